Context: an optimization exercise on an open-source flow, tuned for small area and a short achievable clock period. The choices shown serve that exercise and are no tape-out recipe. Where RTL was checked, it was by simulation tests only, not by an equivalence proof against the original. Order is by start time. A run may have started before the one above it ended, and the first run may already hold edits. Not every run is shown, and edits may drop behaviour that the tests do not exercise. The RTL of runs 2 to 14, 28 and 29 was laid out without a check of its function. No activity file was given, so power comes from the tool's default toggle rates.

==> flow/design.v <==
module p#(parameter DATA_WIDTH = 16, OUT_WIDTH = 32)
(
  input [DATA_WIDTH-1:0] a,  
  input [DATA_WIDTH-1:0] b,  
output reg [OUT_WIDTH-1:0] c,  
output reg done,
input clk,
input rst  
    );
wire [DATA_WIDTH-1:0] a2,a1,d,e;
wire [DATA_WIDTH:0] na;  
assign a1 = (~a) +1'b1;
assign a2 = a;
assign na = (~{a[DATA_WIDTH-1],a}) + 1'b1;
assign d=2*a;
assign e=2*a1;
reg  [DATA_WIDTH+1:0] y;
reg[2:0] j;  
reg[5:0] i;
reg  [DATA_WIDTH:0] b1;  
reg  [OUT_WIDTH-1:0] y1;  
localparam  count = DATA_WIDTH / 2;
localparam  p = OUT_WIDTH / 2;
localparam k = DATA_WIDTH ;
localparam v= (OUT_WIDTH/2)-2;
always@(posedge clk)
begin
if(rst==1)        
begin
c=0;
i=0;
y=0;
done<=0;
end
if(rst==0 && i<count) 
begin
if(rst==0)
begin
b1={b,1'b0};      
if(i<count)
begin
j={b1[2*i+2],b1[2*i+1],b1[2*i]};   
case(j)           
3'b000:y=0*a;
3'b001:y={{2{a2[k-1]}},a2};
3'b010:y={{2{a2[k-1]}},a2};
3'b011:y={a2[k-1],a2,1'b0};
3'b100:y={na,1'b0};
3'b101:y={na[k],na};
3'b110:y={na[k],na};
3'b111:y=0*a;
default:y=128'dX;
endcase
y1={{v{y[p+1]}},y}; 
c=c+(y1*(4**i));      
i=i+1;                
if(i==count)
begin
done<=1;
end
end
end
end
end
endmodule
`timescale 1ns / 1ps
module mac#(
    parameter DATA_WIDTH = 16,
              OUT_WIDTH = 32
)(  
        input clk,
        input rst,
        input clr,
        input [DATA_WIDTH - 1: 0] a,
        input [DATA_WIDTH - 1: 0] b,
        output reg [OUT_WIDTH-1: 0] out
    );
    wire ready;
    wire  [OUT_WIDTH -1: 0] pro;
    wire reset;
    assign reset= rst;
    p#( .DATA_WIDTH(DATA_WIDTH), .OUT_WIDTH(OUT_WIDTH))
product (
   .a(a),.b(b),.c(pro),.done(ready),.clk(clk),.rst(rst)
   );
    always@(posedge clk)
     begin
        if(clr==1)
        begin
            out <= 0;
        end
        else if(ready==1 && reset==0)
        begin
            out <= pro + out;
        end
     end
endmodule
==> flow/run.sh <==
#!/bin/bash
# synth_recipe.tcl (not shown) runs the flow's synth.tcl, then flattens the netlist and writes it again
# the make line also repeats each setting of config.mk as NAME=value (left out here)
make -C /OpenROAD-flow-scripts/flow DESIGN_CONFIG=/design/flow/config.mk WORK_HOME=/design/flow/orfs CLKGATE_MAP_FILE= SYNTH_SCRIPT=/design/flow/synth_recipe.tcl finish
==> flow/config.mk <==
export PLATFORM = sky130hd
export DESIGN_NAME = mac
export DESIGN_NICKNAME = mac
export VERILOG_FILES = /design/flow/design.v
export SDC_FILE = /design/flow/constraint.sdc
export NUM_CORES = 4
export LEC_CHECK = 0
export CAP_MARGIN = 20
export CORE_MARGIN = 2
export CORE_UTILIZATION = 40
export SLEW_MARGIN = 20
==> flow/constraint.sdc <==
create_clock -name core_clock -period 12.0 [get_ports {clk}]
set_input_delay 2.4000 -clock core_clock [delete_from_list [all_inputs] [get_ports {clk}]]
set_output_delay 2.4000 -clock core_clock [all_outputs]
set_load 0.01 [all_outputs]
==> impl_metrics.py, run 1 <==
metrics = {
    "outcome": {
        "status": "no timing/DRC/antenna violations",
    },
    "yosys": {
        "synth_area_um2": 14600,
        "synth-seq-cells": 71,
        "synth_top_area_cell": "fa_1",
        "yosysWarnings": 2,
        "synth_top_area_frac": 0.239,
        "syn_area_per_cell_um2": 8.40,
        "synth_compound_area_frac": 0.139,
        "synth.distinct_cells": 77,
        "ys_seq_area_frac": 0.0975,
        "synthCells": 1736,
        "synth_top_family_by_area": "adder cells",
        "synthTopCellsByArea": "fa_1, ha_1, dfxtp_1",
        "synth_xor_xnor_area_share": 0.0457,
        "synth_mux_area_frac": 0.00635,
        "synth_edf_count": 0,
        "synth_commonest_cells": "inv_1, ha_1, nor2_1",
        "synthFlopType": "dfxtp_1",
        "yosys.area_share.simple": 0.167,
        "async_flop_share": 0,
        "yosysMostFrequentCell": "inv_1",
        "synth_fa_ha_area_frac": 0.460,
    },
    "global_route": {
        "grt_pass1_wl_mm": 62.3,
        "first_global_vias": 12200,
        "gr-total-overflow": 0,
        "grt_max_degree": 40,
        "antenna_found_initial": 0,
        "grt.total_usage": 0.203,
    },
    "timing": {
        "tightest_slew_ns": 0.953,
        "fmax_ghz": 0.0901,
        "fin_tns_setup_ns": 0,
        "setup_viol": 0,
        "hold_viol_final": 0,
        "slew_viol_final": 0,
        "whs_ns": 0.472,
        "fin_crit_ns": 11.10,
        "rsz0062_at_grt": "false",
        "worst_clock_skew_ns": 0.00834,
        "timing.final.crit_share": 0.925,
        "slew_headroom": 0.365,
    },
    "clock_tree": {
        "cts_tree": "yes",
        "cts-resized-gates": 0,
        "clk_pin_slew_worst_paths_ns": 0.07,
        "cts_hold_buf": 0,
        "clock-sinks": 71,
        "cts-root-buf": "clkbuf_16",
        "htree_levels": 3,
        "cts-buffers-inserted": 9,
        "cts_max_path_buffers": 2,
        "post-cts-setup-buffers": 0,
        "clk_latency_ns": 0.35,
    },
    "critical_path": {
        "endpoint_kind": "flip-flop",
        "cp-start-kind": "input port",
        "cp.required_ns": 12.22,
        "worstPathArrival_ns": 11.32,
        "cp_max_fo": 8,
        "crit_type": "in -> reg",
    },
    "drt": {
        "drc": 0,
        "drt_iter0_drc": 639,
        "drt_wl_total_mm": 37.2,
        "vias": 12100,
        "route.detailed.wl_per_inst_um": 16.2,
        "via_per_inst": 5.28,
        "drt_first_pass_iters": 5,
        "ant_nets": 0,
    },
    "floorplanning": {
        "rows": 69,
        "die-width_um": 195,
        "fp.dieH_um": 195,
        "die_area_um2": 38000,
        "coreArea_um2": 35700,
        "initial_core_util": 0.408,
        "io_pins": 67,
    },
    "power": {
        "vdd_ir_drop_max_v": 0.000141,
        "power_density_nw_per_um2": 160,
        "p_leak_uw": 0.00815,
    },
    "placement": {
        "dp_hpwl_mm": 30.6,
        "portBuffers": 66,
        "routabilityCongestion": 0.900,
    },
    "cells_and_area": {
        "nFillCells": 3557,
        "seq_area_um2": 1420,
        "diodes": 0,
        "layout.nets": 2296,
        "multi_input_area_um2": 12100,
        "drive_gt1_frac": 0.0474,
        "area_growth_pct": 11.8,
    },
    "min_path": {
        "hold_path_class": "reg -> reg",
    },
    "flow_run": {
        "cap_violations": 0,
    },
}
## path summary, 6_finish.rpt
| path | end | start | cells after the start | slack (ns) |
|---|---|---|---|---|
| min reg2reg | out[2] | out[2] | 2 | 0.47 |
| max reg2reg | product.c[30] | product.i[0] | 30 | 2.66 |
| min | out[2] | out[2] | 2 | 0.47 |
| max | product.c[30] | a[1] | 28 | 0.90 |
## metal layers
metal,vias up,GRT usage,share of wire
met4,0,0.0563,0.020
met1,5832,0.280,0.46
li1,5941,-,-
met3,44,0.0161,0.046
met2,303,0.340,0.47
met5,-,0,0
## state kept, by name, indices dropped and copies added (netlist names)
| signal | count |
|---|---|
| product.i | 6 |
| out | 32 |
| product.c | 32 |
| product.done | 1 |
## metrics by stage
step / instances / setup WS, ns / util / instance area, µm² / total power, µW
6_report: 2296 / 0.905 / 0.456 / 16300 / 2600
5_1_grt: 2296 / 0.373 / 0.456 / 16300 / 2870
4_1_cts: 2295 / 1.03 / 0.455 / 16300 / 2610
3_5_place_dp: 2279 / 0.691 / 0.447 / 16000 / 2310
3_3_place_gp: 2279 / 0.874 / 0.447 / 16000 / 2290
2_1_floorplan: 1783 / 1.77 / - / 14800 / 1800
## cell usage in the layout, fill, tap and decap left out, types with 19 or more instances in the layout
master and n:
a211oi_1 26, a21o_1 19, a21oi_1 88, buf_4 31, clkdlybuf4s50_1 65, conb_1 49, dfxtp_1 71, fa_1 174
ha_1 257, inv_1 263, nand2_1 139, nand2b_1 38, nand3_1 25, nor2_1 196, nor3_1 29, o21ai_0 44
xnor2_1 55, xor2_1 21
## area by class of cell
cell class,instances,area share
clock inverters,7,0.00476
flip-flops and latches,71,0.0872
well taps,461,0.0354
multi-input cells,1387,0.743
clock buffers,9,0.0138
inverters,263,0.0606
repair buffers,98,0.0554
## critical path: stages
cell and delay [ns]:
clkdlybuf4s50_1 0.44, inv_1 0.12, ha_1 0.22, nor3b_1 0.62, nand2_1 0.22, nor3_1 0.48, nand3_1 0.23, nand2_1 0.13
a211oi_1 0.08, or4_1 0.69, nor2_2 0.16, ha_1 0.24, ha_1 0.31, fa_1 0.53, fa_1 0.44, fa_1 0.47
fa_1 0.52, fa_1 0.43, ha_1 0.38, a22o_1 0.27, nor4_1 0.40, o211ai_1 0.21, o211ai_1 0.18, a31oi_1 0.22
a221o_1 0.42, o21ai_0 0.22, xor2_1 0.16, o22ai_1 0.09
## power breakdown
part	leakage [µW]	switching, µW	internal (µW)
Clock	0.000147	121	163
Combinational	0.00742	1100	859
Sequential	0.000580	64.6	290
## cell families (layout without fill, tap and decap cells)
group | count (synthesis) | after routing
compound gates | 302 | 302
simple gates | 520 | 520
flops | 71 | 71
other cells | 2 | 49
xor+xnor | 76 | 76
buf+inv | 325 | 377
mux | 9 | 9
fa+ha+maj | 431 | 431
==> run 2, diff against run 1 <==
==> flow/design.v (replaced) <==
module p #(parameter DATA_WIDTH = 16, OUT_WIDTH = 32)
(
    input [DATA_WIDTH-1:0] a,
    input [DATA_WIDTH-1:0] b,
    output [OUT_WIDTH-1:0] c,
    output reg done,
    input clk,
    input rst
);
    localparam K = DATA_WIDTH;
    reg [K-1:0] areg;    
    reg [K-1:0] hi;      
    reg [K-1:0] lo;      
    reg bprev;           
    reg [2:0] cnt;
    assign c = {hi, lo};
    wire one = lo[0] ^ bprev;
    wire two = (lo[1] & ~lo[0] & ~bprev) | (~lo[1] & lo[0] & bprev);
    wire neg = lo[1];
    wire [K+1:0] m = one ? {{2{areg[K-1]}}, areg} :
                     two ? {areg[K-1], areg, 1'b0} : {(K+2){1'b0}};
    wire [K+1:0] sum = {{2{hi[K-1]}}, hi} + (m ^ {(K+2){neg}}) + neg;
    always @(posedge clk) begin
        areg <= a;
        if (rst) begin
            hi <= 0;
            lo <= b;
            bprev <= 1'b0;
            cnt <= 3'd0;
            done <= 1'b0;
        end else if (!done) begin
            hi <= sum[K+1:2];
            lo <= {sum[1:0], lo[K-1:2]};
            bprev <= lo[1];
            cnt <= cnt + 3'd1;
            done <= (cnt == 3'd7);
        end
    end
endmodule
`timescale 1ns / 1ps
module mac #(
    parameter DATA_WIDTH = 16,
              OUT_WIDTH = 32
)(
    input clk,
    input rst,
    input clr,
    input [DATA_WIDTH - 1: 0] a,
    input [DATA_WIDTH - 1: 0] b,
    output reg [OUT_WIDTH-1: 0] out
);
    wire ready;
    wire [OUT_WIDTH-1:0] pro;
    p #(.DATA_WIDTH(DATA_WIDTH), .OUT_WIDTH(OUT_WIDTH)) product (
        .a(a), .b(b), .c(pro), .done(ready), .clk(clk), .rst(rst)
    );
    always @(posedge clk) begin
        if (clr)
            out <= 0;
        else if (ready && !rst)
            out <= out + pro;
    end
endmodule
==> impl_metrics.py, run 2 <==
metrics = {
    "outcome": {
        "status": "no timing/DRC/antenna violations",
    },
    "cells_and_area": {
        "largest_reg_flops": 32,
        "area_growth_pct": 17.6,
        "final_common_cell": "a21oi_1",
        "layout.nets": 811,
        "top_register": "out",
        "final_cell_mix": "a21oi_1, nor2_1, dfxtp_1, clkdlybuf4s50_1, nand2_1",
        "diodes": 0,
        "drive_gt1_frac": 0.0726,
    },
    "yosys": {
        "yosysMostFrequentCell": "a21oi_1",
        "synthFlopType": "dfxtp_1",
        "synth_top_area_frac": 0.238,
        "synth_area_um2": 5810,
        "syn_area_per_cell_um2": 8.53,
        "synth_commonest_cells": "a21oi_1, nor2_1, dfxtp_1",
        "synth_edf_count": 16,
        "synth-seq-cells": 85,
        "async_flop_share": 0,
        "ys_seq_area_frac": 0.320,
        "synthTopCellsByArea": "dfxtp_1, ha_1, edfxtp_1",
        "synth_top_area_cell": "dfxtp_1",
        "synthCells": 681,
        "yosysWarnings": 2,
        "synth.distinct_cells": 67,
    },
    "power": {
        "vdd_ir_drop_max_v": 0.0000688,
        "power_density_nw_per_um2": 161,
        "p_leak_uw": 0.00271,
    },
    "global_route": {
        "grt_pass1_wl_mm": 25.2,
        "grt.total_usage": 0.199,
        "gr-total-overflow": 0,
        "first_global_vias": 5078,
        "antenna_found_initial": 0,
        "grt_max_degree": 38,
    },
    "floorplanning": {
        "initial_core_util": 0.404,
        "die_area_um2": 15500,
        "coreArea_um2": 14400,
        "rows": 44,
        "fp.dieH_um": 125,
        "io_pins": 67,
        "die-width_um": 125,
    },
    "timing": {
        "slew_viol_final": 0,
        "fmax_ghz": 0.229,
        "worst_clock_skew_ns": 0.00678,
        "rsz0062_at_grt": "false",
        "fin_tns_setup_ns": 0,
        "slew_headroom": 0.323,
        "hold_viol_final": 0,
        "setup_viol": 0,
        "timing.final.crit_share": 0.364,
        "fin_crit_ns": 4.37,
        "tightest_slew_ns": 1.01,
        "final.setup.worst_slack_ns": 7.63,
    },
    "clock_tree": {
        "htree_levels": 3,
        "cts_max_path_buffers": 2,
        "cts_tree": "yes",
        "clock-sinks": 85,
        "cts-root-buf": "clkbuf_16",
        "clk_latency_ns": 0.35,
        "clk_pin_slew_worst_paths_ns": 0.06,
        "cts-resized-gates": 0,
        "post-cts-setup-buffers": 0,
        "cts-buffers-inserted": 9,
        "cts_hold_buf": 0,
    },
    "flow_run": {
        "cap_violations": 0,
    },
    "critical_path": {
        "worstPathArrival_ns": 4.66,
        "cp-start-kind": "input port",
        "cp_max_fo": 24,
        "crit_type": "in -> reg",
        "cp.required_ns": 12.29,
        "endpoint_kind": "flip-flop",
    },
    "drt": {
        "vias": 5160,
        "drt_first_pass_iters": 5,
        "drt_wl_total_mm": 15.0,
        "via_per_inst": 5.65,
        "drc": 0,
        "drt_iter0_drc": 215,
        "ant_nets": 0,
        "route.detailed.wl_per_inst_um": 16.4,
    },
    "placement": {
        "portBuffers": 66,
        "dp_hpwl_mm": 11.6,
        "place_ws_ns": 7.23,
        "routabilityCongestion": 0.910,
    },
    "min_path": {
        "hold_path_class": "reg -> reg",
    },
}
run 2: where the power goes:
group	internal, µW	leakage (µW)	switching (µW)
Clock	160	0.000137	116
Sequential	331	0.000737	41.1
Combinational	201	0.00184	250
Total	692	0.00271	408
run 2: worst paths after layout:
kind | slack, ns | cells after the start | start | to
worst max register to register | 7.81 | 12 | product.bprev | product.hi[12]
worst max-delay path | 7.63 | 4 | clr | out[25]
worst min register to register | 0.47 | 2 | out[5] | out[5]
worst min-delay path | 0.47 | 2 | out[5] | out[5]
run 2: routing by layer:
layer	routed length, µm	global-route usage
met1	6840	0.252
met2	7490	0.347
met3	506	0.0335
met4	205	0.0588
met5	0	0
run 2: area by class of cell:
type	count	area (µm²)
multi-input cells	537	3680
inverters	21	78.8
clock buffers	11	233
clock inverters	5	51.3
repair buffers	71	698
fillers	1374	7540
flip-flops and latches	85	1860
well taps	184	230
run 2: logic make-up (layout without fill, tap and decap cells):
logic type | count (synthesis) | after routing | share of synthesized area
xor+xnor | 42 | 42 | 0.0633
fa+ha+maj | 51 | 51 | 0.112
flops | 85 | 85 | 0.320
simple gates | 181 | 181 | 0.137
buf+inv | 59 | 108 | 0.0469
compound gates | 243 | 243 | 0.283
mux | 20 | 20 | 0.0377
run 2: worst max-delay path, stage by stage:
cell and delay [ns]:
clkdlybuf4s50_1 0.93, nor2_1 1.02, a22oi_1 0.20, nand2_1 0.11
run 2: per-stage QoR:
stage               area (µm²)  instances  total power (µW)  hold slack (ns)  utilization
global route              6830        914              1180            0.495        0.475
floorplan                 5810        681               732            0.468            -
CTS                       6830        914              1110            0.473        0.475
finish                    6830        914              1100            0.474        0.475
detailed placement        6550        898               829            0.465        0.456
global placement          6550        898               821            0.457        0.456
==> run 3, diff against run 2 <==
--- a/flow/config.mk
+++ b/flow/config.mk
@@ -6,4 +6,5 @@
 export NUM_CORES = 4
 export LEC_CHECK = 0
+export ABC_CLOCK_PERIOD_IN_PS = 3500
 export CAP_MARGIN = 20
 export CORE_MARGIN = 2
==> impl_metrics.py, run 3 <==
metrics = {
    "outcome": {
        "status": "no timing/DRC/antenna violations",
    },
    "clock_tree": {
        "cts_tree": "yes",
        "cts_max_path_buffers": 2,
        "cts-resized-gates": 0,
        "cts-buffers-inserted": 9,
        "cts_hold_buf": 0,
        "clk_latency_ns": 0.35,
        "clock-sinks": 85,
        "clk_pin_slew_worst_paths_ns": 0.06,
        "post-cts-setup-buffers": 0,
        "cts-root-buf": "clkbuf_16",
        "htree_levels": 3,
    },
    "flow_run": {
        "cap_violations": 0,
    },
    "yosys": {
        "synth-seq-cells": 85,
        "synthCells": 681,
        "synth_edf_count": 16,
        "synthTopCellsByArea": "dfxtp_1, ha_1, edfxtp_1",
        "synth_top_area_cell": "dfxtp_1",
        "synth_commonest_cells": "a21oi_1, nor2_1, dfxtp_1",
        "syn_area_per_cell_um2": 8.53,
        "synth_top_area_frac": 0.238,
        "ys_seq_area_frac": 0.320,
        "yosysMostFrequentCell": "a21oi_1",
        "yosysWarnings": 2,
        "synth_area_um2": 5810,
        "async_flop_share": 0,
        "synth.distinct_cells": 67,
        "synthFlopType": "dfxtp_1",
    },
    "drt": {
        "drt_first_pass_iters": 5,
        "drt_iter0_drc": 215,
        "route.detailed.wl_per_inst_um": 16.4,
        "drc": 0,
        "drt_wl_total_mm": 15.0,
        "vias": 5160,
        "via_per_inst": 5.65,
        "ant_nets": 0,
    },
    "placement": {
        "dp_hpwl_mm": 11.6,
        "place_inst": 898,
        "portBuffers": 66,
        "place_ws_ns": 7.23,
        "routabilityCongestion": 0.910,
        "placed_area_um2": 6550,
    },
    "critical_path": {
        "worstReg2RegEnd": "product.hi[12]",
        "cp.required_ns": 12.29,
        "reg2regPathDepth": 12,
        "endpoint_kind": "flip-flop",
        "worstPathArrival_ns": 4.66,
        "crit_type": "in -> reg",
        "cp_max_fo": 24,
        "reg2reg_setup_slack_ns": 7.81,
        "cp-start-kind": "input port",
        "r2r-start": "product.bprev",
    },
    "timing": {
        "fmax_ghz": 0.229,
        "setup_viol": 0,
        "fin_tns_setup_ns": 0,
        "rsz0062_at_grt": "false",
        "hold_viol_final": 0,
        "fin_crit_ns": 4.37,
        "tightest_slew_ns": 1.01,
        "final.setup.worst_slack_ns": 7.63,
        "slew_headroom": 0.323,
        "slew_viol_final": 0,
        "worst_clock_skew_ns": 0.00678,
        "timing.final.crit_share": 0.364,
    },
    "min_path": {
        "hold_depth": 2,
        "min_to": "out[5]",
        "hp-start": "out[5]",
        "hold_path_class": "reg -> reg",
    },
    "cells_and_area": {
        "fin_util": 0.475,
        "layout.nets": 811,
        "diodes": 0,
        "largest_reg_flops": 32,
        "final_cell_area_um2": 6830,
        "top_register": "out",
        "area_growth_pct": 17.6,
        "drive_gt1_frac": 0.0726,
        "final_common_cell": "a21oi_1",
        "final_cell_mix": "a21oi_1, nor2_1, dfxtp_1, clkdlybuf4s50_1, nand2_1",
        "stdcell_count": 914,
    },
    "global_route": {
        "first_global_vias": 5078,
        "grt_max_degree": 38,
        "gr-total-overflow": 0,
        "grt_pass1_wl_mm": 25.2,
        "antenna_found_initial": 0,
        "grt.total_usage": 0.199,
    },
    "floorplanning": {
        "die_area_um2": 15500,
        "fp.dieH_um": 125,
        "initial_core_util": 0.404,
        "coreArea_um2": 14400,
        "die-width_um": 125,
        "io_pins": 67,
        "rows": 44,
    },
    "power": {
        "p_leak_uw": 0.00271,
        "power_density_nw_per_um2": 161,
        "vdd_ir_drop_max_v": 0.0000688,
    },
}
run 3: cell counts in the layout (fill, tap and decap cells not counted):
No cell type changed its count.
run 3: cell families (layout without fill, tap and decap cells):
logic type / count (synthesis) / count (layout) / share of synthesized area
compound gates: 243 / 243 / 0.283
xor+xnor: 42 / 42 / 0.0633
fa+ha+maj: 51 / 51 / 0.112
buf+inv: 59 / 108 / 0.0469
flops: 85 / 85 / 0.320
mux: 20 / 20 / 0.0377
simple gates: 181 / 181 / 0.137
run 3: how the worst max path moves through the flow:
stage | from | to | slack (ns) | cells past startpoint
after CTS | rst | out[25] | 7.60 | 7
after global placement | rst | out[25] | 7.28 | 7
after floorplan | rst | product.lo[10] | 8.31 | 3
final | clr | out[25] | 7.63 | 4
after global routing | clr | out[25] | 7.36 | 4
after detailed placement | rst | out[25] | 7.23 | 7
run 3: per-stage QoR:
step	total power, µW	hold slack, ns
floorplan	732	0.468
global placement	821	0.457
detailed placement	829	0.465
CTS	1110	0.473
global route	1180	0.495
finish	1100	0.474
run 3: report_power, final:
| part | switching [µW] | total, µW | leakage, µW | internal (µW) |
|---|---|---|---|---|
| Clock | 116 | 276 | 0.000137 | 160 |
| Combinational | 250 | 452 | 0.00184 | 201 |
| Sequential | 41.1 | 372 | 0.000737 | 331 |
run 3: final cells by class:
type	count	area [µm²]
clock inverters	5	51.3
repair buffers	71	698
inverters	21	78.8
fillers	1374	7540
clock buffers	11	233
flip-flops and latches	85	1860
well taps	184	230
multi-input cells	537	3680
run 3: critical path, cell delays in order:
cell,delay (ns)
clkdlybuf4s50_1,0.93
nor2_1,1.02
a22oi_1,0.20
nand2_1,0.11
run 3: metal layers:
metal / wire, µm / global-route usage / vias to the layer above
met5: 0 / 0 / -
met4: 205 / 0.0588 / 0
met3: 506 / 0.0335 / 13
met2: 7490 / 0.347 / 102
met1: 6840 / 0.252 / 2431
li1: - / - / 2614
==> run 4, diff against run 3 <==
--- a/flow/config.mk
+++ b/flow/config.mk
@@ -6,5 +6,5 @@
 export NUM_CORES = 4
 export LEC_CHECK = 0
-export ABC_CLOCK_PERIOD_IN_PS = 3500
+export ABC_AREA = 1
 export CAP_MARGIN = 20
 export CORE_MARGIN = 2
==> impl_metrics.py, run 4 <==
metrics = {
    "outcome": {
        "status": "no timing/DRC/antenna violations",
    },
    "yosys": {
        "synth_commonest_cells": "nand2_1, nor2_1, inv_1",
        "yosysMostFrequentCell": "nand2_1",
        "ys_seq_area_frac": 0.295,
        "synth.distinct_cells": 37,
        "synth_top_area_frac": 0.219,
        "synth_area_um2": 6300,
        "synthCells": 959,
        "synthFlopType": "dfxtp_1",
        "synth_edf_count": 16,
        "syn_area_per_cell_um2": 6.57,
        "synth-seq-cells": 85,
        "synthTopCellsByArea": "dfxtp_1, nand2_1, ha_1",
        "yosysWarnings": 2,
        "async_flop_share": 0,
        "synth_top_area_cell": "dfxtp_1",
    },
    "cells_and_area": {
        "final_common_cell": "nand2_1",
        "largest_reg_flops": 32,
        "fin_util": 0.484,
        "stdcell_count": 1235,
        "nFillCells": 1660,
        "final_cell_mix": "nand2_1, nor2_1, inv_1, dfxtp_1, clkdlybuf4s50_1",
        "drive_gt1_frac": 0.0400,
        "top_register": "out",
        "diodes": 0,
        "area_growth_pct": 17.7,
        "layout.nets": 1105,
    },
    "drt": {
        "dr_wl_met2_mm": 7.82,
        "drt_wl_total_mm": 16.8,
        "via_per_inst": 4.89,
        "drc": 0,
        "route.detailed.wl_per_inst_um": 13.6,
        "vias": 6038,
        "wl_met1_mm": 7.98,
        "drt_first_pass_iters": 4,
        "drt_iter0_drc": 317,
        "routed-wl-met3_um": 618,
        "dr.max_layer_used": "met4",
        "ant_nets": 0,
    },
    "clock_tree": {
        "cts_tree": "yes",
        "clk_latency_ns": 0.35,
        "cts-root-buf": "clkbuf_16",
        "post-cts-setup-buffers": 0,
        "cts-resized-gates": 0,
        "clock-sinks": 85,
        "cts-buffers-inserted": 9,
        "htree_levels": 3,
        "cts_hold_buf": 0,
        "clk_pin_slew_worst_paths_ns": 0.06,
        "cts_max_path_buffers": 2,
    },
    "critical_path": {
        "crit_end": "product.lo[14]",
        "reg2reg_setup_slack_ns": 8.28,
        "cpLargestDelayFamily": "buffers and inverters",
        "cp_max_fo": 25,
        "cp-startpoint": "rst",
        "worstReg2RegEnd": "product.hi[7]",
        "endpoint_kind": "flip-flop",
        "cp_slowest_cell": "clkdlybuf4s50_1",
        "worstPathArrival_ns": 4.39,
        "reg2regPathDepth": 13,
        "cp_cell_sequence": "clkdlybuf4s50_1 > inv_1 > nor2_1 > a31oi_1",
        "critical-path-max-stage-delay_ns": 1.02,
        "critPathBufInv": 2,
        "cp-start-kind": "input port",
        "r2r-start": "product.lo[1]",
        "cp.required_ns": 12.07,
        "crit_type": "in -> reg",
        "cp.depth": 4,
    },
    "power": {
        "clockPowerShare": 0.244,
        "switching_share": 0.410,
        "switchingPower_uw": 443,
        "vdd_ir_drop_max_v": 0.000103,
        "seq_power_share": 0.345,
        "power_uw": 1080,
        "combPwrFrac": 0.411,
        "p_leak_uw": 0.00367,
        "p_int_uw": 636,
        "power_density_nw_per_um2": 145,
    },
    "min_path": {
        "hold_path_class": "reg -> reg",
    },
    "timing": {
        "hold_viol_final": 0,
        "fin_tns_setup_ns": 0,
        "final.setup.worst_slack_ns": 7.68,
        "fmax_ghz": 0.232,
        "setup_viol": 0,
        "worst_clock_skew_ns": 0.00981,
        "timing.final.crit_share": 0.360,
        "fin_crit_ns": 4.32,
        "slew_viol_final": 0,
        "rsz0062_at_grt": "false",
        "slew_headroom": 0.376,
        "tightest_slew_ns": 0.935,
    },
    "global_route": {
        "grt_max_degree": 58,
        "grt_pass1_wl_mm": 27.3,
        "gr-total-overflow": 0,
        "first_global_vias": 5757,
        "grt.total_usage": 0.208,
        "antenna_found_initial": 0,
    },
    "floorplanning": {
        "io_pins": 67,
        "coreArea_um2": 15300,
        "rows": 45,
        "die-width_um": 130,
        "initial_core_util": 0.411,
        "fp.dieH_um": 130,
        "die_area_um2": 16800,
    },
    "placement": {
        "portBuffers": 66,
        "place_ws_ns": 7.26,
        "place_inst": 1218,
        "routabilityCongestion": 0.931,
        "dp_hpwl_mm": 13.4,
    },
    "flow_run": {
        "cap_violations": 0,
    },
}
==> run 4: worst min-delay path by stage <==
| stage | start | endpoint | slack [ns] | cells past startpoint |
|---|---|---|---|---|
| floorplan | product.cnt[1] | product.cnt[1] | 0.45 | 1 |
| global placement | product.cnt[2] | product.cnt[2] | 0.46 | 1 |
| detailed placement | product.cnt[1] | product.cnt[1] | 0.46 | 1 |
| CTS | product.cnt[1] | product.cnt[1] | 0.48 | 1 |
| global route | product.cnt[1] | product.cnt[1] | 0.51 | 1 |
| finish | product.cnt[1] | product.cnt[1] | 0.48 | 1 |
==> run 4: stage by stage <==
stage / hold WS, ns / area (µm²)
2_1_floorplan: 0.446 / 6300
3_5_place_dp: 0.459 / 7140
4_1_cts: 0.483 / 7400
6_report: 0.481 / 7420
5_1_grt: 0.510 / 7420
3_3_place_gp: 0.465 / 7140
==> run 4: metal layers <==
layer  vias up  global-route usage
met2       122               0.353
li1       3222                   -
met1      2665               0.266
met4         0              0.0772
met5         -                   0
met3        29              0.0355
==> run 4: area by class of cell <==
type	instances	area (µm²)	area share
multi-input cells	719	3830	0.516
flip-flops and latches	85	1860	0.251
repair buffers	69	691	0.0931
inverters	135	507	0.0683
well taps	211	264	0.0356
clock buffers	11	233	0.0314
clock inverters	5	33.8	0.00455
==> run 4: logic make-up (layout without fill, tap and decap cells) <==
family | count (synthesis) | count (layout) | synth area share
AO/OA/AOI/OAI | 159 | 159 | 0.140
AND/OR/NAND/NOR | 472 | 472 | 0.311
flip-flops | 85 | 85 | 0.295
adder cells (fa/ha/maj) | 51 | 51 | 0.104
XOR/XNOR | 37 | 37 | 0.0514
buffers and inverters | 155 | 220 | 0.0983
==> run 4: power by group through the flow <==
stage          Combinational, µW  Clock, µW  Sequential (µW)
2_1_floorplan                347          0              355
3_3_place_gp                 437          0              378
3_5_place_dp                 439          0              378
4_1_cts                      442        271              372
5_1_grt                      503        281              377
6_report                     444        263              372
==> run 5, diff against run 4 <==
--- a/flow/design.v
+++ b/flow/design.v
@@ -9,5 +9,4 @@
 );
     localparam K = DATA_WIDTH;
-    reg [K-1:0] areg;    
     reg [K-1:0] hi;      
     reg [K-1:0] lo;      
@@ -18,9 +17,8 @@
     wire two = (lo[1] & ~lo[0] & ~bprev) | (~lo[1] & lo[0] & bprev);
     wire neg = lo[1];
-    wire [K+1:0] m = one ? {{2{areg[K-1]}}, areg} :
-                     two ? {areg[K-1], areg, 1'b0} : {(K+2){1'b0}};
+    wire [K+1:0] m = one ? {{2{a[K-1]}}, a} :
+                     two ? {a[K-1], a, 1'b0} : {(K+2){1'b0}};
     wire [K+1:0] sum = {{2{hi[K-1]}}, hi} + (m ^ {(K+2){neg}}) + neg;
     always @(posedge clk) begin
-        areg <= a;
         if (rst) begin
             hi <= 0;
--- a/flow/config.mk
+++ b/flow/config.mk
@@ -6,5 +6,4 @@
 export NUM_CORES = 4
 export LEC_CHECK = 0
-export ABC_AREA = 1
 export CAP_MARGIN = 20
 export CORE_MARGIN = 2
==> impl_metrics.py, run 5 <==
metrics = {
    "timing": {
        "setup_viol": 0,
        "fmax_ghz": 0.185,
        "rsz0062_at_grt": "false",
        "hold_viol_final": 0,
        "fin_tns_setup_ns": 0,
        "slew_headroom": 0.292,
        "slew_viol_final": 0,
        "worst_clock_skew_ns": 0.00840,
        "timing.final.crit_share": 0.451,
        "fin_crit_ns": 5.42,
        "tightest_slew_ns": 1.06,
    },
    "yosys": {
        "synth_area_um2": 5390,
        "synth_top_area_frac": 0.197,
        "yosys.area_share.simple": 0.158,
        "ys_seq_area_frac": 0.286,
        "synth_edf_count": 16,
        "synthTopCellsByArea": "dfxtp_1, ha_1, edfxtp_1",
        "synth_commonest_cells": "nor2_1, a21oi_1, dfxtp_1",
        "synth_xor_xnor_area_share": 0.0582,
        "async_flop_share": 0,
        "yosysWarnings": 2,
        "synth-seq-cells": 69,
        "synth.distinct_cells": 67,
        "synthFlopType": "dfxtp_1",
        "synth_mux_area_frac": 0.0445,
        "synth_compound_area_frac": 0.292,
        "synth_top_area_cell": "dfxtp_1",
        "yosysMostFrequentCell": "nor2_1",
        "syn_area_per_cell_um2": 8.36,
        "synth_fa_ha_area_frac": 0.121,
        "synthCells": 645,
        "synth_top_family_by_area": "compound AO/OA/AOI/OAI gates",
    },
    "power": {
        "vdd_ir_drop_max_v": 0.0000765,
        "p_leak_uw": 0.00260,
        "power_density_nw_per_um2": 156,
    },
    "drt": {
        "ant_nets": 0,
        "dr.max_layer_used": "met4",
        "wl_met1_mm": 6.49,
        "vias": 4882,
        "route.detailed.wl_per_inst_um": 15.1,
        "via_per_inst": 5.59,
        "drc": 0,
        "dr_wl_met2_mm": 5.92,
        "drt_wl_total_mm": 13.2,
        "drt_iter0_drc": 300,
        "routed-wl-met3_um": 607,
        "drt_first_pass_iters": 5,
    },
    "critical_path": {
        "cp.required_ns": 12.22,
        "cp_slowest_cell": "clkdlybuf4s50_1",
        "crit_type": "in -> reg",
        "critPathBufInv": 1,
        "cp_max_fo": 5,
        "cp-start-kind": "input port",
        "cp_cell_sequence": "clkdlybuf4s50_1 > o22ai_1 > nor2_1 > nor2_1 > a221oi_1 > ha_1 > a21o_1 > a21o_1 > a21oi_1 > a2bb2oi_1 > o21ai_1 > o21a_1 > or3_1 > a32o_1",
        "reg2reg_setup_slack_ns": 7.50,
        "cpLargestDelayFamily": "compound AO/OA/AOI/OAI gates",
        "worstPathArrival_ns": 5.64,
        "critical-path-max-stage-delay_ns": 0.55,
        "endpoint_kind": "flip-flop",
    },
    "floorplanning": {
        "initial_core_util": 0.409,
        "die-width_um": 120,
        "fp.dieH_um": 120,
        "coreArea_um2": 13200,
        "io_pins": 67,
        "die_area_um2": 14400,
        "rows": 42,
    },
    "clock_tree": {
        "cts-root-buf": "clkbuf_16",
        "clk_latency_ns": 0.34,
        "cts-resized-gates": 0,
        "clk_pin_slew_worst_paths_ns": 0.06,
        "cts_tree": "yes",
        "cts_hold_buf": 0,
        "post-cts-setup-buffers": 0,
        "clock-sinks": 69,
        "htree_levels": 3,
        "cts-buffers-inserted": 9,
        "cts_max_path_buffers": 2,
    },
    "global_route": {
        "antenna_found_initial": 0,
        "first_global_vias": 4620,
        "grt.total_usage": 0.188,
        "grt_max_degree": 38,
        "grt_pass1_wl_mm": 22.2,
        "gr-total-overflow": 0,
    },
    "placement": {
        "portBuffers": 66,
        "routabilityCongestion": 0.907,
        "dp_hpwl_mm": 10.1,
        "place_inst": 857,
    },
    "flow_run": {
        "cap_violations": 0,
    },
    "cells_and_area": {
        "fin_util": 0.490,
        "area_growth_pct": 19.7,
        "top_register": "out",
        "final_common_cell": "nor2_1",
        "stdcell_count": 873,
        "largest_reg_flops": 32,
        "drive_gt1_frac": 0.0760,
        "layout.nets": 778,
        "diodes": 0,
        "final_cell_mix": "nor2_1, a21oi_1, clkdlybuf4s50_1, dfxtp_1, nand2_1",
    },
    "min_path": {
        "hold_path_class": "reg -> reg",
    },
    "outcome": {
        "status": "no timing/DRC/antenna violations",
    },
}
## run 5: cell count changes in the layout (fill, tap and decap cells not counted), sizes merged, moves of 10 or more
| cell | previous run | this run |
|---|---|---|
| nand3 | 59 | 3 |
| nand2 | 246 | 50 |
| mux2 | 0 | 16 |
| o21ai | 61 | 26 |
| a221oi | 0 | 17 |
| xor2 | 34 | 11 |
| xnor2 | 3 | 24 |
| inv | 137 | 24 |
| dfxtp | 69 | 53 |
| a211oi | 0 | 12 |
| a21o | 4 | 21 |
| a21oi | 60 | 70 |
| nor2 | 143 | 71 |
## run 5: through the flow
step	total power (µW)	setup WS, ns	area [µm²]	hold slack, ns
2_1_floorplan	658	7.15	5390	0.453
3_3_place_gp	743	6.35	6170	0.460
3_5_place_dp	756	6.27	6170	0.470
4_1_cts	1010	6.61	6460	0.480
5_1_grt	1080	6.33	6460	0.494
6_report	1000	6.58	6460	0.476
## run 5: layout make-up
| class | instances | area, µm² |
|---|---|---|
| Tap cell | 176 | 220 |
| Inverter | 20 | 75.1 |
| Timing Repair Buffer | 71 | 698 |
| Multi-Input combinational cell | 521 | 3640 |
| Fill cell | 1247 | 6730 |
| Clock buffer | 9 | 225 |
| Clock inverter | 7 | 57.6 |
| Sequential cell | 69 | 1540 |
## run 5: final timing paths
| kind | start | cells after the start | end |
|---|---|---|---|
| setup / recovery | a[7] | 14 | product.hi[12] |
| hold / removal | out[17] | 2 | out[17] |
| setup reg to reg | product.lo[0] | 14 | product.hi[12] |
| hold reg to reg | out[17] | 2 | out[17] |
## run 5: cell families after synthesis
logic type,count (synthesis)
AO/OA/AOI/OAI,230
XOR/XNOR,35
adder cells (fa/ha/maj),51
buffers and inverters,55
flip-flops,69
multiplexers,22
AND/OR/NAND/NOR,183
## run 5: metal layers
| layer | up-vias | global-route usage |
|---|---|---|
| met5 | - | 0 |
| met4 | 0 | 0.0588 |
| met3 | 16 | 0.0295 |
| met2 | 119 | 0.295 |
| met1 | 2249 | 0.264 |
| li1 | 2498 | - |
## run 5: power by group
part / switching [µW] / internal, µW / total, µW
Clock: 106 / 143 / 249
Sequential: 48.6 / 276 / 324
Combinational: 229 / 202 / 431
## run 5: worst min-delay path: cells and delay by family (launching register included)
family,cells,cell delay (ns)
compound gates,1,0.05
flops,1,0.32
simple gates,1,0.06
==> run 6, diff against run 5 <==
--- a/flow/design.v
+++ b/flow/design.v
@@ -11,18 +11,20 @@
     reg [K-1:0] hi;      
     reg [K-1:0] lo;      
-    reg bprev;           
+    reg [K:0] pp;        
+    reg pneg;            
     reg [2:0] cnt;
     assign c = {hi, lo};
-    wire one = lo[0] ^ bprev;
-    wire two = (lo[1] & ~lo[0] & ~bprev) | (~lo[1] & lo[0] & bprev);
-    wire neg = lo[1];
-    wire [K+1:0] m = one ? {{2{a[K-1]}}, a} :
-                     two ? {a[K-1], a, 1'b0} : {(K+2){1'b0}};
-    wire [K+1:0] sum = {{2{hi[K-1]}}, hi} + (m ^ {(K+2){neg}}) + neg;
+    wire [2:0] bits = rst ? {b[1:0], 1'b0} : lo[3:1];
+    wire one = bits[0] ^ bits[1];
+    wire two = (bits[2] & ~bits[1] & ~bits[0]) | (~bits[2] & bits[1] & bits[0]);
+    wire neg = bits[2];
+    wire [K:0] m = one ? {a[K-1], a} : two ? {a, 1'b0} : {(K+1){1'b0}};
+    wire [K+1:0] sum = {{2{hi[K-1]}}, hi} + {pp[K], pp} + pneg;
     always @(posedge clk) begin
+        pp <= m ^ {(K+1){neg}};
+        pneg <= neg;
         if (rst) begin
             hi <= 0;
             lo <= b;
-            bprev <= 1'b0;
             cnt <= 3'd0;
             done <= 1'b0;
@@ -30,5 +32,4 @@
             hi <= sum[K+1:2];
             lo <= {sum[1:0], lo[K-1:2]};
-            bprev <= lo[1];
             cnt <= cnt + 3'd1;
             done <= (cnt == 3'd7);
==> impl_metrics.py, run 6 <==
metrics = {
    "drt": {
        "route.detailed.wl_per_inst_um": 15.9,
        "ant_nets": 0,
        "vias": 5168,
        "drt_first_pass_iters": 5,
        "via_per_inst": 5.67,
        "drc": 0,
        "drt_wl_total_mm": 14.5,
        "drt_iter0_drc": 206,
    },
    "yosys": {
        "ys_seq_area_frac": 0.327,
        "synthCells": 678,
        "synthFlopType": "dfxtp_1",
        "synth_commonest_cells": "nand2_1, dfxtp_1, a21oi_1",
        "synth_edf_count": 16,
        "synth-seq-cells": 86,
        "async_flop_share": 0,
        "synth_top_area_cell": "dfxtp_1",
        "synth.distinct_cells": 67,
        "yosysWarnings": 2,
        "synthTopCellsByArea": "dfxtp_1, ha_1, edfxtp_1",
        "yosysMostFrequentCell": "nand2_1",
        "syn_area_per_cell_um2": 8.49,
        "synth_area_um2": 5760,
        "synth_top_area_frac": 0.243,
    },
    "timing": {
        "worst_clock_skew_ns": 0.00817,
        "slew_headroom": 0.522,
        "fin_tns_setup_ns": 0,
        "hold_viol_final": 0,
        "slew_viol_final": 0,
        "timing.final.crit_share": 0.361,
        "setup_viol": 0,
        "tightest_slew_ns": 0.717,
        "fin_crit_ns": 4.34,
        "rsz0062_at_grt": "false",
        "fmax_ghz": 0.231,
    },
    "cells_and_area": {
        "area_growth_pct": 18.6,
        "largest_reg_flops": 32,
        "final_cell_mix": "nand2_1, dfxtp_1, a21oi_1, clkdlybuf4s50_1, ha_1",
        "final_common_cell": "nand2_1",
        "layout.nets": 813,
        "drive_gt1_frac": 0.0698,
        "diodes": 0,
        "top_register": "out",
        "fin_util": 0.488,
    },
    "critical_path": {
        "crit_type": "in -> reg",
        "reg2reg_setup_slack_ns": 9.03,
        "reg2regPathDepth": 9,
        "cp-start-kind": "input port",
        "cp_max_fo": 55,
        "worstPathArrival_ns": 4.61,
        "cp-startpoint": "rst",
        "crit_end": "out[29]",
        "r2r-start": "product.hi[0]",
        "endpoint_kind": "flip-flop",
        "cp.required_ns": 12.27,
        "worstReg2RegEnd": "product.hi[14]",
    },
    "floorplanning": {
        "rows": 43,
        "initial_core_util": 0.412,
        "die_area_um2": 15400,
        "fp.dieH_um": 124,
        "die-width_um": 124,
        "io_pins": 67,
        "coreArea_um2": 14000,
    },
    "global_route": {
        "grt_pass1_wl_mm": 23.4,
        "first_global_vias": 4942,
        "grt_max_degree": 56,
        "antenna_found_initial": 0,
        "gr-total-overflow": 0,
        "grt.total_usage": 0.195,
    },
    "placement": {
        "portBuffers": 66,
        "dp_hpwl_mm": 10.9,
        "routabilityCongestion": 0.877,
    },
    "clock_tree": {
        "clk_pin_slew_worst_paths_ns": 0.06,
        "cts-resized-gates": 0,
        "cts_max_path_buffers": 2,
        "cts-root-buf": "clkbuf_16",
        "htree_levels": 3,
        "clock-sinks": 86,
        "cts_tree": "yes",
        "clk_latency_ns": 0.35,
        "post-cts-setup-buffers": 0,
        "cts-buffers-inserted": 9,
        "cts_hold_buf": 0,
    },
    "outcome": {
        "status": "no timing/DRC/antenna violations",
    },
    "power": {
        "vdd_ir_drop_max_v": 0.0000902,
        "p_leak_uw": 0.00272,
        "power_density_nw_per_um2": 159,
    },
    "flow_run": {
        "cap_violations": 0,
    },
    "min_path": {
        "hold_path_class": "reg -> reg",
    },
}
[run 6: worst max-delay path: stages]
cell and delay (ns):
buf_2 0.09, buf_4 0.30, nor2b_4 0.59, inv_1 0.13
nor2_1 0.56, nand3b_1 0.14, a211o_1 0.28, o211ai_1 0.09
[run 6: layout make-up]
cell class / count / area (µm²)
multi-input combinational: 539 / 3690
fill: 1357 / 7160
sequential: 86 / 1880
tap: 180 / 225
inverter: 20 / 75.1
timing repair buffer: 70 / 686
clock buffer: 10 / 239
clock inverter: 6 / 35.0
[run 6: per-layer routing]
metal,global-route usage,wire length (µm),vias up
met2,0.330,6850,140
met4,0.0702,272,0
met3,0.0449,791,25
met5,0,0,-
met1,0.243,6580,2421
li1,-,-,2582
[run 6: kinds of logic after synthesis]
kind of cell    after synthesis  synth area share
flops                        86             0.327
xor+xnor                     46            0.0700
mux                          23            0.0428
fa+ha+maj                    52             0.117
simple gates                206             0.171
compound gates              212             0.236
buf+inv                      53            0.0369
[run 6: metrics by stage]
stage                     power (µW)  worst slack (ns)  cells  hold WS, ns  area [µm²]
after floorplan                  725              8.04    678        0.462        5760
after global placement           810              7.02    895        0.459        6540
after detailed placement         824              6.92    895        0.471        6540
after CTS                       1090              7.27    911        0.479        6810
after global routing            1160              7.48    911        0.500        6830
final                           1080              7.66    911        0.478        6830
[run 6: how the worst min path moves through the flow]
stage,from,endpoint,slack (ns),cells after the start
global placement,out[11],out[11],0.46,2
floorplan,product.hi[8],product.hi[8],0.46,2
detailed placement,out[7],out[7],0.47,2
global route,out[11],out[11],0.50,2
finish,out[12],out[12],0.48,2
CTS,out[7],out[7],0.48,2
[run 6: report_power, final]
part	switching (µW)	internal [µW]
Clock	114	145
Combinational	246	192
Sequential	39.0	347
==> run 7, diff against run 6 <==
==> flow/flow/run.sh (new file) <==
#!/bin/bash
# Standard ORFS layout, with port buffers of a plain buffer cell and setup repair
# aiming further below the clock period. Make's full output goes to flow_make.log.
set -euo pipefail
bash standard.sh \
  "BUFFER_PORTS_ARGS=-buffer_cell sky130_fd_sc_hd__buf_2" \
  SETUP_SLACK_MARGIN=${MARGIN:-8.5} \
  finish > flow_make.log 2>&1
==> flow/standard.sh (new file) <==
#!/bin/bash
# synth_recipe.tcl (not shown) runs the flow's synth.tcl, then flattens the netlist and writes it again
# the make line also repeats each setting of config.mk as NAME=value (left out here)
make -C /OpenROAD-flow-scripts/flow DESIGN_CONFIG=/design/flow/config.mk WORK_HOME=/design/flow/orfs CLKGATE_MAP_FILE= SYNTH_SCRIPT=/design/flow/synth_recipe.tcl "${@:-finish}"
removed: flow/run.sh
==> impl_metrics.py, run 7 <==
metrics = {
    "timing": {
        "fmax_ghz": 0.288,
        "final.setup.worst_slack_ns": 8.52,
        "tightest_slew_ns": 0.766,
        "hold_viol_final": 0,
        "rsz0062_at_grt": "true",
        "slew_headroom": 0.482,
        "setup_viol": 0,
        "fin_tns_setup_ns": 0,
        "fin_crit_ns": 3.48,
        "worst_clock_skew_ns": 0.00913,
        "slew_viol_final": 0,
        "whs_ns": 0.470,
        "timing.final.crit_share": 0.290,
    },
    "drt": {
        "drc": 0,
        "drt_wl_total_mm": 15.0,
        "vias": 5211,
        "route.detailed.wl_per_inst_um": 16.0,
        "drt_iter0_drc": 287,
        "drt_first_pass_iters": 5,
        "ant_nets": 0,
        "via_per_inst": 5.55,
    },
    "yosys": {
        "synth_top_family_by_area": "compound AO/OA/AOI/OAI gates",
        "yosysWarnings": 2,
        "synthCells": 678,
        "synth_edf_count": 16,
        "async_flop_share": 0,
        "synth_mux_area_frac": 0.0428,
        "synth_fa_ha_area_frac": 0.117,
        "synth.distinct_cells": 67,
        "syn_area_per_cell_um2": 8.49,
        "yosysMostFrequentCell": "nand2_1",
        "synthTopCellsByArea": "dfxtp_1, ha_1, edfxtp_1",
        "synth_commonest_cells": "nand2_1, dfxtp_1, a21oi_1",
        "ys_seq_area_frac": 0.327,
        "synthFlopType": "dfxtp_1",
        "synth-seq-cells": 86,
        "yosys.area_share.simple": 0.171,
        "synth_xor_xnor_area_share": 0.0700,
        "synth_compound_area_frac": 0.236,
        "synth_area_um2": 5760,
        "synth_top_area_frac": 0.243,
        "synth_top_area_cell": "dfxtp_1",
    },
    "global_route": {
        "gr-total-overflow": 0,
        "grt_pass1_wl_mm": 23.7,
        "grt_max_degree": 40,
        "first_global_vias": 4843,
        "antenna_found_initial": 0,
        "grt.total_usage": 0.200,
    },
    "outcome": {
        "status": "no timing/DRC/antenna violations",
    },
    "cells_and_area": {
        "largest_reg_flops": 32,
        "diodes": 0,
        "area_growth_pct": 22.3,
        "seq_area_um2": 1880,
        "layout.nets": 841,
        "top_register": "out",
        "drive_gt1_frac": 0.212,
        "final_common_cell": "nand2_1",
        "nFillCells": 1321,
        "final_cell_mix": "nand2_1, dfxtp_1, a21oi_1, buf_2, ha_1",
        "multi_input_area_um2": 3790,
        "final_cell_area_um2": 7040,
    },
    "clock_tree": {
        "cts_max_path_buffers": 2,
        "cts-buffers-inserted": 9,
        "clk_latency_ns": 0.35,
        "clk_pin_slew_worst_paths_ns": 0.06,
        "cts-root-buf": "clkbuf_16",
        "cts_tree": "yes",
        "htree_levels": 3,
        "cts_hold_buf": 0,
        "clock-sinks": 86,
    },
    "power": {
        "vdd_ir_drop_max_v": 0.000100,
        "p_leak_uw": 0.00305,
        "power_density_nw_per_um2": 160,
        "power_uw": 1130,
    },
    "placement": {
        "dp_hpwl_mm": 10.7,
        "placed_area_um2": 6290,
        "portBuffers": 66,
        "routabilityCongestion": 0.916,
        "place_ws_ns": 7.25,
    },
    "critical_path": {
        "endpoint_kind": "flip-flop",
        "worstReg2RegEnd": "out[27]",
        "r2r-start": "product.lo[1]",
        "reg2reg_setup_slack_ns": 9.01,
        "crit_end": "product.pp[12]",
        "cp_max_fo": 8,
        "cp-startpoint": "rst",
        "cp-start-kind": "input port",
        "cp.required_ns": 12.22,
        "reg2regPathDepth": 9,
        "crit_type": "in -> reg",
        "worstPathArrival_ns": 3.70,
    },
    "floorplanning": {
        "coreArea_um2": 14000,
        "die-width_um": 124,
        "die_area_um2": 15400,
        "io_pins": 67,
        "rows": 43,
        "fp.dieH_um": 124,
        "initial_core_util": 0.412,
    },
    "flow_run": {
        "cap_violations": 0,
    },
    "min_path": {
        "hold_path_class": "reg -> reg",
    },
}
run 7: final cells by class:
type / instances / area share
Timing Repair Buffer: 97 / 0.103
Clock inverter: 4 / 0.00640
Sequential cell: 86 / 0.267
Multi-Input combinational cell: 539 / 0.538
Inverter: 20 / 0.0144
Tap cell: 180 / 0.0320
Clock buffer: 12 / 0.0366
Timing Repair inverter: 1 / 0.00160
run 7: cells by family after synthesis:
logic type                 Yosys count
AOI/OAI and AO/OA                  212
xor gates and xnor gates            46
adders and majority gates           52
buffers and inverters               53
DFF                                 86
muxes                               23
and+or+nand+nor                    206
run 7: how the worst min path moves through the flow:
stage	endpoint	depth (start not counted)	slack, ns	from
after detailed placement	out[9]	2	0.46	out[9]
after floorplan	product.hi[8]	2	0.46	product.hi[8]
after CTS	out[9]	2	0.47	out[9]
final	out[14]	2	0.47	out[14]
after global placement	out[12]	2	0.46	out[12]
after global routing	out[3]	2	0.48	out[3]
run 7: critical path: stages:
cell and delay, ns:
buf_8 0.10, buf_12 0.13, mux2i_4 0.19, o31ai_4 0.30, buf_4 0.17, buf_12 0.12
buf_6 0.09, a22oi_2 0.05, xnor2_1 0.14
run 7: timing repair:
| action | 4_1_cts | 5_1_grt |
|---|---|---|
| setup buffers | 12 | 13 |
| pin swaps | 3 | 9 |
| cloned | 3 | 1 |
| gates resized for setup | 17 | 8 |
| endpoints found under the setup margin | 65 | 21 |
run 7: metal layers:
layer  up-vias  track usage  share of wire  wire length (µm)
met3        23       0.0554          0.062               934
met4         0       0.0534          0.018               267
met1      2393        0.252           0.45              6750
met2       159        0.336           0.47              7090
met5         -            0              0                 0
li1       2636            -              -                 -
run 7: power breakdown:
part	internal (µW)	switching (µW)	leakage [µW]	total (µW)
Clock	173	114	0.000151	287
Combinational	204	251	0.00215	454
Sequential	347	39.4	0.000747	386
run 7: metrics by stage:
stage | instances | util
3_3_place_gp | 894 | 0.450
3_5_place_dp | 894 | 0.450
2_1_floorplan | 678 | -
4_1_cts | 925 | 0.492
5_1_grt | 939 | 0.503
6_report | 939 | 0.503
==> run 8, diff against run 7 <==
==> flow/flow/run.sh (replaced) <==
#!/bin/bash
# Standard ORFS layout (standard.sh), with port buffers of a plain buffer
# cell and setup repair aiming further below the clock period. Make's full output
# goes to flow_make.log; ORFS keeps each tool's log under orfs/logs.
set -euo pipefail
bash standard.sh \
  "BUFFER_PORTS_ARGS=-buffer_cell sky130_fd_sc_hd__buf_2" \
  SETUP_SLACK_MARGIN=9.0 \
  finish > flow_make.log 2>&1
==> impl_metrics.py, run 8 <==
metrics = {
    "clock_tree": {
        "cts_tree": "yes",
        "htree_levels": 3,
        "cts-buffers-inserted": 9,
        "clk_latency_ns": 0.35,
        "clk_pin_slew_worst_paths_ns": 0.07,
        "cts-root-buf": "clkbuf_16",
        "clock-sinks": 86,
        "cts_max_path_buffers": 2,
    },
    "yosys": {
        "synth_area_um2": 5760,
        "synth_edf_count": 16,
        "synth_fa_ha_area_frac": 0.117,
        "synth.distinct_cells": 67,
        "synth_top_area_cell": "dfxtp_1",
        "synth_xor_xnor_area_share": 0.0700,
        "synth_commonest_cells": "nand2_1, dfxtp_1, a21oi_1",
        "synthCells": 678,
        "synthFlopType": "dfxtp_1",
        "synth-seq-cells": 86,
        "async_flop_share": 0,
        "synth_top_area_frac": 0.243,
        "synthTopCellsByArea": "dfxtp_1, ha_1, edfxtp_1",
        "synth_compound_area_frac": 0.236,
        "synth_top_family_by_area": "compound AO/OA/AOI/OAI gates",
        "yosys.area_share.simple": 0.171,
        "ys_seq_area_frac": 0.327,
        "yosysWarnings": 2,
        "synth_mux_area_frac": 0.0428,
        "yosysMostFrequentCell": "nand2_1",
        "syn_area_per_cell_um2": 8.49,
    },
    "floorplanning": {
        "die-width_um": 124,
        "io_pins": 67,
        "fp.dieH_um": 124,
        "initial_core_util": 0.412,
        "coreArea_um2": 14000,
        "rows": 43,
        "die_area_um2": 15400,
    },
    "min_path": {
        "hold_path_class": "reg -> reg",
    },
    "critical_path": {
        "critical-path-max-stage-delay_ns": 0.21,
        "cp_cell_sequence": "buf_12 > buf_12 > nor2b_4 > buf_12 > inv_16 > nor2_4 > buf_6 > buf_6 > nand2_2 > nor2_2 > a221o_1",
        "path_common_cell": "buf_12",
        "crit_end": "out[27]",
        "worstPathArrival_ns": 3.72,
        "cp_max_fo": 7,
        "crit_type": "in -> reg",
        "worstReg2RegEnd": "out[27]",
        "cp-startpoint": "rst",
        "reg2regPathDepth": 9,
        "r2r-start": "product.lo[1]",
        "cp_slowest_cell": "nor2_4",
        "critPathBufInv": 6,
        "cp.required_ns": 12.29,
        "cp-start-kind": "input port",
        "endpoint_kind": "flip-flop",
        "cpLargestDelayFamily": "buffers and inverters",
        "cp.depth": 11,
        "reg2reg_setup_slack_ns": 9.06,
    },
    "drt": {
        "drt_first_pass_iters": 5,
        "via_per_inst": 5.63,
        "vias": 5662,
        "drt_wl_total_mm": 17.7,
        "drt_iter0_drc": 326,
        "drc": 0,
        "route.detailed.wl_per_inst_um": 17.6,
        "ant_nets": 0,
    },
    "cells_and_area": {
        "fin_util": 0.599,
        "stdcell_count": 1005,
        "drive_gt1_frac": 0.398,
        "top_register": "out",
        "area_growth_pct": 45.6,
        "layout.nets": 907,
        "diodes": 0,
        "final_common_cell": "buf_6",
        "final_cell_mix": "buf_6, nand2_1, a21oi_1, ha_1, buf_4",
        "nFillCells": 1174,
        "final_cell_area_um2": 8380,
        "largest_reg_flops": 32,
    },
    "timing": {
        "hold_viol_final": 0,
        "slew_headroom": 0.530,
        "tightest_slew_ns": 0.696,
        "rsz0062_at_grt": "true",
        "fin_crit_ns": 3.43,
        "timing.final.crit_share": 0.286,
        "fmax_ghz": 0.291,
        "worst_clock_skew_ns": 0.00835,
        "fin_tns_setup_ns": 0,
        "setup_viol": 0,
        "slew_viol_final": 0,
    },
    "global_route": {
        "grt_max_degree": 40,
        "antenna_found_initial": 0,
        "gr-total-overflow": 0,
        "grt.total_usage": 0.224,
        "grt_pass1_wl_mm": 26.5,
        "first_global_vias": 5386,
    },
    "power": {
        "combPwrFrac": 0.432,
        "vdd_ir_drop_max_v": 0.000103,
        "seq_power_share": 0.330,
        "power_uw": 1170,
        "p_leak_uw": 0.00358,
        "switchingPower_uw": 443,
        "power_density_nw_per_um2": 140,
        "p_int_uw": 729,
        "clockPowerShare": 0.238,
        "switching_share": 0.378,
    },
    "outcome": {
        "status": "no timing/DRC/antenna violations",
    },
    "flow_run": {
        "cap_violations": 0,
    },
    "placement": {
        "place_inst": 894,
        "routabilityCongestion": 0.852,
        "dp_hpwl_mm": 10.6,
        "placed_area_um2": 6360,
        "portBuffers": 66,
    },
}
[run 8: power groups by stage]
stage | Sequential (µW) | Combinational (µW) | Clock [µW]
after floorplan | 375 | 363 | 0
after global placement | 392 | 418 | 0
after detailed placement | 393 | 432 | 0
after CTS | 386 | 467 | 283
after global routing | 392 | 561 | 293
final | 387 | 506 | 279
[run 8: cell type report]
cell class	instances	area (µm²)	share of cell area
inverter	20	96.3	0.0115
clock buffer	10	250	0.0299
sequential	86	1930	0.230
clock inverter	6	43.8	0.00523
timing repair inverter	1	16.3	0.00194
multi-input combinational	539	4130	0.493
tap	180	225	0.0269
timing repair buffer	163	1690	0.201
[run 8: timing repair]
item,4_1_cts,5_1_grt
pin swaps,32,34
setup endpoints to repair,120,120
setup buffers,71,15
hold buffers,0,0
resized for setup,157,60
cloned,8,1
[run 8: metrics by stage]
stage                     hold slack, ns  setup WS [ns]
after floorplan                    0.461           8.43
after global placement             0.460           7.55
after detailed placement           0.466           7.47
after CTS                          0.516           8.64
after global routing               0.549           8.53
final                              0.523           8.57
[run 8: tightest hold or removal path, stage by stage (launching register included)]
cell	delay [ns]
dfxtp_1	0.34
nand2_1	0.09
a21oi_2	0.05
[run 8: per-layer routing]
metal  wire length, µm  track usage  share of wire  vias to the layer above
met5                 0            0              0                        -
met3               970       0.0545          0.055                       36
met2              8900        0.397           0.50                      179
li1                  -            -              -                     2778
met1              7350        0.262           0.42                     2669
met4               448       0.0815          0.025                        0
[run 8: worst min path at each step]
stage | slack (ns) | from | depth (start not counted) | end
floorplan | 0.46 | product.hi[8] | 2 | product.hi[8]
global placement | 0.46 | out[7] | 2 | out[7]
detailed placement | 0.47 | out[0] | 2 | out[0]
CTS | 0.52 | product.hi[8] | 2 | product.hi[8]
global route | 0.55 | product.hi[8] | 2 | product.hi[8]
finish | 0.52 | product.hi[8] | 2 | product.hi[8]
[run 8: logic make-up (layout without fill, tap and decap cells)]
kind of cell,after synthesis,count (layout)
mux,23,23
simple gates,206,206
fa+ha+maj,52,52
buf+inv,53,200
compound gates,212,212
xor+xnor,46,46
flops,86,86
==> run 9, diff against run 8 <==
--- a/flow/flow/run.sh
+++ b/flow/flow/run.sh
@@ -5,5 +5,5 @@
 set -euo pipefail
 bash standard.sh \
-  "BUFFER_PORTS_ARGS=-buffer_cell sky130_fd_sc_hd__buf_2" \
-  SETUP_SLACK_MARGIN=9.0 \
+  "BUFFER_PORTS_ARGS=-buffer_cell sky130_fd_sc_hd__buf_1" \
+  SETUP_SLACK_MARGIN=8.8 \
   finish > flow_make.log 2>&1
==> impl_metrics.py, run 9 <==
metrics = {
    "timing": {
        "fmax_ghz": 0.291,
        "tightest_slew_ns": 0.704,
        "hold_viol_final": 0,
        "worst_clock_skew_ns": 0.00628,
        "timing.final.crit_share": 0.286,
        "slew_headroom": 0.525,
        "fin_tns_setup_ns": 0,
        "rsz0062_at_grt": "true",
        "slew_viol_final": 0,
        "fin_crit_ns": 3.43,
        "setup_viol": 0,
    },
    "cells_and_area": {
        "final_cell_mix": "nand2_1, a21oi_1, buf_4, ha_1, buf_6",
        "largest_reg_flops": 32,
        "top_register": "out",
        "layout.nets": 894,
        "nFillCells": 1256,
        "diodes": 0,
        "area_growth_pct": 37.7,
        "drive_gt1_frac": 0.317,
    },
    "floorplanning": {
        "rows": 43,
        "io_pins": 67,
        "die-width_um": 124,
        "initial_core_util": 0.412,
        "coreArea_um2": 14000,
        "fp.dieH_um": 124,
        "die_area_um2": 15400,
    },
    "flow_run": {
        "cap_violations": 0,
    },
    "outcome": {
        "status": "no timing/DRC/antenna violations",
    },
    "placement": {
        "dp_hpwl_mm": 10.6,
        "portBuffers": 66,
        "routabilityCongestion": 0.872,
    },
    "yosys": {
        "synth-seq-cells": 86,
        "async_flop_share": 0,
        "yosysMostFrequentCell": "nand2_1",
        "synth_commonest_cells": "nand2_1, dfxtp_1, a21oi_1",
        "synth_area_um2": 5760,
        "synth_top_area_cell": "dfxtp_1",
        "syn_area_per_cell_um2": 8.49,
        "synth_edf_count": 16,
        "synthCells": 678,
        "yosysWarnings": 2,
        "synthFlopType": "dfxtp_1",
        "synthTopCellsByArea": "dfxtp_1, ha_1, edfxtp_1",
        "synth.distinct_cells": 67,
        "synth_top_area_frac": 0.243,
        "ys_seq_area_frac": 0.327,
    },
    "global_route": {
        "gr-total-overflow": 0,
        "grt_max_degree": 40,
        "grt_pass1_wl_mm": 25.7,
        "grt.total_usage": 0.215,
        "first_global_vias": 5156,
        "antenna_found_initial": 0,
    },
    "critical_path": {
        "critical-path-max-stage-delay_ns": 0.30,
        "cp_cell_sequence": "clkbuf_16 > buf_12 > mux2i_4 > nand3_2 > o31ai_4 > buf_4 > buf_12 > a22oi_2 > xnor2_2",
        "path_common_cell": "buf_12",
        "crit_type": "in -> reg",
        "cp_slowest_cell": "mux2i_4",
        "cp.required_ns": 12.22,
        "worstPathArrival_ns": 3.66,
        "cp_max_fo": 8,
        "cp-start-kind": "input port",
        "endpoint_kind": "flip-flop",
    },
    "clock_tree": {
        "cts-root-buf": "clkbuf_16",
        "clock-sinks": 86,
        "htree_levels": 3,
        "cts_max_path_buffers": 2,
        "cts_tree": "yes",
        "clk_latency_ns": 0.35,
        "clk_pin_slew_worst_paths_ns": 0.06,
        "cts-buffers-inserted": 9,
    },
    "drt": {
        "ant_nets": 0,
        "drc": 0,
        "drt_wl_total_mm": 16.2,
        "vias": 5476,
        "via_per_inst": 5.52,
        "drt_iter0_drc": 238,
        "drt_first_pass_iters": 5,
        "route.detailed.wl_per_inst_um": 16.3,
    },
    "power": {
        "power_uw": 1150,
        "vdd_ir_drop_max_v": 0.0000884,
        "power_density_nw_per_um2": 145,
        "p_leak_uw": 0.00334,
    },
    "min_path": {
        "hold_path_class": "reg -> reg",
    },
}
## run 9: worst max-delay path: cells and delay by family
family	cells	cell delay, ns
simple gates	1	0.12
compound gates	2	0.15
mux	1	0.30
buf+inv	4	0.52
xor+xnor	1	0.14
## run 9: cell families (layout without fill, tap and decap cells)
| group | after synthesis | count (layout) | share of synthesized area |
|---|---|---|---|
| AOI/OAI and AO/OA | 212 | 212 | 0.236 |
| DFF | 86 | 86 | 0.327 |
| muxes | 23 | 23 | 0.0428 |
| and+or+nand+nor | 206 | 206 | 0.171 |
| xor gates and xnor gates | 46 | 46 | 0.0700 |
| adders and majority gates | 52 | 52 | 0.117 |
| buffers and inverters | 53 | 187 | 0.0369 |
## run 9: worst paths after layout
| path | slack, ns | startpoint | depth (start not counted) | to |
|---|---|---|---|---|
| max | 8.57 | rst | 9 | product.pp[5] |
| max reg2reg | 8.98 | product.hi[0] | 11 | product.hi[8] |
| min reg2reg | 0.52 | product.cnt[0] | 2 | product.cnt[0] |
| min | 0.52 | product.cnt[0] | 2 | product.cnt[0] |
## run 9: repair_timing
item	in CTS	in global routing
hold buffers	0	0
resized for setup	123	53
endpoints found under the setup margin	117	73
cloned	5	2
pin swaps	14	31
setup buffers	54	20
## run 9: report_power, final
part | internal, µW | leakage, µW | switching [µW]
sequential | 346 | 0.000764 | 40.6
combinational | 213 | 0.00242 | 266
clock | 162 | 0.000149 | 123
## run 9: routing by layer
metal,up-vias,global-route usage,share of wire
li1,2741,-,-
met1,2553,0.265,0.43
met2,163,0.370,0.49
met3,19,0.0531,0.055
met4,0,0.0660,0.017
met5,-,0,0
## run 9: cell type report
class / count / area (µm²) / share of cell area
clock buffer: 9 / 225 / 0.0284
clock inverter: 7 / 75.1 / 0.00947
inverter: 20 / 91.3 / 0.0115
multi-input combinational: 539 / 3990 / 0.503
sequential: 86 / 1930 / 0.243
tap: 180 / 225 / 0.0284
timing repair buffer: 150 / 1380 / 0.174
timing repair inverter: 1 / 8.76 / 0.00110
## run 9: through the flow
stage                     utilization  setup WS, ns  cell area, µm²  hold WS (ns)  cells
after floorplan                     -          8.43            6050         0.461    678
after global placement          0.450          7.54            6290         0.462    895
after detailed placement        0.450          7.42            6290         0.472    895
after CTS                       0.539          8.59            7540         0.515    970
after global routing            0.567          8.53            7930         0.566    992
final                           0.567          8.57            7930         0.517    992
==> run 10, diff against run 9 <==
--- a/flow/design.v
+++ b/flow/design.v
@@ -20,5 +20,6 @@
     wire neg = bits[2];
     wire [K:0] m = one ? {a[K-1], a} : two ? {a, 1'b0} : {(K+1){1'b0}};
-    wire [K+1:0] sum = {{2{hi[K-1]}}, hi} + {pp[K], pp} + pneg;
+    wire [K+1:0] sum;
+    pfx_add #(.W(K+2)) stepadd (.x({{2{hi[K-1]}}, hi}), .y({pp[K], pp}), .ci(pneg), .s(sum));
     always @(posedge clk) begin
         pp <= m ^ {(K+1){neg}};
@@ -51,12 +52,75 @@
     wire ready;
     wire [OUT_WIDTH-1:0] pro;
+    wire [OUT_WIDTH-1:0] acc;
     p #(.DATA_WIDTH(DATA_WIDTH), .OUT_WIDTH(OUT_WIDTH)) product (
         .a(a), .b(b), .c(pro), .done(ready), .clk(clk), .rst(rst)
     );
+    pfx_add #(.W(OUT_WIDTH)) accadd (.x(out), .y(pro), .ci(1'b0), .s(acc));
     always @(posedge clk) begin
         if (clr)
             out <= 0;
         else if (ready && !rst)
-            out <= out + pro;
+            out <= acc;
     end
 endmodule
+module pfx_add #(parameter W = 32, KIND = 0) (
+    input [W-1:0] x,
+    input [W-1:0] y,
+    input ci,
+    output [W-1:0] s
+);
+    localparam L = $clog2(W);
+    wire [W-1:0] p0 = x ^ y;
+    wire [W-1:0] g0 = {x[W-1:1] & y[W-1:1], (x[0] & y[0]) | (p0[0] & ci)};
+    wire [W-1:0] g [0:2*L];
+    wire [W-1:0] pp [0:2*L];
+    assign g[0] = g0;
+    assign pp[0] = p0;
+    genvar l, i;
+    generate
+        if (KIND == 0) begin : skl
+            for (l = 0; l < L; l = l + 1) begin : lv
+                for (i = 0; i < W; i = i + 1) begin : bt
+                    if ((i >> l) & 1) begin : nd
+                        localparam J = ((i >> l) << l) - 1;
+                        assign g[l+1][i] = g[l][i] | (pp[l][i] & g[l][J]);
+                        assign pp[l+1][i] = pp[l][i] & pp[l][J];
+                    end else begin : th
+                        assign g[l+1][i] = g[l][i];
+                        assign pp[l+1][i] = pp[l][i];
+                    end
+                end
+            end
+            for (l = L; l < 2*L; l = l + 1) begin : pad
+                assign g[l+1] = g[l];
+                assign pp[l+1] = pp[l];
+            end
+        end else begin : bk
+            for (l = 0; l < L; l = l + 1) begin : up
+                for (i = 0; i < W; i = i + 1) begin : bt
+                    if (((i + 1) % (2 << l)) == 0) begin : nd
+                        assign g[l+1][i] = g[l][i] | (pp[l][i] & g[l][i - (1 << l)]);
+                        assign pp[l+1][i] = pp[l][i] & pp[l][i - (1 << l)];
+                    end else begin : th
+                        assign g[l+1][i] = g[l][i];
+                        assign pp[l+1][i] = pp[l][i];
+                    end
+                end
+            end
+            for (l = L - 2; l >= 0; l = l - 1) begin : dn
+                for (i = 0; i < W; i = i + 1) begin : bt
+                    if (((i + 1) % (2 << l)) == (1 << l) && i >= (2 << l)) begin : nd
+                        assign g[2*L-1-l][i] = g[2*L-2-l][i] | (pp[2*L-2-l][i] & g[2*L-2-l][i - (1 << l)]);
+                        assign pp[2*L-1-l][i] = pp[2*L-2-l][i] & pp[2*L-2-l][i - (1 << l)];
+                    end else begin : th
+                        assign g[2*L-1-l][i] = g[2*L-2-l][i];
+                        assign pp[2*L-1-l][i] = pp[2*L-2-l][i];
+                    end
+                end
+            end
+            assign g[2*L] = g[2*L-1];
+            assign pp[2*L] = pp[2*L-1];
+        end
+    endgenerate
+    assign s = p0 ^ {g[2*L][W-2:0], ci};
+endmodule
--- a/flow/flow/run.sh
+++ b/flow/flow/run.sh
@@ -6,4 +6,4 @@
 bash standard.sh \
   "BUFFER_PORTS_ARGS=-buffer_cell sky130_fd_sc_hd__buf_1" \
-  SETUP_SLACK_MARGIN=8.8 \
+  SETUP_SLACK_MARGIN=8.5 \
   finish > flow_make.log 2>&1
==> impl_metrics.py, run 10 <==
metrics = {
    "outcome": {
        "status": "no timing/DRC/antenna violations",
    },
    "flow_run": {
        "cap_violations": 0,
    },
    "global_route": {
        "grt_max_degree": 38,
        "antenna_found_initial": 0,
        "gr-total-overflow": 0,
        "use_met3": 0.0317,
        "grt.met2_usage": 0.297,
        "first_global_vias": 3913,
        "gr-max-usage-layer": "met2",
        "grt_pass1_wl_mm": 18.7,
        "use_met1": 0.232,
        "grt.total_usage": 0.179,
    },
    "drt": {
        "vias": 4118,
        "drt_wl_total_mm": 12.3,
        "routed-wl-met3_um": 501,
        "route.detailed.wl_per_inst_um": 15.6,
        "wl_met1_mm": 5.65,
        "via_per_inst": 5.23,
        "ant_nets": 0,
        "drt_iter0_drc": 204,
        "dr.max_layer_used": "met4",
        "drc": 0,
        "dr_wl_met2_mm": 5.94,
        "drt_first_pass_iters": 5,
    },
    "floorplanning": {
        "initial_core_util": 0.406,
        "fp.dieH_um": 116,
        "die_area_um2": 13600,
        "die-width_um": 116,
        "rows": 41,
        "coreArea_um2": 12500,
        "io_pins": 67,
    },
    "clock_tree": {
        "clk_latency_ns": 0.34,
        "cts-root-buf": "clkbuf_16",
        "cts_tree": "yes",
        "cts-buffers-inserted": 9,
        "htree_levels": 3,
        "clk_pin_slew_worst_paths_ns": 0.06,
        "cts_hold_buf": 0,
        "cts_max_path_buffers": 2,
        "clock-sinks": 86,
    },
    "yosys": {
        "synth_commonest_cells": "dfxtp_1, nand2_1, ha_1",
        "synthCells": 529,
        "yosysWarnings": 4,
        "synth.distinct_cells": 55,
        "ys_seq_area_frac": 0.372,
        "synth_area_um2": 5060,
        "async_flop_share": 0,
        "syn_area_per_cell_um2": 9.56,
        "yosysMostFrequentCell": "dfxtp_1",
        "synth_edf_count": 16,
        "synth_top_area_cell": "dfxtp_1",
        "synthFlopType": "dfxtp_1",
        "synth_top_area_frac": 0.277,
        "synth-seq-cells": 86,
        "synthTopCellsByArea": "dfxtp_1, ha_1, edfxtp_1",
    },
    "critical_path": {
        "cp-start-kind": "input port",
        "cp-startpoint": "rst",
        "cp.required_ns": 12.22,
        "cp_slowest_cell": "o41ai_4",
        "cp_max_fo": 5,
        "r2r-start": "product.hi[0]",
        "cp_cell_sequence": "buf_12 > buf_12 > nor2b_4 > clkinv_4 > buf_12 > o41ai_4 > a31oi_1 > o211ai_1 > xnor2_1 > nor2_1",
        "cpLargestDelayFamily": "compound AO/OA/AOI/OAI gates",
        "endpoint_kind": "flip-flop",
        "critPathBufInv": 4,
        "critical-path-max-stage-delay_ns": 0.29,
        "worstPathArrival_ns": 3.71,
        "crit_type": "in -> reg",
        "path_common_cell": "buf_12",
    },
    "timing": {
        "slew_viol_final": 0,
        "timing.final.crit_share": 0.291,
        "fin_tns_setup_ns": 0,
        "setup_viol": 0,
        "fin_crit_ns": 3.49,
        "rsz0062_at_grt": "true",
        "fmax_ghz": 0.287,
        "slew_headroom": 0.337,
        "worst_clock_skew_ns": 0.00621,
        "hold_viol_final": 0,
        "tightest_slew_ns": 0.993,
        "whs_ns": 0.472,
    },
    "cells_and_area": {
        "seq_area_um2": 1880,
        "area_growth_pct": 24.1,
        "top_register": "out",
        "nFillCells": 1139,
        "multi_input_area_um2": 3160,
        "largest_reg_flops": 32,
        "drive_gt1_frac": 0.154,
        "final_cell_mix": "dfxtp_1, buf_1, nand2_1, ha_1",
        "diodes": 0,
        "layout.nets": 704,
        "final_common_cell": "dfxtp_1",
    },
    "power": {
        "clockPowerShare": 0.269,
        "seq_power_share": 0.370,
        "switching_share": 0.343,
        "p_leak_uw": 0.00258,
        "switchingPower_uw": 365,
        "vdd_ir_drop_max_v": 0.0000788,
        "power_density_nw_per_um2": 170,
        "p_int_uw": 700,
        "combPwrFrac": 0.360,
    },
    "min_path": {
        "hp-start": "out[7]",
        "hold_path_class": "reg -> reg",
    },
    "placement": {
        "routabilityCongestion": 0.855,
        "portBuffers": 66,
        "dp_hpwl_mm": 8.27,
    },
}
run 10: changes by cell type after synthesis, sizes merged, moves of 6 or more:
| cell | change |
|---|---|
| nor2b | -8 |
| nand3 | -8 |
| nand2 | -24 |
| clkbuf | -10 |
| fa | +9 |
| a21oi | -28 |
| o21ai | -24 |
| nand4 | -6 |
| nor2 | -7 |
| inv | +6 |
| nor3 | -8 |
| or3 | -7 |
run 10: worst reg2reg max path: cells and delay by family (launching register included):
kind | cells | cell delay, ns
compound gates | 7 | 1.31
fa+ha+maj | 3 | 1.07
buf+inv | 2 | 0.13
flops | 1 | 0.34
mux | 1 | 0.06
simple gates | 2 | 0.36
run 10: cell type report:
type | count | area share
inverters | 26 | 0.0164
clock buffers | 12 | 0.0461
repair buffers | 92 | 0.0963
flip-flops and latches | 86 | 0.300
well taps | 172 | 0.0343
multi-input cells | 396 | 0.503
clock inverters | 4 | 0.00379
run 10: cell families after synthesis:
group	count (synthesis)	synth area share
xor gates and xnor gates	48	0.0831
buffers and inverters	47	0.0356
AOI/OAI and AO/OA	141	0.192
muxes	18	0.0386
adders and majority gates	58	0.161
DFF	86	0.372
and+or+nand+nor	131	0.117
run 10: timing repair:
action                                  4_1_cts  5_1_grt
resized for setup                            13       18
pin swaps                                     2        9
setup buffers                                 2       15
gates cloned                                  1        4
endpoints found under the setup margin       62       19
endpoints found under the hold margin         0        0
run 10: final timing paths:
| kind | endpoint | slack [ns] | cells past startpoint |
|---|---|---|---|
| min | out[7] | 0.47 | 2 |
| max reg2reg | product.hi[14] | 8.67 | 15 |
| max | out[31] | 8.51 | 10 |
| min reg2reg | out[7] | 0.47 | 2 |
run 10: through the flow:
| stage | total power [µW] | setup WS (ns) | area, µm² | utilization | cells |
|---|---|---|---|---|---|
| 6_report | 1060 | 8.51 | 6270 | 0.503 | 788 |
| 5_1_grt | 1140 | 8.42 | 6270 | 0.503 | 788 |
| 4_1_cts | 1050 | 8.45 | 5980 | 0.480 | 769 |
| 3_5_place_dp | 750 | 7.59 | 5560 | 0.446 | 750 |
| 3_3_place_gp | 737 | 7.66 | 5560 | 0.446 | 750 |
| 2_1_floorplan | 671 | 8.53 | 5170 | - | 529 |
run 10: power groups by stage:
stage                     combinational [µW]  sequential (µW)  clock [µW]
after floorplan                          293              378           0
after global placement                   339              398           0
after detailed placement                 351              399           0
after CTS                                362              393         293
after global routing                     431              400         308
final                                    384              394         287
==> run 11, diff against run 10 <==
--- a/flow/design.v
+++ b/flow/design.v
@@ -64,5 +64,5 @@
     end
 endmodule
-module pfx_add #(parameter W = 32, KIND = 0) (
+module pfx_add #(parameter W = 32, KIND = 1) (
     input [W-1:0] x,
     input [W-1:0] y,
==> impl_metrics.py, run 11 <==
metrics = {
    "yosys": {
        "synth_top_area_frac": 0.280,
        "synth_area_um2": 5000,
        "synth_edf_count": 16,
        "synthTopCellsByArea": "dfxtp_1, ha_1, fa_1",
        "synth_top_area_cell": "dfxtp_1",
        "synth-seq-cells": 86,
        "yosysMostFrequentCell": "dfxtp_1",
        "yosysWarnings": 4,
        "synthCells": 505,
        "synth_commonest_cells": "dfxtp_1, nand2_1, a21oi_1, ha_1, nor2_1",
        "synth_xor_xnor_area_share": 0.0718,
        "synth_fa_ha_area_frac": 0.221,
        "synth_mux_area_frac": 0.0401,
        "ys_seq_area_frac": 0.376,
        "yosys.area_share.simple": 0.0921,
        "syn_area_per_cell_um2": 9.90,
        "synth_top_family_by_area": "adder cells",
        "synth.distinct_cells": 42,
        "synth_compound_area_frac": 0.160,
        "async_flop_share": 0,
        "synthFlopType": "dfxtp_1",
    },
    "global_route": {
        "antenna_found_initial": 0,
        "first_global_vias": 3659,
        "gr-total-overflow": 0,
        "grt_pass1_wl_mm": 17.6,
        "grt_max_degree": 47,
        "grt.total_usage": 0.169,
    },
    "power": {
        "vdd_ir_drop_max_v": 0.0000932,
        "power_density_nw_per_um2": 174,
        "power_uw": 1040,
        "p_leak_uw": 0.00242,
    },
    "cells_and_area": {
        "multi_input_area_um2": 3030,
        "area_growth_pct": 20.0,
        "final_cell_area_um2": 6000,
        "final_common_cell": "dfxtp_1",
        "final_cell_mix": "dfxtp_1, buf_1, nand2_1",
        "nFillCells": 1142,
        "top_register": "out",
        "layout.nets": 683,
        "seq_area_um2": 1880,
        "diodes": 0,
        "largest_reg_flops": 32,
        "drive_gt1_frac": 0.0947,
    },
    "timing": {
        "slew_viol_final": 0,
        "fin_crit_ns": 3.44,
        "slew_headroom": 0.685,
        "rsz0062_at_grt": "true",
        "fin_tns_setup_ns": 0,
        "fmax_ghz": 0.290,
        "hold_viol_final": 0,
        "tightest_slew_ns": 0.471,
        "setup_viol": 0,
        "worst_clock_skew_ns": 0.00605,
        "whs_ns": 0.476,
        "timing.final.crit_share": 0.287,
    },
    "min_path": {
        "hold_path_class": "reg -> reg",
    },
    "critical_path": {
        "cpLargestDelayFamily": "buffers and inverters",
        "worstPathArrival_ns": 3.65,
        "reg2reg_setup_slack_ns": 8.71,
        "endpoint_kind": "flip-flop",
        "cp_max_fo": 16,
        "cp_slowest_cell": "o31ai_4",
        "path_common_cell": "buf_12",
        "cp-start-kind": "input port",
        "critical-path-max-stage-delay_ns": 0.28,
        "crit_type": "in -> reg",
        "critPathBufInv": 3,
        "cp_cell_sequence": "clkbuf_4 > buf_12 > nand2_1 > o21ai_2 > o31ai_4 > buf_12 > a22oi_1 > xnor2_1",
        "cp.required_ns": 12.21,
    },
    "clock_tree": {
        "cts_max_path_buffers": 2,
        "clock-sinks": 86,
        "cts-root-buf": "clkbuf_16",
        "cts_hold_buf": 0,
        "cts_tree": "yes",
        "htree_levels": 3,
        "cts-buffers-inserted": 9,
        "clk_pin_slew_worst_paths_ns": 0.06,
        "clk_latency_ns": 0.34,
    },
    "floorplanning": {
        "rows": 40,
        "initial_core_util": 0.413,
        "coreArea_um2": 12100,
        "die_area_um2": 13400,
        "die-width_um": 116,
        "fp.dieH_um": 116,
        "io_pins": 67,
    },
    "drt": {
        "drt_wl_total_mm": 11.0,
        "drt_first_pass_iters": 5,
        "vias": 3753,
        "drc": 0,
        "route.detailed.wl_per_inst_um": 14.6,
        "drt_iter0_drc": 150,
        "ant_nets": 0,
        "via_per_inst": 5.01,
    },
    "outcome": {
        "status": "no timing/DRC/antenna violations",
    },
    "placement": {
        "placed_area_um2": 5450,
        "portBuffers": 66,
        "routabilityCongestion": 0.771,
        "dp_hpwl_mm": 7.71,
    },
    "flow_run": {
        "cap_violations": 0,
    },
}
[run 11: changes by cell type after synthesis, moves of 4 or more]
cell      previous run  this run
and3_1               5         0
xnor2_1             35        40
inv_1               25        29
nand3b_1             8         0
mux2i_1              6        11
nor2_1              39        45
fa_1                12        27
o211ai_1             7         2
a211oi_1             7        14
mux2_2              12         8
a21oi_1             39        45
xor2_1              13         1
[run 11: final cells by class]
cell class / instances / share of cell area
Multi-Input combinational cell: 368 / 0.504
Sequential cell: 86 / 0.314
Timing Repair Buffer: 81 / 0.0776
Clock buffer: 13 / 0.0434
Tap cell: 168 / 0.0351
Inverter: 30 / 0.0188
Clock inverter: 3 / 0.00689
[run 11: worst register-to-register path, delay by kind of cell (launching register included)]
kind	cells	cell delay, ns
flip-flops	1	0.34
buffers and inverters	2	0.14
adder cells (fa/ha/maj)	3	0.98
AO/OA/AOI/OAI	7	1.54
multiplexers	1	0.13
AND/OR/NAND/NOR	1	0.05
[run 11: per-layer routing]
layer  vias up  wire [µm]  global-route usage
li1       1889          -                   -
met1      1786       5470               0.236
met2        64       4970               0.265
met3        14        352              0.0267
met4         0        177              0.0627
met5         -          0                   0
[run 11: timing repair]
| item | 4_1_cts | 5_1_grt |
|---|---|---|
| cloned | 1 | 2 |
| setup endpoints to repair | 54 | 55 |
| pin swaps | 4 | 7 |
| buffers inserted | 2 | 5 |
| resized for setup | 7 | 14 |
[run 11: power breakdown]
part | total [µW] | leakage (µW) | internal, µW | switching, µW
Clock | 287 | 0.000150 | 173 | 115
Sequential | 400 | 0.000748 | 346 | 53.8
Combinational | 356 | 0.00152 | 177 | 179
Total | 1040 | 0.00242 | 696 | 347
[run 11: cells by family after synthesis]
family,after synthesis
xor+xnor,41
buf+inv,51
compound gates,124
flops,86
simple gates,112
mux,19
fa+ha+maj,72
[run 11: path summary, 6_finish.rpt]
kind | startpoint | end | cells after the start
worst max-delay path | rst | product.pp[4] | 8
worst min-delay path | out[5] | out[5] | 2
worst max register to register | product.hi[0] | product.hi[14] | 14
worst min register to register | out[5] | out[5] | 2
[run 11: through the flow]
step                      instances  setup WS (ns)  utilization
after global placement          723           7.78        0.450
after detailed placement        723           7.71        0.450
after CTS                       742           8.50        0.482
after global routing            749           8.49        0.495
final                           749           8.56        0.495
after floorplan                 505           8.46            -
==> run 12, diff against run 11 <==
--- a/flow/config.mk
+++ b/flow/config.mk
@@ -9,3 +9,5 @@
 export CORE_MARGIN = 2
 export CORE_UTILIZATION = 40
+export CTS_BUF_LIST = sky130_fd_sc_hd__clkbuf_4 sky130_fd_sc_hd__clkbuf_8
+export CTS_CLUSTER_SIZE = 40
 export SLEW_MARGIN = 20
==> impl_metrics.py, run 12 <==
metrics = {
    "global_route": {
        "use_met3": 0.0329,
        "gr-max-usage-layer": "met2",
        "antenna_found_initial": 0,
        "grt.met2_usage": 0.262,
        "gr-total-overflow": 0,
        "grt.total_usage": 0.166,
        "grt_max_degree": 47,
        "first_global_vias": 3602,
        "use_met1": 0.231,
        "grt_pass1_wl_mm": 17.4,
    },
    "placement": {
        "portBuffers": 66,
        "routabilityCongestion": 0.771,
        "dp_hpwl_mm": 7.71,
        "place_ws_ns": 7.71,
    },
    "clock_tree": {
        "clk_pin_slew_worst_paths_ns": 0.08,
        "clock-sinks": 86,
        "cts_tree": "yes",
        "cts-buffers-inserted": 9,
        "clk_latency_ns": 0.37,
        "cts_max_path_buffers": 2,
        "cts-root-buf": "clkbuf_8",
        "htree_levels": 3,
    },
    "critical_path": {
        "crit_type": "in -> reg",
        "endpoint_kind": "flip-flop",
        "cp.required_ns": 12.24,
        "worstPathArrival_ns": 3.68,
        "cp_max_fo": 16,
        "cp-start-kind": "input port",
    },
    "yosys": {
        "synth_top_area_frac": 0.280,
        "synth_top_area_cell": "dfxtp_1",
        "synthFlopType": "dfxtp_1",
        "synthTopCellsByArea": "dfxtp_1, ha_1, fa_1",
        "ys_seq_area_frac": 0.376,
        "async_flop_share": 0,
        "synth.distinct_cells": 42,
        "synthCells": 505,
        "synth_area_um2": 5000,
        "syn_area_per_cell_um2": 9.90,
        "synth_edf_count": 16,
        "yosysMostFrequentCell": "dfxtp_1",
        "yosysWarnings": 4,
        "synth-seq-cells": 86,
        "synth_commonest_cells": "dfxtp_1, nand2_1, a21oi_1, ha_1, nor2_1",
    },
    "timing": {
        "worst_clock_skew_ns": 0.0111,
        "slew_headroom": 0.686,
        "fmax_ghz": 0.291,
        "final.setup.worst_slack_ns": 8.56,
        "slew_viol_final": 0,
        "setup_viol": 0,
        "timing.final.crit_share": 0.286,
        "tightest_slew_ns": 0.471,
        "fin_tns_setup_ns": 0,
        "rsz0062_at_grt": "false",
        "hold_viol_final": 0,
        "fin_crit_ns": 3.44,
    },
    "power": {
        "vdd_ir_drop_max_v": 0.0000723,
        "power_density_nw_per_um2": 166,
        "p_leak_uw": 0.00238,
    },
    "drt": {
        "vias": 3754,
        "drt_iter0_drc": 117,
        "route.detailed.wl_per_inst_um": 14.7,
        "ant_nets": 0,
        "drc": 0,
        "drt_wl_total_mm": 11.1,
        "drt_first_pass_iters": 4,
        "via_per_inst": 5.01,
    },
    "floorplanning": {
        "coreArea_um2": 12100,
        "rows": 40,
        "fp.dieH_um": 116,
        "die_area_um2": 13400,
        "io_pins": 67,
        "die-width_um": 116,
        "initial_core_util": 0.413,
    },
    "outcome": {
        "status": "no timing/DRC/antenna violations",
    },
    "min_path": {
        "hold_path_class": "reg -> reg",
    },
    "cells_and_area": {
        "top_register": "out",
        "final_common_cell": "dfxtp_1",
        "area_growth_pct": 18.3,
        "largest_reg_flops": 32,
        "nFillCells": 1149,
        "drive_gt1_frac": 0.101,
        "layout.nets": 684,
        "diodes": 0,
        "final_cell_mix": "dfxtp_1, buf_1, nand2_1",
    },
    "flow_run": {
        "cap_violations": 0,
    },
}
## run 12: cell counts after synthesis
No cell type changed its count.
## run 12: final timing paths
path / slack, ns / cells past startpoint / startpoint / end
max: 8.56 / 8 / rst / product.pp[7]
min: 0.48 / 2 / out[5] / out[5]
max reg2reg: 8.70 / 13 / product.lo[0] / out[31]
min reg2reg: 0.48 / 2 / out[5] / out[5]
## run 12: kinds of logic after synthesis
| kind of cell | after synthesis | share of synthesized area |
|---|---|---|
| AOI/OAI and AO/OA | 124 | 0.160 |
| xor gates and xnor gates | 41 | 0.0718 |
| adders and majority gates | 72 | 0.221 |
| buffers and inverters | 51 | 0.0388 |
| DFF | 86 | 0.376 |
| muxes | 19 | 0.0401 |
| and+or+nand+nor | 112 | 0.0921 |
## run 12: per-stage QoR
stage | area [µm²] | instances | hold WS, ns | power, µW | util
floorplan | 5080 | 505 | 0.468 | 661 | -
global placement | 5450 | 723 | 0.459 | 722 | 0.450
detailed placement | 5450 | 723 | 0.469 | 736 | 0.450
CTS | 5720 | 740 | 0.480 | 964 | 0.472
global route | 5910 | 750 | 0.501 | 1050 | 0.488
finish | 5910 | 750 | 0.479 | 982 | 0.488
## run 12: cell type report
type                    instances  area (µm²)  share of cell area
inverters                      30         113              0.0190
flip-flops and latches         86        1880               0.318
multi-input cells             368        3030               0.513
clock buffers                  13         166              0.0281
repair buffers                 82         469              0.0793
clock inverters                 3        41.3             0.00698
well taps                     168         210              0.0355
## run 12: report_power, final
group,internal (µW),switching (µW)
Clock,112,106
Combinational,182,182
Sequential,346,53.5
Total,641,341
## run 12: what timing repair did
action | CTS | global route
resized for setup | 8 | 17
gates cloned | 0 | 3
hold buffers | 0 | 0
setup buffers | 1 | 7
endpoints found under the setup margin | 54 | 53
pin swaps | 4 | 10
## run 12: layer usage
metal | part of all wire | up-vias
met3 | 0.042 | 9
met2 | 0.46 | 67
met5 | 0 | -
met1 | 0.49 | 1793
li1 | - | 1885
met4 | 0.011 | 0
## run 12: worst max-delay path: stages
cell and delay (ns):
clkbuf_4 0.17, buf_12 0.17, nand2_1 0.14, o21ai_2 0.11, o31ai_4 0.28, buf_12 0.17, a22oi_1 0.08, xnor2_1 0.15
==> run 13, diff against run 12 <==
--- a/flow/config.mk
+++ b/flow/config.mk
@@ -6,8 +6,7 @@
 export NUM_CORES = 4
 export LEC_CHECK = 0
+export ABC_AREA = 1
 export CAP_MARGIN = 20
 export CORE_MARGIN = 2
 export CORE_UTILIZATION = 40
-export CTS_BUF_LIST = sky130_fd_sc_hd__clkbuf_4 sky130_fd_sc_hd__clkbuf_8
-export CTS_CLUSTER_SIZE = 40
 export SLEW_MARGIN = 20
==> impl_metrics.py, run 13 <==
metrics = {
    "cells_and_area": {
        "stdcell_count": 833,
        "diodes": 0,
        "drive_gt1_frac": 0.0499,
        "final_cell_mix": "nand2_1, dfxtp_1, buf_1, o21ai_0, nor2_1",
        "top_register": "out",
        "layout.nets": 763,
        "largest_reg_flops": 32,
        "area_growth_pct": 14.2,
        "final_common_cell": "nand2_1",
        "final_cell_area_um2": 5870,
    },
    "yosys": {
        "synth_commonest_cells": "nand2_1, dfxtp_1, o21ai_0",
        "synthCells": 600,
        "syn_area_per_cell_um2": 8.56,
        "synthTopCellsByArea": "dfxtp_1, ha_1, fa_1",
        "synth.distinct_cells": 34,
        "synth_top_area_frac": 0.273,
        "yosysMostFrequentCell": "nand2_1",
        "async_flop_share": 0,
        "yosysWarnings": 4,
        "synth-seq-cells": 86,
        "synth_area_um2": 5140,
        "synth_top_area_cell": "dfxtp_1",
        "ys_seq_area_frac": 0.366,
        "synth_edf_count": 16,
        "synthFlopType": "dfxtp_1",
    },
    "global_route": {
        "grt_max_degree": 56,
        "first_global_vias": 3896,
        "gr-total-overflow": 0,
        "grt.total_usage": 0.163,
        "grt_pass1_wl_mm": 18.5,
        "antenna_found_initial": 0,
    },
    "critical_path": {
        "cp_max_fo": 34,
        "worstPathArrival_ns": 3.62,
        "endpoint_kind": "flip-flop",
        "cp_slowest_cell": "buf_12",
        "cp-start-kind": "input port",
        "cp_cell_sequence": "buf_12 > inv_12 > nand2_1 > nand2_8 > nand2_1 > o21ai_4 > nand2_4 > nand2_1 > xnor2_1",
        "path_common_cell": "nand2_1",
        "critical-path-max-stage-delay_ns": 0.18,
        "cp.required_ns": 12.23,
        "crit_type": "in -> reg",
    },
    "drt": {
        "drt_first_pass_iters": 4,
        "drt_wl_total_mm": 10.7,
        "drt_iter0_drc": 213,
        "drc": 0,
        "ant_nets": 0,
        "route.detailed.wl_per_inst_um": 12.8,
        "via_per_inst": 4.81,
        "vias": 4010,
    },
    "timing": {
        "tightest_slew_ns": 0.854,
        "hold_viol_final": 0,
        "setup_viol": 0,
        "fin_tns_setup_ns": 0,
        "slew_viol_final": 0,
        "fmax_ghz": 0.295,
        "timing.final.crit_share": 0.282,
        "fin_crit_ns": 3.39,
        "rsz0062_at_grt": "false",
        "worst_clock_skew_ns": 0.00811,
        "slew_headroom": 0.430,
    },
    "flow_run": {
        "cap_violations": 0,
    },
    "floorplanning": {
        "rows": 41,
        "die-width_um": 117,
        "initial_core_util": 0.409,
        "io_pins": 67,
        "die_area_um2": 13800,
        "fp.dieH_um": 117,
        "coreArea_um2": 12600,
    },
    "power": {
        "vdd_ir_drop_max_v": 0.0000720,
        "p_leak_uw": 0.00272,
        "power_density_nw_per_um2": 162,
        "power_uw": 952,
    },
    "outcome": {
        "status": "no timing/DRC/antenna violations",
    },
    "clock_tree": {
        "cts-resized-gates": 14,
        "cts_tree": "yes",
        "cts-buffers-inserted": 9,
        "htree_levels": 3,
        "cts-root-buf": "clkbuf_16",
        "cts_max_path_buffers": 2,
        "clock-sinks": 86,
        "clk_pin_slew_worst_paths_ns": 0.07,
        "post-cts-setup-buffers": 0,
        "clk_latency_ns": 0.34,
        "cts_hold_buf": 0,
    },
    "placement": {
        "dp_hpwl_mm": 8.03,
        "placed_area_um2": 5500,
        "routabilityCongestion": 0.815,
        "place_inst": 817,
        "portBuffers": 66,
    },
    "min_path": {
        "hold_path_class": "reg -> reg",
    },
}
run 13: changes by cell type in the layout (fill, tap and decap cells not counted), moves of 8 or more:
cell      change
nor2_1       +14
a22oi_1      -14
o21ai_0      +52
a21o_1       -11
buf_4         -9
xnor2_1      -21
mux2_2        -8
inv_1        +30
mux2i_1      -10
clkbuf_8     -10
xor2_1       +19
nand2_1      +57
a211oi_1     -13
run 13: final timing paths:
| check | start | endpoint | slack (ns) | cells past startpoint |
|---|---|---|---|---|
| hold / removal | out[31] | out[31] | 0.48 | 2 |
| setup / recovery | rst | product.pp[4] | 8.61 | 9 |
| hold reg to reg | out[31] | out[31] | 0.48 | 2 |
| setup reg to reg | product.lo[0] | out[31] | 9.00 | 19 |
run 13: cell type report:
type,count,area [µm²]
clock buffer,12,268
clock inverter,4,27.5
fill,1242,6700
inverter,63,254
multi-input combinational,429,2940
sequential,86,1880
tap,172,215
timing repair buffer,67,284
run 13: cells by family after synthesis:
logic type      synth area share
xor+xnor                  0.0665
flops                      0.366
compound gates             0.135
simple gates               0.149
buf+inv                   0.0689
fa+ha+maj                  0.215
run 13: through the flow:
stage | utilization | hold WS (ns) | setup WS, ns
final | 0.467 | 0.479 | 8.61
after global routing | 0.467 | 0.512 | 8.50
after CTS | 0.466 | 0.484 | 8.51
after detailed placement | 0.437 | 0.475 | 7.35
after global placement | 0.437 | 0.456 | 7.42
after floorplan | - | 0.459 | 8.52
run 13: routing by layer:
layer | wire (µm) | vias up | GRT usage
li1 | - | 2064 | -
met1 | 5020 | 1866 | 0.208
met2 | 5150 | 69 | 0.283
met3 | 368 | 11 | 0.0306
met4 | 127 | 0 | 0.0474
met5 | 0 | - | 0
run 13: worst max-delay path: cells and delay by family:
| family | cells | cell delay [ns] |
|---|---|---|
| compound gates | 1 | 0.08 |
| xor+xnor | 1 | 0.13 |
| simple gates | 5 | 0.71 |
| buf+inv | 2 | 0.26 |
run 13: power breakdown:
group / internal, µW / leakage, µW / switching, µW
logic: 124 / 0.00183 / 158
clock network: 159 / 0.000144 / 119
registers: 345 / 0.000751 / 47.8
total: 627 / 0.00272 / 325
==> run 14, diff against run 13 <==
==> flow/design.v (replaced) <==
module p #(parameter DATA_WIDTH = 16, OUT_WIDTH = 32)
(
    input [DATA_WIDTH-1:0] a,
    input [DATA_WIDTH-1:0] b,
    output [OUT_WIDTH-1:0] c,
    output reg done,
    input clk,
    input rst
);
    localparam K = DATA_WIDTH;
    reg [K-1:0] hi;      
    reg [K-1:0] lo;      
    reg [K:0] pp;        
    reg pneg;            
    reg [2:0] cnt;
    assign c = {hi, lo};
    wire one_l = lo[1] ^ lo[2];
    wire two_l = (lo[3] & ~lo[2] & ~lo[1]) | (~lo[3] & lo[2] & lo[1]);
    wire one = rst ? b[0] : one_l;
    wire two = rst ? (b[1] & ~b[0]) : two_l;
    wire neg = rst ? b[1] : lo[3];
    wire [K:0] m = one ? {a[K-1], a} : two ? {a, 1'b0} : {(K+1){1'b0}};
    wire [K+1:0] sum;
    pfx_add #(.W(K+2)) stepadd (.x({{2{hi[K-1]}}, hi}), .y({pp[K], pp}), .ci(pneg), .s(sum));
    always @(posedge clk) begin
        pp <= m ^ {(K+1){neg}};
        pneg <= neg;
        if (rst) begin
            hi <= 0;
            lo <= b;
            cnt <= 3'd0;
            done <= 1'b0;
        end else if (!done) begin
            hi <= sum[K+1:2];
            lo <= {sum[1:0], lo[K-1:2]};
            cnt <= cnt + 3'd1;
            done <= (cnt == 3'd7);
        end
    end
endmodule
`timescale 1ns / 1ps
module mac #(
    parameter DATA_WIDTH = 16,
              OUT_WIDTH = 32
)(
    input clk,
    input rst,
    input clr,
    input [DATA_WIDTH - 1: 0] a,
    input [DATA_WIDTH - 1: 0] b,
    output reg [OUT_WIDTH-1: 0] out
);
    wire ready;
    wire [OUT_WIDTH-1:0] pro;
    wire [OUT_WIDTH-1:0] acc;
    p #(.DATA_WIDTH(DATA_WIDTH), .OUT_WIDTH(OUT_WIDTH)) product (
        .a(a), .b(b), .c(pro), .done(ready), .clk(clk), .rst(rst)
    );
    pfx_add #(.W(OUT_WIDTH)) accadd (.x(out), .y(pro), .ci(1'b0), .s(acc));
    always @(posedge clk) begin
        if (clr)
            out <= 0;
        else if (ready && !rst)
            out <= acc;
    end
endmodule
module pfx_add #(parameter W = 32, KIND = 1) (
    input [W-1:0] x,
    input [W-1:0] y,
    input ci,
    output [W-1:0] s
);
    localparam L = (W <= 2) ? 1 : (W <= 4) ? 2 : (W <= 8) ? 3 : (W <= 16) ? 4 : (W <= 32) ? 5 : 6;
    wire [W-1:0] p0 = x ^ y;
    wire [W-1:0] g0 = {x[W-1:1] & y[W-1:1], (x[0] & y[0]) | (p0[0] & ci)};
    reg [W-1:0] g, pg;
    integer l, i, j;
    always @* begin
        g = g0;
        pg = p0;
        if (KIND == 0) begin
            for (l = 0; l < L; l = l + 1)
                for (i = 0; i < W; i = i + 1)
                    if ((i >> l) & 1) begin
                        j = ((i >> l) << l) - 1;
                        g[i] = g[i] | (pg[i] & g[j]);
                        pg[i] = pg[i] & pg[j];
                    end
        end else begin
            for (l = 0; l < L; l = l + 1)
                for (i = 0; i < W; i = i + 1)
                    if (((i + 1) % (2 << l)) == 0) begin
                        g[i] = g[i] | (pg[i] & g[i - (1 << l)]);
                        pg[i] = pg[i] & pg[i - (1 << l)];
                    end
            for (l = L - 2; l >= 0; l = l - 1)
                for (i = 0; i < W; i = i + 1)
                    if (((i + 1) % (2 << l)) == (1 << l) && i >= (2 << l)) begin
                        g[i] = g[i] | (pg[i] & g[i - (1 << l)]);
                        pg[i] = pg[i] & pg[i - (1 << l)];
                    end
        end
    end
    assign s = p0 ^ {g[W-2:0], ci};
endmodule
--- a/flow/config.mk
+++ b/flow/config.mk
@@ -10,3 +10,5 @@
 export CORE_MARGIN = 2
 export CORE_UTILIZATION = 40
+export CTS_BUF_LIST = sky130_fd_sc_hd__clkbuf_4 sky130_fd_sc_hd__clkbuf_8
+export CTS_CLUSTER_SIZE = 40
 export SLEW_MARGIN = 20
==> impl_metrics.py, run 14 <==
metrics = {
    "outcome": {
        "status": "no timing/DRC/antenna violations",
    },
    "power": {
        "p_leak_uw": 0.00275,
        "power_density_nw_per_um2": 148,
        "vdd_ir_drop_max_v": 0.0000679,
    },
    "yosys": {
        "synth_compound_area_frac": 0.124,
        "yosysWarnings": 4,
        "synth_top_family_by_area": "adder cells",
        "yosys.area_share.simple": 0.170,
        "synth_commonest_cells": "nand2_1, dfxtp_1, nor2_1",
        "synth_edf_count": 16,
        "ys_seq_area_frac": 0.365,
        "synthFlopType": "dfxtp_1",
        "synthCells": 609,
        "synth_area_um2": 5150,
        "synth-seq-cells": 86,
        "async_flop_share": 0,
        "synth_fa_ha_area_frac": 0.214,
        "synth_top_area_frac": 0.272,
        "synthTopCellsByArea": "dfxtp_1, ha_1, fa_1",
        "synth_top_area_cell": "dfxtp_1",
        "synth.distinct_cells": 33,
        "syn_area_per_cell_um2": 8.46,
        "synth_xor_xnor_area_share": 0.0663,
        "synth_mux_area_frac": 0,
        "yosysMostFrequentCell": "nand2_1",
    },
    "drt": {
        "drt_iter0_drc": 239,
        "via_per_inst": 4.84,
        "drt_wl_total_mm": 11.5,
        "vias": 4115,
        "drc": 0,
        "route.detailed.wl_per_inst_um": 13.5,
        "ant_nets": 0,
        "drt_first_pass_iters": 4,
    },
    "clock_tree": {
        "cts_tree": "yes",
        "clock-sinks": 86,
        "cts-root-buf": "clkbuf_8",
        "clk_latency_ns": 0.37,
        "htree_levels": 3,
        "cts-buffers-inserted": 9,
        "cts_hold_buf": 0,
        "cts_max_path_buffers": 2,
        "clk_pin_slew_worst_paths_ns": 0.08,
    },
    "placement": {
        "place_inst": 828,
        "routabilityCongestion": 0.792,
        "portBuffers": 66,
        "dp_hpwl_mm": 8.32,
    },
    "timing": {
        "worst_clock_skew_ns": 0.0153,
        "slew_viol_final": 0,
        "fmax_ghz": 0.288,
        "hold_viol_final": 0,
        "rsz0062_at_grt": "true",
        "fin_crit_ns": 3.47,
        "slew_headroom": 0.429,
        "timing.final.crit_share": 0.289,
        "tightest_slew_ns": 0.856,
        "setup_viol": 0,
        "fin_tns_setup_ns": 0,
    },
    "cells_and_area": {
        "drive_gt1_frac": 0.0574,
        "diodes": 0,
        "final_common_cell": "nand2_1",
        "final_cell_mix": "nand2_1, dfxtp_1, buf_1, nor2_1, o21ai_0",
        "top_register": "out",
        "nFillCells": 1239,
        "layout.nets": 781,
        "multi_input_area_um2": 2990,
        "seq_area_um2": 1880,
        "stdcell_count": 851,
        "area_growth_pct": 14.0,
        "largest_reg_flops": 32,
    },
    "critical_path": {
        "r2r-start": "product.lo[0]",
        "reg2reg_setup_slack_ns": 8.98,
        "cp-startpoint": "rst",
        "crit_type": "in -> reg",
        "cp_max_fo": 37,
        "endpoint_kind": "flip-flop",
        "cp.required_ns": 12.28,
        "cp-start-kind": "input port",
        "worstPathArrival_ns": 3.75,
    },
    "global_route": {
        "first_global_vias": 3919,
        "gr-total-overflow": 0,
        "grt.total_usage": 0.168,
        "grt_pass1_wl_mm": 18.7,
        "antenna_found_initial": 0,
        "grt_max_degree": 56,
    },
    "floorplanning": {
        "coreArea_um2": 12600,
        "die_area_um2": 13800,
        "rows": 41,
        "fp.dieH_um": 117,
        "initial_core_util": 0.408,
        "io_pins": 67,
        "die-width_um": 117,
    },
    "min_path": {
        "hold_path_class": "reg -> reg",
        "hp-start": "out[31]",
    },
    "flow_run": {
        "cap_violations": 0,
    },
}
-- run 14: cell count changes in the layout (fill, tap and decap cells not counted), moves of 2 or more --
cell	delta
o21ai_0	-4
inv_1	-9
o2111ai_4	+2
xor2_1	+14
o22ai_1	-2
nand2_1	+34
buf_4	+2
clkbuf_8	+11
clkbuf_16	-8
nand2_8	-2
xnor2_1	-14
o21ai_1	-7
-- run 14: final timing paths --
check	to	cells after the start
worst max register to register	out[31]	19
worst min register to register	out[31]	2
worst min-delay path	out[31]	2
worst max-delay path	product.pp[13]	7
-- run 14: kinds of logic (layout without fill, tap and decap cells) --
family | Yosys count | in the layout
fa+ha+maj | 72 | 72
buf+inv | 75 | 144
compound gates | 116 | 117
flops | 86 | 86
xor+xnor | 39 | 39
simple gates | 221 | 221
-- run 14: per-stage QoR --
step	util	setup WS (ns)	instance area, µm²	total power (µW)	hold slack [ns]
after CTS	0.457	8.48	5770	876	0.488
after floorplan	-	8.60	5150	597	0.459
after detailed placement	0.438	7.74	5530	670	0.474
after global routing	0.465	8.44	5870	938	0.538
after global placement	0.438	7.76	5530	652	0.468
final	0.465	8.53	5870	867	0.485
-- run 14: critical path, cell delays in order --
cell and delay, ns:
buf_1 0.13, buf_12 0.22, clkinvlp_4 0.20, nand4_1 0.25, o2111ai_4 0.23, nand2_1 0.13, xor2_1 0.17
-- run 14: repair_timing --
action                     CTS  global route
pin swaps                    0             2
setup buffers                1             2
gates resized for setup      6             7
cloned                       2             2
setup endpoints to repair   41            18
-- run 14: power breakdown --
part	total, µW	switching [µW]	internal (µW)
logic	275	156	119
clock network	200	106	94.2
registers	392	49.4	343
total	867	311	555
-- run 14: routing by layer --
layer	share of wire	global-route usage
met2	0.48	0.274
met4	0.0077	0.0580
met3	0.046	0.0392
met5	0	0
met1	0.47	0.219
-- run 14: final cells by class --
type	instances	share of cell area
Clock buffer	13	0.0294
Inverter	54	0.0369
Sequential cell	86	0.320
Timing Repair Buffer	73	0.0635
Multi-Input combinational cell	449	0.509
Clock inverter	3	0.00277
Timing Repair inverter	1	0.000852
Tap cell	172	0.0367
==> run 15, diff against run 14 <==
--- a/flow/design.v
+++ b/flow/design.v
@@ -15,9 +15,8 @@
     reg [2:0] cnt;
     assign c = {hi, lo};
-    wire one_l = lo[1] ^ lo[2];
-    wire two_l = (lo[3] & ~lo[2] & ~lo[1]) | (~lo[3] & lo[2] & lo[1]);
-    wire one = rst ? b[0] : one_l;
-    wire two = rst ? (b[1] & ~b[0]) : two_l;
-    wire neg = rst ? b[1] : lo[3];
+    wire [2:0] bits = rst ? {b[1:0], 1'b0} : lo[3:1];
+    wire one = bits[0] ^ bits[1];
+    wire two = (bits[2] & ~bits[1] & ~bits[0]) | (~bits[2] & bits[1] & bits[0]);
+    wire neg = bits[2];
     wire [K:0] m = one ? {a[K-1], a} : two ? {a, 1'b0} : {(K+1){1'b0}};
     wire [K+1:0] sum;
--- a/flow/flow/run.sh
+++ b/flow/flow/run.sh
@@ -6,4 +6,4 @@
 bash standard.sh \
   "BUFFER_PORTS_ARGS=-buffer_cell sky130_fd_sc_hd__buf_1" \
-  SETUP_SLACK_MARGIN=8.5 \
+  SETUP_SLACK_MARGIN=8.65 \
   finish > flow_make.log 2>&1
==> impl_metrics.py, run 15 <==
metrics = {
    "critical_path": {
        "r2r-start": "product.lo[3]",
        "crit_type": "in -> reg",
        "worstPathArrival_ns": 3.71,
        "reg2reg_setup_slack_ns": 8.97,
        "cp_slowest_cell": "nor2_4",
        "cp.required_ns": 12.26,
        "critPathBufInv": 7,
        "path_common_cell": "buf_12",
        "endpoint_kind": "flip-flop",
        "cp_cell_sequence": "clkbuf_16 > buf_12 > buf_12 > inv_16 > nand2_8 > nor2_4 > inv_4 > nand2_8 > buf_12 > inv_8 > o21ai_4 > nand2_4 > xnor2_2",
        "cpLargestDelayFamily": "buffers and inverters",
        "cp-startpoint": "rst",
        "critical-path-max-stage-delay_ns": 0.14,
        "cp-start-kind": "input port",
        "cp_max_fo": 7,
    },
    "yosys": {
        "synthTopCellsByArea": "dfxtp_1, ha_1, fa_1",
        "synthFlopType": "dfxtp_1",
        "syn_area_per_cell_um2": 8.56,
        "synth_top_area_frac": 0.273,
        "synthCells": 600,
        "synth_edf_count": 16,
        "yosysWarnings": 4,
        "synth-seq-cells": 86,
        "synth_top_area_cell": "dfxtp_1",
        "synth.distinct_cells": 34,
        "async_flop_share": 0,
        "ys_seq_area_frac": 0.366,
        "synth_commonest_cells": "nand2_1, dfxtp_1, o21ai_0",
        "synth_area_um2": 5140,
        "yosysMostFrequentCell": "nand2_1",
    },
    "placement": {
        "portBuffers": 66,
        "routabilityCongestion": 0.820,
        "dp_hpwl_mm": 8.09,
    },
    "outcome": {
        "status": "no timing/DRC/antenna violations",
    },
    "floorplanning": {
        "die-width_um": 117,
        "initial_core_util": 0.409,
        "die_area_um2": 13800,
        "fp.dieH_um": 117,
        "coreArea_um2": 12600,
        "rows": 41,
        "io_pins": 67,
    },
    "drt": {
        "ant_nets": 0,
        "vias": 4308,
        "route.detailed.wl_per_inst_um": 14.7,
        "drt_first_pass_iters": 4,
        "via_per_inst": 4.94,
        "drc": 0,
        "drt_iter0_drc": 243,
        "drt_wl_total_mm": 12.8,
    },
    "global_route": {
        "first_global_vias": 4382,
        "gr-total-overflow": 0,
        "grt.total_usage": 0.193,
        "antenna_found_initial": 0,
        "grt_max_degree": 33,
        "grt_pass1_wl_mm": 21.5,
    },
    "cells_and_area": {
        "largest_reg_flops": 32,
        "final_common_cell": "nand2_1",
        "diodes": 0,
        "seq_area_um2": 1910,
        "nFillCells": 1169,
        "multi_input_area_um2": 3300,
        "layout.nets": 802,
        "final_cell_mix": "nand2_1, nor2_1, inv_1, buf_1, o21ai_0",
        "area_growth_pct": 28.5,
        "drive_gt1_frac": 0.200,
        "top_register": "out",
    },
    "power": {
        "p_leak_uw": 0.00306,
        "vdd_ir_drop_max_v": 0.0000682,
        "power_density_nw_per_um2": 150,
        "power_uw": 989,
    },
    "timing": {
        "fmax_ghz": 0.290,
        "tightest_slew_ns": 0.757,
        "slew_viol_final": 0,
        "fin_crit_ns": 3.45,
        "rsz0062_at_grt": "true",
        "setup_viol": 0,
        "worst_clock_skew_ns": 0.0152,
        "fin_tns_setup_ns": 0,
        "hold_viol_final": 0,
        "timing.final.crit_share": 0.287,
        "slew_headroom": 0.494,
    },
    "clock_tree": {
        "clk_pin_slew_worst_paths_ns": 0.08,
        "cts_max_path_buffers": 2,
        "cts_tree": "yes",
        "cts-root-buf": "clkbuf_8",
        "cts-buffers-inserted": 9,
        "clock-sinks": 86,
        "htree_levels": 3,
        "clk_latency_ns": 0.37,
    },
    "flow_run": {
        "cap_violations": 0,
    },
    "min_path": {
        "hold_path_class": "reg -> reg",
        "hp-start": "out[31]",
    },
}
==> run 15: changes by cell type after synthesis, moves of 2 or more <==
cell	previous run	this run
nand2_1	142	108
xnor2_1	5	19
xor2_1	34	20
inv_1	50	58
o21ai_1	1	8
o21ai_0	58	62
nand2_2	1	4
o22ai_1	0	2
==> run 15: final timing paths <==
kind                    endpoint  cells past startpoint
setup / recovery  product.pp[13]                     13
hold / removal           out[31]                      2
setup reg to reg         out[31]                     17
hold reg to reg          out[31]                      2
==> run 15: per-stage QoR <==
| stage | instances | setup WS, ns | cell area [µm²] | hold WS, ns | util |
|---|---|---|---|---|---|
| finish | 872 | 8.55 | 6600 | 0.476 | 0.525 |
| detailed placement | 817 | 7.41 | 5500 | 0.474 | 0.438 |
| CTS | 864 | 8.53 | 6430 | 0.484 | 0.512 |
| global placement | 817 | 7.45 | 5500 | 0.464 | 0.438 |
| floorplan | 600 | 8.53 | 5160 | 0.459 | - |
| global route | 872 | 8.48 | 6600 | 0.516 | 0.525 |
==> run 15: layout make-up <==
type	count	share of cell area
multi-input combinational	435	0.500
sequential	86	0.289
timing repair buffer	98	0.0972
inverter	63	0.0408
tap	172	0.0326
clock buffer	12	0.0231
clock inverter	4	0.0144
timing repair inverter	2	0.00227
==> run 15: cells by family after synthesis <==
logic type                 after synthesis  synth area share
DFF                                     86             0.366
and+or+nand+nor                        188             0.149
AOI/OAI and AO/OA                      130             0.135
xor gates and xnor gates                39            0.0665
adders and majority gates               72             0.215
buffers and inverters                   85            0.0689
==> run 15: timing repair <==
item,4_1_cts,5_1_grt
cloned,10,0
gates resized for setup,94,32
pin swaps,26,9
hold buffers,0,0
endpoints found under the setup margin,77,54
buffers inserted,21,8
==> run 15: per-layer routing <==
metal | global-route usage | routed length (µm) | vias up
li1 | - | - | 2153
met1 | 0.233 | 5480 | 2043
met2 | 0.343 | 6610 | 96
met3 | 0.0340 | 573 | 16
met4 | 0.0738 | 172 | 0
met5 | 0 | 0 | -
==> run 15: power by group <==
group	internal, µW	total, µW	switching [µW]
Combinational	155	343	188
Sequential	344	393	49.3
Clock	148	254	105
Total	647	989	342
==> run 15: tightest hold or removal path: stages, from the launching register on <==
cell and delay (ns):
dfxtp_1 0.32, inv_1 0.06, a21oi_1 0.06
==> run 16, diff against run 15 <==
--- a/flow/flow/run.sh
+++ b/flow/flow/run.sh
@@ -6,4 +6,4 @@
 bash standard.sh \
   "BUFFER_PORTS_ARGS=-buffer_cell sky130_fd_sc_hd__buf_1" \
-  SETUP_SLACK_MARGIN=8.65 \
+  SETUP_SLACK_MARGIN=8.8 \
   finish > flow_make.log 2>&1
==> impl_metrics.py, run 16 <==
metrics = {
    "outcome": {
        "status": "no timing/DRC/antenna violations",
    },
    "floorplanning": {
        "rows": 41,
        "die-width_um": 117,
        "fp.dieH_um": 117,
        "coreArea_um2": 12600,
        "initial_core_util": 0.409,
        "io_pins": 67,
        "die_area_um2": 13800,
    },
    "min_path": {
        "hold_path_class": "reg -> reg",
        "hp-start": "out[31]",
        "min_to": "out[31]",
        "hold_depth": 2,
    },
    "critical_path": {
        "critPathBufInv": 5,
        "cp_slowest_cell": "buf_12",
        "cp_cell_sequence": "clkbuf_16 > buf_12 > inv_16 > nand2_8 > buf_12 > nand2_8 > nand2_8 > clkinv_8 > nand2_2 > o21ai_2 > nand2_1 > xnor2_1",
        "reg2reg_setup_slack_ns": 8.97,
        "worstReg2RegEnd": "out[31]",
        "cp.required_ns": 12.25,
        "r2r-start": "out[0]",
        "endpoint_kind": "flip-flop",
        "cp-start-kind": "input port",
        "critical-path-max-stage-delay_ns": 0.14,
        "cp_max_fo": 7,
        "reg2regPathDepth": 20,
        "crit_type": "in -> reg",
        "path_common_cell": "nand2_8",
        "worstPathArrival_ns": 3.52,
        "cpLargestDelayFamily": "buffers and inverters",
    },
    "timing": {
        "setup_viol": 0,
        "fmax_ghz": 0.306,
        "slew_viol_final": 0,
        "tightest_slew_ns": 0.779,
        "fin_crit_ns": 3.27,
        "slew_headroom": 0.480,
        "fin_tns_setup_ns": 0,
        "rsz0062_at_grt": "true",
        "worst_clock_skew_ns": 0.00962,
        "hold_viol_final": 0,
        "timing.final.crit_share": 0.272,
    },
    "cells_and_area": {
        "diodes": 0,
        "area_growth_pct": 34.9,
        "final_common_cell": "nand2_1",
        "stdcell_count": 896,
        "nFillCells": 1099,
        "layout.nets": 826,
        "final_cell_mix": "nand2_1, nor2_1, inv_1, o21ai_0, buf_4",
        "drive_gt1_frac": 0.273,
        "largest_reg_flops": 32,
        "top_register": "out",
        "multi_input_area_um2": 3170,
        "seq_area_um2": 1930,
    },
    "clock_tree": {
        "clk_pin_slew_worst_paths_ns": 0.08,
        "htree_levels": 3,
        "cts-buffers-inserted": 9,
        "cts_hold_buf": 0,
        "clock-sinks": 86,
        "cts_max_path_buffers": 2,
        "cts-root-buf": "clkbuf_8",
        "clk_latency_ns": 0.36,
        "cts_tree": "yes",
    },
    "power": {
        "power_density_nw_per_um2": 138,
        "p_int_uw": 623,
        "combPwrFrac": 0.335,
        "switching_share": 0.348,
        "p_leak_uw": 0.00333,
        "clockPowerShare": 0.255,
        "seq_power_share": 0.411,
        "vdd_ir_drop_max_v": 0.0000595,
        "switchingPower_uw": 332,
    },
    "yosys": {
        "synth.distinct_cells": 34,
        "synth-seq-cells": 86,
        "yosys.area_share.simple": 0.149,
        "synthCells": 600,
        "synthFlopType": "dfxtp_1",
        "yosysMostFrequentCell": "nand2_1",
        "synth_top_family_by_area": "adder cells",
        "synth_area_um2": 5140,
        "syn_area_per_cell_um2": 8.56,
        "synthTopCellsByArea": "dfxtp_1, ha_1, fa_1",
        "synth_compound_area_frac": 0.135,
        "synth_edf_count": 16,
        "ys_seq_area_frac": 0.366,
        "synth_xor_xnor_area_share": 0.0665,
        "synth_mux_area_frac": 0,
        "synth_commonest_cells": "nand2_1, dfxtp_1, o21ai_0",
        "synth_fa_ha_area_frac": 0.215,
        "yosysWarnings": 4,
        "synth_top_area_frac": 0.273,
        "synth_top_area_cell": "dfxtp_1",
        "async_flop_share": 0,
    },
    "flow_run": {
        "cap_violations": 0,
    },
    "placement": {
        "routabilityCongestion": 0.815,
        "place_inst": 818,
        "dp_hpwl_mm": 8.07,
        "portBuffers": 66,
    },
    "drt": {
        "ant_nets": 0,
        "drc": 0,
        "route.detailed.wl_per_inst_um": 14.1,
        "via_per_inst": 4.88,
        "vias": 4368,
        "drt_first_pass_iters": 4,
        "drt_iter0_drc": 218,
        "drt_wl_total_mm": 12.6,
    },
    "global_route": {
        "grt_pass1_wl_mm": 21.2,
        "antenna_found_initial": 0,
        "grt_max_degree": 33,
        "first_global_vias": 4406,
        "gr-total-overflow": 0,
        "grt.total_usage": 0.189,
    },
}
## run 16: kinds of logic after synthesis
family                     after synthesis
DFF                                     86
AOI/OAI and AO/OA                      130
buffers and inverters                   85
xor gates and xnor gates                39
and+or+nand+nor                        188
adders and majority gates               72
## run 16: area by class of cell
class / count / area share
Inverter: 63 / 0.0392
Tap cell: 172 / 0.0310
Timing Repair Buffer: 123 / 0.156
Clock inverter: 3 / 0.00938
Timing Repair inverter: 2 / 0.00361
Sequential cell: 86 / 0.278
Multi-Input combinational cell: 434 / 0.457
Clock buffer: 13 / 0.0249
## run 16: routing by layer
layer  vias up  track usage  wire length (µm)
li1       2195            -                 -
met1      2071        0.237              5660
met2        82        0.335              6370
met3        20       0.0258               416
met4         0       0.0587               167
met5         -            0                 0
## run 16: worst max-delay path by stage
stage | slack [ns] | endpoint | cells past startpoint | startpoint
2_1_floorplan | 8.54 | product.pp[7] | 10 | rst
3_3_place_gp | 7.69 | product.pp[14] | 10 | rst
3_5_place_dp | 7.57 | product.pp[14] | 10 | rst
4_1_cts | 8.73 | product.pp[15] | 11 | rst
5_1_grt | 8.68 | product.pp[15] | 11 | rst
6_report | 8.73 | product.pp[15] | 12 | rst
## run 16: tightest hold or removal path: stages, from the launching register on
cell and delay, ns:
dfxtp_2 0.33, inv_1 0.06, a21oi_1 0.05
## run 16: power groups by stage
stage | Combinational (µW) | Sequential, µW | Clock (µW)
finish | 320 | 392 | 243
global route | 373 | 398 | 259
CTS | 314 | 392 | 246
detailed placement | 283 | 399 | 0
global placement | 271 | 398 | 0
floorplan | 233 | 382 | 0
## run 16: timing repair
item                       in CTS  in global routing
pin swaps                      24                 13
buffers inserted               50                  2
setup endpoints to repair      99                 82
gates cloned                   10                  0
gates resized for setup       151                 24
## run 16: per-stage QoR
| stage | utilization | instance area, µm² | setup slack (ns) | hold slack [ns] | power (µW) |
|---|---|---|---|---|---|
| final | 0.552 | 6930 | 8.73 | 0.477 | 955 |
| after global routing | 0.552 | 6930 | 8.68 | 0.511 | 1030 |
| after CTS | 0.544 | 6840 | 8.73 | 0.482 | 952 |
| after detailed placement | 0.439 | 5520 | 7.57 | 0.467 | 681 |
| after global placement | 0.439 | 5520 | 7.69 | 0.467 | 669 |
| after floorplan | - | 5180 | 8.54 | 0.459 | 614 |
==> run 17, diff against run 16 <==
--- a/flow/flow/run.sh
+++ b/flow/flow/run.sh
@@ -6,4 +6,4 @@
 bash standard.sh \
   "BUFFER_PORTS_ARGS=-buffer_cell sky130_fd_sc_hd__buf_1" \
-  SETUP_SLACK_MARGIN=8.8 \
+  SETUP_SLACK_MARGIN=8.0 \
   finish > flow_make.log 2>&1
==> impl_metrics.py, run 17 <==
metrics = {
    "outcome": {
        "status": "no timing/DRC/antenna violations",
    },
    "cells_and_area": {
        "layout.nets": 763,
        "diodes": 0,
        "final_cell_mix": "nand2_1, dfxtp_1, buf_1, o21ai_0, nor2_1",
        "area_growth_pct": 11.9,
        "nFillCells": 1267,
        "final_common_cell": "nand2_1",
        "seq_area_um2": 1880,
        "drive_gt1_frac": 0.0514,
        "top_register": "out",
        "multi_input_area_um2": 2910,
        "largest_reg_flops": 32,
    },
    "clock_tree": {
        "cts-root-buf": "clkbuf_8",
        "clk_pin_slew_worst_paths_ns": 0.08,
        "clock-sinks": 86,
        "cts_max_path_buffers": 2,
        "clk_latency_ns": 0.36,
        "cts-buffers-inserted": 9,
        "cts_tree": "yes",
        "htree_levels": 3,
        "cts_hold_buf": 0,
    },
    "timing": {
        "fmax_ghz": 0.264,
        "timing.final.crit_share": 0.316,
        "slew_headroom": 0.415,
        "tightest_slew_ns": 0.877,
        "fin_tns_setup_ns": 0,
        "setup_viol": 0,
        "worst_clock_skew_ns": 0.0116,
        "rsz0062_at_grt": "false",
        "slew_viol_final": 0,
        "hold_viol_final": 0,
        "fin_crit_ns": 3.79,
        "whs_ns": 0.478,
    },
    "critical_path": {
        "endpoint_kind": "flip-flop",
        "cp-start-kind": "input port",
        "reg2reg_setup_slack_ns": 9.00,
        "worstReg2RegEnd": "out[31]",
        "reg2regPathDepth": 19,
        "path_common_cell": "a21oi_1",
        "worstPathArrival_ns": 4.04,
        "r2r-start": "product.lo[0]",
        "cp_slowest_cell": "buf_6",
        "cp_cell_sequence": "clkbuf_4 > nor2_4 > buf_6 > inv_2 > a21oi_1 > o21ai_1 > o21ai_0 > a21oi_1",
        "cp_max_fo": 55,
        "cp-startpoint": "rst",
        "cp.required_ns": 12.25,
        "critical-path-max-stage-delay_ns": 0.33,
        "crit_type": "in -> reg",
    },
    "floorplanning": {
        "die_area_um2": 13800,
        "fp.dieH_um": 117,
        "rows": 41,
        "coreArea_um2": 12600,
        "initial_core_util": 0.409,
        "die-width_um": 117,
        "io_pins": 67,
    },
    "drt": {
        "drt_first_pass_iters": 5,
        "drt_wl_total_mm": 10.5,
        "route.detailed.wl_per_inst_um": 12.6,
        "ant_nets": 0,
        "drt_iter0_drc": 188,
        "vias": 3955,
        "via_per_inst": 4.75,
        "drc": 0,
    },
    "yosys": {
        "synth-seq-cells": 86,
        "synth_area_um2": 5140,
        "synthFlopType": "dfxtp_1",
        "async_flop_share": 0,
        "synthCells": 600,
        "yosysWarnings": 4,
        "synthTopCellsByArea": "dfxtp_1, ha_1, fa_1",
        "synth_top_area_frac": 0.273,
        "synth_commonest_cells": "nand2_1, dfxtp_1, o21ai_0",
        "syn_area_per_cell_um2": 8.56,
        "yosysMostFrequentCell": "nand2_1",
        "ys_seq_area_frac": 0.366,
        "synth.distinct_cells": 34,
        "synth_edf_count": 16,
        "synth_top_area_cell": "dfxtp_1",
    },
    "global_route": {
        "grt.total_usage": 0.159,
        "antenna_found_initial": 0,
        "grt_pass1_wl_mm": 17.9,
        "grt_max_degree": 56,
        "gr-total-overflow": 0,
        "first_global_vias": 3865,
    },
    "placement": {
        "routabilityCongestion": 0.814,
        "portBuffers": 66,
        "dp_hpwl_mm": 7.99,
    },
    "power": {
        "vdd_ir_drop_max_v": 0.0000513,
        "p_leak_uw": 0.00269,
        "power_density_nw_per_um2": 160,
    },
    "min_path": {
        "hp-start": "out[31]",
        "hold_depth": 2,
        "hold_path_class": "reg -> reg",
        "min_to": "out[31]",
    },
    "flow_run": {
        "cap_violations": 0,
    },
}
==> run 17: cell counts after synthesis <==
Identical to the previous run, type by type.
==> run 17: cell families after synthesis <==
logic type,share of synthesized area
DFF,0.366
and+or+nand+nor,0.149
buffers and inverters,0.0689
AOI/OAI and AO/OA,0.135
adders and majority gates,0.215
xor gates and xnor gates,0.0665
==> run 17: worst max-delay path by stage <==
stage | endpoint | slack [ns] | cells past startpoint
after floorplan | product.pp[11] | 8.52 | 10
after global placement | product.pp[15] | 7.42 | 9
after detailed placement | product.pp[7] | 7.36 | 9
after CTS | product.pp[7] | 8.02 | 9
after global routing | product.pp[8] | 8.02 | 9
final | out[31] | 8.21 | 8
==> run 17: worst max-delay path, delay by kind of cell <==
kind	cells	cell delay, ns
simple gates	1	0.17
compound gates	4	0.52
buf+inv	3	0.92
==> run 17: timing repair <==
action,in CTS,in global routing
gates resized for setup,1,2
setup buffers,0,0
setup endpoints to repair,17,15
hold endpoints to repair,0,0
==> run 17: cell type report <==
| cell class | count | share of cell area |
|---|---|---|
| inverters | 63 | 0.0416 |
| clock buffers | 12 | 0.0255 |
| repair buffers | 67 | 0.0457 |
| flip-flops and latches | 86 | 0.327 |
| multi-input cells | 429 | 0.506 |
| well taps | 172 | 0.0374 |
| clock inverters | 4 | 0.0165 |
==> run 17: report_power, final <==
group / internal [µW] / leakage [µW] / switching (µW)
clock network: 145 / 0.000125 / 102
logic: 122 / 0.00181 / 158
registers: 344 / 0.000751 / 46.6
==> run 17: metrics by stage <==
step | instances | power (µW) | util | setup slack, ns | cell area (µm²)
final | 833 | 918 | 0.457 | 8.21 | 5750
after global routing | 833 | 996 | 0.457 | 8.02 | 5750
after CTS | 833 | 928 | 0.457 | 8.02 | 5740
after detailed placement | 817 | 680 | 0.437 | 7.36 | 5500
after global placement | 817 | 666 | 0.437 | 7.42 | 5500
after floorplan | 600 | 612 | - | 8.52 | 5140
==> run 17: per-layer routing <==
metal  wire length (µm)  track usage  vias to the layer above
met5                  0            0                        -
li1                   -            -                     2068
met1               4980        0.202                     1803
met2               4990        0.272                       74
met4                104       0.0407                        0
met3                430       0.0394                       10
==> run 18, diff against run 17 <==
--- a/flow/flow/run.sh
+++ b/flow/flow/run.sh
@@ -6,4 +6,4 @@
 bash standard.sh \
   "BUFFER_PORTS_ARGS=-buffer_cell sky130_fd_sc_hd__buf_1" \
-  SETUP_SLACK_MARGIN=8.0 \
+  SETUP_SLACK_MARGIN=8.3 \
   finish > flow_make.log 2>&1
==> impl_metrics.py, run 18 <==
metrics = {
    "drt": {
        "via_per_inst": 4.74,
        "vias": 3950,
        "drt_first_pass_iters": 5,
        "dr_wl_met2_mm": 4.97,
        "drt_wl_total_mm": 10.5,
        "ant_nets": 0,
        "drt_iter0_drc": 163,
        "drc": 0,
        "dr.max_layer_used": "met4",
        "routed-wl-met3_um": 427,
        "route.detailed.wl_per_inst_um": 12.6,
        "wl_met1_mm": 4.99,
    },
    "clock_tree": {
        "cts_hold_buf": 0,
        "cts_max_path_buffers": 2,
        "htree_levels": 3,
        "clk_latency_ns": 0.36,
        "cts_tree": "yes",
        "cts-root-buf": "clkbuf_8",
        "clk_pin_slew_worst_paths_ns": 0.08,
        "clock-sinks": 86,
        "cts-buffers-inserted": 9,
    },
    "floorplanning": {
        "coreArea_um2": 12600,
        "die-width_um": 117,
        "initial_core_util": 0.409,
        "fp.dieH_um": 117,
        "io_pins": 67,
        "die_area_um2": 13800,
        "rows": 41,
    },
    "critical_path": {
        "worstPathArrival_ns": 3.79,
        "r2r-start": "product.lo[0]",
        "crit_type": "in -> reg",
        "worstReg2RegEnd": "out[31]",
        "cp-start-kind": "input port",
        "critPathBufInv": 3,
        "cp.required_ns": 12.25,
        "critical-path-max-stage-delay_ns": 0.34,
        "cpLargestDelayFamily": "buffers and inverters",
        "reg2regPathDepth": 19,
        "endpoint_kind": "flip-flop",
        "cp_max_fo": 55,
        "path_common_cell": "a21oi_1",
        "reg2reg_setup_slack_ns": 9.00,
        "cp_cell_sequence": "clkbuf_8 > nor2_4 > buf_6 > inv_4 > a21oi_1 > o21ai_1 > o21ai_0 > a21oi_1",
        "cp_slowest_cell": "buf_6",
    },
    "global_route": {
        "antenna_found_initial": 0,
        "grt_max_degree": 56,
        "grt.total_usage": 0.159,
        "first_global_vias": 3868,
        "grt_pass1_wl_mm": 17.9,
        "gr-total-overflow": 0,
    },
    "cells_and_area": {
        "seq_area_um2": 1880,
        "final_common_cell": "nand2_1",
        "stdcell_count": 833,
        "nFillCells": 1263,
        "layout.nets": 763,
        "area_growth_pct": 12.3,
        "drive_gt1_frac": 0.0514,
        "diodes": 0,
        "largest_reg_flops": 32,
        "final_cell_mix": "nand2_1, dfxtp_1, buf_1, o21ai_0, nor2_1",
        "top_register": "out",
        "fin_util": 0.459,
        "multi_input_area_um2": 2920,
    },
    "placement": {
        "routabilityCongestion": 0.814,
        "portBuffers": 66,
        "place_ws_ns": 7.36,
        "place_inst": 817,
        "dp_hpwl_mm": 7.99,
    },
    "yosys": {
        "synth.distinct_cells": 34,
        "synth_edf_count": 16,
        "synth_commonest_cells": "nand2_1, dfxtp_1, o21ai_0",
        "synthFlopType": "dfxtp_1",
        "synthTopCellsByArea": "dfxtp_1, ha_1, fa_1",
        "synth-seq-cells": 86,
        "synth_top_area_frac": 0.273,
        "yosysWarnings": 4,
        "synth_top_area_cell": "dfxtp_1",
        "synthCells": 600,
        "ys_seq_area_frac": 0.366,
        "async_flop_share": 0,
        "synth_area_um2": 5140,
        "syn_area_per_cell_um2": 8.56,
        "yosysMostFrequentCell": "nand2_1",
    },
    "power": {
        "seq_power_share": 0.425,
        "switching_share": 0.334,
        "p_leak_uw": 0.00269,
        "clockPowerShare": 0.269,
        "power_density_nw_per_um2": 159,
        "vdd_ir_drop_max_v": 0.0000514,
        "p_int_uw": 612,
        "switchingPower_uw": 308,
        "combPwrFrac": 0.307,
    },
    "outcome": {
        "status": "no timing/DRC/antenna violations",
    },
    "timing": {
        "worst_clock_skew_ns": 0.0116,
        "setup_viol": 0,
        "timing.final.crit_share": 0.295,
        "fin_tns_setup_ns": 0,
        "rsz0062_at_grt": "false",
        "slew_headroom": 0.403,
        "fin_crit_ns": 3.54,
        "hold_viol_final": 0,
        "slew_viol_final": 0,
        "fmax_ghz": 0.282,
        "final.setup.worst_slack_ns": 8.46,
        "tightest_slew_ns": 0.895,
    },
    "min_path": {
        "hp-start": "out[31]",
        "min_to": "out[31]",
        "hold_depth": 2,
        "hold_path_class": "reg -> reg",
    },
    "flow_run": {
        "cap_violations": 0,
    },
}
## run 18: cell counts after synthesis
No cell type changed its count.
## run 18: stage by stage
stage	hold WS [ns]	cell area, µm²	total power [µW]
2_1_floorplan	0.459	5140	612
3_3_place_gp	0.457	5500	666
3_5_place_dp	0.471	5500	680
4_1_cts	0.484	5760	929
5_1_grt	0.519	5770	998
6_report	0.478	5770	920
## run 18: power by group through the flow
stage | logic, µW | clock network, µW | registers [µW]
2_1_floorplan | 230 | 0 | 381
3_3_place_gp | 269 | 0 | 398
3_5_place_dp | 282 | 0 | 398
4_1_cts | 285 | 253 | 391
5_1_grt | 333 | 267 | 398
6_report | 282 | 247 | 391
## run 18: cell families (layout without fill, tap and decap cells)
logic type,count (synthesis),count (layout),synth area share
AOI/OAI and AO/OA,130,130,0.135
DFF,86,86,0.366
and+or+nand+nor,188,188,0.149
adders and majority gates,72,72,0.215
xor gates and xnor gates,39,39,0.0665
buffers and inverters,85,146,0.0689
## run 18: area by class of cell
cell class,instances,share of cell area
Tap cell,172,0.0373
Clock inverter,4,0.0165
Sequential cell,86,0.326
Clock buffer,12,0.0254
Multi-Input combinational cell,429,0.506
Timing Repair Buffer,67,0.0466
Inverter,63,0.0423
## run 18: what timing repair did
item,in CTS,in global routing
cloned,0,0
resized for setup,6,2
buffers inserted,0,0
setup endpoints to repair,43,14
## run 18: routing by layer
metal	vias to the layer above	track usage
li1	2070	-
met1	1793	0.201
met4	0	0.0407
met3	10	0.0394
met5	-	0
met2	77	0.272
## run 18: worst max-delay path by stage
stage | startpoint | to | cells past startpoint
6_report | rst | out[31] | 8
3_3_place_gp | rst | product.pp[15] | 9
4_1_cts | rst | product.pp[7] | 9
5_1_grt | rst | out[31] | 8
2_1_floorplan | rst | product.pp[11] | 10
3_5_place_dp | rst | product.pp[7] | 9
## run 18: worst reg2reg max path, delay by kind of cell (launching register included)
kind	cells	cell delay, ns
flops	1	0.37
simple gates	12	1.03
compound gates	4	0.46
fa+ha+maj	3	1.03
==> run 19, diff against run 18 <==
--- a/flow/flow/run.sh
+++ b/flow/flow/run.sh
@@ -6,4 +6,4 @@
 bash standard.sh \
   "BUFFER_PORTS_ARGS=-buffer_cell sky130_fd_sc_hd__buf_1" \
-  SETUP_SLACK_MARGIN=8.3 \
+  SETUP_SLACK_MARGIN=8.5 \
   finish > flow_make.log 2>&1
==> impl_metrics.py, run 19 <==
metrics = {
    "yosys": {
        "ys_seq_area_frac": 0.366,
        "synth_top_area_cell": "dfxtp_1",
        "synthTopCellsByArea": "dfxtp_1, ha_1, fa_1",
        "async_flop_share": 0,
        "synth_edf_count": 16,
        "synth_top_area_frac": 0.273,
        "synth-seq-cells": 86,
        "synth_area_um2": 5140,
        "synthFlopType": "dfxtp_1",
        "yosysWarnings": 4,
        "synth.distinct_cells": 34,
        "syn_area_per_cell_um2": 8.56,
        "synth_commonest_cells": "nand2_1, dfxtp_1, o21ai_0",
        "yosysMostFrequentCell": "nand2_1",
        "synthCells": 600,
    },
    "global_route": {
        "first_global_vias": 3898,
        "grt.total_usage": 0.160,
        "grt_pass1_wl_mm": 17.9,
        "antenna_found_initial": 0,
        "grt_max_degree": 56,
        "gr-total-overflow": 0,
    },
    "timing": {
        "worst_clock_skew_ns": 0.0116,
        "hold_viol_final": 0,
        "fmax_ghz": 0.294,
        "tightest_slew_ns": 0.887,
        "rsz0062_at_grt": "false",
        "fin_crit_ns": 3.40,
        "slew_headroom": 0.408,
        "setup_viol": 0,
        "slew_viol_final": 0,
        "whs_ns": 0.478,
        "fin_tns_setup_ns": 0,
        "timing.final.crit_share": 0.283,
    },
    "clock_tree": {
        "clock-sinks": 86,
        "cts_max_path_buffers": 2,
        "cts-buffers-inserted": 9,
        "post-cts-setup-buffers": 0,
        "clk_latency_ns": 0.36,
        "clk_pin_slew_worst_paths_ns": 0.09,
        "cts-root-buf": "clkbuf_8",
        "htree_levels": 3,
        "cts_hold_buf": 0,
        "cts_tree": "yes",
    },
    "cells_and_area": {
        "final_cell_mix": "nand2_1, dfxtp_1, buf_1, o21ai_0, nor2_1",
        "largest_reg_flops": 32,
        "stdcell_count": 833,
        "area_growth_pct": 12.8,
        "final_common_cell": "nand2_1",
        "layout.nets": 763,
        "drive_gt1_frac": 0.0514,
        "top_register": "out",
        "diodes": 0,
    },
    "floorplanning": {
        "die_area_um2": 13800,
        "io_pins": 67,
        "coreArea_um2": 12600,
        "initial_core_util": 0.409,
        "die-width_um": 117,
        "rows": 41,
        "fp.dieH_um": 117,
    },
    "power": {
        "seq_power_share": 0.424,
        "switching_share": 0.335,
        "combPwrFrac": 0.307,
        "p_int_uw": 613,
        "vdd_ir_drop_max_v": 0.0000521,
        "p_leak_uw": 0.00270,
        "clockPowerShare": 0.269,
        "power_density_nw_per_um2": 159,
        "power_uw": 921,
        "switchingPower_uw": 308,
    },
    "placement": {
        "place_inst": 817,
        "portBuffers": 66,
        "dp_hpwl_mm": 7.99,
        "routabilityCongestion": 0.814,
    },
    "critical_path": {
        "worstPathArrival_ns": 3.65,
        "cp_slowest_cell": "nand2_4",
        "cpLargestDelayFamily": "buffers and inverters",
        "cp_cell_sequence": "buf_12 > inv_8 > nand2_2 > nor2_4 > inv_2 > nand2_4 > inv_2 > o21ai_1 > nand2_1 > xnor2_1",
        "endpoint_kind": "flip-flop",
        "critical-path-max-stage-delay_ns": 0.17,
        "cp_max_fo": 34,
        "cp.required_ns": 12.26,
        "critPathBufInv": 4,
        "crit_type": "in -> reg",
        "cp-start-kind": "input port",
        "path_common_cell": "inv_2",
    },
    "flow_run": {
        "cap_violations": 0,
    },
    "drt": {
        "wl_met1_mm": 4.89,
        "drt_wl_total_mm": 10.6,
        "dr.max_layer_used": "met4",
        "dr_wl_met2_mm": 5.05,
        "drt_first_pass_iters": 4,
        "route.detailed.wl_per_inst_um": 12.7,
        "drc": 0,
        "ant_nets": 0,
        "routed-wl-met3_um": 489,
        "drt_iter0_drc": 195,
        "vias": 3972,
        "via_per_inst": 4.77,
    },
    "outcome": {
        "status": "no timing/DRC/antenna violations",
    },
    "min_path": {
        "hold_path_class": "reg -> reg",
    },
}
## run 19: cell families after synthesis
family          after synthesis  share of synthesized area
buf+inv                      85                     0.0689
compound gates              130                      0.135
flops                        86                      0.366
simple gates                188                      0.149
fa+ha+maj                    72                      0.215
xor+xnor                     39                     0.0665
## run 19: final timing paths
| check | start | slack, ns | endpoint | depth (start not counted) |
|---|---|---|---|---|
| max | rst | 8.60 | product.pp[7] | 10 |
| min | out[31] | 0.48 | out[31] | 2 |
| max reg2reg | product.lo[0] | 9.01 | out[31] | 19 |
| min reg2reg | out[31] | 0.48 | out[31] | 2 |
## run 19: cell type report
| cell class | count | area, µm² |
|---|---|---|
| fill | 1256 | 6770 |
| multi-input combinational | 429 | 2930 |
| sequential | 86 | 1880 |
| timing repair buffer | 67 | 284 |
| inverter | 63 | 246 |
| tap | 172 | 215 |
| clock buffer | 12 | 146 |
| clock inverter | 4 | 95.1 |
## run 19: through the flow
stage          utilization  cell area, µm²  worst slack, ns
2_1_floorplan            -            5140             8.52
3_3_place_gp         0.437            5500             7.42
3_5_place_dp         0.437            5500             7.36
4_1_cts              0.460            5780             8.50
5_1_grt              0.461            5800             8.51
6_report             0.461            5800             8.60
## run 19: repair_timing
| item | CTS | global route |
|---|---|---|
| resized for setup | 9 | 5 |
| pin swaps | 0 | 0 |
| setup endpoints to repair | 60 | 17 |
## run 19: metal layers
layer,vias up,global-route usage
li1,2072,-
met3,10,0.0394
met1,1811,0.199
met5,-,0
met2,79,0.277
met4,0,0.0407
## run 19: power groups by stage
stage,registers (µW),clock network (µW),logic (µW)
3_5_place_dp,398,0,282
5_1_grt,398,267,335
6_report,391,248,283
4_1_cts,391,253,286
2_1_floorplan,381,0,230
3_3_place_gp,398,0,269
## run 19: tightest hold or removal path: cells and delay by family, from the launching register on
| family | cells | cell delay [ns] |
|---|---|---|
| AO/OA/AOI/OAI | 1 | 0.05 |
| buffers and inverters | 1 | 0.06 |
| flip-flops | 1 | 0.32 |
==> run 20, diff against run 19 <==
--- a/flow/config.mk
+++ b/flow/config.mk
@@ -9,5 +9,5 @@
 export CAP_MARGIN = 20
 export CORE_MARGIN = 2
-export CORE_UTILIZATION = 40
+export CORE_UTILIZATION = 60
 export CTS_BUF_LIST = sky130_fd_sc_hd__clkbuf_4 sky130_fd_sc_hd__clkbuf_8
 export CTS_CLUSTER_SIZE = 40
==> impl_metrics.py, run 20 <==
metrics = {
    "global_route": {
        "grt.total_usage": 0.240,
        "gr-total-overflow": 0,
        "grt_pass1_wl_mm": 17.1,
        "grt_max_degree": 56,
        "first_global_vias": 3770,
        "antenna_found_initial": 0,
    },
    "clock_tree": {
        "cts-root-buf": "clkbuf_8",
        "cts_tree": "yes",
        "cts_max_path_buffers": 2,
        "clk_pin_slew_worst_paths_ns": 0.09,
        "htree_levels": 3,
        "cts-buffers-inserted": 9,
        "cts_hold_buf": 0,
        "clock-sinks": 86,
        "clk_latency_ns": 0.36,
    },
    "yosys": {
        "synth_compound_area_frac": 0.135,
        "synthFlopType": "dfxtp_1",
        "synth-seq-cells": 86,
        "synthTopCellsByArea": "dfxtp_1, ha_1, fa_1",
        "synth.distinct_cells": 34,
        "synthCells": 600,
        "synth_mux_area_frac": 0,
        "synth_area_um2": 5140,
        "synth_xor_xnor_area_share": 0.0665,
        "yosys.area_share.simple": 0.149,
        "yosysMostFrequentCell": "nand2_1",
        "ys_seq_area_frac": 0.366,
        "synth_fa_ha_area_frac": 0.215,
        "synth_top_family_by_area": "adder cells",
        "syn_area_per_cell_um2": 8.56,
        "synth_top_area_frac": 0.273,
        "async_flop_share": 0,
        "yosysWarnings": 4,
        "synth_top_area_cell": "dfxtp_1",
        "synth_commonest_cells": "nand2_1, dfxtp_1, o21ai_0",
        "synth_edf_count": 16,
    },
    "critical_path": {
        "endpoint_kind": "flip-flop",
        "reg2regPathDepth": 19,
        "crit_type": "in -> reg",
        "cp-start-kind": "input port",
        "reg2reg_setup_slack_ns": 8.91,
        "cp.required_ns": 12.24,
        "worstPathArrival_ns": 3.67,
        "cp_max_fo": 14,
    },
    "timing": {
        "slew_viol_final": 0,
        "tightest_slew_ns": 0.883,
        "fin_tns_setup_ns": 0,
        "worst_clock_skew_ns": 0.0143,
        "timing.final.crit_share": 0.285,
        "hold_viol_final": 0,
        "slew_headroom": 0.411,
        "fmax_ghz": 0.292,
        "fin_crit_ns": 3.43,
        "rsz0062_at_grt": "false",
        "whs_ns": 0.480,
        "setup_viol": 0,
    },
    "outcome": {
        "status": "no timing/DRC/antenna violations",
    },
    "placement": {
        "dp_hpwl_mm": 7.74,
        "portBuffers": 66,
        "routabilityCongestion": 0.802,
    },
    "drt": {
        "drc": 0,
        "vias": 4154,
        "via_per_inst": 5.37,
        "drt_wl_total_mm": 11.3,
        "route.detailed.wl_per_inst_um": 14.6,
        "drt_first_pass_iters": 4,
        "drt_iter0_drc": 180,
        "ant_nets": 0,
    },
    "min_path": {
        "hold_depth": 2,
        "hold_path_class": "reg -> reg",
    },
    "cells_and_area": {
        "largest_reg_flops": 32,
        "multi_input_area_um2": 2960,
        "seq_area_um2": 1880,
        "area_growth_pct": 12.6,
        "layout.nets": 770,
        "diodes": 0,
        "nFillCells": 673,
        "final_cell_mix": "nand2_1, dfxtp_1, buf_1, o21ai_0, nor2_1",
        "drive_gt1_frac": 0.0629,
        "final_common_cell": "nand2_1",
        "top_register": "out",
    },
    "floorplanning": {
        "fp.dieH_um": 96.5,
        "io_pins": 67,
        "die-width_um": 96.5,
        "rows": 33,
        "coreArea_um2": 8260,
        "initial_core_util": 0.622,
        "die_area_um2": 9320,
    },
    "flow_run": {
        "cap_violations": 0,
    },
    "power": {
        "vdd_ir_drop_max_v": 0.0000946,
        "power_density_nw_per_um2": 150,
        "p_leak_uw": 0.00273,
    },
}
## run 20: through the flow
| stage | area, µm² | power [µW] | setup slack, ns | instances | utilization |
|---|---|---|---|---|---|
| after CTS | 5710 | 876 | 8.51 | 769 | 0.691 |
| after global routing | 5790 | 939 | 8.50 | 773 | 0.701 |
| after detailed placement | 5420 | 685 | 7.58 | 751 | 0.656 |
| final | 5790 | 870 | 8.57 | 773 | 0.701 |
| after global placement | 5420 | 672 | 7.64 | 751 | 0.656 |
| after floorplan | 5140 | 612 | 8.52 | 600 | - |
## run 20: cell type report
type | instances | share of cell area
Clock inverter | 7 | 0.00843
Clock buffer | 9 | 0.0214
Timing Repair Buffer | 73 | 0.0668
Tap cell | 105 | 0.0227
Sequential cell | 86 | 0.325
Inverter | 63 | 0.0443
Multi-Input combinational cell | 430 | 0.511
## run 20: cells by family after synthesis
group | Yosys count
and+or+nand+nor | 188
AOI/OAI and AO/OA | 130
DFF | 86
buffers and inverters | 85
adders and majority gates | 72
xor gates and xnor gates | 39
## run 20: path summary, 6_finish.rpt
path	start	endpoint
min	out[31]	out[31]
max reg2reg	product.lo[0]	out[31]
max	rst	product.pp[11]
min reg2reg	out[31]	out[31]
## run 20: routing by layer
layer	up-vias	GRT usage	routed length, µm
li1	2077	-	-
met1	1960	0.289	4900
met2	105	0.438	5620
met3	12	0.0357	594
met4	0	0.0763	128
met5	-	0	0
## run 20: what timing repair did
item / CTS / global route
pin swaps: 1 / 1
setup buffers: 0 / 2
gates resized for setup: 16 / 5
cloned: 2 / 2
setup endpoints to repair: 43 / 13
## run 20: power breakdown
group | internal (µW) | total [µW] | switching (µW) | leakage [µW]
registers | 344 | 391 | 46.4 | 0.000751
clock network | 75.9 | 185 | 109 | 0.0000898
logic | 129 | 295 | 166 | 0.00189
## run 20: worst max-delay path: stages
cell and delay, ns:
buf_2 0.13, buf_12 0.15, nand2_1 0.23, nand2_8 0.15
nand2_1 0.15, o21ai_4 0.09, nand2_4 0.14, nand2_1 0.09
xnor2_1 0.13
==> run 21, diff against run 20 <==
--- a/flow/flow/run.sh
+++ b/flow/flow/run.sh
@@ -6,4 +6,4 @@
 bash standard.sh \
   "BUFFER_PORTS_ARGS=-buffer_cell sky130_fd_sc_hd__buf_1" \
-  SETUP_SLACK_MARGIN=8.5 \
+  SETUP_SLACK_MARGIN=8.7 \
   finish > flow_make.log 2>&1
--- a/flow/config.mk
+++ b/flow/config.mk
@@ -9,6 +9,7 @@
 export CAP_MARGIN = 20
 export CORE_MARGIN = 2
-export CORE_UTILIZATION = 60
+export CORE_UTILIZATION = 40
 export CTS_BUF_LIST = sky130_fd_sc_hd__clkbuf_4 sky130_fd_sc_hd__clkbuf_8
 export CTS_CLUSTER_SIZE = 40
 export SLEW_MARGIN = 20
+export TNS_END_PERCENT = 0
==> impl_metrics.py, run 21 <==
metrics = {
    "min_path": {
        "min_to": "out[31]",
        "hp-start": "out[31]",
        "hold_depth": 2,
        "hold_path_class": "reg -> reg",
    },
    "drt": {
        "drt_iter0_drc": 148,
        "drc": 0,
        "drt_wl_total_mm": 12.3,
        "via_per_inst": 4.95,
        "route.detailed.wl_per_inst_um": 14.4,
        "drt_first_pass_iters": 5,
        "ant_nets": 0,
        "vias": 4254,
    },
    "critical_path": {
        "worstPathArrival_ns": 3.62,
        "cp_max_fo": 7,
        "cp-start-kind": "input port",
        "reg2regPathDepth": 19,
        "endpoint_kind": "flip-flop",
        "worstReg2RegEnd": "out[31]",
        "r2r-start": "product.lo[0]",
        "reg2reg_setup_slack_ns": 8.93,
        "crit_type": "in -> reg",
        "cp.required_ns": 12.26,
    },
    "global_route": {
        "grt_pass1_wl_mm": 18.7,
        "first_global_vias": 3912,
        "grt_max_degree": 37,
        "antenna_found_initial": 0,
        "grt.total_usage": 0.166,
        "gr-total-overflow": 0,
    },
    "cells_and_area": {
        "largest_reg_flops": 32,
        "multi_input_area_um2": 3050,
        "top_register": "out",
        "drive_gt1_frac": 0.119,
        "fin_util": 0.487,
        "stdcell_count": 859,
        "seq_area_um2": 1890,
        "layout.nets": 789,
        "area_growth_pct": 19.2,
        "final_cell_mix": "nand2_1, buf_1, o21ai_0, dfxtp_1, nor2_1",
        "final_common_cell": "nand2_1",
        "diodes": 0,
        "nFillCells": 1215,
    },
    "power": {
        "p_leak_uw": 0.00285,
        "power_uw": 913,
        "power_density_nw_per_um2": 149,
        "vdd_ir_drop_max_v": 0.0000596,
    },
    "yosys": {
        "yosysMostFrequentCell": "nand2_1",
        "async_flop_share": 0,
        "synth_top_area_frac": 0.273,
        "yosysWarnings": 4,
        "synthTopCellsByArea": "dfxtp_1, ha_1, fa_1",
        "synth_area_um2": 5140,
        "synthCells": 600,
        "syn_area_per_cell_um2": 8.56,
        "synth.distinct_cells": 34,
        "synth_edf_count": 16,
        "ys_seq_area_frac": 0.366,
        "synth_commonest_cells": "nand2_1, dfxtp_1, o21ai_0",
        "synthFlopType": "dfxtp_1",
        "synth_top_area_cell": "dfxtp_1",
        "synth-seq-cells": 86,
    },
    "timing": {
        "slew_headroom": 0.513,
        "hold_viol_final": 0,
        "fmax_ghz": 0.297,
        "setup_viol": 0,
        "fin_crit_ns": 3.36,
        "timing.final.crit_share": 0.280,
        "fin_tns_setup_ns": 0,
        "worst_clock_skew_ns": 0.0142,
        "tightest_slew_ns": 0.730,
        "rsz0062_at_grt": "true",
        "slew_viol_final": 0,
    },
    "clock_tree": {
        "cts-buffers-inserted": 9,
        "clk_pin_slew_worst_paths_ns": 0.09,
        "clock-sinks": 86,
        "cts_max_path_buffers": 2,
        "cts_hold_buf": 0,
        "cts_tree": "yes",
        "htree_levels": 3,
        "cts-root-buf": "clkbuf_8",
        "clk_latency_ns": 0.36,
    },
    "flow_run": {
        "cap_violations": 0,
    },
    "placement": {
        "place_inst": 817,
        "dp_hpwl_mm": 8.14,
        "routabilityCongestion": 0.829,
        "portBuffers": 66,
    },
    "floorplanning": {
        "coreArea_um2": 12600,
        "initial_core_util": 0.409,
        "rows": 41,
        "die-width_um": 117,
        "io_pins": 67,
        "die_area_um2": 13800,
        "fp.dieH_um": 117,
    },
    "outcome": {
        "status": "no timing/DRC/antenna violations",
    },
}
run 21: cell types whose count changed in the layout (fill, tap and decap cells not counted), moves of 3 or more:
| cell | previous run | this run |
|---|---|---|
| buf_4 | 2 | 14 |
| dfxtp_1 | 70 | 60 |
| dfxtp_2 | 0 | 10 |
| nand2_1 | 107 | 97 |
| nand2_2 | 2 | 10 |
| inv_4 | 1 | 4 |
| inv_6 | 3 | 0 |
| nand2_4 | 3 | 6 |
run 21: worst max-delay path by stage:
stage               startpoint             end  slack, ns  cells after the start
finish                     rst   product.pp[4]       8.64                     11
global route               rst  product.pp[14]       8.60                     11
CTS                        rst  product.pp[14]       8.42                     10
detailed placement         rst         out[31]       7.18                      8
global placement           rst         out[31]       7.25                      8
floorplan                  rst  product.pp[11]       8.53                     10
run 21: what timing repair did:
item	CTS	global route
buffers inserted	1	16
pin swaps	1	9
cloned	2	7
gates resized for setup	7	49
setup endpoints to repair	92	64
run 21: per-stage QoR:
step	setup slack [ns]	instance area, µm²	hold slack (ns)
floorplan	8.53	5150	0.459
global placement	7.25	5500	0.469
detailed placement	7.18	5500	0.472
CTS	8.42	5750	0.487
global route	8.60	6120	0.508
finish	8.64	6120	0.484
run 21: cell families after synthesis:
family,Yosys count,share of synthesized area
compound gates,130,0.135
xor+xnor,39,0.0665
fa+ha+maj,72,0.215
buf+inv,85,0.0689
flops,86,0.366
simple gates,188,0.149
run 21: metal layers:
metal  vias to the layer above  GRT usage  share of wire
met3                        12     0.0345          0.043
met2                       108      0.292           0.50
li1                       2124          -              -
met1                      2010      0.211           0.44
met5                         -          0              0
met4                         0     0.0369          0.010
run 21: power by group:
part | total, µW | internal (µW) | switching (µW)
combinational | 308 | 136 | 172
clock | 213 | 105 | 108
sequential | 392 | 344 | 47.3
run 21: area by class of cell:
class                      count  share of cell area
timing repair inverter         1             0.00184
multi-input combinational    435               0.498
timing repair buffer          86              0.0768
sequential                    86               0.309
clock inverter                 5             0.00919
clock buffer                  11              0.0237
inverter                      63              0.0464
tap                          172              0.0351
run 21: worst max-delay path, stage by stage:
cell,delay [ns]
buf_8,0.11
buf_12,0.15
nand2_2,0.05
o21a_1,0.21
nand2_4,0.12
nand2_8,0.12
buf_6,0.12
nand2_1,0.04
o21ai_0,0.09
nand2_2,0.08
xnor2_1,0.13
==> run 22, diff against run 21 <==
--- a/flow/design.v
+++ b/flow/design.v
@@ -9,20 +9,23 @@
 );
     localparam K = DATA_WIDTH;
+    reg [K-1:0] areg;    
     reg [K-1:0] hi;      
     reg [K-1:0] lo;      
-    reg [K:0] pp;        
-    reg pneg;            
+    reg one, two, neg;   
     reg [2:0] cnt;
     assign c = {hi, lo};
-    wire [2:0] bits = rst ? {b[1:0], 1'b0} : lo[3:1];
-    wire one = bits[0] ^ bits[1];
-    wire two = (bits[2] & ~bits[1] & ~bits[0]) | (~bits[2] & bits[1] & bits[0]);
-    wire neg = bits[2];
-    wire [K:0] m = one ? {a[K-1], a} : two ? {a, 1'b0} : {(K+1){1'b0}};
+    wire one_n = rst ? b[0] : lo[1] ^ lo[2];
+    wire two_n = rst ? b[1] & ~b[0] :
+                 (lo[3] & ~lo[2] & ~lo[1]) | (~lo[3] & lo[2] & lo[1]);
+    wire neg_n = rst ? b[1] : lo[3];
+    wire [K:0] m = one ? {areg[K-1], areg} : two ? {areg, 1'b0} : {(K+1){1'b0}};
+    wire [K:0] pp = m ^ {(K+1){neg}};
     wire [K+1:0] sum;
-    pfx_add #(.W(K+2)) stepadd (.x({{2{hi[K-1]}}, hi}), .y({pp[K], pp}), .ci(pneg), .s(sum));
+    pfx_add #(.W(K+2)) stepadd (.x({{2{hi[K-1]}}, hi}), .y({pp[K], pp}), .ci(neg), .s(sum));
     always @(posedge clk) begin
-        pp <= m ^ {(K+1){neg}};
-        pneg <= neg;
+        areg <= a;
+        one <= one_n;
+        two <= two_n;
+        neg <= neg_n;
         if (rst) begin
             hi <= 0;
--- a/flow/config.mk
+++ b/flow/config.mk
@@ -13,3 +13,2 @@
 export CTS_CLUSTER_SIZE = 40
 export SLEW_MARGIN = 20
-export TNS_END_PERCENT = 0
==> impl_metrics.py, run 22 <==
metrics = {
    "outcome": {
        "status": "no timing/DRC/antenna violations",
    },
    "clock_tree": {
        "cts-root-buf": "clkbuf_8",
        "clock-sinks": 87,
        "cts_tree": "yes",
        "cts_max_path_buffers": 2,
        "clk_pin_slew_worst_paths_ns": 0.08,
        "htree_levels": 3,
        "cts_hold_buf": 0,
        "cts-buffers-inserted": 9,
        "clk_latency_ns": 0.38,
    },
    "drt": {
        "ant_nets": 0,
        "drc": 0,
        "drt_first_pass_iters": 4,
        "via_per_inst": 4.74,
        "vias": 3986,
        "route.detailed.wl_per_inst_um": 13.0,
        "drt_iter0_drc": 249,
        "drt_wl_total_mm": 10.9,
    },
    "yosys": {
        "synth_area_um2": 5080,
        "synth_commonest_cells": "inv_1, nand2_1, dfxtp_1",
        "synth-seq-cells": 87,
        "async_flop_share": 0,
        "synthTopCellsByArea": "dfxtp_1, ha_1, fa_1",
        "synth.distinct_cells": 33,
        "synth_top_area_frac": 0.280,
        "synth_top_area_cell": "dfxtp_1",
        "yosysMostFrequentCell": "inv_1",
        "syn_area_per_cell_um2": 8.66,
        "synthCells": 587,
        "synthFlopType": "dfxtp_1",
        "yosysWarnings": 4,
        "ys_seq_area_frac": 0.374,
        "synth_edf_count": 16,
    },
    "floorplanning": {
        "coreArea_um2": 12500,
        "die-width_um": 117,
        "rows": 41,
        "die_area_um2": 13600,
        "initial_core_util": 0.406,
        "fp.dieH_um": 117,
        "io_pins": 67,
    },
    "placement": {
        "dp_hpwl_mm": 7.79,
        "placed_area_um2": 5480,
        "place_ws_ns": 8.16,
        "routabilityCongestion": 0.825,
        "portBuffers": 66,
    },
    "critical_path": {
        "cp_max_fo": 3,
        "cpLargestDelayFamily": "flip-flops",
        "critPathBufInv": 1,
        "cp.required_ns": 9.60,
        "endpoint_kind": "output pin",
        "cp_cell_sequence": "buf_2",
        "worstPathArrival_ns": 0.87,
        "critical-path-max-stage-delay_ns": 0.37,
        "crit_type": "reg -> out",
        "cp_slowest_cell": "dfxtp_2",
        "cp-start-kind": "flip-flop",
    },
    "cells_and_area": {
        "layout.nets": 769,
        "largest_reg_flops": 32,
        "final_cell_area_um2": 5970,
        "fin_util": 0.477,
        "seq_area_um2": 1970,
        "final_cell_mix": "inv_1, nand2_1, o21ai_0, a21oi_1, nor2_1",
        "area_growth_pct": 17.3,
        "final_common_cell": "inv_1",
        "drive_gt1_frac": 0.193,
        "multi_input_area_um2": 2820,
        "diodes": 0,
        "nFillCells": 1251,
        "top_register": "out",
    },
    "timing": {
        "rsz0062_at_grt": "true",
        "slew_headroom": 0.537,
        "fin_tns_setup_ns": 0,
        "slew_viol_final": 0,
        "setup_viol": 0,
        "final.setup.worst_slack_ns": 8.73,
        "timing.final.crit_share": 0.273,
        "hold_viol_final": 0,
        "fin_crit_ns": 3.27,
        "fmax_ghz": 0.306,
        "worst_clock_skew_ns": 0.0235,
        "tightest_slew_ns": 0.694,
    },
    "power": {
        "power_uw": 853,
        "vdd_ir_drop_max_v": 0.0000908,
        "p_leak_uw": 0.00289,
        "power_density_nw_per_um2": 143,
    },
    "global_route": {
        "grt.total_usage": 0.168,
        "first_global_vias": 3815,
        "gr-total-overflow": 0,
        "grt_pass1_wl_mm": 17.7,
        "antenna_found_initial": 0,
        "grt_max_degree": 55,
    },
    "min_path": {
        "hold_path_class": "reg -> reg",
    },
    "flow_run": {
        "cap_violations": 0,
    },
}
run 22: cell count changes in the layout (fill, tap and decap cells not counted), moves of 10 or more:
cell / previous run / this run
buf_1: 65 / 34
buf_2: 1 / 28
nand2_1: 97 / 71
dfxtp_1: 60 / 39
inv_1: 57 / 72
dfxtp_2: 10 / 22
o22ai_1: 2 / 13
dfxtp_4: 0 / 10
nor2_1: 59 / 49
xnor2_1: 19 / 9
run 22: final timing paths:
path	startpoint	to	slack [ns]	cells after the start
max	out[25]	out[25]	8.73	1
min	out[31]	out[31]	0.47	2
max reg2reg	product.one	product.hi[13]	8.85	16
min reg2reg	out[31]	out[31]	0.47	2
run 22: repair_timing:
item,in CTS,in global routing
buffers inserted,6,12
gates cloned,1,0
endpoints found under the setup margin,84,58
gates resized for setup,64,24
pin swaps,0,1
run 22: final cells by class:
cell class,instances,share of cell area
Multi-Input combinational cell,400,0.473
Sequential cell,87,0.330
Timing Repair Buffer,86,0.0763
Inverter,79,0.0524
Tap cell,172,0.0361
Clock buffer,11,0.0233
Clock inverter,5,0.00839
Timing Repair inverter,1,0.00126
run 22: cells by family (layout without fill, tap and decap cells):
logic type | after synthesis | in the layout | synth area share
AO/OA/AOI/OAI | 143 | 143 | 0.152
AND/OR/NAND/NOR | 149 | 149 | 0.123
buffers and inverters | 100 | 182 | 0.0760
adder cells (fa/ha/maj) | 70 | 70 | 0.209
flip-flops | 87 | 87 | 0.374
XOR/XNOR | 38 | 38 | 0.0655
run 22: metal layers:
metal,up-vias,share of wire,track usage
li1,2076,-,-
met1,1820,0.46,0.212
met2,72,0.47,0.280
met3,18,0.046,0.0337
met4,0,0.021,0.0753
met5,-,0,0
run 22: metrics by stage:
stage | hold WS (ns) | std cells
4_1_cts | 0.479 | 829
2_1_floorplan | 0.459 | 587
5_1_grt | 0.519 | 841
3_3_place_gp | 0.461 | 806
6_report | 0.473 | 841
3_5_place_dp | 0.468 | 806
run 22: worst reg2reg max path, cell delays in order, from the launching register on:
cell	delay, ns
dfxtp_4	0.41
clkinvlp_4	0.15
buf_4	0.17
o22ai_1	0.25
xor2_2	0.25
ha_1	0.18
inv_1	0.04
o211ai_1	0.25
nand4_1	0.18
nand3_2	0.14
nand2_1	0.06
nand2_1	0.11
a21oi_1	0.10
fa_1	0.40
xnor2_1	0.15
o21ai_0	0.14
inv_1	0.05
run 22: power by group:
| group | total, µW | internal [µW] | switching (µW) |
|---|---|---|---|
| registers | 374 | 334 | 40.0 |
| logic | 275 | 121 | 153 |
| clock network | 205 | 99.6 | 105 |
==> run 23, diff against run 22 <==
--- a/flow/flow/run.sh
+++ b/flow/flow/run.sh
@@ -6,4 +6,4 @@
 bash standard.sh \
   "BUFFER_PORTS_ARGS=-buffer_cell sky130_fd_sc_hd__buf_1" \
-  SETUP_SLACK_MARGIN=8.7 \
+  SETUP_SLACK_MARGIN=8.5 \
   finish > flow_make.log 2>&1
==> impl_metrics.py, run 23 <==
metrics = {
    "timing": {
        "timing.final.crit_share": 0.285,
        "fin_tns_setup_ns": 0,
        "fmax_ghz": 0.293,
        "hold_viol_final": 0,
        "final.setup.worst_slack_ns": 8.58,
        "tightest_slew_ns": 0.943,
        "slew_viol_final": 0,
        "slew_headroom": 0.371,
        "rsz0062_at_grt": "true",
        "setup_viol": 0,
        "fin_crit_ns": 3.42,
        "worst_clock_skew_ns": 0.0131,
    },
    "cells_and_area": {
        "fin_util": 0.459,
        "top_register": "out",
        "final_cell_mix": "inv_1, nand2_1, dfxtp_1, buf_1, o21ai_0",
        "largest_reg_flops": 32,
        "final_common_cell": "inv_1",
        "nFillCells": 1298,
        "area_growth_pct": 12.9,
        "layout.nets": 759,
        "drive_gt1_frac": 0.0804,
        "final_cell_area_um2": 5740,
        "diodes": 0,
    },
    "drt": {
        "route.detailed.wl_per_inst_um": 13.4,
        "drt_first_pass_iters": 4,
        "drc": 0,
        "ant_nets": 0,
        "vias": 4015,
        "drt_iter0_drc": 157,
        "drt_wl_total_mm": 11.2,
        "via_per_inst": 4.83,
    },
    "yosys": {
        "synth_commonest_cells": "inv_1, nand2_1, dfxtp_1",
        "synth_area_um2": 5080,
        "ys_seq_area_frac": 0.374,
        "yosysWarnings": 4,
        "async_flop_share": 0,
        "synth.distinct_cells": 33,
        "synthTopCellsByArea": "dfxtp_1, ha_1, fa_1",
        "synth_edf_count": 16,
        "synth_top_area_cell": "dfxtp_1",
        "syn_area_per_cell_um2": 8.66,
        "synth_top_area_frac": 0.280,
        "yosysMostFrequentCell": "inv_1",
        "synth-seq-cells": 87,
        "synthCells": 587,
        "synthFlopType": "dfxtp_1",
    },
    "critical_path": {
        "cp-startpoint": "rst",
        "reg2regPathDepth": 16,
        "crit_type": "in -> reg",
        "cp_max_fo": 36,
        "reg2reg_setup_slack_ns": 8.81,
        "endpoint_kind": "flip-flop",
        "cp.required_ns": 12.30,
        "worstPathArrival_ns": 3.72,
        "cp-start-kind": "input port",
        "r2r-start": "product.one",
    },
    "floorplanning": {
        "die_area_um2": 13600,
        "rows": 41,
        "initial_core_util": 0.406,
        "fp.dieH_um": 117,
        "coreArea_um2": 12500,
        "die-width_um": 117,
        "io_pins": 67,
    },
    "clock_tree": {
        "cts_tree": "yes",
        "cts_max_path_buffers": 2,
        "clk_pin_slew_worst_paths_ns": 0.08,
        "clock-sinks": 87,
        "cts_hold_buf": 0,
        "cts-root-buf": "clkbuf_8",
        "htree_levels": 3,
        "clk_latency_ns": 0.38,
        "cts-buffers-inserted": 9,
    },
    "placement": {
        "routabilityCongestion": 0.819,
        "placed_area_um2": 5470,
        "dp_hpwl_mm": 7.87,
        "place_ws_ns": 7.12,
        "portBuffers": 66,
    },
    "flow_run": {
        "cap_violations": 0,
    },
    "min_path": {
        "hp-start": "out[31]",
        "hold_path_class": "reg -> reg",
        "hold_depth": 2,
    },
    "power": {
        "p_leak_uw": 0.00265,
        "vdd_ir_drop_max_v": 0.0000888,
        "power_density_nw_per_um2": 144,
    },
    "global_route": {
        "gr-total-overflow": 0,
        "grt.total_usage": 0.179,
        "grt_pass1_wl_mm": 18.7,
        "first_global_vias": 3994,
        "grt_max_degree": 36,
        "antenna_found_initial": 0,
    },
    "outcome": {
        "status": "no timing/DRC/antenna violations",
    },
}
run 23: cell counts after synthesis:
Identical to the previous run, type by type.
run 23: cells by family (layout without fill, tap and decap cells):
| kind of cell | count (synthesis) | after routing | synth area share |
|---|---|---|---|
| adders and majority gates | 70 | 70 | 0.209 |
| xor gates and xnor gates | 38 | 38 | 0.0655 |
| AOI/OAI and AO/OA | 143 | 143 | 0.152 |
| and+or+nand+nor | 149 | 151 | 0.123 |
| buffers and inverters | 100 | 170 | 0.0760 |
| DFF | 87 | 87 | 0.374 |
run 23: through the flow:
stage | power [µW] | hold slack, ns | std cells
2_1_floorplan | 584 | 0.459 | 587
3_3_place_gp | 635 | 0.461 | 805
3_5_place_dp | 647 | 0.467 | 805
4_1_cts | 835 | 0.484 | 826
5_1_grt | 898 | 0.499 | 831
6_report | 827 | 0.479 | 831
run 23: worst paths after layout:
kind | to
setup reg to reg | product.hi[13]
setup / recovery | out[31]
hold reg to reg | out[31]
hold / removal | out[31]
run 23: what timing repair did:
item                                    4_1_cts  5_1_grt
pin swaps                                     1        2
gates cloned                                  2        1
buffers inserted                              3        4
resized for setup                             4        9
endpoints found under the setup margin       53       39
endpoints found under the hold margin         0        0
run 23: area by class of cell:
cell class,count,area (µm²),area share
Clock buffer,10,131,0.0229
Multi-Input combinational cell,402,2830,0.493
Timing Repair inverter,1,7.51,0.00131
Tap cell,172,215,0.0375
Inverter,79,307,0.0534
Timing Repair Buffer,74,308,0.0536
Sequential cell,87,1910,0.332
Clock inverter,6,37.5,0.00654
run 23: power breakdown:
group          total (µW)  switching [µW]  internal, µW
Combinational         270             151           119
Clock                 183             107          76.4
Sequential            374            38.7           336
run 23: metal layers:
layer	routed length [µm]	vias to the layer above	track usage
met5	0	-	0
met4	100	0	0.0424
met3	444	7	0.0472
met2	5560	73	0.320
met1	5070	1877	0.215
li1	-	2058	-
run 23: critical path, cell delays in order:
cell,delay [ns]
buf_1,0.07
buf_4,0.40
nor2_4,0.12
inv_4,0.28
a21oi_1,0.07
o21ai_1,0.11
o21ai_0,0.09
a21oi_1,0.16
==> run 24, diff against run 23 <==
--- a/flow/flow/run.sh
+++ b/flow/flow/run.sh
@@ -6,4 +6,4 @@
 bash standard.sh \
   "BUFFER_PORTS_ARGS=-buffer_cell sky130_fd_sc_hd__buf_1" \
-  SETUP_SLACK_MARGIN=8.5 \
+  SETUP_SLACK_MARGIN=8.8 \
   finish > flow_make.log 2>&1
==> impl_metrics.py, run 24 <==
metrics = {
    "critical_path": {
        "crit_type": "reg -> out",
        "reg2regPathDepth": 17,
        "cp_slowest_cell": "dfxtp_4",
        "cp.required_ns": 9.60,
        "r2r-start": "product.one",
        "worstReg2RegEnd": "product.hi[13]",
        "cp-start-kind": "flip-flop",
        "endpoint_kind": "output pin",
        "cp_max_fo": 2,
        "critPathBufInv": 1,
        "worstPathArrival_ns": 0.86,
        "cpLargestDelayFamily": "flip-flops",
        "critical-path-max-stage-delay_ns": 0.37,
        "reg2reg_setup_slack_ns": 8.95,
        "cp_cell_sequence": "buf_6",
    },
    "placement": {
        "portBuffers": 66,
        "dp_hpwl_mm": 7.77,
        "routabilityCongestion": 0.842,
    },
    "drt": {
        "drc": 0,
        "via_per_inst": 4.80,
        "ant_nets": 0,
        "route.detailed.wl_per_inst_um": 13.7,
        "drt_iter0_drc": 237,
        "vias": 4221,
        "drt_wl_total_mm": 12.1,
        "drt_first_pass_iters": 4,
    },
    "clock_tree": {
        "cts-root-buf": "clkbuf_8",
        "clock-sinks": 87,
        "clk_pin_slew_worst_paths_ns": 0.09,
        "cts-buffers-inserted": 9,
        "htree_levels": 3,
        "clk_latency_ns": 0.37,
        "cts_tree": "yes",
        "cts_max_path_buffers": 2,
    },
    "floorplanning": {
        "die_area_um2": 13600,
        "coreArea_um2": 12500,
        "rows": 41,
        "die-width_um": 117,
        "io_pins": 67,
        "initial_core_util": 0.406,
        "fp.dieH_um": 117,
    },
    "yosys": {
        "synthTopCellsByArea": "dfxtp_1, ha_1, fa_1",
        "synthFlopType": "dfxtp_1",
        "yosysMostFrequentCell": "inv_1",
        "synth-seq-cells": 87,
        "synth.distinct_cells": 33,
        "synth_top_area_frac": 0.280,
        "synth_edf_count": 16,
        "yosysWarnings": 4,
        "ys_seq_area_frac": 0.374,
        "synth_area_um2": 5080,
        "syn_area_per_cell_um2": 8.66,
        "synthCells": 587,
        "synth_top_area_cell": "dfxtp_1",
        "synth_commonest_cells": "inv_1, nand2_1, dfxtp_1",
        "async_flop_share": 0,
    },
    "global_route": {
        "first_global_vias": 4225,
        "grt.total_usage": 0.179,
        "grt_pass1_wl_mm": 18.9,
        "grt_max_degree": 55,
        "gr-total-overflow": 0,
        "antenna_found_initial": 0,
    },
    "timing": {
        "setup_viol": 0,
        "hold_viol_final": 0,
        "slew_viol_final": 0,
        "worst_clock_skew_ns": 0.0122,
        "fmax_ghz": 0.307,
        "timing.final.crit_share": 0.272,
        "fin_tns_setup_ns": 0,
        "fin_crit_ns": 3.26,
        "tightest_slew_ns": 0.692,
        "rsz0062_at_grt": "true",
        "slew_headroom": 0.538,
    },
    "cells_and_area": {
        "area_growth_pct": 29.4,
        "diodes": 0,
        "final_common_cell": "inv_1",
        "nFillCells": 1180,
        "final_cell_mix": "inv_1, nand2_1, o21ai_0, a21oi_1, buf_4",
        "top_register": "out",
        "layout.nets": 807,
        "fin_util": 0.526,
        "largest_reg_flops": 32,
        "drive_gt1_frac": 0.252,
    },
    "flow_run": {
        "cap_violations": 0,
    },
    "power": {
        "p_leak_uw": 0.00314,
        "vdd_ir_drop_max_v": 0.0000593,
        "power_density_nw_per_um2": 133,
    },
    "outcome": {
        "status": "no timing/DRC/antenna violations",
    },
    "min_path": {
        "hp-start": "out[31]",
        "min_to": "out[31]",
        "hold_path_class": "reg -> reg",
        "hold_depth": 2,
    },
}
## run 24: cell counts after synthesis
No cell type changed its count.
## run 24: worst max-delay path by stage
stage / to / depth (start not counted) / from / slack, ns
after global placement: product.lo[0] / 5 / rst / 8.18
after global routing: out[24] / 1 / out[24] / 8.70
after detailed placement: product.lo[0] / 5 / rst / 8.18
after floorplan: out[31] / 7 / rst / 8.73
final: out[24] / 1 / out[24] / 8.74
after CTS: out[24] / 1 / out[24] / 8.72
## run 24: metrics by stage
stage	total power [µW]	setup WS [ns]	area [µm²]	cells	hold slack [ns]
finish	874	8.74	6580	879	0.482
global route	947	8.70	6580	879	0.517
CTS	866	8.72	6300	861	0.487
detailed placement	649	8.18	5480	806	0.469
global placement	636	8.18	5480	806	0.464
floorplan	585	8.73	5100	587	0.459
## run 24: cell families (layout without fill, tap and decap cells)
logic type               count (synthesis)  in the layout  synth area share
flip-flops                              87             87             0.374
buffers and inverters                  100            220            0.0760
AND/OR/NAND/NOR                        149            149             0.123
adder cells (fa/ha/maj)                 70             70             0.209
XOR/XNOR                                38             38            0.0655
AO/OA/AOI/OAI                          143            143             0.152
## run 24: where the power goes
group	internal [µW]	switching (µW)	total (µW)
Clock	97.1	107	204
Sequential	335	39.5	374
Combinational	136	160	296
## run 24: area by class of cell
cell class / instances / area [µm²] / share of cell area
flip-flops and latches: 87 / 1960 / 0.298
repair buffers: 123 / 1010 / 0.154
repair inverters: 2 / 16.3 / 0.00247
clock buffers: 14 / 180 / 0.0274
inverters: 79 / 320 / 0.0487
well taps: 172 / 215 / 0.0327
clock inverters: 2 / 15.0 / 0.00228
multi-input cells: 400 / 2860 / 0.435
## run 24: metal layers
| layer | vias up | part of all wire | GRT usage | wire length [µm] |
|---|---|---|---|---|
| li1 | 2152 | - | - | - |
| met1 | 1960 | 0.46 | 0.215 | 5510 |
| met2 | 97 | 0.48 | 0.309 | 5740 |
| met3 | 12 | 0.049 | 0.0379 | 590 |
| met4 | 0 | 0.017 | 0.0745 | 208 |
| met5 | - | 0 | 0 | 0 |
## run 24: what timing repair did
item / in CTS / in global routing
buffers inserted: 38 / 14
hold endpoints to repair: 0 / 0
hold buffers: 0 / 0
gates cloned: 1 / 4
gates resized for setup: 114 / 22
setup endpoints to repair: 90 / 67
pin swaps: 1 / 7
==> run 25, diff against run 24 <==
--- a/flow/flow/run.sh
+++ b/flow/flow/run.sh
@@ -6,4 +6,4 @@
 bash standard.sh \
   "BUFFER_PORTS_ARGS=-buffer_cell sky130_fd_sc_hd__buf_1" \
-  SETUP_SLACK_MARGIN=8.8 \
+  SETUP_SLACK_MARGIN=8.6 \
   finish > flow_make.log 2>&1
==> impl_metrics.py, run 25 <==
metrics = {
    "outcome": {
        "status": "no timing/DRC/antenna violations",
    },
    "yosys": {
        "synthTopCellsByArea": "dfxtp_1, ha_1, fa_1",
        "synth_edf_count": 16,
        "synth.distinct_cells": 33,
        "ys_seq_area_frac": 0.374,
        "async_flop_share": 0,
        "synthFlopType": "dfxtp_1",
        "synth_commonest_cells": "inv_1, nand2_1, dfxtp_1",
        "synth_top_area_frac": 0.280,
        "synth_top_area_cell": "dfxtp_1",
        "synthCells": 587,
        "syn_area_per_cell_um2": 8.66,
        "synth-seq-cells": 87,
        "yosysWarnings": 4,
        "synth_area_um2": 5080,
        "yosysMostFrequentCell": "inv_1",
    },
    "critical_path": {
        "cpLargestDelayFamily": "flip-flops",
        "cp.required_ns": 9.60,
        "worstPathArrival_ns": 0.94,
        "cp_slowest_cell": "dfxtp_1",
        "crit_type": "reg -> out",
        "cp-start-kind": "flip-flop",
        "endpoint_kind": "output pin",
        "critical-path-max-stage-delay_ns": 0.41,
        "cp_cell_sequence": "buf_1",
        "critPathBufInv": 1,
        "cp_max_fo": 3,
    },
    "global_route": {
        "gr-total-overflow": 0,
        "grt.met2_usage": 0.292,
        "grt.total_usage": 0.169,
        "use_met3": 0.0389,
        "use_met1": 0.212,
        "gr-max-usage-layer": "met2",
        "first_global_vias": 3957,
        "grt_pass1_wl_mm": 18.1,
        "grt_max_degree": 55,
        "antenna_found_initial": 0,
    },
    "floorplanning": {
        "die-width_um": 117,
        "coreArea_um2": 12500,
        "fp.dieH_um": 117,
        "io_pins": 67,
        "die_area_um2": 13600,
        "initial_core_util": 0.406,
        "rows": 41,
    },
    "cells_and_area": {
        "top_register": "out",
        "final_common_cell": "inv_1",
        "final_cell_mix": "inv_1, nand2_1, buf_1, dfxtp_1, o21ai_0",
        "largest_reg_flops": 32,
        "nFillCells": 1245,
        "layout.nets": 753,
        "drive_gt1_frac": 0.0904,
        "area_growth_pct": 13.2,
        "diodes": 0,
        "multi_input_area_um2": 2830,
        "seq_area_um2": 1920,
    },
    "clock_tree": {
        "clk_pin_slew_worst_paths_ns": 0.08,
        "clock-sinks": 87,
        "cts_hold_buf": 0,
        "cts_max_path_buffers": 2,
        "cts-buffers-inserted": 9,
        "cts-root-buf": "clkbuf_8",
        "htree_levels": 3,
        "clk_latency_ns": 0.36,
        "cts_tree": "yes",
    },
    "power": {
        "power_density_nw_per_um2": 149,
        "p_leak_uw": 0.00266,
        "vdd_ir_drop_max_v": 0.0000811,
        "power_uw": 857,
    },
    "placement": {
        "dp_hpwl_mm": 7.98,
        "portBuffers": 66,
        "routabilityCongestion": 0.807,
    },
    "timing": {
        "fmax_ghz": 0.299,
        "worst_clock_skew_ns": 0.0174,
        "slew_viol_final": 0,
        "slew_headroom": 0.536,
        "rsz0062_at_grt": "true",
        "setup_viol": 0,
        "hold_viol_final": 0,
        "fin_crit_ns": 3.34,
        "timing.final.crit_share": 0.278,
        "fin_tns_setup_ns": 0,
        "tightest_slew_ns": 0.696,
    },
    "drt": {
        "vias": 3945,
        "ant_nets": 0,
        "route.detailed.wl_per_inst_um": 12.9,
        "drc": 0,
        "drt_first_pass_iters": 4,
        "drt_iter0_drc": 154,
        "via_per_inst": 4.78,
        "drt_wl_total_mm": 10.6,
    },
    "flow_run": {
        "cap_violations": 0,
    },
    "min_path": {
        "hold_path_class": "reg -> reg",
    },
}
[run 25: cell families after synthesis]
| logic type | after synthesis | synth area share |
|---|---|---|
| xor+xnor | 38 | 0.0655 |
| fa+ha+maj | 70 | 0.209 |
| compound gates | 143 | 0.152 |
| buf+inv | 100 | 0.0760 |
| flops | 87 | 0.374 |
| simple gates | 149 | 0.123 |
[run 25: worst register-to-register path, stage by stage, from the launching register on]
cell and delay, ns:
dfxtp_4 0.40, clkinvlp_4 0.15, buf_4 0.18, o22ai_1 0.20, xor2_1 0.13, ha_1 0.36
inv_1 0.06, o211ai_1 0.27, nand4_1 0.20, nand3_2 0.15, nand2_1 0.06, nand2_1 0.11
a21oi_1 0.10, fa_1 0.41, xnor2_1 0.15, o21ai_0 0.16, inv_1 0.05
[run 25: routing by layer]
metal / wire length [µm] / up-vias
met4: 141 / 0
li1: - / 2042
met1: 4870 / 1822
met2: 5130 / 69
met5: 0 / -
met3: 506 / 12
[run 25: final cells by class]
class | instances | share of cell area
Inverter | 79 | 0.0543
Multi-Input combinational cell | 400 | 0.491
Timing Repair inverter | 1 | 0.000869
Timing Repair Buffer | 70 | 0.0496
Clock inverter | 2 | 0.00609
Sequential cell | 87 | 0.333
Clock buffer | 14 | 0.0280
Tap cell | 172 | 0.0374
[run 25: final timing paths]
| check | cells after the start | endpoint | slack [ns] | startpoint |
|---|---|---|---|---|
| hold / removal | 2 | out[31] | 0.48 | out[31] |
| hold reg to reg | 2 | out[31] | 0.48 | out[31] |
| setup reg to reg | 16 | product.hi[13] | 8.76 | product.one |
| setup / recovery | 1 | out[27] | 8.66 | out[27] |
[run 25: per-stage QoR]
stage | instance area, µm² | hold WS, ns | std cells | worst slack [ns] | util
floorplan | 5090 | 0.459 | 587 | 8.64 | -
global placement | 5480 | 0.456 | 806 | 8.21 | 0.437
detailed placement | 5480 | 0.468 | 806 | 8.16 | 0.437
CTS | 5710 | 0.479 | 825 | 8.57 | 0.456
global route | 5760 | 0.508 | 825 | 8.53 | 0.460
finish | 5760 | 0.476 | 825 | 8.66 | 0.460
[run 25: what timing repair did]
action,CTS,global route
setup endpoints to repair,12,32
resized for setup,7,16
pin swaps,0,1
gates cloned,1,0
buffers inserted,2,0
[run 25: where the power goes]
part / internal (µW) / total (µW) / switching, µW
clock network: 108 / 209 / 101
logic: 119 / 273 / 154
registers: 336 / 375 / 39.4
==> run 26, diff against run 25 <==
--- a/flow/config.mk
+++ b/flow/config.mk
@@ -12,3 +12,4 @@
 export CTS_BUF_LIST = sky130_fd_sc_hd__clkbuf_4 sky130_fd_sc_hd__clkbuf_8
 export CTS_CLUSTER_SIZE = 40
+export PLACE_DENSITY = 0.8
 export SLEW_MARGIN = 20
==> impl_metrics.py, run 26 <==
metrics = {
    "yosys": {
        "synth-seq-cells": 87,
        "yosys.area_share.simple": 0.123,
        "syn_area_per_cell_um2": 8.66,
        "yosysMostFrequentCell": "inv_1",
        "synth_top_area_frac": 0.280,
        "synthFlopType": "dfxtp_1",
        "yosysWarnings": 4,
        "synth_area_um2": 5080,
        "synth_fa_ha_area_frac": 0.209,
        "synth.distinct_cells": 33,
        "synth_edf_count": 16,
        "synth_xor_xnor_area_share": 0.0655,
        "synthTopCellsByArea": "dfxtp_1, ha_1, fa_1",
        "async_flop_share": 0,
        "synth_compound_area_frac": 0.152,
        "synth_commonest_cells": "inv_1, nand2_1, dfxtp_1",
        "ys_seq_area_frac": 0.374,
        "synth_top_family_by_area": "adder cells",
        "synth_top_area_cell": "dfxtp_1",
        "synth_mux_area_frac": 0,
        "synthCells": 587,
    },
    "cells_and_area": {
        "final_cell_mix": "inv_1, nand2_1, dfxtp_1, buf_1, o21ai_0",
        "top_register": "out",
        "diodes": 0,
        "final_cell_area_um2": 5770,
        "layout.nets": 755,
        "nFillCells": 1248,
        "drive_gt1_frac": 0.101,
        "multi_input_area_um2": 2820,
        "fin_util": 0.461,
        "final_common_cell": "inv_1",
        "largest_reg_flops": 32,
        "area_growth_pct": 13.4,
        "seq_area_um2": 1910,
    },
    "timing": {
        "setup_viol": 0,
        "final.setup.worst_slack_ns": 8.66,
        "hold_viol_final": 0,
        "fin_tns_setup_ns": 0,
        "rsz0062_at_grt": "true",
        "worst_clock_skew_ns": 0.0135,
        "tightest_slew_ns": 0.673,
        "fin_crit_ns": 3.34,
        "slew_headroom": 0.550,
        "slew_viol_final": 0,
        "timing.final.crit_share": 0.278,
        "fmax_ghz": 0.299,
    },
    "placement": {
        "routabilityCongestion": 0.773,
        "placed_area_um2": 5480,
        "portBuffers": 66,
        "dp_hpwl_mm": 7.85,
        "place_ws_ns": 8.20,
    },
    "critical_path": {
        "cp_max_fo": 4,
        "cp_slowest_cell": "dfxtp_1",
        "r2r-start": "product.one",
        "critPathBufInv": 1,
        "cpLargestDelayFamily": "flip-flops",
        "worstPathArrival_ns": 0.94,
        "critical-path-max-stage-delay_ns": 0.38,
        "reg2regPathDepth": 16,
        "endpoint_kind": "output pin",
        "cp.required_ns": 9.60,
        "crit_type": "reg -> out",
        "cp-start-kind": "flip-flop",
        "cp.depth": 1,
        "cp_cell_sequence": "buf_1",
        "cp-startpoint": "out[18]",
    },
    "clock_tree": {
        "cts_tree": "yes",
        "clk_pin_slew_worst_paths_ns": 0.09,
        "cts_max_path_buffers": 2,
        "cts-root-buf": "clkbuf_8",
        "clock-sinks": 87,
        "htree_levels": 3,
        "cts_hold_buf": 0,
        "clk_latency_ns": 0.38,
        "cts-buffers-inserted": 9,
    },
    "outcome": {
        "status": "no timing/DRC/antenna violations",
    },
    "power": {
        "vdd_ir_drop_max_v": 0.000106,
        "p_leak_uw": 0.00268,
        "power_density_nw_per_um2": 149,
    },
    "global_route": {
        "first_global_vias": 3806,
        "gr-total-overflow": 0,
        "grt_max_degree": 55,
        "grt.total_usage": 0.171,
        "grt_pass1_wl_mm": 17.9,
        "antenna_found_initial": 0,
    },
    "drt": {
        "via_per_inst": 4.82,
        "vias": 3989,
        "drt_iter0_drc": 281,
        "drt_first_pass_iters": 5,
        "drt_wl_total_mm": 10.9,
        "drc": 0,
        "ant_nets": 0,
        "route.detailed.wl_per_inst_um": 13.1,
    },
    "floorplanning": {
        "coreArea_um2": 12500,
        "die_area_um2": 13600,
        "rows": 41,
        "initial_core_util": 0.406,
        "die-width_um": 117,
        "fp.dieH_um": 117,
        "io_pins": 67,
    },
    "min_path": {
        "hold_path_class": "reg -> reg",
        "hp-start": "out[31]",
        "hold_depth": 2,
    },
    "flow_run": {
        "cap_violations": 0,
    },
}
## run 26: cell types whose count changed in the layout (fill, tap and decap cells not counted), sizes merged
cell / change
clkinvlp: +1
clkinv: +1
buf: -2
clkbuf: +2
## run 26: where the power goes
group | internal (µW) | switching (µW) | leakage [µW]
registers | 336 | 39.7 | 0.000763
clock network | 103 | 104 | 0.000101
logic | 123 | 154 | 0.00182
## run 26: final cells by class
type | instances | share of cell area
Clock inverter | 4 | 0.00825
Inverter | 79 | 0.0538
Sequential cell | 87 | 0.332
Timing Repair Buffer | 72 | 0.0534
Tap cell | 172 | 0.0373
Multi-Input combinational cell | 400 | 0.488
Timing Repair inverter | 1 | 0.00130
Clock buffer | 12 | 0.0254
## run 26: what timing repair did
action | in CTS | in global routing
gates cloned | 0 | 1
buffers inserted | 2 | 2
endpoints found under the hold margin | 0 | 0
pin swaps | 0 | 2
resized for setup | 10 | 17
endpoints found under the setup margin | 13 | 55
## run 26: final timing paths
path | end | slack (ns)
hold reg to reg | out[31] | 0.47
setup / recovery | out[18] | 8.66
setup reg to reg | product.hi[13] | 8.79
hold / removal | out[31] | 0.47
## run 26: cell families after synthesis
logic type	Yosys count
buffers and inverters	100
AO/OA/AOI/OAI	143
XOR/XNOR	38
adder cells (fa/ha/maj)	70
flip-flops	87
AND/OR/NAND/NOR	149
## run 26: routing by layer
| layer | track usage | wire (µm) | vias up |
|---|---|---|---|
| met3 | 0.0451 | 627 | 14 |
| met4 | 0.0651 | 187 | 0 |
| met1 | 0.210 | 4810 | 1847 |
| met5 | 0 | 0 | - |
| met2 | 0.287 | 5250 | 83 |
| li1 | - | - | 2045 |
## run 26: metrics by stage
stage | hold WS (ns) | cells | total power, µW
after CTS | 0.474 | 824 | 858
after global placement | 0.454 | 806 | 633
after floorplan | 0.459 | 587 | 584
final | 0.471 | 827 | 859
after detailed placement | 0.462 | 806 | 648
after global routing | 0.502 | 827 | 928
==> run 27, diff against run 26 <==
--- a/flow/config.mk
+++ b/flow/config.mk
@@ -6,5 +6,4 @@
 export NUM_CORES = 4
 export LEC_CHECK = 0
-export ABC_AREA = 1
 export CAP_MARGIN = 20
 export CORE_MARGIN = 2
@@ -12,4 +11,3 @@
 export CTS_BUF_LIST = sky130_fd_sc_hd__clkbuf_4 sky130_fd_sc_hd__clkbuf_8
 export CTS_CLUSTER_SIZE = 40
-export PLACE_DENSITY = 0.8
 export SLEW_MARGIN = 20
==> impl_metrics.py, run 27 <==
metrics = {
    "outcome": {
        "status": "no timing/DRC/antenna violations",
    },
    "timing": {
        "fin_crit_ns": 3.34,
        "rsz0062_at_grt": "true",
        "fmax_ghz": 0.299,
        "fin_tns_setup_ns": 0,
        "slew_headroom": 0.700,
        "setup_viol": 0,
        "timing.final.crit_share": 0.278,
        "whs_ns": 0.487,
        "slew_viol_final": 0,
        "worst_clock_skew_ns": 0.0128,
        "tightest_slew_ns": 0.445,
        "hold_viol_final": 0,
    },
    "yosys": {
        "ys_seq_area_frac": 0.376,
        "yosysMostFrequentCell": "dfxtp_1",
        "async_flop_share": 0,
        "synthTopCellsByArea": "dfxtp_1, ha_1, fa_1",
        "yosys.area_share.simple": 0.107,
        "synth.distinct_cells": 49,
        "synth-seq-cells": 87,
        "synthFlopType": "dfxtp_1",
        "yosysWarnings": 4,
        "synth_commonest_cells": "dfxtp_1, nand2_1, nor2_1",
        "synth_top_area_cell": "dfxtp_1",
        "synth_top_area_frac": 0.281,
        "synth_area_um2": 5060,
        "synth_mux_area_frac": 0.0294,
        "synth_fa_ha_area_frac": 0.210,
        "synthCells": 520,
        "synth_edf_count": 16,
        "synth_top_family_by_area": "adder cells",
        "syn_area_per_cell_um2": 9.73,
        "synth_compound_area_frac": 0.164,
        "synth_xor_xnor_area_share": 0.0710,
    },
    "floorplanning": {
        "fp.dieH_um": 116,
        "coreArea_um2": 12500,
        "die_area_um2": 13600,
        "die-width_um": 116,
        "io_pins": 67,
        "rows": 41,
        "initial_core_util": 0.406,
    },
    "cells_and_area": {
        "nFillCells": 1207,
        "top_register": "out",
        "final_cell_mix": "buf_1, dfxtp_1, nand2_1, nor2_1, ha_1",
        "fin_util": 0.467,
        "area_growth_pct": 14.9,
        "layout.nets": 689,
        "final_common_cell": "buf_1",
        "diodes": 0,
        "drive_gt1_frac": 0.141,
        "largest_reg_flops": 32,
    },
    "min_path": {
        "hold_path_class": "reg -> reg",
    },
    "critical_path": {
        "cp-startpoint": "rst",
        "endpoint_kind": "flip-flop",
        "cp.required_ns": 12.30,
        "r2r-start": "product.lo[0]",
        "reg2reg_setup_slack_ns": 8.68,
        "crit_end": "out[31]",
        "reg2regPathDepth": 14,
        "crit_type": "in -> reg",
        "cp-start-kind": "input port",
        "worstReg2RegEnd": "out[31]",
        "cp_max_fo": 48,
        "worstPathArrival_ns": 3.64,
    },
    "clock_tree": {
        "cts-buffers-inserted": 9,
        "cts_hold_buf": 0,
        "cts-root-buf": "clkbuf_8",
        "cts_max_path_buffers": 2,
        "clk_latency_ns": 0.36,
        "clock-sinks": 87,
        "clk_pin_slew_worst_paths_ns": 0.09,
        "cts_tree": "yes",
        "htree_levels": 3,
    },
    "global_route": {
        "antenna_found_initial": 0,
        "gr-total-overflow": 0,
        "grt.total_usage": 0.167,
        "first_global_vias": 3699,
        "grt_max_degree": 49,
        "grt_pass1_wl_mm": 17.7,
    },
    "placement": {
        "routabilityCongestion": 0.830,
        "portBuffers": 66,
        "dp_hpwl_mm": 7.45,
    },
    "drt": {
        "drc": 0,
        "via_per_inst": 4.90,
        "vias": 3729,
        "route.detailed.wl_per_inst_um": 13.6,
        "ant_nets": 0,
        "drt_iter0_drc": 154,
        "drt_wl_total_mm": 10.4,
        "drt_first_pass_iters": 4,
    },
    "power": {
        "power_density_nw_per_um2": 154,
        "p_leak_uw": 0.00230,
        "vdd_ir_drop_max_v": 0.0000935,
    },
    "flow_run": {
        "cap_violations": 0,
    },
}
## run 27: cell types whose count changed after synthesis, sizes merged, moves of 9 or more
| cell | delta |
|---|---|
| inv | -46 |
| o21ai | -42 |
| nand2 | -29 |
| xnor2 | +25 |
| xor2 | -22 |
| a211oi | +16 |
| a22oi | +16 |
| o22ai | -12 |
| clkbuf | +9 |
## run 27: final cells by class
class	count	area [µm²]	area share
flip-flops and latches	87	1920	0.331
inverters	33	126	0.0217
multi-input cells	376	3010	0.517
repair buffers	77	348	0.0598
clock inverters	7	73.8	0.0127
well taps	172	215	0.0370
clock buffers	9	124	0.0213
## run 27: worst min-delay path by stage
stage | from | endpoint | slack, ns | cells past startpoint
after floorplan | product.cnt[1] | product.cnt[1] | 0.47 | 2
after global placement | out[5] | out[5] | 0.46 | 2
after detailed placement | out[0] | out[0] | 0.48 | 2
after CTS | out[0] | out[0] | 0.49 | 2
after global routing | out[1] | out[1] | 0.52 | 2
final | out[1] | out[1] | 0.49 | 2
## run 27: cell families (layout without fill, tap and decap cells)
logic type / count (synthesis) / in the layout
AND/OR/NAND/NOR: 127 / 127
multiplexers: 14 / 14
buffers and inverters: 57 / 126
flip-flops: 87 / 87
adder cells (fa/ha/maj): 70 / 70
XOR/XNOR: 41 / 41
AO/OA/AOI/OAI: 124 / 124
## run 27: what timing repair did
item	CTS	global route
buffers inserted	5	1
setup endpoints to repair	62	65
gates resized for setup	16	24
hold endpoints to repair	0	0
pin swaps	8	5
## run 27: worst max-delay path, cell delays in order
cell and delay, ns:
clkbuf_2 0.09, buf_6 0.20, nor2b_4 0.22, inv_4 0.19
or3_1 0.38, a21oi_1 0.14
## run 27: where the power goes
part	total [µW]	switching [µW]	internal [µW]
logic	317	168	149
clock network	205	108	96.5
registers	373	37.7	335
## run 27: metrics by stage
step | std cells | setup WS (ns) | instance area [µm²] | total power, µW
5_1_grt | 761 | 8.51 | 5820 | 977
4_1_cts | 760 | 8.58 | 5760 | 898
3_5_place_dp | 739 | 8.00 | 5490 | 686
3_3_place_gp | 739 | 7.58 | 5490 | 674
2_1_floorplan | 520 | 8.60 | 5100 | 623
6_report | 761 | 8.66 | 5820 | 894
## run 27: layer usage
metal | share of wire | track usage
met1 | 0.47 | 0.214
met2 | 0.48 | 0.279
met3 | 0.039 | 0.0400
met4 | 0.014 | 0.0492
met5 | 0 | 0
==> run 28, diff against run 27 <==
--- a/flow/design.v
+++ b/flow/design.v
@@ -22,5 +22,5 @@
     wire [K:0] pp = m ^ {(K+1){neg}};
     wire [K+1:0] sum;
-    pfx_add #(.W(K+2)) stepadd (.x({{2{hi[K-1]}}, hi}), .y({pp[K], pp}), .ci(neg), .s(sum));
+    pfx_add #(.W(K+2), .KIND(0)) stepadd (.x({{2{hi[K-1]}}, hi}), .y({pp[K], pp}), .ci(neg), .s(sum));
     always @(posedge clk) begin
         areg <= a;
--- a/flow/config.mk
+++ b/flow/config.mk
@@ -6,4 +6,5 @@
 export NUM_CORES = 4
 export LEC_CHECK = 0
+export ABC_AREA = 1
 export CAP_MARGIN = 20
 export CORE_MARGIN = 2
==> impl_metrics.py, run 28 <==
metrics = {
    "timing": {
        "timing.final.crit_share": 0.278,
        "fin_crit_ns": 3.34,
        "setup_viol": 0,
        "slew_headroom": 0.630,
        "tightest_slew_ns": 0.553,
        "final.setup.worst_slack_ns": 8.66,
        "fin_tns_setup_ns": 0,
        "fmax_ghz": 0.299,
        "rsz0062_at_grt": "true",
        "worst_clock_skew_ns": 0.0187,
        "hold_viol_final": 0,
        "slew_viol_final": 0,
    },
    "power": {
        "combPwrFrac": 0.330,
        "power_uw": 944,
        "switching_share": 0.357,
        "switchingPower_uw": 337,
        "clockPowerShare": 0.268,
        "seq_power_share": 0.403,
        "p_int_uw": 607,
        "power_density_nw_per_um2": 163,
        "p_leak_uw": 0.00269,
        "vdd_ir_drop_max_v": 0.0000776,
    },
    "clock_tree": {
        "htree_levels": 3,
        "cts_tree": "yes",
        "cts-root-buf": "clkbuf_8",
        "cts_max_path_buffers": 2,
        "clk_pin_slew_worst_paths_ns": 0.09,
        "cts-buffers-inserted": 9,
        "clk_latency_ns": 0.38,
        "clock-sinks": 87,
    },
    "cells_and_area": {
        "diodes": 0,
        "final_cell_area_um2": 5810,
        "nFillCells": 1203,
        "final_common_cell": "nand2_1",
        "drive_gt1_frac": 0.0840,
        "largest_reg_flops": 32,
        "final_cell_mix": "nand2_1, inv_1, dfxtp_1, buf_1, o21ai_0",
        "layout.nets": 763,
        "top_register": "out",
        "area_growth_pct": 15.1,
    },
    "critical_path": {
        "cp_cell_sequence": "buf_1",
        "cp.required_ns": 9.60,
        "crit_type": "reg -> out",
        "critPathBufInv": 1,
        "cpLargestDelayFamily": "flip-flops",
        "cp-start-kind": "flip-flop",
        "endpoint_kind": "output pin",
        "critical-path-max-stage-delay_ns": 0.40,
        "worstPathArrival_ns": 0.94,
        "cp_max_fo": 4,
        "cp_slowest_cell": "dfxtp_2",
    },
    "yosys": {
        "synth_top_area_cell": "dfxtp_1",
        "synth_commonest_cells": "nand2_1, inv_1, dfxtp_1",
        "ys_seq_area_frac": 0.377,
        "synth_top_area_frac": 0.282,
        "yosysWarnings": 4,
        "synth_edf_count": 16,
        "syn_area_per_cell_um2": 8.45,
        "synth.distinct_cells": 31,
        "yosysMostFrequentCell": "nand2_1",
        "synthCells": 597,
        "synth-seq-cells": 87,
        "async_flop_share": 0,
        "synthFlopType": "dfxtp_1",
        "synthTopCellsByArea": "dfxtp_1, ha_1, edfxtp_1",
        "synth_area_um2": 5050,
    },
    "global_route": {
        "antenna_found_initial": 0,
        "grt_max_degree": 65,
        "grt.total_usage": 0.180,
        "gr-total-overflow": 0,
        "grt_pass1_wl_mm": 18.9,
        "first_global_vias": 3961,
    },
    "floorplanning": {
        "coreArea_um2": 12500,
        "rows": 41,
        "initial_core_util": 0.405,
        "fp.dieH_um": 116,
        "die_area_um2": 13500,
        "io_pins": 67,
        "die-width_um": 116,
    },
    "flow_run": {
        "cap_violations": 0,
    },
    "placement": {
        "place_ws_ns": 7.80,
        "placed_area_um2": 5450,
        "portBuffers": 66,
        "dp_hpwl_mm": 8.10,
        "routabilityCongestion": 0.876,
    },
    "drt": {
        "drt_first_pass_iters": 4,
        "drc": 0,
        "ant_nets": 0,
        "vias": 4062,
        "drt_wl_total_mm": 11.2,
        "via_per_inst": 4.84,
        "route.detailed.wl_per_inst_um": 13.4,
        "drt_iter0_drc": 214,
    },
    "outcome": {
        "status": "no timing/DRC/antenna violations",
    },
    "min_path": {
        "hold_path_class": "reg -> reg",
    },
}
==> run 28: area by class of cell <==
type	instances	area [µm²]	area share
Inverter	73	289	0.0498
Multi-Input combinational cell	416	2800	0.481
Sequential cell	87	1910	0.330
Clock inverter	7	121	0.0209
Clock buffer	9	124	0.0213
Timing Repair Buffer	74	340	0.0586
Tap cell	172	215	0.0371
Timing Repair inverter	1	7.51	0.00129
==> run 28: cells by family (layout without fill, tap and decap cells) <==
kind of cell / Yosys count / after routing / share of synthesized area
and+or+nand+nor: 181 / 181 / 0.147
AOI/OAI and AO/OA: 137 / 137 / 0.153
buffers and inverters: 94 / 164 / 0.0722
DFF: 87 / 87 / 0.377
adders and majority gates: 66 / 66 / 0.195
xor gates and xnor gates: 32 / 32 / 0.0555
==> run 28: path summary, 6_finish.rpt <==
kind,depth (start not counted),slack (ns),startpoint,end
worst min register to register,2,0.48,out[31],out[31]
worst max register to register,13,8.86,product.neg,product.hi[15]
worst min-delay path,2,0.48,out[31],out[31]
worst max-delay path,1,8.66,out[24],out[24]
==> run 28: layer usage <==
| metal | GRT usage | part of all wire | up-vias |
|---|---|---|---|
| li1 | - | - | 2104 |
| met1 | 0.236 | 0.47 | 1854 |
| met2 | 0.291 | 0.46 | 88 |
| met3 | 0.0332 | 0.048 | 16 |
| met4 | 0.0802 | 0.020 | 0 |
| met5 | 0 | 0 | - |
==> run 28: power groups by stage <==
stage	clock, µW	combinational (µW)	sequential, µW
2_1_floorplan	0	253	369
3_3_place_gp	0	294	385
3_5_place_dp	0	304	386
4_1_cts	259	309	380
5_1_grt	273	363	386
6_report	252	311	380
==> run 28: timing repair <==
item | in CTS | in global routing
hold buffers | 0 | 0
cloned | 1 | 0
endpoints found under the hold margin | 0 | 0
gates resized for setup | 9 | 17
setup endpoints to repair | 35 | 52
setup buffers | 1 | 4
==> run 28: stage by stage <==
step	hold slack [ns]	std cells	util
2_1_floorplan	0.446	597	-
3_3_place_gp	0.461	817	0.437
3_5_place_dp	0.463	817	0.437
4_1_cts	0.478	835	0.459
5_1_grt	0.504	839	0.466
6_report	0.483	839	0.466
==> run 29, diff against run 28 <==
--- a/flow/flow/run.sh
+++ b/flow/flow/run.sh
@@ -6,4 +6,4 @@
 bash standard.sh \
   "BUFFER_PORTS_ARGS=-buffer_cell sky130_fd_sc_hd__buf_1" \
-  SETUP_SLACK_MARGIN=8.6 \
+  SETUP_SLACK_MARGIN=8.7 \
   finish > flow_make.log 2>&1
==> impl_metrics.py, run 29 <==
metrics = {
    "drt": {
        "route.detailed.wl_per_inst_um": 13.3,
        "via_per_inst": 4.85,
        "drc": 0,
        "ant_nets": 0,
        "drt_first_pass_iters": 4,
        "drt_wl_total_mm": 11.5,
        "drt_iter0_drc": 200,
        "vias": 4173,
    },
    "clock_tree": {
        "cts-root-buf": "clkbuf_8",
        "clock-sinks": 87,
        "cts_tree": "yes",
        "htree_levels": 3,
        "cts-buffers-inserted": 9,
        "cts_max_path_buffers": 2,
        "clk_pin_slew_worst_paths_ns": 0.09,
        "clk_latency_ns": 0.38,
        "cts_hold_buf": 0,
    },
    "power": {
        "vdd_ir_drop_max_v": 0.0000792,
        "p_int_uw": 615,
        "seq_power_share": 0.396,
        "p_leak_uw": 0.00293,
        "clockPowerShare": 0.265,
        "combPwrFrac": 0.339,
        "switchingPower_uw": 342,
        "power_density_nw_per_um2": 158,
        "switching_share": 0.357,
    },
    "cells_and_area": {
        "final_cell_mix": "nand2_1, inv_1, a21oi_1, o21ai_0, nor2_1",
        "stdcell_count": 860,
        "top_register": "out",
        "drive_gt1_frac": 0.185,
        "diodes": 0,
        "area_growth_pct": 20.2,
        "largest_reg_flops": 32,
        "layout.nets": 784,
        "final_cell_area_um2": 6070,
        "final_common_cell": "nand2_1",
    },
    "timing": {
        "fin_crit_ns": 3.28,
        "slew_headroom": 0.628,
        "tightest_slew_ns": 0.557,
        "whs_ns": 0.483,
        "worst_clock_skew_ns": 0.0184,
        "final.setup.worst_slack_ns": 8.72,
        "slew_viol_final": 0,
        "fin_tns_setup_ns": 0,
        "hold_viol_final": 0,
        "fmax_ghz": 0.305,
        "timing.final.crit_share": 0.273,
        "setup_viol": 0,
        "rsz0062_at_grt": "false",
    },
    "flow_run": {
        "cap_violations": 0,
    },
    "yosys": {
        "yosysMostFrequentCell": "nand2_1",
        "synth-seq-cells": 87,
        "syn_area_per_cell_um2": 8.45,
        "synth_top_area_frac": 0.282,
        "synthCells": 597,
        "async_flop_share": 0,
        "synth_edf_count": 16,
        "synth.distinct_cells": 31,
        "synth_top_area_cell": "dfxtp_1",
        "yosysWarnings": 4,
        "synth_area_um2": 5050,
        "synth_commonest_cells": "nand2_1, inv_1, dfxtp_1",
        "synthFlopType": "dfxtp_1",
        "synthTopCellsByArea": "dfxtp_1, ha_1, edfxtp_1",
        "ys_seq_area_frac": 0.377,
    },
    "placement": {
        "portBuffers": 66,
        "placed_area_um2": 5450,
        "dp_hpwl_mm": 8.10,
        "place_ws_ns": 7.80,
        "routabilityCongestion": 0.876,
        "place_inst": 817,
    },
    "critical_path": {
        "endpoint_kind": "output pin",
        "crit_type": "reg -> out",
        "cp_slowest_cell": "dfxtp_4",
        "cp.required_ns": 9.60,
        "cp-startpoint": "out[24]",
        "cpLargestDelayFamily": "flip-flops",
        "r2r-start": "product.one",
        "cp_cell_sequence": "buf_2",
        "cp_max_fo": 2,
        "worstPathArrival_ns": 0.88,
        "critical-path-max-stage-delay_ns": 0.36,
        "critPathBufInv": 1,
        "cp-start-kind": "flip-flop",
    },
    "outcome": {
        "status": "no timing/DRC/antenna violations",
    },
    "floorplanning": {
        "coreArea_um2": 12500,
        "die-width_um": 116,
        "rows": 41,
        "io_pins": 67,
        "initial_core_util": 0.405,
        "fp.dieH_um": 116,
        "die_area_um2": 13500,
    },
    "global_route": {
        "first_global_vias": 4003,
        "gr-total-overflow": 0,
        "grt.total_usage": 0.181,
        "grt_max_degree": 65,
        "grt_pass1_wl_mm": 19.0,
        "antenna_found_initial": 0,
    },
    "min_path": {
        "hp-start": "out[31]",
        "hold_path_class": "reg -> reg",
    },
}
run 29: cell families (layout without fill, tap and decap cells):
logic type | Yosys count | after routing | share of synthesized area
buffers and inverters | 94 | 185 | 0.0722
xor gates and xnor gates | 32 | 32 | 0.0555
DFF | 87 | 87 | 0.377
AOI/OAI and AO/OA | 137 | 137 | 0.153
and+or+nand+nor | 181 | 181 | 0.147
adders and majority gates | 66 | 66 | 0.195
run 29: final timing paths:
path / end / slack (ns) / cells after the start
max: out[24] / 8.72 / 1
min: out[31] / 0.48 / 2
max reg2reg: product.hi[7] / 8.84 / 13
min reg2reg: out[31] / 0.48 / 2
run 29: power groups by stage:
stage	sequential [µW]	clock (µW)	combinational, µW
after global routing	384	273	376
after floorplan	369	0	253
final	379	253	324
after global placement	385	0	294
after CTS	379	259	309
after detailed placement	386	0	304
run 29: routing by layer:
| layer | up-vias | GRT usage | part of all wire | wire, µm |
|---|---|---|---|---|
| li1 | 2147 | - | - | - |
| met4 | 0 | 0.0825 | 0.021 | 237 |
| met3 | 18 | 0.0332 | 0.042 | 480 |
| met5 | - | 0 | 0 | 0 |
| met2 | 83 | 0.294 | 0.47 | 5370 |
| met1 | 1925 | 0.235 | 0.47 | 5360 |
run 29: final cells by class:
class,count,area (µm²)
fill,1196,6400
multi-input combinational,416,2800
sequential,87,1960
timing repair buffer,95,552
inverter,73,289
tap,172,215
clock buffer,9,124
clock inverter,7,121
timing repair inverter,1,7.51
run 29: tightest hold or removal path, stage by stage (launching register included):
cell and delay (ns):
dfxtp_1 0.32, inv_1 0.06, a21oi_1 0.06
run 29: timing repair:
| item | 4_1_cts | 5_1_grt |
|---|---|---|
| pin swaps | 0 | 2 |
| endpoints found under the hold margin | 0 | 0 |
| cloned | 1 | 0 |
| resized for setup | 68 | 20 |
| buffers inserted | 9 | 17 |
| endpoints found under the setup margin | 86 | 58 |
run 29: through the flow:
stage	utilization	power, µW
global route	0.487	1030
floorplan	-	622
global placement	0.437	679
CTS	0.470	947
detailed placement	0.437	691
finish	0.487	956
==> run 30, diff against run 29 <==
--- a/flow/design.v
+++ b/flow/design.v
@@ -22,5 +22,5 @@
     wire [K:0] pp = m ^ {(K+1){neg}};
     wire [K+1:0] sum;
-    pfx_add #(.W(K+2), .KIND(0)) stepadd (.x({{2{hi[K-1]}}, hi}), .y({pp[K], pp}), .ci(neg), .s(sum));
+    pfx_add #(.W(K+2)) stepadd (.x({{2{hi[K-1]}}, hi}), .y({pp[K], pp}), .ci(neg), .s(sum));
     always @(posedge clk) begin
         areg <= a;
--- a/flow/flow/run.sh
+++ b/flow/flow/run.sh
@@ -6,4 +6,4 @@
 bash standard.sh \
   "BUFFER_PORTS_ARGS=-buffer_cell sky130_fd_sc_hd__buf_1" \
-  SETUP_SLACK_MARGIN=8.7 \
+  SETUP_SLACK_MARGIN=8.6 \
   finish > flow_make.log 2>&1
--- a/flow/config.mk
+++ b/flow/config.mk
@@ -10,5 +10,6 @@
 export CORE_MARGIN = 2
 export CORE_UTILIZATION = 40
-export CTS_BUF_LIST = sky130_fd_sc_hd__clkbuf_4 sky130_fd_sc_hd__clkbuf_8
-export CTS_CLUSTER_SIZE = 40
+export CTS_BUF_LIST = sky130_fd_sc_hd__clkbuf_8 sky130_fd_sc_hd__clkbuf_16
+export CTS_CLUSTER_DIAMETER = 80
+export CTS_CLUSTER_SIZE = 60
 export SLEW_MARGIN = 20
==> impl_metrics.py, run 30 <==
metrics = {
    "clock_tree": {
        "cts_hold_buf": 0,
        "htree_levels": 3,
        "clk_latency_ns": 0.34,
        "cts_max_path_buffers": 2,
        "cts-buffers-inserted": 9,
        "clock-sinks": 87,
        "clk_pin_slew_worst_paths_ns": 0.06,
        "cts-root-buf": "clkbuf_16",
        "cts_tree": "yes",
    },
    "yosys": {
        "synth.distinct_cells": 33,
        "synth_commonest_cells": "inv_1, nand2_1, dfxtp_1",
        "synth_top_family_by_area": "adder cells",
        "yosysMostFrequentCell": "inv_1",
        "synth_top_area_frac": 0.280,
        "synth_area_um2": 5080,
        "synth_top_area_cell": "dfxtp_1",
        "yosys.area_share.simple": 0.123,
        "synth_fa_ha_area_frac": 0.209,
        "synth_compound_area_frac": 0.152,
        "syn_area_per_cell_um2": 8.66,
        "async_flop_share": 0,
        "synth_mux_area_frac": 0,
        "synth_edf_count": 16,
        "synth-seq-cells": 87,
        "synth_xor_xnor_area_share": 0.0655,
        "ys_seq_area_frac": 0.374,
        "synthCells": 587,
        "synthTopCellsByArea": "dfxtp_1, ha_1, fa_1",
        "synthFlopType": "dfxtp_1",
        "yosysWarnings": 4,
    },
    "critical_path": {
        "critical-path-max-stage-delay_ns": 0.41,
        "worstReg2RegEnd": "product.hi[13]",
        "cp-start-kind": "flip-flop",
        "cp_max_fo": 4,
        "cp_slowest_cell": "dfxtp_1",
        "crit_end": "out[28]",
        "cp_cell_sequence": "buf_1",
        "r2r-start": "product.one",
        "critPathBufInv": 1,
        "crit_type": "reg -> out",
        "cp-startpoint": "out[28]",
        "endpoint_kind": "output pin",
        "cpLargestDelayFamily": "flip-flops",
        "cp.depth": 1,
        "cp.required_ns": 9.60,
        "reg2regPathDepth": 16,
        "worstPathArrival_ns": 0.93,
        "reg2reg_setup_slack_ns": 8.71,
    },
    "floorplanning": {
        "initial_core_util": 0.406,
        "die_area_um2": 13600,
        "fp.dieH_um": 117,
        "io_pins": 67,
        "die-width_um": 117,
        "coreArea_um2": 12500,
        "rows": 41,
    },
    "timing": {
        "hold_viol_final": 0,
        "fin_crit_ns": 3.33,
        "fin_tns_setup_ns": 0,
        "tightest_slew_ns": 0.690,
        "whs_ns": 0.474,
        "slew_headroom": 0.539,
        "slew_viol_final": 0,
        "worst_clock_skew_ns": 0.0117,
        "fmax_ghz": 0.300,
        "timing.final.crit_share": 0.277,
        "rsz0062_at_grt": "true",
        "final.setup.worst_slack_ns": 8.67,
        "setup_viol": 0,
    },
    "cells_and_area": {
        "area_growth_pct": 14.7,
        "final_cell_mix": "inv_1, nand2_1, buf_1, dfxtp_1, o21ai_0",
        "drive_gt1_frac": 0.0766,
        "nFillCells": 1241,
        "top_register": "out",
        "largest_reg_flops": 32,
        "layout.nets": 753,
        "stdcell_count": 825,
        "final_common_cell": "inv_1",
        "diodes": 0,
    },
    "global_route": {
        "antenna_found_initial": 0,
        "grt_max_degree": 55,
        "gr-total-overflow": 0,
        "grt.total_usage": 0.171,
        "first_global_vias": 4005,
        "grt_pass1_wl_mm": 18.3,
    },
    "power": {
        "switchingPower_uw": 304,
        "seq_power_share": 0.410,
        "vdd_ir_drop_max_v": 0.000100,
        "power_density_nw_per_um2": 157,
        "clockPowerShare": 0.291,
        "switching_share": 0.332,
        "p_leak_uw": 0.00271,
        "p_int_uw": 612,
        "combPwrFrac": 0.299,
    },
    "min_path": {
        "hold_depth": 2,
        "hold_path_class": "reg -> reg",
    },
    "drt": {
        "drc": 0,
        "route.detailed.wl_per_inst_um": 13.0,
        "drt_first_pass_iters": 4,
        "via_per_inst": 4.81,
        "drt_wl_total_mm": 10.7,
        "ant_nets": 0,
        "drt_iter0_drc": 178,
        "vias": 3967,
    },
    "placement": {
        "place_inst": 806,
        "routabilityCongestion": 0.807,
        "dp_hpwl_mm": 7.98,
        "portBuffers": 66,
        "place_ws_ns": 8.16,
    },
    "outcome": {
        "status": "no timing/DRC/antenna violations",
    },
    "flow_run": {
        "cap_violations": 0,
    },
}
run 30: cell types whose count changed after synthesis, moves of 4 or more:
cell / before / now
o21ai_0: 50 / 60
nand3_1: 19 / 10
a22o_1: 4 / 0
inv_2: 0 / 4
nand2_1: 101 / 72
fa_1: 21 / 25
run 30: per-layer routing:
metal,vias up,GRT usage,part of all wire
li1,2048,-,-
met1,1834,0.213,0.45
met2,71,0.294,0.49
met3,14,0.0368,0.046
met4,0,0.0596,0.015
met5,-,0,0
run 30: repair_timing:
| item | 4_1_cts | 5_1_grt |
|---|---|---|
| endpoints found under the setup margin | 18 | 40 |
| gates cloned | 1 | 0 |
| pin swaps | 0 | 1 |
| gates resized for setup | 6 | 12 |
| buffers inserted | 2 | 0 |
run 30: power by group through the flow:
stage	Combinational (µW)	Sequential, µW	Clock, µW
after global placement	256	381	0
after global routing	319	381	287
after CTS	274	375	272
final	273	376	267
after floorplan	218	366	0
after detailed placement	270	381	0
run 30: how the worst min path moves through the flow:
stage                     slack, ns           start              to
after floorplan                0.46  product.cnt[1]  product.cnt[1]
after global placement         0.46         out[31]         out[31]
after detailed placement       0.47         out[31]         out[31]
after CTS                      0.48         out[31]         out[31]
after global routing           0.50         out[31]         out[31]
final                          0.47         out[31]         out[31]
run 30: cells by family (layout without fill, tap and decap cells):
kind of cell             after synthesis  after routing
adder cells (fa/ha/maj)               70             70
flip-flops                            87             87
buffers and inverters                100            166
XOR/XNOR                              38             38
AO/OA/AOI/OAI                        143            143
AND/OR/NAND/NOR                      149            149
run 30: layout make-up:
class / instances / area [µm²] / share of cell area
clock inverter: 7 / 53.8 / 0.00923
tap: 172 / 215 / 0.0369
timing repair inverter: 1 / 5.00 / 0.000858
timing repair buffer: 70 / 285 / 0.0489
inverter: 79 / 313 / 0.0536
multi-input combinational: 400 / 2830 / 0.485
sequential: 87 / 1910 / 0.327
clock buffer: 9 / 225 / 0.0386
run 30: stage by stage:
stage / util / total power [µW] / cell area (µm²)
floorplan: - / 584 / 5090
global placement: 0.437 / 637 / 5480
detailed placement: 0.437 / 651 / 5480
CTS: 0.463 / 921 / 5790
global route: 0.466 / 987 / 5830
finish: 0.466 / 916 / 5830
==> run 31, diff against run 30 <==
--- a/flow/config.mk
+++ b/flow/config.mk
@@ -10,6 +10,6 @@
 export CORE_MARGIN = 2
 export CORE_UTILIZATION = 40
-export CTS_BUF_LIST = sky130_fd_sc_hd__clkbuf_8 sky130_fd_sc_hd__clkbuf_16
-export CTS_CLUSTER_DIAMETER = 80
-export CTS_CLUSTER_SIZE = 60
+export CTS_BUF_LIST = sky130_fd_sc_hd__clkbuf_4 sky130_fd_sc_hd__clkbuf_8
+export CTS_CLUSTER_DIAMETER = 100
+export CTS_CLUSTER_SIZE = 80
 export SLEW_MARGIN = 20
==> impl_metrics.py, run 31 <==
metrics = {
    "timing": {
        "fmax_ghz": 0.299,
        "rsz0062_at_grt": "true",
        "tightest_slew_ns": 0.696,
        "slew_viol_final": 0,
        "worst_clock_skew_ns": 0.0174,
        "setup_viol": 0,
        "slew_headroom": 0.536,
        "hold_viol_final": 0,
        "timing.final.crit_share": 0.278,
        "fin_crit_ns": 3.34,
        "fin_tns_setup_ns": 0,
    },
    "global_route": {
        "first_global_vias": 3957,
        "antenna_found_initial": 0,
        "grt_pass1_wl_mm": 18.1,
        "grt_max_degree": 55,
        "grt.total_usage": 0.169,
        "gr-total-overflow": 0,
    },
    "critical_path": {
        "cp_max_fo": 3,
        "cp_slowest_cell": "dfxtp_1",
        "worstPathArrival_ns": 0.94,
        "cp.depth": 1,
        "reg2regPathDepth": 16,
        "crit_type": "reg -> out",
        "cp-start-kind": "flip-flop",
        "endpoint_kind": "output pin",
        "critPathBufInv": 1,
        "cp_cell_sequence": "buf_1",
        "cp.required_ns": 9.60,
        "cpLargestDelayFamily": "flip-flops",
        "critical-path-max-stage-delay_ns": 0.41,
    },
    "placement": {
        "place_inst": 806,
        "portBuffers": 66,
        "dp_hpwl_mm": 7.98,
        "routabilityCongestion": 0.807,
    },
    "power": {
        "power_uw": 857,
        "power_density_nw_per_um2": 149,
        "vdd_ir_drop_max_v": 0.0000811,
        "p_leak_uw": 0.00266,
    },
    "yosys": {
        "synthFlopType": "dfxtp_1",
        "synth_top_family_by_area": "adder cells",
        "synth_area_um2": 5080,
        "yosysWarnings": 4,
        "synth.distinct_cells": 33,
        "synth_top_area_frac": 0.280,
        "yosysMostFrequentCell": "inv_1",
        "synth_commonest_cells": "inv_1, nand2_1, dfxtp_1",
        "syn_area_per_cell_um2": 8.66,
        "yosys.area_share.simple": 0.123,
        "synth_xor_xnor_area_share": 0.0655,
        "synthTopCellsByArea": "dfxtp_1, ha_1, fa_1",
        "ys_seq_area_frac": 0.374,
        "synth-seq-cells": 87,
        "synth_fa_ha_area_frac": 0.209,
        "synth_edf_count": 16,
        "synthCells": 587,
        "synth_mux_area_frac": 0,
        "synth_top_area_cell": "dfxtp_1",
        "async_flop_share": 0,
        "synth_compound_area_frac": 0.152,
    },
    "drt": {
        "via_per_inst": 4.78,
        "drt_iter0_drc": 154,
        "route.detailed.wl_per_inst_um": 12.9,
        "ant_nets": 0,
        "drc": 0,
        "vias": 3945,
        "drt_first_pass_iters": 4,
        "drt_wl_total_mm": 10.6,
    },
    "clock_tree": {
        "cts-buffers-inserted": 9,
        "clk_latency_ns": 0.36,
        "cts-root-buf": "clkbuf_8",
        "cts_max_path_buffers": 2,
        "clock-sinks": 87,
        "htree_levels": 3,
        "clk_pin_slew_worst_paths_ns": 0.08,
        "cts_tree": "yes",
    },
    "cells_and_area": {
        "layout.nets": 753,
        "largest_reg_flops": 32,
        "drive_gt1_frac": 0.0904,
        "final_common_cell": "inv_1",
        "diodes": 0,
        "final_cell_mix": "inv_1, nand2_1, buf_1, dfxtp_1, o21ai_0",
        "stdcell_count": 825,
        "area_growth_pct": 13.2,
        "top_register": "out",
    },
    "floorplanning": {
        "die_area_um2": 13600,
        "coreArea_um2": 12500,
        "io_pins": 67,
        "fp.dieH_um": 117,
        "rows": 41,
        "die-width_um": 117,
        "initial_core_util": 0.406,
    },
    "min_path": {
        "hold_depth": 2,
        "hold_path_class": "reg -> reg",
    },
    "outcome": {
        "status": "no timing/DRC/antenna violations",
    },
    "flow_run": {
        "cap_violations": 0,
    },
}
run 31: timing repair:
| action | 4_1_cts | 5_1_grt |
|---|---|---|
| setup buffers | 2 | 0 |
| gates cloned | 1 | 0 |
| setup endpoints to repair | 12 | 32 |
| pin swaps | 0 | 1 |
| gates resized for setup | 7 | 16 |
| hold buffers | 0 | 0 |
run 31: power breakdown:
group | total (µW) | switching, µW | internal, µW
combinational | 273 | 154 | 119
clock | 209 | 101 | 108
sequential | 375 | 39.4 | 336
total | 857 | 294 | 562
run 31: layout make-up:
class                   instances  area, µm²
fillers                      1245       6760
multi-input cells             400       2830
flip-flops and latches         87       1920
inverters                      79        313
repair buffers                 70        285
well taps                     172        215
clock buffers                  14        161
clock inverters                 2       35.0
repair inverters                1       5.00
run 31: layer usage:
metal,vias up,part of all wire,track usage
li1,2042,-,-
met1,1822,0.46,0.212
met2,69,0.48,0.292
met3,12,0.048,0.0389
met4,0,0.013,0.0494
met5,-,0,0
run 31: cells by family (layout without fill, tap and decap cells):
group / after synthesis / after routing
compound gates: 143 / 143
buf+inv: 100 / 166
xor+xnor: 38 / 38
flops: 87 / 87
simple gates: 149 / 149
fa+ha+maj: 70 / 70
run 31: path summary, 6_finish.rpt:
path                            slack, ns             end        start
worst min-delay path                 0.48         out[31]      out[31]
worst max register to register       8.76  product.hi[13]  product.one
worst max-delay path                 8.66         out[27]      out[27]
worst min register to register       0.48         out[31]      out[31]
run 31: stage by stage:
step           utilization  area [µm²]  hold WS (ns)  setup WS [ns]
6_report             0.460        5760         0.476           8.66
5_1_grt              0.460        5760         0.508           8.53
4_1_cts              0.456        5710         0.479           8.57
3_5_place_dp         0.437        5480         0.468           8.16
3_3_place_gp         0.437        5480         0.456           8.21
2_1_floorplan            -        5090         0.459           8.64
==> run 32, diff against run 31 <==
--- a/flow/flow/run.sh
+++ b/flow/flow/run.sh
@@ -6,4 +6,4 @@
 bash standard.sh \
   "BUFFER_PORTS_ARGS=-buffer_cell sky130_fd_sc_hd__buf_1" \
-  SETUP_SLACK_MARGIN=8.6 \
+  SETUP_SLACK_MARGIN=8.6 RECOVER_POWER=100 \
   finish > flow_make.log 2>&1
--- a/flow/config.mk
+++ b/flow/config.mk
@@ -11,5 +11,4 @@
 export CORE_UTILIZATION = 40
 export CTS_BUF_LIST = sky130_fd_sc_hd__clkbuf_4 sky130_fd_sc_hd__clkbuf_8
-export CTS_CLUSTER_DIAMETER = 100
-export CTS_CLUSTER_SIZE = 80
+export CTS_CLUSTER_SIZE = 40
 export SLEW_MARGIN = 20
==> impl_metrics.py, run 32 <==
metrics = {
    "cells_and_area": {
        "final_cell_mix": "inv_1, nand2_1, dfxtp_1, buf_1, o21ai_0",
        "final_common_cell": "inv_1",
        "largest_reg_flops": 32,
        "stdcell_count": 825,
        "diodes": 0,
        "top_register": "out",
        "final_cell_area_um2": 5720,
        "drive_gt1_frac": 0.0750,
        "area_growth_pct": 12.5,
        "layout.nets": 753,
    },
    "drt": {
        "vias": 3940,
        "drc": 0,
        "via_per_inst": 4.78,
        "ant_nets": 0,
        "drt_wl_total_mm": 10.7,
        "drt_first_pass_iters": 4,
        "drt_iter0_drc": 153,
        "route.detailed.wl_per_inst_um": 12.9,
    },
    "yosys": {
        "synthCells": 587,
        "syn_area_per_cell_um2": 8.66,
        "yosysWarnings": 4,
        "synthTopCellsByArea": "dfxtp_1, ha_1, fa_1",
        "async_flop_share": 0,
        "synth_commonest_cells": "inv_1, nand2_1, dfxtp_1",
        "synth-seq-cells": 87,
        "synth_top_area_cell": "dfxtp_1",
        "synthFlopType": "dfxtp_1",
        "synth_top_area_frac": 0.280,
        "yosysMostFrequentCell": "inv_1",
        "synth_area_um2": 5080,
        "synth.distinct_cells": 33,
        "synth_edf_count": 16,
        "ys_seq_area_frac": 0.374,
    },
    "clock_tree": {
        "cts_max_path_buffers": 2,
        "htree_levels": 3,
        "cts-root-buf": "clkbuf_8",
        "clk_latency_ns": 0.36,
        "cts_hold_buf": 0,
        "cts-buffers-inserted": 9,
        "clk_pin_slew_worst_paths_ns": 0.09,
        "clock-sinks": 87,
        "cts_tree": "yes",
    },
    "floorplanning": {
        "die-width_um": 117,
        "die_area_um2": 13600,
        "rows": 41,
        "io_pins": 67,
        "coreArea_um2": 12500,
        "initial_core_util": 0.406,
        "fp.dieH_um": 117,
    },
    "placement": {
        "portBuffers": 66,
        "routabilityCongestion": 0.807,
        "place_ws_ns": 8.16,
        "place_inst": 806,
        "dp_hpwl_mm": 7.98,
        "placed_area_um2": 5480,
    },
    "timing": {
        "fin_tns_setup_ns": 0,
        "rsz0062_at_grt": "true",
        "slew_viol_final": 90,
        "fmax_ghz": 0.192,
        "timing.final.crit_share": 0.434,
        "worst_clock_skew_ns": 0.0168,
        "tightest_slew_ns": 2.13,
        "hold_viol_final": 0,
        "slew_headroom": -0.419,
        "final.setup.worst_slack_ns": 6.80,
        "setup_viol": 0,
        "fin_crit_ns": 5.20,
    },
    "critical_path": {
        "crit_type": "in -> reg",
        "reg2regPathDepth": 5,
        "cp_max_fo": 54,
        "worstPathArrival_ns": 5.49,
        "cp-start-kind": "input port",
        "cp.required_ns": 12.29,
        "reg2reg_setup_slack_ns": 8.57,
        "endpoint_kind": "flip-flop",
        "r2r-start": "product.done",
        "cp-startpoint": "rst",
        "crit_end": "out[7]",
        "worstReg2RegEnd": "out[7]",
    },
    "power": {
        "power_uw": 857,
        "vdd_ir_drop_max_v": 0.0000812,
        "power_density_nw_per_um2": 150,
        "p_leak_uw": 0.00265,
    },
    "global_route": {
        "grt_max_degree": 55,
        "gr-total-overflow": 0,
        "first_global_vias": 3957,
        "grt_pass1_wl_mm": 18.1,
        "grt.total_usage": 0.169,
        "antenna_found_initial": 0,
    },
    "outcome": {
        "violations": "max-capacitance violations, max-slew violations",
        "status": "complete, but fails checks",
    },
    "flow_run": {
        "cap_violations": 2,
    },
    "min_path": {
        "hold_path_class": "reg -> reg",
    },
}
run 32: worst min-delay path by stage:
stage	startpoint	endpoint	slack (ns)	cells after the start
2_1_floorplan	product.cnt[1]	product.cnt[1]	0.46	2
3_3_place_gp	out[31]	out[31]	0.46	2
3_5_place_dp	out[31]	out[31]	0.47	2
4_1_cts	out[31]	out[31]	0.48	2
5_1_grt	out[31]	out[31]	0.51	2
6_report	out[31]	out[31]	0.48	2
run 32: critical path, cell delays in order:
cell      delay, ns
buf_1          0.07
clkbuf_1       0.61
nor2_1         0.38
clkbuf_1       1.55
o21ai_0        0.25
a21oi_1        0.19
run 32: cell families after synthesis:
kind of cell,synth area share
AO/OA/AOI/OAI,0.152
XOR/XNOR,0.0655
adder cells (fa/ha/maj),0.209
buffers and inverters,0.0760
flip-flops,0.374
AND/OR/NAND/NOR,0.123
run 32: repair_timing:
item	CTS	global route
gates resized for setup	7	16
setup endpoints to repair	12	32
hold endpoints to repair	0	0
pin swaps	0	1
buffers inserted	2	0
cloned	1	0
run 32: cell type report:
type | instances | area, µm²
fillers | 1253 | 6800
multi-input cells | 400 | 2820
flip-flops and latches | 87 | 1910
inverters | 79 | 307
repair buffers | 70 | 270
well taps | 172 | 215
clock buffers | 14 | 161
clock inverters | 2 | 35.0
repair inverters | 1 | 5.00
run 32: per-stage QoR:
stage           util  hold slack, ns
3_3_place_gp   0.437           0.456
4_1_cts        0.456           0.479
3_5_place_dp   0.437           0.468
2_1_floorplan      -           0.459
6_report       0.457           0.477
5_1_grt        0.457           0.508
run 32: power by group:
part | switching [µW] | internal, µW
clock | 101 | 108
sequential | 39.3 | 336
combinational | 154 | 119
total | 294 | 563
run 32: layer usage:
metal / global-route usage / routed length [µm] / up-vias
met2: 0.292 / 5160 / 65
met5: 0 / 0 / -
met4: 0.0494 / 141 / 0
li1: - / - / 2040
met1: 0.212 / 4870 / 1823
met3: 0.0389 / 476 / 12
==> run 33, diff against run 32 <==
--- a/flow/flow/run.sh
+++ b/flow/flow/run.sh
@@ -6,4 +6,4 @@
 bash standard.sh \
   "BUFFER_PORTS_ARGS=-buffer_cell sky130_fd_sc_hd__buf_1" \
-  SETUP_SLACK_MARGIN=8.6 RECOVER_POWER=100 \
+  SETUP_SLACK_MARGIN=8.6 MATCH_CELL_FOOTPRINT=0 \
   finish > flow_make.log 2>&1
==> impl_metrics.py, run 33 <==
metrics = {
    "power": {
        "switchingPower_uw": 294,
        "power_density_nw_per_um2": 149,
        "seq_power_share": 0.438,
        "power_uw": 857,
        "vdd_ir_drop_max_v": 0.0000811,
        "p_int_uw": 562,
        "combPwrFrac": 0.319,
        "p_leak_uw": 0.00266,
        "clockPowerShare": 0.243,
        "switching_share": 0.344,
    },
    "floorplanning": {
        "die-width_um": 117,
        "die_area_um2": 13600,
        "io_pins": 67,
        "rows": 41,
        "fp.dieH_um": 117,
        "coreArea_um2": 12500,
        "initial_core_util": 0.406,
    },
    "yosys": {
        "synth_commonest_cells": "inv_1, nand2_1, dfxtp_1",
        "yosysMostFrequentCell": "inv_1",
        "async_flop_share": 0,
        "synth_edf_count": 16,
        "synth_top_area_frac": 0.280,
        "syn_area_per_cell_um2": 8.66,
        "synthCells": 587,
        "synth_area_um2": 5080,
        "yosysWarnings": 4,
        "synth.distinct_cells": 33,
        "synthTopCellsByArea": "dfxtp_1, ha_1, fa_1",
        "ys_seq_area_frac": 0.374,
        "synth_top_area_cell": "dfxtp_1",
        "synthFlopType": "dfxtp_1",
        "synth-seq-cells": 87,
    },
    "clock_tree": {
        "clk_latency_ns": 0.36,
        "clk_pin_slew_worst_paths_ns": 0.08,
        "cts_max_path_buffers": 2,
        "cts-root-buf": "clkbuf_8",
        "clock-sinks": 87,
        "cts-buffers-inserted": 9,
        "htree_levels": 3,
        "cts_tree": "yes",
    },
    "timing": {
        "fin_crit_ns": 3.34,
        "rsz0062_at_grt": "true",
        "hold_viol_final": 0,
        "slew_viol_final": 0,
        "worst_clock_skew_ns": 0.0174,
        "fin_tns_setup_ns": 0,
        "timing.final.crit_share": 0.278,
        "tightest_slew_ns": 0.696,
        "fmax_ghz": 0.299,
        "setup_viol": 0,
        "slew_headroom": 0.536,
    },
    "drt": {
        "drt_iter0_drc": 154,
        "drt_first_pass_iters": 4,
        "vias": 3945,
        "via_per_inst": 4.78,
        "ant_nets": 0,
        "route.detailed.wl_per_inst_um": 12.9,
        "drc": 0,
        "drt_wl_total_mm": 10.6,
    },
    "cells_and_area": {
        "final_cell_area_um2": 5760,
        "area_growth_pct": 13.2,
        "nFillCells": 1245,
        "drive_gt1_frac": 0.0904,
        "layout.nets": 753,
        "diodes": 0,
        "final_cell_mix": "inv_1, nand2_1, buf_1, dfxtp_1, o21ai_0",
        "final_common_cell": "inv_1",
        "largest_reg_flops": 32,
        "top_register": "out",
    },
    "placement": {
        "portBuffers": 66,
        "routabilityCongestion": 0.807,
        "dp_hpwl_mm": 7.98,
        "placed_area_um2": 5480,
    },
    "global_route": {
        "gr-total-overflow": 0,
        "antenna_found_initial": 0,
        "first_global_vias": 3957,
        "grt_max_degree": 55,
        "grt_pass1_wl_mm": 18.1,
        "grt.total_usage": 0.169,
    },
    "critical_path": {
        "reg2reg_setup_slack_ns": 8.76,
        "crit_type": "reg -> out",
        "cp.depth": 1,
        "endpoint_kind": "output pin",
        "r2r-start": "product.one",
        "worstPathArrival_ns": 0.94,
        "cp_max_fo": 3,
        "cp-startpoint": "out[27]",
        "crit_end": "out[27]",
        "cp_slowest_cell": "dfxtp_1",
        "cpLargestDelayFamily": "flip-flops",
        "cp-start-kind": "flip-flop",
        "reg2regPathDepth": 16,
        "worstReg2RegEnd": "product.hi[13]",
        "critical-path-max-stage-delay_ns": 0.41,
        "cp.required_ns": 9.60,
        "cp_cell_sequence": "buf_1",
        "critPathBufInv": 1,
    },
    "outcome": {
        "status": "no timing/DRC/antenna violations",
    },
    "flow_run": {
        "cap_violations": 0,
    },
    "min_path": {
        "hold_path_class": "reg -> reg",
    },
}
[run 33: stage by stage]
| step | setup slack [ns] | utilization | std cells | hold slack [ns] |
|---|---|---|---|---|
| finish | 8.66 | 0.460 | 825 | 0.476 |
| global route | 8.53 | 0.460 | 825 | 0.508 |
| CTS | 8.57 | 0.456 | 825 | 0.479 |
| detailed placement | 8.16 | 0.437 | 806 | 0.468 |
| global placement | 8.21 | 0.437 | 806 | 0.456 |
| floorplan | 8.64 | - | 587 | 0.459 |
[run 33: how the worst min path moves through the flow]
stage,startpoint,to,slack [ns],cells after the start
after global placement,out[31],out[31],0.46,2
after detailed placement,out[31],out[31],0.47,2
final,out[31],out[31],0.48,2
after global routing,out[31],out[31],0.51,2
after floorplan,product.cnt[1],product.cnt[1],0.46,2
after CTS,out[31],out[31],0.48,2
[run 33: logic make-up (layout without fill, tap and decap cells)]
| family | Yosys count | after routing | synth area share |
|---|---|---|---|
| DFF | 87 | 87 | 0.374 |
| buffers and inverters | 100 | 166 | 0.0760 |
| AOI/OAI and AO/OA | 143 | 143 | 0.152 |
| xor gates and xnor gates | 38 | 38 | 0.0655 |
| adders and majority gates | 70 | 70 | 0.209 |
| and+or+nand+nor | 149 | 149 | 0.123 |
[run 33: what timing repair did]
action	4_1_cts	5_1_grt
gates resized for setup	7	16
endpoints found under the hold margin	0	0
pin swaps	0	1
buffers inserted	2	0
hold buffers	0	0
cloned	1	0
endpoints found under the setup margin	12	32
[run 33: layout make-up]
cell class / instances / area [µm²] / area share
Multi-Input combinational cell: 400 / 2830 / 0.491
Timing Repair Buffer: 70 / 285 / 0.0496
Clock buffer: 14 / 161 / 0.0280
Clock inverter: 2 / 35.0 / 0.00609
Sequential cell: 87 / 1920 / 0.333
Tap cell: 172 / 215 / 0.0374
Inverter: 79 / 313 / 0.0543
Timing Repair inverter: 1 / 5.00 / 0.000869
[run 33: routing by layer]
layer | track usage | part of all wire | up-vias
li1 | - | - | 2042
met4 | 0.0494 | 0.013 | 0
met5 | 0 | 0 | -
met1 | 0.212 | 0.46 | 1822
met2 | 0.292 | 0.48 | 69
met3 | 0.0389 | 0.048 | 12
[run 33: power groups by stage]
stage | Sequential (µW) | Clock (µW) | Combinational (µW)
final | 375 | 209 | 273
after global routing | 381 | 226 | 318
after CTS | 375 | 213 | 274
after detailed placement | 381 | 0 | 270
after global placement | 381 | 0 | 256
after floorplan | 366 | 0 | 218
==> run 34, diff against run 33 <==
--- a/flow/flow/run.sh
+++ b/flow/flow/run.sh
@@ -6,4 +6,4 @@
 bash standard.sh \
   "BUFFER_PORTS_ARGS=-buffer_cell sky130_fd_sc_hd__buf_1" \
-  SETUP_SLACK_MARGIN=8.6 MATCH_CELL_FOOTPRINT=0 \
+  SETUP_SLACK_MARGIN=8.6  \
   finish > flow_make.log 2>&1
--- a/flow/config.mk
+++ b/flow/config.mk
@@ -7,8 +7,8 @@
 export LEC_CHECK = 0
 export ABC_AREA = 1
-export CAP_MARGIN = 20
+export CAP_MARGIN = 0
 export CORE_MARGIN = 2
 export CORE_UTILIZATION = 40
 export CTS_BUF_LIST = sky130_fd_sc_hd__clkbuf_4 sky130_fd_sc_hd__clkbuf_8
 export CTS_CLUSTER_SIZE = 40
-export SLEW_MARGIN = 20
+export SLEW_MARGIN = 0
==> impl_metrics.py, run 34 <==
metrics = {
    "floorplanning": {
        "rows": 41,
        "fp.dieH_um": 117,
        "coreArea_um2": 12500,
        "die-width_um": 117,
        "initial_core_util": 0.406,
        "die_area_um2": 13600,
        "io_pins": 67,
    },
    "drt": {
        "drt_first_pass_iters": 4,
        "route.detailed.wl_per_inst_um": 12.9,
        "drt_wl_total_mm": 10.6,
        "ant_nets": 0,
        "drt_iter0_drc": 154,
        "vias": 3945,
        "via_per_inst": 4.78,
        "drc": 0,
    },
    "timing": {
        "timing.final.crit_share": 0.278,
        "rsz0062_at_grt": "true",
        "setup_viol": 0,
        "slew_viol_final": 0,
        "hold_viol_final": 0,
        "fin_tns_setup_ns": 0,
        "fmax_ghz": 0.299,
        "worst_clock_skew_ns": 0.0174,
        "fin_crit_ns": 3.34,
        "slew_headroom": 0.536,
        "tightest_slew_ns": 0.696,
    },
    "power": {
        "p_leak_uw": 0.00266,
        "vdd_ir_drop_max_v": 0.0000811,
        "power_density_nw_per_um2": 149,
    },
    "yosys": {
        "yosysMostFrequentCell": "inv_1",
        "synth_area_um2": 5080,
        "synthFlopType": "dfxtp_1",
        "yosysWarnings": 4,
        "synth-seq-cells": 87,
        "synth_edf_count": 16,
        "synth_top_area_frac": 0.280,
        "syn_area_per_cell_um2": 8.66,
        "synthTopCellsByArea": "dfxtp_1, ha_1, fa_1",
        "synth.distinct_cells": 33,
        "synthCells": 587,
        "async_flop_share": 0,
        "synth_commonest_cells": "inv_1, nand2_1, dfxtp_1",
        "ys_seq_area_frac": 0.374,
        "synth_top_area_cell": "dfxtp_1",
    },
    "clock_tree": {
        "clock-sinks": 87,
        "cts_tree": "yes",
        "cts_max_path_buffers": 2,
        "htree_levels": 3,
        "clk_latency_ns": 0.36,
        "cts-buffers-inserted": 9,
        "cts-root-buf": "clkbuf_8",
        "clk_pin_slew_worst_paths_ns": 0.08,
    },
    "critical_path": {
        "cp_max_fo": 3,
        "cp-start-kind": "flip-flop",
        "cp.required_ns": 9.60,
        "cp_slowest_cell": "dfxtp_1",
        "critPathBufInv": 1,
        "worstPathArrival_ns": 0.94,
        "crit_type": "reg -> out",
        "critical-path-max-stage-delay_ns": 0.41,
        "reg2reg_setup_slack_ns": 8.76,
        "endpoint_kind": "output pin",
        "cpLargestDelayFamily": "flip-flops",
        "cp_cell_sequence": "buf_1",
    },
    "cells_and_area": {
        "drive_gt1_frac": 0.0904,
        "final_cell_mix": "inv_1, nand2_1, buf_1, dfxtp_1, o21ai_0",
        "seq_area_um2": 1920,
        "final_common_cell": "inv_1",
        "multi_input_area_um2": 2830,
        "layout.nets": 753,
        "diodes": 0,
        "area_growth_pct": 13.2,
        "stdcell_count": 825,
        "nFillCells": 1245,
        "top_register": "out",
        "largest_reg_flops": 32,
    },
    "global_route": {
        "grt_max_degree": 55,
        "gr-max-usage-layer": "met2",
        "antenna_found_initial": 0,
        "first_global_vias": 3957,
        "grt.total_usage": 0.169,
        "gr-total-overflow": 0,
        "use_met3": 0.0389,
        "use_met1": 0.212,
        "grt.met2_usage": 0.292,
        "grt_pass1_wl_mm": 18.1,
    },
    "flow_run": {
        "cap_violations": 0,
    },
    "placement": {
        "dp_hpwl_mm": 7.98,
        "portBuffers": 66,
        "place_inst": 806,
        "routabilityCongestion": 0.807,
    },
    "outcome": {
        "status": "no timing/DRC/antenna violations",
    },
    "min_path": {
        "hold_path_class": "reg -> reg",
    },
}
[run 34: cell counts after synthesis]
Identical to the previous run, type by type.
[run 34: final timing paths]
check,from,to,depth (start not counted)
worst min register to register,out[31],out[31],2
worst max-delay path,out[27],out[27],1
worst max register to register,product.one,product.hi[13],16
worst min-delay path,out[31],out[31],2
[run 34: layer usage]
layer  vias up  share of wire
li1       2042              -
met5         -              0
met1      1822           0.46
met4         0          0.013
met2        69           0.48
met3        12          0.048
[run 34: cells by family after synthesis]
logic type               Yosys count  share of synthesized area
AND/OR/NAND/NOR                  149                      0.123
AO/OA/AOI/OAI                    143                      0.152
XOR/XNOR                          38                     0.0655
adder cells (fa/ha/maj)           70                      0.209
buffers and inverters            100                     0.0760
flip-flops                        87                      0.374
[run 34: cell type report]
| cell class | instances | share of cell area |
|---|---|---|
| multi-input cells | 400 | 0.491 |
| flip-flops and latches | 87 | 0.333 |
| inverters | 79 | 0.0543 |
| repair buffers | 70 | 0.0496 |
| well taps | 172 | 0.0374 |
| clock buffers | 14 | 0.0280 |
| clock inverters | 2 | 0.00609 |
| repair inverters | 1 | 0.000869 |
[run 34: power by group]
group | total, µW | switching (µW) | leakage (µW) | internal, µW
Combinational | 273 | 154 | 0.00179 | 119
Sequential | 375 | 39.4 | 0.000763 | 336
Clock | 209 | 101 | 0.000106 | 108
[run 34: what timing repair did]
| action | 4_1_cts | 5_1_grt |
|---|---|---|
| pin swaps | 0 | 1 |
| hold buffers | 0 | 0 |
| setup endpoints to repair | 12 | 32 |
| buffers inserted | 2 | 0 |
| resized for setup | 7 | 16 |
| cloned | 1 | 0 |
[run 34: per-stage QoR]
| stage | total power [µW] | area (µm²) | util | hold WS [ns] | setup slack, ns |
|---|---|---|---|---|---|
| 2_1_floorplan | 584 | 5090 | - | 0.459 | 8.64 |
| 6_report | 857 | 5760 | 0.460 | 0.476 | 8.66 |
| 4_1_cts | 862 | 5710 | 0.456 | 0.479 | 8.57 |
| 3_3_place_gp | 637 | 5480 | 0.437 | 0.456 | 8.21 |
| 3_5_place_dp | 651 | 5480 | 0.437 | 0.468 | 8.16 |
| 5_1_grt | 926 | 5760 | 0.460 | 0.508 | 8.53 |
[run 34: worst min-delay path: stages (launching register included)]
cell	delay (ns)
dfxtp_1	0.32
inv_1	0.06
a21oi_1	0.05
==> run 35, diff against run 34 <==
--- a/flow/flow/run.sh
+++ b/flow/flow/run.sh
@@ -6,4 +6,4 @@
 bash standard.sh \
   "BUFFER_PORTS_ARGS=-buffer_cell sky130_fd_sc_hd__buf_1" \
-  SETUP_SLACK_MARGIN=8.6  \
+  SETUP_SLACK_MARGIN=8.6 "CTS_ARGS=-sink_clustering_enable -repair_clock_nets -dont_use_dummy_load -sink_clustering_size 30 -sink_clustering_max_diameter 200 -buf_list {sky130_fd_sc_hd__clkbuf_8 sky130_fd_sc_hd__clkbuf_16}" \
   finish > flow_make.log 2>&1
==> flow/config.mk (replaced) <==
export PLATFORM = sky130hd
export DESIGN_NAME = mac
export DESIGN_NICKNAME = mac
export VERILOG_FILES = /design/flow/design.v
export SDC_FILE = /design/flow/constraint.sdc
export NUM_CORES = 4
export LEC_CHECK = 0
export ABC_AREA = 1
export CAP_MARGIN = 20
export CORE_MARGIN = 2
export CORE_UTILIZATION = 40
export SLEW_MARGIN = 20
==> impl_metrics.py, run 35 <==
metrics = {
    "outcome": {
        "status": "no timing/DRC/antenna violations",
    },
    "power": {
        "switchingPower_uw": 296,
        "switching_share": 0.335,
        "combPwrFrac": 0.312,
        "power_uw": 885,
        "p_leak_uw": 0.00268,
        "vdd_ir_drop_max_v": 0.0000894,
        "clockPowerShare": 0.263,
        "p_int_uw": 589,
        "power_density_nw_per_um2": 153,
        "seq_power_share": 0.425,
    },
    "cells_and_area": {
        "area_growth_pct": 14.0,
        "final_cell_mix": "inv_1, nand2_1, dfxtp_1, buf_1, o21ai_0",
        "largest_reg_flops": 32,
        "nFillCells": 1240,
        "drive_gt1_frac": 0.0740,
        "multi_input_area_um2": 2810,
        "diodes": 0,
        "layout.nets": 756,
        "top_register": "out",
        "seq_area_um2": 1910,
        "final_common_cell": "inv_1",
    },
    "yosys": {
        "yosys.area_share.simple": 0.123,
        "syn_area_per_cell_um2": 8.66,
        "synth_compound_area_frac": 0.152,
        "ys_seq_area_frac": 0.374,
        "synth-seq-cells": 87,
        "synth_xor_xnor_area_share": 0.0655,
        "synthFlopType": "dfxtp_1",
        "synthCells": 587,
        "synth_top_area_frac": 0.280,
        "synth.distinct_cells": 33,
        "yosysMostFrequentCell": "inv_1",
        "synth_top_area_cell": "dfxtp_1",
        "async_flop_share": 0,
        "synth_fa_ha_area_frac": 0.209,
        "synth_area_um2": 5080,
        "synth_edf_count": 16,
        "synth_top_family_by_area": "adder cells",
        "synth_commonest_cells": "inv_1, nand2_1, dfxtp_1",
        "synth_mux_area_frac": 0,
        "synthTopCellsByArea": "dfxtp_1, ha_1, fa_1",
        "yosysWarnings": 4,
    },
    "flow_run": {
        "cap_violations": 0,
    },
    "floorplanning": {
        "fp.dieH_um": 117,
        "die-width_um": 117,
        "initial_core_util": 0.406,
        "io_pins": 67,
        "coreArea_um2": 12500,
        "die_area_um2": 13600,
        "rows": 41,
    },
    "timing": {
        "timing.final.crit_share": 0.277,
        "fmax_ghz": 0.301,
        "slew_headroom": 0.543,
        "fin_tns_setup_ns": 0,
        "setup_viol": 0,
        "rsz0062_at_grt": "true",
        "hold_viol_final": 0,
        "worst_clock_skew_ns": 0.0146,
        "fin_crit_ns": 3.33,
        "tightest_slew_ns": 0.684,
        "slew_viol_final": 0,
    },
    "critical_path": {
        "endpoint_kind": "output pin",
        "cp_max_fo": 4,
        "worstPathArrival_ns": 0.93,
        "critPathBufInv": 1,
        "cp-start-kind": "flip-flop",
        "cp.required_ns": 9.60,
        "cp_cell_sequence": "clkbuf_2",
        "critical-path-max-stage-delay_ns": 0.42,
        "cpLargestDelayFamily": "flip-flops",
        "cp_slowest_cell": "dfxtp_1",
        "crit_type": "reg -> out",
    },
    "clock_tree": {
        "cts_tree": "yes",
        "cts-buffers-inserted": 9,
        "clock-sinks": 87,
        "clk_latency_ns": 0.34,
        "clk_pin_slew_worst_paths_ns": 0.06,
        "htree_levels": 3,
        "cts-root-buf": "clkbuf_16",
        "cts_hold_buf": 0,
        "cts_max_path_buffers": 2,
    },
    "placement": {
        "routabilityCongestion": 0.807,
        "portBuffers": 66,
        "dp_hpwl_mm": 7.98,
    },
    "global_route": {
        "antenna_found_initial": 0,
        "grt_max_degree": 55,
        "gr-total-overflow": 0,
        "grt.total_usage": 0.171,
        "first_global_vias": 4014,
        "grt_pass1_wl_mm": 18.3,
    },
    "min_path": {
        "hold_path_class": "reg -> reg",
    },
    "drt": {
        "drt_wl_total_mm": 10.8,
        "route.detailed.wl_per_inst_um": 13.1,
        "via_per_inst": 4.81,
        "ant_nets": 0,
        "drt_iter0_drc": 182,
        "drc": 0,
        "vias": 3953,
        "drt_first_pass_iters": 4,
    },
}
## run 35: cell counts after synthesis
No cell type changed its count.
## run 35: final timing paths
path / endpoint / from / depth (start not counted) / slack [ns]
worst max-delay path: out[12] / out[12] / 1 / 8.67
worst min-delay path: out[31] / out[31] / 2 / 0.47
worst max register to register: product.hi[13] / product.one / 16 / 8.69
worst min register to register: out[31] / out[31] / 2 / 0.47
## run 35: logic make-up (layout without fill, tap and decap cells)
logic type               Yosys count  in the layout
AND/OR/NAND/NOR                  149            149
AO/OA/AOI/OAI                    143            143
buffers and inverters            100            162
flip-flops                        87             87
adder cells (fa/ha/maj)           70             70
XOR/XNOR                          38             38
## run 35: power by group through the flow
| stage | clock network (µW) | logic, µW | registers, µW |
|---|---|---|---|
| floorplan | 0 | 218 | 366 |
| global placement | 0 | 256 | 381 |
| detailed placement | 0 | 270 | 381 |
| CTS | 238 | 276 | 376 |
| global route | 253 | 320 | 381 |
| finish | 233 | 276 | 376 |
## run 35: area by class of cell
type	count	share of cell area
multi-input cells	400	0.485
flip-flops and latches	87	0.329
repair buffers	73	0.0540
inverters	79	0.0540
clock buffers	9	0.0389
well taps	172	0.0371
repair inverters	1	0.00130
## run 35: through the flow
stage               hold WS [ns]   util  cells  area [µm²]  worst slack (ns)
finish                     0.473  0.463    821        5790              8.67
floorplan                  0.459      -    587        5090              8.64
detailed placement         0.468  0.437    806        5480              8.16
global route               0.504  0.463    821        5790              8.50
CTS                        0.475  0.459    819        5740              8.57
global placement           0.456  0.437    806        5480              8.21
## run 35: routing by layer
| metal | up-vias | GRT usage | share of wire |
|---|---|---|---|
| li1 | 2046 | - | - |
| met1 | 1827 | 0.211 | 0.45 |
| met2 | 68 | 0.299 | 0.49 |
| met3 | 12 | 0.0405 | 0.046 |
| met4 | 0 | 0.0471 | 0.013 |
| met5 | - | 0 | 0 |
## run 35: repair_timing
| item | 4_1_cts | 5_1_grt |
|---|---|---|
| buffers inserted | 3 | 2 |
| gates cloned | 1 | 0 |
| pin swaps | 0 | 2 |
| gates resized for setup | 7 | 12 |
| endpoints found under the setup margin | 23 | 42 |
==> run 36, diff against run 35 <==
==> flow/flow/run.sh (replaced) <==
#!/bin/bash
# Standard ORFS layout (standard.sh), with port buffers of a plain buffer
# cell and setup repair aiming further below the clock period. Make's full output
# goes to flow_make.log; ORFS keeps each tool's log under orfs/logs.
set -euo pipefail
bash standard.sh \
  "BUFFER_PORTS_ARGS=-buffer_cell sky130_fd_sc_hd__buf_1" \
  SETUP_SLACK_MARGIN=8.6 "CTS_ARGS=-repair_clock_nets -dont_use_dummy_load -buf_list {sky130_fd_sc_hd__clkbuf_8 sky130_fd_sc_hd__clkbuf_16}" \
  finish > flow_make.log 2>&1
==> impl_metrics.py, run 36 <==
metrics = {
    "critical_path": {
        "worstReg2RegEnd": "product.hi[13]",
        "critPathBufInv": 1,
        "cp_cell_sequence": "clkbuf_2",
        "cp-startpoint": "out[12]",
        "crit_end": "out[12]",
        "r2r-start": "product.one",
        "cp_max_fo": 4,
        "reg2regPathDepth": 16,
        "critical-path-max-stage-delay_ns": 0.42,
        "cp.depth": 1,
        "endpoint_kind": "output pin",
        "cp.required_ns": 9.60,
        "reg2reg_setup_slack_ns": 8.69,
        "cpLargestDelayFamily": "flip-flops",
        "crit_type": "reg -> out",
        "cp-start-kind": "flip-flop",
        "worstPathArrival_ns": 0.93,
        "cp_slowest_cell": "dfxtp_1",
    },
    "floorplanning": {
        "rows": 41,
        "coreArea_um2": 12500,
        "die-width_um": 117,
        "initial_core_util": 0.406,
        "io_pins": 67,
        "die_area_um2": 13600,
        "fp.dieH_um": 117,
    },
    "cells_and_area": {
        "largest_reg_flops": 32,
        "area_growth_pct": 14.0,
        "top_register": "out",
        "final_cell_mix": "inv_1, nand2_1, dfxtp_1, buf_1, o21ai_0",
        "final_common_cell": "inv_1",
        "layout.nets": 756,
        "diodes": 0,
        "drive_gt1_frac": 0.0740,
    },
    "timing": {
        "slew_viol_final": 0,
        "whs_ns": 0.473,
        "fin_crit_ns": 3.33,
        "timing.final.crit_share": 0.277,
        "worst_clock_skew_ns": 0.0146,
        "fmax_ghz": 0.301,
        "hold_viol_final": 0,
        "slew_headroom": 0.543,
        "tightest_slew_ns": 0.684,
        "setup_viol": 0,
        "rsz0062_at_grt": "true",
        "fin_tns_setup_ns": 0,
    },
    "drt": {
        "route.detailed.wl_per_inst_um": 13.1,
        "drt_first_pass_iters": 4,
        "drt_wl_total_mm": 10.8,
        "vias": 3953,
        "via_per_inst": 4.81,
        "drc": 0,
        "drt_iter0_drc": 182,
        "ant_nets": 0,
    },
    "yosys": {
        "synth-seq-cells": 87,
        "synth_commonest_cells": "inv_1, nand2_1, dfxtp_1",
        "yosysMostFrequentCell": "inv_1",
        "syn_area_per_cell_um2": 8.66,
        "synth_top_area_cell": "dfxtp_1",
        "synthTopCellsByArea": "dfxtp_1, ha_1, fa_1",
        "async_flop_share": 0,
        "synth_top_area_frac": 0.280,
        "synthCells": 587,
        "synth_area_um2": 5080,
        "synth_edf_count": 16,
        "synthFlopType": "dfxtp_1",
        "yosysWarnings": 4,
        "ys_seq_area_frac": 0.374,
        "synth.distinct_cells": 33,
    },
    "clock_tree": {
        "clk_latency_ns": 0.34,
        "cts_max_path_buffers": 2,
        "clock-sinks": 87,
        "cts-buffers-inserted": 9,
        "cts-root-buf": "clkbuf_16",
        "htree_levels": 3,
        "clk_pin_slew_worst_paths_ns": 0.06,
        "cts_tree": "yes",
    },
    "global_route": {
        "grt.total_usage": 0.171,
        "antenna_found_initial": 0,
        "gr-total-overflow": 0,
        "gr-max-usage-layer": "met2",
        "use_met3": 0.0405,
        "grt_pass1_wl_mm": 18.3,
        "grt_max_degree": 55,
        "use_met1": 0.211,
        "grt.met2_usage": 0.299,
        "first_global_vias": 4014,
    },
    "flow_run": {
        "cap_violations": 0,
    },
    "placement": {
        "dp_hpwl_mm": 7.98,
        "routabilityCongestion": 0.807,
        "portBuffers": 66,
    },
    "min_path": {
        "hold_path_class": "reg -> reg",
    },
    "power": {
        "p_leak_uw": 0.00268,
        "power_density_nw_per_um2": 153,
        "vdd_ir_drop_max_v": 0.0000894,
    },
    "outcome": {
        "status": "no timing/DRC/antenna violations",
    },
}
-- run 36: cell counts after synthesis --
Identical to the previous run, type by type.
-- run 36: through the flow --
| step | cell area [µm²] | instances | util | total power (µW) | setup WS, ns |
|---|---|---|---|---|---|
| 5_1_grt | 5790 | 821 | 0.463 | 955 | 8.50 |
| 3_3_place_gp | 5480 | 806 | 0.437 | 637 | 8.21 |
| 4_1_cts | 5740 | 819 | 0.459 | 890 | 8.57 |
| 2_1_floorplan | 5090 | 587 | - | 584 | 8.64 |
| 6_report | 5790 | 821 | 0.463 | 885 | 8.67 |
| 3_5_place_dp | 5480 | 806 | 0.437 | 651 | 8.16 |
-- run 36: cell families after synthesis --
group / after synthesis / synth area share
buf+inv: 100 / 0.0760
compound gates: 143 / 0.152
simple gates: 149 / 0.123
xor+xnor: 38 / 0.0655
flops: 87 / 0.374
fa+ha+maj: 70 / 0.209
-- run 36: repair_timing --
item | CTS | global route
gates resized for setup | 7 | 12
hold endpoints to repair | 0 | 0
cloned | 1 | 0
hold buffers | 0 | 0
buffers inserted | 3 | 2
endpoints found under the setup margin | 23 | 42
pin swaps | 0 | 2
-- run 36: area by class of cell --
class	count	area, µm²
clock buffer	9	225
tap	172	215
sequential	87	1910
fill	1240	6720
multi-input combinational	400	2810
timing repair buffer	73	313
inverter	79	313
timing repair inverter	1	7.51
-- run 36: how the worst min path moves through the flow --
| stage | to | cells past startpoint | from | slack, ns |
|---|---|---|---|---|
| 2_1_floorplan | product.cnt[1] | 2 | product.cnt[1] | 0.46 |
| 3_3_place_gp | out[31] | 2 | out[31] | 0.46 |
| 3_5_place_dp | out[31] | 2 | out[31] | 0.47 |
| 4_1_cts | out[31] | 2 | out[31] | 0.48 |
| 5_1_grt | out[31] | 2 | out[31] | 0.50 |
| 6_report | out[31] | 2 | out[31] | 0.47 |
-- run 36: layer usage --
metal	up-vias	share of wire	wire length [µm]
li1	2046	-	-
met3	12	0.046	500
met2	68	0.49	5270
met4	0	0.013	136
met1	1827	0.45	4860
met5	-	0	0
-- run 36: power breakdown --
part | leakage (µW) | switching (µW) | internal, µW | total, µW
Clock | 0.000111 | 101 | 132 | 233
Combinational | 0.00181 | 156 | 121 | 276
Sequential | 0.000760 | 39.4 | 336 | 376
==> run 37, diff against run 36 <==
--- a/flow/flow/run.sh
+++ b/flow/flow/run.sh
@@ -6,4 +6,4 @@
 bash standard.sh \
   "BUFFER_PORTS_ARGS=-buffer_cell sky130_fd_sc_hd__buf_1" \
-  SETUP_SLACK_MARGIN=8.6 "CTS_ARGS=-repair_clock_nets -dont_use_dummy_load -buf_list {sky130_fd_sc_hd__clkbuf_8 sky130_fd_sc_hd__clkbuf_16}" \
+  SETUP_SLACK_MARGIN=8.6 "CTS_ARGS=-sink_clustering_enable -repair_clock_nets -dont_use_dummy_load -sink_clustering_size 20 -buf_list {sky130_fd_sc_hd__clkbuf_4 sky130_fd_sc_hd__clkbuf_8}" \
   finish > flow_make.log 2>&1
==> impl_metrics.py, run 37 <==
metrics = {
    "outcome": {
        "status": "no timing/DRC/antenna violations",
    },
    "floorplanning": {
        "initial_core_util": 0.406,
        "fp.dieH_um": 117,
        "die_area_um2": 13600,
        "rows": 41,
        "io_pins": 67,
        "coreArea_um2": 12500,
        "die-width_um": 117,
    },
    "timing": {
        "worst_clock_skew_ns": 0.0209,
        "tightest_slew_ns": 0.678,
        "slew_headroom": 0.548,
        "setup_viol": 0,
        "fin_tns_setup_ns": 0,
        "timing.final.crit_share": 0.279,
        "fin_crit_ns": 3.34,
        "rsz0062_at_grt": "true",
        "hold_viol_final": 0,
        "fmax_ghz": 0.299,
        "slew_viol_final": 0,
    },
    "placement": {
        "dp_hpwl_mm": 7.98,
        "portBuffers": 66,
        "placed_area_um2": 5480,
        "routabilityCongestion": 0.807,
        "place_inst": 806,
    },
    "power": {
        "switching_share": 0.354,
        "power_density_nw_per_um2": 142,
        "seq_power_share": 0.465,
        "clockPowerShare": 0.198,
        "combPwrFrac": 0.337,
        "p_leak_uw": 0.00262,
        "power_uw": 807,
        "switchingPower_uw": 286,
        "p_int_uw": 522,
        "vdd_ir_drop_max_v": 0.0000778,
    },
    "critical_path": {
        "worstPathArrival_ns": 0.94,
        "cp_slowest_cell": "dfxtp_1",
        "crit_type": "reg -> out",
        "cp_cell_sequence": "buf_1",
        "cp.required_ns": 9.60,
        "cp_max_fo": 4,
        "critPathBufInv": 1,
        "critical-path-max-stage-delay_ns": 0.42,
        "endpoint_kind": "output pin",
        "cp-start-kind": "flip-flop",
        "cpLargestDelayFamily": "flip-flops",
    },
    "cells_and_area": {
        "fin_util": 0.454,
        "drive_gt1_frac": 0.0789,
        "layout.nets": 753,
        "final_common_cell": "inv_1",
        "top_register": "out",
        "final_cell_area_um2": 5690,
        "stdcell_count": 818,
        "diodes": 0,
        "final_cell_mix": "inv_1, nand2_1, buf_1, dfxtp_1, o21ai_0",
        "nFillCells": 1249,
        "largest_reg_flops": 32,
        "area_growth_pct": 11.8,
    },
    "clock_tree": {
        "htree_levels": 3,
        "cts-buffers-inserted": 9,
        "clk_pin_slew_worst_paths_ns": 0.07,
        "clock-sinks": 87,
        "cts_max_path_buffers": 2,
        "cts_hold_buf": 0,
        "cts_tree": "yes",
        "clk_latency_ns": 0.36,
        "cts-root-buf": "clkbuf_8",
    },
    "global_route": {
        "grt_max_degree": 55,
        "first_global_vias": 3926,
        "gr-total-overflow": 0,
        "antenna_found_initial": 0,
        "grt_pass1_wl_mm": 18.0,
        "grt.total_usage": 0.169,
    },
    "yosys": {
        "ys_seq_area_frac": 0.374,
        "synthCells": 587,
        "syn_area_per_cell_um2": 8.66,
        "async_flop_share": 0,
        "synth_edf_count": 16,
        "synth_top_area_frac": 0.280,
        "synthTopCellsByArea": "dfxtp_1, ha_1, fa_1",
        "yosysMostFrequentCell": "inv_1",
        "synth_commonest_cells": "inv_1, nand2_1, dfxtp_1",
        "synth_top_area_cell": "dfxtp_1",
        "yosysWarnings": 4,
        "synth-seq-cells": 87,
        "synthFlopType": "dfxtp_1",
        "synth.distinct_cells": 33,
        "synth_area_um2": 5080,
    },
    "drt": {
        "drt_iter0_drc": 178,
        "route.detailed.wl_per_inst_um": 13.0,
        "ant_nets": 0,
        "vias": 3941,
        "drc": 0,
        "drt_wl_total_mm": 10.6,
        "drt_first_pass_iters": 4,
        "via_per_inst": 4.82,
    },
    "min_path": {
        "hold_path_class": "reg -> reg",
    },
    "flow_run": {
        "cap_violations": 0,
    },
}
run 37: final cells by class:
class,instances,area [µm²],share of cell area
Tap cell,172,215,0.0379
Timing Repair inverter,1,7.51,0.00132
Sequential cell,87,1910,0.336
Multi-Input combinational cell,400,2830,0.497
Inverter,79,313,0.0550
Clock buffer,9,124,0.0218
Timing Repair Buffer,70,287,0.0504
run 37: stage by stage:
step	hold slack [ns]	worst slack, ns
final	0.476	8.66
after global routing	0.507	8.52
after CTS	0.478	8.57
after detailed placement	0.468	8.16
after global placement	0.456	8.21
after floorplan	0.459	8.64
run 37: kinds of logic (layout without fill, tap and decap cells):
kind of cell	after synthesis	count (layout)	synth area share
buf+inv	100	159	0.0760
compound gates	143	143	0.152
simple gates	149	149	0.123
fa+ha+maj	70	70	0.209
flops	87	87	0.374
xor+xnor	38	38	0.0655
run 37: final timing paths:
| kind | cells after the start | slack (ns) | endpoint | from |
|---|---|---|---|---|
| max | 1 | 8.66 | out[22] | out[22] |
| min | 2 | 0.48 | out[31] | out[31] |
| max reg2reg | 16 | 8.76 | product.hi[13] | product.one |
| min reg2reg | 2 | 0.48 | out[31] | out[31] |
run 37: what timing repair did:
item	in CTS	in global routing
gates resized for setup	8	15
buffers inserted	2	0
pin swaps	0	1
endpoints found under the setup margin	12	26
cloned	1	0
run 37: power groups by stage:
stage | registers (µW) | logic (µW) | clock network, µW
floorplan | 366 | 218 | 0
global placement | 381 | 256 | 0
detailed placement | 381 | 270 | 0
CTS | 375 | 273 | 166
global route | 381 | 317 | 179
finish | 375 | 272 | 160
run 37: routing by layer:
metal	global-route usage	wire length, µm	share of wire
met5	0	0	0
met4	0.0494	142	0.013
met3	0.0405	503	0.047
met2	0.291	5090	0.48
met1	0.212	4860	0.46
==> run 38, diff against run 37 <==
==> flow/flow/run.sh (replaced) <==
#!/bin/bash
# Standard ORFS layout (standard.sh), with port buffers of a plain buffer
# cell and setup repair aiming further below the clock period. Make's full output
# goes to flow_make.log; ORFS keeps each tool's log under orfs/logs.
set -euo pipefail
bash standard.sh \
  "BUFFER_PORTS_ARGS=-buffer_cell sky130_fd_sc_hd__buf_1" \
  SETUP_SLACK_MARGIN=8.7 "CTS_ARGS=-sink_clustering_enable -repair_clock_nets -dont_use_dummy_load -sink_clustering_size 40 -buf_list {sky130_fd_sc_hd__clkbuf_4 sky130_fd_sc_hd__clkbuf_8}" \
  finish > flow_make.log 2>&1
==> impl_metrics.py, run 38 <==
metrics = {
    "outcome": {
        "status": "no timing/DRC/antenna violations",
    },
    "floorplanning": {
        "die-width_um": 117,
        "initial_core_util": 0.406,
        "coreArea_um2": 12500,
        "fp.dieH_um": 117,
        "die_area_um2": 13600,
        "rows": 41,
        "io_pins": 67,
    },
    "critical_path": {
        "cp_slowest_cell": "dfxtp_4",
        "cp_max_fo": 4,
        "endpoint_kind": "output pin",
        "worstPathArrival_ns": 0.86,
        "cpLargestDelayFamily": "flip-flops",
        "critPathBufInv": 1,
        "critical-path-max-stage-delay_ns": 0.37,
        "crit_type": "reg -> out",
        "cp_cell_sequence": "buf_2",
        "cp.required_ns": 9.60,
        "cp-start-kind": "flip-flop",
    },
    "clock_tree": {
        "cts_tree": "yes",
        "cts-buffers-inserted": 9,
        "cts_hold_buf": 0,
        "htree_levels": 3,
        "clk_pin_slew_worst_paths_ns": 0.07,
        "clock-sinks": 87,
        "cts_max_path_buffers": 2,
        "clk_latency_ns": 0.37,
        "cts-root-buf": "clkbuf_8",
    },
    "global_route": {
        "antenna_found_initial": 0,
        "grt_pass1_wl_mm": 17.6,
        "grt.total_usage": 0.168,
        "use_met1": 0.211,
        "gr-max-usage-layer": "met2",
        "grt.met2_usage": 0.277,
        "first_global_vias": 3783,
        "grt_max_degree": 55,
        "use_met3": 0.0368,
        "gr-total-overflow": 0,
    },
    "yosys": {
        "yosysMostFrequentCell": "inv_1",
        "synth_commonest_cells": "inv_1, nand2_1, dfxtp_1",
        "synth_area_um2": 5080,
        "synth-seq-cells": 87,
        "syn_area_per_cell_um2": 8.66,
        "synth_edf_count": 16,
        "synth.distinct_cells": 33,
        "synthCells": 587,
        "synth_top_area_frac": 0.280,
        "ys_seq_area_frac": 0.374,
        "async_flop_share": 0,
        "synthFlopType": "dfxtp_1",
        "yosysWarnings": 4,
        "synth_top_area_cell": "dfxtp_1",
        "synthTopCellsByArea": "dfxtp_1, ha_1, fa_1",
    },
    "power": {
        "vdd_ir_drop_max_v": 0.0000893,
        "power_density_nw_per_um2": 138,
        "p_leak_uw": 0.00283,
    },
    "min_path": {
        "hold_path_class": "reg -> reg",
    },
    "cells_and_area": {
        "final_cell_mix": "inv_1, nand2_1, o21ai_0, a21oi_1, nor2_1",
        "largest_reg_flops": 32,
        "layout.nets": 766,
        "stdcell_count": 831,
        "final_common_cell": "inv_1",
        "diodes": 0,
        "area_growth_pct": 15.4,
        "drive_gt1_frac": 0.179,
        "top_register": "out",
    },
    "placement": {
        "routabilityCongestion": 0.825,
        "place_inst": 806,
        "portBuffers": 66,
        "dp_hpwl_mm": 7.79,
    },
    "timing": {
        "fmax_ghz": 0.306,
        "fin_tns_setup_ns": 0,
        "fin_crit_ns": 3.26,
        "setup_viol": 0,
        "tightest_slew_ns": 0.697,
        "slew_headroom": 0.535,
        "hold_viol_final": 0,
        "slew_viol_final": 0,
        "worst_clock_skew_ns": 0.0200,
        "rsz0062_at_grt": "true",
        "timing.final.crit_share": 0.272,
    },
    "drt": {
        "ant_nets": 0,
        "drt_first_pass_iters": 4,
        "vias": 3943,
        "drt_wl_total_mm": 10.7,
        "route.detailed.wl_per_inst_um": 12.9,
        "via_per_inst": 4.74,
        "drc": 0,
        "drt_iter0_drc": 243,
    },
    "flow_run": {
        "cap_violations": 0,
    },
}
## run 38: through the flow
step                      setup WS, ns  power (µW)  area (µm²)  hold WS [ns]   util
final                             8.74         810        5870         0.479  0.469
after global routing              8.63         883        5870         0.517  0.469
after CTS                         8.70         813        5730         0.478  0.458
after detailed placement          8.16         647        5480         0.468  0.438
after global placement            8.18         636        5480         0.461  0.438
after floorplan                   8.71         584        5090         0.459      -
## run 38: logic make-up after synthesis
kind of cell / count (synthesis) / synth area share
buffers and inverters: 100 / 0.0760
AOI/OAI and AO/OA: 143 / 0.152
and+or+nand+nor: 149 / 0.123
xor gates and xnor gates: 38 / 0.0655
adders and majority gates: 70 / 0.209
DFF: 87 / 0.374
## run 38: routing by layer
layer	vias up	wire length [µm]
met5	-	0
met4	0	249
met3	17	450
met2	69	5040
met1	1796	5010
li1	2061	-
## run 38: final timing paths
check | from | end | slack, ns | cells after the start
max | out[24] | out[24] | 8.74 | 1
min | out[31] | out[31] | 0.48 | 2
max reg2reg | product.one | product.hi[13] | 8.83 | 16
min reg2reg | out[31] | out[31] | 0.48 | 2
## run 38: power breakdown
group	internal [µW]	switching, µW	total [µW]
sequential	335	39.8	374
combinational	120	153	274
clock	67.2	94.5	162
## run 38: cell type report
class / count / area (µm²)
flip-flops and latches: 87 / 1960
fillers: 1261 / 6650
repair buffers: 83 / 427
multi-input cells: 400 / 2820
repair inverters: 1 / 7.51
clock buffers: 9 / 124
inverters: 79 / 313
well taps: 172 / 215
## run 38: timing repair
action / in CTS / in global routing
setup endpoints to repair: 82 / 62
setup buffers: 3 / 12
gates cloned: 1 / 0
resized for setup: 58 / 26
pin swaps: 0 / 1
==> run 39, diff against run 38 <==
==> flow/flow/run.sh (replaced) <==
#!/bin/bash
# Standard ORFS layout (standard.sh), with port buffers of a plain buffer
# cell and setup repair aiming further below the clock period. Make's full output
# goes to flow_make.log; ORFS keeps each tool's log under orfs/logs.
set -euo pipefail
bash standard.sh \
  "BUFFER_PORTS_ARGS=-buffer_cell sky130_fd_sc_hd__buf_1" \
  SETUP_SLACK_MARGIN=8.6 "CTS_ARGS=-sink_clustering_enable -repair_clock_nets -dont_use_dummy_load -sink_clustering_size 40 -buf_list {sky130_fd_sc_hd__clkbuf_4 sky130_fd_sc_hd__clkbuf_8}" \
  finish > flow_make.log 2>&1
==> impl_metrics.py, run 39 <==
metrics = {
    "outcome": {
        "status": "no timing/DRC/antenna violations",
    },
    "floorplanning": {
        "die_area_um2": 13600,
        "initial_core_util": 0.406,
        "fp.dieH_um": 117,
        "die-width_um": 117,
        "rows": 41,
        "io_pins": 67,
        "coreArea_um2": 12500,
    },
    "critical_path": {
        "cp.depth": 1,
        "cp-startpoint": "out[22]",
        "r2r-start": "product.one",
        "critical-path-max-stage-delay_ns": 0.42,
        "worstPathArrival_ns": 0.94,
        "cp_slowest_cell": "dfxtp_1",
        "cp.required_ns": 9.60,
        "cp-start-kind": "flip-flop",
        "cp_cell_sequence": "buf_1",
        "cp_max_fo": 4,
        "endpoint_kind": "output pin",
        "crit_type": "reg -> out",
        "reg2regPathDepth": 16,
        "crit_end": "out[22]",
        "cpLargestDelayFamily": "flip-flops",
        "worstReg2RegEnd": "product.hi[13]",
        "reg2reg_setup_slack_ns": 8.76,
        "critPathBufInv": 1,
    },
    "clock_tree": {
        "clk_latency_ns": 0.36,
        "clk_pin_slew_worst_paths_ns": 0.07,
        "cts-buffers-inserted": 9,
        "clock-sinks": 87,
        "cts-root-buf": "clkbuf_8",
        "cts_max_path_buffers": 2,
        "htree_levels": 3,
        "cts_tree": "yes",
    },
    "timing": {
        "rsz0062_at_grt": "true",
        "hold_viol_final": 0,
        "final.setup.worst_slack_ns": 8.66,
        "tightest_slew_ns": 0.678,
        "setup_viol": 0,
        "worst_clock_skew_ns": 0.0209,
        "timing.final.crit_share": 0.279,
        "slew_viol_final": 0,
        "fin_tns_setup_ns": 0,
        "fin_crit_ns": 3.34,
        "fmax_ghz": 0.299,
        "slew_headroom": 0.548,
    },
    "placement": {
        "routabilityCongestion": 0.807,
        "dp_hpwl_mm": 7.98,
        "place_ws_ns": 8.16,
        "portBuffers": 66,
    },
    "global_route": {
        "gr-max-usage-layer": "met2",
        "gr-total-overflow": 0,
        "grt.total_usage": 0.169,
        "grt_pass1_wl_mm": 18.0,
        "first_global_vias": 3926,
        "use_met3": 0.0405,
        "grt_max_degree": 55,
        "use_met1": 0.212,
        "antenna_found_initial": 0,
        "grt.met2_usage": 0.291,
    },
    "flow_run": {
        "cap_violations": 0,
    },
    "yosys": {
        "syn_area_per_cell_um2": 8.66,
        "ys_seq_area_frac": 0.374,
        "yosysMostFrequentCell": "inv_1",
        "synth.distinct_cells": 33,
        "synth_area_um2": 5080,
        "synth-seq-cells": 87,
        "synthCells": 587,
        "synth_top_area_cell": "dfxtp_1",
        "synth_commonest_cells": "inv_1, nand2_1, dfxtp_1",
        "async_flop_share": 0,
        "yosysWarnings": 4,
        "synthFlopType": "dfxtp_1",
        "synth_top_area_frac": 0.280,
        "synthTopCellsByArea": "dfxtp_1, ha_1, fa_1",
        "synth_edf_count": 16,
    },
    "drt": {
        "via_per_inst": 4.82,
        "ant_nets": 0,
        "route.detailed.wl_per_inst_um": 13.0,
        "drc": 0,
        "drt_wl_total_mm": 10.6,
        "drt_iter0_drc": 178,
        "vias": 3941,
        "drt_first_pass_iters": 4,
    },
    "cells_and_area": {
        "final_common_cell": "inv_1",
        "layout.nets": 753,
        "diodes": 0,
        "final_cell_mix": "inv_1, nand2_1, buf_1, dfxtp_1, o21ai_0",
        "largest_reg_flops": 32,
        "drive_gt1_frac": 0.0789,
        "area_growth_pct": 11.8,
        "top_register": "out",
    },
    "power": {
        "p_leak_uw": 0.00262,
        "vdd_ir_drop_max_v": 0.0000778,
        "power_density_nw_per_um2": 142,
    },
    "min_path": {
        "hold_path_class": "reg -> reg",
    },
}
[run 39: cell counts after synthesis]
No cell type changed its count.
[run 39: final cells by class]
class / count / area, µm²
fillers: 1249 / 6830
multi-input cells: 400 / 2830
flip-flops and latches: 87 / 1910
inverters: 79 / 313
repair buffers: 70 / 287
well taps: 172 / 215
clock buffers: 9 / 124
repair inverters: 1 / 7.51
[run 39: report_power, final]
part           total, µW  leakage [µW]  switching [µW]  internal, µW
clock                160     0.0000647            92.9          67.2
combinational        272       0.00180             153           118
sequential           375      0.000762            39.2           336
[run 39: logic make-up (layout without fill, tap and decap cells)]
kind of cell | Yosys count | after routing | synth area share
adders and majority gates | 70 | 70 | 0.209
AOI/OAI and AO/OA | 143 | 143 | 0.152
and+or+nand+nor | 149 | 149 | 0.123
DFF | 87 | 87 | 0.374
buffers and inverters | 100 | 159 | 0.0760
xor gates and xnor gates | 38 | 38 | 0.0655
[run 39: routing by layer]
| layer | vias to the layer above | routed length, µm |
|---|---|---|
| li1 | 2036 | - |
| met1 | 1812 | 4860 |
| met2 | 82 | 5090 |
| met3 | 11 | 503 |
| met4 | 0 | 142 |
| met5 | - | 0 |
[run 39: per-stage QoR]
| stage | instances | area [µm²] | hold WS, ns | util | power, µW |
|---|---|---|---|---|---|
| after floorplan | 587 | 5090 | 0.459 | - | 584 |
| after global placement | 806 | 5480 | 0.456 | 0.437 | 637 |
| after detailed placement | 806 | 5480 | 0.468 | 0.437 | 651 |
| after CTS | 818 | 5640 | 0.478 | 0.450 | 814 |
| after global routing | 818 | 5690 | 0.507 | 0.454 | 877 |
| final | 818 | 5690 | 0.476 | 0.454 | 807 |
[run 39: worst min path at each step]
stage / start / slack (ns) / to / cells past startpoint
floorplan: product.cnt[1] / 0.46 / product.cnt[1] / 2
detailed placement: out[31] / 0.47 / out[31] / 2
CTS: out[31] / 0.48 / out[31] / 2
global placement: out[31] / 0.46 / out[31] / 2
global route: out[31] / 0.51 / out[31] / 2
finish: out[31] / 0.48 / out[31] / 2
[run 39: timing repair]
item	in CTS	in global routing
setup buffers	2	0
hold buffers	0	0
gates cloned	1	0
pin swaps	0	1
endpoints found under the setup margin	12	26
gates resized for setup	8	15
==> run 40, diff against run 39 <==
--- a/flow/config.mk
+++ b/flow/config.mk
@@ -10,3 +10,4 @@
 export CORE_MARGIN = 2
 export CORE_UTILIZATION = 40
+export PLACE_DENSITY = 0.7
 export SLEW_MARGIN = 20
==> impl_metrics.py, run 40 <==
metrics = {
    "yosys": {
        "synth_edf_count": 16,
        "synth_top_area_cell": "dfxtp_1",
        "synthFlopType": "dfxtp_1",
        "synth_commonest_cells": "inv_1, nand2_1, dfxtp_1",
        "yosysWarnings": 4,
        "syn_area_per_cell_um2": 8.66,
        "async_flop_share": 0,
        "yosysMostFrequentCell": "inv_1",
        "synth_top_area_frac": 0.280,
        "synth-seq-cells": 87,
        "synth.distinct_cells": 33,
        "ys_seq_area_frac": 0.374,
        "synth_area_um2": 5080,
        "synthTopCellsByArea": "dfxtp_1, ha_1, fa_1",
        "synthCells": 587,
    },
    "global_route": {
        "grt_max_degree": 55,
        "antenna_found_initial": 0,
        "grt.total_usage": 0.172,
        "first_global_vias": 4029,
        "gr-total-overflow": 0,
        "grt_pass1_wl_mm": 18.2,
    },
    "clock_tree": {
        "cts-buffers-inserted": 9,
        "clk_pin_slew_worst_paths_ns": 0.08,
        "cts-root-buf": "clkbuf_8",
        "cts_max_path_buffers": 2,
        "clock-sinks": 87,
        "cts_tree": "yes",
        "cts_hold_buf": 0,
        "clk_latency_ns": 0.37,
        "htree_levels": 3,
    },
    "cells_and_area": {
        "largest_reg_flops": 32,
        "stdcell_count": 821,
        "seq_area_um2": 1920,
        "top_register": "out",
        "area_growth_pct": 12.2,
        "final_common_cell": "inv_1",
        "diodes": 0,
        "layout.nets": 756,
        "multi_input_area_um2": 2820,
        "final_cell_mix": "inv_1, nand2_1, buf_1, dfxtp_1, o21ai_0",
        "nFillCells": 1239,
        "fin_util": 0.456,
        "drive_gt1_frac": 0.0832,
    },
    "timing": {
        "fmax_ghz": 0.299,
        "tightest_slew_ns": 0.717,
        "timing.final.crit_share": 0.279,
        "setup_viol": 0,
        "slew_viol_final": 0,
        "worst_clock_skew_ns": 0.0258,
        "slew_headroom": 0.521,
        "rsz0062_at_grt": "true",
        "fin_crit_ns": 3.35,
        "whs_ns": 0.468,
        "fin_tns_setup_ns": 0,
        "hold_viol_final": 0,
    },
    "critical_path": {
        "critPathBufInv": 1,
        "endpoint_kind": "output pin",
        "r2r-start": "product.one",
        "worstPathArrival_ns": 0.95,
        "crit_type": "reg -> out",
        "cp_slowest_cell": "dfxtp_2",
        "cp_cell_sequence": "buf_1",
        "critical-path-max-stage-delay_ns": 0.40,
        "cp_max_fo": 4,
        "reg2reg_setup_slack_ns": 8.78,
        "cp-start-kind": "flip-flop",
        "cp-startpoint": "out[24]",
        "cpLargestDelayFamily": "flip-flops",
        "cp.required_ns": 9.60,
    },
    "placement": {
        "routabilityCongestion": 0.807,
        "dp_hpwl_mm": 8.09,
        "portBuffers": 66,
        "place_inst": 806,
    },
    "floorplanning": {
        "initial_core_util": 0.406,
        "coreArea_um2": 12500,
        "die_area_um2": 13600,
        "fp.dieH_um": 117,
        "die-width_um": 117,
        "io_pins": 67,
        "rows": 41,
    },
    "drt": {
        "drt_iter0_drc": 228,
        "via_per_inst": 4.88,
        "drc": 0,
        "ant_nets": 0,
        "drt_first_pass_iters": 5,
        "vias": 4003,
        "drt_wl_total_mm": 11.1,
        "route.detailed.wl_per_inst_um": 13.6,
    },
    "power": {
        "power_density_nw_per_um2": 144,
        "vdd_ir_drop_max_v": 0.0000916,
        "power_uw": 819,
        "p_leak_uw": 0.00263,
    },
    "outcome": {
        "status": "no timing/DRC/antenna violations",
    },
    "min_path": {
        "hold_path_class": "reg -> reg",
        "hp-start": "out[31]",
    },
    "flow_run": {
        "cap_violations": 0,
    },
}
[run 40: worst min-delay path, cell delays in order (launching register included)]
cell and delay (ns):
dfxtp_1 0.31, inv_1 0.06, a21oi_1 0.05
[run 40: kinds of logic after synthesis]
kind of cell / after synthesis / share of synthesized area
AO/OA/AOI/OAI: 143 / 0.152
XOR/XNOR: 38 / 0.0655
adder cells (fa/ha/maj): 70 / 0.209
buffers and inverters: 100 / 0.0760
flip-flops: 87 / 0.374
AND/OR/NAND/NOR: 149 / 0.123
[run 40: final cells by class]
type,instances,share of cell area
Sequential cell,87,0.336
Inverter,79,0.0548
Timing Repair Buffer,73,0.0540
Timing Repair inverter,1,0.00132
Multi-Input combinational cell,400,0.495
Clock buffer,9,0.0217
Tap cell,172,0.0377
[run 40: repair_timing]
action | CTS | global route
buffers inserted | 4 | 1
gates cloned | 0 | 1
pin swaps | 0 | 3
gates resized for setup | 7 | 17
setup endpoints to repair | 11 | 38
[run 40: layer usage]
layer / vias to the layer above / track usage / wire, µm
met5: - / 0 / 0
met4: 0 / 0.0573 / 218
met3: 15 / 0.0457 / 598
met2: 91 / 0.300 / 5280
met1: 1853 / 0.206 / 5050
li1: 2044 / - / -
[run 40: power by group]
part	leakage [µW]	total [µW]	internal [µW]	switching, µW
registers	0.000763	375	336	39.4
clock network	0.0000647	162	67.2	95.1
logic	0.00181	281	122	159
[run 40: metrics by stage]
stage          setup slack (ns)  cell area (µm²)
4_1_cts                    8.56             5640
2_1_floorplan              8.64             5090
5_1_grt                    8.57             5700
3_3_place_gp               8.23             5480
6_report                   8.65             5700
3_5_place_dp               8.16             5480
[run 40: final timing paths]
check | end | cells after the start
hold reg to reg | out[31] | 2
hold / removal | out[31] | 2
setup / recovery | out[24] | 1
setup reg to reg | product.hi[11] | 16
==> run 41, diff against run 40 <==
==> flow/flow/run.sh (replaced) <==
#!/bin/bash
# Standard ORFS layout (standard.sh), with port buffers of a plain buffer
# cell and setup repair aiming further below the clock period. Make's full output
# goes to flow_make.log; ORFS keeps each tool's log under orfs/logs.
set -euo pipefail
bash standard.sh \
  "BUFFER_PORTS_ARGS=-buffer_cell sky130_fd_sc_hd__buf_1" \
  SETUP_SLACK_MARGIN=8.65 "CTS_ARGS=-sink_clustering_enable -repair_clock_nets -dont_use_dummy_load -sink_clustering_size 40 -buf_list {sky130_fd_sc_hd__clkbuf_4 sky130_fd_sc_hd__clkbuf_8}" \
  finish > flow_make.log 2>&1
--- a/flow/config.mk
+++ b/flow/config.mk
@@ -10,4 +10,3 @@
 export CORE_MARGIN = 2
 export CORE_UTILIZATION = 40
-export PLACE_DENSITY = 0.7
 export SLEW_MARGIN = 20
==> impl_metrics.py, run 41 <==
metrics = {
    "outcome": {
        "status": "no timing/DRC/antenna violations",
    },
    "critical_path": {
        "cp-start-kind": "flip-flop",
        "worstPathArrival_ns": 0.91,
        "r2r-start": "product.one",
        "cp_cell_sequence": "clkbuf_2",
        "cp.required_ns": 9.60,
        "critPathBufInv": 1,
        "endpoint_kind": "output pin",
        "reg2regPathDepth": 16,
        "cp_slowest_cell": "dfxtp_1",
        "worstReg2RegEnd": "product.hi[13]",
        "crit_type": "reg -> out",
        "cp_max_fo": 4,
        "cp.depth": 1,
        "cpLargestDelayFamily": "flip-flops",
        "critical-path-max-stage-delay_ns": 0.38,
        "reg2reg_setup_slack_ns": 8.88,
    },
    "clock_tree": {
        "cts_hold_buf": 0,
        "cts_tree": "yes",
        "cts_max_path_buffers": 2,
        "clock-sinks": 87,
        "cts-buffers-inserted": 9,
        "htree_levels": 3,
        "clk_pin_slew_worst_paths_ns": 0.08,
        "cts-root-buf": "clkbuf_8",
        "clk_latency_ns": 0.37,
    },
    "power": {
        "vdd_ir_drop_max_v": 0.0000695,
        "p_int_uw": 524,
        "seq_power_share": 0.461,
        "power_density_nw_per_um2": 142,
        "clockPowerShare": 0.202,
        "switching_share": 0.356,
        "combPwrFrac": 0.337,
        "switchingPower_uw": 290,
        "p_leak_uw": 0.00270,
    },
    "cells_and_area": {
        "final_common_cell": "inv_1",
        "diodes": 0,
        "layout.nets": 756,
        "largest_reg_flops": 32,
        "top_register": "out",
        "stdcell_count": 821,
        "nFillCells": 1253,
        "multi_input_area_um2": 2820,
        "drive_gt1_frac": 0.123,
        "seq_area_um2": 1930,
        "final_cell_mix": "inv_1, nand2_1, o21ai_0, dfxtp_1, a21oi_1",
        "area_growth_pct": 13.1,
        "fin_util": 0.460,
    },
    "yosys": {
        "async_flop_share": 0,
        "synth_area_um2": 5080,
        "synthCells": 587,
        "synthTopCellsByArea": "dfxtp_1, ha_1, fa_1",
        "synth_top_area_cell": "dfxtp_1",
        "synth_top_area_frac": 0.280,
        "yosysWarnings": 4,
        "ys_seq_area_frac": 0.374,
        "synth_commonest_cells": "inv_1, nand2_1, dfxtp_1",
        "synthFlopType": "dfxtp_1",
        "synth.distinct_cells": 33,
        "synth-seq-cells": 87,
        "syn_area_per_cell_um2": 8.66,
        "yosysMostFrequentCell": "inv_1",
        "synth_edf_count": 16,
    },
    "min_path": {
        "hold_path_class": "reg -> reg",
        "hold_depth": 2,
        "min_to": "out[31]",
        "hp-start": "out[31]",
    },
    "timing": {
        "worst_clock_skew_ns": 0.0156,
        "rsz0062_at_grt": "true",
        "fmax_ghz": 0.303,
        "tightest_slew_ns": 0.698,
        "setup_viol": 0,
        "fin_tns_setup_ns": 0,
        "slew_headroom": 0.534,
        "fin_crit_ns": 3.31,
        "hold_viol_final": 0,
        "timing.final.crit_share": 0.275,
        "slew_viol_final": 0,
        "whs_ns": 0.471,
    },
    "floorplanning": {
        "io_pins": 67,
        "die_area_um2": 13600,
        "die-width_um": 117,
        "fp.dieH_um": 117,
        "initial_core_util": 0.406,
        "coreArea_um2": 12500,
        "rows": 41,
    },
    "global_route": {
        "gr-total-overflow": 0,
        "grt.total_usage": 0.171,
        "first_global_vias": 3849,
        "antenna_found_initial": 0,
        "grt_max_degree": 55,
        "grt_pass1_wl_mm": 18.0,
    },
    "drt": {
        "vias": 3915,
        "route.detailed.wl_per_inst_um": 13.2,
        "drt_wl_total_mm": 10.8,
        "ant_nets": 0,
        "drc": 0,
        "drt_iter0_drc": 228,
        "drt_first_pass_iters": 4,
        "via_per_inst": 4.77,
    },
    "placement": {
        "routabilityCongestion": 0.820,
        "place_inst": 806,
        "portBuffers": 66,
        "dp_hpwl_mm": 7.82,
    },
    "flow_run": {
        "cap_violations": 0,
    },
}
==> run 41: cell counts after synthesis <==
No cell type changed its count.
==> run 41: worst max-delay path by stage <==
stage | start | endpoint | slack (ns)
3_5_place_dp | rst | product.lo[0] | 8.17
6_report | out[8] | out[8] | 8.69
4_1_cts | out[12] | out[12] | 8.65
5_1_grt | product.one | product.hi[13] | 8.60
2_1_floorplan | rst | out[31] | 8.66
3_3_place_gp | rst | product.lo[0] | 8.18
==> run 41: final cells by class <==
cell class,instances,area share
Multi-Input combinational cell,400,0.491
Sequential cell,87,0.336
Timing Repair Buffer,73,0.0583
Inverter,79,0.0544
Tap cell,172,0.0374
Clock buffer,9,0.0215
Timing Repair inverter,1,0.00131
==> run 41: cells by family after synthesis <==
family | after synthesis | share of synthesized area
buffers and inverters | 100 | 0.0760
AOI/OAI and AO/OA | 143 | 0.152
xor gates and xnor gates | 38 | 0.0655
adders and majority gates | 70 | 0.209
and+or+nand+nor | 149 | 0.123
DFF | 87 | 0.374
==> run 41: what timing repair did <==
item                       CTS  global route
resized for setup           16            39
setup endpoints to repair   25            58
pin swaps                    0             4
hold endpoints to repair     0             0
gates cloned                 1             0
buffers inserted             2             3
==> run 41: power groups by stage <==
stage          combinational, µW  clock [µW]  sequential (µW)
2_1_floorplan                218           0              366
3_3_place_gp                 256           0              380
3_5_place_dp                 266           0              381
4_1_cts                      270         169              375
5_1_grt                      321         181              381
6_report                     275         165              375
==> run 41: routing by layer <==
metal / GRT usage / vias to the layer above / wire length (µm)
met5: 0 / - / 0
met4: 0.0667 / 0 / 180
met3: 0.0311 / 13 / 426
met2: 0.287 / 72 / 5020
met1: 0.220 / 1790 / 5190
li1: - / 2040 / -
==> run 41: metrics by stage <==
| step | setup slack (ns) | total power [µW] | instance area, µm² |
|---|---|---|---|
| CTS | 8.65 | 815 | 5650 |
| global route | 8.60 | 884 | 5750 |
| floorplan | 8.66 | 584 | 5090 |
| finish | 8.69 | 815 | 5750 |
| global placement | 8.18 | 636 | 5480 |
| detailed placement | 8.17 | 648 | 5480 |
==> run 42, diff against run 41 <==
==> flow/flow/run.sh (replaced) <==
#!/bin/bash
# Standard ORFS layout (standard.sh), with port buffers of a plain buffer
# cell and setup repair aiming further below the clock period. Make's full output
# goes to flow_make.log; ORFS keeps each tool's log under orfs/logs.
set -euo pipefail
bash standard.sh \
  "BUFFER_PORTS_ARGS=-buffer_cell sky130_fd_sc_hd__buf_1" \
  SETUP_SLACK_MARGIN=8.7 "CTS_ARGS=-sink_clustering_enable -repair_clock_nets -dont_use_dummy_load -sink_clustering_size 40 -buf_list {sky130_fd_sc_hd__clkbuf_4 sky130_fd_sc_hd__clkbuf_8}" SKIP_GATE_CLONING=1 \
  finish > flow_make.log 2>&1
==> impl_metrics.py, run 42 <==
metrics = {
    "outcome": {
        "status": "no timing/DRC/antenna violations",
    },
    "timing": {
        "rsz0062_at_grt": "true",
        "fin_tns_setup_ns": 0,
        "slew_headroom": 0.545,
        "fmax_ghz": 0.306,
        "setup_viol": 0,
        "whs_ns": 0.479,
        "timing.final.crit_share": 0.272,
        "tightest_slew_ns": 0.681,
        "slew_viol_final": 0,
        "fin_crit_ns": 3.27,
        "hold_viol_final": 0,
        "worst_clock_skew_ns": 0.0196,
    },
    "yosys": {
        "synth_edf_count": 16,
        "synth_area_um2": 5080,
        "synthFlopType": "dfxtp_1",
        "ys_seq_area_frac": 0.374,
        "synth-seq-cells": 87,
        "yosysMostFrequentCell": "inv_1",
        "synth_commonest_cells": "inv_1, nand2_1, dfxtp_1",
        "yosysWarnings": 4,
        "syn_area_per_cell_um2": 8.66,
        "async_flop_share": 0,
        "synth_top_area_cell": "dfxtp_1",
        "synthCells": 587,
        "synthTopCellsByArea": "dfxtp_1, ha_1, fa_1",
        "synth_top_area_frac": 0.280,
        "synth.distinct_cells": 33,
    },
    "global_route": {
        "grt_max_degree": 55,
        "grt.total_usage": 0.168,
        "grt_pass1_wl_mm": 17.7,
        "gr-total-overflow": 0,
        "antenna_found_initial": 0,
        "first_global_vias": 3784,
    },
    "clock_tree": {
        "cts-buffers-inserted": 9,
        "clock-sinks": 87,
        "clk_latency_ns": 0.37,
        "cts_max_path_buffers": 2,
        "cts_tree": "yes",
        "clk_pin_slew_worst_paths_ns": 0.07,
        "cts_hold_buf": 0,
        "htree_levels": 3,
        "cts-root-buf": "clkbuf_8",
    },
    "floorplanning": {
        "rows": 41,
        "io_pins": 67,
        "die_area_um2": 13600,
        "initial_core_util": 0.406,
        "die-width_um": 117,
        "fp.dieH_um": 117,
        "coreArea_um2": 12500,
    },
    "power": {
        "power_density_nw_per_um2": 138,
        "switchingPower_uw": 288,
        "vdd_ir_drop_max_v": 0.0000893,
        "seq_power_share": 0.462,
        "combPwrFrac": 0.338,
        "clockPowerShare": 0.200,
        "switching_share": 0.355,
        "p_leak_uw": 0.00285,
        "p_int_uw": 523,
    },
    "critical_path": {
        "crit_type": "reg -> out",
        "cp-start-kind": "flip-flop",
        "critical-path-max-stage-delay_ns": 0.37,
        "cp_cell_sequence": "buf_2",
        "cp_slowest_cell": "dfxtp_2",
        "critPathBufInv": 1,
        "cp.required_ns": 9.60,
        "cp_max_fo": 3,
        "cpLargestDelayFamily": "flip-flops",
        "worstPathArrival_ns": 0.87,
        "endpoint_kind": "output pin",
    },
    "placement": {
        "place_inst": 806,
        "routabilityCongestion": 0.825,
        "portBuffers": 66,
        "dp_hpwl_mm": 7.79,
    },
    "cells_and_area": {
        "final_common_cell": "inv_1",
        "final_cell_mix": "inv_1, nand2_1, o21ai_0, a21oi_1, nor2_1",
        "layout.nets": 768,
        "stdcell_count": 833,
        "top_register": "out",
        "drive_gt1_frac": 0.182,
        "area_growth_pct": 15.7,
        "diodes": 0,
        "largest_reg_flops": 32,
    },
    "drt": {
        "ant_nets": 0,
        "via_per_inst": 4.75,
        "vias": 3953,
        "drc": 0,
        "route.detailed.wl_per_inst_um": 12.9,
        "drt_first_pass_iters": 4,
        "drt_iter0_drc": 205,
        "drt_wl_total_mm": 10.8,
    },
    "min_path": {
        "hold_path_class": "reg -> reg",
    },
    "flow_run": {
        "cap_violations": 0,
    },
}
-- run 42: cell counts after synthesis --
Identical to the previous run, type by type.
-- run 42: logic make-up after synthesis --
kind of cell,count (synthesis),share of synthesized area
AND/OR/NAND/NOR,149,0.123
AO/OA/AOI/OAI,143,0.152
buffers and inverters,100,0.0760
flip-flops,87,0.374
adder cells (fa/ha/maj),70,0.209
XOR/XNOR,38,0.0655
-- run 42: final timing paths --
path | to | depth (start not counted) | slack, ns | startpoint
setup / recovery | out[27] | 1 | 8.73 | out[27]
hold / removal | out[31] | 2 | 0.48 | out[31]
setup reg to reg | product.hi[13] | 16 | 8.83 | product.one
hold reg to reg | out[31] | 2 | 0.48 | out[31]
-- run 42: layout make-up --
class                   count  area, µm²
well taps                 172        215
flip-flops and latches     87       1960
repair buffers             86        449
clock buffers               9        124
fillers                  1261       6640
multi-input cells         400       2820
inverters                  79        313
-- run 42: stage by stage --
| step | cell area [µm²] | total power [µW] | setup slack, ns | util |
|---|---|---|---|---|
| final | 5880 | 811 | 8.73 | 0.470 |
| after CTS | 5740 | 813 | 8.70 | 0.458 |
| after floorplan | 5090 | 584 | 8.71 | - |
| after detailed placement | 5480 | 647 | 8.16 | 0.438 |
| after global routing | 5880 | 883 | 8.63 | 0.470 |
| after global placement | 5480 | 636 | 8.18 | 0.438 |
-- run 42: what timing repair did --
action                                  in CTS  in global routing
gates cloned                                 0                  0
setup buffers                                6                 12
pin swaps                                    0                  1
resized for setup                           56                 27
endpoints found under the setup margin      82                 64
-- run 42: power by group through the flow --
stage | sequential (µW) | combinational, µW | clock, µW
final | 375 | 274 | 162
after global routing | 381 | 324 | 179
after CTS | 375 | 271 | 167
after detailed placement | 382 | 265 | 0
after global placement | 381 | 256 | 0
after floorplan | 366 | 218 | 0
-- run 42: routing by layer --
layer / wire (µm) / global-route usage / up-vias / part of all wire
li1: - / - / 2062 / -
met1: 5020 / 0.214 / 1812 / 0.47
met2: 5080 / 0.279 / 64 / 0.47
met3: 467 / 0.0358 / 15 / 0.043
met4: 195 / 0.0667 / 0 / 0.018
met5: 0 / 0 / - / 0
==> run 43, diff against run 42 <==
--- a/flow/design.v
+++ b/flow/design.v
@@ -3,5 +3,6 @@
     input [DATA_WIDTH-1:0] a,
     input [DATA_WIDTH-1:0] b,
-    output [OUT_WIDTH-1:0] c,
+    input [OUT_WIDTH-1:0] acc,
+    output [OUT_WIDTH-1:0] sum,
     output reg done,
     input clk,
@@ -14,13 +15,17 @@
     reg one, two, neg;   
     reg [2:0] cnt;
-    assign c = {hi, lo};
-    wire one_n = rst ? b[0] : lo[1] ^ lo[2];
+    wire [OUT_WIDTH-1:0] c = {hi, lo};
+    wire last = done | (cnt == 3'd7);
+    wire one_n = rst ? b[0] : ~last & (lo[1] ^ lo[2]);
     wire two_n = rst ? b[1] & ~b[0] :
-                 (lo[3] & ~lo[2] & ~lo[1]) | (~lo[3] & lo[2] & lo[1]);
-    wire neg_n = rst ? b[1] : lo[3];
-    wire [K:0] m = one ? {areg[K-1], areg} : two ? {areg, 1'b0} : {(K+1){1'b0}};
-    wire [K:0] pp = m ^ {(K+1){neg}};
-    wire [K+1:0] sum;
-    pfx_add #(.W(K+2)) stepadd (.x({{2{hi[K-1]}}, hi}), .y({pp[K], pp}), .ci(neg), .s(sum));
+                 ~last & ((lo[3] & ~lo[2] & ~lo[1]) | (~lo[3] & lo[2] & lo[1]));
+    wire neg_n = rst ? b[1] : ~last & lo[3];
+    wire [K+1:0] m = one ? {areg[K-1], areg[K-1], areg} :
+                     two ? {areg[K-1], areg, 1'b0} : {(K+2){1'b0}};
+    wire [K+1:0] ylo = (m | (c[K+1:0] & {(K+2){done}})) ^ {(K+2){neg}};
+    wire [K+1:0] xlo = done ? acc[K+1:0] : {{2{hi[K-1]}}, hi};
+    wire [OUT_WIDTH-1:0] x = {acc[OUT_WIDTH-1:K+2], xlo};
+    wire [OUT_WIDTH-1:0] y = {c[OUT_WIDTH-1:K+2], ylo};
+    pfx_add #(.W(OUT_WIDTH)) adder (.x(x), .y(y), .ci(neg), .s(sum));
     always @(posedge clk) begin
         areg <= a;
@@ -54,15 +59,13 @@
 );
     wire ready;
-    wire [OUT_WIDTH-1:0] pro;
-    wire [OUT_WIDTH-1:0] acc;
+    wire [OUT_WIDTH-1:0] sum;
     p #(.DATA_WIDTH(DATA_WIDTH), .OUT_WIDTH(OUT_WIDTH)) product (
-        .a(a), .b(b), .c(pro), .done(ready), .clk(clk), .rst(rst)
+        .a(a), .b(b), .acc(out), .sum(sum), .done(ready), .clk(clk), .rst(rst)
     );
-    pfx_add #(.W(OUT_WIDTH)) accadd (.x(out), .y(pro), .ci(1'b0), .s(acc));
     always @(posedge clk) begin
         if (clr)
             out <= 0;
         else if (ready && !rst)
-            out <= acc;
+            out <= sum;
     end
 endmodule
==> flow/flow/run.sh (replaced) <==
#!/bin/bash
# Standard ORFS layout (standard.sh), with port buffers of a plain buffer
# cell and setup repair aiming further below the clock period. Make's full output
# goes to flow_make.log; ORFS keeps each tool's log under orfs/logs.
set -euo pipefail
bash standard.sh \
  "BUFFER_PORTS_ARGS=-buffer_cell sky130_fd_sc_hd__buf_1" \
  SETUP_SLACK_MARGIN=8.4 "CTS_ARGS=-sink_clustering_enable -repair_clock_nets -dont_use_dummy_load -sink_clustering_size 40 -buf_list {sky130_fd_sc_hd__clkbuf_4 sky130_fd_sc_hd__clkbuf_8}" \
  finish > flow_make.log 2>&1
==> impl_metrics.py, run 43 <==
metrics = {
    "cells_and_area": {
        "layout.nets": 701,
        "top_register": "out",
        "final_common_cell": "nand2_1",
        "final_cell_area_um2": 5390,
        "final_cell_mix": "nand2_1, dfxtp_1, buf_1, inv_1, o21ai_0",
        "drive_gt1_frac": 0.0955,
        "area_growth_pct": 13.5,
        "stdcell_count": 761,
        "fin_util": 0.468,
        "diodes": 0,
        "largest_reg_flops": 32,
    },
    "floorplanning": {
        "coreArea_um2": 11500,
        "initial_core_util": 0.412,
        "io_pins": 67,
        "rows": 39,
        "die-width_um": 113,
        "fp.dieH_um": 113,
        "die_area_um2": 12800,
    },
    "drt": {
        "via_per_inst": 5.12,
        "vias": 3893,
        "drc": 0,
        "drt_first_pass_iters": 15,
        "ant_nets": 0,
        "drt_wl_total_mm": 10.9,
        "route.detailed.wl_per_inst_um": 14.3,
        "drt_iter0_drc": 202,
    },
    "yosys": {
        "synth-seq-cells": 87,
        "synth.distinct_cells": 34,
        "synth_top_area_frac": 0.299,
        "synth_edf_count": 16,
        "synthFlopType": "dfxtp_1",
        "synth_area_um2": 4750,
        "synthTopCellsByArea": "dfxtp_1, edfxtp_1, ha_1",
        "synth_top_area_cell": "dfxtp_1",
        "synthCells": 556,
        "synth_commonest_cells": "nand2_1, dfxtp_1, inv_1",
        "syn_area_per_cell_um2": 8.54,
        "ys_seq_area_frac": 0.401,
        "async_flop_share": 0,
        "yosysWarnings": 3,
        "yosysMostFrequentCell": "nand2_1",
    },
    "placement": {
        "placed_area_um2": 5080,
        "dp_hpwl_mm": 8.07,
        "place_inst": 744,
        "portBuffers": 66,
        "routabilityCongestion": 0.833,
    },
    "timing": {
        "fin_crit_ns": 3.40,
        "tightest_slew_ns": 0.884,
        "fmax_ghz": 0.294,
        "slew_headroom": 0.410,
        "slew_viol_final": 0,
        "setup_viol": 0,
        "timing.final.crit_share": 0.284,
        "worst_clock_skew_ns": 0.0263,
        "rsz0062_at_grt": "true",
        "fin_tns_setup_ns": 0,
        "hold_viol_final": 0,
    },
    "clock_tree": {
        "cts_tree": "yes",
        "cts_max_path_buffers": 2,
        "htree_levels": 3,
        "cts-root-buf": "clkbuf_8",
        "clk_pin_slew_worst_paths_ns": 0.07,
        "cts-buffers-inserted": 9,
        "clk_latency_ns": 0.36,
        "cts_hold_buf": 0,
        "clock-sinks": 87,
    },
    "global_route": {
        "antenna_found_initial": 0,
        "grt_pass1_wl_mm": 18.0,
        "gr-max-usage-layer": "met2",
        "gr-total-overflow": 0,
        "grt.total_usage": 0.177,
        "use_met3": 0.0466,
        "first_global_vias": 3778,
        "use_met1": 0.237,
        "grt_max_degree": 58,
        "grt.met2_usage": 0.292,
    },
    "critical_path": {
        "worstPathArrival_ns": 3.68,
        "cp-start-kind": "input port",
        "cp.required_ns": 12.28,
        "cp_max_fo": 57,
        "crit_type": "in -> reg",
        "reg2regPathDepth": 23,
        "endpoint_kind": "flip-flop",
    },
    "power": {
        "power_density_nw_per_um2": 161,
        "p_leak_uw": 0.00241,
        "vdd_ir_drop_max_v": 0.0000971,
    },
    "outcome": {
        "status": "no timing/DRC/antenna violations",
    },
    "min_path": {
        "hold_depth": 2,
        "hold_path_class": "reg -> reg",
    },
    "flow_run": {
        "cap_violations": 0,
    },
}
-- run 43: cell types whose count changed after synthesis, moves of 3 or more --
cell	delta
o22ai_1	+8
a21oi_1	-12
a31oi_1	-4
nand2_1	+25
fa_1	-9
xor2_1	-6
ha_1	-15
inv_1	-11
o221ai_1	+6
buf_2	+4
nor2_1	-20
o221ai_2	+3
-- run 43: path summary, 6_finish.rpt --
kind | from | endpoint | slack [ns]
setup / recovery | rst | out[11] | 8.60
hold reg to reg | out[31] | out[31] | 0.48
hold / removal | out[31] | out[31] | 0.48
setup reg to reg | product.done | out[31] | 8.70
-- run 43: critical path, cell delays in order --
cell and delay [ns]:
buf_1 0.07, buf_4 0.23, nor2_4 0.17, buf_4 0.45, o21ai_0 0.15, a21oi_1 0.18
-- run 43: routing by layer --
layer | vias up | share of wire
met5 | - | 0
met4 | 0 | 0.0054
met3 | 5 | 0.056
met2 | 105 | 0.47
met1 | 1805 | 0.47
li1 | 1978 | -
-- run 43: repair_timing --
item | in CTS | in global routing
gates cloned | 0 | 1
resized for setup | 7 | 22
endpoints found under the setup margin | 8 | 7
buffers inserted | 1 | 6
pin swaps | 0 | 3
-- run 43: cells by family after synthesis --
group / Yosys count / synth area share
and+or+nand+nor: 155 / 0.138
adders and majority gates: 46 / 0.147
AOI/OAI and AO/OA: 142 / 0.174
buffers and inverters: 92 / 0.0778
DFF: 87 / 0.401
xor gates and xnor gates: 34 / 0.0627
-- run 43: metrics by stage --
stage / worst slack, ns / hold slack, ns / total power (µW)
floorplan: 8.82 / 0.446 / 625
global placement: 8.03 / 0.461 / 700
detailed placement: 8.01 / 0.477 / 711
CTS: 8.45 / 0.487 / 871
global route: 8.38 / 0.517 / 948
finish: 8.60 / 0.484 / 868
-- run 43: cell type report --
cell class                      count  area, µm²
Inverter                           68        269
Tap cell                          143        179
Clock buffer                        9        124
Sequential cell                    87       1910
Timing Repair Buffer               77        358
Multi-Input combinational cell    377       2540
Fill cell                        1150       6130
-- run 43: where the power goes --
group | internal, µW | leakage [µW] | total (µW) | switching, µW
clock | 67.1 | 0.0000647 | 157 | 89.4
sequential | 335 | 0.000761 | 364 | 29.6
combinational | 141 | 0.00158 | 348 | 207
total | 542 | 0.00241 | 868 | 326
==> run 44, diff against run 43 <==
==> flow/flow/run.sh (replaced) <==
#!/bin/bash
# Standard ORFS layout (standard.sh), with port buffers of a plain buffer
# cell and setup repair aiming further below the clock period. Make's full output
# goes to flow_make.log; ORFS keeps each tool's log under orfs/logs.
set -euo pipefail
bash standard.sh \
  "BUFFER_PORTS_ARGS=-buffer_cell sky130_fd_sc_hd__buf_1" \
  SETUP_SLACK_MARGIN=8.6 "CTS_ARGS=-sink_clustering_enable -repair_clock_nets -dont_use_dummy_load -sink_clustering_size 40 -buf_list {sky130_fd_sc_hd__clkbuf_4 sky130_fd_sc_hd__clkbuf_8}" \
  finish > flow_make.log 2>&1
==> impl_metrics.py, run 44 <==
metrics = {
    "critical_path": {
        "worstPathArrival_ns": 0.92,
        "crit_type": "reg -> out",
        "cp-start-kind": "flip-flop",
        "reg2regPathDepth": 23,
        "cp-startpoint": "out[26]",
        "reg2reg_setup_slack_ns": 8.73,
        "worstReg2RegEnd": "out[31]",
        "cp_slowest_cell": "dfxtp_1",
        "r2r-start": "product.one",
        "cp_cell_sequence": "buf_1",
        "cp_max_fo": 4,
        "critPathBufInv": 1,
        "critical-path-max-stage-delay_ns": 0.40,
        "cpLargestDelayFamily": "flip-flops",
        "endpoint_kind": "output pin",
        "cp.required_ns": 9.60,
    },
    "timing": {
        "fin_crit_ns": 3.32,
        "slew_headroom": 0.663,
        "hold_viol_final": 0,
        "fin_tns_setup_ns": 0,
        "timing.final.crit_share": 0.277,
        "setup_viol": 0,
        "rsz0062_at_grt": "true",
        "slew_viol_final": 0,
        "tightest_slew_ns": 0.505,
        "worst_clock_skew_ns": 0.0278,
        "fmax_ghz": 0.301,
    },
    "clock_tree": {
        "cts_tree": "yes",
        "clk_pin_slew_worst_paths_ns": 0.07,
        "cts-root-buf": "clkbuf_8",
        "clk_latency_ns": 0.36,
        "clock-sinks": 87,
        "cts_hold_buf": 0,
        "cts-buffers-inserted": 9,
        "cts_max_path_buffers": 2,
        "htree_levels": 3,
    },
    "global_route": {
        "first_global_vias": 3782,
        "grt.total_usage": 0.177,
        "grt_max_degree": 58,
        "antenna_found_initial": 0,
        "grt_pass1_wl_mm": 18.0,
        "gr-total-overflow": 0,
    },
    "floorplanning": {
        "fp.dieH_um": 113,
        "die-width_um": 113,
        "initial_core_util": 0.412,
        "io_pins": 67,
        "coreArea_um2": 11500,
        "rows": 39,
        "die_area_um2": 12800,
    },
    "cells_and_area": {
        "final_cell_mix": "nand2_1, buf_1, dfxtp_1, inv_1, o21ai_0",
        "largest_reg_flops": 32,
        "area_growth_pct": 17.1,
        "drive_gt1_frac": 0.136,
        "diodes": 0,
        "final_cell_area_um2": 5560,
        "top_register": "out",
        "final_common_cell": "nand2_1",
        "layout.nets": 710,
    },
    "placement": {
        "placed_area_um2": 5080,
        "routabilityCongestion": 0.833,
        "portBuffers": 66,
        "dp_hpwl_mm": 8.07,
    },
    "min_path": {
        "hp-start": "out[31]",
        "hold_depth": 2,
        "min_to": "out[31]",
        "hold_path_class": "reg -> reg",
    },
    "yosys": {
        "synth_top_area_frac": 0.299,
        "synth_commonest_cells": "nand2_1, dfxtp_1, inv_1",
        "yosysWarnings": 3,
        "ys_seq_area_frac": 0.401,
        "synth_area_um2": 4750,
        "synth_edf_count": 16,
        "async_flop_share": 0,
        "synthCells": 556,
        "synthTopCellsByArea": "dfxtp_1, edfxtp_1, ha_1",
        "synth.distinct_cells": 34,
        "synthFlopType": "dfxtp_1",
        "synth_top_area_cell": "dfxtp_1",
        "syn_area_per_cell_um2": 8.54,
        "yosysMostFrequentCell": "nand2_1",
        "synth-seq-cells": 87,
    },
    "power": {
        "power_density_nw_per_um2": 160,
        "vdd_ir_drop_max_v": 0.0000990,
        "p_leak_uw": 0.00246,
    },
    "drt": {
        "drt_first_pass_iters": 16,
        "drt_wl_total_mm": 11.1,
        "vias": 3963,
        "ant_nets": 0,
        "drt_iter0_drc": 190,
        "via_per_inst": 5.15,
        "route.detailed.wl_per_inst_um": 14.4,
        "drc": 0,
    },
    "outcome": {
        "status": "no timing/DRC/antenna violations",
    },
    "flow_run": {
        "cap_violations": 0,
    },
}
## run 44: changes by cell type in the layout (fill, tap and decap cells not counted), sizes merged
cell	before	now
buf	75	84
clkinv	0	1
clkinvlp	1	2
inv	67	65
## run 44: area by class of cell
class / instances / area [µm²]
sequential: 87 / 1910
inverter: 68 / 283
fill: 1134 / 5960
timing repair buffer: 86 / 433
tap: 143 / 179
clock buffer: 9 / 124
multi-input combinational: 377 / 2630
## run 44: kinds of logic after synthesis
logic type | after synthesis | share of synthesized area
flops | 87 | 0.401
compound gates | 142 | 0.174
simple gates | 155 | 0.138
xor+xnor | 34 | 0.0627
buf+inv | 92 | 0.0778
fa+ha+maj | 46 | 0.147
## run 44: metrics by stage
stage / hold slack, ns / total power (µW) / setup WS [ns] / utilization / std cells
after global routing: 0.517 / 968 / 8.52 / 0.483 / 770
after global placement: 0.461 / 700 / 8.03 / 0.441 / 744
after floorplan: 0.446 / 625 / 8.82 / - / 556
final: 0.487 / 891 / 8.68 / 0.483 / 770
after CTS: 0.487 / 872 / 8.56 / 0.457 / 756
after detailed placement: 0.477 / 711 / 8.01 / 0.441 / 744
## run 44: worst max path at each step
stage          slack (ns)  cells after the start             to
2_1_floorplan        8.82                      3  product.lo[0]
3_3_place_gp         8.03                      8        out[31]
3_5_place_dp         8.01                      8        out[31]
4_1_cts              8.56                     23        out[31]
5_1_grt              8.52                     23        out[31]
6_report             8.68                      1        out[26]
## run 44: per-layer routing
layer	part of all wire	GRT usage	up-vias
li1	-	-	1998
met1	0.46	0.238	1838
met2	0.47	0.292	121
met3	0.059	0.0466	6
met4	0.0068	0.0358	0
met5	0	0	-
## run 44: tightest hold or removal path: stages, from the launching register on
cell	delay [ns]
dfxtp_1	0.31
inv_1	0.07
a21oi_1	0.06
## run 44: repair_timing
item	CTS	global route
gates resized for setup	11	44
gates cloned	0	1
endpoints found under the setup margin	42	32
setup buffers	3	13
pin swaps	0	11
## run 44: report_power, final
part | switching, µW | internal, µW | leakage [µW] | total [µW]
Clock | 90.2 | 67.2 | 0.0000647 | 157
Combinational | 215 | 153 | 0.00164 | 368
Sequential | 30.5 | 335 | 0.000762 | 365
==> run 45, diff against run 44 <==
==> flow/flow/run.sh (replaced) <==
#!/bin/bash
# Standard ORFS layout (standard.sh), with port buffers of a plain buffer
# cell and setup repair aiming further below the clock period. Make's full output
# goes to flow_make.log; ORFS keeps each tool's log under orfs/logs.
set -euo pipefail
bash standard.sh \
  "BUFFER_PORTS_ARGS=-buffer_cell sky130_fd_sc_hd__buf_1" \
  SETUP_SLACK_MARGIN=8.7 "CTS_ARGS=-sink_clustering_enable -repair_clock_nets -dont_use_dummy_load -sink_clustering_size 40 -buf_list {sky130_fd_sc_hd__clkbuf_4 sky130_fd_sc_hd__clkbuf_8}" \
  finish > flow_make.log 2>&1
==> impl_metrics.py, run 45 <==
metrics = {
    "outcome": {
        "status": "no timing/DRC/antenna violations",
    },
    "min_path": {
        "hold_depth": 2,
        "hold_path_class": "reg -> reg",
    },
    "critical_path": {
        "endpoint_kind": "flip-flop",
        "cp-start-kind": "input port",
        "reg2regPathDepth": 24,
        "cp_slowest_cell": "clkbuf_8",
        "cp_max_fo": 57,
        "crit_type": "in -> reg",
        "worstPathArrival_ns": 3.57,
        "cp_cell_sequence": "buf_1 > buf_4 > nor2_4 > clkbuf_8 > o21ai_0 > a21oi_1",
        "critical-path-max-stage-delay_ns": 0.36,
        "cp.required_ns": 12.27,
    },
    "global_route": {
        "antenna_found_initial": 0,
        "gr-total-overflow": 0,
        "grt_pass1_wl_mm": 18.0,
        "grt_max_degree": 58,
        "first_global_vias": 3783,
        "grt.total_usage": 0.177,
    },
    "timing": {
        "worst_clock_skew_ns": 0.0266,
        "timing.final.crit_share": 0.275,
        "fmax_ghz": 0.303,
        "whs_ns": 0.484,
        "fin_crit_ns": 3.30,
        "slew_headroom": 0.671,
        "setup_viol": 0,
        "rsz0062_at_grt": "true",
        "fin_tns_setup_ns": 0,
        "tightest_slew_ns": 0.493,
        "slew_viol_final": 0,
        "hold_viol_final": 0,
    },
    "cells_and_area": {
        "drive_gt1_frac": 0.254,
        "final_common_cell": "nand2_1",
        "area_growth_pct": 21.8,
        "diodes": 0,
        "layout.nets": 720,
        "final_cell_mix": "nand2_1, inv_1, o21ai_0, dfxtp_1, buf_1",
        "top_register": "out",
        "largest_reg_flops": 32,
    },
    "yosys": {
        "synth_top_area_frac": 0.299,
        "synthTopCellsByArea": "dfxtp_1, edfxtp_1, ha_1",
        "syn_area_per_cell_um2": 8.54,
        "synth_edf_count": 16,
        "synthCells": 556,
        "synth_area_um2": 4750,
        "synthFlopType": "dfxtp_1",
        "synth_commonest_cells": "nand2_1, dfxtp_1, inv_1",
        "yosysWarnings": 3,
        "synth_top_area_cell": "dfxtp_1",
        "synth.distinct_cells": 34,
        "synth-seq-cells": 87,
        "yosysMostFrequentCell": "nand2_1",
        "async_flop_share": 0,
        "ys_seq_area_frac": 0.401,
    },
    "floorplanning": {
        "die-width_um": 113,
        "fp.dieH_um": 113,
        "coreArea_um2": 11500,
        "io_pins": 67,
        "initial_core_util": 0.412,
        "rows": 39,
        "die_area_um2": 12800,
    },
    "power": {
        "power_uw": 906,
        "p_leak_uw": 0.00266,
        "vdd_ir_drop_max_v": 0.0000977,
        "power_density_nw_per_um2": 157,
    },
    "placement": {
        "dp_hpwl_mm": 8.07,
        "routabilityCongestion": 0.833,
        "portBuffers": 66,
    },
    "drt": {
        "route.detailed.wl_per_inst_um": 14.5,
        "vias": 3982,
        "drt_iter0_drc": 232,
        "drt_wl_total_mm": 11.3,
        "via_per_inst": 5.11,
        "drc": 0,
        "drt_first_pass_iters": 15,
        "ant_nets": 0,
    },
    "clock_tree": {
        "cts_tree": "yes",
        "clk_latency_ns": 0.36,
        "clock-sinks": 87,
        "cts_max_path_buffers": 2,
        "clk_pin_slew_worst_paths_ns": 0.06,
        "cts_hold_buf": 0,
        "cts-buffers-inserted": 9,
        "htree_levels": 3,
        "cts-root-buf": "clkbuf_8",
    },
    "flow_run": {
        "cap_violations": 0,
    },
}
## run 45: logic make-up (layout without fill, tap and decap cells)
| logic type | count (synthesis) | count (layout) | synth area share |
|---|---|---|---|
| AND/OR/NAND/NOR | 155 | 155 | 0.138 |
| AO/OA/AOI/OAI | 142 | 142 | 0.174 |
| buffers and inverters | 92 | 173 | 0.0778 |
| flip-flops | 87 | 87 | 0.401 |
| adder cells (fa/ha/maj) | 46 | 46 | 0.147 |
| XOR/XNOR | 34 | 34 | 0.0627 |
## run 45: final timing paths
kind              slack (ns)  endpoint   startpoint
hold / removal          0.48   out[31]      out[31]
setup / recovery        8.70    out[4]          rst
setup reg to reg        8.76   out[31]  product.one
hold reg to reg         0.48   out[31]      out[31]
## run 45: layout make-up
cell class,instances,area (µm²)
fill,1111,5730
multi-input combinational,377,2690
sequential,87,1950
timing repair buffer,96,553
inverter,68,285
tap,143,179
clock buffer,9,124
## run 45: metal layers
layer	part of all wire	GRT usage
met4	0.014	0.0358
met2	0.47	0.290
met1	0.46	0.239
met5	0	0
met3	0.053	0.0466
## run 45: worst max-delay path: cells and delay by family
family / cells / cell delay (ns)
AOI/OAI and AO/OA: 2 / 0.26
buffers and inverters: 3 / 0.66
and+or+nand+nor: 1 / 0.21
## run 45: metrics by stage
stage               area [µm²]  setup slack, ns  cells   util
global placement          5080             8.03    744  0.441
detailed placement        5080             8.01    744  0.441
global route              5780             8.54    780  0.502
CTS                       5300             8.56    756  0.460
floorplan                 4750             8.82    556      -
finish                    5780             8.70    780  0.502
## run 45: where the power goes
| group | leakage (µW) | switching [µW] | internal, µW | total [µW] |
|---|---|---|---|---|
| combinational | 0.00182 | 220 | 165 | 385 |
| clock | 0.0000647 | 88.9 | 67.1 | 156 |
| sequential | 0.000775 | 31.0 | 335 | 366 |
## run 45: timing repair
action / in CTS / in global routing
setup endpoints to repair: 83 / 74
cloned: 0 / 1
pin swaps: 0 / 26
setup buffers: 3 / 23
resized for setup: 37 / 91
==> run 46, diff against run 45 <==
==> flow/flow/run.sh (replaced) <==
#!/bin/bash
# Standard ORFS layout (standard.sh), with port buffers of a plain buffer
# cell and setup repair aiming further below the clock period. Make's full output
# goes to flow_make.log; ORFS keeps each tool's log under orfs/logs.
set -euo pipefail
bash standard.sh \
  "BUFFER_PORTS_ARGS=-buffer_cell sky130_fd_sc_hd__buf_1" \
  SETUP_SLACK_MARGIN=8.6 "CTS_ARGS=-sink_clustering_enable -repair_clock_nets -dont_use_dummy_load -sink_clustering_size 40 -buf_list {sky130_fd_sc_hd__clkbuf_4 sky130_fd_sc_hd__clkbuf_8}" \
  finish > flow_make.log 2>&1
--- a/flow/config.mk
+++ b/flow/config.mk
@@ -9,4 +9,4 @@
 export CAP_MARGIN = 20
 export CORE_MARGIN = 2
-export CORE_UTILIZATION = 40
+export CORE_UTILIZATION = 35
 export SLEW_MARGIN = 20
==> impl_metrics.py, run 46 <==
metrics = {
    "cells_and_area": {
        "final_cell_area_um2": 5930,
        "diodes": 0,
        "final_cell_mix": "nand2_1, buf_1, dfxtp_1, inv_1, o21ai_0",
        "area_growth_pct": 24.9,
        "drive_gt1_frac": 0.169,
        "final_common_cell": "nand2_1",
        "stdcell_count": 820,
        "top_register": "out",
        "fin_util": 0.448,
        "largest_reg_flops": 32,
        "layout.nets": 727,
    },
    "placement": {
        "place_ws_ns": 7.51,
        "place_inst": 777,
        "placed_area_um2": 5120,
        "portBuffers": 66,
        "dp_hpwl_mm": 8.17,
        "routabilityCongestion": 0.825,
    },
    "floorplanning": {
        "fp.dieH_um": 120,
        "coreArea_um2": 13200,
        "die_area_um2": 14500,
        "rows": 42,
        "die-width_um": 120,
        "io_pins": 67,
        "initial_core_util": 0.358,
    },
    "critical_path": {
        "cp_max_fo": 3,
        "cp_cell_sequence": "buf_1",
        "critPathBufInv": 1,
        "critical-path-max-stage-delay_ns": 0.41,
        "cp.required_ns": 9.60,
        "cpLargestDelayFamily": "flip-flops",
        "worstPathArrival_ns": 0.93,
        "endpoint_kind": "output pin",
        "crit_type": "reg -> out",
        "cp-start-kind": "flip-flop",
        "cp_slowest_cell": "dfxtp_1",
    },
    "yosys": {
        "synth_edf_count": 16,
        "synthCells": 556,
        "synth_top_area_frac": 0.299,
        "yosysMostFrequentCell": "nand2_1",
        "ys_seq_area_frac": 0.401,
        "synth.distinct_cells": 34,
        "yosysWarnings": 3,
        "synth_commonest_cells": "nand2_1, dfxtp_1, inv_1",
        "synthFlopType": "dfxtp_1",
        "synth_area_um2": 4750,
        "async_flop_share": 0,
        "synth-seq-cells": 87,
        "synth_top_area_cell": "dfxtp_1",
        "synthTopCellsByArea": "dfxtp_1, edfxtp_1, ha_1",
        "syn_area_per_cell_um2": 8.54,
    },
    "drt": {
        "ant_nets": 0,
        "drt_iter0_drc": 188,
        "drc": 0,
        "drt_first_pass_iters": 5,
        "drt_wl_total_mm": 12.3,
        "via_per_inst": 4.98,
        "route.detailed.wl_per_inst_um": 15.0,
        "vias": 4085,
    },
    "power": {
        "switchingPower_uw": 353,
        "power_density_nw_per_um2": 158,
        "clockPowerShare": 0.169,
        "combPwrFrac": 0.439,
        "p_leak_uw": 0.00263,
        "switching_share": 0.378,
        "seq_power_share": 0.392,
        "p_int_uw": 581,
        "vdd_ir_drop_max_v": 0.000104,
    },
    "global_route": {
        "grt_max_degree": 44,
        "antenna_found_initial": 0,
        "grt_pass1_wl_mm": 18.9,
        "gr-total-overflow": 0,
        "first_global_vias": 3898,
        "grt.met2_usage": 0.262,
        "grt.total_usage": 0.164,
        "use_met1": 0.225,
        "gr-max-usage-layer": "met2",
        "use_met3": 0.0340,
    },
    "clock_tree": {
        "cts-buffers-inserted": 9,
        "cts-root-buf": "clkbuf_8",
        "htree_levels": 3,
        "cts_max_path_buffers": 2,
        "clk_latency_ns": 0.36,
        "cts_hold_buf": 0,
        "cts_tree": "yes",
        "clock-sinks": 87,
        "clk_pin_slew_worst_paths_ns": 0.08,
    },
    "timing": {
        "final.setup.worst_slack_ns": 8.67,
        "hold_viol_final": 0,
        "slew_viol_final": 0,
        "setup_viol": 0,
        "fmax_ghz": 0.300,
        "fin_crit_ns": 3.33,
        "rsz0062_at_grt": "true",
        "timing.final.crit_share": 0.278,
        "tightest_slew_ns": 0.827,
        "fin_tns_setup_ns": 0,
        "slew_headroom": 0.448,
        "worst_clock_skew_ns": 0.0240,
    },
    "min_path": {
        "hold_path_class": "reg -> reg",
    },
    "outcome": {
        "status": "no timing/DRC/antenna violations",
    },
    "flow_run": {
        "cap_violations": 0,
    },
}
==> run 46: routing by layer <==
metal | wire length (µm) | share of wire
met1 | 5660 | 0.46
met2 | 5770 | 0.47
met3 | 750 | 0.061
met4 | 153 | 0.012
met5 | 0 | 0
==> run 46: cell families (layout without fill, tap and decap cells) <==
kind of cell / after synthesis / in the layout / share of synthesized area
flops: 87 / 87 / 0.401
buf+inv: 92 / 179 / 0.0778
fa+ha+maj: 46 / 46 / 0.147
compound gates: 142 / 142 / 0.174
xor+xnor: 34 / 34 / 0.0627
simple gates: 155 / 156 / 0.138
==> run 46: worst paths after layout <==
kind,from,slack (ns),to,cells after the start
min,out[31],0.48,out[31],2
max,out[11],8.67,out[11],1
max reg2reg,product.one,8.76,out[31],23
min reg2reg,out[31],0.48,out[31],2
==> run 46: layout make-up <==
type / instances / area, µm²
clock buffers: 9 / 124
repair inverters: 1 / 8.76
flip-flops and latches: 87 / 1920
fillers: 1315 / 7310
multi-input cells: 378 / 2730
well taps: 176 / 220
repair buffers: 101 / 637
inverters: 68 / 292
==> run 46: power by group through the flow <==
| stage | Sequential, µW | Clock, µW | Combinational, µW |
|---|---|---|---|
| final | 367 | 158 | 410 |
| after global routing | 371 | 174 | 462 |
| after CTS | 363 | 161 | 351 |
| after detailed placement | 369 | 0 | 341 |
| after global placement | 368 | 0 | 329 |
| after floorplan | 358 | 0 | 267 |
==> run 46: timing repair <==
| action | 4_1_cts | 5_1_grt |
|---|---|---|
| setup endpoints to repair | 51 | 20 |
| gates resized for setup | 18 | 60 |
| setup buffers | 7 | 22 |
| cloned | 1 | 4 |
| pin swaps | 0 | 20 |
==> run 46: worst min-delay path, stage by stage (launching register included) <==
cell	delay, ns
dfxtp_1	0.31
inv_1	0.07
a21oi_1	0.06
==> run 46: per-stage QoR <==
step / power [µW] / hold slack [ns]
after floorplan: 625 / 0.446
after global placement: 698 / 0.457
after detailed placement: 710 / 0.463
after CTS: 875 / 0.477
after global routing: 1010 / 0.514
final: 934 / 0.482
==> run 47, diff against run 46 <==
==> flow/flow/run.sh (replaced) <==
#!/bin/bash
# Standard ORFS layout (standard.sh), with port buffers of a plain buffer
# cell and setup repair aiming further below the clock period. Make's full output
# goes to flow_make.log; ORFS keeps each tool's log under orfs/logs.
set -euo pipefail
bash standard.sh \
  "BUFFER_PORTS_ARGS=-buffer_cell sky130_fd_sc_hd__buf_1" \
  SETUP_SLACK_MARGIN=8.65 "CTS_ARGS=-sink_clustering_enable -repair_clock_nets -dont_use_dummy_load -sink_clustering_size 40 -buf_list {sky130_fd_sc_hd__clkbuf_4 sky130_fd_sc_hd__clkbuf_8}" \
  finish > flow_make.log 2>&1
--- a/flow/config.mk
+++ b/flow/config.mk
@@ -9,4 +9,4 @@
 export CAP_MARGIN = 20
 export CORE_MARGIN = 2
-export CORE_UTILIZATION = 35
+export CORE_UTILIZATION = 40
 export SLEW_MARGIN = 20
==> impl_metrics.py, run 47 <==
metrics = {
    "critical_path": {
        "endpoint_kind": "output pin",
        "reg2reg_setup_slack_ns": 8.77,
        "cpLargestDelayFamily": "flip-flops",
        "cp.required_ns": 9.60,
        "r2r-start": "product.one",
        "cp-start-kind": "flip-flop",
        "cp_cell_sequence": "clkbuf_2",
        "cp_slowest_cell": "dfxtp_1",
        "cp_max_fo": 3,
        "critPathBufInv": 1,
        "reg2regPathDepth": 24,
        "worstPathArrival_ns": 0.90,
        "worstReg2RegEnd": "out[31]",
        "crit_type": "reg -> out",
        "critical-path-max-stage-delay_ns": 0.39,
    },
    "flow_run": {
        "cap_violations": 0,
    },
    "global_route": {
        "gr-total-overflow": 0,
        "grt_max_degree": 58,
        "antenna_found_initial": 0,
        "grt.total_usage": 0.177,
        "grt_pass1_wl_mm": 18.0,
        "first_global_vias": 3782,
    },
    "yosys": {
        "synthTopCellsByArea": "dfxtp_1, edfxtp_1, ha_1",
        "synth-seq-cells": 87,
        "syn_area_per_cell_um2": 8.54,
        "synth.distinct_cells": 34,
        "ys_seq_area_frac": 0.401,
        "yosysWarnings": 3,
        "synthFlopType": "dfxtp_1",
        "synth_edf_count": 16,
        "yosysMostFrequentCell": "nand2_1",
        "synth_commonest_cells": "nand2_1, dfxtp_1, inv_1",
        "synth_area_um2": 4750,
        "synthCells": 556,
        "synth_top_area_frac": 0.299,
        "async_flop_share": 0,
        "synth_top_area_cell": "dfxtp_1",
    },
    "drt": {
        "route.detailed.wl_per_inst_um": 14.5,
        "drt_iter0_drc": 224,
        "via_per_inst": 5.10,
        "drt_wl_total_mm": 11.2,
        "ant_nets": 0,
        "drc": 0,
        "drt_first_pass_iters": 15,
        "vias": 3945,
    },
    "timing": {
        "worst_clock_skew_ns": 0.0263,
        "hold_viol_final": 0,
        "rsz0062_at_grt": "true",
        "tightest_slew_ns": 0.498,
        "timing.final.crit_share": 0.275,
        "whs_ns": 0.481,
        "fmax_ghz": 0.303,
        "slew_headroom": 0.668,
        "slew_viol_final": 0,
        "setup_viol": 0,
        "fin_tns_setup_ns": 0,
        "fin_crit_ns": 3.30,
    },
    "placement": {
        "routabilityCongestion": 0.833,
        "portBuffers": 66,
        "dp_hpwl_mm": 8.07,
    },
    "floorplanning": {
        "fp.dieH_um": 113,
        "die-width_um": 113,
        "io_pins": 67,
        "rows": 39,
        "coreArea_um2": 11500,
        "die_area_um2": 12800,
        "initial_core_util": 0.412,
    },
    "cells_and_area": {
        "final_common_cell": "nand2_1",
        "final_cell_mix": "nand2_1, inv_1, buf_1, o21ai_0, dfxtp_1",
        "largest_reg_flops": 32,
        "area_growth_pct": 19.4,
        "drive_gt1_frac": 0.176,
        "layout.nets": 713,
        "top_register": "out",
        "nFillCells": 1114,
        "diodes": 0,
    },
    "power": {
        "power_density_nw_per_um2": 158,
        "vdd_ir_drop_max_v": 0.0000975,
        "p_leak_uw": 0.00251,
    },
    "min_path": {
        "min_to": "out[31]",
        "hp-start": "out[31]",
        "hold_depth": 2,
        "hold_path_class": "reg -> reg",
    },
    "clock_tree": {
        "htree_levels": 3,
        "clock-sinks": 87,
        "cts_max_path_buffers": 2,
        "clk_pin_slew_worst_paths_ns": 0.07,
        "cts-buffers-inserted": 9,
        "clk_latency_ns": 0.37,
        "cts-root-buf": "clkbuf_8",
        "cts_tree": "yes",
    },
    "outcome": {
        "status": "no timing/DRC/antenna violations",
    },
}
run 47: tightest hold or removal path, delay by kind of cell (launching register included):
| family | cells | cell delay [ns] |
|---|---|---|
| AO/OA/AOI/OAI | 1 | 0.06 |
| flip-flops | 1 | 0.31 |
| buffers and inverters | 1 | 0.06 |
run 47: cell type report:
cell class | instances | area (µm²) | share of cell area
Multi-Input combinational cell | 377 | 2690 | 0.474
Inverter | 68 | 285 | 0.0503
Sequential cell | 87 | 1930 | 0.340
Clock buffer | 9 | 124 | 0.0219
Tap cell | 143 | 179 | 0.0316
Timing Repair Buffer | 89 | 468 | 0.0826
run 47: cell families after synthesis:
group,share of synthesized area
AO/OA/AOI/OAI,0.174
XOR/XNOR,0.0627
adder cells (fa/ha/maj),0.147
buffers and inverters,0.0778
flip-flops,0.401
AND/OR/NAND/NOR,0.138
run 47: worst max-delay path by stage:
stage                           start       endpoint  slack (ns)  cells after the start
final                          out[1]         out[1]        8.70                      1
after global routing      product.one        out[31]        8.52                     24
after CTS                 product.one        out[31]        8.56                     23
after detailed placement          rst        out[31]        8.01                      8
after global placement            rst        out[31]        8.03                      8
after floorplan                   rst  product.lo[0]        8.82                      3
run 47: per-stage QoR:
stage | util | cell area [µm²] | setup slack, ns | power (µW) | cells
final | 0.492 | 5670 | 8.70 | 898 | 773
after global placement | 0.441 | 5080 | 8.03 | 700 | 744
after global routing | 0.492 | 5670 | 8.52 | 977 | 773
after CTS | 0.457 | 5260 | 8.56 | 872 | 756
after floorplan | - | 4750 | 8.82 | 625 | 556
after detailed placement | 0.441 | 5080 | 8.01 | 711 | 744
run 47: where the power goes:
part / switching, µW / total, µW / internal (µW)
Combinational: 217 / 376 / 159
Clock: 89.2 / 156 / 67.1
Sequential: 30.7 / 365 / 335
Total: 337 / 898 / 561
run 47: layer usage:
layer / vias up / track usage / wire, µm
li1: 1994 / - / -
met2: 100 / 0.292 / 5280
met1: 1843 / 0.238 / 5280
met5: - / 0 / 0
met3: 8 / 0.0466 / 496
met4: 0 / 0.0358 / 161
run 47: what timing repair did:
action | CTS | global route
hold buffers | 0 | 0
setup buffers | 3 | 16
endpoints found under the setup margin | 54 | 49
gates cloned | 0 | 1
gates resized for setup | 12 | 72
pin swaps | 0 | 21
==> run 48, diff against run 47 <==
==> flow/flow/run.sh (replaced) <==
#!/bin/bash
# Standard ORFS layout (standard.sh), with port buffers of a plain buffer
# cell and setup repair aiming further below the clock period. Make's full output
# goes to flow_make.log; ORFS keeps each tool's log under orfs/logs.
set -euo pipefail
bash standard.sh \
  "BUFFER_PORTS_ARGS=-buffer_cell sky130_fd_sc_hd__buf_1" \
  SETUP_SLACK_MARGIN=8.6 "CTS_ARGS=-sink_clustering_enable -repair_clock_nets -dont_use_dummy_load -sink_clustering_size 40 -buf_list {sky130_fd_sc_hd__clkbuf_4 sky130_fd_sc_hd__clkbuf_8}" \
  finish > flow_make.log 2>&1
--- a/flow/config.mk
+++ b/flow/config.mk
@@ -6,5 +6,4 @@
 export NUM_CORES = 4
 export LEC_CHECK = 0
-export ABC_AREA = 1
 export CAP_MARGIN = 20
 export CORE_MARGIN = 2
==> impl_metrics.py, run 48 <==
metrics = {
    "floorplanning": {
        "coreArea_um2": 11500,
        "rows": 39,
        "die-width_um": 113,
        "die_area_um2": 12800,
        "fp.dieH_um": 113,
        "initial_core_util": 0.415,
        "io_pins": 67,
    },
    "clock_tree": {
        "cts-buffers-inserted": 9,
        "cts_hold_buf": 0,
        "clk_latency_ns": 0.35,
        "htree_levels": 3,
        "clk_pin_slew_worst_paths_ns": 0.08,
        "clock-sinks": 87,
        "cts_max_path_buffers": 2,
        "cts-root-buf": "clkbuf_8",
        "cts_tree": "yes",
    },
    "critical_path": {
        "reg2regPathDepth": 16,
        "critPathBufInv": 4,
        "worstReg2RegEnd": "out[19]",
        "endpoint_kind": "flip-flop",
        "cp-start-kind": "flip-flop",
        "cp_max_fo": 6,
        "crit_type": "reg -> reg",
        "reg2reg_setup_slack_ns": 8.52,
        "cpLargestDelayFamily": "compound AO/OA/AOI/OAI gates",
        "path_common_cell": "fa_2",
        "cp.required_ns": 12.26,
        "critical-path-max-stage-delay_ns": 0.40,
        "worstPathArrival_ns": 3.74,
        "cp_slowest_cell": "fa_2",
        "cp_cell_sequence": "buf_16 > a22oi_2 > o21ai_1 > xor2_1 > fa_2 > a211oi_2 > o21ai_2 > o221a_4 > a31oi_4 > buf_4 > buf_6 > inv_2 > a31o_1 > fa_2 > xnor2_1 > a211oi_1",
        "r2r-start": "product.done",
    },
    "cells_and_area": {
        "nFillCells": 1089,
        "largest_reg_flops": 32,
        "final_cell_mix": "nand2_1, dfxtp_1, buf_1, nor2_1, a21oi_1",
        "top_register": "out",
        "final_common_cell": "nand2_1",
        "diodes": 0,
        "layout.nets": 664,
        "final_cell_area_um2": 5920,
        "area_growth_pct": 24.0,
        "drive_gt1_frac": 0.222,
    },
    "power": {
        "power_uw": 1020,
        "seq_power_share": 0.373,
        "vdd_ir_drop_max_v": 0.0000989,
        "p_leak_uw": 0.00233,
        "switchingPower_uw": 371,
        "power_density_nw_per_um2": 172,
        "combPwrFrac": 0.473,
        "p_int_uw": 647,
        "switching_share": 0.364,
        "clockPowerShare": 0.155,
    },
    "yosys": {
        "synthTopCellsByArea": "dfxtp_1, edfxtp_1, ha_1",
        "synth_top_area_frac": 0.298,
        "synth.distinct_cells": 47,
        "ys_seq_area_frac": 0.398,
        "synth_area_um2": 4780,
        "async_flop_share": 0,
        "synth_commonest_cells": "dfxtp_1, nand2_1, a21oi_1",
        "synthCells": 496,
        "synth-seq-cells": 87,
        "synth_top_area_cell": "dfxtp_1",
        "syn_area_per_cell_um2": 9.63,
        "yosysWarnings": 3,
        "yosysMostFrequentCell": "dfxtp_1",
        "synthFlopType": "dfxtp_1",
        "synth_edf_count": 16,
    },
    "timing": {
        "slew_viol_final": 0,
        "fmax_ghz": 0.288,
        "setup_viol": 0,
        "timing.final.crit_share": 0.290,
        "worst_clock_skew_ns": 0.0176,
        "hold_viol_final": 0,
        "tightest_slew_ns": 0.657,
        "fin_crit_ns": 3.48,
        "fin_tns_setup_ns": 0,
        "slew_headroom": 0.561,
        "whs_ns": 0.478,
        "rsz0062_at_grt": "true",
    },
    "drt": {
        "drc": 0,
        "ant_nets": 0,
        "drt_wl_total_mm": 12.0,
        "route.detailed.wl_per_inst_um": 16.5,
        "drt_first_pass_iters": 17,
        "vias": 3855,
        "via_per_inst": 5.32,
        "drt_iter0_drc": 155,
    },
    "global_route": {
        "grt.total_usage": 0.187,
        "grt_pass1_wl_mm": 18.9,
        "first_global_vias": 3817,
        "gr-total-overflow": 0,
        "antenna_found_initial": 0,
        "grt_max_degree": 41,
    },
    "placement": {
        "dp_hpwl_mm": 7.75,
        "portBuffers": 66,
        "placed_area_um2": 5150,
        "routabilityCongestion": 0.759,
    },
    "min_path": {
        "hold_depth": 2,
        "hold_path_class": "reg -> reg",
        "hp-start": "out[14]",
        "min_to": "out[14]",
    },
    "flow_run": {
        "cap_violations": 0,
    },
    "outcome": {
        "status": "no timing/DRC/antenna violations",
    },
}
==> run 48: cell types whose count changed in the layout (fill, tap and decap cells not counted), sizes merged, moves of 15 or more <==
cell / delta
a211oi: +15
nand2: -37
xnor2: +16
inv: -49
mux2: +27
o21ai: -47
o22ai: -20
==> run 48: stage by stage <==
step                       util  cells  setup slack, ns
after global routing      0.514    724             8.33
after CTS                 0.488    711             8.45
final                     0.514    724             8.52
after global placement    0.447    682             7.13
after floorplan               -    496             8.54
after detailed placement  0.447    682             7.10
==> run 48: power groups by stage <==
| stage | Combinational (µW) | Sequential [µW] | Clock [µW] |
|---|---|---|---|
| after CTS | 419 | 376 | 164 |
| after detailed placement | 393 | 384 | 0 |
| final | 481 | 379 | 157 |
| after global placement | 380 | 382 | 0 |
| after floorplan | 319 | 365 | 0 |
| after global routing | 534 | 385 | 174 |
==> run 48: what timing repair did <==
item,CTS,global route
gates resized for setup,22,49
buffers inserted,15,13
endpoints found under the setup margin,56,50
cloned,5,0
pin swaps,11,13
==> run 48: cell families after synthesis <==
kind of cell / Yosys count / share of synthesized area
AOI/OAI and AO/OA: 118 / 0.162
xor gates and xnor gates: 36 / 0.0660
adders and majority gates: 46 / 0.146
buffers and inverters: 42 / 0.0338
DFF: 87 / 0.398
muxes: 38 / 0.0867
and+or+nand+nor: 129 / 0.108
==> run 48: routing by layer <==
metal | share of wire | GRT usage
met1 | 0.46 | 0.244
met2 | 0.48 | 0.307
met3 | 0.046 | 0.0423
met4 | 0.019 | 0.0626
met5 | 0 | 0
==> run 48: final cells by class <==
cell class	count	area, µm²	share of cell area
Timing Repair Buffer	100	626	0.106
Inverter	16	62.6	0.0106
Sequential cell	87	1920	0.323
Multi-Input combinational cell	369	3020	0.509
Tap cell	143	179	0.0302
Clock buffer	9	124	0.0209
==> run 48: tightest hold or removal path, stage by stage, from the launching register on <==
cell and delay [ns]:
dfxtp_1 0.33, nand2_1 0.05, a21oi_1 0.05
==> run 48: worst max path at each step <==
stage,endpoint,cells past startpoint,slack [ns],from
6_report,out[19],16,8.52,product.done
5_1_grt,out[19],17,8.33,product.done
4_1_cts,out[31],14,8.45,product.done
3_5_place_dp,out[31],6,7.10,rst
3_3_place_gp,out[31],6,7.13,rst
2_1_floorplan,out[31],16,8.54,product.one
==> run 49, diff against run 48 <==
==> flow/flow/run.sh (replaced) <==
#!/bin/bash
# Standard ORFS layout (standard.sh), with port buffers of a plain buffer
# cell and setup repair aiming further below the clock period. Make's full output
# goes to flow_make.log; ORFS keeps each tool's log under orfs/logs.
set -euo pipefail
bash standard.sh \
  "BUFFER_PORTS_ARGS=-buffer_cell sky130_fd_sc_hd__buf_1" \
  SETUP_SLACK_MARGIN=8.5 "CTS_ARGS=-sink_clustering_enable -repair_clock_nets -dont_use_dummy_load -sink_clustering_size 40 -buf_list {sky130_fd_sc_hd__clkbuf_4 sky130_fd_sc_hd__clkbuf_8}" \
  finish > flow_make.log 2>&1
--- a/flow/config.mk
+++ b/flow/config.mk
@@ -6,4 +6,5 @@
 export NUM_CORES = 4
 export LEC_CHECK = 0
+export ABC_AREA = 1
 export CAP_MARGIN = 20
 export CORE_MARGIN = 2
==> impl_metrics.py, run 49 <==
metrics = {
    "clock_tree": {
        "cts-root-buf": "clkbuf_8",
        "clk_pin_slew_worst_paths_ns": 0.07,
        "clock-sinks": 87,
        "cts-buffers-inserted": 9,
        "cts_max_path_buffers": 2,
        "clk_latency_ns": 0.36,
        "htree_levels": 3,
        "cts_tree": "yes",
    },
    "yosys": {
        "synth_top_area_cell": "dfxtp_1",
        "synth.distinct_cells": 34,
        "synthFlopType": "dfxtp_1",
        "yosysMostFrequentCell": "nand2_1",
        "syn_area_per_cell_um2": 8.54,
        "synth_area_um2": 4750,
        "ys_seq_area_frac": 0.401,
        "yosysWarnings": 3,
        "synth_top_area_frac": 0.299,
        "synth_commonest_cells": "nand2_1, dfxtp_1, inv_1",
        "synth_edf_count": 16,
        "async_flop_share": 0,
        "synthCells": 556,
        "synth-seq-cells": 87,
        "synthTopCellsByArea": "dfxtp_1, edfxtp_1, ha_1",
    },
    "power": {
        "power_uw": 869,
        "vdd_ir_drop_max_v": 0.0000974,
        "p_leak_uw": 0.00241,
        "switchingPower_uw": 327,
        "power_density_nw_per_um2": 161,
        "combPwrFrac": 0.401,
        "seq_power_share": 0.419,
        "clockPowerShare": 0.180,
        "p_int_uw": 543,
        "switching_share": 0.376,
    },
    "cells_and_area": {
        "layout.nets": 701,
        "final_cell_area_um2": 5390,
        "largest_reg_flops": 32,
        "area_growth_pct": 13.5,
        "diodes": 0,
        "final_common_cell": "nand2_1",
        "stdcell_count": 761,
        "final_cell_mix": "nand2_1, dfxtp_1, buf_1, inv_1, o21ai_0",
        "top_register": "out",
        "drive_gt1_frac": 0.0955,
    },
    "critical_path": {
        "endpoint_kind": "flip-flop",
        "worstPathArrival_ns": 3.65,
        "cp-start-kind": "input port",
        "path_common_cell": "buf_4",
        "cp.required_ns": 12.28,
        "crit_type": "in -> reg",
        "cp_slowest_cell": "buf_4",
        "critical-path-max-stage-delay_ns": 0.44,
        "cp_max_fo": 57,
        "cp_cell_sequence": "buf_1 > buf_4 > nor2_4 > buf_4 > o21ai_0 > a21oi_1",
    },
    "timing": {
        "fin_crit_ns": 3.37,
        "fin_tns_setup_ns": 0,
        "timing.final.crit_share": 0.281,
        "slew_headroom": 0.422,
        "fmax_ghz": 0.297,
        "tightest_slew_ns": 0.866,
        "setup_viol": 0,
        "worst_clock_skew_ns": 0.0257,
        "hold_viol_final": 0,
        "slew_viol_final": 0,
        "rsz0062_at_grt": "true",
        "final.setup.worst_slack_ns": 8.63,
    },
    "drt": {
        "route.detailed.wl_per_inst_um": 14.2,
        "dr.max_layer_used": "met4",
        "ant_nets": 0,
        "drc": 0,
        "dr_wl_met2_mm": 5.06,
        "via_per_inst": 5.12,
        "wl_met1_mm": 5.11,
        "routed-wl-met3_um": 601,
        "drt_iter0_drc": 199,
        "drt_first_pass_iters": 16,
        "drt_wl_total_mm": 10.8,
        "vias": 3899,
    },
    "min_path": {
        "hold_path_class": "reg -> reg",
    },
    "placement": {
        "placed_area_um2": 5080,
        "place_inst": 744,
        "routabilityCongestion": 0.833,
        "place_ws_ns": 8.01,
        "portBuffers": 66,
        "dp_hpwl_mm": 8.07,
    },
    "floorplanning": {
        "io_pins": 67,
        "fp.dieH_um": 113,
        "rows": 39,
        "coreArea_um2": 11500,
        "initial_core_util": 0.412,
        "die-width_um": 113,
        "die_area_um2": 12800,
    },
    "flow_run": {
        "cap_violations": 0,
    },
    "global_route": {
        "grt_max_degree": 58,
        "antenna_found_initial": 0,
        "grt_pass1_wl_mm": 18.0,
        "grt.total_usage": 0.177,
        "gr-total-overflow": 0,
        "first_global_vias": 3769,
    },
    "outcome": {
        "status": "no timing/DRC/antenna violations",
    },
}
[run 49: changes by cell type after synthesis, moves of 14 or more]
cell	change
inv_1	+50
o21ai_0	+46
mux2_2	-27
nand2_1	+27
o22ai_1	+20
nor2_1	-17
xnor2_1	-16
a211oi_1	-15
xor2_1	+14
[run 49: final timing paths]
path	from	endpoint	slack [ns]	cells past startpoint
min	out[31]	out[31]	0.48	2
min reg2reg	out[31]	out[31]	0.48	2
max reg2reg	product.done	out[31]	8.68	22
max	rst	out[17]	8.63	6
[run 49: layout make-up]
type                       instances  area [µm²]
multi-input combinational        377        2540
fill                            1152        6130
timing repair buffer              77         358
inverter                          68         269
sequential                        87        1910
tap                              143         179
clock buffer                       9         124
[run 49: power groups by stage]
stage / clock [µW] / sequential (µW) / combinational [µW]
global route: 175 / 368 / 405
detailed placement: 0 / 369 / 342
global placement: 0 / 368 / 332
floorplan: 0 / 358 / 267
finish: 156 / 364 / 349
CTS: 162 / 363 / 346
[run 49: metal layers]
layer | GRT usage | vias to the layer above
li1 | - | 1973
met1 | 0.238 | 1792
met2 | 0.291 | 129
met3 | 0.0466 | 5
met4 | 0.0358 | 0
met5 | 0 | -
[run 49: cell families after synthesis]
group | count (synthesis) | share of synthesized area
fa+ha+maj | 46 | 0.147
compound gates | 142 | 0.174
xor+xnor | 34 | 0.0627
flops | 87 | 0.401
simple gates | 155 | 0.138
buf+inv | 92 | 0.0778
[run 49: worst max-delay path: cells and delay by family]
kind | cells | cell delay [ns]
buffers and inverters | 3 | 0.73
AOI/OAI and AO/OA | 2 | 0.32
and+or+nand+nor | 1 | 0.17
[run 49: timing repair]
item | in CTS | in global routing
endpoints found under the setup margin | 17 | 10
hold buffers | 0 | 0
cloned | 0 | 1
pin swaps | 0 | 3
hold endpoints to repair | 0 | 0
gates resized for setup | 9 | 19
setup buffers | 1 | 6
[run 49: per-stage QoR]
stage          hold slack [ns]  utilization
2_1_floorplan            0.446            -
3_3_place_gp             0.461        0.441
3_5_place_dp             0.477        0.441
4_1_cts                  0.487        0.455
5_1_grt                  0.517        0.468
6_report                 0.484        0.468
==> run 50, diff against run 49 <==
--- a/flow/design.v
+++ b/flow/design.v
@@ -20,8 +20,9 @@
     wire two_n = rst ? b[1] & ~b[0] :
                  ~last & ((lo[3] & ~lo[2] & ~lo[1]) | (~lo[3] & lo[2] & lo[1]));
-    wire neg_n = rst ? b[1] : ~last & lo[3];
-    wire [K+1:0] m = one ? {areg[K-1], areg[K-1], areg} :
-                     two ? {areg[K-1], areg, 1'b0} : {(K+2){1'b0}};
-    wire [K+1:0] ylo = (m | (c[K+1:0] & {(K+2){done}})) ^ {(K+2){neg}};
+    wire neg_n = rst ? b[1] : ~last & lo[3] & ~(lo[2] & lo[1]);
+    wire [K-1:0] an = areg ^ {K{neg}};
+    wire [K+1:0] m = one ? {an[K-1], an[K-1], an} :
+                     two ? {an[K-1], an, neg} : {(K+2){1'b0}};
+    wire [K+1:0] ylo = m | (c[K+1:0] & {(K+2){done}});
     wire [K+1:0] xlo = done ? acc[K+1:0] : {{2{hi[K-1]}}, hi};
     wire [OUT_WIDTH-1:0] x = {acc[OUT_WIDTH-1:K+2], xlo};
==> flow/flow/run.sh (replaced) <==
#!/bin/bash
# Standard ORFS layout (standard.sh), with port buffers of a plain buffer
# cell and setup repair aiming further below the clock period. Make's full output
# goes to flow_make.log; ORFS keeps each tool's log under orfs/logs.
set -euo pipefail
bash standard.sh \
  "BUFFER_PORTS_ARGS=-buffer_cell sky130_fd_sc_hd__buf_1" \
  SETUP_SLACK_MARGIN=8.6 "CTS_ARGS=-sink_clustering_enable -repair_clock_nets -dont_use_dummy_load -sink_clustering_size 40 -buf_list {sky130_fd_sc_hd__clkbuf_4 sky130_fd_sc_hd__clkbuf_8}" \
  finish > flow_make.log 2>&1
==> impl_metrics.py, run 50 <==
metrics = {
    "outcome": {
        "status": "no timing/DRC/antenna violations",
    },
    "yosys": {
        "async_flop_share": 0,
        "synth_edf_count": 16,
        "synth_top_area_cell": "dfxtp_1",
        "synth_commonest_cells": "nand2_1, dfxtp_1, o21ai_0",
        "synth.distinct_cells": 36,
        "yosysWarnings": 3,
        "yosysMostFrequentCell": "nand2_1",
        "syn_area_per_cell_um2": 8.51,
        "synth-seq-cells": 87,
        "synth_area_um2": 4690,
        "synthTopCellsByArea": "dfxtp_1, edfxtp_1, nand2_1",
        "synth_top_area_frac": 0.303,
        "synthFlopType": "dfxtp_1",
        "ys_seq_area_frac": 0.406,
        "synthCells": 551,
    },
    "cells_and_area": {
        "final_common_cell": "nand2_1",
        "diodes": 0,
        "largest_reg_flops": 32,
        "layout.nets": 704,
        "final_cell_mix": "nand2_1, buf_1, dfxtp_1, o21ai_0, inv_1",
        "area_growth_pct": 16.4,
        "top_register": "out",
        "drive_gt1_frac": 0.118,
    },
    "floorplanning": {
        "die-width_um": 112,
        "initial_core_util": 0.411,
        "rows": 39,
        "coreArea_um2": 11400,
        "io_pins": 67,
        "fp.dieH_um": 112,
        "die_area_um2": 12600,
    },
    "critical_path": {
        "cp-startpoint": "out[1]",
        "crit_end": "out[1]",
        "worstPathArrival_ns": 0.97,
        "r2r-start": "product.done",
        "cpLargestDelayFamily": "flip-flops",
        "cp-start-kind": "flip-flop",
        "reg2regPathDepth": 19,
        "cp_cell_sequence": "buf_1",
        "cp.required_ns": 9.60,
        "critical-path-max-stage-delay_ns": 0.42,
        "worstReg2RegEnd": "out[23]",
        "critPathBufInv": 1,
        "crit_type": "reg -> out",
        "cp.depth": 1,
        "cp_max_fo": 3,
        "cp_slowest_cell": "dfxtp_1",
        "reg2reg_setup_slack_ns": 8.71,
        "endpoint_kind": "output pin",
    },
    "placement": {
        "dp_hpwl_mm": 8.15,
        "routabilityCongestion": 0.828,
        "portBuffers": 66,
    },
    "drt": {
        "ant_nets": 0,
        "vias": 3915,
        "drt_first_pass_iters": 4,
        "drc": 0,
        "drt_wl_total_mm": 11.7,
        "via_per_inst": 5.14,
        "route.detailed.wl_per_inst_um": 15.3,
        "drt_iter0_drc": 300,
    },
    "timing": {
        "tightest_slew_ns": 0.879,
        "fin_crit_ns": 3.37,
        "timing.final.crit_share": 0.280,
        "rsz0062_at_grt": "true",
        "slew_viol_final": 0,
        "fmax_ghz": 0.297,
        "fin_tns_setup_ns": 0,
        "hold_viol_final": 0,
        "slew_headroom": 0.413,
        "worst_clock_skew_ns": 0.0232,
        "setup_viol": 0,
    },
    "global_route": {
        "gr-total-overflow": 0,
        "antenna_found_initial": 0,
        "grt.total_usage": 0.189,
        "first_global_vias": 3857,
        "use_met3": 0.0427,
        "grt.met2_usage": 0.312,
        "gr-max-usage-layer": "met2",
        "grt_max_degree": 61,
        "grt_pass1_wl_mm": 18.8,
        "use_met1": 0.243,
    },
    "power": {
        "switchingPower_uw": 288,
        "p_int_uw": 518,
        "p_leak_uw": 0.00242,
        "combPwrFrac": 0.349,
        "vdd_ir_drop_max_v": 0.0000739,
        "power_density_nw_per_um2": 148,
        "seq_power_share": 0.453,
        "power_uw": 805,
        "clockPowerShare": 0.198,
        "switching_share": 0.357,
    },
    "flow_run": {
        "cap_violations": 0,
    },
    "clock_tree": {
        "cts_tree": "yes",
        "clk_latency_ns": 0.37,
        "htree_levels": 3,
        "cts_hold_buf": 0,
        "clk_pin_slew_worst_paths_ns": 0.09,
        "cts_max_path_buffers": 2,
        "clock-sinks": 87,
        "cts-root-buf": "clkbuf_8",
        "cts-buffers-inserted": 9,
    },
    "min_path": {
        "hold_path_class": "reg -> reg",
    },
}
[run 50: power by group through the flow]
stage | Combinational [µW] | Clock, µW | Sequential, µW
6_report | 281 | 160 | 365
3_5_place_dp | 257 | 0 | 369
2_1_floorplan | 199 | 0 | 356
4_1_cts | 268 | 167 | 362
5_1_grt | 320 | 177 | 368
3_3_place_gp | 249 | 0 | 367
[run 50: worst min-delay path by stage]
stage	start	to	slack, ns	cells after the start
2_1_floorplan	product.cnt[1]	product.cnt[1]	0.45	1
3_3_place_gp	product.cnt[2]	product.cnt[2]	0.46	1
3_5_place_dp	product.cnt[1]	product.cnt[1]	0.47	1
4_1_cts	product.cnt[1]	product.cnt[1]	0.49	1
5_1_grt	out[31]	out[31]	0.52	2
6_report	product.cnt[1]	product.cnt[1]	0.49	1
[run 50: logic make-up (layout without fill, tap and decap cells)]
family | after synthesis | count (layout) | synth area share
mux | 1 | 1 | 0.00214
compound gates | 126 | 126 | 0.154
flops | 87 | 87 | 0.406
fa+ha+maj | 48 | 48 | 0.155
buf+inv | 75 | 143 | 0.0635
simple gates | 183 | 183 | 0.161
xor+xnor | 31 | 31 | 0.0579
[run 50: layer usage]
| metal | share of wire | vias up |
|---|---|---|
| met3 | 0.052 | 15 |
| li1 | - | 1964 |
| met4 | 0.015 | 0 |
| met2 | 0.48 | 115 |
| met1 | 0.45 | 1821 |
| met5 | 0 | - |
[run 50: cell type report]
cell class,instances,area [µm²]
multi-input cells,389,2610
flip-flops and latches,87,1920
inverters,50,196
well taps,143,179
clock buffers,9,124
repair buffers,84,432
fillers,1135,5960
[run 50: timing repair]
| item | CTS | global route |
|---|---|---|
| buffers inserted | 7 | 7 |
| pin swaps | 2 | 13 |
| resized for setup | 20 | 25 |
| endpoints found under the setup margin | 39 | 35 |
| gates cloned | 1 | 0 |
[run 50: stage by stage]
stage               cells  hold WS (ns)  utilization  cell area (µm²)  worst slack (ns)
finish                762         0.486        0.478             5460              8.63
detailed placement    738         0.470        0.441             5030              8.03
global route          762         0.516        0.478             5460              8.47
floorplan             551         0.446            -             4700              8.63
CTS                   755         0.490        0.464             5300              8.61
global placement      738         0.461        0.441             5030              8.06
==> run 51, diff against run 50 <==
==> flow/flow/run.sh (replaced) <==
#!/bin/bash
# Standard ORFS layout (standard.sh), with port buffers of a plain buffer
# cell and setup repair aiming further below the clock period. Make's full output
# goes to flow_make.log; ORFS keeps each tool's log under orfs/logs.
set -euo pipefail
bash standard.sh \
  "BUFFER_PORTS_ARGS=-buffer_cell sky130_fd_sc_hd__buf_1" \
  SETUP_SLACK_MARGIN=8.5 "CTS_ARGS=-sink_clustering_enable -repair_clock_nets -dont_use_dummy_load -sink_clustering_size 40 -buf_list {sky130_fd_sc_hd__clkbuf_4 sky130_fd_sc_hd__clkbuf_8}" \
  finish > flow_make.log 2>&1
==> impl_metrics.py, run 51 <==
metrics = {
    "drt": {
        "drc": 0,
        "via_per_inst": 5.13,
        "drt_iter0_drc": 191,
        "drt_wl_total_mm": 11.5,
        "ant_nets": 0,
        "vias": 3886,
        "route.detailed.wl_per_inst_um": 15.1,
        "drt_first_pass_iters": 5,
    },
    "floorplanning": {
        "coreArea_um2": 11400,
        "io_pins": 67,
        "fp.dieH_um": 112,
        "rows": 39,
        "die_area_um2": 12600,
        "initial_core_util": 0.411,
        "die-width_um": 112,
    },
    "clock_tree": {
        "cts-root-buf": "clkbuf_8",
        "cts-buffers-inserted": 9,
        "cts_tree": "yes",
        "clock-sinks": 87,
        "clk_latency_ns": 0.36,
        "clk_pin_slew_worst_paths_ns": 0.07,
        "htree_levels": 3,
        "cts_max_path_buffers": 2,
    },
    "cells_and_area": {
        "largest_reg_flops": 32,
        "final_common_cell": "nand2_1",
        "nFillCells": 1152,
        "top_register": "out",
        "stdcell_count": 758,
        "diodes": 0,
        "layout.nets": 700,
        "seq_area_um2": 1910,
        "final_cell_mix": "nand2_1, dfxtp_1, buf_1, o21ai_0, inv_1",
        "multi_input_area_um2": 2530,
        "area_growth_pct": 13.6,
        "drive_gt1_frac": 0.0894,
    },
    "placement": {
        "place_ws_ns": 8.03,
        "routabilityCongestion": 0.838,
        "place_inst": 738,
        "portBuffers": 66,
        "dp_hpwl_mm": 8.18,
    },
    "yosys": {
        "synth_xor_xnor_area_share": 0.0579,
        "synth.distinct_cells": 36,
        "synth_top_area_cell": "dfxtp_1",
        "synthCells": 551,
        "synthFlopType": "dfxtp_1",
        "synth_top_area_frac": 0.303,
        "synth_edf_count": 16,
        "syn_area_per_cell_um2": 8.51,
        "ys_seq_area_frac": 0.406,
        "async_flop_share": 0,
        "synth_compound_area_frac": 0.154,
        "synth_commonest_cells": "nand2_1, dfxtp_1, o21ai_0",
        "synth-seq-cells": 87,
        "yosysWarnings": 3,
        "synthTopCellsByArea": "dfxtp_1, edfxtp_1, nand2_1",
        "synth_area_um2": 4690,
        "synth_fa_ha_area_frac": 0.155,
        "synth_mux_area_frac": 0.00214,
        "yosys.area_share.simple": 0.161,
        "synth_top_family_by_area": "simple AND/OR/NAND/NOR gates",
        "yosysMostFrequentCell": "nand2_1",
    },
    "critical_path": {
        "critPathBufInv": 1,
        "endpoint_kind": "output pin",
        "cp_slowest_cell": "dfxtp_1",
        "worstPathArrival_ns": 0.96,
        "cp.required_ns": 9.60,
        "crit_type": "reg -> out",
        "cp-start-kind": "flip-flop",
        "cp_cell_sequence": "buf_1",
        "cp_max_fo": 4,
        "cpLargestDelayFamily": "flip-flops",
        "critical-path-max-stage-delay_ns": 0.43,
    },
    "global_route": {
        "grt_max_degree": 61,
        "gr-max-usage-layer": "met2",
        "use_met3": 0.0432,
        "gr-total-overflow": 0,
        "grt.met2_usage": 0.316,
        "use_met1": 0.227,
        "grt_pass1_wl_mm": 18.6,
        "grt.total_usage": 0.185,
        "first_global_vias": 3914,
        "antenna_found_initial": 0,
    },
    "flow_run": {
        "cap_violations": 0,
    },
    "outcome": {
        "status": "no timing/DRC/antenna violations",
    },
    "timing": {
        "final.setup.worst_slack_ns": 8.64,
        "worst_clock_skew_ns": 0.0142,
        "fin_crit_ns": 3.36,
        "tightest_slew_ns": 0.885,
        "slew_headroom": 0.409,
        "rsz0062_at_grt": "true",
        "slew_viol_final": 0,
        "setup_viol": 0,
        "fmax_ghz": 0.298,
        "timing.final.crit_share": 0.280,
        "hold_viol_final": 0,
        "fin_tns_setup_ns": 0,
    },
    "min_path": {
        "hold_path_class": "reg -> reg",
    },
    "power": {
        "p_leak_uw": 0.00236,
        "vdd_ir_drop_max_v": 0.0000870,
        "power_density_nw_per_um2": 149,
    },
}
[run 51: cell counts after synthesis]
No cell type changed its count.
[run 51: area by class of cell]
cell class,instances,area share
multi-input cells,389,0.475
flip-flops and latches,87,0.359
repair buffers,80,0.0726
inverters,50,0.0364
well taps,143,0.0336
clock buffers,9,0.0233
[run 51: through the flow]
step / total power, µW / hold WS (ns) / area (µm²) / utilization
2_1_floorplan: 554 / 0.446 / 4690 / -
3_3_place_gp: 615 / 0.460 / 5030 / 0.440
3_5_place_dp: 625 / 0.470 / 5030 / 0.440
4_1_cts: 790 / 0.484 / 5200 / 0.455
5_1_grt: 851 / 0.493 / 5330 / 0.466
6_report: 793 / 0.485 / 5330 / 0.466
[run 51: worst paths after layout]
path / startpoint / to / slack (ns) / cells past startpoint
worst min register to register: out[31] / out[31] / 0.49 / 2
worst min-delay path: out[31] / out[31] / 0.49 / 2
worst max-delay path: out[26] / out[26] / 8.64 / 1
worst max register to register: product.one / out[31] / 8.68 / 24
[run 51: tightest hold or removal path, cell delays in order, from the launching register on]
cell	delay, ns
dfxtp_1	0.31
inv_1	0.07
a21oi_1	0.06
[run 51: per-layer routing]
metal / vias up / wire [µm] / part of all wire
met2: 115 / 5530 / 0.48
met3: 19 / 588 / 0.051
met4: 0 / 208 / 0.018
met1: 1796 / 5140 / 0.45
met5: - / 0 / 0
li1: 1956 / - / -
[run 51: kinds of logic after synthesis]
group | after synthesis
fa+ha+maj | 48
compound gates | 126
flops | 87
mux | 1
xor+xnor | 31
buf+inv | 75
simple gates | 183
[run 51: report_power, final]
part | internal (µW) | switching (µW) | leakage, µW
clock | 67.2 | 94.0 | 0.0000647
combinational | 111 | 159 | 0.00153
sequential | 333 | 29.6 | 0.000761
[run 51: what timing repair did]
| action | CTS | global route |
|---|---|---|
| pin swaps | 0 | 3 |
| hold buffers | 0 | 0 |
| buffers inserted | 1 | 9 |
| gates cloned | 0 | 1 |
| resized for setup | 12 | 11 |
| setup endpoints to repair | 20 | 8 |
| hold endpoints to repair | 0 | 0 |

## re-timing with driven ports
How much do the figures lean on ideal ports? The routed layouts below were timed once more, with nothing changed but the port constraints.
Step 1 sets driving cells, clkbuf_16 on the clock port and buf_2 on the other inputs (assumed; they add their load-dependent delay and slew).
Step 2 times the ports against the registers' clock, not the clock port: input delays grow and output delays shrink by t, the midpoint of the rising clock arrivals with the driver on.
Three values: no drivers, after step 1, after step 2; two values: the first two.
run	t, ns	slack for setup (ns)	worst setup path at the end	worst data-port slew with drivers (ns)	pins driven straight from the clock port
run 1	0.395	0.905 / 0.926 / 0.532	input to register	0.04	1
run 2	0.390	7.631 / 7.643 / 7.253	input to register	0.04	1
run 3	0.390	7.631 / 7.643 / 7.253	input to register	0.04	1
run 4	0.393	7.681 / 7.703 / 7.311	input to register	0.03	1
run 5	0.372	6.584 / 6.601 / 6.228	input to register	0.04	1
run 6	0.387	7.665 / 7.687 / 7.300	input to register	0.03	1
run 7	0.389	8.524 / 8.526 / 8.138	input to register	0.05	1
run 8	0.389	8.569 / 8.561 / 8.172	input to register	0.06	1
run 9	0.392	8.565 / 8.547 / 8.155	input to register	0.06	1
run 10	0.379	8.512 / 8.508 / 8.129	input to register	0.06	1
run 11	0.373	8.557 / 8.573 / 8.200	input to register	0.04	1
run 12	0.394	8.563 / 8.576 / 8.182	input to register	0.04	1
run 13	0.377	8.611 / 8.588 / 8.211	input to register	0.06	1
run 14	0.398	8.533 / 8.545 / 8.147	input to register	0.04	1
run 15	0.400	8.552 / 8.547 / 8.147	input to register	0.05	1
run 16	0.392	8.731 / 8.723 / 8.331	input to register	0.05	1
run 17	0.393	8.209 / 8.225 / 7.832	input to register	0.04	1
run 18	0.393	8.459 / 8.465 / 8.072	input to register	0.04	1
run 19	0.392	8.601 / 8.590 / 8.198	input to register	0.06	1
run 20	0.391	8.575 / 8.582 / 8.196	input to register	0.04	1
run 21	0.389	8.636 / 8.630 / 8.241	input to register	0.05	1
run 22	0.402	8.728 / 8.695 / 8.433	input to register	0.04	1
run 23	0.404	8.585 / 8.573 / 8.192	input to register	0.04	1
run 24	0.403	8.739 / 8.704 / 8.411	input to register	0.04	1
run 25	0.387	8.660 / 8.628 / 8.335	input to register	0.04	1
run 26	0.408	8.658 / 8.623 / 8.362	input to register	0.04	1
run 27	0.393	8.659 / 8.627 / 8.278	input to register	0.04	1
run 28	0.405	8.661 / 8.626 / 8.320	input to register	0.04	1
run 29	0.406	8.724 / 8.690 / 8.420	input to register	0.04	1
run 30	0.368	8.671 / 8.636 / 8.348	input to register	0.04	1
run 31	0.387	8.660 / 8.628 / 8.335	input to register	0.04	1
run 32	0.388	6.795 / 6.805 / 6.418	input to register	0.04	1
run 33	0.387	8.660 / 8.628 / 8.335	input to register	0.04	1
run 34	0.387	8.660 / 8.628 / 8.335	input to register	0.04	1
run 35	0.365	8.675 / 8.639 / 8.358	input to register	0.04	1
run 36	0.365	8.675 / 8.639 / 8.358	input to register	0.04	1
run 37	0.383	8.656 / 8.623 / 8.358	input to register	0.04	1
run 38	0.395	8.736 / 8.703 / 8.421	input to register	0.04	1
run 39	0.383	8.656 / 8.623 / 8.358	input to register	0.04	1
run 40	0.392	8.654 / 8.621 / 8.344	input to register	0.03	1
run 41	0.398	8.694 / 8.661 / 8.384	input to register	0.03	1
run 42	0.397	8.734 / 8.701 / 8.441	input to register	0.04	1
run 43	0.383	8.597 / 8.609 / 8.226	input to register	0.03	1
run 44	0.383	8.680 / 8.648 / 8.337	input to register	0.03	1
run 45	0.381	8.704 / 8.713 / 8.335	input to register	0.03	1
run 46	0.377	8.668 / 8.635 / 8.349	input to register	0.03	1
run 47	0.386	8.699 / 8.667 / 8.330	input to register	0.03	1
run 48	0.378	8.525 / 8.525 / 8.276	input to register	0.03	1
run 49	0.380	8.627 / 8.637 / 8.258	input to register	0.03	1
run 50	0.389	8.635 / 8.601 / 8.304	input to register	0.03	1
run 51	0.388	8.642 / 8.611 / 8.280	input to register	0.03	1
The setup slack of run 9, which loses most, moves by -0.018 ns with the drivers and by -0.410 ns with both steps.
